Context: an optimization exercise on an open-source flow, tuned for small area. The choices shown serve that exercise and are no tape-out recipe. RTL that was checked went through simulation tests only; none was proved equivalent to the original. Runs are listed by start time; runs that overlapped did not see each other's results, and the first one shown may already differ from the original design. Some runs may be left out. An edit can pass the tests and still lose a function that they never use. No functional check of the RTL was part of runs 10 to 16. The clock port is modelled as an ideal driver; clocking choices that lean on that would not hold on a real chip. Power figures rest on the tool's default switching activity, not on a simulated workload.

File: flow/design.v
module debounce #(
    parameter counter_size = 19    
) (
    input  wire clk,       
    input  wire rst,       
    input  wire button,    
    output reg  result     
);
    reg [1:0]            flipflops;     
    reg [counter_size:0] counter_out;   
    wire counter_set = flipflops[0] ^ flipflops[1];   
    always @(posedge clk) begin
        if (rst) begin
            flipflops   <= 2'b00;
            counter_out <= {(counter_size+1){1'b0}};
            result      <= 1'b0;
        end else begin
            flipflops[0] <= button;
            flipflops[1] <= flipflops[0];
            if (counter_set)                     
                counter_out <= {(counter_size+1){1'b0}};
            else if (!counter_out[counter_size])  
                counter_out <= counter_out + 1'b1;
            else                                 
                result <= flipflops[1];
        end
    end
endmodule
module ps2_keyboard #(
    parameter clk_freq              = 50_000_000,  
    parameter debounce_counter_size = 8            
) (
    input  wire       clk,           
    input  wire       rst,           
    input  wire       ps2_clk,       
    input  wire       ps2_data,      
    output reg        ps2_code_new,  
    output reg  [7:0] ps2_code       
);
    localparam IDLE_MAX = clk_freq / 18_000;
    reg  [1:0]  sync_ffs;         
    wire        ps2_clk_int;      
    wire        ps2_data_int;     
    reg         ps2_clk_int_d;    
    reg  [10:0] ps2_word;         
    wire        error;            
    reg  [$clog2(IDLE_MAX+1)-1:0] count_idle;  
    always @(posedge clk) begin
        if (rst) begin
            sync_ffs <= 2'b00;
        end else begin
            sync_ffs[0] <= ps2_clk;    
            sync_ffs[1] <= ps2_data;   
        end
    end
    debounce #(.counter_size(debounce_counter_size)) debounce_ps2_clk (
        .clk(clk), .rst(rst), .button(sync_ffs[0]), .result(ps2_clk_int));
    debounce #(.counter_size(debounce_counter_size)) debounce_ps2_data (
        .clk(clk), .rst(rst), .button(sync_ffs[1]), .result(ps2_data_int));
    always @(posedge clk) begin
        if (rst) begin
            ps2_clk_int_d <= 1'b0;
            ps2_word      <= 11'd0;
        end else begin
            ps2_clk_int_d <= ps2_clk_int;
            if (ps2_clk_int_d && !ps2_clk_int)
                ps2_word <= {ps2_data_int, ps2_word[10:1]};   
        end
    end
    assign error = ~(~ps2_word[0] & ps2_word[10] & (^ps2_word[9:1]));
    always @(posedge clk) begin
        if (rst) begin
            count_idle   <= 0;
            ps2_code_new <= 1'b0;
            ps2_code     <= 8'd0;
        end else begin
            if (!ps2_clk_int)                    
                count_idle <= 0;                 
            else if (count_idle != IDLE_MAX)     
                count_idle <= count_idle + 1'b1;  
            if (count_idle == IDLE_MAX && !error) begin  
                ps2_code_new <= 1'b1;                  
                ps2_code     <= ps2_word[8:1];         
            end else begin                            
                ps2_code_new <= 1'b0;                  
            end
        end
    end
endmodule
module ps2_keyboard_to_ascii #(
    parameter clk_freq                  = 50_000_000,  
    parameter ps2_debounce_counter_size = 8            
) (
    input  wire       clk,         
    input  wire       rst,         
    input  wire       ps2_clk,     
    input  wire       ps2_data,    
    output reg        ascii_new,   
    output reg  [6:0] ascii_code   
);
    localparam [2:0] S_READY = 3'd0, S_NEW_CODE = 3'd1, S_TRANSLATE = 3'd2, S_OUTPUT = 3'd3,
                     S_WAIT1 = 3'd4, S_WAIT2 = 3'd5, S_WAIT3 = 3'd6, S_WAIT4 = 3'd7;
    reg  [2:0] state;               
    wire       ps2_code_new;        
    wire [7:0] ps2_code;            
    reg        prev_ps2_code_new;   
    reg        break_code;          
    reg        e0_code;             
    reg        caps_lock;           
    reg        control_r;           
    reg        control_l;           
    reg        shift_r;             
    reg        shift_l;             
    reg  [7:0] ascii;               
    ps2_keyboard #(.clk_freq(clk_freq), .debounce_counter_size(ps2_debounce_counter_size)) ps2_keyboard_0 (
        .clk(clk), .rst(rst), .ps2_clk(ps2_clk), .ps2_data(ps2_data),
        .ps2_code_new(ps2_code_new), .ps2_code(ps2_code));
    always @(posedge clk) begin
        if (rst) begin
            state             <= S_READY;
            prev_ps2_code_new <= 1'b1;
            break_code        <= 1'b0;
            e0_code           <= 1'b0;
            caps_lock         <= 1'b0;
            control_r         <= 1'b0;
            control_l         <= 1'b0;
            shift_r           <= 1'b0;
            shift_l           <= 1'b0;
            ascii             <= 8'hFF;
            ascii_new         <= 1'b0;
            ascii_code        <= 7'd0;
        end else begin
            prev_ps2_code_new <= ps2_code_new;  
            case (state)
            S_READY: begin
                ascii_new <= 1'b0;
                if (!prev_ps2_code_new && ps2_code_new)  
                    state <= S_NEW_CODE;                 
                else                                     
                    state <= S_READY;                    
            end
            S_NEW_CODE: begin
                if (ps2_code == 8'hF0) begin         
                    break_code <= 1'b1;              
                    state      <= S_READY;           
                end else if (ps2_code == 8'hE0) begin  
                    e0_code <= 1'b1;                 
                    state   <= S_READY;              
                end else begin                       
                    ascii[7] <= 1'b1;                
                    state    <= S_TRANSLATE;         
                end
            end
            S_TRANSLATE: begin
                break_code <= 1'b0;   
                e0_code    <= 1'b0;   
                case (ps2_code)
                8'h58: if (!break_code) caps_lock <= ~caps_lock;   
                8'h14: if (e0_code) control_r <= ~break_code;      
                       else         control_l <= ~break_code;      
                8'h12: shift_l <= ~break_code;                     
                8'h59: shift_r <= ~break_code;                     
                default: ;
                endcase
                if (control_l || control_r) begin
                    case (ps2_code)
                    8'h1E: ascii <= 8'h00;  
                    8'h1C: ascii <= 8'h01;  
                    8'h32: ascii <= 8'h02;  
                    8'h21: ascii <= 8'h03;  
                    8'h23: ascii <= 8'h04;  
                    8'h24: ascii <= 8'h05;  
                    8'h2B: ascii <= 8'h06;  
                    8'h34: ascii <= 8'h07;  
                    8'h33: ascii <= 8'h08;  
                    8'h43: ascii <= 8'h09;  
                    8'h3B: ascii <= 8'h0A;  
                    8'h42: ascii <= 8'h0B;  
                    8'h4B: ascii <= 8'h0C;  
                    8'h3A: ascii <= 8'h0D;  
                    8'h31: ascii <= 8'h0E;  
                    8'h44: ascii <= 8'h0F;  
                    8'h4D: ascii <= 8'h10;  
                    8'h15: ascii <= 8'h11;  
                    8'h2D: ascii <= 8'h12;  
                    8'h1B: ascii <= 8'h13;  
                    8'h2C: ascii <= 8'h14;  
                    8'h3C: ascii <= 8'h15;  
                    8'h2A: ascii <= 8'h16;  
                    8'h1D: ascii <= 8'h17;  
                    8'h22: ascii <= 8'h18;  
                    8'h35: ascii <= 8'h19;  
                    8'h1A: ascii <= 8'h1A;  
                    8'h54: ascii <= 8'h1B;  
                    8'h5D: ascii <= 8'h1C;  
                    8'h5B: ascii <= 8'h1D;  
                    8'h36: ascii <= 8'h1E;  
                    8'h4E: ascii <= 8'h1F;  
                    8'h4A: ascii <= 8'h7F;  
                    default: ;
                    endcase
                end else begin
                    case (ps2_code)
                    8'h29: ascii <= 8'h20;  
                    8'h66: ascii <= 8'h08;  
                    8'h0D: ascii <= 8'h09;  
                    8'h5A: ascii <= 8'h0D;  
                    8'h76: ascii <= 8'h1B;  
                    8'h71: if (e0_code) ascii <= 8'h7F;  
                    default: ;
                    endcase
                    if ((!shift_r && !shift_l && !caps_lock) ||
                        ((shift_r || shift_l) && caps_lock)) begin  
                        case (ps2_code)
                        8'h1C: ascii <= 8'h41;  
                        8'h32: ascii <= 8'h42;  
                        8'h21: ascii <= 8'h43;  
                        8'h23: ascii <= 8'h44;  
                        8'h24: ascii <= 8'h45;  
                        8'h2B: ascii <= 8'h46;  
                        8'h34: ascii <= 8'h47;  
                        8'h33: ascii <= 8'h48;  
                        8'h43: ascii <= 8'h49;  
                        8'h3B: ascii <= 8'h4A;  
                        8'h42: ascii <= 8'h4B;  
                        8'h4B: ascii <= 8'h4C;  
                        8'h3A: ascii <= 8'h4D;  
                        8'h31: ascii <= 8'h4E;  
                        8'h44: ascii <= 8'h4F;  
                        8'h4D: ascii <= 8'h50;  
                        8'h15: ascii <= 8'h51;  
                        8'h2D: ascii <= 8'h52;  
                        8'h1B: ascii <= 8'h53;  
                        8'h2C: ascii <= 8'h54;  
                        8'h3C: ascii <= 8'h55;  
                        8'h2A: ascii <= 8'h56;  
                        8'h1D: ascii <= 8'h57;  
                        8'h22: ascii <= 8'h58;  
                        8'h35: ascii <= 8'h59;  
                        8'h1A: ascii <= 8'h5A;  
                        default: ;
                        endcase
                    end else begin                                   
                        case (ps2_code)
                        8'h1C: ascii <= 8'h41;  
                        8'h32: ascii <= 8'h42;  
                        8'h21: ascii <= 8'h43;  
                        8'h23: ascii <= 8'h44;  
                        8'h24: ascii <= 8'h45;  
                        8'h2B: ascii <= 8'h46;  
                        8'h34: ascii <= 8'h47;  
                        8'h33: ascii <= 8'h48;  
                        8'h43: ascii <= 8'h49;  
                        8'h3B: ascii <= 8'h4A;  
                        8'h42: ascii <= 8'h4B;  
                        8'h4B: ascii <= 8'h4C;  
                        8'h3A: ascii <= 8'h4D;  
                        8'h31: ascii <= 8'h4E;  
                        8'h44: ascii <= 8'h4F;  
                        8'h4D: ascii <= 8'h50;  
                        8'h15: ascii <= 8'h51;  
                        8'h2D: ascii <= 8'h52;  
                        8'h1B: ascii <= 8'h53;  
                        8'h2C: ascii <= 8'h54;  
                        8'h3C: ascii <= 8'h55;  
                        8'h2A: ascii <= 8'h56;  
                        8'h1D: ascii <= 8'h57;  
                        8'h22: ascii <= 8'h58;  
                        8'h35: ascii <= 8'h59;  
                        8'h1A: ascii <= 8'h5A;  
                        default: ;
                        endcase
                    end
                    if (shift_l || shift_r) begin   
                        case (ps2_code)
                        8'h16: ascii <= 8'h21;  
                        8'h52: ascii <= 8'h22;  
                        8'h26: ascii <= 8'h23;  
                        8'h25: ascii <= 8'h24;  
                        8'h2E: ascii <= 8'h25;  
                        8'h3D: ascii <= 8'h26;  
                        8'h46: ascii <= 8'h28;  
                        8'h45: ascii <= 8'h29;  
                        8'h3E: ascii <= 8'h2A;  
                        8'h55: ascii <= 8'h2B;  
                        8'h4C: ascii <= 8'h3A;  
                        8'h41: ascii <= 8'h3C;  
                        8'h49: ascii <= 8'h3E;  
                        8'h4A: ascii <= 8'h3F;  
                        8'h1E: ascii <= 8'h40;  
                        8'h36: ascii <= 8'h5E;  
                        8'h4E: ascii <= 8'h5F;  
                        8'h54: ascii <= 8'h7B;  
                        8'h5D: ascii <= 8'h7C;  
                        8'h5B: ascii <= 8'h7D;  
                        8'h0E: ascii <= 8'h7E;  
                        default: ;
                        endcase
                    end else begin                  
                        case (ps2_code)
                        8'h45: ascii <= 8'h30;  
                        8'h16: ascii <= 8'h31;  
                        8'h1E: ascii <= 8'h32;  
                        8'h26: ascii <= 8'h33;  
                        8'h25: ascii <= 8'h34;  
                        8'h2E: ascii <= 8'h35;  
                        8'h36: ascii <= 8'h36;  
                        8'h3D: ascii <= 8'h37;  
                        8'h3E: ascii <= 8'h38;  
                        8'h46: ascii <= 8'h39;  
                        8'h52: ascii <= 8'h27;  
                        8'h41: ascii <= 8'h2C;  
                        8'h4E: ascii <= 8'h2D;  
                        8'h49: ascii <= 8'h2E;  
                        8'h4A: ascii <= 8'h2F;  
                        8'h4C: ascii <= 8'h3B;  
                        8'h55: ascii <= 8'h3D;  
                        8'h54: ascii <= 8'h5B;  
                        8'h5D: ascii <= 8'h5C;  
                        8'h5B: ascii <= 8'h5D;  
                        8'h0E: ascii <= 8'h60;  
                        default: ;
                        endcase
                    end
                end
                if (!break_code)        
                    state <= S_OUTPUT;  
                else                    
                    state <= S_READY;   
            end
            S_OUTPUT: begin
                if (!ascii[7]) begin           
                    ascii_new  <= 1'b1;        
                    ascii_code <= ascii[6:0];  
                end
                state <= S_WAIT1;
            end
            S_WAIT1: state <= S_WAIT2;
            S_WAIT2: state <= S_WAIT3;
            S_WAIT3: state <= S_WAIT4;
            S_WAIT4: state <= S_READY;
            default: state <= S_READY;
            endcase
        end
    end
endmodule
module top_ps2(input wire clk, input wire rst, input wire ps2_clk, input wire ps2_data,
           output wire ascii_new, output wire [6:0] ascii_code);
    ps2_keyboard_to_ascii ps2ascii  (.clk(clk), .rst(rst), .ps2_clk(ps2_clk),
                               .ps2_data(ps2_data), .ascii_code(ascii_code),
                               .ascii_new(ascii_new)) ;
endmodule
File: flow/run.sh
#!/bin/bash
# synth_recipe.tcl (not shown) runs the flow's synth.tcl, then flattens the netlist and writes it again
# the make line also repeats each setting of config.mk as NAME=value (left out here)
make -C /OpenROAD-flow-scripts/flow DESIGN_CONFIG=/design/flow/config.mk WORK_HOME=/design/flow/orfs CLKGATE_MAP_FILE= SYNTH_SCRIPT=/design/flow/synth_recipe.tcl finish
File: flow/config.mk
export PLATFORM = sky130hd
export DESIGN_NAME = top_ps2
export DESIGN_NICKNAME = top_ps2
export VERILOG_FILES = /design/flow/design.v
export SDC_FILE = /design/flow/constraint.sdc
export NUM_CORES = 4
export LEC_CHECK = 0
export CAP_MARGIN = 20
export CORE_MARGIN = 2
export CORE_UTILIZATION = 40
export PLACE_DENSITY = 0.6
export SLEW_MARGIN = 20
File: flow/constraint.sdc
create_clock -name core_clock -period 20.0 [get_ports {clk}]
set_input_delay 4.0000 -clock core_clock [delete_from_list [all_inputs] [get_ports {clk}]]
set_output_delay 4.0000 -clock core_clock [all_outputs]
set_load 0.01 [all_outputs]
==> reports/qor.tcl, run 1 <==
set qor(avg_vias_per_cell) 5.81
set qor(start_util) 0.406
set qor(totalWireLength_um) 13000
set qor(synth_enable_flop_cells) 0
set qor(cp-start-kind) {flip-flop}
set qor(design.final.nets) 646
set qor(worstPathBufferInverterCount) 1
set qor(post-route-drc-count) 0
set qor(synth.cell_area_sq_um) 5080
set qor(port-buffer-count) 11
set qor(sum_of_overflow_across_all_layers_after_global_routing) 0
set qor(synth_cells) 648
set qor(seqPwrFrac) 0.489
set qor(cts_repair_resize_count) 0
set qor(clk_root_buffer_cell) {sky130_fd_sc_hd__clkbuf_16}
set qor(grt_antenna_before_repair) 0
set qor(drt_iter0_markers) 335
set qor(p_per_area_nw_per_um2) 62.9
set qor(cts_setup_buffers) 0
set qor(whs_ns) 0.440
set qor(power.combinational.fraction) 0.017
set qor(num_rows) 41
set qor(finClkSkew_ns) 0.0100
set qor(maxCapViolCount) 0
set qor(routed-via-count) 4732
set qor(route.antenna.remaining_nets) 0
set qor(design.portCount) 12
set qor(critPathArrivalTime_ns) 1.22
set qor(critPathSlowestCell) {sky130_fd_sc_hd__clkdlybuf4s50_1}
set qor(global_route_wire_length_before_repair_um) 22000
set qor(chipWidth_um) 117
set qor(wl_per_cell_um) 16.0
set qor(timing_max_transition_violations_final) 0
set qor(most_instantiated_flip_flop_cell_in_the_synthesis_netlist) {sky130_fd_sc_hd__dfxtp_1}
set qor(design.die.area_sq_um) 13600
set qor(required_ns) 16.00
set qor(cp_cell_sequence) {clkdlybuf4s50_1}
set qor(holdBufCountCts) 0
set qor(grt_util_all_layers) 0.202
set qor(layout-area-overhead-vs-synth_pct) 10.1
set qor(internal-power_uw) 275
set qor(drive_gt1_frac) 0.0747
set qor(core_area_sq_um) 12500
set qor(yosysTopAreaCellShare) 0.335
set qor(cts_made_buffers) 9
set qor(final-hold-violation-count) 0
set qor(grt_setup_unrepaired) {false}
set qor(clock_sink_count) 85
set qor(postSynthRegisterBits) 85
set qor(power.share.switching) 0.218
set qor(ys_seq_area_frac) 0.335
set qor(fillerInstances) 1292
set qor(tns_ns) 0
set qor(yosys_warnings) 3
set qor(place_hpwl_um) 9280
set qor(post-route-min-period_ns) 5.22
set qor(measured_slew_at_the_worst_slew_check_pin_ns) 1.01
set qor(synth_top_cell_by_area) {sky130_fd_sc_hd__dfxtp_1}
set qor(number_of_distinct_library_cells_after_synthesis) 70
set qor(fp.dieH_um) 117
set qor(p_leak_uw) 0.00198
set qor(syn_area_per_cell_sq_um) 7.84
set qor(max_slew_margin) 0.328
set qor(outcome) {finished clean}
set qor(hold_path_class) {flip-flop to flip-flop}
set qor(globalplace.congestion) 0.956
set qor(crit_fanout) 2
set qor(timing.critical_path.max_delay_family) {buffers and inverters}
set qor(period_share) 0.261
set qor(slowest_delay_ns) 0.54
set qor(clock_path_buffers) 2
set qor(synthTopCellsByArea) {sky130_fd_sc_hd__dfxtp_1 33%, sky130_fd_sc_hd__nand2_1 5.1%, sky130_fd_sc_hd__nor2_1 5.1%, sky130_fd_sc_hd__a21oi_1 4.5%, sky130_fd_sc_hd__o21ai_0 4.1%}
set qor(clock_power_frac) 0.494
set qor(synthArstFlopShare) 0
set qor(drt-pass1-iter-count) 5
set qor(vias_in_the_first_global_route) 4390
set qor(max-vdd-ir-drop_v) 0.0000611
set qor(cp-end-kind) {primary output}
set qor(timing.fmax_ghz) 0.191
set qor(synth_nets) 656
set qor(antenna_cells_inserted) 0
set qor(power_switching_uw) 76.5
set qor(critical_path_class) {flip-flop to primary output}
set qor(htreeDepth) 3
set qor(cts.reportedPaths.clkPinSlew_ns) 0.07
set qor(setup_violations) 0
set qor(grt_start_max_net_pins) 59
set qor(clock_latency_ns) 0.34
set qor(cts_tree) {yes}
==> power by group through the flow <==
stage          logic (uW)  registers (uW)  clock network, uW
6_report             6.06             172                174
5_1_grt              6.96             172                186
4_1_cts              6.24             172                179
3_5_place_dp         6.21             176                  0
3_3_place_gp         5.84             176                  0
2_1_floorplan        4.92             176                  0
==> per-stage QoR <==
step	utilization	cells	total power (uW)	setup slack, ns	area, sq um
6_report	0.447	815	352	14.78	5600
5_1_grt	0.447	815	365	14.64	5600
4_1_cts	0.447	815	357	14.75	5600
3_5_place_dp	0.422	799	182	14.43	5280
3_3_place_gp	0.422	799	182	14.50	5280
2_1_floorplan	-	648	180	15.23	5080
==> sequential cells by signal, summed over array words and instances, names as in the netlist, 2 cells and up <==
signal                                                 flops
ps2ascii.ps2_keyboard_0.count_idle                        12
ps2ascii.ps2_keyboard_0.ps2_word                          11
ps2ascii.state                                             3
ps2ascii.ps2_keyboard_0.sync_ffs                           2
ps2ascii.ps2_keyboard_0.debounce_ps2_clk.flipflops         2
ps2ascii.ps2_keyboard_0.debounce_ps2_data.counter_out      9
ps2ascii.ascii                                             8
ps2ascii.ps2_keyboard_0.ps2_code                           8
ps2ascii.ascii_code                                        7
ps2ascii.ps2_keyboard_0.debounce_ps2_data.flipflops        2
ps2ascii.ps2_keyboard_0.debounce_ps2_clk.counter_out       9
==> cell type report <==
type / instances / area (sq um) / share of cell area
Multi-Input combinational cell: 508 / 3130 / 0.560
Sequential cell: 85 / 1700 / 0.304
Clock buffer: 10 / 239 / 0.0427
Tap cell: 172 / 215 / 0.0385
Timing Repair Buffer: 22 / 188 / 0.0335
Clock inverter: 6 / 75.1 / 0.0134
Inverter: 12 / 45.0 / 0.00805
==> worst paths after layout <==
kind	startpoint	to	slack, ns	depth (start not counted)
hold / removal	ps2ascii.ps2_keyboard_0.sync_ffs[1]	flip-flop	0.44	1
setup / recovery	ps2ascii.ascii_code[6]	ascii_code[6]	14.78	1
hold reg to reg	ps2ascii.ps2_keyboard_0.sync_ffs[1]	flip-flop	0.44	1
setup reg to reg	ps2ascii.ps2_keyboard_0.ps2_code[4]	ps2ascii.ascii[3]	16.61	7
==> kinds of logic (layout without fill, tap and decap cells) <==
family                     Yosys count  count (layout)  share of synthesized area
and+or+nand+nor                    304             304                      0.326
xor gates and xnor gates            34              34                     0.0586
adders and majority gates            4               4                    0.00985
DFF                                 85              85                      0.335
AOI/OAI and AO/OA                  147             147                      0.184
muxes                               19              19                     0.0377
buffers and inverters               55              50                     0.0485
==> metal layers <==
| layer | vias up | track usage | part of all wire |
|---|---|---|---|
| met5 | - | 0 | 0 |
| met4 | 0 | 0.0831 | 0.034 |
| met3 | 38 | 0.0457 | 0.059 |
| met2 | 148 | 0.332 | 0.47 |
| met1 | 2221 | 0.256 | 0.44 |
| li1 | 2325 | - | - |
==> synthesized netlist by cell type (all sizes together), types with 6 or more instances <==
| cell type | number |
|---|---|
| buf | 25 |
| xor2 | 17 |
| nor2b | 19 |
| o211ai | 6 |
| and3 | 9 |
| mux2i | 18 |
| clkbuf | 18 |
| o31ai | 8 |
| nor3b | 7 |
| nand3 | 32 |
| dfxtp | 85 |
| nor4b | 11 |
| o21ai | 44 |
| inv | 12 |
| or3 | 12 |
| a21oi | 46 |
| nor3 | 20 |
| xnor2 | 17 |
| nor2 | 69 |
| nand2b | 9 |
| nand2 | 69 |
| nand4 | 7 |
==> placed cells by master, fill, tap and decap left out, types with 4 or more instances in the layout <==
| cell type | netlist | final |
|---|---|---|
| sky130_fd_sc_hd__a21oi_1 | 46 | 46 |
| sky130_fd_sc_hd__ha_1 | 4 | 4 |
| sky130_fd_sc_hd__clkbuf_16 | 0 | 9 |
| sky130_fd_sc_hd__inv_1 | 12 | 12 |
| sky130_fd_sc_hd__xor2_1 | 17 | 17 |
| sky130_fd_sc_hd__nor3_1 | 20 | 20 |
| sky130_fd_sc_hd__nor4_1 | 4 | 4 |
| sky130_fd_sc_hd__nor2_1 | 69 | 69 |
| sky130_fd_sc_hd__a32oi_1 | 5 | 5 |
| sky130_fd_sc_hd__a31oi_1 | 5 | 5 |
| sky130_fd_sc_hd__nor2b_1 | 19 | 19 |
| sky130_fd_sc_hd__or3_1 | 11 | 11 |
| sky130_fd_sc_hd__o21ai_0 | 42 | 42 |
| sky130_fd_sc_hd__buf_4 | 5 | 11 |
| sky130_fd_sc_hd__nand2b_1 | 9 | 9 |
| sky130_fd_sc_hd__dfxtp_1 | 85 | 85 |
| sky130_fd_sc_hd__nor4b_1 | 8 | 8 |
| sky130_fd_sc_hd__o31ai_1 | 6 | 6 |
| sky130_fd_sc_hd__nand4_1 | 7 | 7 |
| sky130_fd_sc_hd__clkdlybuf4s50_1 | 0 | 10 |
| sky130_fd_sc_hd__nor3b_1 | 7 | 7 |
| sky130_fd_sc_hd__o211ai_1 | 5 | 5 |
| sky130_fd_sc_hd__or2_2 | 4 | 4 |
| sky130_fd_sc_hd__nand3_1 | 32 | 32 |
| sky130_fd_sc_hd__mux2i_1 | 18 | 18 |
| sky130_fd_sc_hd__xnor2_1 | 17 | 17 |
| sky130_fd_sc_hd__nand2_1 | 69 | 69 |
| sky130_fd_sc_hd__a211oi_1 | 5 | 5 |
| sky130_fd_sc_hd__nand4bb_1 | 4 | 4 |
| sky130_fd_sc_hd__and3_1 | 9 | 9 |
==> run 2, diff against run 1 <==
==> flow/design.v (replaced) <==
module debounce (
    input  wire clk,
    input  wire rst,
    input  wire button,      
    output reg  result,      
    output wire result_nx    
);
    reg       sync_ff;
    reg [1:0] flipflops;
    reg [8:0] cnt;
    wire set = flipflops[0] ^ flipflops[1];
    wire hit = ~cnt[8] & ~cnt[5] & ~cnt[3] & cnt[2] & ~cnt[1];
    assign result_nx = (hit & ~set) ? flipflops[1] : result;
    always @(posedge clk) begin
        if (rst) begin
            sync_ff   <= 1'b0;
            flipflops <= 2'b00;
            result    <= 1'b0;
        end else begin
            sync_ff   <= button;
            flipflops <= {flipflops[0], sync_ff};
            result    <= result_nx;
        end
        if (set) cnt <= 9'b010110110;
        else     cnt <= {cnt[7:0], cnt[8] ^ cnt[1]};
    end
endmodule
module ps2_keyboard (
    input  wire       clk,
    input  wire       rst,
    input  wire       ps2_clk,
    input  wire       ps2_data,
    output wire       new_code,
    output wire       clk_int,    
    output wire [10:0] word
);
    wire clk_nx, data_nx, data_int;
    reg  [10:0] ps2_word;
    reg  [11:0] idle;
    debounce debounce_ps2_clk  (.clk(clk), .rst(rst), .button(ps2_clk),  .result(clk_int),  .result_nx(clk_nx));
    debounce debounce_ps2_data (.clk(clk), .rst(rst), .button(ps2_data), .result(data_int), .result_nx(data_nx));
    wire fall = clk_int & ~clk_nx;
    always @(posedge clk) begin
        if (rst)
            ps2_word <= 11'd0;
        else if (fall)
            ps2_word <= {data_nx, ps2_word[10:1]};
    end
    wire idle_low0 = ~|idle[10:0];
    always @(posedge clk) begin
        if (!clk_int) idle <= 12'h8d3;
        else          idle <= {idle[10:0], (idle[11] ^ idle[0]) & ~idle_low0};
    end
    assign new_code = idle_low0 & idle[11] & clk_int &
                      ~ps2_word[0] & ps2_word[10] & (^ps2_word[9:1]);
    assign word = ps2_word;
endmodule
module ps2_keyboard_to_ascii (
    input  wire       clk,
    input  wire       rst,
    input  wire       ps2_clk,
    input  wire       ps2_data,
    output wire       ascii_new,
    output reg  [6:0] ascii_code
);
    wire        new_code, clk_int;
    wire [10:0] word;
    reg         break_code, e0_code, control_r, control_l, shift_r, shift_l;
    reg  [3:0]  timer;
    ps2_keyboard ps2_keyboard_0 (.clk(clk), .rst(rst), .ps2_clk(ps2_clk), .ps2_data(ps2_data),
                                 .new_code(new_code), .clk_int(clk_int), .word(word));
    wire [7:0] code  = clk_int ? word[8:1] : word[7:0];
    wire       ctrl  = control_l | control_r;
    wire       shift = shift_l | shift_r;
    reg in_ctrl, in_plain;
    always @(*) begin
        case (code)
        8'h15, 8'h1A, 8'h1B, 8'h1C, 8'h1D, 8'h1E, 8'h21, 8'h22, 8'h23, 8'h24, 8'h2A,
        8'h2B, 8'h2C, 8'h2D, 8'h31, 8'h32, 8'h33, 8'h34, 8'h35, 8'h36, 8'h3A, 8'h3B,
        8'h3C, 8'h42, 8'h43, 8'h44, 8'h4A, 8'h4B, 8'h4D, 8'h4E, 8'h54, 8'h5B, 8'h5D:
            in_ctrl = 1'b1;
        default: in_ctrl = 1'b0;
        endcase
        case (code)
        8'h0D, 8'h0E, 8'h15, 8'h16, 8'h1A, 8'h1B, 8'h1C, 8'h1D, 8'h1E, 8'h21, 8'h22,
        8'h23, 8'h24, 8'h25, 8'h26, 8'h29, 8'h2A, 8'h2B, 8'h2C, 8'h2D, 8'h2E, 8'h31,
        8'h32, 8'h33, 8'h34, 8'h35, 8'h36, 8'h3A, 8'h3B, 8'h3C, 8'h3D, 8'h3E, 8'h41,
        8'h42, 8'h43, 8'h44, 8'h45, 8'h46, 8'h49, 8'h4A, 8'h4B, 8'h4C, 8'h4D, 8'h4E,
        8'h52, 8'h54, 8'h55, 8'h5A, 8'h5B, 8'h5D, 8'h66, 8'h76:
            in_plain = 1'b1;
        default: in_plain = 1'b0;
        endcase
    end
    wire valid = ctrl ? in_ctrl : (in_plain | (code == 8'h71 && e0_code));
    wire is_f0 = code == 8'hF0;
    wire is_e0 = code == 8'hE0;
    wire last  = ~is_f0 & ~is_e0;    
    always @(posedge clk) begin
        if (rst) begin
            break_code <= 1'b0;
            e0_code    <= 1'b0;
            control_r  <= 1'b0;
            control_l  <= 1'b0;
            shift_r    <= 1'b0;
            shift_l    <= 1'b0;
        end else if (new_code) begin
            if (is_f0) break_code <= 1'b1;
            if (is_e0) e0_code    <= 1'b1;
            if (last) begin
                break_code <= 1'b0;
                e0_code    <= 1'b0;
                if (code == 8'h14 &&  e0_code) control_r <= ~break_code;
                if (code == 8'h14 && !e0_code) control_l <= ~break_code;
                if (code == 8'h12) shift_l <= ~break_code;
                if (code == 8'h59) shift_r <= ~break_code;
            end
        end
    end
    reg [3:0] timer_nx;
    always @(*) begin
        case (timer)
        4'd1: timer_nx = 4'd2;   4'd2: timer_nx = 4'd3;   4'd3: timer_nx = 4'd4;
        4'd4: timer_nx = 4'd5;   4'd5: timer_nx = 4'd6;   4'd6: timer_nx = 4'd7;
        4'd7: timer_nx = 4'd8;   4'd8: timer_nx = 4'd9;   4'd9: timer_nx = 4'd10;
        default: timer_nx = 4'd0;
        endcase
    end
    always @(posedge clk) begin
        if (rst)
            timer <= 4'd0;
        else if (new_code && !break_code && valid)
            timer <= 4'd1;
        else
            timer <= timer_nx;
    end
    assign ascii_new = (timer[3] & ~timer[2]) | (timer[2] & timer[1]);
    wire [6:0] tr;
    assign tr[0] = (~code[0] & ~code[2] & code[3] & code[4] & code[5]) | (~code[0] & ~code[1] & code[4]) | (code[0] & ~code[5] & ~code[6]) | (~code[0] & ~code[5] & code[6] & ~shift) | (~code[0] & ~code[1] & ~code[3]) | (~code[1] & code[2] & ~code[3] & code[4]) | (code[0] & ~code[2] & code[4] & code[6]) | (code[1] & ~code[2] & ~code[3] & ~code[4] & ~code[5]) | (~code[0] & code[1] & code[3] & code[6]) | (code[1] & code[2] & ~code[4] & code[5] & ~code[6]) | (~code[1] & ~code[2] & ~code[3] & ~code[4] & code[5]) | (~code[3] & ~code[5] & ~code[6]) | (code[4] & code[5] & code[6]) | (~code[1] & code[2] & code[4] & code[5] & ~shift) | (code[0] & code[2] & ~code[3] & code[6] & shift);
    assign tr[1] = (code[0] & code[3] & code[4] & ~code[6]) | (code[0] & code[2] & code[3] & code[5]) | (~code[2] & ~code[5] & ~code[6]) | (code[1] & code[2] & code[4] & code[5] & shift) | (~code[3] & code[4] & code[6] & shift) | (~code[0] & ~code[3] & code[4] & code[5]) | (~code[0] & code[6] & ctrl) | (~code[1] & ~code[2] & ~code[3] & code[5]) | (code[1] & ~code[2] & code[3] & ~code[4] & code[5]) | (~code[0] & ~code[1] & code[6]) | (~code[0] & ~code[2] & ~code[4] & code[6]) | (~code[1] & ~code[2] & code[3] & code[6]) | (code[1] & code[2] & ~code[3] & ~code[4] & ~code[6]) | (~code[0] & code[3] & ~code[4] & ~code[5] & shift) | (~code[0] & ~code[3] & code[4] & code[6]) | (code[1] & code[3] & code[4] & ~code[5] & ~code[6] & ~ctrl & ~shift);
    assign tr[2] = (~code[1] & ~code[2] & code[4]) | (~code[0] & ~code[2] & code[3] & code[5]) | (~code[0] & ~code[1] & ~code[3] & ~code[4]) | (code[1] & code[3] & code[6]) | (code[0] & code[4] & code[6] & ~shift) | (~code[0] & ~code[1] & code[5]) | (code[0] & code[2] & code[3] & code[4]) | (code[0] & code[1] & ~code[4] & ~code[6]) | (~code[1] & ~code[2] & ~code[5]) | (code[1] & code[2] & ~code[3] & code[4] & code[5] & ~code[6]) | (~code[0] & code[3] & ~code[4] & code[5]) | (~code[1] & code[2] & ~code[3] & ~code[4] & code[5]) | (~code[2] & code[4] & code[6] & ~shift) | (code[1] & code[3] & ~code[4] & shift);
    assign tr[3] = (~code[0] & ~code[2] & ~code[3] & ~code[4]) | (code[0] & ~code[3] & code[4] & code[5]) | (code[1] & code[3] & code[4] & code[5]) | (code[1] & code[2] & code[4] & code[5] & shift) | (code[1] & ~code[4] & code[6]) | (code[2] & code[4] & code[6]) | (code[0] & ~code[2] & code[6]) | (~code[0] & ~code[1] & code[6]) | (~code[0] & ~code[2] & code[3] & ~code[5]) | (~code[4] & ~code[5] & ~code[6] & shift) | (~code[1] & ~code[3] & code[6] & shift) | (code[1] & code[2] & ~code[3] & ctrl) | (~code[1] & ~code[4] & ~code[5] & ~code[6]);
    assign tr[4] = (code[1] & code[2] & ~code[3] & ~code[5] & ~shift) | (~code[2] & ~code[5] & ~code[6]) | (code[1] & code[2] & ~code[3] & code[4] & code[5]) | (~code[0] & ~code[1] & code[3] & code[5]) | (~code[0] & ~code[2] & ~code[4] & code[5]) | (code[0] & code[3] & code[4] & ~code[5]) | (~code[0] & code[3] & ~code[4] & ~code[5] & shift) | (code[0] & code[2] & ~code[3] & ~shift) | (~code[0] & code[2] & code[4] & code[6]) | (code[2] & code[3] & code[5] & ~shift) | (~code[1] & ~code[2] & code[6] & shift) | (~code[1] & code[2] & code[3] & code[6]) | (~code[0] & code[3] & code[6] & ctrl) | (code[0] & code[2] & ~code[3] & code[4] & ~code[6]) | (~code[2] & code[5] & code[6]) | (code[1] & code[2] & code[4] & ~ctrl & ~shift) | (code[1] & code[2] & code[5] & ~code[6] & ~shift) | (~code[1] & code[2] & code[3] & ~code[4] & code[5]);
    assign tr[5] = (code[0] & code[2] & ~code[3] & ~code[4]) | (code[1] & code[2] & ~code[4] & ~code[6]) | (~code[1] & ~code[2] & code[3]) | (code[1] & code[2] & ~code[6] & ~ctrl & ~shift) | (code[1] & code[2] & code[3] & code[5]) | (code[1] & code[2] & ~code[3] & ~code[5]) | (code[0] & code[4] & code[6] & ~ctrl & shift) | (code[0] & ~code[1] & ~code[3] & code[6]) | (~code[0] & ~code[2] & code[3] & ~code[4] & ~code[5]) | (~code[0] & ~code[1] & code[3] & code[6]) | (~code[2] & ~code[3] & code[4] & code[6]) | (code[0] & code[2] & code[3] & code[4] & code[5]) | (code[1] & code[2] & code[3] & ~ctrl & ~shift) | (~code[1] & code[4] & code[6] & ~ctrl & shift);
    assign tr[6] = ~((code[1] & code[2] & code[4] & ~shift) | (code[0] & code[2] & ~code[3] & ~code[4]) | (~code[1] & ~code[2] & code[3]) | (~code[3] & ctrl) | (code[0] & ctrl) | (code[1] & code[2] & code[3] & code[5]) | (code[2] & ctrl) | (~code[6] & ctrl) | (code[1] & code[2] & ~code[3] & ~code[4]) | (~code[0] & code[1] & code[4] & code[6]) | (code[0] & ~code[1] & ~code[3] & ~code[5] & code[6]) | (~code[0] & code[3] & code[6] & ~ctrl & ~shift) | (~code[1] & ~code[4] & ~code[5] & ~code[6]) | (code[0] & code[2] & code[3] & code[4] & code[5]) | (~code[0] & ~code[1] & code[3] & code[6]) | (code[1] & ~code[3] & ~code[5] & ~code[6]) | (~code[0] & ~code[2] & code[3] & code[6] & ~ctrl));
    always @(*) ascii_code = tr;
endmodule
module top_ps2(input wire clk, input wire rst, input wire ps2_clk, input wire ps2_data,
           output wire ascii_new, output wire [6:0] ascii_code);
    ps2_keyboard_to_ascii ps2ascii  (.clk(clk), .rst(rst), .ps2_clk(ps2_clk),
                               .ps2_data(ps2_data), .ascii_code(ascii_code),
                               .ascii_new(ascii_new)) ;
endmodule
==> run 2 against run 1 <==
  * Clock power down about 30%
  * Critical path depth up 8
  * Cell area down 25%
  * Sequential share of layout area down 2.2 points
  * Synthesized cell count down 27%
  * Critical endpoint is now ascii_code[3]
==> reports/qor.tcl, run 2 <==
set qor(timing.fmax_ghz) 0.124 ;# was 0.191 GHz
set qor(most_instantiated_flip_flop_cell_in_the_synthesis_netlist) {sky130_fd_sc_hd__dfxtp_1} ;# unchanged
set qor(slowest_delay_ns) 0.80 ;# was 0.54 ns
set qor(power_switching_uw) 59.4 ;# was 76.5 uW
set qor(ys_seq_area_frac) 0.307 ;# was 0.335
set qor(synth_cells) 475 ;# was 648
set qor(seqPwrFrac) 0.500 ;# was 0.489
set qor(synth.top_cells.by_count) {59 x sky130_fd_sc_hd__dfxtp_1, 37 x sky130_fd_sc_hd__nor2_1, 35 x sky130_fd_sc_hd__nand2_1, 31 x sky130_fd_sc_hd__a21oi_1, 24 x sky130_fd_sc_hd__o21ai_0} ;# was 85 x sky130_fd_sc_hd__dfxtp_1, 69 x sky130_fd_sc_hd__nand2_1, 69 x sky130_fd_sc_hd__nor2_1, 46 x sky130_fd_sc_hd__a21oi_1, 42 x sky130_fd_sc_hd__o21ai_0
set qor(globalplace.congestion) 0.964 ;# was 0.956
set qor(internal-power_uw) 215 ;# was 275 uW
set qor(antenna_cells_inserted) 0 ;# unchanged
set qor(tns_ns) 0 ;# unchanged
set qor(core_area_sq_um) 9280 ;# was 12500 sq um
set qor(cp-start-kind) {flip-flop} ;# unchanged
set qor(outcome) {finished clean} ;# unchanged
set qor(crit_fanout) 64 ;# was 2
set qor(drt_iter0_markers) 420 ;# was 335
set qor(wire_length_the_detailed_router_placed_on_met1_um) 4740 ;# was 5720 um
set qor(period_share) 0.402 ;# was 0.261
set qor(grt_util_all_layers) 0.204 ;# was 0.202
set qor(synth_nets) 494 ;# was 656
set qor(measured_slew_at_the_worst_slew_check_pin_ns) 0.872 ;# was 1.01 ns
set qor(p_leak_uw) 0.00157 ;# was 0.00198 uW
set qor(syn_area_per_cell_sq_um) 8.11 ;# was 7.84 sq um
set qor(drt-pass1-iter-count) 5 ;# unchanged
set qor(synth_enable_flop_cells) 0 ;# unchanged
set qor(final-hold-violation-count) 0 ;# unchanged
set qor(synth_top_cell_by_area) {sky130_fd_sc_hd__dfxtp_1} ;# unchanged
set qor(post-route-min-period_ns) 8.04 ;# was 5.22 ns
set qor(max_ffs_per_register) 12 ;# unchanged
set qor(cts_tree) {yes} ;# unchanged
set qor(cp-end-kind) {primary output} ;# unchanged
set qor(power.combinational.fraction) 0.055 ;# was 0.017
set qor(synth_most_common_cell) {sky130_fd_sc_hd__dfxtp_1} ;# unchanged
set qor(postSynthRegisterBits) 59 ;# was 85
set qor(sum_of_overflow_across_all_layers_after_global_routing) 0 ;# unchanged
set qor(grt_setup_unrepaired) {false} ;# unchanged
set qor(port-buffer-count) 11 ;# unchanged
set qor(final_cell_mix) {58 x sky130_fd_sc_hd__dfxtp_1, 37 x sky130_fd_sc_hd__nor2_1, 35 x sky130_fd_sc_hd__nand2_1, 31 x sky130_fd_sc_hd__a21oi_1, 24 x sky130_fd_sc_hd__o21ai_0} ;# was 85 x sky130_fd_sc_hd__dfxtp_1, 69 x sky130_fd_sc_hd__nor2_1, 69 x sky130_fd_sc_hd__nand2_1, 46 x sky130_fd_sc_hd__a21oi_1, 42 x sky130_fd_sc_hd__o21ai_0
set qor(totalWireLength_um) 10000 ;# was 13000 um
set qor(post-route-drc-count) 0 ;# unchanged
set qor(dr_wl_met2_um) 4230 ;# was 6070 um
set qor(design.portCount) 12 ;# unchanged
set qor(max_slew_margin) 0.407 ;# was 0.328
set qor(setup_violations) 0 ;# unchanged
set qor(p_per_area_nw_per_um2) 65.4 ;# was 62.9 nW/um^2
set qor(start_util) 0.415 ;# was 0.406
set qor(grt_antenna_before_repair) 0 ;# unchanged
set qor(finClkSkew_ns) 0.00684 ;# was 0.0100 ns
set qor(critical_path_class) {flip-flop to primary output} ;# unchanged
set qor(vias_in_the_first_global_route) 3238 ;# was 4390
set qor(largest_register) {ps2ascii.ps2_keyboard_0.idle} ;# was ps2ascii.ps2_keyboard_0.count_idle
set qor(place_hpwl_um) 6900 ;# was 9280 um
set qor(fillerInstances) 966 ;# was 1292
set qor(design.final.nets) 483 ;# was 646
set qor(max-vdd-ir-drop_v) 0.0000493 ;# was 0.0000611 V
set qor(mostFrequentLayoutCell) {sky130_fd_sc_hd__dfxtp_1} ;# unchanged
set qor(timing_max_transition_violations_final) 0 ;# unchanged
set qor(route.antenna.remaining_nets) 0 ;# unchanged
set qor(cts_setup_buffers) 0 ;# unchanged
set qor(clock_sink_count) 59 ;# was 85
set qor(required_ns) 16.00 ;# about the same
set qor(htreeDepth) 3 ;# unchanged
set qor(synthArstFlopShare) 0 ;# unchanged
set qor(clock_power_frac) 0.445 ;# was 0.494
set qor(critPathArrivalTime_ns) 4.04 ;# was 1.22 ns
set qor(clock_latency_ns) 0.34 ;# about the same
set qor(hold_path_class) {flip-flop to flip-flop} ;# unchanged
set qor(cts_repair_resize_count) 0 ;# unchanged
set qor(routed-via-count) 3512 ;# was 4732
set qor(met3_wire_length_um) 785 ;# was 771 um
set qor(number_of_distinct_library_cells_after_synthesis) 72 ;# was 70
set qor(power.share.switching) 0.217 ;# was 0.218
set qor(synth.cell_area_sq_um) 3850 ;# was 5080 sq um
set qor(layout-area-overhead-vs-synth_pct) 8.93 ;# was 10.1%
set qor(design.die.area_sq_um) 10400 ;# was 13600 sq um
set qor(num_rows) 35 ;# was 41
set qor(avg_vias_per_cell) 5.87 ;# was 5.81
set qor(wl_per_cell_um) 16.8 ;# was 16.0 um
set qor(maxCapViolCount) 0 ;# unchanged
set qor(holdBufCountCts) 0 ;# unchanged
set qor(post_dp_cell_area_sq_um) 3970 ;# was 5280 sq um
set qor(clk_root_buffer_cell) {sky130_fd_sc_hd__clkbuf_8} ;# was sky130_fd_sc_hd__clkbuf_16
set qor(cts.reportedPaths.clkPinSlew_ns) 0.07 ;# about the same
set qor(chipWidth_um) 102 ;# was 117 um
set qor(grt_start_max_net_pins) 65 ;# was 59
set qor(cp_cell_sequence) {buf_4 -> mux2i_2 -> inv_2 -> ha_1 -> and3_1 -> a31oi_1 -> o21ai_1 -> or4_1 -> clkdlybuf4s50_1} ;# was clkdlybuf4s50_1
set qor(yosys_warnings) 3 ;# unchanged
set qor(clock_path_buffers) 2 ;# unchanged
set qor(drive_gt1_frac) 0.0853 ;# was 0.0747
set qor(yosysTopAreaCellShare) 0.307 ;# was 0.335
set qor(largest_registers) {ps2ascii.ps2_keyboard_0.idle x12, ps2ascii.ps2_keyboard_0.ps2_word x11} ;# was ps2ascii.ps2_keyboard_0.count_idle x12, ps2ascii.ps2_keyboard_0.ps2_word x11
set qor(top_signal_layer_used) {met4} ;# unchanged
set qor(synthTopCellsByArea) {sky130_fd_sc_hd__dfxtp_1 31%, sky130_fd_sc_hd__mux2i_1 4.9%, sky130_fd_sc_hd__ha_1 4.9%, sky130_fd_sc_hd__a21oi_1 4.0%, sky130_fd_sc_hd__nor2_1 3.6%} ;# was sky130_fd_sc_hd__dfxtp_1 33%, sky130_fd_sc_hd__nand2_1 5.1%, sky130_fd_sc_hd__nor2_1 5.1%, sky130_fd_sc_hd__a21oi_1 4.5%, sky130_fd_sc_hd__o21ai_0 4.1%
set qor(critPathSlowestCell) {sky130_fd_sc_hd__mux2i_2} ;# was sky130_fd_sc_hd__clkdlybuf4s50_1
set qor(cts_made_buffers) 9 ;# unchanged
set qor(stdcell_area_sq_um) 4200 ;# was 5600 sq um
set qor(global_route_wire_length_before_repair_um) 16800 ;# was 22000 um
set qor(fp.dieH_um) 102 ;# was 117 um
run 2: power groups by stage:
stage / Combinational (uW) / Sequential, uW / Clock (uW)
after floorplan: 13.2 / 138 / 0
after global placement: 14.9 / 140 / 0
after detailed placement: 15.6 / 140 / 0
after CTS: 15.6 / 137 / 126
after global routing: 17.6 / 139 / 131
final: 15.1 / 137 / 122
run 2: worst paths after layout:
| check | from | to | slack (ns) | depth (start not counted) |
|---|---|---|---|---|
| min | ps2ascii.ps2_keyboard_0.debounce_ps2_data.cnt[6] | ps2ascii.ps2_keyboard_0.debounce_ps2_data.cnt[7] | 0.40 | 1 |
| max reg2reg | ps2ascii.ps2_keyboard_0.debounce_ps2_clk.result | ps2ascii.timer[3] | 15.96 | 10 |
| min reg2reg | ps2ascii.ps2_keyboard_0.debounce_ps2_data.cnt[6] | ps2ascii.ps2_keyboard_0.debounce_ps2_data.cnt[7] | 0.40 | 1 |
| max | ps2ascii.ps2_keyboard_0.debounce_ps2_clk.result | ascii_code[3] | 11.96 | 9 |
run 2: cell type report:
class                      count  area, sq um  share of cell area
multi-input combinational    364         2430               0.580
sequential                    59         1180               0.282
timing repair buffer          15          135              0.0322
clock buffer                  10          138              0.0328
tap                          129          161              0.0385
inverter                      15         56.3              0.0134
clock inverter                 6         88.8              0.0212
run 2: metrics by stage:
step	instances	total power (uW)	utilization	worst slack, ns	hold WS (ns)
after floorplan	475	152	-	13.64	0.386
after CTS	598	279	0.452	12.00	0.408
after detailed placement	582	155	0.428	12.37	0.395
final	598	274	0.452	11.96	0.403
after global placement	582	155	0.428	12.43	0.389
after global routing	598	288	0.452	11.65	0.420
run 2: per-layer routing:
layer | vias up | global-route usage
li1 | 1690 | -
met1 | 1648 | 0.306
met2 | 148 | 0.282
met3 | 26 | 0.0492
met4 | 0 | 0.0697
met5 | - | 0
run 2: cells by family after synthesis:
family,Yosys count,share of synthesized area
flip-flops,59,0.307
XOR/XNOR,11,0.0286
multiplexers,26,0.0734
adder cells (fa/ha/maj),16,0.0517
buffers and inverters,52,0.0614
AND/OR/NAND/NOR,181,0.255
AO/OA/AOI/OAI,130,0.224
run 2: worst max-delay path, delay by kind of cell (launching register included):
kind            cells  cell delay, ns
compound gates      2            0.22
fa+ha+maj           1            0.39
buf+inv             3            1.29
flops               1            0.31
mux                 1            0.80
simple gates        2            0.67
==> run 3, diff against run 2 <==
==> flow/design.v (replaced) <==
module top_ps2(input wire clk, input wire rst, input wire ps2_clk, input wire ps2_data,
           output wire ascii_new, output wire [6:0] ascii_code);
    reg break_code, control_l, control_r, e0_code, kb_dc_cnt_0, kb_dc_cnt_1, kb_dc_cnt_2, kb_dc_cnt_3, kb_dc_cnt_4, kb_dc_cnt_5, kb_dc_cnt_6, kb_dc_cnt_7, kb_dc_cnt_8, kb_dc_flipflops_0, kb_dc_flipflops_1, kb_dc_result, kb_dc_sync_ff, kb_dd_cnt_0, kb_dd_cnt_1, kb_dd_cnt_2, kb_dd_cnt_3, kb_dd_cnt_4, kb_dd_cnt_5, kb_dd_cnt_6, kb_dd_cnt_7, kb_dd_cnt_8, kb_dd_flipflops_0, kb_dd_flipflops_1, kb_dd_result, kb_dd_sync_ff, kb_idle_0, kb_idle_1, kb_idle_10, kb_idle_11, kb_idle_2, kb_idle_3, kb_idle_4, kb_idle_5, kb_idle_6, kb_idle_7, kb_idle_8, kb_idle_9, kb_ps2_word_0, kb_ps2_word_1, kb_ps2_word_10, kb_ps2_word_2, kb_ps2_word_3, kb_ps2_word_4, kb_ps2_word_5, kb_ps2_word_6, kb_ps2_word_7, kb_ps2_word_8, kb_ps2_word_9, shift_l, shift_r, timer_0, timer_1, timer_2, timer_3;
    wire n101_li15, n106_li16, n111_li17, n116_li18, n121_li19, n126_li20, n131_li21, n136_li22, n141_li23, n146_li24, n151_li25, n156_li26, n161_li27, n166_li28, n171_li29, n176_li30, n181_li31, n186_li32, n191_li33, n196_li34, n201_li35, n206_li36, n211_li37, n216_li38, n221_li39, n226_li40, n231_li41, n236_li42, n241_li43, n246_li44, n251_li45, n256_li46, n261_li47, n266_li48, n26_li00, n271_li49, n276_li50, n281_li51, n286_li52, n291_li53, n296_li54, n301_li55, n306_li56, n311_li57, n316_li58, n31_li01, n36_li02, n41_li03, n46_li04, n51_li05, n56_li06, n61_li07, n66_li08, n71_li09, n76_li10, n81_li11, n86_li12, n91_li13, n96_li14, new_n190, new_n191, new_n193, new_n194, new_n195, new_n196, new_n197, new_n198, new_n199, new_n200, new_n201, new_n202, new_n203, new_n204, new_n205, new_n206, new_n207, new_n208, new_n209, new_n210, new_n211, new_n212, new_n213, new_n214, new_n215, new_n216, new_n217, new_n218, new_n219, new_n220, new_n221, new_n222, new_n223, new_n224, new_n225, new_n226, new_n227, new_n228, new_n229, new_n230, new_n231, new_n232, new_n233, new_n234, new_n235, new_n236, new_n237, new_n238, new_n239, new_n240, new_n241, new_n242, new_n243, new_n244, new_n245, new_n246, new_n247, new_n248, new_n249, new_n250, new_n251, new_n252, new_n253, new_n254, new_n255, new_n256, new_n257, new_n258, new_n259, new_n260, new_n261, new_n262, new_n263, new_n264, new_n265, new_n266, new_n267, new_n268, new_n269, new_n270, new_n271, new_n272, new_n273, new_n274, new_n276, new_n277, new_n278, new_n279, new_n280, new_n281, new_n282, new_n283, new_n284, new_n285, new_n286, new_n287, new_n288, new_n289, new_n290, new_n291, new_n292, new_n293, new_n294, new_n295, new_n296, new_n297, new_n298, new_n299, new_n300, new_n301, new_n302, new_n303, new_n304, new_n305, new_n306, new_n307, new_n308, new_n309, new_n310, new_n311, new_n313, new_n314, new_n315, new_n316, new_n317, new_n318, new_n319, new_n320, new_n321, new_n322, new_n323, new_n324, new_n325, new_n326, new_n327, new_n328, new_n329, new_n330, new_n332, new_n333, new_n334, new_n335, new_n336, new_n337, new_n338, new_n339, new_n340, new_n341, new_n342, new_n343, new_n344, new_n345, new_n346, new_n348, new_n349, new_n350, new_n351, new_n352, new_n353, new_n354, new_n355, new_n356, new_n357, new_n358, new_n359, new_n360, new_n361, new_n362, new_n363, new_n364, new_n365, new_n366, new_n367, new_n368, new_n369, new_n370, new_n371, new_n372, new_n373, new_n374, new_n375, new_n376, new_n377, new_n379, new_n380, new_n381, new_n382, new_n383, new_n384, new_n385, new_n386, new_n387, new_n388, new_n389, new_n390, new_n391, new_n392, new_n393, new_n394, new_n395, new_n396, new_n398, new_n399, new_n401, new_n402, new_n403, new_n404, new_n405, new_n406, new_n407, new_n408, new_n409, new_n410, new_n411, new_n412, new_n413, new_n414, new_n415, new_n416, new_n417, new_n418, new_n419, new_n420, new_n421, new_n422, new_n423, new_n424, new_n425, new_n426, new_n427, new_n428, new_n429, new_n430, new_n431, new_n432, new_n433, new_n434, new_n435, new_n436, new_n437, new_n438, new_n439, new_n440, new_n441, new_n442, new_n443, new_n444, new_n445, new_n446, new_n447, new_n448, new_n449, new_n450, new_n451, new_n452, new_n453, new_n454, new_n455, new_n456, new_n457, new_n458, new_n459, new_n460, new_n461, new_n462, new_n463, new_n464, new_n465, new_n466, new_n467, new_n468, new_n469, new_n470, new_n471, new_n472, new_n473, new_n474, new_n475, new_n476, new_n477, new_n478, new_n480, new_n481, new_n482, new_n483, new_n486, new_n487, new_n488, new_n489, new_n491, new_n492, new_n493, new_n494, new_n495, new_n496, new_n498, new_n499, new_n501, new_n502, new_n503, new_n504, new_n505, new_n506, new_n507, new_n508, new_n510, new_n511, new_n512, new_n513, new_n515, new_n516, new_n517, new_n518, new_n519, new_n521, new_n522, new_n523, new_n524, new_n525, new_n526, new_n528, new_n529, new_n530, new_n532, new_n533, new_n534, new_n535, new_n536, new_n537, new_n538, new_n543, new_n544, new_n553, new_n554, new_n555, new_n557, new_n558, new_n559, new_n560, new_n561, new_n562, new_n563, new_n568, new_n569, new_n578, new_n579, new_n580, new_n581, new_n594, new_n595, new_n596, new_n597, new_n598, new_n600, new_n601, new_n603, new_n604, new_n606, new_n607, new_n609, new_n610, new_n612, new_n613, new_n615, new_n616, new_n618, new_n619, new_n621, new_n622, new_n624, new_n625, new_n627, new_n628;
    assign new_n190 = timer_1 & timer_2;
    assign new_n191 = ~timer_2 & timer_3;
    assign ascii_new = ~(~new_n190 & ~new_n191);
    assign new_n193 = kb_dc_result & ~kb_ps2_word_3;
    assign new_n194 = ~kb_dc_result & ~kb_ps2_word_2;
    assign new_n195 = ~new_n193 & ~new_n194;
    assign new_n196 = kb_dc_result & ~kb_ps2_word_1;
    assign new_n197 = ~kb_dc_result & ~kb_ps2_word_0;
    assign new_n198 = ~new_n196 & ~new_n197;
    assign new_n199 = new_n195 & new_n198;
    assign new_n200 = kb_dc_result & ~kb_ps2_word_4;
    assign new_n201 = ~kb_dc_result & ~kb_ps2_word_3;
    assign new_n202 = ~new_n200 & ~new_n201;
    assign new_n203 = new_n199 & new_n202;
    assign new_n204 = kb_dc_result & ~kb_ps2_word_7;
    assign new_n205 = ~kb_dc_result & ~kb_ps2_word_6;
    assign new_n206 = ~new_n204 & ~new_n205;
    assign new_n207 = kb_dc_result & ~kb_ps2_word_5;
    assign new_n208 = ~kb_dc_result & ~kb_ps2_word_4;
    assign new_n209 = ~new_n207 & ~new_n208;
    assign new_n210 = ~new_n206 & new_n209;
    assign new_n211 = kb_dc_result & ~kb_ps2_word_2;
    assign new_n212 = ~kb_dc_result & ~kb_ps2_word_1;
    assign new_n213 = ~new_n211 & ~new_n212;
    assign new_n214 = new_n195 & new_n213;
    assign new_n215 = ~new_n202 & new_n214;
    assign new_n216 = kb_dc_result & ~kb_ps2_word_6;
    assign new_n217 = ~kb_dc_result & ~kb_ps2_word_5;
    assign new_n218 = ~new_n216 & ~new_n217;
    assign new_n219 = new_n209 & new_n218;
    assign new_n220 = new_n215 & new_n219;
    assign new_n221 = new_n198 & new_n209;
    assign new_n222 = ~new_n214 & ~new_n221;
    assign new_n223 = ~new_n195 & ~new_n209;
    assign new_n224 = new_n222 & ~new_n223;
    assign new_n225 = new_n202 & ~new_n213;
    assign new_n226 = new_n218 & new_n225;
    assign new_n227 = new_n224 & new_n226;
    assign new_n228 = ~new_n220 & ~new_n227;
    assign new_n229 = new_n210 & new_n228;
    assign new_n230 = new_n206 & new_n225;
    assign new_n231 = ~new_n198 & new_n206;
    assign new_n232 = new_n209 & new_n231;
    assign new_n233 = ~new_n230 & ~new_n232;
    assign new_n234 = new_n195 & ~new_n233;
    assign new_n235 = ~shift_r & ~shift_l;
    assign new_n236 = new_n206 & ~new_n235;
    assign new_n237 = ~new_n234 & ~new_n236;
    assign new_n238 = ~new_n229 & new_n237;
    assign new_n239 = ~new_n203 & ~new_n238;
    assign new_n240 = new_n199 & new_n239;
    assign new_n241 = ~new_n198 & new_n202;
    assign new_n242 = ~new_n195 & new_n241;
    assign new_n243 = new_n210 & ~new_n242;
    assign new_n244 = new_n218 & ~new_n243;
    assign new_n245 = new_n202 & ~new_n218;
    assign new_n246 = new_n195 & new_n235;
    assign new_n247 = ~new_n245 & new_n246;
    assign new_n248 = ~new_n213 & new_n247;
    assign new_n249 = ~new_n198 & ~new_n213;
    assign new_n250 = ~new_n248 & ~new_n249;
    assign new_n251 = ~new_n244 & new_n250;
    assign new_n252 = ~new_n206 & ~new_n209;
    assign new_n253 = new_n214 & new_n252;
    assign new_n254 = ~new_n195 & ~new_n213;
    assign new_n255 = ~new_n202 & new_n254;
    assign new_n256 = ~new_n209 & ~new_n255;
    assign new_n257 = ~new_n253 & new_n256;
    assign new_n258 = ~new_n251 & ~new_n257;
    assign new_n259 = ~new_n202 & ~new_n209;
    assign new_n260 = ~new_n221 & ~new_n259;
    assign new_n261 = ~new_n195 & ~new_n218;
    assign new_n262 = ~new_n209 & ~new_n213;
    assign new_n263 = new_n261 & ~new_n262;
    assign new_n264 = ~new_n260 & new_n263;
    assign new_n265 = ~new_n218 & new_n235;
    assign new_n266 = new_n202 & new_n213;
    assign new_n267 = ~new_n265 & ~new_n266;
    assign new_n268 = new_n231 & ~new_n267;
    assign new_n269 = ~new_n206 & ~new_n218;
    assign new_n270 = ~new_n249 & ~new_n269;
    assign new_n271 = ~new_n241 & ~new_n270;
    assign new_n272 = ~new_n268 & ~new_n271;
    assign new_n273 = ~new_n264 & new_n272;
    assign new_n274 = ~new_n258 & new_n273;
    assign ascii_code[0] = ~(~new_n240 & new_n274);
    assign new_n276 = ~control_r & ~control_l;
    assign new_n277 = new_n235 & new_n276;
    assign new_n278 = new_n214 & new_n277;
    assign new_n279 = ~new_n198 & ~new_n278;
    assign new_n280 = new_n209 & ~new_n279;
    assign new_n281 = new_n195 & new_n218;
    assign new_n282 = new_n202 & ~new_n281;
    assign new_n283 = new_n280 & new_n282;
    assign new_n284 = ~new_n209 & new_n215;
    assign new_n285 = ~new_n261 & ~new_n284;
    assign new_n286 = ~new_n283 & new_n285;
    assign new_n287 = ~new_n206 & ~new_n286;
    assign new_n288 = ~new_n209 & ~new_n218;
    assign new_n289 = ~new_n235 & new_n288;
    assign new_n290 = new_n241 & new_n289;
    assign new_n291 = new_n231 & ~new_n276;
    assign new_n292 = ~new_n290 & ~new_n291;
    assign new_n293 = new_n198 & ~new_n236;
    assign new_n294 = ~new_n202 & new_n209;
    assign new_n295 = ~new_n269 & new_n294;
    assign new_n296 = ~new_n293 & new_n295;
    assign new_n297 = ~new_n195 & new_n230;
    assign new_n298 = ~new_n296 & ~new_n297;
    assign new_n299 = new_n292 & new_n298;
    assign new_n300 = ~new_n203 & ~new_n255;
    assign new_n301 = new_n218 & ~new_n300;
    assign new_n302 = new_n218 & new_n266;
    assign new_n303 = ~new_n231 & ~new_n302;
    assign new_n304 = new_n223 & ~new_n303;
    assign new_n305 = ~new_n213 & new_n231;
    assign new_n306 = new_n214 & ~new_n235;
    assign new_n307 = new_n219 & new_n306;
    assign new_n308 = ~new_n305 & ~new_n307;
    assign new_n309 = ~new_n304 & new_n308;
    assign new_n310 = ~new_n301 & new_n309;
    assign new_n311 = new_n299 & new_n310;
    assign ascii_code[1] = ~(~new_n287 & new_n311);
    assign new_n313 = ~new_n265 & new_n266;
    assign new_n314 = ~new_n209 & ~new_n313;
    assign new_n315 = ~new_n239 & ~new_n314;
    assign new_n316 = ~new_n198 & new_n252;
    assign new_n317 = ~new_n202 & new_n206;
    assign new_n318 = ~new_n210 & new_n213;
    assign new_n319 = ~new_n317 & new_n318;
    assign new_n320 = ~new_n316 & new_n319;
    assign new_n321 = ~new_n242 & ~new_n249;
    assign new_n322 = new_n218 & ~new_n321;
    assign new_n323 = new_n198 & ~new_n281;
    assign new_n324 = new_n259 & ~new_n323;
    assign new_n325 = ~new_n195 & new_n209;
    assign new_n326 = ~new_n261 & ~new_n325;
    assign new_n327 = ~new_n324 & new_n326;
    assign new_n328 = ~new_n213 & ~new_n327;
    assign new_n329 = ~new_n322 & ~new_n328;
    assign new_n330 = ~new_n320 & new_n329;
    assign ascii_code[2] = ~(~new_n315 & new_n330);
    assign new_n332 = new_n215 & ~new_n276;
    assign new_n333 = new_n262 & new_n269;
    assign new_n334 = ~new_n332 & ~new_n333;
    assign new_n335 = ~new_n219 & ~new_n236;
    assign new_n336 = ~new_n198 & ~new_n202;
    assign new_n337 = ~new_n225 & ~new_n336;
    assign new_n338 = ~new_n335 & new_n337;
    assign new_n339 = ~new_n245 & ~new_n259;
    assign new_n340 = ~new_n195 & ~new_n198;
    assign new_n341 = ~new_n339 & new_n340;
    assign new_n342 = ~new_n338 & ~new_n341;
    assign new_n343 = new_n334 & new_n342;
    assign new_n344 = ~new_n206 & ~new_n289;
    assign new_n345 = ~new_n224 & ~new_n344;
    assign new_n346 = new_n308 & ~new_n345;
    assign ascii_code[3] = ~(new_n343 & new_n346);
    assign new_n348 = ~new_n206 & new_n240;
    assign new_n349 = new_n199 & new_n259;
    assign new_n350 = ~new_n222 & new_n281;
    assign new_n351 = ~new_n254 & ~new_n305;
    assign new_n352 = ~new_n350 & new_n351;
    assign new_n353 = new_n202 & ~new_n352;
    assign new_n354 = ~new_n349 & ~new_n353;
    assign new_n355 = new_n215 & ~new_n218;
    assign new_n356 = ~new_n253 & ~new_n355;
    assign new_n357 = new_n278 & ~new_n317;
    assign new_n358 = new_n198 & ~new_n213;
    assign new_n359 = ~new_n325 & ~new_n358;
    assign new_n360 = new_n317 & ~new_n359;
    assign new_n361 = ~new_n357 & ~new_n360;
    assign new_n362 = new_n356 & new_n361;
    assign new_n363 = new_n354 & new_n362;
    assign new_n364 = new_n247 & ~new_n363;
    assign new_n365 = ~new_n218 & new_n280;
    assign new_n366 = new_n292 & ~new_n365;
    assign new_n367 = new_n202 & ~new_n366;
    assign new_n368 = ~new_n213 & new_n236;
    assign new_n369 = new_n206 & new_n218;
    assign new_n370 = ~new_n269 & ~new_n369;
    assign new_n371 = ~new_n316 & new_n370;
    assign new_n372 = ~new_n368 & new_n371;
    assign new_n373 = ~new_n195 & ~new_n372;
    assign new_n374 = new_n228 & ~new_n234;
    assign new_n375 = ~new_n373 & new_n374;
    assign new_n376 = ~new_n367 & new_n375;
    assign new_n377 = ~new_n364 & new_n376;
    assign ascii_code[4] = ~(~new_n348 & new_n377);
    assign new_n379 = ~new_n209 & ~new_n231;
    assign new_n380 = new_n278 & ~new_n379;
    assign new_n381 = ~new_n202 & new_n269;
    assign new_n382 = ~new_n232 & ~new_n381;
    assign new_n383 = ~new_n380 & new_n382;
    assign new_n384 = new_n213 & ~new_n383;
    assign new_n385 = new_n206 & new_n242;
    assign new_n386 = ~new_n218 & new_n317;
    assign new_n387 = new_n358 & new_n386;
    assign new_n388 = new_n276 & ~new_n387;
    assign new_n389 = ~new_n385 & new_n388;
    assign new_n390 = new_n385 & ~new_n388;
    assign new_n391 = ~new_n389 & ~new_n390;
    assign new_n392 = ~new_n384 & ~new_n391;
    assign new_n393 = new_n209 & new_n236;
    assign new_n394 = new_n392 & new_n393;
    assign new_n395 = new_n242 & new_n288;
    assign new_n396 = new_n363 & ~new_n395;
    assign ascii_code[5] = ~(~new_n394 & new_n396);
    assign new_n398 = ~new_n333 & new_n354;
    assign new_n399 = ~new_n284 & new_n392;
    assign ascii_code[6] = new_n398 & new_n399;
    assign new_n401 = kb_ps2_word_3 & kb_ps2_word_4;
    assign new_n402 = kb_ps2_word_7 & ~new_n401;
    assign new_n403 = new_n356 & ~new_n402;
    assign new_n404 = ~new_n304 & ~new_n403;
    assign new_n405 = new_n398 & ~new_n404;
    assign new_n406 = kb_ps2_word_1 & kb_ps2_word_2;
    assign new_n407 = ~kb_ps2_word_1 & ~kb_ps2_word_2;
    assign new_n408 = ~new_n406 & ~new_n407;
    assign new_n409 = new_n404 & ~new_n408;
    assign new_n410 = ~new_n276 & ~new_n409;
    assign new_n411 = ~new_n405 & new_n410;
    assign new_n412 = kb_ps2_word_3 & new_n408;
    assign new_n413 = ~kb_ps2_word_3 & ~new_n408;
    assign new_n414 = ~new_n412 & ~new_n413;
    assign new_n415 = ~kb_ps2_word_4 & ~kb_ps2_word_5;
    assign new_n416 = kb_ps2_word_4 & kb_ps2_word_5;
    assign new_n417 = ~new_n415 & ~new_n416;
    assign new_n418 = kb_ps2_word_6 & kb_ps2_word_7;
    assign new_n419 = ~kb_ps2_word_6 & ~kb_ps2_word_7;
    assign new_n420 = ~new_n418 & ~new_n419;
    assign new_n421 = new_n417 & ~new_n420;
    assign new_n422 = ~new_n417 & new_n420;
    assign new_n423 = ~new_n421 & ~new_n422;
    assign new_n424 = ~kb_ps2_word_8 & kb_ps2_word_9;
    assign new_n425 = kb_ps2_word_8 & ~kb_ps2_word_9;
    assign new_n426 = ~new_n424 & ~new_n425;
    assign new_n427 = new_n423 & ~new_n426;
    assign new_n428 = ~new_n423 & new_n426;
    assign new_n429 = ~new_n427 & ~new_n428;
    assign new_n430 = ~new_n414 & new_n429;
    assign new_n431 = ~kb_idle_8 & ~kb_idle_9;
    assign new_n432 = ~kb_idle_10 & new_n431;
    assign new_n433 = ~kb_idle_4 & ~kb_idle_5;
    assign new_n434 = ~kb_idle_6 & ~kb_idle_7;
    assign new_n435 = new_n433 & new_n434;
    assign new_n436 = ~kb_idle_0 & ~kb_idle_1;
    assign new_n437 = ~kb_idle_2 & ~kb_idle_3;
    assign new_n438 = new_n436 & new_n437;
    assign new_n439 = new_n435 & new_n438;
    assign new_n440 = new_n432 & new_n439;
    assign new_n441 = kb_dc_result & kb_idle_11;
    assign new_n442 = ~kb_ps2_word_0 & kb_ps2_word_10;
    assign new_n443 = new_n441 & new_n442;
    assign new_n444 = new_n440 & new_n443;
    assign new_n445 = new_n414 & ~new_n429;
    assign new_n446 = new_n444 & ~new_n445;
    assign new_n447 = ~new_n430 & new_n446;
    assign new_n448 = ~new_n412 & ~new_n416;
    assign new_n449 = ~new_n231 & ~new_n415;
    assign new_n450 = ~new_n448 & new_n449;
    assign new_n451 = new_n222 & new_n402;
    assign new_n452 = ~kb_ps2_word_5 & new_n231;
    assign new_n453 = ~kb_ps2_word_6 & ~new_n452;
    assign new_n454 = ~new_n451 & new_n453;
    assign new_n455 = ~new_n450 & new_n454;
    assign new_n456 = e0_code & ~kb_ps2_word_2;
    assign new_n457 = ~kb_ps2_word_3 & kb_ps2_word_5;
    assign new_n458 = new_n456 & new_n457;
    assign new_n459 = new_n418 & ~new_n458;
    assign new_n460 = ~new_n215 & new_n459;
    assign new_n461 = new_n225 & new_n325;
    assign new_n462 = ~kb_ps2_word_3 & new_n407;
    assign new_n463 = kb_ps2_word_3 & new_n406;
    assign new_n464 = ~break_code & ~kb_ps2_word_8;
    assign new_n465 = ~new_n463 & new_n464;
    assign new_n466 = ~new_n462 & new_n465;
    assign new_n467 = ~new_n461 & new_n466;
    assign new_n468 = ~new_n460 & new_n467;
    assign new_n469 = ~new_n455 & new_n468;
    assign new_n470 = new_n447 & new_n469;
    assign new_n471 = ~new_n411 & new_n470;
    assign new_n472 = ~rst & ~new_n471;
    assign new_n473 = ~timer_1 & ~timer_2;
    assign new_n474 = timer_3 & ~new_n473;
    assign new_n475 = new_n472 & ~new_n474;
    assign new_n476 = timer_1 & timer_0;
    assign new_n477 = ~timer_1 & ~timer_0;
    assign new_n478 = ~new_n476 & ~new_n477;
    assign n26_li00 = new_n475 & new_n478;
    assign new_n480 = timer_2 & new_n476;
    assign new_n481 = ~timer_3 & ~new_n480;
    assign new_n482 = ~timer_2 & ~new_n476;
    assign new_n483 = new_n481 & ~new_n482;
    assign n31_li01 = new_n472 & new_n483;
    assign n36_li02 = new_n475 & ~new_n481;
    assign new_n486 = ~timer_3 & new_n473;
    assign new_n487 = ~timer_0 & ~new_n474;
    assign new_n488 = ~new_n486 & new_n487;
    assign new_n489 = ~new_n471 & ~new_n488;
    assign n41_li03 = ~rst & ~new_n489;
    assign new_n491 = kb_ps2_word_8 & new_n231;
    assign new_n492 = new_n301 & new_n491;
    assign new_n493 = new_n447 & ~new_n492;
    assign new_n494 = ~rst & ~new_n493;
    assign new_n495 = kb_ps2_word_5 & new_n447;
    assign new_n496 = ~break_code & ~new_n495;
    assign n46_li04 = new_n494 & ~new_n496;
    assign new_n498 = ~kb_ps2_word_5 & new_n447;
    assign new_n499 = ~e0_code & ~new_n498;
    assign n51_li05 = new_n494 & ~new_n499;
    assign new_n501 = new_n424 & new_n444;
    assign new_n502 = new_n381 & new_n501;
    assign new_n503 = new_n249 & new_n502;
    assign new_n504 = new_n329 & new_n503;
    assign new_n505 = e0_code & new_n504;
    assign new_n506 = break_code & new_n505;
    assign new_n507 = ~control_r & ~new_n505;
    assign new_n508 = ~rst & ~new_n507;
    assign n56_li06 = ~new_n506 & new_n508;
    assign new_n510 = ~e0_code & new_n504;
    assign new_n511 = break_code & new_n510;
    assign new_n512 = ~control_l & ~new_n510;
    assign new_n513 = ~rst & ~new_n512;
    assign n61_li07 = ~new_n511 & new_n513;
    assign new_n515 = new_n230 & new_n264;
    assign new_n516 = new_n501 & new_n515;
    assign new_n517 = break_code & new_n516;
    assign new_n518 = ~shift_r & ~new_n516;
    assign new_n519 = ~rst & ~new_n518;
    assign n66_li08 = ~new_n517 & new_n519;
    assign new_n521 = kb_ps2_word_2 & new_n209;
    assign new_n522 = new_n222 & new_n521;
    assign new_n523 = new_n502 & new_n522;
    assign new_n524 = break_code & new_n523;
    assign new_n525 = ~shift_l & ~new_n523;
    assign new_n526 = ~rst & ~new_n525;
    assign n71_li09 = ~new_n524 & new_n526;
    assign new_n528 = ~kb_dd_flipflops_0 & ~kb_dd_flipflops_1;
    assign new_n529 = kb_dd_flipflops_0 & kb_dd_flipflops_1;
    assign new_n530 = ~new_n528 & ~new_n529;
    assign n111_li17 = kb_dd_cnt_2 & ~new_n530;
    assign new_n532 = ~kb_dd_cnt_1 & ~kb_dd_cnt_8;
    assign new_n533 = ~kb_dd_cnt_3 & ~kb_dd_cnt_5;
    assign new_n534 = new_n532 & new_n533;
    assign new_n535 = n111_li17 & new_n534;
    assign new_n536 = ~kb_dd_flipflops_1 & new_n535;
    assign new_n537 = ~kb_dd_result & ~new_n535;
    assign new_n538 = ~rst & ~new_n537;
    assign n76_li10 = ~new_n536 & new_n538;
    assign n81_li11 = ~rst & ps2_data;
    assign n86_li12 = ~rst & kb_dd_sync_ff;
    assign n91_li13 = ~rst & kb_dd_flipflops_0;
    assign new_n543 = kb_dd_cnt_1 & kb_dd_cnt_8;
    assign new_n544 = ~new_n532 & ~new_n543;
    assign n96_li14 = ~new_n530 & new_n544;
    assign n101_li15 = ~(~kb_dd_cnt_0 & ~new_n530);
    assign n106_li16 = ~(~kb_dd_cnt_1 & ~new_n530);
    assign n116_li18 = ~(~kb_dd_cnt_3 & ~new_n530);
    assign n121_li19 = ~(~kb_dd_cnt_4 & ~new_n530);
    assign n126_li20 = kb_dd_cnt_5 & ~new_n530;
    assign n131_li21 = ~(~kb_dd_cnt_6 & ~new_n530);
    assign n136_li22 = kb_dd_cnt_7 & ~new_n530;
    assign new_n553 = ~kb_dc_flipflops_0 & ~kb_dc_flipflops_1;
    assign new_n554 = kb_dc_flipflops_0 & kb_dc_flipflops_1;
    assign new_n555 = ~new_n553 & ~new_n554;
    assign n176_li30 = kb_dc_cnt_2 & ~new_n555;
    assign new_n557 = ~kb_dc_cnt_1 & ~kb_dc_cnt_8;
    assign new_n558 = ~kb_dc_cnt_3 & ~kb_dc_cnt_5;
    assign new_n559 = new_n557 & new_n558;
    assign new_n560 = n176_li30 & new_n559;
    assign new_n561 = ~kb_dc_flipflops_1 & new_n560;
    assign new_n562 = ~kb_dc_result & ~new_n560;
    assign new_n563 = ~rst & ~new_n562;
    assign n141_li23 = ~new_n561 & new_n563;
    assign n146_li24 = ~rst & ps2_clk;
    assign n151_li25 = ~rst & kb_dc_sync_ff;
    assign n156_li26 = ~rst & kb_dc_flipflops_0;
    assign new_n568 = kb_dc_cnt_1 & kb_dc_cnt_8;
    assign new_n569 = ~new_n557 & ~new_n568;
    assign n161_li27 = ~new_n555 & new_n569;
    assign n166_li28 = ~(~kb_dc_cnt_0 & ~new_n555);
    assign n171_li29 = ~(~kb_dc_cnt_1 & ~new_n555);
    assign n181_li31 = ~(~kb_dc_cnt_3 & ~new_n555);
    assign n186_li32 = ~(~kb_dc_cnt_4 & ~new_n555);
    assign n191_li33 = kb_dc_cnt_5 & ~new_n555;
    assign n196_li34 = ~(~kb_dc_cnt_6 & ~new_n555);
    assign n201_li35 = kb_dc_cnt_7 & ~new_n555;
    assign new_n578 = ~kb_idle_0 & ~kb_idle_11;
    assign new_n579 = kb_idle_0 & kb_idle_11;
    assign new_n580 = ~new_n578 & ~new_n579;
    assign new_n581 = ~new_n440 & new_n580;
    assign n206_li36 = ~(kb_dc_result & ~new_n581);
    assign n211_li37 = ~(kb_dc_result & ~kb_idle_0);
    assign n216_li38 = kb_dc_result & kb_idle_1;
    assign n221_li39 = kb_dc_result & kb_idle_2;
    assign n226_li40 = ~(kb_dc_result & ~kb_idle_3);
    assign n231_li41 = kb_dc_result & kb_idle_4;
    assign n236_li42 = ~(kb_dc_result & ~kb_idle_5);
    assign n241_li43 = ~(kb_dc_result & ~kb_idle_6);
    assign n246_li44 = kb_dc_result & kb_idle_7;
    assign n251_li45 = kb_dc_result & kb_idle_8;
    assign n256_li46 = kb_dc_result & kb_idle_9;
    assign n261_li47 = ~(kb_dc_result & ~kb_idle_10);
    assign new_n594 = kb_dc_result & new_n561;
    assign new_n595 = ~rst & new_n594;
    assign new_n596 = kb_ps2_word_1 & new_n595;
    assign new_n597 = ~rst & ~new_n594;
    assign new_n598 = kb_ps2_word_0 & new_n597;
    assign n266_li48 = ~(~new_n596 & ~new_n598);
    assign new_n600 = kb_ps2_word_2 & new_n595;
    assign new_n601 = kb_ps2_word_1 & new_n597;
    assign n271_li49 = ~(~new_n600 & ~new_n601);
    assign new_n603 = kb_ps2_word_3 & new_n595;
    assign new_n604 = kb_ps2_word_2 & new_n597;
    assign n276_li50 = ~(~new_n603 & ~new_n604);
    assign new_n606 = kb_ps2_word_4 & new_n595;
    assign new_n607 = kb_ps2_word_3 & new_n597;
    assign n281_li51 = ~(~new_n606 & ~new_n607);
    assign new_n609 = kb_ps2_word_5 & new_n595;
    assign new_n610 = kb_ps2_word_4 & new_n597;
    assign n286_li52 = ~(~new_n609 & ~new_n610);
    assign new_n612 = kb_ps2_word_6 & new_n595;
    assign new_n613 = kb_ps2_word_5 & new_n597;
    assign n291_li53 = ~(~new_n612 & ~new_n613);
    assign new_n615 = kb_ps2_word_7 & new_n595;
    assign new_n616 = kb_ps2_word_6 & new_n597;
    assign n296_li54 = ~(~new_n615 & ~new_n616);
    assign new_n618 = kb_ps2_word_8 & new_n595;
    assign new_n619 = kb_ps2_word_7 & new_n597;
    assign n301_li55 = ~(~new_n618 & ~new_n619);
    assign new_n621 = kb_ps2_word_9 & new_n595;
    assign new_n622 = kb_ps2_word_8 & new_n597;
    assign n306_li56 = ~(~new_n621 & ~new_n622);
    assign new_n624 = kb_ps2_word_10 & new_n595;
    assign new_n625 = kb_ps2_word_9 & new_n597;
    assign n311_li57 = ~(~new_n624 & ~new_n625);
    assign new_n627 = kb_ps2_word_10 & new_n597;
    assign new_n628 = n76_li10 & new_n594;
    assign n316_li58 = ~(~new_n627 & ~new_n628);
    always @(posedge clk) begin
        timer_1 <= n26_li00;
        timer_2 <= n31_li01;
        timer_3 <= n36_li02;
        timer_0 <= n41_li03;
        break_code <= n46_li04;
        e0_code <= n51_li05;
        control_r <= n56_li06;
        control_l <= n61_li07;
        shift_r <= n66_li08;
        shift_l <= n71_li09;
        kb_dd_result <= n76_li10;
        kb_dd_sync_ff <= n81_li11;
        kb_dd_flipflops_0 <= n86_li12;
        kb_dd_flipflops_1 <= n91_li13;
        kb_dd_cnt_0 <= n96_li14;
        kb_dd_cnt_1 <= n101_li15;
        kb_dd_cnt_2 <= n106_li16;
        kb_dd_cnt_3 <= n111_li17;
        kb_dd_cnt_4 <= n116_li18;
        kb_dd_cnt_5 <= n121_li19;
        kb_dd_cnt_6 <= n126_li20;
        kb_dd_cnt_7 <= n131_li21;
        kb_dd_cnt_8 <= n136_li22;
        kb_dc_result <= n141_li23;
        kb_dc_sync_ff <= n146_li24;
        kb_dc_flipflops_0 <= n151_li25;
        kb_dc_flipflops_1 <= n156_li26;
        kb_dc_cnt_0 <= n161_li27;
        kb_dc_cnt_1 <= n166_li28;
        kb_dc_cnt_2 <= n171_li29;
        kb_dc_cnt_3 <= n176_li30;
        kb_dc_cnt_4 <= n181_li31;
        kb_dc_cnt_5 <= n186_li32;
        kb_dc_cnt_6 <= n191_li33;
        kb_dc_cnt_7 <= n196_li34;
        kb_dc_cnt_8 <= n201_li35;
        kb_idle_0 <= n206_li36;
        kb_idle_1 <= n211_li37;
        kb_idle_2 <= n216_li38;
        kb_idle_3 <= n221_li39;
        kb_idle_4 <= n226_li40;
        kb_idle_5 <= n231_li41;
        kb_idle_6 <= n236_li42;
        kb_idle_7 <= n241_li43;
        kb_idle_8 <= n246_li44;
        kb_idle_9 <= n251_li45;
        kb_idle_10 <= n256_li46;
        kb_idle_11 <= n261_li47;
        kb_ps2_word_0 <= n266_li48;
        kb_ps2_word_1 <= n271_li49;
        kb_ps2_word_2 <= n276_li50;
        kb_ps2_word_3 <= n281_li51;
        kb_ps2_word_4 <= n286_li52;
        kb_ps2_word_5 <= n291_li53;
        kb_ps2_word_6 <= n296_li54;
        kb_ps2_word_7 <= n301_li55;
        kb_ps2_word_8 <= n306_li56;
        kb_ps2_word_9 <= n311_li57;
        kb_ps2_word_10 <= n316_li58;
    end
endmodule
--- a/flow/config.mk
+++ b/flow/config.mk
@@ -6,4 +6,5 @@
 export NUM_CORES = 4
 export LEC_CHECK = 0
+export ABC_AREA = 1
 export CAP_MARGIN = 20
 export CORE_MARGIN = 2
==> run 3 against run 2 <==
  * Clock skew down 0.00057 ns
  * Die area down 18%
  * Routed wire length down 27%
  * Sequential power about the same
  * Synthesized area down 19%
  * Flip-flop and latch count unchanged
  * Setup slack better by 0.68 ns
  * Largest cell class unchanged
==> reports/qor.tcl, run 3 <==
set qor(multi_input_comb_area_sq_um) 1570 ;# was 2430 sq um
set qor(min-delay-start) {kb_dc_sync_ff} ;# was ps2ascii.ps2_keyboard_0.debounce_ps2_data.cnt[6]
set qor(grt_setup_unrepaired) {false} ;# unchanged
set qor(totalWireLength_um) 7270 ;# was 10000 um
set qor(whs_path_depth) 2 ;# was 1
set qor(hold_path_class) {flip-flop to flip-flop} ;# unchanged
set qor(route.antenna.remaining_nets) 0 ;# unchanged
set qor(p_per_area_nw_per_um2) 77.5 ;# was 65.4 nW/um^2
set qor(holdBufCountCts) 0 ;# unchanged
set qor(design.final.nets) 489 ;# was 483
set qor(post-place-ws_ns) 13.04 ;# was 12.37 ns
set qor(tns_ns) 0 ;# unchanged
set qor(clock_path_buffers) 2 ;# unchanged
set qor(crit_fanout) 24 ;# was 64
set qor(synth_top_cell_by_area) {sky130_fd_sc_hd__dfxtp_1} ;# unchanged
set qor(required_ns) 16.00 ;# about the same
set qor(cells_after_dpl) 565 ;# was 582
set qor(yosysTopAreaCellShare) 0.378 ;# was 0.307
set qor(syn_area_per_cell_sq_um) 6.76 ;# was 8.11 sq um
set qor(final_cell_mix) {104 x sky130_fd_sc_hd__nand2_1, 76 x sky130_fd_sc_hd__inv_1, 59 x sky130_fd_sc_hd__dfxtp_1, 55 x sky130_fd_sc_hd__nor2_1, 29 x sky130_fd_sc_hd__nand3_1} ;# was 58 x sky130_fd_sc_hd__dfxtp_1, 37 x sky130_fd_sc_hd__nor2_1, 35 x sky130_fd_sc_hd__nand2_1, 31 x sky130_fd_sc_hd__a21oi_1, 24 x sky130_fd_sc_hd__o21ai_0
set qor(synthArstFlopShare) 0 ;# unchanged
set qor(yosys_warnings) 1 ;# was 3
set qor(core_area_sq_um) 7650 ;# was 9280 sq um
set qor(postSynthRegisterBits) 59 ;# unchanged
set qor(routed-via-count) 2923 ;# was 3512
set qor(rr_startpoint) {kb_dc_result} ;# was ps2ascii.ps2_keyboard_0.debounce_ps2_clk.result
set qor(ff_latch_area_sq_um) 1180 ;# about the same
set qor(design.die.area_sq_um) 8530 ;# was 10400 sq um
set qor(measured_slew_at_the_worst_slew_check_pin_ns) 0.950 ;# was 0.872 ns
set qor(setup_violations) 0 ;# unchanged
set qor(htreeDepth) 3 ;# unchanged
set qor(drive_gt1_frac) 0.0960 ;# was 0.0853
set qor(reg2reg_depth) 12 ;# was 10
set qor(clock_latency_ns) 0.34 ;# about the same
set qor(clock_sink_count) 59 ;# unchanged
set qor(final-hold-violation-count) 0 ;# unchanged
set qor(cts_made_buffers) 9 ;# unchanged
set qor(fp.dieH_um) 92.3 ;# was 102 um
set qor(critical_path_class) {flip-flop to primary output} ;# unchanged
set qor(sum_of_overflow_across_all_layers_after_global_routing) 0 ;# unchanged
set qor(synth.top_cells.by_count) {104 x sky130_fd_sc_hd__nand2_1, 76 x sky130_fd_sc_hd__inv_1, 59 x sky130_fd_sc_hd__dfxtp_1, 55 x sky130_fd_sc_hd__nor2_1, 29 x sky130_fd_sc_hd__nand3_1} ;# was 59 x sky130_fd_sc_hd__dfxtp_1, 37 x sky130_fd_sc_hd__nor2_1, 35 x sky130_fd_sc_hd__nand2_1, 31 x sky130_fd_sc_hd__a21oi_1, 24 x sky130_fd_sc_hd__o21ai_0
set qor(cts_tree) {yes} ;# unchanged
set qor(finClkSkew_ns) 0.00627 ;# was 0.00684 ns
set qor(cp-end-kind) {primary output} ;# unchanged
set qor(timing.fmax_ghz) 0.136 ;# was 0.124 GHz
set qor(timing_max_transition_violations_final) 0 ;# unchanged
set qor(cts_repair_resize_count) 0 ;# unchanged
set qor(max_slew_margin) 0.362 ;# was 0.407
set qor(wl_per_cell_um) 12.5 ;# was 16.8 um
set qor(maxCapViolCount) 0 ;# unchanged
set qor(max-vdd-ir-drop_v) 0.0000647 ;# was 0.0000493 V
set qor(post-route-min-period_ns) 7.36 ;# was 8.04 ns
set qor(number_of_distinct_library_cells_after_synthesis) 37 ;# was 72
set qor(layoutNonFillerInstCount) 581 ;# was 598
set qor(avg_vias_per_cell) 5.03 ;# was 5.87
set qor(design.portCount) 12 ;# unchanged
set qor(post-route-worst-setup-slack_ns) 12.64 ;# was 11.96 ns
set qor(cp-start-kind) {flip-flop} ;# unchanged
set qor(vias_in_the_first_global_route) 2796 ;# was 3238
set qor(cts_setup_buffers) 0 ;# unchanged
set qor(chipWidth_um) 92.3 ;# was 102 um
set qor(port-buffer-count) 11 ;# unchanged
set qor(synth_cells) 462 ;# was 475
set qor(cp_cell_sequence) {nand2_1 -> o21ai_1 -> nand2_1 -> nand2_1 -> nor2_1 -> a22oi_2 -> nand3_1 -> nand2_1 -> nand4_1 -> nand2_1 -> clkdlybuf4s50_1} ;# was buf_4 -> mux2i_2 -> inv_2 -> ha_1 -> and3_1 -> a31oi_1 -> o21ai_1 -> or4_1 -> clkdlybuf4s50_1
set qor(globalplace.congestion) 0.996 ;# was 0.964
set qor(num_rows) 32 ;# was 35
set qor(global_route_wire_length_before_repair_um) 12800 ;# was 16800 um
set qor(critical_path.reg2reg.endpoint) {control_l} ;# was ps2ascii.timer[3]
set qor(clk_root_buffer_cell) {sky130_fd_sc_hd__clkbuf_8} ;# unchanged
set qor(synth_enable_flop_cells) 0 ;# unchanged
set qor(antenna_cells_inserted) 0 ;# unchanged
set qor(cts.reportedPaths.clkPinSlew_ns) 0.07 ;# about the same
set qor(fillerInstances) 775 ;# was 966
set qor(grt_util_all_layers) 0.188 ;# was 0.204
set qor(layout-area-overhead-vs-synth_pct) 11.4 ;# was 8.93%
set qor(post-layout-total-power_uw) 270 ;# was 274 uW
set qor(drt_iter0_markers) 160 ;# was 420
set qor(grt_antenna_before_repair) 0 ;# unchanged
set qor(synthTopCellsByArea) {sky130_fd_sc_hd__dfxtp_1 38%, sky130_fd_sc_hd__nand2_1 13%, sky130_fd_sc_hd__inv_1 9.1%, sky130_fd_sc_hd__nor2_1 6.6%, sky130_fd_sc_hd__nand3_1 4.6%} ;# was sky130_fd_sc_hd__dfxtp_1 31%, sky130_fd_sc_hd__mux2i_1 4.9%, sky130_fd_sc_hd__ha_1 4.9%, sky130_fd_sc_hd__a21oi_1 4.0%, sky130_fd_sc_hd__nor2_1 3.6%
set qor(grt_start_max_net_pins) 25 ;# was 65
set qor(p_leak_uw) 0.00157 ;# about the same
set qor(synth_nets) 477 ;# was 494
set qor(synth_most_common_cell) {sky130_fd_sc_hd__nand2_1} ;# was sky130_fd_sc_hd__dfxtp_1
set qor(timing.hold.worst_endpoint) {kb_dc_flipflops_0} ;# was ps2ascii.ps2_keyboard_0.debounce_ps2_data.cnt[7]
set qor(post-route-drc-count) 0 ;# unchanged
set qor(critPathMostFrequentCell) {sky130_fd_sc_hd__nand2_1}
set qor(drt-pass1-iter-count) 5 ;# unchanged
set qor(critPathSlowestCell) {sky130_fd_sc_hd__dfxtp_1} ;# was sky130_fd_sc_hd__mux2i_2
set qor(critPathArrivalTime_ns) 3.36 ;# was 4.04 ns
set qor(ys_seq_area_frac) 0.378 ;# was 0.307
set qor(mostFrequentLayoutCell) {sky130_fd_sc_hd__nand2_1} ;# was sky130_fd_sc_hd__dfxtp_1
set qor(most_instantiated_flip_flop_cell_in_the_synthesis_netlist) {sky130_fd_sc_hd__dfxtp_1} ;# unchanged
set qor(start_util) 0.408 ;# was 0.415
set qor(slowest_delay_ns) 0.82 ;# was 0.80 ns
set qor(outcome) {finished clean} ;# unchanged
set qor(r2r_slack_ns) 17.30 ;# was 15.96 ns
set qor(period_share) 0.368 ;# was 0.402
set qor(synth.cell_area_sq_um) 3120 ;# was 3850 sq um
set qor(place_hpwl_um) 5460 ;# was 6900 um
[run 3: cell types whose count changed after synthesis, moves of 13 or more]
cell,previous run,this run
sky130_fd_sc_hd__nor2b_1,13,0
sky130_fd_sc_hd__mux2i_1,19,0
sky130_fd_sc_hd__clkbuf_1,21,2
sky130_fd_sc_hd__nor2_1,37,55
sky130_fd_sc_hd__nand2b_1,21,0
sky130_fd_sc_hd__and2_1,15,2
sky130_fd_sc_hd__nand2_1,35,104
sky130_fd_sc_hd__nand3_1,10,29
sky130_fd_sc_hd__inv_1,14,76
sky130_fd_sc_hd__a21oi_1,31,10
[run 3: worst max path at each step]
stage / from / to / slack (ns) / depth (start not counted)
6_report: kb_dc_result / ascii_code[4] / 12.64 / 11
5_1_grt: kb_dc_result / ascii_code[2] / 12.24 / 12
3_3_place_gp: kb_dc_result / ascii_code[2] / 13.06 / 11
2_1_floorplan: kb_dc_result / ascii_code[6] / 14.33 / 10
4_1_cts: kb_dc_result / ascii_code[4] / 12.67 / 11
3_5_place_dp: kb_dc_result / ascii_code[4] / 13.04 / 11
[run 3: critical path: cells and delay by family, from the launching register on]
family          cells  cell delay [ns]
compound gates      2             0.71
flops               1             0.82
buf+inv             1             0.52
simple gates        8             0.96
[run 3: through the flow]
step	hold slack [ns]	utilization	area, sq um
4_1_cts	0.411	0.455	3480
3_5_place_dp	0.399	0.431	3290
6_report	0.407	0.455	3480
2_1_floorplan	0.388	-	3120
3_3_place_gp	0.390	0.431	3290
5_1_grt	0.422	0.455	3480
[run 3: final cells by class]
class	count	area share
Clock inverter	7	0.0173
Tap cell	102	0.0367
Timing Repair Buffer	11	0.0317
Clock buffer	9	0.0356
Sequential cell	59	0.340
Inverter	81	0.0874
Multi-Input combinational cell	312	0.452
[run 3: metal layers]
layer  up-vias  global-route usage  wire [um]
met3        26              0.0382        403
met4         0               0.108        287
li1       1499                   -          -
met1      1284               0.239       3420
met5         -                   0          0
met2       114               0.296       3160
[run 3: cells by family (layout without fill, tap and decap cells)]
| logic type | count (synthesis) | count (layout) | share of synthesized area |
|---|---|---|---|
| xor gates and xnor gates | 4 | 4 | 0.0112 |
| AOI/OAI and AO/OA | 64 | 64 | 0.121 |
| adders and majority gates | 11 | 11 | 0.0441 |
| muxes | 1 | 1 | 0.00361 |
| buffers and inverters | 91 | 108 | 0.118 |
| DFF | 59 | 59 | 0.378 |
| and+or+nand+nor | 232 | 232 | 0.323 |
[run 3: power by group]
group / internal (uW) / switching (uW) / leakage, uW
Combinational: 13.4 / 18.1 / 0.000998
Sequential: 133 / 5.65 / 0.000483
Clock: 46.9 / 52.7 / 0.0000848
==> run 4, diff against run 3 <==
--- a/flow/config.mk
+++ b/flow/config.mk
@@ -10,4 +10,7 @@
 export CORE_MARGIN = 2
 export CORE_UTILIZATION = 40
+export CTS_BUF_LIST = sky130_fd_sc_hd__clkbuf_4 sky130_fd_sc_hd__clkbuf_2
+export CTS_CLUSTER_DIAMETER = 100
+export CTS_CLUSTER_SIZE = 30
 export PLACE_DENSITY = 0.6
 export SLEW_MARGIN = 20
==> run 4 against run 3 <==
  * Synthesized cell count unchanged
  * Critical path depth unchanged
  * Global-route usage decreased by 0.086 points
  * Still clean
  * Die area unchanged
  * Non-clock buffer count unchanged
  * Routed wire length about the same
  * Total power decreased by 8.4%
  * Sequential power about the same
  * Flip-flop and latch count unchanged
  * Utilization decreased by 0.74 points
  * Critical path type unchanged
  * Fmax decreased by 1.1%
==> reports/qor.tcl, run 4 <==
set qor(routed-via-count) 2913 ;# was 2923
set qor(antenna_cells_inserted) 0 ;# unchanged
set qor(critPathMostFrequentCell) {sky130_fd_sc_hd__nand2_1} ;# unchanged
set qor(cts_repair_resize_count) 0 ;# unchanged
set qor(yosys_warnings) 1 ;# unchanged
set qor(timing_max_transition_violations_final) 0 ;# unchanged
set qor(whs_ns) 0.412 ;# was 0.407 ns
set qor(cp-start-kind) {flip-flop} ;# unchanged
set qor(design.portCount) 12 ;# unchanged
set qor(slowest_delay_ns) 0.84 ;# was 0.82 ns
set qor(layout-area-overhead-vs-synth_pct) 9.62 ;# was 11.4%
set qor(postSynthRegisterBits) 59 ;# unchanged
set qor(cts_setup_buffers) 0 ;# unchanged
set qor(synth.top_cells.by_count) {104 x sky130_fd_sc_hd__nand2_1, 76 x sky130_fd_sc_hd__inv_1, 59 x sky130_fd_sc_hd__dfxtp_1, 55 x sky130_fd_sc_hd__nor2_1, 29 x sky130_fd_sc_hd__nand3_1} ;# unchanged
set qor(drt-pass1-iter-count) 5 ;# unchanged
set qor(measured_slew_at_the_worst_slew_check_pin_ns) 0.948 ;# was 0.950 ns
set qor(sum_of_overflow_across_all_layers_after_global_routing) 0 ;# unchanged
set qor(synth_cells) 462 ;# unchanged
set qor(design.die.area_sq_um) 8530 ;# unchanged
set qor(post-route-drc-count) 0 ;# unchanged
set qor(totalWireLength_um) 7280 ;# was 7270 um
set qor(critPathSlowestCell) {sky130_fd_sc_hd__dfxtp_1} ;# unchanged
set qor(cp-end-kind) {primary output} ;# unchanged
set qor(final-hold-violation-count) 0 ;# unchanged
set qor(chipWidth_um) 92.3 ;# unchanged
set qor(synth.cell_area_sq_um) 3120 ;# unchanged
set qor(max_slew_margin) 0.364 ;# was 0.362
set qor(clock_sink_count) 59 ;# unchanged
set qor(post-route-worst-setup-slack_ns) 12.55 ;# was 12.64 ns
set qor(critical_path_class) {flip-flop to primary output} ;# unchanged
set qor(num_rows) 32 ;# unchanged
set qor(synthArstFlopShare) 0 ;# unchanged
set qor(drive_gt1_frac) 0.0960 ;# unchanged
set qor(global_route_wire_length_before_repair_um) 12800 ;# about the same
set qor(grt_util_all_layers) 0.187 ;# was 0.188
set qor(syn_area_per_cell_sq_um) 6.76 ;# unchanged
set qor(cts_made_buffers) 9 ;# unchanged
set qor(critPathArrivalTime_ns) 3.45 ;# was 3.36 ns
set qor(globalplace.congestion) 0.996 ;# unchanged
set qor(period_share) 0.372 ;# was 0.368
set qor(grt_start_max_net_pins) 25 ;# unchanged
set qor(post-route-min-period_ns) 7.45 ;# was 7.36 ns
set qor(timing.fmax_ghz) 0.134 ;# was 0.136 GHz
set qor(synth_enable_flop_cells) 0 ;# unchanged
set qor(required_ns) 16.00 ;# about the same
set qor(mostFrequentLayoutCell) {sky130_fd_sc_hd__nand2_1} ;# unchanged
set qor(vias_in_the_first_global_route) 2798 ;# was 2796
set qor(final_core_util) 0.447 ;# was 0.455
set qor(design.final.nets) 489 ;# unchanged
set qor(synth_top_cell_by_area) {sky130_fd_sc_hd__dfxtp_1} ;# unchanged
set qor(synthTopCellsByArea) {sky130_fd_sc_hd__dfxtp_1 38%, sky130_fd_sc_hd__nand2_1 13%, sky130_fd_sc_hd__inv_1 9.1%, sky130_fd_sc_hd__nor2_1 6.6%, sky130_fd_sc_hd__nand3_1 4.6%} ;# unchanged
set qor(port-buffer-count) 11 ;# unchanged
set qor(clk_root_buffer_cell) {sky130_fd_sc_hd__clkbuf_4} ;# was sky130_fd_sc_hd__clkbuf_8
set qor(wl_per_cell_um) 12.5 ;# about the same
set qor(tns_ns) 0 ;# unchanged
set qor(ys_seq_area_frac) 0.378 ;# unchanged
set qor(grt_setup_unrepaired) {false} ;# unchanged
set qor(hold_path_class) {flip-flop to flip-flop} ;# unchanged
set qor(route.antenna.remaining_nets) 0 ;# unchanged
set qor(timing.critical_path.max_delay_family) {simple AND/OR/NAND/NOR gates} ;# unchanged
set qor(worstPathBufferInverterCount) 1 ;# unchanged
set qor(crit_fanout) 24 ;# unchanged
set qor(fp.dieH_um) 92.3 ;# unchanged
set qor(cp_cell_sequence) {nand2_1 -> o21ai_1 -> nand2_1 -> nand2_1 -> nor2_1 -> a22oi_2 -> nand3_1 -> nand2_1 -> nand4_1 -> nand2_1 -> clkdlybuf4s50_1} ;# unchanged
set qor(cts_tree) {yes} ;# unchanged
set qor(finClkSkew_ns) 0.0129 ;# was 0.00627 ns
set qor(clock_path_buffers) 2 ;# unchanged
set qor(start_util) 0.408 ;# unchanged
set qor(htreeDepth) 3 ;# unchanged
set qor(maxCapViolCount) 0 ;# unchanged
set qor(avg_vias_per_cell) 5.01 ;# was 5.03
set qor(post-place-ws_ns) 13.04 ;# unchanged
set qor(outcome) {finished clean} ;# unchanged
set qor(setup_violations) 0 ;# unchanged
set qor(place_hpwl_um) 5460 ;# unchanged
set qor(cts.reportedPaths.clkPinSlew_ns) 0.11 ;# was 0.07 ns
set qor(p_per_area_nw_per_um2) 72.2 ;# was 77.5 nW/um^2
set qor(p_leak_uw) 0.00154 ;# was 0.00157 uW
set qor(clock_latency_ns) 0.41 ;# was 0.34 ns
set qor(core_area_sq_um) 7650 ;# unchanged
set qor(max-vdd-ir-drop_v) 0.0000536 ;# was 0.0000647 V
set qor(synth_most_common_cell) {sky130_fd_sc_hd__nand2_1} ;# unchanged
set qor(drt_iter0_markers) 140 ;# was 160
set qor(yosysTopAreaCellShare) 0.378 ;# unchanged
set qor(number_of_distinct_library_cells_after_synthesis) 37 ;# unchanged
set qor(grt_antenna_before_repair) 0 ;# unchanged
set qor(synth_nets) 477 ;# unchanged
set qor(holdBufCountCts) 0 ;# unchanged
set qor(most_instantiated_flip_flop_cell_in_the_synthesis_netlist) {sky130_fd_sc_hd__dfxtp_1} ;# unchanged
set qor(final_cell_mix) {104 x sky130_fd_sc_hd__nand2_1, 76 x sky130_fd_sc_hd__inv_1, 59 x sky130_fd_sc_hd__dfxtp_1, 55 x sky130_fd_sc_hd__nor2_1, 29 x sky130_fd_sc_hd__nand3_1} ;# unchanged
==> run 4: cell counts after synthesis <==
Identical to the previous run, type by type.
==> run 4: where the power goes <==
| group | internal [uW] | switching (uW) |
|---|---|---|
| combinational | 13.4 | 18.1 |
| sequential | 133 | 5.68 |
| clock | 27.5 | 49.5 |
| total | 174 | 73.3 |
==> run 4: final cells by class <==
class	instances	area, sq um
multi-input cells	312	1570
clock inverters	7	60.1
fillers	787	4230
clock buffers	9	67.6
inverters	81	304
flip-flops and latches	59	1180
repair buffers	11	110
well taps	102	128
==> run 4: tightest hold or removal path, stage by stage, from the launching register on <==
cell and delay (ns):
sky130_fd_sc_hd__dfxtp_1 0.31, sky130_fd_sc_hd__inv_1 0.04, sky130_fd_sc_hd__nor2_1 0.03
==> run 4: cell families after synthesis <==
family	Yosys count	synth area share
AND/OR/NAND/NOR	232	0.323
AO/OA/AOI/OAI	64	0.121
XOR/XNOR	4	0.0112
multiplexers	1	0.00361
buffers and inverters	91	0.118
adder cells (fa/ha/maj)	11	0.0441
flip-flops	59	0.378
==> run 4: final timing paths <==
kind / from / endpoint / slack (ns) / depth (start not counted)
max: kb_dc_result / ascii_code[4] / 12.55 / 11
min: kb_dc_sync_ff / kb_dc_flipflops_0 / 0.41 / 2
max reg2reg: kb_dc_result / control_l / 17.27 / 12
min reg2reg: kb_dc_sync_ff / kb_dc_flipflops_0 / 0.41 / 2
==> run 4: per-stage QoR <==
stage                     area [sq um]  power, uW  std cells
after floorplan                   3120        166        462
after global placement            3290        172        565
after detailed placement          3290        173        565
after CTS                         3420        251        581
after global routing              3420        264        581
final                             3420        247        581
==> run 4: routing by layer <==
metal	GRT usage	up-vias	wire length (um)
met5	0	-	0
met4	0.0945	0	222
met3	0.0382	21	432
met2	0.299	119	3230
met1	0.239	1270	3390
li1	-	1503	-
==> run 5, diff against run 4 <==
--- a/flow/config.mk
+++ b/flow/config.mk
@@ -10,7 +10,7 @@
 export CORE_MARGIN = 2
 export CORE_UTILIZATION = 40
-export CTS_BUF_LIST = sky130_fd_sc_hd__clkbuf_4 sky130_fd_sc_hd__clkbuf_2
-export CTS_CLUSTER_DIAMETER = 100
-export CTS_CLUSTER_SIZE = 30
+export CTS_BUF_LIST = sky130_fd_sc_hd__clkbuf_8
+export CTS_CLUSTER_DIAMETER = 500
+export CTS_CLUSTER_SIZE = 60
 export PLACE_DENSITY = 0.6
 export SLEW_MARGIN = 20
==> run 5 against run 4 <==
  * Worst hold slack worse by 0.0047 ns
  * Clock power is 29% higher
  * Synthesized area stayed put
  * Critical path type unchanged
  * Cell area is 1.6% higher
  * Final cell count stayed put
  * Critical endpoint unchanged
==> reports/qor.tcl, run 5 <==
set qor(outcome) {finished clean} ;# unchanged
set qor(htreeDepth) 3 ;# unchanged
set qor(required_ns) 16.00 ;# about the same
set qor(p_leak_uw) 0.00157 ;# was 0.00154 uW
set qor(holdBufCountCts) 0 ;# unchanged
set qor(setup_violations) 0 ;# unchanged
set qor(drive_gt1_frac) 0.0960 ;# unchanged
set qor(synth.cell_area_sq_um) 3120 ;# unchanged
set qor(global_route_wire_length_before_repair_um) 12800 ;# about the same
set qor(clock_path_buffers) 2 ;# unchanged
set qor(cts_setup_buffers) 0 ;# unchanged
set qor(sum_of_overflow_across_all_layers_after_global_routing) 0 ;# unchanged
set qor(most_instantiated_flip_flop_cell_in_the_synthesis_netlist) {sky130_fd_sc_hd__dfxtp_1} ;# unchanged
set qor(design.die.area_sq_um) 8530 ;# unchanged
set qor(clock_latency_ns) 0.34 ;# was 0.41 ns
set qor(mostFrequentLayoutCell) {sky130_fd_sc_hd__nand2_1} ;# unchanged
set qor(design.portCount) 12 ;# unchanged
set qor(drt-pass1-iter-count) 5 ;# unchanged
set qor(cts_made_buffers) 9 ;# unchanged
set qor(post-route-drc-count) 0 ;# unchanged
set qor(ys_seq_area_frac) 0.378 ;# unchanged
set qor(max_slew_margin) 0.362 ;# was 0.364
set qor(post-place-ws_ns) 13.04 ;# unchanged
set qor(core_area_sq_um) 7650 ;# unchanged
set qor(final_cell_mix) {104 x sky130_fd_sc_hd__nand2_1, 76 x sky130_fd_sc_hd__inv_1, 59 x sky130_fd_sc_hd__dfxtp_1, 55 x sky130_fd_sc_hd__nor2_1, 29 x sky130_fd_sc_hd__nand3_1} ;# unchanged
set qor(drt_iter0_markers) 160 ;# was 140
set qor(design.final.nets) 489 ;# unchanged
set qor(synth_cells) 462 ;# unchanged
set qor(maxCapViolCount) 0 ;# unchanged
set qor(synth_enable_flop_cells) 0 ;# unchanged
set qor(synth_most_common_cell) {sky130_fd_sc_hd__nand2_1} ;# unchanged
set qor(p_per_area_nw_per_um2) 77.5 ;# was 72.2 nW/um^2
set qor(syn_area_per_cell_sq_um) 6.76 ;# unchanged
set qor(synthArstFlopShare) 0 ;# unchanged
set qor(number_of_distinct_library_cells_after_synthesis) 37 ;# unchanged
set qor(post-route-worst-setup-slack_ns) 12.64 ;# was 12.55 ns
set qor(port-buffer-count) 11 ;# unchanged
set qor(final-hold-violation-count) 0 ;# unchanged
set qor(yosys_warnings) 1 ;# unchanged
set qor(cts_tree) {yes} ;# unchanged
set qor(globalplace.congestion) 0.996 ;# unchanged
set qor(synth_nets) 477 ;# unchanged
set qor(chipWidth_um) 92.3 ;# unchanged
set qor(cp-start-kind) {flip-flop} ;# unchanged
set qor(layout-area-overhead-vs-synth_pct) 11.4 ;# was 9.62%
set qor(crit_fanout) 24 ;# unchanged
set qor(vias_in_the_first_global_route) 2796 ;# was 2798
set qor(synthTopCellsByArea) {sky130_fd_sc_hd__dfxtp_1 38%, sky130_fd_sc_hd__nand2_1 13%, sky130_fd_sc_hd__inv_1 9.1%, sky130_fd_sc_hd__nor2_1 6.6%, sky130_fd_sc_hd__nand3_1 4.6%} ;# unchanged
set qor(clk_root_buffer_cell) {sky130_fd_sc_hd__clkbuf_8} ;# was sky130_fd_sc_hd__clkbuf_4
set qor(synth.top_cells.by_count) {104 x sky130_fd_sc_hd__nand2_1, 76 x sky130_fd_sc_hd__inv_1, 59 x sky130_fd_sc_hd__dfxtp_1, 55 x sky130_fd_sc_hd__nor2_1, 29 x sky130_fd_sc_hd__nand3_1} ;# unchanged
set qor(num_rows) 32 ;# unchanged
set qor(routed-via-count) 2923 ;# was 2913
set qor(grt_start_max_net_pins) 25 ;# unchanged
set qor(hold_path_class) {flip-flop to flip-flop} ;# unchanged
set qor(cp-end-kind) {primary output} ;# unchanged
set qor(start_util) 0.408 ;# unchanged
set qor(grt_setup_unrepaired) {false} ;# unchanged
set qor(cts.reportedPaths.clkPinSlew_ns) 0.07 ;# was 0.11 ns
set qor(antenna_cells_inserted) 0 ;# unchanged
set qor(yosysTopAreaCellShare) 0.378 ;# unchanged
set qor(cts_repair_resize_count) 0 ;# unchanged
set qor(measured_slew_at_the_worst_slew_check_pin_ns) 0.950 ;# was 0.948 ns
set qor(route.antenna.remaining_nets) 0 ;# unchanged
set qor(tns_ns) 0 ;# unchanged
set qor(timing.fmax_ghz) 0.136 ;# was 0.134 GHz
set qor(max-vdd-ir-drop_v) 0.0000647 ;# was 0.0000536 V
set qor(period_share) 0.368 ;# was 0.372
set qor(fp.dieH_um) 92.3 ;# unchanged
set qor(clock_sink_count) 59 ;# unchanged
set qor(avg_vias_per_cell) 5.03 ;# was 5.01
set qor(postSynthRegisterBits) 59 ;# unchanged
set qor(timing_max_transition_violations_final) 0 ;# unchanged
set qor(place_hpwl_um) 5460 ;# unchanged
set qor(post-route-min-period_ns) 7.36 ;# was 7.45 ns
set qor(synth_top_cell_by_area) {sky130_fd_sc_hd__dfxtp_1} ;# unchanged
set qor(wl_per_cell_um) 12.5 ;# about the same
set qor(totalWireLength_um) 7270 ;# was 7280 um
set qor(grt_util_all_layers) 0.188 ;# was 0.187
set qor(finClkSkew_ns) 0.00627 ;# was 0.0129 ns
set qor(grt_antenna_before_repair) 0 ;# unchanged
set qor(critPathArrivalTime_ns) 3.36 ;# was 3.45 ns
set qor(critical_path_class) {flip-flop to primary output} ;# unchanged
[run 5: cell counts after synthesis]
Identical to the previous run, type by type.
[run 5: final timing paths]
kind	end	startpoint	slack, ns	cells past startpoint
worst max-delay path	ascii_code[4]	kb_dc_result	12.64	11
worst min-delay path	kb_dc_flipflops_0	kb_dc_sync_ff	0.41	2
worst max register to register	control_l	kb_dc_result	17.30	12
worst min register to register	kb_dc_flipflops_0	kb_dc_sync_ff	0.41	2
[run 5: report_power, final]
group          total [uW]  internal, uW  switching [uW]
logic                31.5          13.4            18.1
registers             139           133            5.65
clock network        99.6          46.9            52.7
total                 270           193            76.4
[run 5: logic make-up (layout without fill, tap and decap cells)]
logic type | count (synthesis) | count (layout) | share of synthesized area
flops | 59 | 59 | 0.378
mux | 1 | 1 | 0.00361
xor+xnor | 4 | 4 | 0.0112
buf+inv | 91 | 108 | 0.118
simple gates | 232 | 232 | 0.323
compound gates | 64 | 64 | 0.121
fa+ha+maj | 11 | 11 | 0.0441
[run 5: per-stage QoR]
stage | instances | total power (uW) | util | instance area [sq um] | hold slack, ns
floorplan | 462 | 166 | - | 3120 | 0.388
global placement | 565 | 172 | 0.431 | 3290 | 0.390
detailed placement | 565 | 173 | 0.431 | 3290 | 0.399
CTS | 581 | 273 | 0.455 | 3480 | 0.411
global route | 581 | 286 | 0.455 | 3480 | 0.422
finish | 581 | 270 | 0.455 | 3480 | 0.407
[run 5: cell type report]
class	instances	area, sq um
Timing Repair Buffer	11	110
Clock inverter	7	60.1
Tap cell	102	128
Multi-Input combinational cell	312	1570
Clock buffer	9	124
Fill cell	775	4170
Inverter	81	304
Sequential cell	59	1180
[run 5: per-layer routing]
layer / up-vias / global-route usage / routed length [um]
li1: 1499 / - / -
met1: 1284 / 0.239 / 3420
met2: 114 / 0.296 / 3160
met5: - / 0 / 0
met3: 26 / 0.0382 / 403
met4: 0 / 0.108 / 287
[run 5: critical path, cell delays in order, from the launching register on]
cell                              delay (ns)
sky130_fd_sc_hd__dfxtp_1                0.82
sky130_fd_sc_hd__nand2_1                0.10
sky130_fd_sc_hd__o21ai_1                0.53
sky130_fd_sc_hd__nand2_1                0.15
sky130_fd_sc_hd__nand2_1                0.21
sky130_fd_sc_hd__nor2_1                 0.07
sky130_fd_sc_hd__a22oi_2                0.18
sky130_fd_sc_hd__nand3_1                0.12
sky130_fd_sc_hd__nand2_1                0.15
sky130_fd_sc_hd__nand4_1                0.09
sky130_fd_sc_hd__nand2_1                0.07
sky130_fd_sc_hd__clkdlybuf4s50_1        0.52
==> run 6, diff against run 5 <==
--- a/flow/config.mk
+++ b/flow/config.mk
@@ -10,5 +10,5 @@
 export CORE_MARGIN = 2
 export CORE_UTILIZATION = 40
-export CTS_BUF_LIST = sky130_fd_sc_hd__clkbuf_8
+export CTS_BUF_LIST = sky130_fd_sc_hd__clkbuf_16
 export CTS_CLUSTER_DIAMETER = 500
 export CTS_CLUSTER_SIZE = 60
==> run 6 against run 5 <==
  * Clock-buffer cell count did not move
  * Largest power group is now clock
  * Synthesized cell count did not move
  * Register-to-register slack got worse by 0.03 ns
  * Synthesized area did not move
  * Clock power rose by 43%
  * Critical endpoint unchanged
  * Clock skew fell by 0.0022 ns
==> reports/qor.tcl, run 6 <==
set qor(ys_seq_area_frac) 0.378 ;# unchanged
set qor(power.share.switching) 0.257 ;# was 0.283
set qor(mostFrequentLayoutCell) {sky130_fd_sc_hd__nand2_1} ;# unchanged
set qor(holdBufCountCts) 0 ;# unchanged
set qor(cts_made_buffers) 9 ;# unchanged
set qor(synth_top_cell_by_area) {sky130_fd_sc_hd__dfxtp_1} ;# unchanged
set qor(drt_iter0_markers) 207 ;# was 160
set qor(seqPwrFrac) 0.444 ;# was 0.514
set qor(tns_ns) 0 ;# unchanged
set qor(grt_antenna_before_repair) 0 ;# unchanged
set qor(cts_repair_resize_count) 0 ;# unchanged
set qor(final_core_util) 0.468 ;# was 0.455
set qor(final-hold-violation-count) 0 ;# unchanged
set qor(rr_startpoint) {kb_dc_result} ;# unchanged
set qor(required_ns) 16.00 ;# about the same
set qor(antenna_cells_inserted) 0 ;# unchanged
set qor(clock_sink_count) 59 ;# unchanged
set qor(critPathArrivalTime_ns) 3.37 ;# was 3.36 ns
set qor(postSynthRegisterBits) 59 ;# unchanged
set qor(measured_slew_at_the_worst_slew_check_pin_ns) 0.968 ;# was 0.950 ns
set qor(max-vdd-ir-drop_v) 0.0000737 ;# was 0.0000647 V
set qor(post-route-min-period_ns) 7.37 ;# was 7.36 ns
set qor(grt_setup_unrepaired) {false} ;# unchanged
set qor(yosysTopAreaCellShare) 0.378 ;# unchanged
set qor(num_rows) 32 ;# unchanged
set qor(whs_ns) 0.407 ;# about the same
set qor(design.final.nets) 489 ;# unchanged
set qor(whs_path_depth) 2 ;# unchanged
set qor(vias_in_the_first_global_route) 2828 ;# was 2796
set qor(drt-pass1-iter-count) 5 ;# unchanged
set qor(critical_path.startpoint) {kb_dc_result} ;# unchanged
set qor(final_cell_mix) {104 x sky130_fd_sc_hd__nand2_1, 76 x sky130_fd_sc_hd__inv_1, 59 x sky130_fd_sc_hd__dfxtp_1, 55 x sky130_fd_sc_hd__nor2_1, 29 x sky130_fd_sc_hd__nand3_1} ;# unchanged
set qor(synthArstFlopShare) 0 ;# unchanged
set qor(start_util) 0.408 ;# unchanged
set qor(chipWidth_um) 92.3 ;# unchanged
set qor(globalplace.congestion) 0.996 ;# unchanged
set qor(cp-end-kind) {primary output} ;# unchanged
set qor(drive_gt1_frac) 0.0960 ;# unchanged
set qor(max_slew_margin) 0.350 ;# was 0.362
set qor(hold_path_class) {flip-flop to flip-flop} ;# unchanged
set qor(cts_setup_buffers) 0 ;# unchanged
set qor(most_instantiated_flip_flop_cell_in_the_synthesis_netlist) {sky130_fd_sc_hd__dfxtp_1} ;# unchanged
set qor(timing.fmax_ghz) 0.136 ;# about the same
set qor(synth_nets) 477 ;# unchanged
set qor(yosys_warnings) 1 ;# unchanged
set qor(cp-start-kind) {flip-flop} ;# unchanged
set qor(layout-area-overhead-vs-synth_pct) 14.7 ;# was 11.4%
set qor(internal-power_uw) 232 ;# was 193 uW
set qor(synth_most_common_cell) {sky130_fd_sc_hd__nand2_1} ;# unchanged
set qor(power.combinational.fraction) 0.101 ;# was 0.117
set qor(p_leak_uw) 0.00161 ;# was 0.00157 uW
set qor(timing_max_transition_violations_final) 0 ;# unchanged
set qor(synth.cell_area_sq_um) 3120 ;# unchanged
set qor(fillerInstances) 763 ;# was 775
set qor(design.die.area_sq_um) 8530 ;# unchanged
set qor(multi_input_comb_area_sq_um) 1570 ;# unchanged
set qor(post-route-drc-count) 0 ;# unchanged
set qor(r2r_slack_ns) 17.27 ;# was 17.30 ns
set qor(route.antenna.remaining_nets) 0 ;# unchanged
set qor(avg_vias_per_cell) 5.05 ;# was 5.03
set qor(grt_util_all_layers) 0.188 ;# about the same
set qor(global_route_wire_length_before_repair_um) 12900 ;# was 12800 um
set qor(synthTopCellsByArea) {sky130_fd_sc_hd__dfxtp_1 38%, sky130_fd_sc_hd__nand2_1 13%, sky130_fd_sc_hd__inv_1 9.1%, sky130_fd_sc_hd__nor2_1 6.6%, sky130_fd_sc_hd__nand3_1 4.6%} ;# unchanged
set qor(timing.hold.worst_endpoint) {kb_dc_flipflops_0} ;# unchanged
set qor(htreeDepth) 3 ;# unchanged
set qor(number_of_distinct_library_cells_after_synthesis) 37 ;# unchanged
set qor(outcome) {finished clean} ;# unchanged
set qor(routed-via-count) 2936 ;# was 2923
set qor(clock_path_buffers) 2 ;# unchanged
set qor(clk_root_buffer_cell) {sky130_fd_sc_hd__clkbuf_16} ;# was sky130_fd_sc_hd__clkbuf_8
set qor(reg2reg_depth) 12 ;# unchanged
set qor(min-delay-start) {kb_dc_sync_ff} ;# unchanged
set qor(sum_of_overflow_across_all_layers_after_global_routing) 0 ;# unchanged
set qor(ff_latch_area_sq_um) 1180 ;# unchanged
set qor(core_area_sq_um) 7650 ;# unchanged
set qor(setup_violations) 0 ;# unchanged
set qor(syn_area_per_cell_sq_um) 6.76 ;# unchanged
set qor(p_per_area_nw_per_um2) 87.4 ;# was 77.5 nW/um^2
set qor(fp.dieH_um) 92.3 ;# unchanged
set qor(totalWireLength_um) 7340 ;# was 7270 um
set qor(port-buffer-count) 11 ;# unchanged
set qor(period_share) 0.368 ;# about the same
set qor(power_switching_uw) 80.6 ;# was 76.4 uW
set qor(critical_path.reg2reg.endpoint) {control_l} ;# unchanged
set qor(crit_fanout) 24 ;# unchanged
set qor(finClkSkew_ns) 0.00402 ;# was 0.00627 ns
set qor(synth_cells) 462 ;# unchanged
set qor(clock_latency_ns) 0.32 ;# was 0.34 ns
set qor(clock_power_frac) 0.455 ;# was 0.369
set qor(critical_path_class) {flip-flop to primary output} ;# unchanged
set qor(grt_start_max_net_pins) 25 ;# unchanged
set qor(synth_enable_flop_cells) 0 ;# unchanged
set qor(wl_per_cell_um) 12.6 ;# was 12.5 um
set qor(place_hpwl_um) 5460 ;# unchanged
set qor(maxCapViolCount) 0 ;# unchanged
set qor(cts.reportedPaths.clkPinSlew_ns) 0.06 ;# was 0.07 ns
set qor(synth.top_cells.by_count) {104 x sky130_fd_sc_hd__nand2_1, 76 x sky130_fd_sc_hd__inv_1, 59 x sky130_fd_sc_hd__dfxtp_1, 55 x sky130_fd_sc_hd__nor2_1, 29 x sky130_fd_sc_hd__nand3_1} ;# unchanged
set qor(cts_tree) {yes} ;# unchanged
set qor(design.portCount) 12 ;# unchanged
==> run 6: routing by layer <==
| metal | vias up | track usage | part of all wire |
|---|---|---|---|
| met4 | 0 | 0.0970 | 0.027 |
| met1 | 1296 | 0.241 | 0.46 |
| met5 | - | 0 | 0 |
| met3 | 20 | 0.0301 | 0.058 |
| li1 | 1500 | - | - |
| met2 | 120 | 0.305 | 0.45 |
==> run 6: area by class of cell <==
cell class              instances  area share
flip-flops and latches         59       0.330
multi-input cells             312       0.439
clock buffers                   9      0.0629
well taps                     102      0.0357
repair buffers                 11      0.0308
inverters                      81      0.0849
clock inverters                 7      0.0168
==> run 6: worst max-delay path by stage <==
stage	depth (start not counted)	end
2_1_floorplan	10	ascii_code[6]
4_1_cts	11	ascii_code[4]
6_report	11	ascii_code[4]
5_1_grt	12	ascii_code[2]
3_5_place_dp	11	ascii_code[4]
3_3_place_gp	11	ascii_code[2]
==> run 6: power by group through the flow <==
stage | clock network [uW] | logic (uW) | registers, uW
final | 142 | 31.6 | 139
after global routing | 151 | 37.6 | 141
after CTS | 146 | 31.8 | 139
after detailed placement | 0 | 31.6 | 141
after global placement | 0 | 31.1 | 141
after floorplan | 0 | 26.5 | 139
==> run 6: through the flow <==
stage	std cells	setup WS, ns	power (uW)	cell area [sq um]
finish	581	12.63	313	3580
global route	581	12.26	330	3580
CTS	581	12.70	317	3580
detailed placement	565	13.04	173	3290
global placement	565	13.06	172	3290
floorplan	462	14.33	166	3120
==> run 6: critical path: stages, from the launching register on <==
cell and delay, ns:
sky130_fd_sc_hd__dfxtp_1 0.83, sky130_fd_sc_hd__nand2_1 0.10, sky130_fd_sc_hd__o21ai_1 0.54, sky130_fd_sc_hd__nand2_1 0.15
sky130_fd_sc_hd__nand2_1 0.22, sky130_fd_sc_hd__nor2_1 0.07, sky130_fd_sc_hd__a22oi_2 0.18, sky130_fd_sc_hd__nand3_1 0.12
sky130_fd_sc_hd__nand2_1 0.15, sky130_fd_sc_hd__nand4_1 0.09, sky130_fd_sc_hd__nand2_1 0.07, sky130_fd_sc_hd__clkdlybuf4s50_1 0.52
==> run 6: logic make-up (layout without fill, tap and decap cells) <==
logic type,count (synthesis),in the layout,synth area share
muxes,1,1,0.00361
and+or+nand+nor,232,232,0.323
DFF,59,59,0.378
AOI/OAI and AO/OA,64,64,0.121
buffers and inverters,91,108,0.118
adders and majority gates,11,11,0.0441
xor gates and xnor gates,4,4,0.0112
==> run 7, diff against run 6 <==
==> flow/flow/run.sh (new file) <==
#!/bin/bash
# Own layout flow: the standard synthesis, then the combinational logic between the
# (unchanged) registers is mapped again with an area-oriented ABC script, then the standard flow's
# standard layout steps from that netlist on. Each tool's output goes to its own log here.
set -euo pipefail
W=$(pwd)
F=$W/flow
R=$W/orfs/results/$FLOW_PLATFORM/top_ps2/base
LIB=$FLOW_HOME/platforms/$FLOW_PLATFORM/lib/sky130_fd_sc_hd__tt_025C_1v80.lib
YOSYS=$FLOW_HOME/../tools/install/yosys/bin/yosys
[ -x "$YOSYS" ] || YOSYS=yosys

bash standard.sh "$R/1_2_yosys.v" > synth_standard.log 2>&1
cp "$R/1_2_yosys.v" netlist_standard.v

# 2. map the logic between the registers again (registers kept as black boxes)
DONT_USE=$(sed -n '/DONT_USE_CELLS += /,/^#/p' "$FLOW_HOME/platforms/$FLOW_PLATFORM/config.mk" \
  | grep -o 'sky130_fd_sc_hd__[a-z0-9_]*' | sed 's/^/-dont_use /' | tr '\n' ' ')
cat > remap.ys <<EOY
read_liberty -ignore_miss_func $LIB
read_verilog netlist_standard.v
hierarchy -top $FLOW_TOP
blackbox sky130_fd_sc_hd__dfxtp_1
flatten
opt -purge
abc -liberty $LIB $DONT_USE -script $F/remap.abc
opt_clean -purge
splitnets
opt_clean -purge
hilomap -singleton -hicell sky130_fd_sc_hd__conb_1 HI -locell sky130_fd_sc_hd__conb_1 LO
insbuf -buf sky130_fd_sc_hd__buf_4 A X
stat -liberty $LIB
write_verilog -noattr -nohex -nodec netlist_remapped.v
EOY
"$YOSYS" -l remap.log -q -s remap.ys
cp netlist_remapped.v "$R/1_2_yosys.v"
touch "$R/1_2_yosys.v"

# 3. the standard layout steps on the remapped netlist
source "$F/layout_env.sh"
bash standard.sh finish > layout.log 2>&1
==> flow/flow/layout_env.sh (new file) <==
# extra settings for the layout steps (none)
==> flow/flow/remap.abc (new file) <==
strash
dch -f
amap
topo
stime -c
==> flow/standard.sh (new file) <==
#!/bin/bash
# synth_recipe.tcl (not shown) runs the flow's synth.tcl, then flattens the netlist and writes it again
# the make line also repeats each setting of config.mk as NAME=value (left out here)
make -C /OpenROAD-flow-scripts/flow DESIGN_CONFIG=/design/flow/config.mk WORK_HOME=/design/flow/orfs CLKGATE_MAP_FILE= SYNTH_SCRIPT=/design/flow/synth_recipe.tcl "${@:-finish}"
--- a/flow/config.mk
+++ b/flow/config.mk
@@ -10,7 +10,4 @@
 export CORE_MARGIN = 2
 export CORE_UTILIZATION = 40
-export CTS_BUF_LIST = sky130_fd_sc_hd__clkbuf_16
-export CTS_CLUSTER_DIAMETER = 500
-export CTS_CLUSTER_SIZE = 60
 export PLACE_DENSITY = 0.6
 export SLEW_MARGIN = 20
removed: flow/run.sh
==> run 7 against run 6 <==
  * Final cell count decreased by 22%
  * Global-route usage increased by 1.8 points
  * Total power decreased by 9.7%
  * Flip-flop and latch count unchanged
  * Fmax decreased by 15%
  * Utilization increased by 1.8 points
  * Cell area decreased by 13%
  * Worst hold slack improved by 0.0092 ns
  * Die area decreased by 14%
  * Clock skew increased by 0.0082 ns
  * Routed wire length decreased by 3.9%
  * Largest power group is now sequential cells
==> reports/qor.tcl, run 7 <==
set qor(outcome) {finished clean} ;# unchanged
set qor(period_share) 0.435 ;# was 0.368
set qor(worstPathBufferInverterCount) 3 ;# was 1
set qor(p_leak_uw) 0.00104 ;# was 0.00161 uW
set qor(power.combinational.fraction) 0.102 ;# was 0.101
set qor(synth.cell_area_sq_um) 2680 ;# was 3120 sq um
set qor(cts_made_buffers) 9 ;# unchanged
set qor(max-vdd-ir-drop_v) 0.0000541 ;# was 0.0000737 V
set qor(drt_iter0_markers) 242 ;# was 207
set qor(synth_nets) 351 ;# was 477
set qor(totalWireLength_um) 7050 ;# was 7340 um
set qor(grt_start_max_net_pins) 19 ;# was 25
set qor(timing.hold.worst_endpoint) {kb_dd_cnt_5} ;# was kb_dc_flipflops_0
set qor(design.die.area_sq_um) 7360 ;# was 8530 sq um
set qor(final-hold-violation-count) 0 ;# unchanged
set qor(cp-start-kind) {flip-flop} ;# unchanged
set qor(synth_cells) 347 ;# was 462
set qor(vias_in_the_first_global_route) 2538 ;# was 2828
set qor(critical_path_class) {flip-flop to primary output} ;# unchanged
set qor(mostFrequentLayoutCell) {sky130_fd_sc_hd__nor2_1} ;# was sky130_fd_sc_hd__nand2_1
set qor(antenna_cells_inserted) 0 ;# unchanged
set qor(required_ns) 16.00 ;# about the same
set qor(grt_antenna_before_repair) 0 ;# unchanged
set qor(post_dp_cell_area_sq_um) 2900 ;# was 3290 sq um
set qor(design.portCount) 12 ;# unchanged
set qor(max_slew_margin) 0.420 ;# was 0.350
set qor(place_hpwl_um) 5180 ;# was 5460 um
set qor(clock_path_buffers) 2 ;# unchanged
set qor(clock_latency_ns) 0.34 ;# was 0.32 ns
set qor(timing.critical_path.max_delay_family) {buffers and inverters} ;# was simple AND/OR/NAND/NOR gates
set qor(min-delay-start) {kb_dd_cnt_4} ;# was kb_dc_sync_ff
set qor(measured_slew_at_the_worst_slew_check_pin_ns) 0.870 ;# was 0.968 ns
set qor(cts.reportedPaths.clkPinSlew_ns) 0.07 ;# was 0.06 ns
set qor(seqPwrFrac) 0.473 ;# was 0.444
set qor(maxCapViolCount) 0 ;# unchanged
set qor(crit_fanout) 18 ;# was 24
set qor(power.share.switching) 0.249 ;# was 0.257
set qor(setup_violations) 0 ;# unchanged
set qor(global_route_wire_length_before_repair_um) 11900 ;# was 12900 um
set qor(whs_ns) 0.416 ;# was 0.407 ns
set qor(clock_power_frac) 0.425 ;# was 0.455
set qor(critPathArrivalTime_ns) 4.70 ;# was 3.37 ns
set qor(power_switching_uw) 70.4 ;# was 80.6 uW
set qor(final_core_util) 0.486 ;# was 0.468
set qor(grt_setup_unrepaired) {false} ;# unchanged
set qor(rr_startpoint) {kb_dc_result} ;# unchanged
set qor(start_util) 0.417 ;# was 0.408
set qor(p_per_area_nw_per_um2) 90.6 ;# was 87.4 nW/um^2
set qor(routed-via-count) 2612 ;# was 2936
set qor(cts_setup_buffers) 0 ;# unchanged
set qor(critPathSlowestCell) {sky130_fd_sc_hd__o22ai_1} ;# was sky130_fd_sc_hd__dfxtp_1
set qor(layout-area-overhead-vs-synth_pct) 16.6 ;# was 14.7%
set qor(globalplace.congestion) 0.928 ;# was 0.996
set qor(core_area_sq_um) 6420 ;# was 7650 sq um
set qor(design.final.nets) 375 ;# was 489
set qor(chipWidth_um) 85.8 ;# was 92.3 um
set qor(whs_path_depth) 1 ;# was 2
set qor(critical_path.reg2reg.endpoint) {timer_3} ;# was control_l
set qor(stdcell_area_sq_um) 3120 ;# was 3580 sq um
set qor(timing_max_transition_violations_final) 0 ;# unchanged
set qor(route.antenna.remaining_nets) 0 ;# unchanged
set qor(hold_path_class) {flip-flop to flip-flop} ;# unchanged
set qor(finClkSkew_ns) 0.0122 ;# was 0.00402 ns
set qor(tns_ns) 0 ;# unchanged
set qor(grt_util_all_layers) 0.206 ;# was 0.188
set qor(yosys_warnings) 1 ;# unchanged
set qor(num_rows) 29 ;# was 32
set qor(cts_repair_resize_count) 0 ;# unchanged
set qor(r2r_slack_ns) 15.60 ;# was 17.27 ns
set qor(crit_cells) 11 ;# unchanged
set qor(cts_tree) {yes} ;# unchanged
set qor(drt-pass1-iter-count) 16 ;# was 5
set qor(port-buffer-count) 11 ;# unchanged
set qor(syn_area_per_cell_sq_um) 7.71 ;# was 6.76 sq um
set qor(final_cell_mix) {71 x sky130_fd_sc_hd__nor2_1, 59 x sky130_fd_sc_hd__dfxtp_1, 37 x sky130_fd_sc_hd__clkinv_1, 23 x sky130_fd_sc_hd__o22ai_1, 19 x sky130_fd_sc_hd__nor3_1} ;# was 104 x sky130_fd_sc_hd__nand2_1, 76 x sky130_fd_sc_hd__inv_1, 59 x sky130_fd_sc_hd__dfxtp_1, 55 x sky130_fd_sc_hd__nor2_1, 29 x sky130_fd_sc_hd__nand3_1
set qor(clock_sink_count) 59 ;# unchanged
set qor(fp.dieH_um) 85.8 ;# was 92.3 um
set qor(holdBufCountCts) 0 ;# unchanged
set qor(slowest_delay_ns) 0.80 ;# was 0.83 ns
set qor(cp_cell_sequence) {clkinv_1 -> o22ai_1 -> clkinv_1 -> nor2_1 -> nand2_1 -> o21ai_0 -> nor2_1 -> nor3_1 -> nor3_1 -> or4_1 -> clkdlybuf4s50_1} ;# was nand2_1 -> o21ai_1 -> nand2_1 -> nand2_1 -> nor2_1 -> a22oi_2 -> nand3_1 -> nand2_1 -> nand4_1 -> nand2_1 -> clkdlybuf4s50_1
set qor(cp-end-kind) {primary output} ;# unchanged
set qor(drive_gt1_frac) 0.0479 ;# was 0.0960
set qor(post-route-drc-count) 0 ;# unchanged
set qor(post-route-min-period_ns) 8.70 ;# was 7.37 ns
set qor(reg2reg_depth) 14 ;# was 12
set qor(avg_vias_per_cell) 5.77 ;# was 5.05
set qor(internal-power_uw) 212 ;# was 232 uW
set qor(timing.fmax_ghz) 0.115 ;# was 0.136 GHz
set qor(sum_of_overflow_across_all_layers_after_global_routing) 0 ;# unchanged
set qor(clk_root_buffer_cell) {sky130_fd_sc_hd__clkbuf_8} ;# was sky130_fd_sc_hd__clkbuf_16
set qor(wl_per_cell_um) 15.6 ;# was 12.6 um
set qor(htreeDepth) 3 ;# unchanged
==> run 7: cell count changes in the layout (fill, tap and decap cells not counted), moves of 10 or more <==
cell,change
sky130_fd_sc_hd__or2_0,+17
sky130_fd_sc_hd__nand3_1,-20
sky130_fd_sc_hd__o22ai_1,+12
sky130_fd_sc_hd__nor2b_1,+17
sky130_fd_sc_hd__nor2_1,+16
sky130_fd_sc_hd__nor3_1,+10
sky130_fd_sc_hd__clkinv_1,+37
sky130_fd_sc_hd__ha_1,-11
sky130_fd_sc_hd__inv_1,-76
sky130_fd_sc_hd__nand2_1,-90
==> run 7: cell type report <==
cell class	instances	area (sq um)
multi-input combinational	251	1360
fill	661	3300
clock buffer	9	124
inverter	37	139
tap	77	96.3
timing repair buffer	13	125
sequential	59	1180
clock inverter	7	98.8
==> run 7: through the flow <==
stage / power (uW) / instances / setup WS (ns)
6_report: 283 / 453 / 11.30
2_1_floorplan: 155 / 347 / 13.02
4_1_cts: 285 / 453 / 11.42
5_1_grt: 296 / 453 / 10.83
3_5_place_dp: 165 / 437 / 11.80
3_3_place_gp: 165 / 437 / 11.70
==> run 7: how the worst max path moves through the flow <==
stage	from	endpoint	slack [ns]
finish	kb_dc_result	ascii_code[0]	11.30
global route	kb_dc_result	ascii_code[6]	10.83
CTS	kb_dc_result	ascii_code[0]	11.42
floorplan	kb_dc_result	ascii_code[0]	13.02
detailed placement	kb_dc_result	ascii_code[6]	11.80
global placement	kb_dc_result	ascii_code[6]	11.70
==> run 7: power groups by stage <==
stage          clock (uW)  combinational [uW]  sequential (uW)
2_1_floorplan           0                20.0              135
3_3_place_gp            0                29.1              136
3_5_place_dp            0                28.3              136
4_1_cts               123                28.5              134
5_1_grt               128                32.5              135
6_report              120                28.8              134
==> run 7: metal layers <==
layer | routed length [um] | up-vias | track usage
li1 | - | 1294 | -
met1 | 3250 | 1171 | 0.275
met4 | 187 | 0 | 0.0967
met2 | 3040 | 124 | 0.308
met5 | 0 | - | 0
met3 | 569 | 23 | 0.0587
==> run 8, diff against run 7 <==
==> flow/design.v (replaced) <==
module top_ps2(input wire clk, input wire rst, input wire ps2_clk, input wire ps2_data,
           output wire ascii_new, output wire [6:0] ascii_code);
    reg break_code, control_l_n, control_r_n, e0_code, kb_dc_cnt_0, kb_dc_cnt_1, kb_dc_cnt_2, kb_dc_cnt_3, kb_dc_cnt_4__n, kb_dc_cnt_5__n, kb_dc_cnt_6, kb_dc_cnt_7__n, kb_dc_cnt_8, kb_dc_flipflops_0, kb_dc_flipflops_1, kb_dc_result, kb_dc_sync_ff_n, kb_dd_cnt_0, kb_dd_cnt_1, kb_dd_cnt_2__n, kb_dd_cnt_3, kb_dd_cnt_4__n, kb_dd_cnt_5__n, kb_dd_cnt_6, kb_dd_cnt_7__n, kb_dd_cnt_8, kb_dd_flipflops_0, kb_dd_flipflops_1, kb_dd_result_n, kb_dd_sync_ff_n, kb_idle_0, kb_idle_1, kb_idle_10, kb_idle_11, kb_idle_2, kb_idle_3, kb_idle_4, kb_idle_5__n, kb_idle_6, kb_idle_7__n, kb_idle_8, kb_idle_9, kb_parity, kb_ps2_word_0__n, kb_ps2_word_1, kb_ps2_word_10, kb_ps2_word_2__n, kb_ps2_word_3__n, kb_ps2_word_4__n, kb_ps2_word_5, kb_ps2_word_6__n, kb_ps2_word_7__n, kb_ps2_word_8__n, kb_ps2_word_9__n, shift_l_n, shift_r_n, timer_0, timer_1__n, timer_2, timer_3__n;
    wire n101, n106, n111, n116, n121, n126, n131, n136, n141, n146, n151, n156, n161, n166, n171, n176, n181, n186, n191, n196, n201, n206, n211, n216, n221, n226, n231, n236, n241, n246, n251, n256, n26, n261, n266, n271, n276, n281, n286, n291, n296, n301, n306, n31, n311, n316, n321, n36, n41, n46, n51, n56, n61, n66, n71, n76, n81, n86, n91, n96, new_n193, new_n194, new_n196_1, new_n197, new_n198, new_n199, new_n200, new_n201_1, new_n202, new_n203, new_n204, new_n205, new_n206_1, new_n207, new_n208, new_n209, new_n210, new_n211_1, new_n212, new_n213, new_n214, new_n215, new_n216_1, new_n217, new_n218, new_n219, new_n220, new_n221_1, new_n222, new_n223, new_n224, new_n225, new_n226_1, new_n227, new_n228, new_n229, new_n230, new_n231_1, new_n232, new_n233, new_n234, new_n235, new_n236_1, new_n237, new_n238, new_n239, new_n240, new_n241_1, new_n242, new_n243, new_n244, new_n245, new_n246_1, new_n247, new_n248, new_n249, new_n250, new_n251_1, new_n252, new_n253, new_n254, new_n255, new_n256_1, new_n257, new_n258, new_n259, new_n260, new_n261_1, new_n262, new_n263, new_n264, new_n265, new_n266_1, new_n267, new_n268, new_n270, new_n271_1, new_n272, new_n273, new_n274, new_n275, new_n276_1, new_n277, new_n278, new_n279, new_n280, new_n281_1, new_n282, new_n283, new_n284, new_n285, new_n286_1, new_n287, new_n288, new_n289, new_n290, new_n291_1, new_n292, new_n293, new_n294, new_n295, new_n296_1, new_n297, new_n298, new_n299, new_n300, new_n301_1, new_n302, new_n303, new_n304, new_n305, new_n306_1, new_n307, new_n308, new_n309, new_n310, new_n311_1, new_n312, new_n313, new_n314, new_n315, new_n317, new_n318, new_n319, new_n320, new_n321_1, new_n322, new_n323, new_n324, new_n325, new_n326, new_n327, new_n328, new_n329, new_n330, new_n331, new_n332, new_n333, new_n334, new_n335, new_n336, new_n337, new_n338, new_n339, new_n340, new_n341, new_n342, new_n343, new_n344, new_n345, new_n346, new_n347, new_n349, new_n350, new_n351, new_n352, new_n353, new_n354, new_n355, new_n356, new_n357, new_n358, new_n359, new_n360, new_n361, new_n362, new_n363, new_n364, new_n365, new_n366, new_n367, new_n369, new_n370, new_n371, new_n372, new_n373, new_n374, new_n375, new_n376, new_n377, new_n378, new_n379, new_n380, new_n381, new_n382, new_n383, new_n384, new_n385, new_n386, new_n387, new_n388, new_n389, new_n390, new_n391, new_n392, new_n393, new_n394, new_n396, new_n397, new_n398, new_n399, new_n400, new_n401, new_n402, new_n403, new_n404, new_n405, new_n406, new_n407, new_n408, new_n409, new_n410, new_n411, new_n412, new_n413, new_n415, new_n416, new_n417, new_n419, new_n420, new_n421, new_n422, new_n423, new_n424, new_n425, new_n426, new_n427, new_n428, new_n429, new_n430, new_n431, new_n432, new_n433, new_n434, new_n435, new_n436, new_n437, new_n438, new_n439, new_n440, new_n441, new_n442, new_n443, new_n444, new_n445, new_n446, new_n447, new_n448, new_n449, new_n450, new_n451, new_n452, new_n453, new_n454, new_n455, new_n456, new_n457, new_n458, new_n459, new_n460, new_n461, new_n462, new_n463, new_n464, new_n465, new_n466, new_n467, new_n468, new_n469, new_n470, new_n471, new_n473, new_n474, new_n475, new_n476, new_n479, new_n480, new_n481, new_n482, new_n484, new_n485, new_n486, new_n487, new_n488, new_n489, new_n491, new_n492, new_n494, new_n495, new_n496, new_n497, new_n498, new_n499, new_n500, new_n502, new_n503, new_n504, new_n505, new_n507, new_n508, new_n509, new_n510, new_n511, new_n513, new_n514, new_n515, new_n516, new_n518, new_n519, new_n520, new_n522, new_n523, new_n524, new_n525, new_n526, new_n527, new_n528, new_n533, new_n534, new_n543, new_n544, new_n545, new_n547, new_n548, new_n549, new_n550, new_n551, new_n552, new_n553, new_n558, new_n559, new_n568, new_n569, new_n570, new_n571, new_n572, new_n574, new_n575, new_n577, new_n578, new_n580, new_n581, new_n583, new_n584, new_n586, new_n587, new_n589, new_n590, new_n592, new_n593, new_n595, new_n596, new_n598, new_n599, new_n601, new_n602, new_n604, new_n605, new_n606, new_n607, new_n620, new_n621, new_n622, new_n623, new_n624, new_n625, new_n626;
    assign new_n193 = ~timer_1__n & timer_2;
    assign new_n194 = ~timer_2 & ~timer_3__n;
    assign ascii_new = ~(~new_n193 & ~new_n194);
    assign new_n196_1 = kb_dc_result & kb_ps2_word_6__n;
    assign new_n197 = ~kb_dc_result & ~kb_ps2_word_5;
    assign new_n198 = ~new_n196_1 & ~new_n197;
    assign new_n199 = kb_dc_result & kb_ps2_word_4__n;
    assign new_n200 = ~kb_dc_result & kb_ps2_word_3__n;
    assign new_n201_1 = ~new_n199 & ~new_n200;
    assign new_n202 = kb_dc_result & kb_ps2_word_2__n;
    assign new_n203 = ~kb_dc_result & ~kb_ps2_word_1;
    assign new_n204 = ~new_n202 & ~new_n203;
    assign new_n205 = kb_dc_result & kb_ps2_word_3__n;
    assign new_n206_1 = ~kb_dc_result & kb_ps2_word_2__n;
    assign new_n207 = ~new_n205 & ~new_n206_1;
    assign new_n208 = ~new_n204 & ~new_n207;
    assign new_n209 = ~new_n201_1 & new_n208;
    assign new_n210 = new_n198 & new_n209;
    assign new_n211_1 = kb_dc_result & ~kb_ps2_word_5;
    assign new_n212 = ~kb_dc_result & kb_ps2_word_4__n;
    assign new_n213 = ~new_n211_1 & ~new_n212;
    assign new_n214 = ~new_n210 & ~new_n213;
    assign new_n215 = ~new_n201_1 & ~new_n213;
    assign new_n216_1 = ~new_n198 & ~new_n215;
    assign new_n217 = kb_dc_result & ~kb_ps2_word_1;
    assign new_n218 = ~kb_dc_result & kb_ps2_word_0__n;
    assign new_n219 = ~new_n217 & ~new_n218;
    assign new_n220 = ~new_n204 & ~new_n219;
    assign new_n221_1 = ~new_n207 & ~new_n219;
    assign new_n222 = new_n201_1 & new_n221_1;
    assign new_n223 = ~new_n220 & ~new_n222;
    assign new_n224 = ~new_n216_1 & ~new_n223;
    assign new_n225 = ~new_n204 & new_n207;
    assign new_n226_1 = ~new_n201_1 & new_n225;
    assign new_n227 = kb_dc_result & kb_ps2_word_7__n;
    assign new_n228 = ~kb_dc_result & kb_ps2_word_6__n;
    assign new_n229 = ~new_n227 & ~new_n228;
    assign new_n230 = new_n198 & new_n229;
    assign new_n231_1 = new_n213 & ~new_n230;
    assign new_n232 = ~new_n226_1 & new_n231_1;
    assign new_n233 = ~new_n224 & new_n232;
    assign new_n234 = ~new_n214 & ~new_n233;
    assign new_n235 = ~new_n219 & new_n229;
    assign new_n236_1 = new_n201_1 & new_n204;
    assign new_n237 = shift_r_n & shift_l_n;
    assign new_n238 = ~new_n198 & new_n237;
    assign new_n239 = ~new_n236_1 & ~new_n238;
    assign new_n240 = new_n235 & ~new_n239;
    assign new_n241_1 = ~new_n201_1 & new_n219;
    assign new_n242 = new_n229 & new_n241_1;
    assign new_n243 = new_n207 & ~new_n237;
    assign new_n244 = new_n242 & new_n243;
    assign new_n245 = ~new_n240 & ~new_n244;
    assign new_n246_1 = new_n213 & new_n237;
    assign new_n247 = new_n198 & new_n225;
    assign new_n248 = new_n246_1 & new_n247;
    assign new_n249 = ~new_n213 & ~new_n229;
    assign new_n250 = new_n204 & new_n207;
    assign new_n251_1 = new_n198 & new_n250;
    assign new_n252 = new_n249 & new_n251_1;
    assign new_n253 = ~new_n248 & ~new_n252;
    assign new_n254 = new_n245 & new_n253;
    assign new_n255 = new_n213 & new_n219;
    assign new_n256_1 = new_n204 & new_n215;
    assign new_n257 = ~new_n255 & ~new_n256_1;
    assign new_n258 = ~new_n198 & ~new_n207;
    assign new_n259 = ~new_n257 & new_n258;
    assign new_n260 = ~new_n198 & ~new_n229;
    assign new_n261_1 = ~new_n198 & new_n201_1;
    assign new_n262 = ~new_n219 & new_n261_1;
    assign new_n263 = new_n260 & ~new_n262;
    assign new_n264 = new_n201_1 & ~new_n213;
    assign new_n265 = new_n220 & ~new_n264;
    assign new_n266_1 = ~new_n263 & ~new_n265;
    assign new_n267 = ~new_n259 & new_n266_1;
    assign new_n268 = new_n254 & new_n267;
    assign ascii_code[0] = ~(~new_n234 & new_n268);
    assign new_n270 = ~new_n213 & ~new_n262;
    assign new_n271_1 = new_n201_1 & new_n213;
    assign new_n272 = new_n213 & ~new_n229;
    assign new_n273 = ~new_n271_1 & ~new_n272;
    assign new_n274 = ~new_n270 & new_n273;
    assign new_n275 = ~new_n237 & new_n274;
    assign new_n276_1 = new_n198 & new_n213;
    assign new_n277 = ~new_n201_1 & ~new_n276_1;
    assign new_n278 = control_r_n & control_l_n;
    assign new_n279 = new_n237 & new_n278;
    assign new_n280 = ~new_n249 & ~new_n279;
    assign new_n281_1 = ~new_n277 & new_n280;
    assign new_n282 = new_n250 & ~new_n281_1;
    assign new_n283 = new_n260 & new_n271_1;
    assign new_n284 = new_n282 & new_n283;
    assign new_n285 = new_n235 & ~new_n278;
    assign new_n286_1 = ~new_n284 & ~new_n285;
    assign new_n287 = ~new_n275 & new_n286_1;
    assign new_n288 = new_n204 & new_n213;
    assign new_n289 = ~new_n250 & ~new_n288;
    assign new_n290 = new_n236_1 & new_n289;
    assign new_n291_1 = new_n201_1 & new_n219;
    assign new_n292 = new_n207 & new_n291_1;
    assign new_n293 = ~new_n290 & ~new_n292;
    assign new_n294 = ~new_n209 & new_n293;
    assign new_n295 = new_n198 & ~new_n294;
    assign new_n296_1 = new_n219 & ~new_n229;
    assign new_n297 = new_n271_1 & new_n296_1;
    assign new_n298 = ~new_n207 & new_n260;
    assign new_n299 = new_n201_1 & new_n229;
    assign new_n300 = new_n208 & new_n299;
    assign new_n301_1 = ~new_n298 & ~new_n300;
    assign new_n302 = ~new_n297 & new_n301_1;
    assign new_n303 = ~new_n201_1 & new_n250;
    assign new_n304 = new_n249 & new_n303;
    assign new_n305 = new_n213 & ~new_n237;
    assign new_n306_1 = new_n251_1 & new_n305;
    assign new_n307 = ~new_n304 & ~new_n306_1;
    assign new_n308 = ~new_n201_1 & ~new_n219;
    assign new_n309 = new_n213 & ~new_n260;
    assign new_n310 = new_n308 & new_n309;
    assign new_n311_1 = new_n235 & new_n289;
    assign new_n312 = ~new_n310 & ~new_n311_1;
    assign new_n313 = new_n307 & new_n312;
    assign new_n314 = new_n302 & new_n313;
    assign new_n315 = ~new_n295 & new_n314;
    assign ascii_code[1] = ~(new_n287 & new_n315);
    assign new_n317 = ~new_n204 & new_n235;
    assign new_n318 = ~new_n208 & ~new_n251_1;
    assign new_n319 = ~new_n317 & new_n318;
    assign new_n320 = new_n201_1 & ~new_n319;
    assign new_n321_1 = ~new_n215 & ~new_n271_1;
    assign new_n322 = new_n207 & new_n219;
    assign new_n323 = ~new_n261_1 & new_n322;
    assign new_n324 = ~new_n321_1 & new_n323;
    assign new_n325 = ~new_n320 & ~new_n324;
    assign new_n326 = ~new_n201_1 & new_n204;
    assign new_n327 = new_n260 & new_n326;
    assign new_n328 = new_n325 & ~new_n327;
    assign new_n329 = new_n272 & new_n328;
    assign new_n330 = new_n303 & new_n329;
    assign new_n331 = new_n215 & new_n247;
    assign new_n332 = ~new_n198 & new_n208;
    assign new_n333 = ~new_n331 & ~new_n332;
    assign new_n334 = ~new_n224 & new_n333;
    assign new_n335 = new_n201_1 & ~new_n238;
    assign new_n336 = ~new_n296_1 & ~new_n335;
    assign new_n337 = new_n204 & ~new_n213;
    assign new_n338 = ~new_n336 & new_n337;
    assign new_n339 = ~new_n208 & ~new_n292;
    assign new_n340 = new_n213 & ~new_n339;
    assign new_n341 = new_n207 & ~new_n219;
    assign new_n342 = new_n246_1 & ~new_n341;
    assign new_n343 = ~new_n236_1 & ~new_n342;
    assign new_n344 = new_n229 & ~new_n343;
    assign new_n345 = ~new_n340 & ~new_n344;
    assign new_n346 = ~new_n338 & new_n345;
    assign new_n347 = new_n334 & new_n346;
    assign ascii_code[2] = ~(~new_n330 & new_n347);
    assign new_n349 = new_n204 & new_n237;
    assign new_n350 = ~new_n198 & new_n249;
    assign new_n351 = ~new_n349 & new_n350;
    assign new_n352 = ~new_n215 & ~new_n261_1;
    assign new_n353 = new_n221_1 & ~new_n352;
    assign new_n354 = new_n229 & ~new_n237;
    assign new_n355 = ~new_n276_1 & ~new_n354;
    assign new_n356 = ~new_n236_1 & ~new_n241_1;
    assign new_n357 = ~new_n355 & ~new_n356;
    assign new_n358 = ~new_n353 & ~new_n357;
    assign new_n359 = ~new_n351 & new_n358;
    assign new_n360 = ~new_n213 & new_n225;
    assign new_n361 = new_n219 & new_n360;
    assign new_n362 = new_n221_1 & new_n288;
    assign new_n363 = new_n229 & ~new_n362;
    assign new_n364 = ~new_n361 & new_n363;
    assign new_n365 = ~new_n278 & new_n303;
    assign new_n366 = ~new_n306_1 & ~new_n365;
    assign new_n367 = ~new_n364 & new_n366;
    assign ascii_code[3] = ~(new_n359 & new_n367);
    assign new_n369 = ~new_n220 & ~new_n360;
    assign new_n370 = new_n198 & ~new_n369;
    assign new_n371 = ~new_n198 & new_n255;
    assign new_n372 = new_n225 & new_n229;
    assign new_n373 = ~new_n371 & ~new_n372;
    assign new_n374 = ~new_n370 & new_n373;
    assign new_n375 = new_n287 & new_n374;
    assign new_n376 = new_n201_1 & ~new_n375;
    assign new_n377 = new_n213 & new_n235;
    assign new_n378 = new_n230 & new_n308;
    assign new_n379 = new_n237 & ~new_n261_1;
    assign new_n380 = ~new_n220 & new_n379;
    assign new_n381 = ~new_n378 & new_n380;
    assign new_n382 = ~new_n377 & ~new_n381;
    assign new_n383 = new_n207 & ~new_n382;
    assign new_n384 = new_n272 & new_n322;
    assign new_n385 = ~new_n306_1 & ~new_n384;
    assign new_n386 = ~new_n201_1 & ~new_n385;
    assign new_n387 = ~new_n204 & ~new_n237;
    assign new_n388 = ~new_n198 & ~new_n387;
    assign new_n389 = ~new_n207 & ~new_n296_1;
    assign new_n390 = ~new_n272 & new_n389;
    assign new_n391 = ~new_n388 & new_n390;
    assign new_n392 = ~new_n298 & ~new_n391;
    assign new_n393 = ~new_n386 & new_n392;
    assign new_n394 = ~new_n383 & new_n393;
    assign ascii_code[4] = ~(~new_n376 & new_n394);
    assign new_n396 = new_n285 & ~new_n293;
    assign new_n397 = ~new_n242 & ~new_n249;
    assign new_n398 = ~new_n198 & ~new_n204;
    assign new_n399 = ~new_n397 & new_n398;
    assign new_n400 = new_n201_1 & ~new_n243;
    assign new_n401 = ~new_n288 & ~new_n400;
    assign new_n402 = new_n235 & ~new_n401;
    assign new_n403 = new_n278 & ~new_n402;
    assign new_n404 = ~new_n399 & new_n403;
    assign new_n405 = ~new_n396 & ~new_n404;
    assign new_n406 = new_n213 & new_n354;
    assign new_n407 = ~new_n405 & new_n406;
    assign new_n408 = ~new_n230 & new_n282;
    assign new_n409 = ~new_n207 & new_n274;
    assign new_n410 = ~new_n204 & new_n242;
    assign new_n411 = ~new_n409 & ~new_n410;
    assign new_n412 = ~new_n408 & new_n411;
    assign new_n413 = new_n325 & new_n412;
    assign ascii_code[5] = ~(~new_n407 & new_n413);
    assign new_n415 = ~new_n215 & ~new_n246_1;
    assign new_n416 = new_n250 & ~new_n415;
    assign new_n417 = new_n328 & ~new_n416;
    assign ascii_code[6] = ~new_n405 & new_n417;
    assign new_n419 = ~kb_ps2_word_5 & new_n295;
    assign new_n420 = ~kb_ps2_word_4__n & new_n229;
    assign new_n421 = ~kb_ps2_word_3__n & ~new_n420;
    assign new_n422 = ~new_n377 & ~new_n421;
    assign new_n423 = new_n319 & new_n422;
    assign new_n424 = new_n220 & ~new_n422;
    assign new_n425 = ~new_n278 & ~new_n424;
    assign new_n426 = ~new_n423 & new_n425;
    assign new_n427 = ~new_n419 & new_n426;
    assign new_n428 = ~new_n329 & new_n427;
    assign new_n429 = ~new_n291_1 & new_n364;
    assign new_n430 = new_n233 & new_n429;
    assign new_n431 = e0_code & new_n213;
    assign new_n432 = new_n208 & new_n431;
    assign new_n433 = new_n230 & ~new_n303;
    assign new_n434 = ~new_n432 & new_n433;
    assign new_n435 = new_n219 & ~new_n271_1;
    assign new_n436 = new_n208 & ~new_n435;
    assign new_n437 = new_n219 & new_n250;
    assign new_n438 = ~break_code & ~new_n437;
    assign new_n439 = ~new_n436 & new_n438;
    assign new_n440 = ~new_n434 & new_n439;
    assign new_n441 = new_n207 & ~new_n215;
    assign new_n442 = ~new_n220 & new_n441;
    assign new_n443 = new_n260 & ~new_n271_1;
    assign new_n444 = ~new_n442 & new_n443;
    assign new_n445 = ~kb_idle_8 & ~kb_idle_9;
    assign new_n446 = ~kb_idle_10 & new_n445;
    assign new_n447 = ~kb_idle_4 & kb_idle_5__n;
    assign new_n448 = ~kb_idle_6 & kb_idle_7__n;
    assign new_n449 = new_n447 & new_n448;
    assign new_n450 = ~kb_idle_0 & ~kb_idle_1;
    assign new_n451 = ~kb_idle_2 & ~kb_idle_3;
    assign new_n452 = new_n450 & new_n451;
    assign new_n453 = new_n449 & new_n452;
    assign new_n454 = new_n446 & new_n453;
    assign new_n455 = kb_dc_result & kb_ps2_word_0__n;
    assign new_n456 = kb_ps2_word_10 & kb_idle_11;
    assign new_n457 = kb_parity & new_n456;
    assign new_n458 = new_n455 & new_n457;
    assign new_n459 = new_n454 & new_n458;
    assign new_n460 = kb_ps2_word_8__n & new_n459;
    assign new_n461 = ~new_n444 & new_n460;
    assign new_n462 = new_n440 & new_n461;
    assign new_n463 = ~new_n430 & new_n462;
    assign new_n464 = ~new_n428 & new_n463;
    assign new_n465 = ~rst & ~new_n464;
    assign new_n466 = timer_1__n & ~timer_2;
    assign new_n467 = ~timer_3__n & ~new_n466;
    assign new_n468 = new_n465 & ~new_n467;
    assign new_n469 = ~timer_1__n & timer_0;
    assign new_n470 = timer_1__n & ~timer_0;
    assign new_n471 = ~new_n469 & ~new_n470;
    assign n26 = ~(new_n468 & new_n471);
    assign new_n473 = timer_2 & new_n469;
    assign new_n474 = timer_3__n & ~new_n473;
    assign new_n475 = ~timer_2 & ~new_n469;
    assign new_n476 = new_n474 & ~new_n475;
    assign n31 = new_n465 & new_n476;
    assign n36 = ~(new_n468 & ~new_n474);
    assign new_n479 = timer_3__n & new_n466;
    assign new_n480 = ~timer_0 & ~new_n467;
    assign new_n481 = ~new_n479 & new_n480;
    assign new_n482 = ~new_n464 & ~new_n481;
    assign n41 = ~rst & ~new_n482;
    assign new_n484 = ~kb_ps2_word_8__n & new_n235;
    assign new_n485 = new_n210 & new_n484;
    assign new_n486 = new_n459 & ~new_n485;
    assign new_n487 = ~rst & ~new_n486;
    assign new_n488 = new_n213 & new_n459;
    assign new_n489 = ~break_code & ~new_n488;
    assign n46 = new_n487 & ~new_n489;
    assign new_n491 = ~new_n213 & new_n459;
    assign new_n492 = ~e0_code & ~new_n491;
    assign n51 = new_n487 & ~new_n492;
    assign new_n494 = new_n444 & new_n460;
    assign new_n495 = new_n234 & new_n494;
    assign new_n496 = e0_code & new_n495;
    assign new_n497 = ~rst & ~break_code;
    assign new_n498 = new_n496 & new_n497;
    assign new_n499 = ~rst & ~control_r_n;
    assign new_n500 = ~new_n496 & new_n499;
    assign n56 = ~new_n498 & ~new_n500;
    assign new_n502 = ~e0_code & new_n495;
    assign new_n503 = new_n497 & new_n502;
    assign new_n504 = ~rst & ~control_l_n;
    assign new_n505 = ~new_n502 & new_n504;
    assign n61 = ~new_n503 & ~new_n505;
    assign new_n507 = new_n300 & new_n371;
    assign new_n508 = new_n460 & new_n507;
    assign new_n509 = new_n497 & new_n508;
    assign new_n510 = ~rst & ~shift_r_n;
    assign new_n511 = ~new_n508 & new_n510;
    assign n66 = ~new_n509 & ~new_n511;
    assign new_n513 = new_n362 & new_n494;
    assign new_n514 = new_n497 & new_n513;
    assign new_n515 = ~rst & ~shift_l_n;
    assign new_n516 = ~new_n513 & new_n515;
    assign n71 = ~new_n514 & ~new_n516;
    assign new_n518 = ~kb_dd_flipflops_0 & ~kb_dd_flipflops_1;
    assign new_n519 = kb_dd_flipflops_0 & kb_dd_flipflops_1;
    assign new_n520 = ~new_n518 & ~new_n519;
    assign n111 = ~kb_dd_cnt_2__n & ~new_n520;
    assign new_n522 = ~kb_dd_cnt_1 & ~kb_dd_cnt_8;
    assign new_n523 = ~kb_dd_cnt_3 & kb_dd_cnt_5__n;
    assign new_n524 = new_n522 & new_n523;
    assign new_n525 = n111 & new_n524;
    assign new_n526 = ~kb_dd_flipflops_1 & new_n525;
    assign new_n527 = kb_dd_result_n & ~new_n525;
    assign new_n528 = ~rst & ~new_n527;
    assign n76 = ~(~new_n526 & new_n528);
    assign n81 = ~(~rst & ps2_data);
    assign n86 = ~rst & ~kb_dd_sync_ff_n;
    assign n91 = ~rst & kb_dd_flipflops_0;
    assign new_n533 = kb_dd_cnt_1 & kb_dd_cnt_8;
    assign new_n534 = ~new_n522 & ~new_n533;
    assign n96 = ~new_n520 & new_n534;
    assign n101 = ~(~kb_dd_cnt_0 & ~new_n520);
    assign n106 = ~kb_dd_cnt_1 & ~new_n520;
    assign n116 = ~kb_dd_cnt_3 & ~new_n520;
    assign n121 = kb_dd_cnt_4__n & ~new_n520;
    assign n126 = ~kb_dd_cnt_5__n & ~new_n520;
    assign n131 = ~kb_dd_cnt_6 & ~new_n520;
    assign n136 = ~kb_dd_cnt_7__n & ~new_n520;
    assign new_n543 = ~kb_dc_flipflops_0 & ~kb_dc_flipflops_1;
    assign new_n544 = kb_dc_flipflops_0 & kb_dc_flipflops_1;
    assign new_n545 = ~new_n543 & ~new_n544;
    assign n176 = kb_dc_cnt_2 & ~new_n545;
    assign new_n547 = ~kb_dc_cnt_1 & ~kb_dc_cnt_8;
    assign new_n548 = ~kb_dc_cnt_3 & kb_dc_cnt_5__n;
    assign new_n549 = new_n547 & new_n548;
    assign new_n550 = n176 & new_n549;
    assign new_n551 = kb_dc_result & ~new_n550;
    assign new_n552 = kb_dc_flipflops_1 & new_n550;
    assign new_n553 = ~new_n551 & ~new_n552;
    assign n141 = ~rst & ~new_n553;
    assign n146 = ~(~rst & ps2_clk);
    assign n151 = ~rst & ~kb_dc_sync_ff_n;
    assign n156 = ~rst & kb_dc_flipflops_0;
    assign new_n558 = kb_dc_cnt_1 & kb_dc_cnt_8;
    assign new_n559 = ~new_n547 & ~new_n558;
    assign n161 = ~new_n545 & new_n559;
    assign n166 = ~(~kb_dc_cnt_0 & ~new_n545);
    assign n171 = ~(~kb_dc_cnt_1 & ~new_n545);
    assign n181 = ~kb_dc_cnt_3 & ~new_n545;
    assign n186 = kb_dc_cnt_4__n & ~new_n545;
    assign n191 = ~kb_dc_cnt_5__n & ~new_n545;
    assign n196 = ~kb_dc_cnt_6 & ~new_n545;
    assign n201 = ~kb_dc_cnt_7__n & ~new_n545;
    assign new_n568 = kb_dc_result & new_n553;
    assign new_n569 = ~rst & new_n568;
    assign new_n570 = kb_ps2_word_1 & new_n569;
    assign new_n571 = ~rst & ~new_n568;
    assign new_n572 = ~kb_ps2_word_0__n & new_n571;
    assign n206 = ~new_n570 & ~new_n572;
    assign new_n574 = ~kb_ps2_word_2__n & new_n569;
    assign new_n575 = kb_ps2_word_1 & new_n571;
    assign n211 = ~(~new_n574 & ~new_n575);
    assign new_n577 = ~kb_ps2_word_3__n & new_n569;
    assign new_n578 = ~kb_ps2_word_2__n & new_n571;
    assign n216 = ~new_n577 & ~new_n578;
    assign new_n580 = ~kb_ps2_word_4__n & new_n569;
    assign new_n581 = ~kb_ps2_word_3__n & new_n571;
    assign n221 = ~new_n580 & ~new_n581;
    assign new_n583 = kb_ps2_word_5 & new_n569;
    assign new_n584 = ~kb_ps2_word_4__n & new_n571;
    assign n226 = ~new_n583 & ~new_n584;
    assign new_n586 = ~kb_ps2_word_6__n & new_n569;
    assign new_n587 = kb_ps2_word_5 & new_n571;
    assign n231 = ~(~new_n586 & ~new_n587);
    assign new_n589 = ~kb_ps2_word_7__n & new_n569;
    assign new_n590 = ~kb_ps2_word_6__n & new_n571;
    assign n236 = ~new_n589 & ~new_n590;
    assign new_n592 = ~kb_ps2_word_8__n & new_n569;
    assign new_n593 = ~kb_ps2_word_7__n & new_n571;
    assign n241 = ~new_n592 & ~new_n593;
    assign new_n595 = ~kb_ps2_word_9__n & new_n569;
    assign new_n596 = ~kb_ps2_word_8__n & new_n571;
    assign n246 = ~new_n595 & ~new_n596;
    assign new_n598 = kb_ps2_word_10 & new_n569;
    assign new_n599 = ~kb_ps2_word_9__n & new_n571;
    assign n251 = ~new_n598 & ~new_n599;
    assign new_n601 = ~n76 & new_n568;
    assign new_n602 = kb_ps2_word_10 & new_n571;
    assign n256 = ~(~new_n601 & ~new_n602);
    assign new_n604 = ~kb_idle_0 & ~kb_idle_11;
    assign new_n605 = kb_idle_0 & kb_idle_11;
    assign new_n606 = ~new_n604 & ~new_n605;
    assign new_n607 = ~new_n454 & new_n606;
    assign n261 = ~(kb_dc_result & ~new_n607);
    assign n266 = ~(kb_dc_result & ~kb_idle_0);
    assign n271 = kb_dc_result & kb_idle_1;
    assign n276 = kb_dc_result & kb_idle_2;
    assign n281 = ~(kb_dc_result & ~kb_idle_3);
    assign n286 = ~(kb_dc_result & kb_idle_4);
    assign n291 = ~(kb_dc_result & kb_idle_5__n);
    assign n296 = kb_dc_result & ~kb_idle_6;
    assign n301 = kb_dc_result & ~kb_idle_7__n;
    assign n306 = kb_dc_result & kb_idle_8;
    assign n311 = kb_dc_result & kb_idle_9;
    assign n316 = ~(kb_dc_result & ~kb_idle_10);
    assign new_n620 = kb_ps2_word_1 & ~kb_ps2_word_10;
    assign new_n621 = ~kb_ps2_word_1 & kb_ps2_word_10;
    assign new_n622 = ~new_n620 & ~new_n621;
    assign new_n623 = new_n568 & ~new_n622;
    assign new_n624 = ~kb_parity & ~new_n623;
    assign new_n625 = kb_parity & new_n623;
    assign new_n626 = ~rst & ~new_n625;
    assign n321 = ~new_n624 & new_n626;
    always @(posedge clk) begin
        timer_1__n <= n26;
        timer_2 <= n31;
        timer_3__n <= n36;
        timer_0 <= n41;
        break_code <= n46;
        e0_code <= n51;
        control_r_n <= n56;
        control_l_n <= n61;
        shift_r_n <= n66;
        shift_l_n <= n71;
        kb_dd_result_n <= n76;
        kb_dd_sync_ff_n <= n81;
        kb_dd_flipflops_0 <= n86;
        kb_dd_flipflops_1 <= n91;
        kb_dd_cnt_0 <= n96;
        kb_dd_cnt_1 <= n101;
        kb_dd_cnt_2__n <= n106;
        kb_dd_cnt_3 <= n111;
        kb_dd_cnt_4__n <= n116;
        kb_dd_cnt_5__n <= n121;
        kb_dd_cnt_6 <= n126;
        kb_dd_cnt_7__n <= n131;
        kb_dd_cnt_8 <= n136;
        kb_dc_result <= n141;
        kb_dc_sync_ff_n <= n146;
        kb_dc_flipflops_0 <= n151;
        kb_dc_flipflops_1 <= n156;
        kb_dc_cnt_0 <= n161;
        kb_dc_cnt_1 <= n166;
        kb_dc_cnt_2 <= n171;
        kb_dc_cnt_3 <= n176;
        kb_dc_cnt_4__n <= n181;
        kb_dc_cnt_5__n <= n186;
        kb_dc_cnt_6 <= n191;
        kb_dc_cnt_7__n <= n196;
        kb_dc_cnt_8 <= n201;
        kb_ps2_word_0__n <= n206;
        kb_ps2_word_1 <= n211;
        kb_ps2_word_2__n <= n216;
        kb_ps2_word_3__n <= n221;
        kb_ps2_word_4__n <= n226;
        kb_ps2_word_5 <= n231;
        kb_ps2_word_6__n <= n236;
        kb_ps2_word_7__n <= n241;
        kb_ps2_word_8__n <= n246;
        kb_ps2_word_9__n <= n251;
        kb_ps2_word_10 <= n256;
        kb_idle_0 <= n261;
        kb_idle_1 <= n266;
        kb_idle_2 <= n271;
        kb_idle_3 <= n276;
        kb_idle_4 <= n281;
        kb_idle_5__n <= n286;
        kb_idle_6 <= n291;
        kb_idle_7__n <= n296;
        kb_idle_8 <= n301;
        kb_idle_9 <= n306;
        kb_idle_10 <= n311;
        kb_idle_11 <= n316;
        kb_parity <= n321;
    end
endmodule
==> flow/flow/layout_env.sh (replaced) <==
export CTS_ARGS="-sink_clustering_enable -repair_clock_nets -dont_use_dummy_load -buf_list {sky130_fd_sc_hd__clkbuf_8}"
# Port buffers: the smallest buffer (the ports are lightly loaded).
export BUFFER_PORTS_ARGS="-buffer_cell sky130_fd_sc_hd__buf_1"
==> run 8 against run 7 <==
  * Still clean
  * Fmax up 7.2%
  * Synthesized cell count decreased by 1.7%
  * Global-route usage shrank 0.36 points
  * Critical path depth up 1
  * Worst hold slack got worse by 0.039 ns
  * Sequential share of layout area grew 3.3 points
  * Flip-flop and latch count rose by 1
  * Utilization shrank 2.6 points
  * Clock power decreased by 35%
  * Clock skew is 0.014 ns higher
  * Critical path type unchanged
  * Critical endpoint is now ascii_code[1]
  * Largest power group unchanged
  * Highest routed layer unchanged
==> reports/qor.tcl, run 8 <==
set qor(outcome) {finished clean} ;# unchanged
set qor(drt_iter0_markers) 211 ;# was 242
set qor(timing.fmax_ghz) 0.123 ;# was 0.115 GHz
set qor(clock_sink_count) 60 ;# was 59
set qor(core_area_sq_um) 6350 ;# was 6420 sq um
set qor(seqPwrFrac) 0.601 ;# was 0.473
set qor(synth_nets) 345 ;# was 351
set qor(mostFrequentLayoutCell) {sky130_fd_sc_hd__nor2_1} ;# unchanged
set qor(cp_cell_sequence) {clkinv_1 -> o22ai_1 -> clkinv_1 -> nor2_1 -> clkinv_1 -> nor2_1 -> clkinv_1 -> nor2_1 -> nor4_1 -> o211ai_1 -> or3_1 -> buf_1} ;# was clkinv_1 -> o22ai_1 -> clkinv_1 -> nor2_1 -> nand2_1 -> o21ai_0 -> nor2_1 -> nor3_1 -> nor3_1 -> or4_1 -> clkdlybuf4s50_1
set qor(cp-end-kind) {primary output} ;# unchanged
set qor(syn_area_per_cell_sq_um) 7.69 ;# was 7.71 sq um
set qor(design.final.nets) 372 ;# was 375
set qor(htreeDepth) 3 ;# unchanged
set qor(clk_root_buffer_cell) {sky130_fd_sc_hd__clkbuf_8} ;# unchanged
set qor(grt_util_all_layers) 0.203 ;# was 0.206
set qor(power.combinational.fraction) 0.056 ;# was 0.102
set qor(cp-start-kind) {flip-flop} ;# unchanged
set qor(setup_violations) 0 ;# unchanged
set qor(clock_path_buffers) 2 ;# unchanged
set qor(cts_setup_buffers) 0 ;# unchanged
set qor(cells_after_dpl) 434 ;# was 437
set qor(critPathMostFrequentCell) {sky130_fd_sc_hd__clkinv_1}
set qor(cts_tree) {yes} ;# unchanged
set qor(grt_antenna_before_repair) 0 ;# unchanged
set qor(critical_path_class) {flip-flop to primary output} ;# unchanged
set qor(crit_fanout) 16 ;# was 18
set qor(timing_max_transition_violations_final) 0 ;# unchanged
set qor(design.die.area_sq_um) 7220 ;# was 7360 sq um
set qor(timing.critical_path.max_delay_family) {buffers and inverters} ;# unchanged
set qor(port-buffer-count) 11 ;# unchanged
set qor(cts_repair_resize_count) 0 ;# unchanged
set qor(num_rows) 29 ;# unchanged
set qor(finClkSkew_ns) 0.0262 ;# was 0.0122 ns
set qor(worstPathBufferInverterCount) 5 ;# was 3
set qor(totalWireLength_um) 7110 ;# was 7050 um
set qor(clock_latency_ns) 0.34 ;# about the same
set qor(final_cell_mix) {76 x sky130_fd_sc_hd__nor2_1, 60 x sky130_fd_sc_hd__dfxtp_1, 34 x sky130_fd_sc_hd__clkinv_1, 30 x sky130_fd_sc_hd__nand2_1, 23 x sky130_fd_sc_hd__nor3_1} ;# was 71 x sky130_fd_sc_hd__nor2_1, 59 x sky130_fd_sc_hd__dfxtp_1, 37 x sky130_fd_sc_hd__clkinv_1, 23 x sky130_fd_sc_hd__o22ai_1, 19 x sky130_fd_sc_hd__nor3_1
set qor(chipWidth_um) 85.0 ;# was 85.8 um
set qor(place_hpwl_um) 5210 ;# was 5180 um
set qor(post-route-drc-count) 0 ;# unchanged
set qor(holdBufCountCts) 0 ;# unchanged
set qor(max_slew_margin) 0.469 ;# was 0.420
set qor(power.share.switching) 0.219 ;# was 0.249
set qor(drive_gt1_frac) 0.0383 ;# was 0.0479
set qor(fp.dieH_um) 85.0 ;# was 85.8 um
set qor(clock_power_frac) 0.344 ;# was 0.425
set qor(tns_ns) 0 ;# unchanged
set qor(layoutNonFillerInstCount) 443 ;# was 453
set qor(slowest_delay_ns) 0.75 ;# was 0.80 ns
set qor(period_share) 0.406 ;# was 0.435
set qor(cts_made_buffers) 9 ;# unchanged
set qor(hold_path_class) {flip-flop to flip-flop} ;# unchanged
set qor(p_per_area_nw_per_um2) 77.4 ;# was 90.6 nW/um^2
set qor(synth.cell_area_sq_um) 2620 ;# was 2680 sq um
set qor(vias_in_the_first_global_route) 2387 ;# was 2538
set qor(avg_vias_per_cell) 5.94 ;# was 5.77
set qor(grt_setup_unrepaired) {false} ;# unchanged
set qor(design.portCount) 12 ;# unchanged
set qor(power_switching_uw) 49.6 ;# was 70.4 uW
set qor(globalplace.congestion) 1.05 ;# was 0.928
set qor(critPathArrivalTime_ns) 4.12 ;# was 4.70 ns
set qor(sum_of_overflow_across_all_layers_after_global_routing) 0 ;# unchanged
set qor(route.antenna.remaining_nets) 0 ;# unchanged
set qor(layout-area-overhead-vs-synth_pct) 11.4 ;# was 16.6%
set qor(post-route-min-period_ns) 8.12 ;# was 8.70 ns
set qor(antenna_cells_inserted) 0 ;# unchanged
set qor(final-hold-violation-count) 0 ;# unchanged
set qor(maxCapViolCount) 0 ;# unchanged
set qor(internal-power_uw) 177 ;# was 212 uW
set qor(required_ns) 16.00 ;# about the same
set qor(routed-via-count) 2631 ;# was 2612
set qor(drt-pass1-iter-count) 6 ;# was 16
set qor(yosys_warnings) 1 ;# unchanged
set qor(grt_start_max_net_pins) 17 ;# was 19
set qor(measured_slew_at_the_worst_slew_check_pin_ns) 0.797 ;# was 0.870 ns
set qor(start_util) 0.413 ;# was 0.417
set qor(whs_ns) 0.377 ;# was 0.416 ns
set qor(cts.reportedPaths.clkPinSlew_ns) 0.06 ;# was 0.07 ns
set qor(p_leak_uw) 0.000990 ;# was 0.00104 uW
set qor(synth_cells) 341 ;# was 347
set qor(global_route_wire_length_before_repair_um) 11500 ;# was 11900 um
set qor(max-vdd-ir-drop_v) 0.0000474 ;# was 0.0000541 V
set qor(wl_per_cell_um) 16.1 ;# was 15.6 um
set qor(critPathSlowestCell) {sky130_fd_sc_hd__o22ai_1} ;# unchanged
==> run 8: layout make-up <==
type / count / area (sq um)
clock buffer: 9 / 124
inverter: 34 / 128
timing repair buffer: 16 / 78.8
fill: 645 / 3430
tap: 77 / 96.3
sequential: 60 / 1200
multi-input combinational: 247 / 1290
==> run 8: stage by stage <==
stage	power [uW]	instance area, sq um	utilization	worst slack, ns
after floorplan	147	2620	-	12.96
after global placement	151	2800	0.440	12.31
after detailed placement	151	2800	0.440	12.38
after CTS	229	2920	0.460	12.04
after global routing	238	2920	0.460	11.55
final	226	2920	0.460	11.88
==> run 8: final timing paths <==
path                    from           endpoint  slack [ns]  cells past startpoint
max             kb_dc_result      ascii_code[1]       11.88                     12
min          kb_dd_sync_ff_n  kb_dd_flipflops_0        0.38                      1
max reg2reg     kb_dc_result         timer_1__n       15.36                     14
min reg2reg  kb_dd_sync_ff_n  kb_dd_flipflops_0        0.38                      1
==> run 8: worst reg2reg max path, delay by kind of cell (launching register included) <==
kind	cells	cell delay, ns
AO/OA/AOI/OAI	6	1.50
AND/OR/NAND/NOR	5	1.27
buffers and inverters	3	1.17
flip-flops	1	0.59
==> run 8: per-layer routing <==
layer	global-route usage	up-vias	part of all wire
li1	-	1267	-
met1	0.258	1148	0.44
met2	0.298	166	0.42
met3	0.0710	50	0.086
met4	0.113	0	0.052
met5	0	-	0
==> run 8: power by group through the flow <==
stage               clock [uW]  combinational [uW]  sequential [uW]
floorplan                    0                9.76              137
finish                    77.7                12.6              136
global placement             0                12.4              138
global route              86.4                14.3              137
CTS                       80.8                12.8              136
detailed placement           0                12.7              138
==> run 9, diff against run 8 <==
==> flow/flow/layout_env.sh (replaced) <==
export CTS_ARGS="-sink_clustering_enable -repair_clock_nets -dont_use_dummy_load -buf_list {sky130_fd_sc_hd__clkbuf_4 sky130_fd_sc_hd__clkbuf_2}"
# Port buffers: the smallest buffer (the ports are lightly loaded).
export BUFFER_PORTS_ARGS="-buffer_cell sky130_fd_sc_hd__buf_1"
==> run 9 against run 8 <==
  * Still clean on timing, DRC and antenna
  * Cell area decreased by 1.9%
  * Clock-buffer cell count unchanged
  * Clock skew up 0.016 ns
  * Utilization decreased by 0.89 points
  * Global-route usage about the same
  * Highest routed layer unchanged
==> reports/qor.tcl, run 9 <==
set qor(htreeDepth) 3 ;# unchanged
set qor(outcome) {finished clean} ;# unchanged
set qor(period_share) 0.406 ;# about the same
set qor(chipWidth_um) 85.0 ;# unchanged
set qor(drt_iter0_markers) 278 ;# was 211
set qor(hold_path_class) {flip-flop to flip-flop} ;# unchanged
set qor(measured_slew_at_the_worst_slew_check_pin_ns) 0.786 ;# was 0.797 ns
set qor(final-hold-violation-count) 0 ;# unchanged
set qor(maxCapViolCount) 0 ;# unchanged
set qor(cp_cell_sequence) {clkinv_1 -> o22ai_1 -> clkinv_1 -> nor2_1 -> clkinv_1 -> nor2_1 -> clkinv_1 -> nor2_1 -> nor4_1 -> o211ai_1 -> or3_1 -> buf_1} ;# unchanged
set qor(critPathMostFrequentCell) {sky130_fd_sc_hd__clkinv_1} ;# unchanged
set qor(critical_path_class) {flip-flop to primary output} ;# unchanged
set qor(design.final.nets) 372 ;# unchanged
set qor(cp-end-kind) {primary output} ;# unchanged
set qor(grt_antenna_before_repair) 0 ;# unchanged
set qor(routed-via-count) 2587 ;# was 2631
set qor(max_slew_margin) 0.476 ;# was 0.469
set qor(whs_ns) 0.381 ;# was 0.377 ns
set qor(cts.reportedPaths.clkPinSlew_ns) 0.08 ;# was 0.06 ns
set qor(layout-area-overhead-vs-synth_pct) 9.26 ;# was 11.4%
set qor(port-buffer-count) 11 ;# unchanged
set qor(clk_root_buffer_cell) {sky130_fd_sc_hd__clkbuf_4} ;# was sky130_fd_sc_hd__clkbuf_8
set qor(timing.critical_path.max_delay_family) {buffers and inverters} ;# unchanged
set qor(cts_repair_resize_count) 0 ;# unchanged
set qor(p_per_area_nw_per_um2) 71.2 ;# was 77.4 nW/um^2
set qor(wl_per_cell_um) 15.8 ;# was 16.1 um
set qor(yosys_warnings) 1 ;# unchanged
set qor(critPathSlowestCell) {sky130_fd_sc_hd__o22ai_1} ;# unchanged
set qor(grt_setup_unrepaired) {false} ;# unchanged
set qor(totalWireLength_um) 7020 ;# was 7110 um
set qor(avg_vias_per_cell) 5.84 ;# was 5.94
set qor(timing.fmax_ghz) 0.123 ;# about the same
set qor(clock_sink_count) 60 ;# unchanged
set qor(cts_made_buffers) 9 ;# unchanged
set qor(max-vdd-ir-drop_v) 0.0000486 ;# was 0.0000474 V
set qor(required_ns) 16.00 ;# about the same
set qor(num_rows) 29 ;# unchanged
set qor(synth_nets) 345 ;# unchanged
set qor(global_route_wire_length_before_repair_um) 11600 ;# was 11500 um
set qor(final_cell_mix) {76 x sky130_fd_sc_hd__nor2_1, 60 x sky130_fd_sc_hd__dfxtp_1, 34 x sky130_fd_sc_hd__clkinv_1, 30 x sky130_fd_sc_hd__nand2_1, 23 x sky130_fd_sc_hd__nor3_1} ;# unchanged
set qor(core_area_sq_um) 6350 ;# unchanged
set qor(cts_tree) {yes} ;# unchanged
set qor(fp.dieH_um) 85.0 ;# unchanged
set qor(post-route-min-period_ns) 8.13 ;# was 8.12 ns
set qor(syn_area_per_cell_sq_um) 7.69 ;# unchanged
set qor(finClkSkew_ns) 0.0418 ;# was 0.0262 ns
set qor(place_hpwl_um) 5210 ;# unchanged
set qor(grt_start_max_net_pins) 17 ;# unchanged
set qor(cts_setup_buffers) 0 ;# unchanged
set qor(post-route-worst-setup-slack_ns) 11.87 ;# was 11.88 ns
set qor(cp-start-kind) {flip-flop} ;# unchanged
set qor(antenna_cells_inserted) 0 ;# unchanged
set qor(clock_latency_ns) 0.40 ;# was 0.34 ns
set qor(crit_fanout) 16 ;# unchanged
set qor(tns_ns) 0 ;# unchanged
set qor(setup_violations) 0 ;# unchanged
set qor(start_util) 0.413 ;# unchanged
set qor(drt-pass1-iter-count) 5 ;# was 6
set qor(r2r_slack_ns) 15.42 ;# was 15.36 ns
set qor(route.antenna.remaining_nets) 0 ;# unchanged
set qor(synth_cells) 341 ;# unchanged
set qor(globalplace.congestion) 1.05 ;# unchanged
set qor(slowest_delay_ns) 0.74 ;# was 0.75 ns
set qor(design.die.area_sq_um) 7220 ;# unchanged
set qor(holdBufCountCts) 0 ;# unchanged
set qor(mostFrequentLayoutCell) {sky130_fd_sc_hd__nor2_1} ;# unchanged
set qor(timing_max_transition_violations_final) 0 ;# unchanged
set qor(sum_of_overflow_across_all_layers_after_global_routing) 0 ;# unchanged
set qor(design.portCount) 12 ;# unchanged
set qor(clock_path_buffers) 2 ;# unchanged
set qor(post-route-drc-count) 0 ;# unchanged
set qor(worstPathBufferInverterCount) 5 ;# unchanged
set qor(post-place-ws_ns) 12.38 ;# unchanged
set qor(synth.cell_area_sq_um) 2620 ;# unchanged
set qor(vias_in_the_first_global_route) 2413 ;# was 2387
set qor(p_leak_uw) 0.000967 ;# was 0.000990 uW
set qor(grt_util_all_layers) 0.203 ;# about the same
set qor(critPathArrivalTime_ns) 4.13 ;# was 4.12 ns
set qor(drive_gt1_frac) 0.0383 ;# unchanged
[run 9: per-stage QoR]
| stage | util | instance area [sq um] | power, uW | instances |
|---|---|---|---|---|
| finish | 0.451 | 2860 | 204 | 443 |
| global route | 0.451 | 2860 | 216 | 443 |
| CTS | 0.451 | 2860 | 207 | 443 |
| detailed placement | 0.440 | 2800 | 151 | 434 |
| global placement | 0.440 | 2800 | 151 | 434 |
| floorplan | - | 2620 | 147 | 341 |
[run 9: final timing paths]
check	from	cells past startpoint	end
hold / removal	kb_dd_sync_ff_n	1	kb_dd_flipflops_0
setup reg to reg	kb_dc_result	14	timer_1__n
setup / recovery	kb_dc_result	12	ascii_code[1]
hold reg to reg	kb_dd_sync_ff_n	1	kb_dd_flipflops_0
[run 9: area by class of cell]
class / count / area [sq um]
Clock buffer: 9 / 67.6
Multi-Input combinational cell: 247 / 1290
Fill cell: 651 / 3490
Tap cell: 77 / 96.3
Timing Repair Buffer: 16 / 78.8
Inverter: 34 / 128
Sequential cell: 60 / 1200
[run 9: power by group]
part,leakage (uW),switching (uW),internal (uW)
Clock,0.0000414,34.8,20.8
Sequential,0.000492,4.66,131
Combinational,0.000434,7.06,5.52
Total,0.000967,46.5,157
[run 9: layer usage]
layer  track usage  vias up  part of all wire
met4         0.121        0             0.050
met1         0.258     1127              0.44
met5             0        -                 0
met2         0.299      148              0.42
li1              -     1271                 -
met3        0.0652       41             0.088
[run 9: worst reg2reg max path, delay by kind of cell (launching register included)]
family,cells,cell delay [ns]
DFF,1,0.60
buffers and inverters,3,1.15
AOI/OAI and AO/OA,6,1.49
and+or+nand+nor,5,1.25
==> run 10, diff against run 9 <==
==> flow/design.v (replaced) <==
module top_ps2(input wire clk, input wire rst, input wire ps2_clk, input wire ps2_data,
           output wire ascii_new, output wire [6:0] ascii_code);
    reg break_code, control_l, control_r, e0_code, kb_dc_cnt_0, kb_dc_cnt_1, kb_dc_cnt_2__n, kb_dc_cnt_3, kb_dc_cnt_4__n, kb_dc_cnt_5__n, kb_dc_cnt_6, kb_dc_cnt_7__n, kb_dc_cnt_8, kb_dc_flipflops_0, kb_dc_flipflops_1__n, kb_dc_result_n, kb_dc_sync_ff_n, kb_dd_cnt_0, kb_dd_cnt_1, kb_dd_cnt_2__n, kb_dd_cnt_3, kb_dd_cnt_4__n, kb_dd_cnt_5__n, kb_dd_cnt_6, kb_dd_cnt_7__n, kb_dd_cnt_8, kb_dd_flipflops_0, kb_dd_flipflops_1, kb_dd_result_n, kb_dd_sync_ff_n, kb_idle_0, kb_idle_10, kb_idle_11, kb_idle_1__n, kb_idle_2, kb_idle_3, kb_idle_4, kb_idle_5, kb_idle_6, kb_idle_7, kb_idle_8, kb_idle_9, kb_parity_n, kb_ps2_word_0__n, kb_ps2_word_1, kb_ps2_word_10, kb_ps2_word_2, kb_ps2_word_3, kb_ps2_word_4__n, kb_ps2_word_5__n, kb_ps2_word_6__n, kb_ps2_word_7__n, kb_ps2_word_8__n, kb_ps2_word_9__n, kb_tail, out_char_n, shift_l, shift_r;
    wire n101, n106, n111, n116, n121, n126, n131, n136, n141, n146, n151, n156, n161, n166, n171, n176, n181, n186, n191, n196, n201, n206, n211, n216, n221, n226, n231, n236, n241, n246, n251, n256, n26, n261, n266, n271, n276, n281, n286, n291, n296, n301, n306, n31, n311, n36, n41, n46, n51, n56, n61, n66, n71, n76, n81, n86, n91, n96, new_n187, new_n188, new_n189, new_n190, new_n191_1, new_n192, new_n193, new_n195, new_n196_1, new_n197, new_n198, new_n199, new_n200, new_n201_1, new_n202, new_n203, new_n204, new_n205, new_n206_1, new_n207, new_n208, new_n209, new_n210, new_n211_1, new_n212, new_n213, new_n214, new_n215, new_n216_1, new_n217, new_n218, new_n219, new_n220, new_n221_1, new_n222, new_n223, new_n224, new_n225, new_n226_1, new_n227, new_n228, new_n229, new_n230, new_n231_1, new_n232, new_n233, new_n234, new_n235, new_n236_1, new_n237, new_n238, new_n239, new_n240, new_n241_1, new_n242, new_n243, new_n244, new_n245, new_n246_1, new_n247, new_n248, new_n249, new_n250, new_n251_1, new_n252, new_n253, new_n254, new_n255, new_n256_1, new_n257, new_n258, new_n259, new_n260, new_n261_1, new_n262, new_n263, new_n264, new_n265, new_n266_1, new_n267, new_n268, new_n269, new_n270, new_n271_1, new_n272, new_n273, new_n275, new_n276_1, new_n277, new_n278, new_n279, new_n280, new_n281_1, new_n282, new_n283, new_n284, new_n285, new_n286_1, new_n287, new_n288, new_n289, new_n290, new_n291_1, new_n292, new_n293, new_n294, new_n295, new_n296_1, new_n297, new_n298, new_n299, new_n300, new_n301_1, new_n302, new_n303, new_n304, new_n305, new_n306_1, new_n307, new_n308, new_n309, new_n310, new_n311_1, new_n312, new_n313, new_n314, new_n315, new_n316, new_n317, new_n318, new_n319, new_n320, new_n321, new_n322, new_n323, new_n325, new_n326, new_n327, new_n328, new_n329, new_n330, new_n331, new_n332, new_n333, new_n334, new_n335, new_n336, new_n337, new_n338, new_n339, new_n340, new_n341, new_n342, new_n343, new_n344, new_n345, new_n346, new_n347, new_n348, new_n349, new_n350, new_n352, new_n353, new_n354, new_n355, new_n356, new_n357, new_n358, new_n359, new_n360, new_n361, new_n362, new_n363, new_n364, new_n365, new_n366, new_n367, new_n368, new_n369, new_n371, new_n372, new_n373, new_n374, new_n375, new_n376, new_n377, new_n378, new_n380, new_n381, new_n382, new_n383, new_n384, new_n385, new_n386, new_n387, new_n388, new_n389, new_n390, new_n391, new_n392, new_n393, new_n394, new_n395, new_n396, new_n397, new_n398, new_n399, new_n400, new_n401, new_n402, new_n403, new_n404, new_n405, new_n406, new_n407, new_n408, new_n409, new_n411, new_n412, new_n413, new_n414, new_n415, new_n416, new_n418, new_n419, new_n420, new_n421, new_n422, new_n423, new_n424, new_n425, new_n426, new_n427, new_n428, new_n429, new_n430, new_n431, new_n432, new_n433, new_n434, new_n435, new_n436, new_n437, new_n438, new_n439, new_n440, new_n441, new_n442, new_n443, new_n444, new_n445, new_n446, new_n447, new_n448, new_n449, new_n450, new_n451, new_n452, new_n453, new_n454, new_n455, new_n456, new_n457, new_n458, new_n459, new_n460, new_n461, new_n463, new_n464, new_n465, new_n466, new_n467, new_n468, new_n470, new_n471, new_n473, new_n474, new_n475, new_n476, new_n477, new_n478, new_n479, new_n481, new_n482, new_n483, new_n484, new_n486, new_n487, new_n488, new_n489, new_n490, new_n492, new_n493, new_n494, new_n495, new_n497, new_n498, new_n499, new_n501, new_n502, new_n503, new_n504, new_n505, new_n506, new_n507, new_n512, new_n513, new_n522, new_n523, new_n524, new_n526, new_n527, new_n528, new_n529, new_n530, new_n531, new_n532, new_n537, new_n538, new_n547, new_n548, new_n549, new_n550, new_n551, new_n552, new_n553, new_n554, new_n556, new_n557, new_n558, new_n559, new_n561, new_n562, new_n564, new_n565, new_n567, new_n568, new_n570, new_n571, new_n573, new_n574, new_n576, new_n577, new_n579, new_n580, new_n582, new_n583, new_n585, new_n586, new_n588, new_n589, new_n591, new_n592, new_n593, new_n594, new_n595, new_n597, new_n609, new_n610, new_n611;
    assign new_n187 = ~kb_idle_4 & ~kb_idle_6;
    assign new_n188 = ~kb_idle_0 & new_n187;
    assign new_n189 = ~kb_idle_3 & ~kb_idle_5;
    assign new_n190 = kb_idle_1__n & ~kb_idle_2;
    assign new_n191_1 = new_n189 & new_n190;
    assign new_n192 = new_n188 & new_n191_1;
    assign new_n193 = ~out_char_n & kb_tail;
    assign ascii_new = new_n192 & new_n193;
    assign new_n195 = ~kb_dc_result_n & ~kb_ps2_word_2;
    assign new_n196_1 = kb_dc_result_n & ~kb_ps2_word_1;
    assign new_n197 = ~new_n195 & ~new_n196_1;
    assign new_n198 = ~kb_dc_result_n & kb_ps2_word_5__n;
    assign new_n199 = kb_dc_result_n & kb_ps2_word_4__n;
    assign new_n200 = ~new_n198 & ~new_n199;
    assign new_n201_1 = ~new_n197 & new_n200;
    assign new_n202 = ~kb_dc_result_n & kb_ps2_word_7__n;
    assign new_n203 = kb_dc_result_n & kb_ps2_word_6__n;
    assign new_n204 = ~new_n202 & ~new_n203;
    assign new_n205 = ~kb_dc_result_n & ~kb_ps2_word_1;
    assign new_n206_1 = kb_dc_result_n & kb_ps2_word_0__n;
    assign new_n207 = ~new_n205 & ~new_n206_1;
    assign new_n208 = new_n204 & ~new_n207;
    assign new_n209 = ~kb_dc_result_n & kb_ps2_word_4__n;
    assign new_n210 = kb_dc_result_n & ~kb_ps2_word_3;
    assign new_n211_1 = ~new_n209 & ~new_n210;
    assign new_n212 = ~kb_dc_result_n & kb_ps2_word_6__n;
    assign new_n213 = kb_dc_result_n & kb_ps2_word_5__n;
    assign new_n214 = ~new_n212 & ~new_n213;
    assign new_n215 = ~new_n211_1 & new_n214;
    assign new_n216_1 = new_n208 & new_n215;
    assign new_n217 = ~kb_dc_result_n & ~kb_ps2_word_3;
    assign new_n218 = kb_dc_result_n & ~kb_ps2_word_2;
    assign new_n219 = ~new_n217 & ~new_n218;
    assign new_n220 = ~new_n197 & ~new_n207;
    assign new_n221_1 = new_n219 & ~new_n220;
    assign new_n222 = ~new_n216_1 & new_n221_1;
    assign new_n223 = ~shift_r & ~shift_l;
    assign new_n224 = new_n211_1 & ~new_n214;
    assign new_n225 = new_n223 & ~new_n224;
    assign new_n226_1 = new_n222 & new_n225;
    assign new_n227 = ~new_n211_1 & new_n219;
    assign new_n228 = ~new_n204 & new_n207;
    assign new_n229 = new_n200 & new_n228;
    assign new_n230 = new_n227 & new_n229;
    assign new_n231_1 = new_n200 & new_n219;
    assign new_n232 = new_n208 & new_n231_1;
    assign new_n233 = ~new_n230 & ~new_n232;
    assign new_n234 = ~new_n226_1 & new_n233;
    assign new_n235 = new_n201_1 & ~new_n234;
    assign new_n236_1 = ~new_n207 & ~new_n219;
    assign new_n237 = new_n211_1 & new_n214;
    assign new_n238 = new_n236_1 & new_n237;
    assign new_n239 = new_n207 & ~new_n214;
    assign new_n240 = ~new_n219 & new_n239;
    assign new_n241_1 = new_n204 & new_n214;
    assign new_n242 = ~new_n240 & ~new_n241_1;
    assign new_n243 = ~new_n238 & new_n242;
    assign new_n244 = new_n200 & ~new_n243;
    assign new_n245 = ~new_n200 & new_n214;
    assign new_n246_1 = ~new_n197 & ~new_n219;
    assign new_n247 = new_n215 & new_n246_1;
    assign new_n248 = new_n197 & ~new_n200;
    assign new_n249 = new_n219 & new_n248;
    assign new_n250 = ~new_n204 & new_n249;
    assign new_n251_1 = ~new_n247 & ~new_n250;
    assign new_n252 = new_n245 & ~new_n251_1;
    assign new_n253 = new_n197 & new_n211_1;
    assign new_n254 = ~new_n214 & new_n223;
    assign new_n255 = ~new_n253 & ~new_n254;
    assign new_n256_1 = new_n208 & ~new_n255;
    assign new_n257 = new_n207 & ~new_n211_1;
    assign new_n258 = new_n204 & ~new_n223;
    assign new_n259 = new_n219 & new_n258;
    assign new_n260 = new_n257 & new_n259;
    assign new_n261_1 = ~new_n256_1 & ~new_n260;
    assign new_n262 = ~new_n211_1 & ~new_n214;
    assign new_n263 = ~new_n219 & new_n248;
    assign new_n264 = new_n262 & new_n263;
    assign new_n265 = ~new_n204 & ~new_n214;
    assign new_n266_1 = ~new_n220 & ~new_n265;
    assign new_n267 = ~new_n207 & new_n211_1;
    assign new_n268 = ~new_n201_1 & new_n267;
    assign new_n269 = ~new_n266_1 & ~new_n268;
    assign new_n270 = ~new_n264 & ~new_n269;
    assign new_n271_1 = new_n261_1 & new_n270;
    assign new_n272 = ~new_n252 & new_n271_1;
    assign new_n273 = ~new_n244 & new_n272;
    assign ascii_code[0] = ~(~new_n235 & new_n273);
    assign new_n275 = ~new_n197 & new_n204;
    assign new_n276_1 = ~new_n227 & new_n275;
    assign new_n277 = new_n200 & new_n211_1;
    assign new_n278 = new_n197 & new_n219;
    assign new_n279 = ~control_r & ~control_l;
    assign new_n280 = new_n223 & new_n279;
    assign new_n281_1 = ~new_n262 & ~new_n280;
    assign new_n282 = new_n278 & ~new_n281_1;
    assign new_n283 = new_n277 & new_n282;
    assign new_n284 = ~new_n276_1 & ~new_n283;
    assign new_n285 = ~new_n219 & new_n223;
    assign new_n286_1 = ~new_n284 & ~new_n285;
    assign new_n287 = ~new_n207 & new_n277;
    assign new_n288 = ~new_n214 & ~new_n287;
    assign new_n289 = new_n277 & new_n288;
    assign new_n290 = ~new_n241_1 & ~new_n265;
    assign new_n291_1 = ~new_n219 & ~new_n290;
    assign new_n292 = ~new_n289 & ~new_n291_1;
    assign new_n293 = ~new_n286_1 & new_n292;
    assign new_n294 = new_n265 & ~new_n293;
    assign new_n295 = new_n207 & ~new_n258;
    assign new_n296_1 = new_n200 & ~new_n265;
    assign new_n297 = ~new_n295 & new_n296_1;
    assign new_n298 = ~new_n211_1 & ~new_n250;
    assign new_n299 = ~new_n297 & new_n298;
    assign new_n300 = new_n207 & new_n219;
    assign new_n301_1 = ~new_n263 & ~new_n300;
    assign new_n302 = new_n214 & ~new_n301_1;
    assign new_n303 = new_n275 & ~new_n300;
    assign new_n304 = new_n211_1 & ~new_n303;
    assign new_n305 = ~new_n229 & new_n304;
    assign new_n306_1 = ~new_n302 & new_n305;
    assign new_n307 = ~new_n299 & ~new_n306_1;
    assign new_n308 = new_n200 & ~new_n211_1;
    assign new_n309 = new_n207 & new_n308;
    assign new_n310 = new_n288 & ~new_n309;
    assign new_n311_1 = ~new_n223 & new_n267;
    assign new_n312 = new_n310 & new_n311_1;
    assign new_n313 = ~new_n200 & ~new_n278;
    assign new_n314 = new_n279 & ~new_n313;
    assign new_n315 = new_n208 & ~new_n314;
    assign new_n316 = new_n219 & ~new_n223;
    assign new_n317 = new_n197 & new_n200;
    assign new_n318 = new_n214 & new_n317;
    assign new_n319 = new_n316 & new_n318;
    assign new_n320 = ~new_n247 & ~new_n319;
    assign new_n321 = ~new_n315 & new_n320;
    assign new_n322 = ~new_n312 & new_n321;
    assign new_n323 = ~new_n307 & new_n322;
    assign ascii_code[1] = ~(~new_n294 & new_n323);
    assign new_n325 = new_n227 & new_n318;
    assign new_n326 = new_n300 & new_n313;
    assign new_n327 = ~new_n220 & ~new_n326;
    assign new_n328 = new_n237 & ~new_n327;
    assign new_n329 = ~new_n325 & ~new_n328;
    assign new_n330 = ~new_n204 & new_n329;
    assign new_n331 = new_n200 & ~new_n258;
    assign new_n332 = ~new_n232 & new_n331;
    assign new_n333 = ~new_n253 & ~new_n332;
    assign new_n334 = ~new_n330 & ~new_n333;
    assign new_n335 = ~new_n197 & new_n227;
    assign new_n336 = ~new_n253 & ~new_n335;
    assign new_n337 = new_n245 & ~new_n336;
    assign new_n338 = ~new_n245 & new_n246_1;
    assign new_n339 = new_n277 & new_n300;
    assign new_n340 = ~new_n238 & ~new_n339;
    assign new_n341 = ~new_n338 & new_n340;
    assign new_n342 = new_n200 & ~new_n214;
    assign new_n343 = new_n220 & ~new_n224;
    assign new_n344 = ~new_n342 & new_n343;
    assign new_n345 = new_n211_1 & ~new_n223;
    assign new_n346 = ~new_n228 & ~new_n345;
    assign new_n347 = new_n248 & ~new_n346;
    assign new_n348 = ~new_n344 & ~new_n347;
    assign new_n349 = new_n341 & new_n348;
    assign new_n350 = ~new_n337 & new_n349;
    assign ascii_code[2] = ~(~new_n334 & new_n350);
    assign new_n352 = new_n236_1 & ~new_n237;
    assign new_n353 = ~new_n308 & new_n352;
    assign new_n354 = ~new_n200 & new_n265;
    assign new_n355 = new_n197 & new_n223;
    assign new_n356 = new_n354 & ~new_n355;
    assign new_n357 = new_n200 & new_n214;
    assign new_n358 = ~new_n258 & ~new_n357;
    assign new_n359 = ~new_n253 & ~new_n257;
    assign new_n360 = ~new_n358 & ~new_n359;
    assign new_n361 = ~new_n356 & ~new_n360;
    assign new_n362 = ~new_n353 & new_n361;
    assign new_n363 = new_n236_1 & new_n317;
    assign new_n364 = new_n204 & ~new_n363;
    assign new_n365 = ~new_n326 & new_n364;
    assign new_n366 = ~new_n211_1 & ~new_n279;
    assign new_n367 = new_n278 & new_n366;
    assign new_n368 = ~new_n319 & ~new_n367;
    assign new_n369 = ~new_n365 & new_n368;
    assign ascii_code[3] = ~(new_n362 & new_n369);
    assign new_n371 = ~new_n200 & new_n236_1;
    assign new_n372 = ~new_n204 & new_n371;
    assign new_n373 = new_n211_1 & ~new_n279;
    assign new_n374 = new_n208 & new_n373;
    assign new_n375 = ~new_n372 & ~new_n374;
    assign new_n376 = new_n234 & new_n375;
    assign new_n377 = ~new_n312 & new_n376;
    assign new_n378 = new_n329 & new_n377;
    assign ascii_code[4] = ~(new_n293 & new_n378);
    assign new_n380 = new_n207 & new_n275;
    assign new_n381 = new_n200 & new_n204;
    assign new_n382 = ~new_n219 & new_n381;
    assign new_n383 = ~new_n380 & ~new_n382;
    assign new_n384 = ~new_n211_1 & ~new_n383;
    assign new_n385 = ~new_n197 & new_n211_1;
    assign new_n386 = new_n222 & ~new_n308;
    assign new_n387 = ~new_n385 & ~new_n386;
    assign new_n388 = new_n214 & new_n327;
    assign new_n389 = new_n219 & new_n304;
    assign new_n390 = ~new_n388 & new_n389;
    assign new_n391 = ~new_n387 & ~new_n390;
    assign new_n392 = ~new_n384 & ~new_n391;
    assign new_n393 = new_n211_1 & ~new_n316;
    assign new_n394 = ~new_n317 & ~new_n393;
    assign new_n395 = new_n208 & ~new_n394;
    assign new_n396 = new_n197 & ~new_n204;
    assign new_n397 = ~new_n380 & ~new_n396;
    assign new_n398 = new_n262 & ~new_n397;
    assign new_n399 = ~new_n197 & new_n354;
    assign new_n400 = new_n279 & ~new_n399;
    assign new_n401 = ~new_n398 & new_n400;
    assign new_n402 = ~new_n395 & new_n401;
    assign new_n403 = new_n200 & new_n258;
    assign new_n404 = new_n402 & new_n403;
    assign new_n405 = ~new_n241_1 & new_n282;
    assign new_n406 = new_n224 & new_n371;
    assign new_n407 = ~new_n250 & ~new_n406;
    assign new_n408 = ~new_n405 & new_n407;
    assign new_n409 = ~new_n404 & new_n408;
    assign ascii_code[5] = ~(new_n392 & new_n409);
    assign new_n411 = new_n371 & new_n374;
    assign new_n412 = ~new_n402 & ~new_n411;
    assign new_n413 = ~new_n211_1 & new_n249;
    assign new_n414 = new_n231_1 & new_n355;
    assign new_n415 = ~new_n413 & ~new_n414;
    assign new_n416 = ~new_n391 & new_n415;
    assign ascii_code[6] = ~new_n412 & new_n416;
    assign new_n418 = ~kb_idle_11 & ~kb_idle_0;
    assign new_n419 = ~kb_idle_7 & ~kb_idle_9;
    assign new_n420 = new_n189 & new_n419;
    assign new_n421 = new_n418 & new_n420;
    assign new_n422 = kb_idle_6 & kb_idle_8;
    assign new_n423 = kb_idle_10 & new_n422;
    assign new_n424 = ~kb_dc_result_n & ~kb_idle_1__n;
    assign new_n425 = kb_idle_2 & kb_idle_4;
    assign new_n426 = new_n424 & new_n425;
    assign new_n427 = new_n423 & new_n426;
    assign new_n428 = new_n421 & new_n427;
    assign new_n429 = ~out_char_n & ~new_n428;
    assign new_n430 = ~new_n279 & ~new_n392;
    assign new_n431 = e0_code & ~kb_ps2_word_2;
    assign new_n432 = ~kb_ps2_word_3 & new_n431;
    assign new_n433 = new_n200 & new_n432;
    assign new_n434 = new_n204 & ~new_n433;
    assign new_n435 = ~new_n310 & new_n434;
    assign new_n436 = ~new_n430 & ~new_n435;
    assign new_n437 = ~new_n243 & ~new_n278;
    assign new_n438 = new_n279 & ~new_n437;
    assign new_n439 = ~new_n391 & new_n438;
    assign new_n440 = ~new_n436 & ~new_n439;
    assign new_n441 = ~new_n366 & ~new_n381;
    assign new_n442 = kb_ps2_word_6__n & ~new_n441;
    assign new_n443 = ~new_n207 & ~new_n442;
    assign new_n444 = new_n278 & ~new_n443;
    assign new_n445 = new_n265 & ~new_n277;
    assign new_n446 = ~new_n221_1 & new_n445;
    assign new_n447 = new_n211_1 & new_n279;
    assign new_n448 = new_n354 & ~new_n447;
    assign new_n449 = ~break_code & ~new_n448;
    assign new_n450 = ~new_n446 & new_n449;
    assign new_n451 = new_n200 & ~new_n215;
    assign new_n452 = new_n207 & ~new_n451;
    assign new_n453 = new_n246_1 & ~new_n452;
    assign new_n454 = ~kb_parity_n & kb_ps2_word_0__n;
    assign new_n455 = kb_ps2_word_10 & new_n454;
    assign new_n456 = new_n428 & new_n455;
    assign new_n457 = kb_ps2_word_8__n & new_n456;
    assign new_n458 = ~new_n453 & new_n457;
    assign new_n459 = new_n450 & new_n458;
    assign new_n460 = ~new_n444 & new_n459;
    assign new_n461 = ~new_n440 & new_n460;
    assign n26 = ~new_n429 & ~new_n461;
    assign new_n463 = ~kb_ps2_word_8__n & new_n208;
    assign new_n464 = new_n247 & new_n463;
    assign new_n465 = new_n456 & ~new_n464;
    assign new_n466 = ~rst & ~new_n465;
    assign new_n467 = new_n200 & new_n456;
    assign new_n468 = ~break_code & ~new_n467;
    assign n31 = new_n466 & ~new_n468;
    assign new_n470 = new_n252 & new_n456;
    assign new_n471 = ~e0_code & ~new_n470;
    assign n36 = new_n466 & ~new_n471;
    assign new_n473 = new_n446 & new_n457;
    assign new_n474 = new_n231_1 & new_n473;
    assign new_n475 = e0_code & new_n474;
    assign new_n476 = ~rst & ~break_code;
    assign new_n477 = new_n475 & new_n476;
    assign new_n478 = ~rst & control_r;
    assign new_n479 = ~new_n475 & new_n478;
    assign n41 = ~(~new_n477 & ~new_n479);
    assign new_n481 = ~e0_code & new_n474;
    assign new_n482 = new_n476 & new_n481;
    assign new_n483 = ~rst & control_l;
    assign new_n484 = ~new_n481 & new_n483;
    assign n46 = ~(~new_n482 & ~new_n484);
    assign new_n486 = new_n289 & new_n303;
    assign new_n487 = new_n457 & new_n486;
    assign new_n488 = new_n476 & new_n487;
    assign new_n489 = ~rst & shift_r;
    assign new_n490 = ~new_n487 & new_n489;
    assign n51 = ~(~new_n488 & ~new_n490);
    assign new_n492 = new_n363 & new_n473;
    assign new_n493 = new_n476 & new_n492;
    assign new_n494 = ~rst & shift_l;
    assign new_n495 = ~new_n492 & new_n494;
    assign n56 = ~(~new_n493 & ~new_n495);
    assign new_n497 = ~kb_dd_flipflops_0 & ~kb_dd_flipflops_1;
    assign new_n498 = kb_dd_flipflops_0 & kb_dd_flipflops_1;
    assign new_n499 = ~new_n497 & ~new_n498;
    assign n96 = ~kb_dd_cnt_2__n & ~new_n499;
    assign new_n501 = ~kb_dd_cnt_1 & ~kb_dd_cnt_8;
    assign new_n502 = ~kb_dd_cnt_3 & kb_dd_cnt_5__n;
    assign new_n503 = new_n501 & new_n502;
    assign new_n504 = n96 & new_n503;
    assign new_n505 = ~kb_dd_flipflops_1 & new_n504;
    assign new_n506 = kb_dd_result_n & ~new_n504;
    assign new_n507 = ~rst & ~new_n506;
    assign n61 = ~(~new_n505 & new_n507);
    assign n66 = ~(~rst & ps2_data);
    assign n71 = ~rst & ~kb_dd_sync_ff_n;
    assign n76 = ~rst & kb_dd_flipflops_0;
    assign new_n512 = kb_dd_cnt_1 & kb_dd_cnt_8;
    assign new_n513 = ~new_n501 & ~new_n512;
    assign n81 = ~new_n499 & new_n513;
    assign n86 = ~(~kb_dd_cnt_0 & ~new_n499);
    assign n91 = ~kb_dd_cnt_1 & ~new_n499;
    assign n101 = ~kb_dd_cnt_3 & ~new_n499;
    assign n106 = kb_dd_cnt_4__n & ~new_n499;
    assign n111 = ~kb_dd_cnt_5__n & ~new_n499;
    assign n116 = ~kb_dd_cnt_6 & ~new_n499;
    assign n121 = ~kb_dd_cnt_7__n & ~new_n499;
    assign new_n522 = ~kb_dc_flipflops_0 & kb_dc_flipflops_1__n;
    assign new_n523 = kb_dc_flipflops_0 & ~kb_dc_flipflops_1__n;
    assign new_n524 = ~new_n522 & ~new_n523;
    assign n161 = ~kb_dc_cnt_2__n & ~new_n524;
    assign new_n526 = ~kb_dc_cnt_1 & ~kb_dc_cnt_8;
    assign new_n527 = ~kb_dc_cnt_3 & kb_dc_cnt_5__n;
    assign new_n528 = new_n526 & new_n527;
    assign new_n529 = n161 & new_n528;
    assign new_n530 = kb_dc_flipflops_1__n & new_n529;
    assign new_n531 = kb_dc_result_n & ~new_n529;
    assign new_n532 = ~rst & ~new_n531;
    assign n126 = ~(~new_n530 & new_n532);
    assign n131 = ~(~rst & ps2_clk);
    assign n136 = ~rst & ~kb_dc_sync_ff_n;
    assign n141 = ~(~rst & kb_dc_flipflops_0);
    assign new_n537 = kb_dc_cnt_1 & kb_dc_cnt_8;
    assign new_n538 = ~new_n526 & ~new_n537;
    assign n146 = ~new_n524 & new_n538;
    assign n151 = ~(~kb_dc_cnt_0 & ~new_n524);
    assign n156 = ~kb_dc_cnt_1 & ~new_n524;
    assign n166 = ~kb_dc_cnt_3 & ~new_n524;
    assign n171 = kb_dc_cnt_4__n & ~new_n524;
    assign n176 = ~kb_dc_cnt_5__n & ~new_n524;
    assign n181 = ~kb_dc_cnt_6 & ~new_n524;
    assign n186 = ~kb_dc_cnt_7__n & ~new_n524;
    assign new_n547 = ~kb_dc_result_n & new_n530;
    assign new_n548 = kb_ps2_word_1 & ~kb_ps2_word_10;
    assign new_n549 = ~kb_ps2_word_1 & kb_ps2_word_10;
    assign new_n550 = ~new_n548 & ~new_n549;
    assign new_n551 = new_n547 & ~new_n550;
    assign new_n552 = kb_parity_n & ~new_n551;
    assign new_n553 = ~kb_parity_n & new_n551;
    assign new_n554 = ~rst & ~new_n553;
    assign n191 = ~(~new_n552 & new_n554);
    assign new_n556 = ~rst & ~new_n547;
    assign new_n557 = ~kb_ps2_word_0__n & new_n556;
    assign new_n558 = ~rst & new_n547;
    assign new_n559 = kb_ps2_word_1 & new_n558;
    assign n196 = ~new_n557 & ~new_n559;
    assign new_n561 = kb_ps2_word_1 & new_n556;
    assign new_n562 = kb_ps2_word_2 & new_n558;
    assign n201 = ~(~new_n561 & ~new_n562);
    assign new_n564 = kb_ps2_word_2 & new_n556;
    assign new_n565 = kb_ps2_word_3 & new_n558;
    assign n206 = ~(~new_n564 & ~new_n565);
    assign new_n567 = kb_ps2_word_3 & new_n556;
    assign new_n568 = ~kb_ps2_word_4__n & new_n558;
    assign n211 = ~(~new_n567 & ~new_n568);
    assign new_n570 = ~kb_ps2_word_4__n & new_n556;
    assign new_n571 = ~kb_ps2_word_5__n & new_n558;
    assign n216 = ~new_n570 & ~new_n571;
    assign new_n573 = ~kb_ps2_word_5__n & new_n556;
    assign new_n574 = ~kb_ps2_word_6__n & new_n558;
    assign n221 = ~new_n573 & ~new_n574;
    assign new_n576 = ~kb_ps2_word_6__n & new_n556;
    assign new_n577 = ~kb_ps2_word_7__n & new_n558;
    assign n226 = ~new_n576 & ~new_n577;
    assign new_n579 = ~kb_ps2_word_7__n & new_n556;
    assign new_n580 = ~kb_ps2_word_8__n & new_n558;
    assign n231 = ~new_n579 & ~new_n580;
    assign new_n582 = ~kb_ps2_word_8__n & new_n556;
    assign new_n583 = ~kb_ps2_word_9__n & new_n558;
    assign n236 = ~new_n582 & ~new_n583;
    assign new_n585 = ~kb_ps2_word_9__n & new_n556;
    assign new_n586 = kb_ps2_word_10 & new_n558;
    assign n241 = ~new_n585 & ~new_n586;
    assign new_n588 = kb_ps2_word_10 & new_n556;
    assign new_n589 = ~n61 & new_n547;
    assign n246 = ~(~new_n588 & ~new_n589);
    assign new_n591 = ~kb_tail & ~new_n428;
    assign new_n592 = ~kb_idle_8 & ~kb_idle_10;
    assign new_n593 = new_n419 & new_n592;
    assign new_n594 = new_n192 & new_n593;
    assign new_n595 = ~rst & ~new_n594;
    assign n251 = ~new_n591 & new_n595;
    assign new_n597 = kb_dc_result_n & ~kb_tail;
    assign n256 = ~kb_idle_0 & ~new_n597;
    assign n261 = ~kb_idle_1__n & ~new_n597;
    assign n266 = ~(~kb_idle_2 & ~new_n597);
    assign n271 = ~(~kb_idle_3 & ~new_n597);
    assign n276 = kb_idle_4 & ~new_n597;
    assign n281 = ~(~kb_idle_5 & ~new_n597);
    assign n286 = kb_idle_6 & ~new_n597;
    assign n291 = kb_idle_7 & ~new_n597;
    assign n296 = kb_idle_8 & ~new_n597;
    assign n301 = ~(~kb_idle_9 & ~new_n597);
    assign n306 = ~(~kb_idle_10 & ~new_n597);
    assign new_n609 = kb_idle_11 & kb_idle_0;
    assign new_n610 = ~kb_dc_result_n & ~kb_tail;
    assign new_n611 = ~new_n418 & new_n610;
    assign n311 = ~new_n609 & new_n611;
    always @(posedge clk) begin
        out_char_n <= n26;
        break_code <= n31;
        e0_code <= n36;
        control_r <= n41;
        control_l <= n46;
        shift_r <= n51;
        shift_l <= n56;
        kb_dd_result_n <= n61;
        kb_dd_sync_ff_n <= n66;
        kb_dd_flipflops_0 <= n71;
        kb_dd_flipflops_1 <= n76;
        kb_dd_cnt_0 <= n81;
        kb_dd_cnt_1 <= n86;
        kb_dd_cnt_2__n <= n91;
        kb_dd_cnt_3 <= n96;
        kb_dd_cnt_4__n <= n101;
        kb_dd_cnt_5__n <= n106;
        kb_dd_cnt_6 <= n111;
        kb_dd_cnt_7__n <= n116;
        kb_dd_cnt_8 <= n121;
        kb_dc_result_n <= n126;
        kb_dc_sync_ff_n <= n131;
        kb_dc_flipflops_0 <= n136;
        kb_dc_flipflops_1__n <= n141;
        kb_dc_cnt_0 <= n146;
        kb_dc_cnt_1 <= n151;
        kb_dc_cnt_2__n <= n156;
        kb_dc_cnt_3 <= n161;
        kb_dc_cnt_4__n <= n166;
        kb_dc_cnt_5__n <= n171;
        kb_dc_cnt_6 <= n176;
        kb_dc_cnt_7__n <= n181;
        kb_dc_cnt_8 <= n186;
        kb_parity_n <= n191;
        kb_ps2_word_0__n <= n196;
        kb_ps2_word_1 <= n201;
        kb_ps2_word_2 <= n206;
        kb_ps2_word_3 <= n211;
        kb_ps2_word_4__n <= n216;
        kb_ps2_word_5__n <= n221;
        kb_ps2_word_6__n <= n226;
        kb_ps2_word_7__n <= n231;
        kb_ps2_word_8__n <= n236;
        kb_ps2_word_9__n <= n241;
        kb_ps2_word_10 <= n246;
        kb_tail <= n251;
        kb_idle_1__n <= n256;
        kb_idle_2 <= n261;
        kb_idle_3 <= n266;
        kb_idle_4 <= n271;
        kb_idle_5 <= n276;
        kb_idle_6 <= n281;
        kb_idle_7 <= n286;
        kb_idle_8 <= n291;
        kb_idle_9 <= n296;
        kb_idle_10 <= n301;
        kb_idle_11 <= n306;
        kb_idle_0 <= n311;
    end
endmodule
==> run 10 against run 9 <==
  * Combinational power is 23% higher
  * Synthesized area is 1.8% lower
  * Highest routed layer unchanged
  * Sequential share of layout area is 0.60 points lower
  * Final cell count is 2.0% lower
==> reports/qor.tcl, run 10 <==
set qor(globalplace.congestion) 1.01 ;# was 1.05
set qor(synth_nets) 337 ;# was 345
set qor(totalWireLength_um) 7140 ;# was 7020 um
set qor(antenna_cells_inserted) 0 ;# unchanged
set qor(cts_repair_resize_count) 0 ;# unchanged
set qor(hold_path_class) {flip-flop to flip-flop} ;# unchanged
set qor(critPathSlowestCell) {sky130_fd_sc_hd__o22ai_1} ;# unchanged
set qor(timing.hold.worst_endpoint) {kb_dc_cnt_7__n} ;# was kb_dd_flipflops_0
set qor(post-route-min-period_ns) 8.25 ;# was 8.13 ns
set qor(chipWidth_um) 84.2 ;# was 85.0 um
set qor(synth.cell_area_sq_um) 2570 ;# was 2620 sq um
set qor(synth_cells) 333 ;# was 341
set qor(wl_per_cell_um) 16.5 ;# was 15.8 um
set qor(stdcell_area_sq_um) 2810 ;# was 2860 sq um
set qor(design.final.nets) 363 ;# was 372
set qor(grt_antenna_before_repair) 0 ;# unchanged
set qor(cts_made_buffers) 9 ;# unchanged
set qor(max-vdd-ir-drop_v) 0.0000479 ;# was 0.0000486 V
set qor(grt_util_all_layers) 0.210 ;# was 0.203
set qor(holdBufCountCts) 0 ;# unchanged
set qor(drt-pass1-iter-count) 7 ;# was 5
set qor(clock_path_buffers) 2 ;# unchanged
set qor(r2r_slack_ns) 15.95 ;# was 15.42 ns
set qor(timing_max_transition_violations_final) 0 ;# unchanged
set qor(measured_slew_at_the_worst_slew_check_pin_ns) 0.918 ;# was 0.786 ns
set qor(design.portCount) 12 ;# unchanged
set qor(post-layout-total-power_uw) 201 ;# was 204 uW
set qor(final_core_util) 0.447 ;# was 0.451
set qor(min-delay-start) {kb_dc_cnt_6} ;# was kb_dd_sync_ff_n
set qor(clock_sink_count) 58 ;# was 60
set qor(cp-end-kind) {primary output} ;# unchanged
set qor(cp-start-kind) {flip-flop} ;# unchanged
set qor(maxCapViolCount) 0 ;# unchanged
set qor(p_leak_uw) 0.000949 ;# was 0.000967 uW
set qor(yosys_warnings) 1 ;# unchanged
set qor(core_area_sq_um) 6280 ;# was 6350 sq um
set qor(drt_iter0_markers) 279 ;# was 278
set qor(layoutNonFillerInstCount) 434 ;# was 443
set qor(critical_path.reg2reg.endpoint) {out_char_n} ;# was timer_1__n
set qor(final-hold-violation-count) 0 ;# unchanged
set qor(required_ns) 16.00 ;# about the same
set qor(cts.reportedPaths.clkPinSlew_ns) 0.10 ;# was 0.08 ns
set qor(final_cell_mix) {84 x sky130_fd_sc_hd__nor2_1, 58 x sky130_fd_sc_hd__dfxtp_1, 27 x sky130_fd_sc_hd__nand2_1, 25 x sky130_fd_sc_hd__clkinv_1, 16 x sky130_fd_sc_hd__o22ai_1} ;# was 76 x sky130_fd_sc_hd__nor2_1, 60 x sky130_fd_sc_hd__dfxtp_1, 34 x sky130_fd_sc_hd__clkinv_1, 30 x sky130_fd_sc_hd__nand2_1, 23 x sky130_fd_sc_hd__nor3_1
set qor(start_util) 0.410 ;# was 0.413
set qor(whs_path_depth) 1 ;# unchanged
set qor(post_dp_cell_area_sq_um) 2740 ;# was 2800 sq um
set qor(global_route_wire_length_before_repair_um) 11900 ;# was 11600 um
set qor(vias_in_the_first_global_route) 2454 ;# was 2413
set qor(rr_startpoint) {kb_dc_result_n} ;# was kb_dc_result
set qor(clk_root_buffer_cell) {sky130_fd_sc_hd__clkbuf_4} ;# unchanged
set qor(grt_setup_unrepaired) {false} ;# unchanged
set qor(port-buffer-count) 11 ;# unchanged
set qor(reg2reg_depth) 13 ;# was 14
set qor(fp.dieH_um) 84.2 ;# was 85.0 um
set qor(num_rows) 29 ;# unchanged
set qor(avg_vias_per_cell) 6.05 ;# was 5.84
set qor(p_per_area_nw_per_um2) 71.7 ;# was 71.2 nW/um^2
set qor(grt_start_max_net_pins) 16 ;# was 17
set qor(tns_ns) 0 ;# unchanged
set qor(setup_violations) 0 ;# unchanged
set qor(cells_after_dpl) 425 ;# was 434
set qor(syn_area_per_cell_sq_um) 7.73 ;# was 7.69 sq um
set qor(place_hpwl_um) 5290 ;# was 5210 um
set qor(crit_fanout) 11 ;# was 16
set qor(design.die.area_sq_um) 7090 ;# was 7220 sq um
set qor(fillerInstances) 678 ;# was 651
set qor(critPathMostFrequentCell) {sky130_fd_sc_hd__clkinv_1} ;# unchanged
set qor(critPathArrivalTime_ns) 4.25 ;# was 4.13 ns
set qor(cts_tree) {yes} ;# unchanged
set qor(routed-via-count) 2625 ;# was 2587
set qor(period_share) 0.413 ;# was 0.406
set qor(drive_gt1_frac) 0.0364 ;# was 0.0383
set qor(htreeDepth) 3 ;# unchanged
set qor(layout-area-overhead-vs-synth_pct) 9.14 ;# was 9.26%
set qor(clock_latency_ns) 0.39 ;# was 0.40 ns
set qor(outcome) {finished clean} ;# unchanged
set qor(timing.fmax_ghz) 0.121 ;# was 0.123 GHz
set qor(max_slew_margin) 0.388 ;# was 0.476
set qor(post-route-drc-count) 0 ;# unchanged
set qor(critical_path_class) {flip-flop to primary output} ;# unchanged
set qor(sum_of_overflow_across_all_layers_after_global_routing) 0 ;# unchanged
set qor(slowest_delay_ns) 0.64 ;# was 0.74 ns
set qor(finClkSkew_ns) 0.0355 ;# was 0.0418 ns
set qor(cts_setup_buffers) 0 ;# unchanged
set qor(mostFrequentLayoutCell) {sky130_fd_sc_hd__nor2_1} ;# unchanged
set qor(route.antenna.remaining_nets) 0 ;# unchanged
set qor(cp_cell_sequence) {clkinv_1 -> o22ai_1 -> clkinv_1 -> nor2_1 -> clkinv_1 -> o31ai_1 -> a211oi_1 -> a221oi_1 -> o211ai_1 -> or3_1 -> buf_1} ;# was clkinv_1 -> o22ai_1 -> clkinv_1 -> nor2_1 -> clkinv_1 -> nor2_1 -> clkinv_1 -> nor2_1 -> nor4_1 -> o211ai_1 -> or3_1 -> buf_1
run 10: cell count changes in the layout (fill, tap and decap cells not counted), sizes merged, moves of 3 or more:
cell,previous run,this run
nor3,23,15
nor2,76,84
nand3,7,3
clkinv,34,25
a311oi,3,0
nand2,30,27
a211oi,8,4
o21a,0,3
run 10: cell type report:
type,count,area [sq um],area share
Clock buffer,9,67.6,0.0241
Inverter,25,93.8,0.0334
Multi-Input combinational cell,250,1320,0.469
Sequential cell,58,1160,0.413
Tap cell,77,96.3,0.0343
Timing Repair Buffer,15,71.3,0.0254
run 10: where the power goes:
group          switching, uW  internal [uW]  total, uW
sequential              4.62            127        132
clock                   33.5           20.8       54.3
combinational           9.28           6.18       15.5
total                   47.4            154        201
run 10: critical path: cells and delay by family, from the launching register on:
| kind | cells | cell delay (ns) |
|---|---|---|
| compound gates | 5 | 1.51 |
| simple gates | 2 | 0.70 |
| flops | 1 | 0.49 |
| buf+inv | 4 | 1.21 |
run 10: how the worst max path moves through the flow:
| stage | from | to | slack [ns] | cells after the start |
|---|---|---|---|---|
| CTS | kb_dc_result_n | ascii_code[4] | 11.84 | 11 |
| floorplan | kb_dc_result_n | ascii_code[1] | 13.13 | 7 |
| global placement | kb_dc_result_n | ascii_code[4] | 12.12 | 11 |
| finish | kb_dc_result_n | ascii_code[4] | 11.75 | 11 |
| global route | kb_dc_result_n | ascii_code[1] | 11.51 | 11 |
| detailed placement | kb_dc_result_n | ascii_code[4] | 12.23 | 11 |
run 10: stage by stage:
stage,hold slack [ns],setup WS [ns]
2_1_floorplan,0.363,13.13
3_3_place_gp,0.363,12.12
3_5_place_dp,0.371,12.23
4_1_cts,0.384,11.84
5_1_grt,0.412,11.51
6_report,0.389,11.75
run 10: layer usage:
metal,part of all wire,vias up,track usage
li1,-,1246,-
met2,0.44,132,0.322
met5,0,-,0
met1,0.45,1220,0.276
met3,0.069,27,0.0570
met4,0.035,0,0.0953
==> run 11, diff against run 10 <==
==> flow/flow/layout_env.sh (replaced) <==
export CTS_ARGS="-sink_clustering_enable -repair_clock_nets -dont_use_dummy_load -buf_list {sky130_fd_sc_hd__clkbuf_8 sky130_fd_sc_hd__clkbuf_4} -sink_clustering_size 30 -sink_clustering_max_diameter 300"
# Port buffers: the smallest buffer (the ports are lightly loaded).
export BUFFER_PORTS_ARGS="-buffer_cell sky130_fd_sc_hd__buf_1"
==> run 11 against run 10 <==
  * Critical path depth unchanged
  * Flip-flop and latch count unchanged
  * Synthesized cell count unchanged
  * Still clean on timing, DRC and antenna
  * Largest cell class unchanged
  * Clock power increased by 41%
  * Cell area increased by 2.0%
  * Setup slack improved by 0.091 ns
==> reports/qor.tcl, run 11 <==
set qor(antenna_cells_inserted) 0 ;# unchanged
set qor(timing.critical_path.max_delay_family) {compound AO/OA/AOI/OAI gates} ;# unchanged
set qor(drive_gt1_frac) 0.0364 ;# unchanged
set qor(layout-area-overhead-vs-synth_pct) 11.3 ;# was 9.14%
set qor(design.final.nets) 363 ;# unchanged
set qor(fp.dieH_um) 84.2 ;# unchanged
set qor(slowest_delay_ns) 0.61 ;# was 0.64 ns
set qor(cts_made_buffers) 9 ;# unchanged
set qor(holdBufCountCts) 0 ;# unchanged
set qor(post-route-min-period_ns) 8.16 ;# was 8.25 ns
set qor(worstPathBufferInverterCount) 4 ;# unchanged
set qor(critPathMostFrequentCell) {sky130_fd_sc_hd__clkinv_1} ;# unchanged
set qor(finClkSkew_ns) 0.0240 ;# was 0.0355 ns
set qor(multi_input_comb_area_sq_um) 1320 ;# unchanged
set qor(crit_fanout) 11 ;# unchanged
set qor(maxCapViolCount) 0 ;# unchanged
set qor(wl_per_cell_um) 16.6 ;# was 16.5 um
set qor(p_leak_uw) 0.000973 ;# was 0.000949 uW
set qor(start_util) 0.410 ;# unchanged
set qor(critical_path.startpoint) {kb_dc_result_n} ;# unchanged
set qor(grt_start_max_net_pins) 16 ;# unchanged
set qor(global_route_wire_length_before_repair_um) 11900 ;# about the same
set qor(cts.reportedPaths.clkPinSlew_ns) 0.06 ;# was 0.10 ns
set qor(synth_nets) 337 ;# unchanged
set qor(r2r_slack_ns) 15.99 ;# was 15.95 ns
set qor(vias_in_the_first_global_route) 2462 ;# was 2454
set qor(design.portCount) 12 ;# unchanged
set qor(synth.cell_area_sq_um) 2570 ;# unchanged
set qor(route.antenna.remaining_nets) 0 ;# unchanged
set qor(max-vdd-ir-drop_v) 0.0000510 ;# was 0.0000479 V
set qor(yosys_warnings) 1 ;# unchanged
set qor(clock_latency_ns) 0.33 ;# was 0.39 ns
set qor(internal-power_uw) 173 ;# was 154 uW
set qor(syn_area_per_cell_sq_um) 7.73 ;# unchanged
set qor(measured_slew_at_the_worst_slew_check_pin_ns) 0.920 ;# was 0.918 ns
set qor(cts_tree) {yes} ;# unchanged
set qor(sum_of_overflow_across_all_layers_after_global_routing) 0 ;# unchanged
set qor(chipWidth_um) 84.2 ;# unchanged
set qor(grt_setup_unrepaired) {false} ;# unchanged
set qor(p_per_area_nw_per_um2) 78.0 ;# was 71.7 nW/um^2
set qor(cp-start-kind) {flip-flop} ;# unchanged
set qor(period_share) 0.408 ;# was 0.413
set qor(cells_after_dpl) 425 ;# unchanged
set qor(timing.fmax_ghz) 0.123 ;# was 0.121 GHz
set qor(critPathSlowestCell) {sky130_fd_sc_hd__o22ai_1} ;# unchanged
set qor(power.combinational.fraction) 0.069 ;# was 0.077
set qor(crit_cells) 11 ;# unchanged
set qor(crit_path_end) {ascii_code[4]} ;# unchanged
set qor(max_slew_margin) 0.386 ;# was 0.388
set qor(globalplace.congestion) 1.01 ;# unchanged
set qor(whs_ns) 0.381 ;# was 0.389 ns
set qor(fillerInstances) 667 ;# was 678
set qor(drt-pass1-iter-count) 5 ;# was 7
set qor(critPathArrivalTime_ns) 4.16 ;# was 4.25 ns
set qor(clock_sink_count) 58 ;# unchanged
set qor(hold_path_class) {flip-flop to flip-flop} ;# unchanged
set qor(totalWireLength_um) 7220 ;# was 7140 um
set qor(critical_path_class) {flip-flop to primary output} ;# unchanged
set qor(rr_startpoint) {kb_dc_result_n} ;# unchanged
set qor(reg2reg_depth) 13 ;# unchanged
set qor(synth_cells) 333 ;# unchanged
set qor(avg_vias_per_cell) 5.99 ;# was 6.05
set qor(tns_ns) 0 ;# unchanged
set qor(setup_violations) 0 ;# unchanged
set qor(design.die.area_sq_um) 7090 ;# unchanged
set qor(cts_setup_buffers) 0 ;# unchanged
set qor(final_cell_mix) {84 x sky130_fd_sc_hd__nor2_1, 58 x sky130_fd_sc_hd__dfxtp_1, 27 x sky130_fd_sc_hd__nand2_1, 25 x sky130_fd_sc_hd__clkinv_1, 16 x sky130_fd_sc_hd__o22ai_1} ;# unchanged
set qor(power.share.switching) 0.226 ;# was 0.235
set qor(outcome) {finished clean} ;# unchanged
set qor(clock_power_frac) 0.341 ;# was 0.270
set qor(cp_cell_sequence) {clkinv_1 -> o22ai_1 -> clkinv_1 -> nor2_1 -> clkinv_1 -> o31ai_1 -> a211oi_1 -> a221oi_1 -> o211ai_1 -> or3_1 -> buf_1} ;# unchanged
set qor(seqPwrFrac) 0.590 ;# was 0.654
set qor(num_rows) 29 ;# unchanged
set qor(clk_root_buffer_cell) {sky130_fd_sc_hd__clkbuf_8} ;# was sky130_fd_sc_hd__clkbuf_4
set qor(grt_antenna_before_repair) 0 ;# unchanged
set qor(routed-via-count) 2598 ;# was 2625
set qor(drt_iter0_markers) 262 ;# was 279
set qor(port-buffer-count) 11 ;# unchanged
set qor(layoutNonFillerInstCount) 434 ;# unchanged
set qor(final-hold-violation-count) 0 ;# unchanged
set qor(place_hpwl_um) 5290 ;# unchanged
set qor(cp-end-kind) {primary output} ;# unchanged
set qor(required_ns) 16.00 ;# about the same
set qor(critical_path.reg2reg.endpoint) {out_char_n} ;# unchanged
set qor(mostFrequentLayoutCell) {sky130_fd_sc_hd__nor2_1} ;# unchanged
set qor(htreeDepth) 3 ;# unchanged
set qor(power_switching_uw) 50.5 ;# was 47.4 uW
set qor(grt_util_all_layers) 0.211 ;# was 0.210
set qor(post-route-drc-count) 0 ;# unchanged
set qor(clock_path_buffers) 2 ;# unchanged
set qor(ff_latch_area_sq_um) 1160 ;# unchanged
set qor(cts_repair_resize_count) 0 ;# unchanged
set qor(core_area_sq_um) 6280 ;# unchanged
set qor(timing_max_transition_violations_final) 0 ;# unchanged
[run 11: per-stage QoR]
step / power [uW] / worst slack, ns / area [sq um] / util
floorplan: 144 / 13.13 / 2570 / -
global placement: 149 / 12.12 / 2740 / 0.437
detailed placement: 150 / 12.23 / 2740 / 0.437
CTS: 227 / 11.89 / 2870 / 0.456
global route: 235 / 11.57 / 2870 / 0.456
finish: 224 / 11.84 / 2870 / 0.456
[run 11: area by class of cell]
type	count	share of cell area
well taps	77	0.0336
flip-flops and latches	58	0.405
multi-input cells	250	0.460
clock buffers	9	0.0432
repair buffers	15	0.0249
inverters	25	0.0328
[run 11: per-layer routing]
layer / GRT usage / part of all wire / vias to the layer above
li1: - / - / 1249
met5: 0 / 0 / -
met2: 0.323 / 0.45 / 126
met1: 0.278 / 0.46 / 1198
met3: 0.0600 / 0.059 / 25
met4: 0.0953 / 0.032 / 0
[run 11: how the worst min path moves through the flow]
stage,startpoint,to,slack (ns),depth (start not counted)
floorplan,kb_dc_sync_ff_n,kb_dc_flipflops_0,0.36,1
global placement,kb_dd_sync_ff_n,kb_dd_flipflops_0,0.36,1
detailed placement,kb_dd_sync_ff_n,kb_dd_flipflops_0,0.37,1
CTS,kb_dd_sync_ff_n,kb_dd_flipflops_0,0.38,1
global route,kb_dd_cnt_7__n,kb_dd_cnt_8,0.40,1
finish,kb_dd_sync_ff_n,kb_dd_flipflops_0,0.38,1
[run 11: power by group through the flow]
stage                     Clock, uW  Sequential, uW  Combinational (uW)
final                          76.3             132                15.5
after global routing           84.2             133                17.8
after CTS                      79.9             132                15.5
after detailed placement          0             134                15.3
after global placement            0             134                15.2
after floorplan                   0             133                11.5
==> run 12, diff against run 11 <==
==> flow/flow/layout_env.sh (replaced) <==
export CTS_ARGS="-sink_clustering_enable -repair_clock_nets -dont_use_dummy_load -buf_list {sky130_fd_sc_hd__clkbuf_16} -sink_clustering_size 60 -sink_clustering_max_diameter 500"
# Port buffers: the smallest buffer (the ports are lightly loaded).
export BUFFER_PORTS_ARGS="-buffer_cell sky130_fd_sc_hd__buf_1"
==> run 12 against run 11 <==
  * Largest power group unchanged
  * First-iteration DRC count down 8.0%
  * Clock-buffer cell count is the same
  * Largest cell class unchanged
  * Synthesized cell count unchanged
  * Still clean
==> reports/qor.tcl, run 12 <==
set qor(critPathMostFrequentCell) {sky130_fd_sc_hd__clkinv_1} ;# unchanged
set qor(groute.layer.met2.usage) 0.328 ;# was 0.323
set qor(clk_root_buffer_cell) {sky130_fd_sc_hd__clkbuf_16} ;# was sky130_fd_sc_hd__clkbuf_8
set qor(grt_antenna_before_repair) 0 ;# unchanged
set qor(synth.cell_area_sq_um) 2570 ;# unchanged
set qor(finClkSkew_ns) 0.0149 ;# was 0.0240 ns
set qor(grt_util_all_layers) 0.214 ;# was 0.211
set qor(cts_made_buffers) 9 ;# unchanged
set qor(globalRouteMet3Util) 0.0541 ;# was 0.0600
set qor(timing.critical_path.max_delay_family) {compound AO/OA/AOI/OAI gates} ;# unchanged
set qor(layoutNonFillerInstCount) 434 ;# unchanged
set qor(fillerInstances) 660 ;# was 667
set qor(grt_setup_unrepaired) {false} ;# unchanged
set qor(period_share) 0.409 ;# was 0.408
set qor(design.portCount) 12 ;# unchanged
set qor(clock_sink_count) 58 ;# unchanged
set qor(drt_iter0_markers) 241 ;# was 262
set qor(fp.dieH_um) 84.2 ;# unchanged
set qor(chipWidth_um) 84.2 ;# unchanged
set qor(synth_cells) 333 ;# unchanged
set qor(place_hpwl_um) 5290 ;# unchanged
set qor(start_util) 0.410 ;# unchanged
set qor(cts_repair_resize_count) 0 ;# unchanged
set qor(routed-via-count) 2618 ;# was 2598
set qor(avg_vias_per_cell) 6.03 ;# was 5.99
set qor(post-route-min-period_ns) 8.17 ;# was 8.16 ns
set qor(sum_of_overflow_across_all_layers_after_global_routing) 0 ;# unchanged
set qor(rr_startpoint) {kb_dc_result_n} ;# unchanged
set qor(final_cell_mix) {84 x sky130_fd_sc_hd__nor2_1, 58 x sky130_fd_sc_hd__dfxtp_1, 27 x sky130_fd_sc_hd__nand2_1, 25 x sky130_fd_sc_hd__clkinv_1, 16 x sky130_fd_sc_hd__o22ai_1} ;# unchanged
set qor(required_ns) 16.00 ;# about the same
set qor(measured_slew_at_the_worst_slew_check_pin_ns) 0.935 ;# was 0.920 ns
set qor(drive_gt1_frac) 0.0364 ;# unchanged
set qor(final-hold-violation-count) 0 ;# unchanged
set qor(cp-end-kind) {primary output} ;# unchanged
set qor(clock_latency_ns) 0.32 ;# was 0.33 ns
set qor(setup_violations) 0 ;# unchanged
set qor(cts.reportedPaths.clkPinSlew_ns) 0.05 ;# was 0.06 ns
set qor(vias_in_the_first_global_route) 2476 ;# was 2462
set qor(outcome) {finished clean} ;# unchanged
set qor(cts_tree) {yes} ;# unchanged
set qor(grt_start_max_net_pins) 16 ;# unchanged
set qor(min-delay-start) {kb_dd_sync_ff_n} ;# unchanged
set qor(post-route-drc-count) 0 ;# unchanged
set qor(cts_setup_buffers) 0 ;# unchanged
set qor(design.die.area_sq_um) 7090 ;# unchanged
set qor(critPathSlowestCell) {sky130_fd_sc_hd__o22ai_1} ;# unchanged
set qor(p_per_area_nw_per_um2) 90.3 ;# was 78.0 nW/um^2
set qor(ff_latch_area_sq_um) 1160 ;# unchanged
set qor(maxCapViolCount) 0 ;# unchanged
set qor(timing.fmax_ghz) 0.122 ;# was 0.123 GHz
set qor(global_route_wire_length_before_repair_um) 12100 ;# was 11900 um
set qor(critical_path.startpoint) {kb_dc_result_n} ;# unchanged
set qor(cells_after_dpl) 425 ;# unchanged
set qor(crit_fanout) 15 ;# was 11
set qor(tns_ns) 0 ;# unchanged
set qor(max_slew_margin) 0.376 ;# was 0.386
set qor(num_rows) 29 ;# unchanged
set qor(totalWireLength_um) 7310 ;# was 7220 um
set qor(p_leak_uw) 0.00102 ;# was 0.000973 uW
set qor(clock_path_buffers) 2 ;# unchanged
set qor(antenna_cells_inserted) 0 ;# unchanged
set qor(whs_ns) 0.380 ;# was 0.381 ns
set qor(syn_area_per_cell_sq_um) 7.73 ;# unchanged
set qor(drt-pass1-iter-count) 6 ;# was 5
set qor(slowest_delay_ns) 0.79 ;# was 0.61 ns
set qor(critical_path_class) {flip-flop to primary output} ;# unchanged
set qor(yosys_warnings) 1 ;# unchanged
set qor(post_dp_cell_area_sq_um) 2740 ;# unchanged
set qor(layout-area-overhead-vs-synth_pct) 15.3 ;# was 11.3%
set qor(groute.layer.met1.usage) 0.278 ;# unchanged
set qor(synth_nets) 337 ;# unchanged
set qor(route.antenna.remaining_nets) 0 ;# unchanged
set qor(stdcell_area_sq_um) 2970 ;# was 2870 sq um
set qor(critPathArrivalTime_ns) 4.17 ;# was 4.16 ns
set qor(busiest_layer) {met2} ;# unchanged
set qor(design.final.nets) 363 ;# unchanged
set qor(port-buffer-count) 11 ;# unchanged
set qor(timing_max_transition_violations_final) 0 ;# unchanged
set qor(hold_path_class) {flip-flop to flip-flop} ;# unchanged
set qor(worstPathBufferInverterCount) 4 ;# unchanged
set qor(cp-start-kind) {flip-flop} ;# unchanged
set qor(globalplace.congestion) 1.01 ;# unchanged
set qor(max-vdd-ir-drop_v) 0.0000691 ;# was 0.0000510 V
set qor(core_area_sq_um) 6280 ;# unchanged
set qor(wl_per_cell_um) 16.8 ;# was 16.6 um
set qor(multi_input_comb_area_sq_um) 1320 ;# unchanged
set qor(htreeDepth) 3 ;# unchanged
set qor(mostFrequentLayoutCell) {sky130_fd_sc_hd__nor2_1} ;# unchanged
set qor(holdBufCountCts) 0 ;# unchanged
set qor(cp_cell_sequence) {clkinv_1 -> o22ai_1 -> clkinv_1 -> nor2_1 -> clkinv_1 -> o22ai_1 -> o21a_1 -> nor2_1 -> o21ai_0 -> a2111o_1 -> buf_1} ;# was clkinv_1 -> o22ai_1 -> clkinv_1 -> nor2_1 -> clkinv_1 -> o31ai_1 -> a211oi_1 -> a221oi_1 -> o211ai_1 -> or3_1 -> buf_1
## run 12: cell type report
| class | count | area share |
|---|---|---|
| timing repair buffer | 15 | 0.0240 |
| sequential | 58 | 0.391 |
| clock buffer | 9 | 0.0759 |
| tap | 77 | 0.0325 |
| inverter | 25 | 0.0316 |
| multi-input combinational | 250 | 0.445 |
## run 12: metrics by stage
| stage | util | total power (uW) | setup slack [ns] |
|---|---|---|---|
| CTS | 0.473 | 271 | 11.91 |
| detailed placement | 0.437 | 150 | 12.23 |
| finish | 0.473 | 268 | 11.83 |
| global placement | 0.437 | 149 | 12.12 |
| global route | 0.473 | 280 | 11.58 |
| floorplan | - | 144 | 13.13 |
## run 12: final timing paths
kind	to	slack [ns]	cells past startpoint
worst max-delay path	ascii_code[1]	11.83	11
worst min-delay path	kb_dd_flipflops_0	0.38	1
worst max register to register	out_char_n	15.98	13
worst min register to register	kb_dd_flipflops_0	0.38	1
## run 12: where the power goes
group          switching [uW]  internal [uW]
combinational            9.27           6.18
clock                    42.3           77.9
sequential               4.62            128
## run 12: per-layer routing
layer	routed length (um)	vias to the layer above
met4	253	0
met1	3230	1187
met5	0	-
met2	3250	155
li1	-	1244
met3	578	32
==> run 13, diff against run 12 <==
==> flow/flow/layout_env.sh (replaced) <==
export CTS_ARGS="-sink_clustering_enable -repair_clock_nets -dont_use_dummy_load -buf_list {sky130_fd_sc_hd__clkbuf_4 sky130_fd_sc_hd__clkbuf_2} -wire_unit 40"
# Port buffers: the smallest buffer (the ports are lightly loaded).
export BUFFER_PORTS_ARGS="-buffer_cell sky130_fd_sc_hd__buf_1"
==> run 13 against run 12 <==
  * Still clean
  * Register-to-register slack worse by 0.03 ns
  * Clock power down 55%
  * Sequential power about the same
  * Synthesized cell count unchanged
  * Critical path type unchanged
  * Largest power group unchanged
==> reports/qor.tcl, run 13 <==
set qor(design.die.area_sq_um) 7090 ;# unchanged
set qor(vias_in_the_first_global_route) 2454 ;# was 2476
set qor(design.portCount) 12 ;# unchanged
set qor(cp_cell_sequence) {clkinv_1 -> o22ai_1 -> clkinv_1 -> nor2_1 -> clkinv_1 -> o31ai_1 -> a211oi_1 -> a221oi_1 -> o211ai_1 -> or3_1 -> buf_1} ;# was clkinv_1 -> o22ai_1 -> clkinv_1 -> nor2_1 -> clkinv_1 -> o22ai_1 -> o21a_1 -> nor2_1 -> o21ai_0 -> a2111o_1 -> buf_1
set qor(layout-area-overhead-vs-synth_pct) 9.14 ;# was 15.3%
set qor(globalplace.congestion) 1.01 ;# unchanged
set qor(fillerInstances) 678 ;# was 660
set qor(critPathSlowestCell) {sky130_fd_sc_hd__o22ai_1} ;# unchanged
set qor(drt_iter0_markers) 279 ;# was 241
set qor(finClkSkew_ns) 0.0355 ;# was 0.0149 ns
set qor(r2r_slack_ns) 15.95 ;# was 15.98 ns
set qor(worstPathBufferInverterCount) 4 ;# unchanged
set qor(grt_util_all_layers) 0.210 ;# was 0.214
set qor(timing.hold.worst_endpoint) {kb_dc_cnt_7__n} ;# was kb_dd_flipflops_0
set qor(min-delay-start) {kb_dc_cnt_6} ;# was kb_dd_sync_ff_n
set qor(totalWireLength_um) 7140 ;# was 7310 um
set qor(final-hold-violation-count) 0 ;# unchanged
set qor(tns_ns) 0 ;# unchanged
set qor(whs_path_depth) 1 ;# unchanged
set qor(cts_tree) {yes} ;# unchanged
set qor(post-place-ws_ns) 12.23 ;# unchanged
set qor(outcome) {finished clean} ;# unchanged
set qor(power.combinational.fraction) 0.077 ;# was 0.058
set qor(critical_path.reg2reg.endpoint) {out_char_n} ;# unchanged
set qor(p_per_area_nw_per_um2) 71.7 ;# was 90.3 nW/um^2
set qor(critPathArrivalTime_ns) 4.25 ;# was 4.17 ns
set qor(clock_sink_count) 58 ;# unchanged
set qor(max-vdd-ir-drop_v) 0.0000479 ;# was 0.0000691 V
set qor(cts_repair_resize_count) 0 ;# unchanged
set qor(cts.reportedPaths.clkPinSlew_ns) 0.10 ;# was 0.05 ns
set qor(clock_power_frac) 0.270 ;# was 0.449
set qor(slowest_delay_ns) 0.64 ;# was 0.79 ns
set qor(yosys_warnings) 1 ;# unchanged
set qor(final_cell_mix) {84 x sky130_fd_sc_hd__nor2_1, 58 x sky130_fd_sc_hd__dfxtp_1, 27 x sky130_fd_sc_hd__nand2_1, 25 x sky130_fd_sc_hd__clkinv_1, 16 x sky130_fd_sc_hd__o22ai_1} ;# unchanged
set qor(global_route_wire_length_before_repair_um) 11900 ;# was 12100 um
set qor(port-buffer-count) 11 ;# unchanged
set qor(route.antenna.remaining_nets) 0 ;# unchanged
set qor(wl_per_cell_um) 16.5 ;# was 16.8 um
set qor(cts_setup_buffers) 0 ;# unchanged
set qor(cp-end-kind) {primary output} ;# unchanged
set qor(multi_input_comb_area_sq_um) 1320 ;# unchanged
set qor(internal-power_uw) 154 ;# was 212 uW
set qor(grt_antenna_before_repair) 0 ;# unchanged
set qor(cts_made_buffers) 9 ;# unchanged
set qor(power.share.switching) 0.235 ;# was 0.210
set qor(chipWidth_um) 84.2 ;# unchanged
set qor(synth.cell_area_sq_um) 2570 ;# unchanged
set qor(drt-pass1-iter-count) 7 ;# was 6
set qor(place_hpwl_um) 5290 ;# unchanged
set qor(core_area_sq_um) 6280 ;# unchanged
set qor(timing.fmax_ghz) 0.121 ;# was 0.122 GHz
set qor(num_rows) 29 ;# unchanged
set qor(clock_path_buffers) 2 ;# unchanged
set qor(timing_max_transition_violations_final) 0 ;# unchanged
set qor(clock_latency_ns) 0.39 ;# was 0.32 ns
set qor(avg_vias_per_cell) 6.05 ;# was 6.03
set qor(htreeDepth) 3 ;# unchanged
set qor(max_slew_margin) 0.388 ;# was 0.376
set qor(critPathMostFrequentCell) {sky130_fd_sc_hd__clkinv_1} ;# unchanged
set qor(reg2reg_depth) 13 ;# unchanged
set qor(post-route-drc-count) 0 ;# unchanged
set qor(cp-start-kind) {flip-flop} ;# unchanged
set qor(seqPwrFrac) 0.654 ;# was 0.493
set qor(design.final.nets) 363 ;# unchanged
set qor(maxCapViolCount) 0 ;# unchanged
set qor(holdBufCountCts) 0 ;# unchanged
set qor(routed-via-count) 2625 ;# was 2618
set qor(antenna_cells_inserted) 0 ;# unchanged
set qor(period_share) 0.413 ;# was 0.409
set qor(measured_slew_at_the_worst_slew_check_pin_ns) 0.918 ;# was 0.935 ns
set qor(rr_startpoint) {kb_dc_result_n} ;# unchanged
set qor(sum_of_overflow_across_all_layers_after_global_routing) 0 ;# unchanged
set qor(post-route-min-period_ns) 8.25 ;# was 8.17 ns
set qor(setup_violations) 0 ;# unchanged
set qor(synth_nets) 337 ;# unchanged
set qor(grt_start_max_net_pins) 16 ;# unchanged
set qor(stdcell_area_sq_um) 2810 ;# was 2970 sq um
set qor(clk_root_buffer_cell) {sky130_fd_sc_hd__clkbuf_4} ;# was sky130_fd_sc_hd__clkbuf_16
set qor(start_util) 0.410 ;# unchanged
set qor(hold_path_class) {flip-flop to flip-flop} ;# unchanged
set qor(power_switching_uw) 47.4 ;# was 56.2 uW
set qor(mostFrequentLayoutCell) {sky130_fd_sc_hd__nor2_1} ;# unchanged
set qor(drive_gt1_frac) 0.0364 ;# unchanged
set qor(fp.dieH_um) 84.2 ;# unchanged
set qor(grt_setup_unrepaired) {false} ;# unchanged
set qor(synth_cells) 333 ;# unchanged
set qor(syn_area_per_cell_sq_um) 7.73 ;# unchanged
set qor(required_ns) 16.00 ;# about the same
set qor(ff_latch_area_sq_um) 1160 ;# unchanged
set qor(post_dp_cell_area_sq_um) 2740 ;# unchanged
set qor(critical_path_class) {flip-flop to primary output} ;# unchanged
set qor(crit_fanout) 11 ;# was 15
set qor(post-route-worst-setup-slack_ns) 11.75 ;# was 11.83 ns
set qor(p_leak_uw) 0.000949 ;# was 0.00102 uW
set qor(timing.critical_path.max_delay_family) {compound AO/OA/AOI/OAI gates} ;# unchanged
[run 13: through the flow]
stage / util / power [uW] / instances / hold WS, ns
2_1_floorplan: - / 144 / 333 / 0.363
5_1_grt: 0.447 / 214 / 434 / 0.412
3_5_place_dp: 0.437 / 150 / 425 / 0.371
6_report: 0.447 / 201 / 434 / 0.389
4_1_cts: 0.447 / 205 / 434 / 0.384
3_3_place_gp: 0.437 / 149 / 425 / 0.363
[run 13: power groups by stage]
| stage | registers (uW) | logic, uW | clock network, uW |
|---|---|---|---|
| final | 132 | 15.5 | 54.3 |
| after detailed placement | 134 | 15.3 | 0 |
| after CTS | 132 | 15.5 | 57.4 |
| after floorplan | 133 | 11.5 | 0 |
| after global placement | 134 | 15.2 | 0 |
| after global routing | 133 | 17.8 | 62.7 |
[run 13: worst max-delay path by stage]
stage | to | slack (ns) | cells after the start | start
detailed placement | ascii_code[4] | 12.23 | 11 | kb_dc_result_n
global route | ascii_code[1] | 11.51 | 11 | kb_dc_result_n
CTS | ascii_code[4] | 11.84 | 11 | kb_dc_result_n
floorplan | ascii_code[1] | 13.13 | 7 | kb_dc_result_n
global placement | ascii_code[4] | 12.12 | 11 | kb_dc_result_n
finish | ascii_code[4] | 11.75 | 11 | kb_dc_result_n
[run 13: routing by layer]
layer / part of all wire / up-vias / track usage
met5: 0 / - / 0
met4: 0.035 / 0 / 0.0953
met3: 0.069 / 27 / 0.0570
met2: 0.44 / 132 / 0.322
met1: 0.45 / 1220 / 0.276
li1: - / 1246 / -
[run 13: layout make-up]
type	instances	area share
clock buffers	9	0.0241
inverters	25	0.0334
multi-input cells	250	0.469
flip-flops and latches	58	0.413
well taps	77	0.0343
repair buffers	15	0.0254
==> run 14, diff against run 13 <==
==> flow/flow/layout_env.sh (replaced) <==
export CTS_ARGS="-sink_clustering_enable -repair_clock_nets -dont_use_dummy_load -buf_list {sky130_fd_sc_hd__clkbuf_4 sky130_fd_sc_hd__clkbuf_2}"
# Port buffers: the smallest buffer (the ports are lightly loaded).
export BUFFER_PORTS_ARGS="-buffer_cell sky130_fd_sc_hd__buf_1"
--- a/flow/config.mk
+++ b/flow/config.mk
@@ -7,7 +7,7 @@
 export LEC_CHECK = 0
 export ABC_AREA = 1
-export CAP_MARGIN = 20
+export CAP_MARGIN = 0
 export CORE_MARGIN = 2
 export CORE_UTILIZATION = 40
 export PLACE_DENSITY = 0.6
-export SLEW_MARGIN = 20
+export SLEW_MARGIN = 0
==> run 14 against run 13 <==
  * Global-route usage unchanged
  * Synthesized cell count unchanged
  * Worst hold slack stayed put
  * Synthesized area is the same
  * Combinational power is essentially flat
  * Non-clock buffer count unchanged
  * Final cell count is the same
  * Sequential power about the same
  * Fmax unchanged
  * Utilization did not move
  * Via count unchanged
  * Setup slack did not move
  * Largest cell class unchanged
  * Highest routed layer unchanged
==> reports/qor.tcl, run 14 <==
set qor(outcome) {finished clean} ;# unchanged
set qor(routed-via-count) 2625 ;# unchanged
set qor(drive_gt1_frac) 0.0364 ;# unchanged
set qor(fp.dieH_um) 84.2 ;# unchanged
set qor(power_switching_uw) 47.4 ;# unchanged
set qor(cts_made_buffers) 9 ;# unchanged
set qor(cts_setup_buffers) 0 ;# unchanged
set qor(totalWireLength_um) 7140 ;# unchanged
set qor(num_rows) 29 ;# unchanged
set qor(grt_setup_unrepaired) {false} ;# unchanged
set qor(stdcell_area_sq_um) 2810 ;# unchanged
set qor(layout-area-overhead-vs-synth_pct) 9.14 ;# unchanged
set qor(syn_area_per_cell_sq_um) 7.73 ;# unchanged
set qor(post-route-min-period_ns) 8.25 ;# unchanged
set qor(worstPathBufferInverterCount) 4 ;# unchanged
set qor(start_util) 0.410 ;# unchanged
set qor(timing_max_transition_violations_final) 0 ;# unchanged
set qor(grt_antenna_before_repair) 0 ;# unchanged
set qor(r2r_slack_ns) 15.95 ;# about the same
set qor(wl_per_cell_um) 16.5 ;# unchanged
set qor(required_ns) 16.00 ;# about the same
set qor(port-buffer-count) 11 ;# unchanged
set qor(mostFrequentLayoutCell) {sky130_fd_sc_hd__nor2_1} ;# unchanged
set qor(cp-end-kind) {primary output} ;# unchanged
set qor(finClkSkew_ns) 0.0355 ;# unchanged
set qor(final-hold-violation-count) 0 ;# unchanged
set qor(power.share.switching) 0.235 ;# unchanged
set qor(drt-pass1-iter-count) 7 ;# unchanged
set qor(internal-power_uw) 154 ;# unchanged
set qor(drt_iter0_markers) 279 ;# unchanged
set qor(whs_ns) 0.389 ;# unchanged
set qor(period_share) 0.413 ;# unchanged
set qor(critPathSlowestCell) {sky130_fd_sc_hd__o22ai_1} ;# unchanged
set qor(clock_sink_count) 58 ;# unchanged
set qor(grt_start_max_net_pins) 16 ;# unchanged
set qor(cp_cell_sequence) {clkinv_1 -> o22ai_1 -> clkinv_1 -> nor2_1 -> clkinv_1 -> o31ai_1 -> a211oi_1 -> a221oi_1 -> o211ai_1 -> or3_1 -> buf_1} ;# unchanged
set qor(place_hpwl_um) 5290 ;# unchanged
set qor(core_area_sq_um) 6280 ;# unchanged
set qor(clock_latency_ns) 0.39 ;# about the same
set qor(maxCapViolCount) 0 ;# unchanged
set qor(p_leak_uw) 0.000949 ;# unchanged
set qor(measured_slew_at_the_worst_slew_check_pin_ns) 0.918 ;# unchanged
set qor(cp-start-kind) {flip-flop} ;# unchanged
set qor(max_slew_margin) 0.388 ;# unchanged
set qor(chipWidth_um) 84.2 ;# unchanged
set qor(timing.critical_path.max_delay_family) {compound AO/OA/AOI/OAI gates} ;# unchanged
set qor(tns_ns) 0 ;# unchanged
set qor(clock_power_frac) 0.270 ;# about the same
set qor(design.die.area_sq_um) 7090 ;# unchanged
set qor(seqPwrFrac) 0.654 ;# about the same
set qor(post-route-drc-count) 0 ;# unchanged
set qor(cts_tree) {yes} ;# unchanged
set qor(synth_cells) 333 ;# unchanged
set qor(design.final.nets) 363 ;# unchanged
set qor(clk_root_buffer_cell) {sky130_fd_sc_hd__clkbuf_4} ;# unchanged
set qor(power.combinational.fraction) 0.077 ;# about the same
set qor(antenna_cells_inserted) 0 ;# unchanged
set qor(cts_repair_resize_count) 0 ;# unchanged
set qor(globalplace.congestion) 1.01 ;# unchanged
set qor(yosys_warnings) 1 ;# unchanged
set qor(post-place-ws_ns) 12.23 ;# unchanged
set qor(synth_nets) 337 ;# unchanged
set qor(vias_in_the_first_global_route) 2454 ;# unchanged
set qor(cts.reportedPaths.clkPinSlew_ns) 0.10 ;# about the same
set qor(clock_path_buffers) 2 ;# unchanged
set qor(global_route_wire_length_before_repair_um) 11900 ;# unchanged
set qor(synth.cell_area_sq_um) 2570 ;# unchanged
set qor(setup_violations) 0 ;# unchanged
set qor(hold_path_class) {flip-flop to flip-flop} ;# unchanged
set qor(crit_fanout) 11 ;# unchanged
set qor(post_dp_cell_area_sq_um) 2740 ;# unchanged
set qor(max-vdd-ir-drop_v) 0.0000479 ;# unchanged
set qor(critPathMostFrequentCell) {sky130_fd_sc_hd__clkinv_1} ;# unchanged
set qor(timing.fmax_ghz) 0.121 ;# unchanged
set qor(grt_util_all_layers) 0.210 ;# unchanged
set qor(route.antenna.remaining_nets) 0 ;# unchanged
set qor(htreeDepth) 3 ;# unchanged
set qor(holdBufCountCts) 0 ;# unchanged
set qor(sum_of_overflow_across_all_layers_after_global_routing) 0 ;# unchanged
set qor(post-route-worst-setup-slack_ns) 11.75 ;# unchanged
set qor(slowest_delay_ns) 0.64 ;# about the same
set qor(avg_vias_per_cell) 6.05 ;# unchanged
set qor(design.portCount) 12 ;# unchanged
set qor(critical_path_class) {flip-flop to primary output} ;# unchanged
set qor(critPathArrivalTime_ns) 4.25 ;# about the same
set qor(p_per_area_nw_per_um2) 71.7 ;# unchanged
set qor(final_cell_mix) {84 x sky130_fd_sc_hd__nor2_1, 58 x sky130_fd_sc_hd__dfxtp_1, 27 x sky130_fd_sc_hd__nand2_1, 25 x sky130_fd_sc_hd__clkinv_1, 16 x sky130_fd_sc_hd__o22ai_1} ;# unchanged
## run 14: cell counts in the layout (fill, tap and decap cells not counted)
Identical to the previous run, type by type.
## run 14: path summary, 6_finish.rpt
| check | start | to | cells after the start |
|---|---|---|---|
| worst max-delay path | kb_dc_result_n | ascii_code[4] | 11 |
| worst min-delay path | kb_dc_cnt_6 | kb_dc_cnt_7__n | 1 |
| worst max register to register | kb_dc_result_n | out_char_n | 13 |
| worst min register to register | kb_dc_cnt_6 | kb_dc_cnt_7__n | 1 |
## run 14: layout make-up
class                           instances  area (sq um)
Multi-Input combinational cell        250          1320
Tap cell                               77          96.3
Clock buffer                            9          67.6
Sequential cell                        58          1160
Inverter                               25          93.8
Timing Repair Buffer                   15          71.3
Fill cell                             678          3470
## run 14: routing by layer
metal / track usage / share of wire
met4: 0.0953 / 0.035
met1: 0.276 / 0.45
met3: 0.0570 / 0.069
met2: 0.322 / 0.44
met5: 0 / 0
## run 14: power groups by stage
stage	clock (uW)	combinational [uW]	sequential, uW
2_1_floorplan	0	11.5	133
3_3_place_gp	0	15.2	134
3_5_place_dp	0	15.3	134
4_1_cts	57.4	15.5	132
5_1_grt	62.7	17.8	133
6_report	54.3	15.5	132
## run 14: per-stage QoR
| step | total power, uW | util | cells |
|---|---|---|---|
| final | 201 | 0.447 | 434 |
| after global routing | 214 | 0.447 | 434 |
| after CTS | 205 | 0.447 | 434 |
| after detailed placement | 150 | 0.437 | 425 |
| after global placement | 149 | 0.437 | 425 |
| after floorplan | 144 | - | 333 |
## run 14: worst register-to-register path: stages (launching register included)
cell and delay [ns]:
sky130_fd_sc_hd__dfxtp_1 0.49, sky130_fd_sc_hd__clkinv_1 0.32, sky130_fd_sc_hd__o22ai_1 0.64, sky130_fd_sc_hd__clkinv_1 0.46
sky130_fd_sc_hd__nor2_1 0.33, sky130_fd_sc_hd__clkinv_1 0.29, sky130_fd_sc_hd__o31ai_1 0.33, sky130_fd_sc_hd__o21ai_0 0.15
sky130_fd_sc_hd__nand2_1 0.09, sky130_fd_sc_hd__a31oi_1 0.08, sky130_fd_sc_hd__nor2_1 0.24, sky130_fd_sc_hd__o32ai_1 0.10
sky130_fd_sc_hd__o31a_1 0.14, sky130_fd_sc_hd__o32a_1 0.28
==> run 15, diff against run 14 <==
--- a/flow/config.mk
+++ b/flow/config.mk
@@ -9,5 +9,5 @@
 export CAP_MARGIN = 0
 export CORE_MARGIN = 2
-export CORE_UTILIZATION = 40
-export PLACE_DENSITY = 0.6
+export CORE_UTILIZATION = 65
+export PLACE_DENSITY = 0.8
 export SLEW_MARGIN = 0
==> run 15 against run 14 <==
  * Still clean on timing, DRC and antenna
  * Synthesized cell count stayed put
  * Clock skew is 0.0036 ns lower
  * Flip-flop and latch count stayed put
  * Setup slack better by 0.24 ns
  * Fmax is 3.0% higher
  * Critical path type unchanged
  * Clock power is 2% higher
  * Via count is 3.6% higher
==> reports/qor.tcl, run 15 <==
set qor(grt_antenna_before_repair) 0 ;# unchanged
set qor(max_slew_margin) 0.513 ;# was 0.388
set qor(num_rows) 22 ;# was 29
set qor(totalWireLength_um) 7260 ;# was 7140 um
set qor(cts_made_buffers) 9 ;# unchanged
set qor(maxCapViolCount) 0 ;# unchanged
set qor(start_util) 0.687 ;# was 0.410
set qor(setup_violations) 0 ;# unchanged
set qor(design.die.area_sq_um) 4480 ;# was 7090 sq um
set qor(internal-power_uw) 154 ;# about the same
set qor(post-route-drc-count) 0 ;# unchanged
set qor(tns_ns) 0 ;# unchanged
set qor(power.combinational.fraction) 0.081 ;# was 0.077
set qor(cp-start-kind) {flip-flop} ;# unchanged
set qor(r2r_slack_ns) 16.22 ;# was 15.95 ns
set qor(clock_path_buffers) 2 ;# unchanged
set qor(dr_wl_met2_um) 3220 ;# was 3170 um
set qor(post-route-worst-setup-slack_ns) 11.99 ;# was 11.75 ns
set qor(cts_tree) {yes} ;# unchanged
set qor(cp-end-kind) {primary output} ;# unchanged
set qor(global_route_wire_length_before_repair_um) 12100 ;# was 11900 um
set qor(cts_repair_resize_count) 0 ;# unchanged
set qor(clock_power_frac) 0.271 ;# was 0.270
set qor(yosys_warnings) 1 ;# unchanged
set qor(wire_length_the_detailed_router_placed_on_met1_um) 2790 ;# was 3230 um
set qor(final-hold-violation-count) 0 ;# unchanged
set qor(fp.dieH_um) 66.9 ;# was 84.2 um
set qor(met3_wire_length_um) 917 ;# was 492 um
set qor(outcome) {finished clean} ;# unchanged
set qor(avg_vias_per_cell) 6.72 ;# was 6.05
set qor(post_dp_cell_area_sq_um) 2710 ;# was 2740 sq um
set qor(hold_path_class) {flip-flop to flip-flop} ;# unchanged
set qor(power.share.switching) 0.248 ;# was 0.235
set qor(antenna_cells_inserted) 0 ;# unchanged
set qor(sum_of_overflow_across_all_layers_after_global_routing) 0 ;# unchanged
set qor(drive_gt1_frac) 0.0364 ;# unchanged
set qor(post-route-min-period_ns) 8.01 ;# was 8.25 ns
set qor(crit_fanout) 11 ;# unchanged
set qor(stdcell_area_sq_um) 2770 ;# was 2810 sq um
set qor(synth_cells) 333 ;# unchanged
set qor(timing_max_transition_violations_final) 0 ;# unchanged
set qor(seqPwrFrac) 0.647 ;# was 0.654
set qor(period_share) 0.400 ;# was 0.413
set qor(top_signal_layer_used) {met4} ;# unchanged
set qor(synth_nets) 337 ;# unchanged
set qor(measured_slew_at_the_worst_slew_check_pin_ns) 0.731 ;# was 0.918 ns
set qor(required_ns) 16.00 ;# about the same
set qor(timing.fmax_ghz) 0.125 ;# was 0.121 GHz
set qor(place_hpwl_um) 5340 ;# was 5290 um
set qor(max-vdd-ir-drop_v) 0.0000703 ;# was 0.0000479 V
set qor(routed-via-count) 2720 ;# was 2625
set qor(design.final.nets) 363 ;# unchanged
set qor(drt_iter0_markers) 509 ;# was 279
set qor(cts.reportedPaths.clkPinSlew_ns) 0.09 ;# was 0.10 ns
set qor(post-place-ws_ns) 12.51 ;# was 12.23 ns
set qor(final_cell_mix) {84 x sky130_fd_sc_hd__nor2_1, 58 x sky130_fd_sc_hd__dfxtp_1, 27 x sky130_fd_sc_hd__nand2_1, 25 x sky130_fd_sc_hd__clkinv_1, 16 x sky130_fd_sc_hd__o22ai_1} ;# unchanged
set qor(holdBufCountCts) 0 ;# unchanged
set qor(post-layout-total-power_uw) 205 ;# was 201 uW
set qor(power_switching_uw) 50.8 ;# was 47.4 uW
set qor(globalplace.congestion) 1.09 ;# was 1.01
set qor(cts_setup_buffers) 0 ;# unchanged
set qor(grt_setup_unrepaired) {false} ;# unchanged
set qor(clock_sink_count) 58 ;# unchanged
set qor(clock_latency_ns) 0.39 ;# about the same
set qor(vias_in_the_first_global_route) 2579 ;# was 2454
set qor(critPathArrivalTime_ns) 4.01 ;# was 4.25 ns
set qor(design.portCount) 12 ;# unchanged
set qor(htreeDepth) 3 ;# unchanged
set qor(grt_start_max_net_pins) 16 ;# unchanged
set qor(critical_path_class) {flip-flop to primary output} ;# unchanged
set qor(layout-area-overhead-vs-synth_pct) 7.73 ;# was 9.14%
set qor(core_area_sq_um) 3740 ;# was 6280 sq um
set qor(port-buffer-count) 11 ;# unchanged
set qor(syn_area_per_cell_sq_um) 7.73 ;# unchanged
set qor(p_per_area_nw_per_um2) 73.8 ;# was 71.7 nW/um^2
set qor(synth.cell_area_sq_um) 2570 ;# unchanged
set qor(clk_root_buffer_cell) {sky130_fd_sc_hd__clkbuf_4} ;# unchanged
set qor(mostFrequentLayoutCell) {sky130_fd_sc_hd__nor2_1} ;# unchanged
set qor(route.antenna.remaining_nets) 0 ;# unchanged
set qor(wl_per_cell_um) 17.9 ;# was 16.5 um
set qor(finClkSkew_ns) 0.0318 ;# was 0.0355 ns
set qor(p_leak_uw) 0.000951 ;# was 0.000949 uW
set qor(chipWidth_um) 66.9 ;# was 84.2 um
set qor(grt_util_all_layers) 0.366 ;# was 0.210
set qor(drt-pass1-iter-count) 7 ;# unchanged
run 15: power by group through the flow:
| stage | Clock [uW] | Sequential, uW | Combinational (uW) |
|---|---|---|---|
| floorplan | 0 | 133 | 11.5 |
| finish | 55.5 | 132 | 16.7 |
| global route | 60.0 | 134 | 18.3 |
| CTS | 56.2 | 133 | 16.3 |
| detailed placement | 0 | 135 | 16.1 |
| global placement | 0 | 134 | 14.7 |
run 15: layout make-up:
class / instances / area (sq um)
Multi-Input combinational cell: 250 / 1320
Inverter: 25 / 93.8
Fill cell: 288 / 971
Clock buffer: 9 / 67.6
Sequential cell: 58 / 1160
Timing Repair Buffer: 15 / 71.3
Tap cell: 48 / 60.1
run 15: routing by layer:
layer	track usage	vias up
met4	0.212	0
met3	0.106	50
met2	0.581	227
met1	0.439	1196
met5	0	-
li1	-	1247
run 15: worst max-delay path, cell delays in order (launching register included):
cell	delay, ns
sky130_fd_sc_hd__dfxtp_1	0.51
sky130_fd_sc_hd__clkinv_1	0.32
sky130_fd_sc_hd__o22ai_1	0.56
sky130_fd_sc_hd__clkinv_1	0.42
sky130_fd_sc_hd__nor2_1	0.28
sky130_fd_sc_hd__clkinv_1	0.24
sky130_fd_sc_hd__o31ai_1	0.30
sky130_fd_sc_hd__a211oi_1	0.08
sky130_fd_sc_hd__a221oi_1	0.29
sky130_fd_sc_hd__o211ai_1	0.13
sky130_fd_sc_hd__or3_1	0.36
sky130_fd_sc_hd__buf_1	0.13
run 15: worst paths after layout:
| path | startpoint | cells past startpoint | endpoint |
|---|---|---|---|
| worst max-delay path | kb_dc_result_n | 11 | ascii_code[4] |
| worst min register to register | kb_dc_cnt_7__n | 1 | kb_dc_cnt_8 |
| worst max register to register | kb_dc_result_n | 13 | out_char_n |
| worst min-delay path | kb_dc_cnt_7__n | 1 | kb_dc_cnt_8 |
run 15: metrics by stage:
step / utilization / hold slack [ns] / cells
final: 0.741 / 0.379 / 405
after global routing: 0.741 / 0.373 / 405
after CTS: 0.741 / 0.376 / 405
after detailed placement: 0.723 / 0.381 / 396
after global placement: 0.723 / 0.368 / 396
after floorplan: - / 0.363 / 333
==> run 16, diff against run 15 <==
--- a/flow/config.mk
+++ b/flow/config.mk
@@ -7,7 +7,8 @@
 export LEC_CHECK = 0
 export ABC_AREA = 1
-export CAP_MARGIN = 0
+export CAP_MARGIN = 20
 export CORE_MARGIN = 2
-export CORE_UTILIZATION = 65
-export PLACE_DENSITY = 0.8
-export SLEW_MARGIN = 0
+export CORE_UTILIZATION = 40
+export GPL_TIMING_DRIVEN = 0
+export PLACE_DENSITY = 0.6
+export SLEW_MARGIN = 20
==> run 16 against run 15 <==
  * Final cell count increased by 6.4%
  * Register-to-register slack got worse by 0.48 ns
  * Sequential power about the same
  * Clock-buffer cell count unchanged
  * Sequential share of layout area decreased by 0.26 points
  * Critical path depth unchanged
  * Total power decreased by 0.94%
  * Highest routed layer unchanged
  * Fmax decreased by 8.0%
  * Still clean
  * Largest cell class unchanged
  * Synthesized cell count unchanged
  * Via count decreased by 7.1%
==> reports/qor.tcl, run 16 <==
set qor(outcome) {finished clean} ;# unchanged
set qor(drt_iter0_markers) 274 ;# was 509
set qor(design.portCount) 12 ;# unchanged
set qor(htreeDepth) 3 ;# unchanged
set qor(post-route-min-period_ns) 8.71 ;# was 8.01 ns
set qor(internal-power_uw) 154 ;# about the same
set qor(wl_per_cell_um) 15.9 ;# was 17.9 um
set qor(post-route-drc-count) 0 ;# unchanged
set qor(timing.hold.worst_endpoint) {kb_dc_cnt_8} ;# unchanged
set qor(avg_vias_per_cell) 5.87 ;# was 6.72
set qor(sum_of_overflow_across_all_layers_after_global_routing) 0 ;# unchanged
set qor(cp_cell_sequence) {clkinv_1 -> o22ai_1 -> clkinv_1 -> nor2_1 -> clkinv_1 -> o22ai_1 -> o21a_1 -> nor2_1 -> o21ai_0 -> a2111o_1 -> buf_1} ;# was clkinv_1 -> o22ai_1 -> clkinv_1 -> nor2_1 -> clkinv_1 -> o31ai_1 -> a211oi_1 -> a221oi_1 -> o211ai_1 -> or3_1 -> buf_1
set qor(grt_util_all_layers) 0.204 ;# was 0.366
set qor(p_per_area_nw_per_um2) 72.7 ;# was 73.8 nW/um^2
set qor(power.combinational.fraction) 0.074 ;# was 0.081
set qor(timing.fmax_ghz) 0.115 ;# was 0.125 GHz
set qor(period_share) 0.435 ;# was 0.400
set qor(grt_setup_unrepaired) {false} ;# unchanged
set qor(clock_sink_count) 58 ;# unchanged
set qor(max-vdd-ir-drop_v) 0.0000502 ;# was 0.0000703 V
set qor(chipWidth_um) 84.2 ;# was 66.9 um
set qor(critical_path_class) {flip-flop to primary output} ;# unchanged
set qor(antenna_cells_inserted) 0 ;# unchanged
set qor(cp-end-kind) {primary output} ;# unchanged
set qor(power_switching_uw) 49.0 ;# was 50.8 uW
set qor(max_slew_margin) 0.229 ;# was 0.513
set qor(mostFrequentLayoutCell) {sky130_fd_sc_hd__nor2_1} ;# unchanged
set qor(cts_repair_resize_count) 0 ;# unchanged
set qor(totalWireLength_um) 6860 ;# was 7260 um
set qor(vias_in_the_first_global_route) 2428 ;# was 2579
set qor(start_util) 0.410 ;# was 0.687
set qor(critPathMostFrequentCell) {sky130_fd_sc_hd__clkinv_1} ;# unchanged
set qor(seqPwrFrac) 0.650 ;# was 0.647
set qor(stdcell_area_sq_um) 2790 ;# was 2770 sq um
set qor(setup_violations) 0 ;# unchanged
set qor(timing_max_transition_violations_final) 0 ;# unchanged
set qor(cts_setup_buffers) 0 ;# unchanged
set qor(power.share.switching) 0.242 ;# was 0.248
set qor(synth_cells) 333 ;# unchanged
set qor(synth_nets) 337 ;# unchanged
set qor(cts.reportedPaths.clkPinSlew_ns) 0.10 ;# was 0.09 ns
set qor(design.final.nets) 360 ;# was 363
set qor(critPathArrivalTime_ns) 4.71 ;# was 4.01 ns
set qor(crit_fanout) 15 ;# was 11
set qor(grt_antenna_before_repair) 0 ;# unchanged
set qor(cp-start-kind) {flip-flop} ;# unchanged
set qor(post_dp_cell_area_sq_um) 2720 ;# was 2710 sq um
set qor(clock_power_frac) 0.276 ;# was 0.271
set qor(cts_tree) {yes} ;# unchanged
set qor(slowest_delay_ns) 0.91 ;# was 0.56 ns
set qor(hold_path_class) {flip-flop to flip-flop} ;# unchanged
set qor(cts_made_buffers) 9 ;# unchanged
set qor(rr_startpoint) {kb_dc_result_n} ;# unchanged
set qor(measured_slew_at_the_worst_slew_check_pin_ns) 1.16 ;# was 0.731 ns
set qor(core_area_sq_um) 6280 ;# was 3740 sq um
set qor(global_route_wire_length_before_repair_um) 11600 ;# was 12100 um
set qor(critical_path.reg2reg.endpoint) {out_char_n} ;# unchanged
set qor(maxCapViolCount) 0 ;# unchanged
set qor(critPathSlowestCell) {sky130_fd_sc_hd__o22ai_1} ;# unchanged
set qor(reg2reg_depth) 13 ;# unchanged
set qor(whs_path_depth) 1 ;# unchanged
set qor(routed-via-count) 2528 ;# was 2720
set qor(syn_area_per_cell_sq_um) 7.73 ;# unchanged
set qor(drive_gt1_frac) 0.0311 ;# was 0.0364
set qor(drt-pass1-iter-count) 5 ;# was 7
set qor(yosys_warnings) 1 ;# unchanged
set qor(clk_root_buffer_cell) {sky130_fd_sc_hd__clkbuf_4} ;# unchanged
set qor(grt_start_max_net_pins) 16 ;# unchanged
set qor(min-delay-start) {kb_dc_cnt_7__n} ;# unchanged
set qor(place_hpwl_um) 4890 ;# was 5340 um
set qor(num_rows) 29 ;# was 22
set qor(synth.cell_area_sq_um) 2570 ;# unchanged
set qor(holdBufCountCts) 0 ;# unchanged
set qor(clock_path_buffers) 2 ;# unchanged
set qor(route.antenna.remaining_nets) 0 ;# unchanged
set qor(finClkSkew_ns) 0.0299 ;# was 0.0318 ns
set qor(port-buffer-count) 11 ;# unchanged
set qor(final_cell_mix) {84 x sky130_fd_sc_hd__nor2_1, 58 x sky130_fd_sc_hd__dfxtp_1, 27 x sky130_fd_sc_hd__nand2_1, 25 x sky130_fd_sc_hd__clkinv_1} ;# was 84 x sky130_fd_sc_hd__nor2_1, 58 x sky130_fd_sc_hd__dfxtp_1, 27 x sky130_fd_sc_hd__nand2_1, 25 x sky130_fd_sc_hd__clkinv_1, 16 x sky130_fd_sc_hd__o22ai_1
set qor(final-hold-violation-count) 0 ;# unchanged
set qor(required_ns) 16.00 ;# about the same
set qor(fp.dieH_um) 84.2 ;# was 66.9 um
set qor(tns_ns) 0 ;# unchanged
set qor(r2r_slack_ns) 15.74 ;# was 16.22 ns
set qor(layout-area-overhead-vs-synth_pct) 8.41 ;# was 7.73%
set qor(clock_latency_ns) 0.39 ;# about the same
set qor(p_leak_uw) 0.000935 ;# was 0.000951 uW
set qor(design.die.area_sq_um) 7090 ;# was 4480 sq um
set qor(critical_path.startpoint) {kb_dc_result_n} ;# unchanged
set qor(globalplace.congestion) 0.942 ;# was 1.09
run 16: worst max-delay path: cells and delay by family (launching register included):
family | cells | cell delay, ns
AND/OR/NAND/NOR | 2 | 0.62
flip-flops | 1 | 0.55
buffers and inverters | 4 | 1.49
AO/OA/AOI/OAI | 5 | 1.65
run 16: per-stage QoR:
stage               hold WS (ns)  total power (uW)  cells   util  worst slack [ns]
finish                     0.365               203    431  0.444             11.29
global route               0.397               214    431  0.444             11.00
CTS                        0.375               206    430  0.444             11.50
detailed placement         0.367               150    421  0.433             11.95
global placement           0.364               149    421  0.432             11.67
floorplan                  0.363               144    333      -             13.13
run 16: layout make-up:
| cell class | instances | area [sq um] |
|---|---|---|
| Clock buffer | 9 | 67.6 |
| Fill cell | 647 | 3490 |
| Inverter | 25 | 93.8 |
| Multi-Input combinational cell | 250 | 1330 |
| Sequential cell | 58 | 1160 |
| Tap cell | 77 | 96.3 |
| Timing Repair Buffer | 12 | 46.3 |
run 16: layer usage:
metal | global-route usage | up-vias | part of all wire
met4 | 0.120 | 0 | 0.042
met1 | 0.271 | 1132 | 0.45
met2 | 0.297 | 128 | 0.43
li1 | - | 1234 | -
met3 | 0.0580 | 34 | 0.074
met5 | 0 | - | 0
run 16: worst max path at each step:
stage | endpoint | slack (ns) | cells past startpoint
6_report | ascii_code[1] | 11.29 | 11
5_1_grt | ascii_code[1] | 11.00 | 11
4_1_cts | ascii_code[1] | 11.50 | 11
3_5_place_dp | ascii_code[1] | 11.95 | 11
3_3_place_gp | ascii_code[1] | 11.67 | 11
2_1_floorplan | ascii_code[1] | 13.13 | 7
run 16: power by group through the flow:
stage	clock [uW]	combinational (uW)	sequential, uW
final	56.0	15.1	132
after global routing	63.4	17.2	133
after CTS	58.7	15.1	132
after detailed placement	0	15.0	135
after global placement	0	14.6	134
after floorplan	0	11.5	133
==> run 17, diff against run 16 <==
==> flow/design.v (replaced) <==
module top_ps2(input wire clk, input wire rst, input wire ps2_clk, input wire ps2_data,
           output wire ascii_new, output wire [6:0] ascii_code);
    reg break_code_n, control_l, control_r, e0_code, kb_dc_cnt_0, kb_dc_cnt_1, kb_dc_cnt_2__n, kb_dc_cnt_3, kb_dc_cnt_4__n, kb_dc_cnt_5__n, kb_dc_cnt_6, kb_dc_cnt_7__n, kb_dc_cnt_8, kb_dc_flipflops_0, kb_dc_flipflops_1, kb_dc_result, kb_dc_sync_ff_n, kb_dd_cnt_0, kb_dd_cnt_1, kb_dd_cnt_2__n, kb_dd_cnt_3, kb_dd_cnt_4__n, kb_dd_cnt_5__n, kb_dd_cnt_6, kb_dd_cnt_7__n, kb_dd_cnt_8, kb_dd_flipflops_0, kb_dd_flipflops_1, kb_dd_result_n, kb_dd_sync_ff_n, kb_idle_0, kb_idle_10, kb_idle_11__n, kb_idle_1__n, kb_idle_2, kb_idle_3__n, kb_idle_4, kb_idle_5, kb_idle_6__n, kb_idle_7__n, kb_idle_8, kb_idle_9__n, kb_parity, kb_ps2_word_0__n, kb_ps2_word_1, kb_ps2_word_10, kb_ps2_word_2__n, kb_ps2_word_3, kb_ps2_word_4__n, kb_ps2_word_5__n, kb_ps2_word_6__n, kb_ps2_word_7__n, kb_ps2_word_8__n, kb_ps2_word_9__n, kb_tail, out_char_n, shift_l, shift_r;
    wire n101, n106, n111, n116, n121, n126, n131, n136, n141, n146, n151, n156, n161, n166, n171, n176, n181, n186, n191, n196, n201, n206, n211, n216, n221, n226, n231, n236, n241, n246, n251, n256, n26, n261, n266, n271, n276, n281, n286, n291, n296, n301, n306, n31, n311, n36, n41, n46, n51, n56, n61, n66, n71, n76, n81, n86, n91, n96, new_n187, new_n188, new_n189, new_n190, new_n191_1, new_n192, new_n193, new_n195, new_n196_1, new_n197, new_n198, new_n199, new_n200, new_n201_1, new_n202, new_n203, new_n204, new_n205, new_n206_1, new_n207, new_n208, new_n209, new_n210, new_n211_1, new_n212, new_n213, new_n214, new_n215, new_n216_1, new_n217, new_n218, new_n219, new_n220, new_n221_1, new_n222, new_n223, new_n224, new_n225, new_n226_1, new_n227, new_n228, new_n229, new_n230, new_n231_1, new_n232, new_n233, new_n234, new_n235, new_n236_1, new_n237, new_n238, new_n239, new_n240, new_n241_1, new_n242, new_n243, new_n244, new_n245, new_n246_1, new_n247, new_n248, new_n249, new_n250, new_n251_1, new_n252, new_n253, new_n254, new_n255, new_n256_1, new_n257, new_n258, new_n259, new_n260, new_n261_1, new_n262, new_n263, new_n264, new_n265, new_n266_1, new_n267, new_n268, new_n269, new_n270, new_n271_1, new_n272, new_n274, new_n275, new_n276_1, new_n277, new_n278, new_n279, new_n280, new_n281_1, new_n282, new_n283, new_n284, new_n285, new_n286_1, new_n287, new_n288, new_n289, new_n290, new_n291_1, new_n292, new_n293, new_n294, new_n295, new_n296_1, new_n297, new_n298, new_n299, new_n300, new_n301_1, new_n302, new_n304, new_n305, new_n306_1, new_n307, new_n308, new_n309, new_n310, new_n311_1, new_n312, new_n313, new_n314, new_n315, new_n316, new_n317, new_n318, new_n319, new_n320, new_n321, new_n322, new_n323, new_n324, new_n325, new_n326, new_n327, new_n328, new_n329, new_n330, new_n331, new_n332, new_n333, new_n334, new_n335, new_n337, new_n338, new_n339, new_n340, new_n341, new_n342, new_n343, new_n344, new_n345, new_n346, new_n347, new_n348, new_n349, new_n350, new_n351, new_n352, new_n353, new_n354, new_n355, new_n356, new_n357, new_n359, new_n360, new_n361, new_n362, new_n363, new_n364, new_n365, new_n366, new_n367, new_n368, new_n369, new_n370, new_n371, new_n372, new_n373, new_n374, new_n375, new_n376, new_n377, new_n378, new_n379, new_n380, new_n381, new_n382, new_n383, new_n384, new_n386, new_n387, new_n388, new_n389, new_n390, new_n391, new_n392, new_n393, new_n394, new_n395, new_n396, new_n397, new_n398, new_n399, new_n401, new_n402, new_n403, new_n404, new_n405, new_n406, new_n407, new_n408, new_n410, new_n411, new_n412, new_n413, new_n414, new_n415, new_n416, new_n417, new_n418, new_n419, new_n420, new_n421, new_n422, new_n423, new_n424, new_n425, new_n426, new_n427, new_n428, new_n429, new_n430, new_n431, new_n432, new_n433, new_n434, new_n435, new_n436, new_n437, new_n438, new_n439, new_n440, new_n441, new_n442, new_n443, new_n444, new_n445, new_n446, new_n447, new_n448, new_n449, new_n450, new_n451, new_n452, new_n454, new_n455, new_n456, new_n457, new_n458, new_n459, new_n460, new_n462, new_n463, new_n465, new_n466, new_n467, new_n468, new_n469, new_n470, new_n471, new_n472, new_n474, new_n475, new_n476, new_n477, new_n479, new_n480, new_n481, new_n482, new_n484, new_n485, new_n486, new_n487, new_n489, new_n490, new_n491, new_n493, new_n494, new_n495, new_n496, new_n497, new_n498, new_n499, new_n504, new_n505, new_n514, new_n515, new_n516, new_n518, new_n519, new_n520, new_n521, new_n522, new_n523, new_n524, new_n529, new_n530, new_n539, new_n540, new_n541, new_n542, new_n543, new_n544, new_n545, new_n546, new_n548, new_n549, new_n550, new_n551, new_n553, new_n554, new_n556, new_n557, new_n559, new_n560, new_n562, new_n563, new_n565, new_n566, new_n568, new_n569, new_n571, new_n572, new_n574, new_n575, new_n577, new_n578, new_n580, new_n581, new_n583, new_n584, new_n585, new_n586, new_n587, new_n589, new_n601, new_n602, new_n603, new_n604;
    assign new_n187 = kb_idle_3__n & ~kb_idle_5;
    assign new_n188 = ~kb_idle_0 & new_n187;
    assign new_n189 = kb_idle_1__n & ~kb_idle_2;
    assign new_n190 = ~kb_idle_4 & kb_idle_6__n;
    assign new_n191_1 = new_n189 & new_n190;
    assign new_n192 = new_n188 & new_n191_1;
    assign new_n193 = ~out_char_n & kb_tail;
    assign ascii_new = new_n192 & new_n193;
    assign new_n195 = ~kb_dc_result & ~kb_ps2_word_3;
    assign new_n196_1 = kb_dc_result & kb_ps2_word_4__n;
    assign new_n197 = ~new_n195 & ~new_n196_1;
    assign new_n198 = ~kb_dc_result & kb_ps2_word_5__n;
    assign new_n199 = kb_dc_result & kb_ps2_word_6__n;
    assign new_n200 = ~new_n198 & ~new_n199;
    assign new_n201_1 = new_n197 & new_n200;
    assign new_n202 = ~kb_dc_result & kb_ps2_word_2__n;
    assign new_n203 = kb_dc_result & ~kb_ps2_word_3;
    assign new_n204 = ~new_n202 & ~new_n203;
    assign new_n205 = ~kb_dc_result & kb_ps2_word_4__n;
    assign new_n206_1 = kb_dc_result & kb_ps2_word_5__n;
    assign new_n207 = ~new_n205 & ~new_n206_1;
    assign new_n208 = ~kb_dc_result & ~kb_ps2_word_1;
    assign new_n209 = kb_dc_result & kb_ps2_word_2__n;
    assign new_n210 = ~new_n208 & ~new_n209;
    assign new_n211_1 = ~new_n207 & ~new_n210;
    assign new_n212 = new_n204 & new_n211_1;
    assign new_n213 = ~kb_dc_result & kb_ps2_word_0__n;
    assign new_n214 = kb_dc_result & ~kb_ps2_word_1;
    assign new_n215 = ~new_n213 & ~new_n214;
    assign new_n216_1 = ~new_n210 & ~new_n215;
    assign new_n217 = ~control_r & ~control_l;
    assign new_n218 = ~shift_r & ~shift_l;
    assign new_n219 = new_n217 & new_n218;
    assign new_n220 = new_n204 & new_n219;
    assign new_n221_1 = ~new_n216_1 & ~new_n220;
    assign new_n222 = ~new_n212 & new_n221_1;
    assign new_n223 = new_n201_1 & ~new_n222;
    assign new_n224 = new_n197 & ~new_n223;
    assign new_n225 = new_n204 & new_n207;
    assign new_n226_1 = ~new_n210 & new_n225;
    assign new_n227 = ~new_n224 & new_n226_1;
    assign new_n228 = new_n200 & new_n207;
    assign new_n229 = new_n204 & ~new_n219;
    assign new_n230 = ~new_n197 & new_n215;
    assign new_n231_1 = new_n229 & new_n230;
    assign new_n232 = ~new_n228 & ~new_n231_1;
    assign new_n233 = ~kb_dc_result & kb_ps2_word_6__n;
    assign new_n234 = kb_dc_result & kb_ps2_word_7__n;
    assign new_n235 = ~new_n233 & ~new_n234;
    assign new_n236_1 = ~new_n232 & new_n235;
    assign new_n237 = new_n200 & ~new_n207;
    assign new_n238 = ~new_n204 & ~new_n210;
    assign new_n239 = new_n237 & new_n238;
    assign new_n240 = ~new_n200 & ~new_n215;
    assign new_n241_1 = new_n219 & new_n240;
    assign new_n242 = ~new_n239 & ~new_n241_1;
    assign new_n243 = ~new_n197 & ~new_n242;
    assign new_n244 = new_n197 & ~new_n215;
    assign new_n245 = ~new_n225 & new_n244;
    assign new_n246_1 = ~new_n197 & ~new_n207;
    assign new_n247 = new_n204 & new_n215;
    assign new_n248 = new_n246_1 & new_n247;
    assign new_n249 = ~new_n245 & ~new_n248;
    assign new_n250 = new_n228 & ~new_n249;
    assign new_n251_1 = ~new_n243 & ~new_n250;
    assign new_n252 = ~new_n236_1 & new_n251_1;
    assign new_n253 = ~new_n204 & new_n207;
    assign new_n254 = new_n215 & new_n253;
    assign new_n255 = ~new_n204 & new_n210;
    assign new_n256_1 = new_n246_1 & new_n255;
    assign new_n257 = ~new_n235 & ~new_n244;
    assign new_n258 = ~new_n256_1 & ~new_n257;
    assign new_n259 = ~new_n254 & new_n258;
    assign new_n260 = ~new_n200 & ~new_n259;
    assign new_n261_1 = ~new_n210 & ~new_n219;
    assign new_n262 = new_n235 & ~new_n261_1;
    assign new_n263 = new_n244 & new_n262;
    assign new_n264 = new_n204 & new_n210;
    assign new_n265 = ~new_n235 & new_n264;
    assign new_n266_1 = new_n237 & new_n265;
    assign new_n267 = new_n197 & ~new_n207;
    assign new_n268 = new_n216_1 & ~new_n267;
    assign new_n269 = ~new_n266_1 & ~new_n268;
    assign new_n270 = ~new_n263 & new_n269;
    assign new_n271_1 = ~new_n260 & new_n270;
    assign new_n272 = new_n252 & new_n271_1;
    assign ascii_code[0] = ~(~new_n227 & new_n272);
    assign new_n274 = new_n215 & new_n235;
    assign new_n275 = ~new_n230 & ~new_n274;
    assign new_n276_1 = ~new_n223 & new_n275;
    assign new_n277 = new_n210 & ~new_n276_1;
    assign new_n278 = new_n197 & new_n207;
    assign new_n279 = ~new_n237 & ~new_n278;
    assign new_n280 = ~new_n216_1 & ~new_n235;
    assign new_n281_1 = ~new_n279 & ~new_n280;
    assign new_n282 = ~new_n250 & ~new_n281_1;
    assign new_n283 = ~new_n277 & new_n282;
    assign new_n284 = new_n197 & new_n247;
    assign new_n285 = ~new_n197 & ~new_n247;
    assign new_n286_1 = ~new_n284 & ~new_n285;
    assign new_n287 = ~new_n210 & new_n286_1;
    assign new_n288 = ~new_n256_1 & ~new_n287;
    assign new_n289 = ~new_n235 & ~new_n288;
    assign new_n290 = new_n210 & ~new_n219;
    assign new_n291_1 = new_n278 & ~new_n290;
    assign new_n292 = ~new_n200 & ~new_n231_1;
    assign new_n293 = ~new_n291_1 & new_n292;
    assign new_n294 = new_n249 & ~new_n293;
    assign new_n295 = ~new_n204 & new_n230;
    assign new_n296_1 = ~new_n264 & ~new_n295;
    assign new_n297 = ~new_n247 & new_n296_1;
    assign new_n298 = new_n240 & new_n267;
    assign new_n299 = ~new_n219 & new_n298;
    assign new_n300 = ~new_n297 & ~new_n299;
    assign new_n301_1 = ~new_n294 & new_n300;
    assign new_n302 = ~new_n289 & ~new_n301_1;
    assign ascii_code[1] = new_n283 & new_n302;
    assign new_n304 = ~new_n204 & new_n235;
    assign new_n305 = ~new_n274 & ~new_n304;
    assign new_n306_1 = new_n219 & ~new_n305;
    assign new_n307 = ~new_n284 & ~new_n306_1;
    assign new_n308 = ~new_n197 & new_n264;
    assign new_n309 = ~new_n304 & ~new_n308;
    assign new_n310 = new_n246_1 & new_n264;
    assign new_n311_1 = new_n200 & ~new_n310;
    assign new_n312 = ~new_n309 & new_n311_1;
    assign new_n313 = new_n197 & new_n235;
    assign new_n314 = ~new_n210 & new_n313;
    assign new_n315 = new_n204 & new_n314;
    assign new_n316 = ~new_n312 & ~new_n315;
    assign new_n317 = ~ascii_code[0] & ~new_n316;
    assign new_n318 = new_n307 & ~new_n317;
    assign new_n319 = new_n207 & ~new_n318;
    assign new_n320 = ~new_n207 & ~new_n215;
    assign new_n321 = new_n204 & new_n237;
    assign new_n322 = ~new_n320 & ~new_n321;
    assign new_n323 = ~new_n197 & ~new_n322;
    assign new_n324 = ~new_n210 & ~new_n323;
    assign new_n325 = ~new_n207 & new_n215;
    assign new_n326 = ~new_n235 & new_n325;
    assign new_n327 = new_n210 & ~new_n313;
    assign new_n328 = ~new_n326 & new_n327;
    assign new_n329 = ~new_n299 & new_n328;
    assign new_n330 = ~new_n324 & ~new_n329;
    assign new_n331 = ~new_n216_1 & ~new_n245;
    assign new_n332 = new_n200 & ~new_n331;
    assign new_n333 = ~new_n237 & new_n238;
    assign new_n334 = ~new_n332 & ~new_n333;
    assign new_n335 = ~new_n330 & new_n334;
    assign ascii_code[2] = ~(~new_n319 & new_n335);
    assign new_n337 = ~new_n197 & ~new_n229;
    assign new_n338 = new_n210 & ~new_n337;
    assign new_n339 = ~new_n230 & ~new_n338;
    assign new_n340 = new_n228 & ~new_n339;
    assign new_n341 = ~new_n204 & ~new_n215;
    assign new_n342 = new_n207 & new_n210;
    assign new_n343 = new_n341 & new_n342;
    assign new_n344 = new_n210 & new_n219;
    assign new_n345 = ~new_n200 & ~new_n207;
    assign new_n346 = ~new_n344 & new_n345;
    assign new_n347 = ~new_n235 & ~new_n346;
    assign new_n348 = ~new_n343 & ~new_n347;
    assign new_n349 = ~new_n197 & new_n253;
    assign new_n350 = ~new_n210 & new_n230;
    assign new_n351 = ~new_n349 & ~new_n350;
    assign new_n352 = ~new_n201_1 & new_n341;
    assign new_n353 = new_n351 & new_n352;
    assign new_n354 = ~new_n348 & ~new_n353;
    assign new_n355 = new_n212 & new_n235;
    assign new_n356 = ~new_n307 & new_n355;
    assign new_n357 = ~new_n354 & ~new_n356;
    assign ascii_code[3] = ~(~new_n340 & ~new_n357);
    assign new_n359 = new_n207 & ~new_n219;
    assign new_n360 = ~new_n215 & ~new_n229;
    assign new_n361 = new_n313 & new_n360;
    assign new_n362 = new_n217 & new_n361;
    assign new_n363 = ~new_n215 & new_n235;
    assign new_n364 = ~new_n220 & ~new_n363;
    assign new_n365 = new_n342 & ~new_n364;
    assign new_n366 = ~new_n217 & ~new_n361;
    assign new_n367 = ~new_n365 & ~new_n366;
    assign new_n368 = ~new_n362 & new_n367;
    assign new_n369 = new_n359 & new_n368;
    assign new_n370 = new_n351 & ~new_n369;
    assign new_n371 = new_n235 & ~new_n370;
    assign new_n372 = new_n204 & ~new_n246_1;
    assign new_n373 = ~new_n314 & new_n372;
    assign new_n374 = ~new_n255 & new_n286_1;
    assign new_n375 = ~new_n373 & new_n374;
    assign new_n376 = new_n201_1 & ~new_n211_1;
    assign new_n377 = ~new_n297 & new_n376;
    assign new_n378 = ~new_n375 & ~new_n377;
    assign new_n379 = ~new_n229 & new_n298;
    assign new_n380 = new_n265 & ~new_n359;
    assign new_n381 = ~new_n200 & new_n308;
    assign new_n382 = ~new_n380 & ~new_n381;
    assign new_n383 = ~new_n379 & new_n382;
    assign new_n384 = new_n378 & new_n383;
    assign ascii_code[5] = ~(~new_n371 & new_n384);
    assign new_n386 = new_n220 & ~new_n267;
    assign new_n387 = ascii_code[5] & new_n386;
    assign new_n388 = ~new_n204 & ~new_n262;
    assign new_n389 = new_n215 & new_n278;
    assign new_n390 = ~new_n388 & ~new_n389;
    assign new_n391 = new_n200 & ~new_n320;
    assign new_n392 = ~new_n390 & ~new_n391;
    assign new_n393 = ~new_n230 & ~new_n235;
    assign new_n394 = new_n225 & ~new_n274;
    assign new_n395 = ~new_n393 & new_n394;
    assign new_n396 = ~new_n299 & ~new_n395;
    assign new_n397 = ~new_n223 & new_n396;
    assign new_n398 = new_n316 & new_n397;
    assign new_n399 = ~new_n392 & new_n398;
    assign ascii_code[4] = ~(~new_n387 & new_n399);
    assign new_n401 = ~new_n197 & new_n210;
    assign new_n402 = ~new_n211_1 & ~new_n235;
    assign new_n403 = ~new_n401 & new_n402;
    assign new_n404 = new_n235 & ~new_n350;
    assign new_n405 = ~new_n200 & ~new_n404;
    assign new_n406 = ~new_n403 & new_n405;
    assign new_n407 = ~new_n310 & ~new_n406;
    assign new_n408 = new_n368 & new_n407;
    assign ascii_code[6] = new_n378 & new_n408;
    assign new_n410 = kb_idle_7__n & kb_idle_9__n;
    assign new_n411 = kb_dc_result & ~kb_idle_1__n;
    assign new_n412 = kb_idle_2 & kb_idle_4;
    assign new_n413 = new_n411 & new_n412;
    assign new_n414 = new_n410 & new_n413;
    assign new_n415 = ~kb_idle_6__n & kb_idle_8;
    assign new_n416 = kb_idle_10 & kb_idle_11__n;
    assign new_n417 = new_n415 & new_n416;
    assign new_n418 = new_n188 & new_n417;
    assign new_n419 = new_n414 & new_n418;
    assign new_n420 = ~out_char_n & ~new_n419;
    assign new_n421 = ~new_n278 & ~new_n311_1;
    assign new_n422 = ~new_n395 & new_n421;
    assign new_n423 = new_n378 & ~new_n422;
    assign new_n424 = new_n235 & new_n422;
    assign new_n425 = ~new_n237 & ~new_n372;
    assign new_n426 = ~new_n216_1 & new_n217;
    assign new_n427 = ~new_n425 & new_n426;
    assign new_n428 = ~new_n424 & ~new_n427;
    assign new_n429 = ~new_n423 & new_n428;
    assign new_n430 = ~new_n238 & ~new_n308;
    assign new_n431 = ~new_n343 & new_n430;
    assign new_n432 = ~new_n287 & new_n431;
    assign new_n433 = ~new_n217 & ~new_n432;
    assign new_n434 = ~new_n200 & new_n207;
    assign new_n435 = ~new_n296_1 & new_n434;
    assign new_n436 = e0_code & new_n333;
    assign new_n437 = new_n200 & ~new_n308;
    assign new_n438 = ~new_n436 & new_n437;
    assign new_n439 = ~new_n435 & ~new_n438;
    assign new_n440 = ~new_n433 & new_n439;
    assign new_n441 = new_n235 & ~new_n440;
    assign new_n442 = kb_parity & kb_ps2_word_0__n;
    assign new_n443 = kb_ps2_word_10 & new_n442;
    assign new_n444 = new_n419 & new_n443;
    assign new_n445 = kb_ps2_word_8__n & new_n444;
    assign new_n446 = ~new_n210 & new_n341;
    assign new_n447 = new_n210 & new_n247;
    assign new_n448 = break_code_n & ~new_n447;
    assign new_n449 = ~new_n446 & new_n448;
    assign new_n450 = new_n445 & new_n449;
    assign new_n451 = ~new_n441 & new_n450;
    assign new_n452 = ~new_n429 & new_n451;
    assign n26 = ~new_n420 & ~new_n452;
    assign new_n454 = new_n207 & new_n444;
    assign new_n455 = break_code_n & ~new_n454;
    assign new_n456 = new_n216_1 & new_n249;
    assign new_n457 = new_n312 & new_n456;
    assign new_n458 = new_n444 & ~new_n457;
    assign new_n459 = ~rst & ~new_n445;
    assign new_n460 = ~new_n458 & new_n459;
    assign n31 = ~(~new_n455 & new_n460);
    assign new_n462 = ~new_n207 & new_n444;
    assign new_n463 = ~e0_code & ~new_n462;
    assign n36 = new_n460 & ~new_n463;
    assign new_n465 = new_n260 & new_n445;
    assign new_n466 = new_n216_1 & new_n225;
    assign new_n467 = new_n465 & new_n466;
    assign new_n468 = e0_code & new_n467;
    assign new_n469 = ~rst & break_code_n;
    assign new_n470 = new_n468 & new_n469;
    assign new_n471 = ~rst & control_r;
    assign new_n472 = ~new_n468 & new_n471;
    assign n41 = ~(~new_n470 & ~new_n472);
    assign new_n474 = ~e0_code & new_n467;
    assign new_n475 = new_n469 & new_n474;
    assign new_n476 = ~rst & control_l;
    assign new_n477 = ~new_n474 & new_n476;
    assign n46 = ~(~new_n475 & ~new_n477);
    assign new_n479 = new_n314 & new_n465;
    assign new_n480 = new_n469 & new_n479;
    assign new_n481 = ~rst & shift_r;
    assign new_n482 = ~new_n479 & new_n481;
    assign n51 = ~(~new_n480 & ~new_n482);
    assign new_n484 = new_n343 & new_n465;
    assign new_n485 = new_n469 & new_n484;
    assign new_n486 = ~rst & shift_l;
    assign new_n487 = ~new_n484 & new_n486;
    assign n56 = ~(~new_n485 & ~new_n487);
    assign new_n489 = ~kb_dd_flipflops_0 & ~kb_dd_flipflops_1;
    assign new_n490 = kb_dd_flipflops_0 & kb_dd_flipflops_1;
    assign new_n491 = ~new_n489 & ~new_n490;
    assign n96 = ~kb_dd_cnt_2__n & ~new_n491;
    assign new_n493 = ~kb_dd_cnt_1 & ~kb_dd_cnt_8;
    assign new_n494 = ~kb_dd_cnt_3 & kb_dd_cnt_5__n;
    assign new_n495 = new_n493 & new_n494;
    assign new_n496 = n96 & new_n495;
    assign new_n497 = kb_dd_result_n & ~new_n496;
    assign new_n498 = ~kb_dd_flipflops_1 & new_n496;
    assign new_n499 = ~rst & ~new_n498;
    assign n61 = ~(~new_n497 & new_n499);
    assign n66 = ~(~rst & ps2_data);
    assign n71 = ~rst & ~kb_dd_sync_ff_n;
    assign n76 = ~rst & kb_dd_flipflops_0;
    assign new_n504 = kb_dd_cnt_1 & kb_dd_cnt_8;
    assign new_n505 = ~new_n493 & ~new_n504;
    assign n81 = ~new_n491 & new_n505;
    assign n86 = ~(~kb_dd_cnt_0 & ~new_n491);
    assign n91 = ~kb_dd_cnt_1 & ~new_n491;
    assign n101 = ~kb_dd_cnt_3 & ~new_n491;
    assign n106 = kb_dd_cnt_4__n & ~new_n491;
    assign n111 = ~kb_dd_cnt_5__n & ~new_n491;
    assign n116 = ~kb_dd_cnt_6 & ~new_n491;
    assign n121 = ~kb_dd_cnt_7__n & ~new_n491;
    assign new_n514 = ~kb_dc_flipflops_0 & ~kb_dc_flipflops_1;
    assign new_n515 = kb_dc_flipflops_0 & kb_dc_flipflops_1;
    assign new_n516 = ~new_n514 & ~new_n515;
    assign n161 = ~kb_dc_cnt_2__n & ~new_n516;
    assign new_n518 = ~kb_dc_cnt_1 & ~kb_dc_cnt_8;
    assign new_n519 = ~kb_dc_cnt_3 & kb_dc_cnt_5__n;
    assign new_n520 = new_n518 & new_n519;
    assign new_n521 = n161 & new_n520;
    assign new_n522 = ~kb_dc_result & ~new_n521;
    assign new_n523 = ~kb_dc_flipflops_1 & new_n521;
    assign new_n524 = ~rst & ~new_n523;
    assign n126 = ~new_n522 & new_n524;
    assign n131 = ~(~rst & ps2_clk);
    assign n136 = ~rst & ~kb_dc_sync_ff_n;
    assign n141 = ~rst & kb_dc_flipflops_0;
    assign new_n529 = kb_dc_cnt_1 & kb_dc_cnt_8;
    assign new_n530 = ~new_n518 & ~new_n529;
    assign n146 = ~new_n516 & new_n530;
    assign n151 = ~(~kb_dc_cnt_0 & ~new_n516);
    assign n156 = ~kb_dc_cnt_1 & ~new_n516;
    assign n166 = ~kb_dc_cnt_3 & ~new_n516;
    assign n171 = kb_dc_cnt_4__n & ~new_n516;
    assign n176 = ~kb_dc_cnt_5__n & ~new_n516;
    assign n181 = ~kb_dc_cnt_6 & ~new_n516;
    assign n186 = ~kb_dc_cnt_7__n & ~new_n516;
    assign new_n539 = kb_dc_result & new_n523;
    assign new_n540 = kb_ps2_word_1 & ~kb_ps2_word_10;
    assign new_n541 = ~kb_ps2_word_1 & kb_ps2_word_10;
    assign new_n542 = ~new_n540 & ~new_n541;
    assign new_n543 = new_n539 & ~new_n542;
    assign new_n544 = kb_parity & new_n543;
    assign new_n545 = ~kb_parity & ~new_n543;
    assign new_n546 = ~rst & ~new_n545;
    assign n191 = ~new_n544 & new_n546;
    assign new_n548 = ~rst & ~new_n539;
    assign new_n549 = ~kb_ps2_word_0__n & new_n548;
    assign new_n550 = ~rst & new_n539;
    assign new_n551 = kb_ps2_word_1 & new_n550;
    assign n196 = ~new_n549 & ~new_n551;
    assign new_n553 = kb_ps2_word_1 & new_n548;
    assign new_n554 = ~kb_ps2_word_2__n & new_n550;
    assign n201 = ~(~new_n553 & ~new_n554);
    assign new_n556 = ~kb_ps2_word_2__n & new_n548;
    assign new_n557 = kb_ps2_word_3 & new_n550;
    assign n206 = ~new_n556 & ~new_n557;
    assign new_n559 = kb_ps2_word_3 & new_n548;
    assign new_n560 = ~kb_ps2_word_4__n & new_n550;
    assign n211 = ~(~new_n559 & ~new_n560);
    assign new_n562 = ~kb_ps2_word_4__n & new_n548;
    assign new_n563 = ~kb_ps2_word_5__n & new_n550;
    assign n216 = ~new_n562 & ~new_n563;
    assign new_n565 = ~kb_ps2_word_5__n & new_n548;
    assign new_n566 = ~kb_ps2_word_6__n & new_n550;
    assign n221 = ~new_n565 & ~new_n566;
    assign new_n568 = ~kb_ps2_word_6__n & new_n548;
    assign new_n569 = ~kb_ps2_word_7__n & new_n550;
    assign n226 = ~new_n568 & ~new_n569;
    assign new_n571 = ~kb_ps2_word_7__n & new_n548;
    assign new_n572 = ~kb_ps2_word_8__n & new_n550;
    assign n231 = ~new_n571 & ~new_n572;
    assign new_n574 = ~kb_ps2_word_8__n & new_n548;
    assign new_n575 = ~kb_ps2_word_9__n & new_n550;
    assign n236 = ~new_n574 & ~new_n575;
    assign new_n577 = ~kb_ps2_word_9__n & new_n548;
    assign new_n578 = kb_ps2_word_10 & new_n550;
    assign n241 = ~new_n577 & ~new_n578;
    assign new_n580 = ~n61 & new_n539;
    assign new_n581 = kb_ps2_word_10 & new_n548;
    assign n246 = ~(~new_n580 & ~new_n581);
    assign new_n583 = ~kb_tail & ~new_n419;
    assign new_n584 = ~kb_idle_8 & ~kb_idle_10;
    assign new_n585 = new_n410 & new_n584;
    assign new_n586 = new_n192 & new_n585;
    assign new_n587 = ~rst & ~new_n586;
    assign n251 = ~new_n583 & new_n587;
    assign new_n589 = ~kb_dc_result & ~kb_tail;
    assign n256 = ~kb_idle_0 & ~new_n589;
    assign n261 = ~kb_idle_1__n & ~new_n589;
    assign n266 = ~kb_idle_2 & ~new_n589;
    assign n271 = ~(kb_idle_3__n & ~new_n589);
    assign n276 = kb_idle_4 & ~new_n589;
    assign n281 = ~kb_idle_5 & ~new_n589;
    assign n286 = ~(~kb_idle_6__n & ~new_n589);
    assign n291 = ~kb_idle_7__n & ~new_n589;
    assign n296 = ~(kb_idle_8 & ~new_n589);
    assign n301 = ~(kb_idle_9__n & ~new_n589);
    assign n306 = ~kb_idle_10 & ~new_n589;
    assign new_n601 = ~kb_idle_11__n & ~kb_idle_0;
    assign new_n602 = kb_idle_11__n & kb_idle_0;
    assign new_n603 = ~new_n601 & ~new_n602;
    assign new_n604 = kb_dc_result & ~kb_tail;
    assign n311 = ~new_n603 & new_n604;
    always @(posedge clk) begin
        out_char_n <= n26;
        break_code_n <= n31;
        e0_code <= n36;
        control_r <= n41;
        control_l <= n46;
        shift_r <= n51;
        shift_l <= n56;
        kb_dd_result_n <= n61;
        kb_dd_sync_ff_n <= n66;
        kb_dd_flipflops_0 <= n71;
        kb_dd_flipflops_1 <= n76;
        kb_dd_cnt_0 <= n81;
        kb_dd_cnt_1 <= n86;
        kb_dd_cnt_2__n <= n91;
        kb_dd_cnt_3 <= n96;
        kb_dd_cnt_4__n <= n101;
        kb_dd_cnt_5__n <= n106;
        kb_dd_cnt_6 <= n111;
        kb_dd_cnt_7__n <= n116;
        kb_dd_cnt_8 <= n121;
        kb_dc_result <= n126;
        kb_dc_sync_ff_n <= n131;
        kb_dc_flipflops_0 <= n136;
        kb_dc_flipflops_1 <= n141;
        kb_dc_cnt_0 <= n146;
        kb_dc_cnt_1 <= n151;
        kb_dc_cnt_2__n <= n156;
        kb_dc_cnt_3 <= n161;
        kb_dc_cnt_4__n <= n166;
        kb_dc_cnt_5__n <= n171;
        kb_dc_cnt_6 <= n176;
        kb_dc_cnt_7__n <= n181;
        kb_dc_cnt_8 <= n186;
        kb_parity <= n191;
        kb_ps2_word_0__n <= n196;
        kb_ps2_word_1 <= n201;
        kb_ps2_word_2__n <= n206;
        kb_ps2_word_3 <= n211;
        kb_ps2_word_4__n <= n216;
        kb_ps2_word_5__n <= n221;
        kb_ps2_word_6__n <= n226;
        kb_ps2_word_7__n <= n231;
        kb_ps2_word_8__n <= n236;
        kb_ps2_word_9__n <= n241;
        kb_ps2_word_10 <= n246;
        kb_tail <= n251;
        kb_idle_1__n <= n256;
        kb_idle_2 <= n261;
        kb_idle_3__n <= n266;
        kb_idle_4 <= n271;
        kb_idle_5 <= n276;
        kb_idle_6__n <= n281;
        kb_idle_7__n <= n286;
        kb_idle_8 <= n291;
        kb_idle_9__n <= n296;
        kb_idle_10 <= n301;
        kb_idle_11__n <= n306;
        kb_idle_0 <= n311;
    end
endmodule
==> run 17 against run 16 <==
  * Synthesized area down 0.73%
  * Largest cell class unchanged
  * Clock skew rose by 0.016 ns
  * Critical path type unchanged
  * Still clean
  * Setup slack worse by 0.042 ns
  * Final cell count decreased by 1.6%
==> reports/qor.tcl, run 17 <==
set qor(globalplace.congestion) 0.921 ;# was 0.942
set qor(route.antenna.remaining_nets) 0 ;# unchanged
set qor(fillerInstances) 628 ;# was 647
set qor(measured_slew_at_the_worst_slew_check_pin_ns) 1.11 ;# was 1.16 ns
set qor(p_per_area_nw_per_um2) 70.9 ;# was 72.7 nW/um^2
set qor(totalWireLength_um) 6220 ;# was 6860 um
set qor(period_share) 0.437 ;# was 0.435
set qor(rr_startpoint) {kb_dc_result} ;# was kb_dc_result_n
set qor(synth.cell_area_sq_um) 2550 ;# was 2570 sq um
set qor(drt-pass1-iter-count) 6 ;# was 5
set qor(cts_repair_resize_count) 0 ;# unchanged
set qor(avg_vias_per_cell) 5.78 ;# was 5.87
set qor(chipWidth_um) 83.9 ;# was 84.2 um
set qor(final-hold-violation-count) 0 ;# unchanged
set qor(num_rows) 29 ;# unchanged
set qor(place_hpwl_um) 4430 ;# was 4890 um
set qor(mostFrequentLayoutCell) {sky130_fd_sc_hd__nor2_1} ;# unchanged
set qor(start_util) 0.407 ;# was 0.410
set qor(required_ns) 16.00 ;# about the same
set qor(max_slew_margin) 0.261 ;# was 0.229
set qor(tns_ns) 0 ;# unchanged
set qor(post-route-min-period_ns) 8.75 ;# was 8.71 ns
set qor(timing_max_transition_violations_final) 0 ;# unchanged
set qor(drive_gt1_frac) 0.0288 ;# was 0.0311
set qor(clock_sink_count) 58 ;# unchanged
set qor(syn_area_per_cell_sq_um) 7.81 ;# was 7.73 sq um
set qor(hold_path_class) {flip-flop to flip-flop} ;# unchanged
set qor(maxCapViolCount) 0 ;# unchanged
set qor(crit_path_end) {ascii_code[2]} ;# was ascii_code[1]
set qor(wl_per_cell_um) 14.7 ;# was 15.9 um
set qor(port-buffer-count) 11 ;# unchanged
set qor(grt_setup_unrepaired) {false} ;# unchanged
set qor(htreeDepth) 3 ;# unchanged
set qor(p_leak_uw) 0.000892 ;# was 0.000935 uW
set qor(synth_cells) 327 ;# was 333
set qor(critical_path.reg2reg.endpoint) {out_char_n} ;# unchanged
set qor(timing.fmax_ghz) 0.114 ;# was 0.115 GHz
set qor(design.portCount) 12 ;# unchanged
set qor(routed-via-count) 2452 ;# was 2528
set qor(post-route-drc-count) 0 ;# unchanged
set qor(global_route_wire_length_before_repair_um) 10500 ;# was 11600 um
set qor(cts_tree) {yes} ;# unchanged
set qor(vias_in_the_first_global_route) 2221 ;# was 2428
set qor(clk_root_buffer_cell) {sky130_fd_sc_hd__clkbuf_4} ;# unchanged
set qor(cts_made_buffers) 9 ;# unchanged
set qor(synth_nets) 331 ;# was 337
set qor(slowest_delay_ns) 0.88 ;# was 0.91 ns
set qor(crit_cells) 13 ;# was 11
set qor(yosys_warnings) 1 ;# unchanged
set qor(reg2reg_depth) 12 ;# was 13
set qor(clock_path_buffers) 2 ;# unchanged
set qor(post-layout-total-power_uw) 196 ;# was 203 uW
set qor(sum_of_overflow_across_all_layers_after_global_routing) 0 ;# unchanged
set qor(design.die.area_sq_um) 7040 ;# was 7090 sq um
set qor(cp-end-kind) {primary output} ;# unchanged
set qor(critical_path_class) {flip-flop to primary output} ;# unchanged
set qor(critPathArrivalTime_ns) 4.75 ;# was 4.71 ns
set qor(design.final.nets) 353 ;# was 360
set qor(crit_fanout) 15 ;# unchanged
set qor(critPathMostFrequentCell) {sky130_fd_sc_hd__nor2_1} ;# was sky130_fd_sc_hd__clkinv_1
set qor(cp-start-kind) {flip-flop} ;# unchanged
set qor(outcome) {finished clean} ;# unchanged
set qor(core_area_sq_um) 6280 ;# unchanged
set qor(layout-area-overhead-vs-synth_pct) 8.28 ;# was 8.41%
set qor(cp_cell_sequence) {clkinv_1 -> o22ai_1 -> clkinv_1 -> nor2_1 -> nor2_1 -> a21oi_1 -> nor3_1 -> nor2_1 -> o21ai_0 -> or4b_1 -> o21a_1 -> o221ai_1 -> buf_1} ;# was clkinv_1 -> o22ai_1 -> clkinv_1 -> nor2_1 -> clkinv_1 -> o22ai_1 -> o21a_1 -> nor2_1 -> o21ai_0 -> a2111o_1 -> buf_1
set qor(grt_util_all_layers) 0.183 ;# was 0.204
set qor(grt_start_max_net_pins) 19 ;# was 16
set qor(antenna_cells_inserted) 0 ;# unchanged
set qor(finClkSkew_ns) 0.0454 ;# was 0.0299 ns
set qor(cts.reportedPaths.clkPinSlew_ns) 0.09 ;# was 0.10 ns
set qor(max-vdd-ir-drop_v) 0.0000464 ;# was 0.0000502 V
set qor(cts_setup_buffers) 0 ;# unchanged
set qor(drt_iter0_markers) 293 ;# was 274
set qor(grt_antenna_before_repair) 0 ;# unchanged
set qor(critPathSlowestCell) {sky130_fd_sc_hd__o22ai_1} ;# unchanged
set qor(worstPathBufferInverterCount) 3 ;# was 4
set qor(final_cell_mix) {82 x sky130_fd_sc_hd__nor2_1, 58 x sky130_fd_sc_hd__dfxtp_1, 37 x sky130_fd_sc_hd__clkinv_1, 15 x sky130_fd_sc_hd__nand2_1, 15 x sky130_fd_sc_hd__o21ai_0} ;# was 84 x sky130_fd_sc_hd__nor2_1, 58 x sky130_fd_sc_hd__dfxtp_1, 27 x sky130_fd_sc_hd__nand2_1, 25 x sky130_fd_sc_hd__clkinv_1
set qor(setup_violations) 0 ;# unchanged
set qor(critical_path.startpoint) {kb_dc_result} ;# was kb_dc_result_n
set qor(clock_latency_ns) 0.38 ;# was 0.39 ns
set qor(r2r_slack_ns) 15.73 ;# was 15.74 ns
set qor(fp.dieH_um) 83.9 ;# was 84.2 um
set qor(multi_input_comb_area_sq_um) 1260 ;# was 1330 sq um
set qor(ff_latch_area_sq_um) 1160 ;# unchanged
set qor(holdBufCountCts) 0 ;# unchanged
set qor(timing.critical_path.max_delay_family) {compound AO/OA/AOI/OAI gates} ;# unchanged
-- run 17: worst min-delay path by stage --
stage | startpoint | endpoint | slack (ns) | depth (start not counted)
after global placement | kb_dc_sync_ff_n | kb_dc_flipflops_0 | 0.37 | 1
after CTS | kb_dd_cnt_7__n | kb_dd_cnt_8 | 0.35 | 1
final | kb_dd_cnt_7__n | kb_dd_cnt_8 | 0.35 | 1
after detailed placement | kb_dc_sync_ff_n | kb_dc_flipflops_0 | 0.37 | 1
after floorplan | kb_dc_sync_ff_n | kb_dc_flipflops_0 | 0.36 | 1
after global routing | kb_dd_cnt_7__n | kb_dd_cnt_8 | 0.37 | 1
-- run 17: per-stage QoR --
| stage | area (sq um) | hold WS [ns] | utilization | std cells | setup slack (ns) |
|---|---|---|---|---|---|
| finish | 2770 | 0.349 | 0.441 | 424 | 11.25 |
| global route | 2770 | 0.370 | 0.441 | 424 | 10.99 |
| CTS | 2760 | 0.352 | 0.440 | 424 | 11.15 |
| detailed placement | 2690 | 0.371 | 0.429 | 415 | 11.53 |
| global placement | 2690 | 0.367 | 0.429 | 415 | 11.50 |
| floorplan | 2550 | 0.363 | - | 327 | 12.51 |
-- run 17: cell type report --
| type | instances | area share |
|---|---|---|
| timing repair buffer | 11 | 0.0149 |
| clock buffer | 9 | 0.0244 |
| multi-input combinational | 232 | 0.456 |
| sequential | 58 | 0.420 |
| tap | 77 | 0.0348 |
| inverter | 37 | 0.0502 |
-- run 17: worst register-to-register path: cells and delay by family (launching register included) --
kind / cells / cell delay (ns)
buffers and inverters: 2 / 0.96
and+or+nand+nor: 4 / 0.77
AOI/OAI and AO/OA: 6 / 1.77
DFF: 1 / 0.65
-- run 17: report_power, final --
part	switching, uW	internal (uW)	leakage (uW)
registers	4.91	127	0.000476
logic	5.66	4.83	0.000375
clock network	32.9	20.8	0.0000414
total	43.5	153	0.000892
-- run 17: per-layer routing --
layer,up-vias,global-route usage,share of wire
li1,1218,-,-
met1,1079,0.252,0.46
met2,127,0.268,0.43
met3,28,0.0435,0.077
met4,0,0.0894,0.033
met5,-,0,0
==> run 18, diff against run 17 <==
==> flow/design.v (replaced) <==
module top_ps2(input wire clk, input wire rst, input wire ps2_clk, input wire ps2_data,
           output wire ascii_new, output wire [6:0] ascii_code);
    reg break_code, control_l, control_r_n, e0_code, kb_dc_cnt_0, kb_dc_cnt_1, kb_dc_cnt_2__n, kb_dc_cnt_3, kb_dc_cnt_4__n, kb_dc_cnt_5__n, kb_dc_cnt_6, kb_dc_cnt_7__n, kb_dc_cnt_8, kb_dc_flipflops_0, kb_dc_flipflops_1__n, kb_dc_result, kb_dc_sync_ff_n, kb_dd_cnt_0, kb_dd_cnt_1, kb_dd_cnt_2__n, kb_dd_cnt_3, kb_dd_cnt_4__n, kb_dd_cnt_5__n, kb_dd_cnt_6, kb_dd_cnt_7__n, kb_dd_cnt_8, kb_dd_flipflops_0, kb_dd_flipflops_1, kb_dd_result_n, kb_dd_sync_ff_n, kb_idle_0, kb_idle_1, kb_idle_10, kb_idle_11, kb_idle_2, kb_idle_3__n, kb_idle_4, kb_idle_5, kb_idle_6, kb_idle_7, kb_idle_8, kb_idle_9__n, kb_parity_n, kb_ps2_word_0, kb_ps2_word_1, kb_ps2_word_10, kb_ps2_word_2__n, kb_ps2_word_3__n, kb_ps2_word_4__n, kb_ps2_word_5__n, kb_ps2_word_6, kb_ps2_word_7__n, kb_ps2_word_8, kb_ps2_word_9__n, kb_tail_n, shift_l, shift_r;
    wire n101, n106, n111, n116, n121, n126, n131, n136, n141, n146, n151, n156, n161, n166, n171, n176, n181, n186, n191, n196, n201, n206, n211, n216, n221, n226, n231, n236, n241, n246, n251, n256, n26, n261, n266, n271, n276, n281, n286, n291, n296, n301, n306, n31, n36, n41, n46, n51, n56, n61, n66, n71, n76, n81, n86, n91, n96, new_n184, new_n185, new_n186_1, new_n187, new_n188, new_n189, new_n191_1, new_n192, new_n193, new_n194, new_n195, new_n196_1, new_n197, new_n198, new_n199, new_n200, new_n201_1, new_n202, new_n203, new_n204, new_n205, new_n206_1, new_n207, new_n208, new_n209, new_n210, new_n211_1, new_n212, new_n213, new_n214, new_n215, new_n216_1, new_n217, new_n218, new_n219, new_n220, new_n221_1, new_n222, new_n223, new_n224, new_n225, new_n226_1, new_n227, new_n228, new_n229, new_n230, new_n231_1, new_n232, new_n233, new_n234, new_n235, new_n236_1, new_n237, new_n238, new_n239, new_n240, new_n241_1, new_n242, new_n243, new_n244, new_n245, new_n246_1, new_n247, new_n248, new_n249, new_n250, new_n251_1, new_n252, new_n253, new_n254, new_n255, new_n256_1, new_n257, new_n258, new_n259, new_n260, new_n261_1, new_n262, new_n263, new_n264, new_n265, new_n266_1, new_n267, new_n268, new_n269, new_n270, new_n271_1, new_n273, new_n274, new_n275, new_n276_1, new_n277, new_n278, new_n279, new_n280, new_n281_1, new_n282, new_n283, new_n284, new_n286_1, new_n287, new_n288, new_n289, new_n290, new_n291_1, new_n292, new_n293, new_n294, new_n295, new_n296_1, new_n297, new_n298, new_n299, new_n300, new_n301_1, new_n302, new_n303, new_n304, new_n305, new_n306_1, new_n307, new_n308, new_n309, new_n310, new_n311, new_n312, new_n313, new_n314, new_n315, new_n316, new_n317, new_n318, new_n319, new_n320, new_n321, new_n322, new_n323, new_n324, new_n325, new_n326, new_n327, new_n328, new_n329, new_n330, new_n331, new_n332, new_n333, new_n334, new_n336, new_n337, new_n338, new_n339, new_n340, new_n341, new_n342, new_n343, new_n344, new_n345, new_n346, new_n347, new_n348, new_n349, new_n350, new_n351, new_n352, new_n353, new_n354, new_n355, new_n356, new_n357, new_n358, new_n360, new_n361, new_n362, new_n363, new_n364, new_n365, new_n366, new_n367, new_n368, new_n369, new_n370, new_n371, new_n372, new_n373, new_n374, new_n375, new_n376, new_n377, new_n378, new_n379, new_n380, new_n381, new_n382, new_n384, new_n385, new_n386, new_n387, new_n388, new_n389, new_n390, new_n391, new_n392, new_n393, new_n394, new_n395, new_n396, new_n397, new_n400, new_n401, new_n402, new_n403, new_n404, new_n405, new_n406, new_n407, new_n408, new_n409, new_n410, new_n411, new_n412, new_n413, new_n414, new_n415, new_n416, new_n417, new_n418, new_n419, new_n421, new_n422, new_n423, new_n425, new_n426, new_n427, new_n428, new_n429, new_n430, new_n431, new_n432, new_n433, new_n435, new_n436, new_n437, new_n438, new_n440, new_n441, new_n442, new_n443, new_n444, new_n445, new_n446, new_n447, new_n448, new_n449, new_n451, new_n452, new_n453, new_n454, new_n456, new_n457, new_n458, new_n460, new_n461, new_n462, new_n463, new_n464, new_n465, new_n466, new_n471, new_n472, new_n481, new_n482, new_n483, new_n485, new_n486, new_n487, new_n488, new_n489, new_n490, new_n491, new_n496, new_n497, new_n506, new_n507, new_n508, new_n509, new_n510, new_n511, new_n512, new_n513, new_n515, new_n516, new_n517, new_n518, new_n520, new_n521, new_n523, new_n524, new_n526, new_n527, new_n529, new_n530, new_n532, new_n533, new_n535, new_n536, new_n538, new_n539, new_n541, new_n542, new_n544, new_n545, new_n547, new_n548, new_n550, new_n551, new_n552, new_n553, new_n554, new_n555, new_n556, new_n557, new_n559, new_n560, new_n561, new_n562, new_n563, new_n564, new_n565, new_n566, new_n567, new_n568, new_n569, new_n570, new_n571, new_n572, new_n573, new_n574, new_n575, new_n576, new_n577, new_n578, new_n579, new_n580, new_n581, new_n582, new_n583, new_n584, new_n585, new_n586, new_n587, new_n588, new_n589, new_n590, new_n591, new_n592, new_n593, new_n594, new_n595;
    assign new_n184 = ~kb_idle_2 & ~kb_idle_4;
    assign new_n185 = ~kb_idle_6 & ~kb_idle_0;
    assign new_n186_1 = new_n184 & new_n185;
    assign new_n187 = ~kb_idle_1 & kb_idle_3__n;
    assign new_n188 = ~kb_idle_5 & new_n187;
    assign new_n189 = new_n186_1 & new_n188;
    assign ascii_new = ~kb_tail_n & new_n189;
    assign new_n191_1 = ~kb_dc_result & kb_ps2_word_5__n;
    assign new_n192 = kb_dc_result & ~kb_ps2_word_6;
    assign new_n193 = ~new_n191_1 & ~new_n192;
    assign new_n194 = ~kb_dc_result & ~kb_ps2_word_6;
    assign new_n195 = kb_dc_result & kb_ps2_word_7__n;
    assign new_n196_1 = ~new_n194 & ~new_n195;
    assign new_n197 = new_n193 & new_n196_1;
    assign new_n198 = ~kb_dc_result & ~kb_ps2_word_1;
    assign new_n199 = kb_dc_result & kb_ps2_word_2__n;
    assign new_n200 = ~new_n198 & ~new_n199;
    assign new_n201_1 = ~kb_dc_result & kb_ps2_word_2__n;
    assign new_n202 = kb_dc_result & kb_ps2_word_3__n;
    assign new_n203 = ~new_n201_1 & ~new_n202;
    assign new_n204 = control_r_n & ~control_l;
    assign new_n205 = ~kb_dc_result & kb_ps2_word_4__n;
    assign new_n206_1 = kb_dc_result & kb_ps2_word_5__n;
    assign new_n207 = ~new_n205 & ~new_n206_1;
    assign new_n208 = new_n200 & new_n203;
    assign new_n209 = ~shift_r & ~shift_l;
    assign new_n210 = new_n204 & new_n209;
    assign new_n211_1 = new_n208 & new_n210;
    assign new_n212 = new_n207 & new_n211_1;
    assign new_n213 = new_n196_1 & ~new_n210;
    assign new_n214 = ~kb_dc_result & kb_ps2_word_3__n;
    assign new_n215 = kb_dc_result & kb_ps2_word_4__n;
    assign new_n216_1 = ~new_n214 & ~new_n215;
    assign new_n217 = ~kb_dc_result & ~kb_ps2_word_0;
    assign new_n218 = kb_dc_result & ~kb_ps2_word_1;
    assign new_n219 = ~new_n217 & ~new_n218;
    assign new_n220 = new_n203 & new_n219;
    assign new_n221_1 = ~new_n207 & new_n220;
    assign new_n222 = new_n196_1 & new_n207;
    assign new_n223 = ~new_n203 & new_n222;
    assign new_n224 = ~new_n193 & new_n208;
    assign new_n225 = ~new_n223 & ~new_n224;
    assign new_n226_1 = ~new_n221_1 & new_n225;
    assign new_n227 = ~new_n216_1 & ~new_n226_1;
    assign new_n228 = ~new_n213 & new_n227;
    assign new_n229 = ~new_n200 & ~new_n210;
    assign new_n230 = new_n196_1 & ~new_n229;
    assign new_n231_1 = new_n216_1 & new_n230;
    assign new_n232 = ~new_n228 & ~new_n231_1;
    assign new_n233 = ~new_n207 & ~new_n219;
    assign new_n234 = new_n203 & ~new_n210;
    assign new_n235 = new_n233 & ~new_n234;
    assign new_n236_1 = ~new_n232 & new_n235;
    assign new_n237 = ~new_n212 & ~new_n236_1;
    assign new_n238 = new_n204 & ~new_n237;
    assign new_n239 = ~new_n200 & ~new_n203;
    assign new_n240 = ~new_n200 & new_n221_1;
    assign new_n241_1 = ~new_n200 & ~new_n219;
    assign new_n242 = new_n193 & ~new_n241_1;
    assign new_n243 = new_n203 & new_n242;
    assign new_n244 = ~new_n240 & new_n243;
    assign new_n245 = ~new_n239 & ~new_n244;
    assign new_n246_1 = new_n216_1 & ~new_n245;
    assign new_n247 = new_n204 & ~new_n246_1;
    assign new_n248 = new_n237 & ~new_n247;
    assign new_n249 = new_n216_1 & ~new_n219;
    assign new_n250 = new_n200 & ~new_n219;
    assign new_n251_1 = ~new_n249 & ~new_n250;
    assign new_n252 = new_n196_1 & ~new_n200;
    assign new_n253 = ~new_n222 & ~new_n252;
    assign new_n254 = ~new_n251_1 & ~new_n253;
    assign new_n255 = ~new_n193 & ~new_n196_1;
    assign new_n256_1 = ~new_n207 & new_n255;
    assign new_n257 = ~new_n200 & new_n256_1;
    assign new_n258 = ~new_n254 & ~new_n257;
    assign new_n259 = ~new_n216_1 & new_n219;
    assign new_n260 = ~new_n249 & ~new_n259;
    assign new_n261_1 = new_n252 & ~new_n260;
    assign new_n262 = new_n200 & ~new_n216_1;
    assign new_n263 = ~new_n196_1 & new_n262;
    assign new_n264 = ~new_n261_1 & ~new_n263;
    assign new_n265 = ~new_n193 & ~new_n264;
    assign new_n266_1 = ~new_n207 & ~new_n216_1;
    assign new_n267 = new_n203 & ~new_n241_1;
    assign new_n268 = new_n266_1 & new_n267;
    assign new_n269 = ~new_n265 & ~new_n268;
    assign new_n270 = new_n258 & new_n269;
    assign new_n271_1 = ~new_n248 & new_n270;
    assign ascii_code[6] = ~new_n238 & new_n271_1;
    assign new_n273 = new_n207 & new_n213;
    assign new_n274 = ascii_code[6] & new_n273;
    assign new_n275 = ~new_n193 & new_n216_1;
    assign new_n276_1 = new_n233 & new_n275;
    assign new_n277 = ~new_n234 & new_n276_1;
    assign new_n278 = ~new_n227 & ~new_n277;
    assign new_n279 = ~new_n246_1 & new_n278;
    assign new_n280 = ~new_n196_1 & new_n208;
    assign new_n281_1 = new_n207 & ~new_n210;
    assign new_n282 = new_n280 & ~new_n281_1;
    assign new_n283 = ~new_n261_1 & ~new_n282;
    assign new_n284 = new_n279 & new_n283;
    assign ascii_code[5] = ~(~new_n274 & new_n284);
    assign new_n286_1 = new_n210 & ~new_n275;
    assign new_n287 = ascii_code[5] & new_n286_1;
    assign new_n288 = ~new_n200 & new_n216_1;
    assign new_n289 = ~new_n196_1 & new_n207;
    assign new_n290 = ~new_n255 & ~new_n289;
    assign new_n291_1 = new_n288 & new_n290;
    assign new_n292 = ~new_n219 & new_n222;
    assign new_n293 = new_n259 & new_n289;
    assign new_n294 = ~new_n292 & ~new_n293;
    assign new_n295 = ~new_n291_1 & new_n294;
    assign new_n296_1 = ~new_n287 & new_n295;
    assign new_n297 = new_n203 & ~new_n296_1;
    assign new_n298 = new_n207 & new_n216_1;
    assign new_n299 = ~new_n193 & ~new_n219;
    assign new_n300 = new_n298 & ~new_n299;
    assign new_n301_1 = ~new_n242 & new_n300;
    assign new_n302 = new_n193 & ~new_n233;
    assign new_n303 = ~new_n230 & ~new_n302;
    assign new_n304 = ~new_n197 & ~new_n303;
    assign new_n305 = new_n203 & new_n237;
    assign new_n306_1 = ~new_n304 & ~new_n305;
    assign new_n307 = ~new_n301_1 & ~new_n306_1;
    assign new_n308 = ~new_n297 & new_n307;
    assign new_n309 = new_n193 & new_n308;
    assign new_n310 = ~new_n200 & ~new_n309;
    assign new_n311 = ~new_n197 & ~new_n310;
    assign new_n312 = new_n207 & ~new_n301_1;
    assign new_n313 = ~new_n311 & new_n312;
    assign new_n314 = ~new_n193 & ~new_n216_1;
    assign new_n315 = ~ascii_code[5] & new_n314;
    assign new_n316 = new_n193 & ~new_n207;
    assign new_n317 = ~new_n216_1 & new_n239;
    assign new_n318 = ~new_n280 & ~new_n317;
    assign new_n319 = new_n316 & ~new_n318;
    assign new_n320 = new_n193 & ~new_n208;
    assign new_n321 = ~new_n266_1 & ~new_n320;
    assign new_n322 = ~new_n219 & ~new_n321;
    assign new_n323 = ~new_n267 & ~new_n298;
    assign new_n324 = ~new_n266_1 & ~new_n323;
    assign new_n325 = new_n322 & new_n324;
    assign new_n326 = ~new_n319 & ~new_n325;
    assign new_n327 = new_n232 & ~new_n251_1;
    assign new_n328 = new_n213 & new_n227;
    assign new_n329 = new_n219 & ~new_n255;
    assign new_n330 = ~new_n223 & new_n329;
    assign new_n331 = ~new_n328 & new_n330;
    assign new_n332 = ~new_n327 & ~new_n331;
    assign new_n333 = new_n326 & ~new_n332;
    assign new_n334 = ~new_n315 & new_n333;
    assign ascii_code[0] = ~(~new_n313 & new_n334);
    assign new_n336 = new_n211_1 & ~new_n279;
    assign new_n337 = new_n216_1 & ~new_n281_1;
    assign new_n338 = new_n208 & ~new_n337;
    assign new_n339 = ~new_n234 & new_n259;
    assign new_n340 = ~new_n221_1 & ~new_n339;
    assign new_n341 = ~new_n338 & new_n340;
    assign new_n342 = ~new_n326 & new_n341;
    assign new_n343 = ~new_n220 & new_n288;
    assign new_n344 = ~new_n203 & ~new_n219;
    assign new_n345 = new_n266_1 & new_n344;
    assign new_n346 = ~new_n259 & ~new_n345;
    assign new_n347 = ~new_n239 & ~new_n346;
    assign new_n348 = ~new_n343 & ~new_n347;
    assign new_n349 = ~new_n196_1 & ~new_n348;
    assign new_n350 = ~new_n193 & ~new_n341;
    assign new_n351 = ~new_n196_1 & ~new_n241_1;
    assign new_n352 = new_n200 & new_n219;
    assign new_n353 = ~new_n298 & ~new_n316;
    assign new_n354 = ~new_n352 & new_n353;
    assign new_n355 = ~new_n351 & ~new_n354;
    assign new_n356 = ~new_n350 & ~new_n355;
    assign new_n357 = ~new_n349 & new_n356;
    assign new_n358 = ~new_n342 & new_n357;
    assign ascii_code[1] = ~new_n336 & new_n358;
    assign new_n360 = new_n200 & new_n210;
    assign new_n361 = new_n256_1 & ~new_n360;
    assign new_n362 = ~new_n290 & ~new_n361;
    assign new_n363 = new_n200 & ~new_n362;
    assign new_n364 = ~new_n322 & ~new_n363;
    assign new_n365 = ~new_n262 & ~new_n364;
    assign new_n366 = new_n193 & new_n207;
    assign new_n367 = new_n208 & ~new_n216_1;
    assign new_n368 = new_n366 & new_n367;
    assign new_n369 = ~new_n207 & new_n352;
    assign new_n370 = ~new_n368 & ~new_n369;
    assign new_n371 = ~new_n196_1 & ~new_n370;
    assign new_n372 = new_n203 & ~new_n219;
    assign new_n373 = new_n210 & new_n222;
    assign new_n374 = ~new_n372 & new_n373;
    assign new_n375 = new_n203 & new_n266_1;
    assign new_n376 = new_n320 & new_n375;
    assign new_n377 = new_n239 & ~new_n316;
    assign new_n378 = new_n220 & new_n298;
    assign new_n379 = ~new_n377 & ~new_n378;
    assign new_n380 = ~new_n376 & new_n379;
    assign new_n381 = ~new_n374 & new_n380;
    assign new_n382 = ~new_n371 & new_n381;
    assign ascii_code[2] = ~(~new_n365 & new_n382);
    assign new_n384 = new_n262 & new_n344;
    assign new_n385 = new_n275 & new_n344;
    assign new_n386 = ~new_n196_1 & ~new_n385;
    assign new_n387 = ~new_n240 & ~new_n386;
    assign new_n388 = ~new_n328 & ~new_n387;
    assign new_n389 = ~new_n384 & ~new_n388;
    assign new_n390 = ~new_n276_1 & ~new_n368;
    assign new_n391 = ~new_n210 & ~new_n390;
    assign new_n392 = ~new_n216_1 & ~new_n219;
    assign new_n393 = ~new_n288 & new_n366;
    assign new_n394 = ~new_n392 & new_n393;
    assign new_n395 = ~new_n345 & ~new_n361;
    assign new_n396 = ~new_n394 & new_n395;
    assign new_n397 = ~new_n391 & new_n396;
    assign ascii_code[3] = ~(~new_n389 & new_n397);
    assign ascii_code[4] = ~(new_n308 & ~new_n391);
    assign new_n400 = ~kb_idle_10 & ~kb_idle_11;
    assign new_n401 = kb_dc_result & kb_idle_1;
    assign new_n402 = ~kb_idle_3__n & kb_idle_5;
    assign new_n403 = new_n401 & new_n402;
    assign new_n404 = new_n400 & new_n403;
    assign new_n405 = kb_idle_7 & ~kb_idle_8;
    assign new_n406 = ~kb_idle_9__n & new_n405;
    assign new_n407 = new_n186_1 & new_n406;
    assign new_n408 = new_n404 & new_n407;
    assign new_n409 = ~kb_parity_n & ~kb_ps2_word_0;
    assign new_n410 = kb_ps2_word_10 & new_n409;
    assign new_n411 = new_n408 & new_n410;
    assign new_n412 = ~rst & ~new_n411;
    assign new_n413 = ~rst & kb_ps2_word_8;
    assign new_n414 = ~new_n219 & new_n413;
    assign new_n415 = new_n197 & new_n414;
    assign new_n416 = new_n317 & new_n415;
    assign new_n417 = ~new_n412 & ~new_n416;
    assign new_n418 = new_n207 & new_n411;
    assign new_n419 = ~break_code & ~new_n418;
    assign n26 = ~new_n417 & ~new_n419;
    assign new_n421 = e0_code & ~new_n417;
    assign new_n422 = kb_ps2_word_5__n & new_n411;
    assign new_n423 = new_n416 & new_n422;
    assign n31 = ~(~new_n421 & ~new_n423);
    assign new_n425 = new_n255 & ~new_n324;
    assign new_n426 = ~kb_ps2_word_8 & new_n411;
    assign new_n427 = new_n207 & new_n426;
    assign new_n428 = new_n425 & new_n427;
    assign new_n429 = new_n203 & new_n428;
    assign new_n430 = e0_code & new_n429;
    assign new_n431 = break_code & new_n430;
    assign new_n432 = control_r_n & ~new_n430;
    assign new_n433 = ~rst & ~new_n432;
    assign n36 = ~(~new_n431 & new_n433);
    assign new_n435 = ~e0_code & new_n429;
    assign new_n436 = break_code & new_n435;
    assign new_n437 = ~control_l & ~new_n435;
    assign new_n438 = ~rst & ~new_n437;
    assign n41 = ~new_n436 & new_n438;
    assign new_n440 = kb_ps2_word_2__n & ~kb_ps2_word_6;
    assign new_n441 = ~kb_ps2_word_7__n & ~new_n440;
    assign new_n442 = new_n207 & new_n441;
    assign new_n443 = new_n269 & ~new_n442;
    assign new_n444 = new_n216_1 & new_n223;
    assign new_n445 = new_n426 & new_n444;
    assign new_n446 = new_n443 & new_n445;
    assign new_n447 = break_code & new_n446;
    assign new_n448 = ~shift_r & ~new_n446;
    assign new_n449 = ~rst & ~new_n448;
    assign n46 = ~new_n447 & new_n449;
    assign new_n451 = new_n250 & new_n428;
    assign new_n452 = break_code & new_n451;
    assign new_n453 = ~shift_l & ~new_n451;
    assign new_n454 = ~rst & ~new_n453;
    assign n51 = ~new_n452 & new_n454;
    assign new_n456 = ~kb_dd_flipflops_0 & ~kb_dd_flipflops_1;
    assign new_n457 = kb_dd_flipflops_0 & kb_dd_flipflops_1;
    assign new_n458 = ~new_n456 & ~new_n457;
    assign n91 = ~kb_dd_cnt_2__n & ~new_n458;
    assign new_n460 = ~kb_dd_cnt_1 & ~kb_dd_cnt_8;
    assign new_n461 = ~kb_dd_cnt_3 & kb_dd_cnt_5__n;
    assign new_n462 = new_n460 & new_n461;
    assign new_n463 = n91 & new_n462;
    assign new_n464 = ~kb_dd_flipflops_1 & new_n463;
    assign new_n465 = kb_dd_result_n & ~new_n463;
    assign new_n466 = ~rst & ~new_n465;
    assign n56 = ~(~new_n464 & new_n466);
    assign n61 = ~(~rst & ps2_data);
    assign n66 = ~rst & ~kb_dd_sync_ff_n;
    assign n71 = ~rst & kb_dd_flipflops_0;
    assign new_n471 = kb_dd_cnt_1 & kb_dd_cnt_8;
    assign new_n472 = ~new_n460 & ~new_n471;
    assign n76 = ~new_n458 & new_n472;
    assign n81 = ~(~kb_dd_cnt_0 & ~new_n458);
    assign n86 = ~kb_dd_cnt_1 & ~new_n458;
    assign n96 = ~kb_dd_cnt_3 & ~new_n458;
    assign n101 = kb_dd_cnt_4__n & ~new_n458;
    assign n106 = ~kb_dd_cnt_5__n & ~new_n458;
    assign n111 = ~kb_dd_cnt_6 & ~new_n458;
    assign n116 = ~kb_dd_cnt_7__n & ~new_n458;
    assign new_n481 = ~kb_dc_flipflops_0 & kb_dc_flipflops_1__n;
    assign new_n482 = kb_dc_flipflops_0 & ~kb_dc_flipflops_1__n;
    assign new_n483 = ~new_n481 & ~new_n482;
    assign n156 = ~kb_dc_cnt_2__n & ~new_n483;
    assign new_n485 = ~kb_dc_cnt_1 & ~kb_dc_cnt_8;
    assign new_n486 = ~kb_dc_cnt_3 & kb_dc_cnt_5__n;
    assign new_n487 = new_n485 & new_n486;
    assign new_n488 = n156 & new_n487;
    assign new_n489 = kb_dc_flipflops_1__n & new_n488;
    assign new_n490 = ~kb_dc_result & ~new_n488;
    assign new_n491 = ~rst & ~new_n490;
    assign n121 = ~new_n489 & new_n491;
    assign n126 = ~(~rst & ps2_clk);
    assign n131 = ~rst & ~kb_dc_sync_ff_n;
    assign n136 = ~(~rst & kb_dc_flipflops_0);
    assign new_n496 = kb_dc_cnt_1 & kb_dc_cnt_8;
    assign new_n497 = ~new_n485 & ~new_n496;
    assign n141 = ~new_n483 & new_n497;
    assign n146 = ~(~kb_dc_cnt_0 & ~new_n483);
    assign n151 = ~kb_dc_cnt_1 & ~new_n483;
    assign n161 = ~kb_dc_cnt_3 & ~new_n483;
    assign n166 = kb_dc_cnt_4__n & ~new_n483;
    assign n171 = ~kb_dc_cnt_5__n & ~new_n483;
    assign n176 = ~kb_dc_cnt_6 & ~new_n483;
    assign n181 = ~kb_dc_cnt_7__n & ~new_n483;
    assign new_n506 = kb_dc_result & new_n489;
    assign new_n507 = kb_ps2_word_1 & ~kb_ps2_word_10;
    assign new_n508 = ~kb_ps2_word_1 & kb_ps2_word_10;
    assign new_n509 = ~new_n507 & ~new_n508;
    assign new_n510 = new_n506 & ~new_n509;
    assign new_n511 = ~kb_parity_n & new_n510;
    assign new_n512 = kb_parity_n & ~new_n510;
    assign new_n513 = ~rst & ~new_n512;
    assign n186 = ~(~new_n511 & new_n513);
    assign new_n515 = ~rst & ~new_n506;
    assign new_n516 = kb_ps2_word_0 & new_n515;
    assign new_n517 = ~rst & new_n506;
    assign new_n518 = kb_ps2_word_1 & new_n517;
    assign n191 = ~(~new_n516 & ~new_n518);
    assign new_n520 = kb_ps2_word_1 & new_n515;
    assign new_n521 = ~kb_ps2_word_2__n & new_n517;
    assign n196 = ~(~new_n520 & ~new_n521);
    assign new_n523 = ~kb_ps2_word_2__n & new_n515;
    assign new_n524 = ~kb_ps2_word_3__n & new_n517;
    assign n201 = ~new_n523 & ~new_n524;
    assign new_n526 = ~kb_ps2_word_3__n & new_n515;
    assign new_n527 = ~kb_ps2_word_4__n & new_n517;
    assign n206 = ~new_n526 & ~new_n527;
    assign new_n529 = ~kb_ps2_word_4__n & new_n515;
    assign new_n530 = ~kb_ps2_word_5__n & new_n517;
    assign n211 = ~new_n529 & ~new_n530;
    assign new_n532 = ~kb_ps2_word_5__n & new_n515;
    assign new_n533 = kb_ps2_word_6 & new_n517;
    assign n216 = ~new_n532 & ~new_n533;
    assign new_n535 = kb_ps2_word_6 & new_n515;
    assign new_n536 = ~kb_ps2_word_7__n & new_n517;
    assign n221 = ~(~new_n535 & ~new_n536);
    assign new_n538 = ~kb_ps2_word_7__n & new_n515;
    assign new_n539 = kb_ps2_word_8 & new_n517;
    assign n226 = ~new_n538 & ~new_n539;
    assign new_n541 = ~kb_ps2_word_9__n & new_n517;
    assign new_n542 = kb_ps2_word_8 & new_n515;
    assign n231 = ~(~new_n541 & ~new_n542);
    assign new_n544 = ~kb_ps2_word_9__n & new_n515;
    assign new_n545 = kb_ps2_word_10 & new_n517;
    assign n236 = ~new_n544 & ~new_n545;
    assign new_n547 = ~n56 & new_n506;
    assign new_n548 = kb_ps2_word_10 & new_n515;
    assign n241 = ~(~new_n547 & ~new_n548);
    assign new_n550 = ~kb_dc_result & kb_idle_0;
    assign new_n551 = ~kb_tail_n & ~new_n550;
    assign new_n552 = ~new_n408 & ~new_n551;
    assign new_n553 = ~kb_idle_7 & ~kb_idle_8;
    assign new_n554 = kb_idle_9__n & ~kb_idle_10;
    assign new_n555 = new_n553 & new_n554;
    assign new_n556 = new_n189 & new_n555;
    assign new_n557 = ~rst & ~new_n556;
    assign n246 = ~(~new_n552 & new_n557);
    assign new_n559 = ~new_n246_1 & ~new_n256_1;
    assign new_n560 = new_n443 & new_n559;
    assign new_n561 = ~new_n204 & ~new_n301_1;
    assign new_n562 = ~new_n560 & new_n561;
    assign new_n563 = kb_ps2_word_4__n & ~new_n203;
    assign new_n564 = new_n258 & ~new_n563;
    assign new_n565 = ~new_n203 & ~new_n258;
    assign new_n566 = ~kb_ps2_word_5__n & ~kb_ps2_word_6;
    assign new_n567 = ~new_n565 & new_n566;
    assign new_n568 = ~new_n564 & new_n567;
    assign new_n569 = e0_code & new_n207;
    assign new_n570 = new_n239 & new_n569;
    assign new_n571 = new_n197 & ~new_n367;
    assign new_n572 = ~new_n570 & new_n571;
    assign new_n573 = new_n219 & ~new_n298;
    assign new_n574 = new_n239 & ~new_n573;
    assign new_n575 = new_n200 & new_n220;
    assign new_n576 = ~break_code & ~new_n575;
    assign new_n577 = ~new_n574 & new_n576;
    assign new_n578 = new_n426 & new_n577;
    assign new_n579 = ~new_n572 & new_n578;
    assign new_n580 = ~new_n425 & new_n579;
    assign new_n581 = ~new_n568 & new_n580;
    assign new_n582 = ~new_n562 & new_n581;
    assign new_n583 = new_n408 & ~new_n582;
    assign new_n584 = ~kb_tail_n & kb_idle_0;
    assign new_n585 = kb_idle_10 & kb_idle_11;
    assign new_n586 = ~new_n400 & ~new_n585;
    assign new_n587 = ~kb_idle_3__n & kb_idle_9__n;
    assign new_n588 = kb_idle_3__n & ~kb_idle_9__n;
    assign new_n589 = ~new_n587 & ~new_n588;
    assign new_n590 = new_n586 & new_n589;
    assign new_n591 = ~new_n586 & ~new_n589;
    assign new_n592 = kb_dc_result & ~new_n591;
    assign new_n593 = ~new_n590 & new_n592;
    assign new_n594 = kb_tail_n & ~new_n593;
    assign new_n595 = ~new_n584 & ~new_n594;
    assign n306 = ~(~new_n583 & new_n595);
    assign n261 = ~kb_idle_2;
    assign n266 = ~kb_idle_3__n;
    assign n291 = ~kb_idle_8;
    assign n296 = ~kb_idle_9__n;
    assign n251 = kb_idle_0;
    assign n256 = kb_idle_1;
    assign n271 = kb_idle_4;
    assign n276 = kb_idle_5;
    assign n281 = kb_idle_6;
    assign n286 = kb_idle_7;
    assign n301 = kb_idle_10;
    always @(posedge clk) begin
        break_code <= n26;
        e0_code <= n31;
        control_r_n <= n36;
        control_l <= n41;
        shift_r <= n46;
        shift_l <= n51;
        kb_dd_result_n <= n56;
        kb_dd_sync_ff_n <= n61;
        kb_dd_flipflops_0 <= n66;
        kb_dd_flipflops_1 <= n71;
        kb_dd_cnt_0 <= n76;
        kb_dd_cnt_1 <= n81;
        kb_dd_cnt_2__n <= n86;
        kb_dd_cnt_3 <= n91;
        kb_dd_cnt_4__n <= n96;
        kb_dd_cnt_5__n <= n101;
        kb_dd_cnt_6 <= n106;
        kb_dd_cnt_7__n <= n111;
        kb_dd_cnt_8 <= n116;
        kb_dc_result <= n121;
        kb_dc_sync_ff_n <= n126;
        kb_dc_flipflops_0 <= n131;
        kb_dc_flipflops_1__n <= n136;
        kb_dc_cnt_0 <= n141;
        kb_dc_cnt_1 <= n146;
        kb_dc_cnt_2__n <= n151;
        kb_dc_cnt_3 <= n156;
        kb_dc_cnt_4__n <= n161;
        kb_dc_cnt_5__n <= n166;
        kb_dc_cnt_6 <= n171;
        kb_dc_cnt_7__n <= n176;
        kb_dc_cnt_8 <= n181;
        kb_parity_n <= n186;
        kb_ps2_word_0 <= n191;
        kb_ps2_word_1 <= n196;
        kb_ps2_word_2__n <= n201;
        kb_ps2_word_3__n <= n206;
        kb_ps2_word_4__n <= n211;
        kb_ps2_word_5__n <= n216;
        kb_ps2_word_6 <= n221;
        kb_ps2_word_7__n <= n226;
        kb_ps2_word_8 <= n231;
        kb_ps2_word_9__n <= n236;
        kb_ps2_word_10 <= n241;
        kb_tail_n <= n246;
        kb_idle_1 <= n251;
        kb_idle_2 <= n256;
        kb_idle_3__n <= n261;
        kb_idle_4 <= n266;
        kb_idle_5 <= n271;
        kb_idle_6 <= n276;
        kb_idle_7 <= n281;
        kb_idle_8 <= n286;
        kb_idle_9__n <= n291;
        kb_idle_10 <= n296;
        kb_idle_11 <= n301;
        kb_idle_0 <= n306;
    end
endmodule
==> run 18 against run 17 <==
  * Critical path depth increased by 6
  * Highest routed layer unchanged
  * Sequential power about the same
  * Setup slack got worse by 0.68 ns
  * Largest power group unchanged
  * Still clean on timing, DRC and antenna
  * Clock skew decreased by 0.017 ns
  * Synthesized area decreased by 1.8%
==> reports/qor.tcl, run 18 <==
set qor(outcome) {finished clean} ;# unchanged
set qor(power.share.switching) 0.248 ;# was 0.222
set qor(yosys_warnings) 1 ;# unchanged
set qor(grt_setup_unrepaired) {false} ;# unchanged
set qor(final-hold-violation-count) 0 ;# unchanged
set qor(synth_cells) 321 ;# was 327
set qor(port-buffer-count) 11 ;# unchanged
set qor(wl_per_cell_um) 15.1 ;# was 14.7 um
set qor(final_cell_mix) {64 x sky130_fd_sc_hd__nor2_1, 57 x sky130_fd_sc_hd__dfxtp_1, 45 x sky130_fd_sc_hd__clkinv_1, 23 x sky130_fd_sc_hd__o21ai_0, 22 x sky130_fd_sc_hd__nand2_1} ;# was 82 x sky130_fd_sc_hd__nor2_1, 58 x sky130_fd_sc_hd__dfxtp_1, 37 x sky130_fd_sc_hd__clkinv_1, 15 x sky130_fd_sc_hd__nand2_1, 15 x sky130_fd_sc_hd__o21ai_0
set qor(chipWidth_um) 83.2 ;# was 83.9 um
set qor(layout-area-overhead-vs-synth_pct) 8.08 ;# was 8.28%
set qor(crit_fanout) 11 ;# was 15
set qor(drt_iter0_markers) 255 ;# was 293
set qor(cp-start-kind) {flip-flop} ;# unchanged
set qor(core_area_sq_um) 5990 ;# was 6280 sq um
set qor(clock_power_frac) 0.268 ;# was 0.274
set qor(r2r_slack_ns) 15.70 ;# was 15.73 ns
set qor(synth.cell_area_sq_um) 2510 ;# was 2550 sq um
set qor(whs_ns) 0.345 ;# was 0.349 ns
set qor(avg_vias_per_cell) 5.88 ;# was 5.78
set qor(timing.fmax_ghz) 0.106 ;# was 0.114 GHz
set qor(syn_area_per_cell_sq_um) 7.82 ;# was 7.81 sq um
set qor(design.portCount) 12 ;# unchanged
set qor(setup_violations) 0 ;# unchanged
set qor(power_switching_uw) 50.6 ;# was 43.5 uW
set qor(measured_slew_at_the_worst_slew_check_pin_ns) 1.03 ;# was 1.11 ns
set qor(design.final.nets) 347 ;# was 353
set qor(mostFrequentLayoutCell) {sky130_fd_sc_hd__nor2_1} ;# unchanged
set qor(totalWireLength_um) 6280 ;# was 6220 um
set qor(drt-pass1-iter-count) 6 ;# unchanged
set qor(post-route-min-period_ns) 9.43 ;# was 8.75 ns
set qor(holdBufCountCts) 0 ;# unchanged
set qor(cts_made_buffers) 9 ;# unchanged
set qor(seqPwrFrac) 0.637 ;# was 0.672
set qor(hold_path_class) {flip-flop to flip-flop} ;# unchanged
set qor(clock_sink_count) 57 ;# was 58
set qor(post-route-worst-setup-slack_ns) 10.57 ;# was 11.25 ns
set qor(period_share) 0.472 ;# was 0.437
set qor(cts_tree) {yes} ;# unchanged
set qor(final_core_util) 0.453 ;# was 0.441
set qor(post-place-ws_ns) 11.12 ;# was 11.53 ns
set qor(wire_length_the_detailed_router_placed_on_met1_um) 2880 ;# was 2830 um
set qor(fillerInstances) 596 ;# was 628
set qor(max-vdd-ir-drop_v) 0.0000615 ;# was 0.0000464 V
set qor(top_signal_layer_used) {met4} ;# unchanged
set qor(fp.dieH_um) 83.2 ;# was 83.9 um
set qor(routed-via-count) 2448 ;# was 2452
set qor(cts_setup_buffers) 0 ;# unchanged
set qor(finClkSkew_ns) 0.0288 ;# was 0.0454 ns
set qor(reg2reg_depth) 12 ;# unchanged
set qor(place_hpwl_um) 4530 ;# was 4430 um
set qor(p_per_area_nw_per_um2) 75.2 ;# was 70.9 nW/um^2
set qor(grt_start_max_net_pins) 15 ;# was 19
set qor(internal-power_uw) 153 ;# about the same
set qor(htreeDepth) 3 ;# unchanged
set qor(grt_util_all_layers) 0.188 ;# was 0.183
set qor(power.combinational.fraction) 0.095 ;# was 0.053
set qor(tns_ns) 0 ;# unchanged
set qor(dr_wl_met2_um) 2680 ;# was 2700 um
set qor(clk_root_buffer_cell) {sky130_fd_sc_hd__clkbuf_4} ;# unchanged
set qor(cells_after_dpl) 407 ;# was 415
set qor(layoutNonFillerInstCount) 416 ;# was 424
set qor(critPathArrivalTime_ns) 5.43 ;# was 4.75 ns
set qor(met3_wire_length_um) 540 ;# was 480 um
set qor(max_slew_margin) 0.312 ;# was 0.261
set qor(sum_of_overflow_across_all_layers_after_global_routing) 0 ;# unchanged
set qor(start_util) 0.419 ;# was 0.407
set qor(critical_path_class) {flip-flop to primary output} ;# unchanged
set qor(global_route_wire_length_before_repair_um) 10600 ;# was 10500 um
set qor(required_ns) 16.00 ;# about the same
set qor(grt_antenna_before_repair) 0 ;# unchanged
set qor(globalplace.congestion) 0.930 ;# was 0.921
set qor(cts_repair_resize_count) 0 ;# unchanged
set qor(timing_max_transition_violations_final) 0 ;# unchanged
set qor(maxCapViolCount) 0 ;# unchanged
set qor(drive_gt1_frac) 0.0264 ;# was 0.0288
set qor(cts.reportedPaths.clkPinSlew_ns) 0.08 ;# was 0.09 ns
set qor(synth_nets) 325 ;# was 331
set qor(clock_path_buffers) 2 ;# unchanged
set qor(vias_in_the_first_global_route) 2299 ;# was 2221
set qor(p_leak_uw) 0.000884 ;# was 0.000892 uW
set qor(cp-end-kind) {primary output} ;# unchanged
set qor(post-route-drc-count) 0 ;# unchanged
set qor(whs_path_depth) 0 ;# was 1
set qor(route.antenna.remaining_nets) 0 ;# unchanged
set qor(clock_latency_ns) 0.39 ;# was 0.38 ns
set qor(num_rows) 28 ;# was 29
set qor(antenna_cells_inserted) 0 ;# unchanged
set qor(design.die.area_sq_um) 6920 ;# was 7040 sq um
[run 18: worst max-delay path, stage by stage, from the launching register on]
cell and delay [ns]:
sky130_fd_sc_hd__dfxtp_1 0.52, sky130_fd_sc_hd__clkinv_1 0.33, sky130_fd_sc_hd__o22ai_1 0.67, sky130_fd_sc_hd__clkinv_1 0.53
sky130_fd_sc_hd__nor2_1 0.44, sky130_fd_sc_hd__nand2_1 0.10, sky130_fd_sc_hd__a31oi_1 0.28, sky130_fd_sc_hd__clkinv_1 0.11
sky130_fd_sc_hd__o22ai_1 0.24, sky130_fd_sc_hd__clkinv_1 0.10, sky130_fd_sc_hd__o32ai_1 0.26, sky130_fd_sc_hd__o2111a_1 0.28
sky130_fd_sc_hd__a31o_1 0.21, sky130_fd_sc_hd__nand3_1 0.09, sky130_fd_sc_hd__a31oi_1 0.31, sky130_fd_sc_hd__nor3_1 0.09
sky130_fd_sc_hd__nor2_1 0.09, sky130_fd_sc_hd__nor2_1 0.05, sky130_fd_sc_hd__o21ai_0 0.16, sky130_fd_sc_hd__buf_1 0.17
[run 18: worst paths after layout]
| path | startpoint | to |
|---|---|---|
| worst max-delay path | kb_dc_result | ascii_code[0] |
| worst min-delay path | kb_idle_4 | kb_idle_5 |
| worst max register to register | kb_dc_result | kb_idle_0 |
| worst min register to register | kb_idle_4 | kb_idle_5 |
[run 18: area by class of cell]
cell class	count	area (sq um)	area share
tap	75	93.8	0.0346
multi-input combinational	219	1200	0.442
sequential	57	1140	0.421
inverter	45	169	0.0623
timing repair buffer	11	41.3	0.0152
clock buffer	9	67.6	0.0249
[run 18: power groups by stage]
| stage | Sequential (uW) | Clock [uW] | Combinational [uW] |
|---|---|---|---|
| after floorplan | 131 | 0 | 14.7 |
| after global placement | 133 | 0 | 19.1 |
| after detailed placement | 133 | 0 | 19.2 |
| after CTS | 130 | 57.5 | 19.4 |
| after global routing | 131 | 61.8 | 21.9 |
| final | 130 | 54.6 | 19.4 |
[run 18: layer usage]
layer	up-vias	track usage
li1	1208	-
met1	1085	0.248
met2	132	0.279
met3	23	0.0477
met4	0	0.103
met5	-	0
[run 18: metrics by stage]
stage / instance area (sq um) / power, uW
after floorplan: 2510 / 146
after detailed placement: 2640 / 152
after global placement: 2640 / 152
final: 2710 / 204
after CTS: 2710 / 207
after global routing: 2710 / 215
==> run 19, diff against run 18 <==
--- a/flow/design.v
+++ b/flow/design.v
@@ -1,29 +1,29 @@
 module top_ps2(input wire clk, input wire rst, input wire ps2_clk, input wire ps2_data,
            output wire ascii_new, output wire [6:0] ascii_code);
-    reg break_code, control_l, control_r_n, e0_code, kb_dc_cnt_0, kb_dc_cnt_1, kb_dc_cnt_2__n, kb_dc_cnt_3, kb_dc_cnt_4__n, kb_dc_cnt_5__n, kb_dc_cnt_6, kb_dc_cnt_7__n, kb_dc_cnt_8, kb_dc_flipflops_0, kb_dc_flipflops_1__n, kb_dc_result, kb_dc_sync_ff_n, kb_dd_cnt_0, kb_dd_cnt_1, kb_dd_cnt_2__n, kb_dd_cnt_3, kb_dd_cnt_4__n, kb_dd_cnt_5__n, kb_dd_cnt_6, kb_dd_cnt_7__n, kb_dd_cnt_8, kb_dd_flipflops_0, kb_dd_flipflops_1, kb_dd_result_n, kb_dd_sync_ff_n, kb_idle_0, kb_idle_1, kb_idle_10, kb_idle_11, kb_idle_2, kb_idle_3__n, kb_idle_4, kb_idle_5, kb_idle_6, kb_idle_7, kb_idle_8, kb_idle_9__n, kb_parity_n, kb_ps2_word_0, kb_ps2_word_1, kb_ps2_word_10, kb_ps2_word_2__n, kb_ps2_word_3__n, kb_ps2_word_4__n, kb_ps2_word_5__n, kb_ps2_word_6, kb_ps2_word_7__n, kb_ps2_word_8, kb_ps2_word_9__n, kb_tail_n, shift_l, shift_r;
+    reg break_code, control_l, control_r_n, e0_code_n, kb_dc_cnt_0, kb_dc_cnt_1, kb_dc_cnt_2, kb_dc_cnt_3, kb_dc_cnt_4__n, kb_dc_cnt_5, kb_dc_cnt_6, kb_dc_cnt_7__n, kb_dc_cnt_8, kb_dc_flipflops_0, kb_dc_flipflops_1, kb_dc_result, kb_dc_sync_ff_n, kb_dd_cnt_0, kb_dd_cnt_1, kb_dd_cnt_2__n, kb_dd_cnt_3, kb_dd_cnt_4__n, kb_dd_cnt_5__n, kb_dd_cnt_6, kb_dd_cnt_7__n, kb_dd_cnt_8, kb_dd_flipflops_0, kb_dd_flipflops_1, kb_dd_result_n, kb_dd_sync_ff_n, kb_idle_0, kb_idle_1, kb_idle_10__n, kb_idle_11__n, kb_idle_2, kb_idle_3, kb_idle_4, kb_idle_5, kb_idle_6, kb_idle_7, kb_idle_8, kb_idle_9, kb_parity, kb_ps2_word_0__n, kb_ps2_word_1, kb_ps2_word_10, kb_ps2_word_2, kb_ps2_word_3, kb_ps2_word_4, kb_ps2_word_5, kb_ps2_word_6, kb_ps2_word_7, kb_ps2_word_8, kb_ps2_word_9__n, kb_tail, shift_l, shift_r;
     wire n101, n106, n111, n116, n121, n126, n131, n136, n141, n146, n151, n156, n161, n166, n171, n176, n181, n186, n191, n196, n201, n206, n211, n216, n221, n226, n231, n236, n241, n246, n251, n256, n26, n261, n266, n271, n276, n281, n286, n291, n296, n301, n306, n31, n36, n41, n46, n51, n56, n61, n66, n71, n76, n81, n86, n91, n96, new_n184, new_n185, new_n186_1, new_n187, new_n188, new_n189, new_n191_1, new_n192, new_n193, new_n194, new_n195, new_n196_1, new_n197, new_n198, new_n199, new_n200, new_n201_1, new_n202, new_n203, new_n204, new_n205, new_n206_1, new_n207, new_n208, new_n209, new_n210, new_n211_1, new_n212, new_n213, new_n214, new_n215, new_n216_1, new_n217, new_n218, new_n219, new_n220, new_n221_1, new_n222, new_n223, new_n224, new_n225, new_n226_1, new_n227, new_n228, new_n229, new_n230, new_n231_1, new_n232, new_n233, new_n234, new_n235, new_n236_1, new_n237, new_n238, new_n239, new_n240, new_n241_1, new_n242, new_n243, new_n244, new_n245, new_n246_1, new_n247, new_n248, new_n249, new_n250, new_n251_1, new_n252, new_n253, new_n254, new_n255, new_n256_1, new_n257, new_n258, new_n259, new_n260, new_n261_1, new_n262, new_n263, new_n264, new_n265, new_n266_1, new_n267, new_n268, new_n269, new_n270, new_n271_1, new_n273, new_n274, new_n275, new_n276_1, new_n277, new_n278, new_n279, new_n280, new_n281_1, new_n282, new_n283, new_n284, new_n286_1, new_n287, new_n288, new_n289, new_n290, new_n291_1, new_n292, new_n293, new_n294, new_n295, new_n296_1, new_n297, new_n298, new_n299, new_n300, new_n301_1, new_n302, new_n303, new_n304, new_n305, new_n306_1, new_n307, new_n308, new_n309, new_n310, new_n311, new_n312, new_n313, new_n314, new_n315, new_n316, new_n317, new_n318, new_n319, new_n320, new_n321, new_n322, new_n323, new_n324, new_n325, new_n326, new_n327, new_n328, new_n329, new_n330, new_n331, new_n332, new_n333, new_n334, new_n336, new_n337, new_n338, new_n339, new_n340, new_n341, new_n342, new_n343, new_n344, new_n345, new_n346, new_n347, new_n348, new_n349, new_n350, new_n351, new_n352, new_n353, new_n354, new_n355, new_n356, new_n357, new_n358, new_n360, new_n361, new_n362, new_n363, new_n364, new_n365, new_n366, new_n367, new_n368, new_n369, new_n370, new_n371, new_n372, new_n373, new_n374, new_n375, new_n376, new_n377, new_n378, new_n379, new_n380, new_n381, new_n382, new_n384, new_n385, new_n386, new_n387, new_n388, new_n389, new_n390, new_n391, new_n392, new_n393, new_n394, new_n395, new_n396, new_n397, new_n400, new_n401, new_n402, new_n403, new_n404, new_n405, new_n406, new_n407, new_n408, new_n409, new_n410, new_n411, new_n412, new_n413, new_n414, new_n415, new_n416, new_n417, new_n418, new_n419, new_n421, new_n422, new_n423, new_n425, new_n426, new_n427, new_n428, new_n429, new_n430, new_n431, new_n432, new_n433, new_n435, new_n436, new_n437, new_n438, new_n440, new_n441, new_n442, new_n443, new_n444, new_n445, new_n446, new_n447, new_n448, new_n449, new_n451, new_n452, new_n453, new_n454, new_n456, new_n457, new_n458, new_n460, new_n461, new_n462, new_n463, new_n464, new_n465, new_n466, new_n471, new_n472, new_n481, new_n482, new_n483, new_n485, new_n486, new_n487, new_n488, new_n489, new_n490, new_n491, new_n496, new_n497, new_n506, new_n507, new_n508, new_n509, new_n510, new_n511, new_n512, new_n513, new_n515, new_n516, new_n517, new_n518, new_n520, new_n521, new_n523, new_n524, new_n526, new_n527, new_n529, new_n530, new_n532, new_n533, new_n535, new_n536, new_n538, new_n539, new_n541, new_n542, new_n544, new_n545, new_n547, new_n548, new_n550, new_n551, new_n552, new_n553, new_n554, new_n555, new_n556, new_n557, new_n559, new_n560, new_n561, new_n562, new_n563, new_n564, new_n565, new_n566, new_n567, new_n568, new_n569, new_n570, new_n571, new_n572, new_n573, new_n574, new_n575, new_n576, new_n577, new_n578, new_n579, new_n580, new_n581, new_n582, new_n583, new_n584, new_n585, new_n586, new_n587, new_n588, new_n589, new_n590, new_n591, new_n592, new_n593, new_n594, new_n595;
     assign new_n184 = ~kb_idle_2 & ~kb_idle_4;
     assign new_n185 = ~kb_idle_6 & ~kb_idle_0;
     assign new_n186_1 = new_n184 & new_n185;
-    assign new_n187 = ~kb_idle_1 & kb_idle_3__n;
+    assign new_n187 = ~kb_idle_1 & ~kb_idle_3;
     assign new_n188 = ~kb_idle_5 & new_n187;
     assign new_n189 = new_n186_1 & new_n188;
-    assign ascii_new = ~kb_tail_n & new_n189;
-    assign new_n191_1 = ~kb_dc_result & kb_ps2_word_5__n;
+    assign ascii_new = kb_tail & new_n189;
+    assign new_n191_1 = ~kb_dc_result & ~kb_ps2_word_5;
     assign new_n192 = kb_dc_result & ~kb_ps2_word_6;
     assign new_n193 = ~new_n191_1 & ~new_n192;
     assign new_n194 = ~kb_dc_result & ~kb_ps2_word_6;
-    assign new_n195 = kb_dc_result & kb_ps2_word_7__n;
+    assign new_n195 = kb_dc_result & ~kb_ps2_word_7;
     assign new_n196_1 = ~new_n194 & ~new_n195;
     assign new_n197 = new_n193 & new_n196_1;
     assign new_n198 = ~kb_dc_result & ~kb_ps2_word_1;
-    assign new_n199 = kb_dc_result & kb_ps2_word_2__n;
+    assign new_n199 = kb_dc_result & ~kb_ps2_word_2;
     assign new_n200 = ~new_n198 & ~new_n199;
-    assign new_n201_1 = ~kb_dc_result & kb_ps2_word_2__n;
-    assign new_n202 = kb_dc_result & kb_ps2_word_3__n;
+    assign new_n201_1 = ~kb_dc_result & ~kb_ps2_word_2;
+    assign new_n202 = kb_dc_result & ~kb_ps2_word_3;
     assign new_n203 = ~new_n201_1 & ~new_n202;
     assign new_n204 = control_r_n & ~control_l;
-    assign new_n205 = ~kb_dc_result & kb_ps2_word_4__n;
-    assign new_n206_1 = kb_dc_result & kb_ps2_word_5__n;
+    assign new_n205 = ~kb_dc_result & ~kb_ps2_word_4;
+    assign new_n206_1 = kb_dc_result & ~kb_ps2_word_5;
     assign new_n207 = ~new_n205 & ~new_n206_1;
     assign new_n208 = new_n200 & new_n203;
@@ -33,8 +33,8 @@
     assign new_n212 = new_n207 & new_n211_1;
     assign new_n213 = new_n196_1 & ~new_n210;
-    assign new_n214 = ~kb_dc_result & kb_ps2_word_3__n;
-    assign new_n215 = kb_dc_result & kb_ps2_word_4__n;
+    assign new_n214 = ~kb_dc_result & ~kb_ps2_word_3;
+    assign new_n215 = kb_dc_result & ~kb_ps2_word_4;
     assign new_n216_1 = ~new_n214 & ~new_n215;
-    assign new_n217 = ~kb_dc_result & ~kb_ps2_word_0;
+    assign new_n217 = ~kb_dc_result & kb_ps2_word_0__n;
     assign new_n218 = kb_dc_result & ~kb_ps2_word_1;
     assign new_n219 = ~new_n217 & ~new_n218;
@@ -219,14 +219,14 @@
     assign ascii_code[3] = ~(~new_n389 & new_n397);
     assign ascii_code[4] = ~(new_n308 & ~new_n391);
-    assign new_n400 = ~kb_idle_10 & ~kb_idle_11;
+    assign new_n400 = kb_idle_10__n & kb_idle_11__n;
     assign new_n401 = kb_dc_result & kb_idle_1;
-    assign new_n402 = ~kb_idle_3__n & kb_idle_5;
+    assign new_n402 = kb_idle_3 & kb_idle_5;
     assign new_n403 = new_n401 & new_n402;
     assign new_n404 = new_n400 & new_n403;
     assign new_n405 = kb_idle_7 & ~kb_idle_8;
-    assign new_n406 = ~kb_idle_9__n & new_n405;
+    assign new_n406 = kb_idle_9 & new_n405;
     assign new_n407 = new_n186_1 & new_n406;
     assign new_n408 = new_n404 & new_n407;
-    assign new_n409 = ~kb_parity_n & ~kb_ps2_word_0;
+    assign new_n409 = kb_parity & kb_ps2_word_0__n;
     assign new_n410 = kb_ps2_word_10 & new_n409;
     assign new_n411 = new_n408 & new_n410;
@@ -240,8 +240,8 @@
     assign new_n419 = ~break_code & ~new_n418;
     assign n26 = ~new_n417 & ~new_n419;
-    assign new_n421 = e0_code & ~new_n417;
-    assign new_n422 = kb_ps2_word_5__n & new_n411;
+    assign new_n421 = ~e0_code_n & ~new_n417;
+    assign new_n422 = ~kb_ps2_word_5 & new_n411;
     assign new_n423 = new_n416 & new_n422;
-    assign n31 = ~(~new_n421 & ~new_n423);
+    assign n31 = ~new_n421 & ~new_n423;
     assign new_n425 = new_n255 & ~new_n324;
     assign new_n426 = ~kb_ps2_word_8 & new_n411;
@@ -249,16 +249,16 @@
     assign new_n428 = new_n425 & new_n427;
     assign new_n429 = new_n203 & new_n428;
-    assign new_n430 = e0_code & new_n429;
+    assign new_n430 = ~e0_code_n & new_n429;
     assign new_n431 = break_code & new_n430;
     assign new_n432 = control_r_n & ~new_n430;
     assign new_n433 = ~rst & ~new_n432;
     assign n36 = ~(~new_n431 & new_n433);
-    assign new_n435 = ~e0_code & new_n429;
+    assign new_n435 = e0_code_n & new_n429;
     assign new_n436 = break_code & new_n435;
     assign new_n437 = ~control_l & ~new_n435;
     assign new_n438 = ~rst & ~new_n437;
     assign n41 = ~new_n436 & new_n438;
-    assign new_n440 = kb_ps2_word_2__n & ~kb_ps2_word_6;
-    assign new_n441 = ~kb_ps2_word_7__n & ~new_n440;
+    assign new_n440 = ~kb_ps2_word_2 & ~kb_ps2_word_6;
+    assign new_n441 = kb_ps2_word_7 & ~new_n440;
     assign new_n442 = new_n207 & new_n441;
     assign new_n443 = new_n269 & ~new_n442;
@@ -300,13 +300,13 @@
     assign n111 = ~kb_dd_cnt_6 & ~new_n458;
     assign n116 = ~kb_dd_cnt_7__n & ~new_n458;
-    assign new_n481 = ~kb_dc_flipflops_0 & kb_dc_flipflops_1__n;
-    assign new_n482 = kb_dc_flipflops_0 & ~kb_dc_flipflops_1__n;
+    assign new_n481 = ~kb_dc_flipflops_0 & ~kb_dc_flipflops_1;
+    assign new_n482 = kb_dc_flipflops_0 & kb_dc_flipflops_1;
     assign new_n483 = ~new_n481 & ~new_n482;
-    assign n156 = ~kb_dc_cnt_2__n & ~new_n483;
+    assign n156 = kb_dc_cnt_2 & ~new_n483;
     assign new_n485 = ~kb_dc_cnt_1 & ~kb_dc_cnt_8;
-    assign new_n486 = ~kb_dc_cnt_3 & kb_dc_cnt_5__n;
+    assign new_n486 = ~kb_dc_cnt_3 & ~kb_dc_cnt_5;
     assign new_n487 = new_n485 & new_n486;
     assign new_n488 = n156 & new_n487;
-    assign new_n489 = kb_dc_flipflops_1__n & new_n488;
+    assign new_n489 = ~kb_dc_flipflops_1 & new_n488;
     assign new_n490 = ~kb_dc_result & ~new_n488;
     assign new_n491 = ~rst & ~new_n490;
@@ -314,13 +314,13 @@
     assign n126 = ~(~rst & ps2_clk);
     assign n131 = ~rst & ~kb_dc_sync_ff_n;
-    assign n136 = ~(~rst & kb_dc_flipflops_0);
+    assign n136 = ~rst & kb_dc_flipflops_0;
     assign new_n496 = kb_dc_cnt_1 & kb_dc_cnt_8;
     assign new_n497 = ~new_n485 & ~new_n496;
     assign n141 = ~new_n483 & new_n497;
     assign n146 = ~(~kb_dc_cnt_0 & ~new_n483);
-    assign n151 = ~kb_dc_cnt_1 & ~new_n483;
+    assign n151 = ~(~kb_dc_cnt_1 & ~new_n483);
     assign n161 = ~kb_dc_cnt_3 & ~new_n483;
-    assign n166 = kb_dc_cnt_4__n & ~new_n483;
-    assign n171 = ~kb_dc_cnt_5__n & ~new_n483;
+    assign n166 = ~(kb_dc_cnt_4__n & ~new_n483);
+    assign n171 = kb_dc_cnt_5 & ~new_n483;
     assign n176 = ~kb_dc_cnt_6 & ~new_n483;
     assign n181 = ~kb_dc_cnt_7__n & ~new_n483;
@@ -330,34 +330,34 @@
     assign new_n509 = ~new_n507 & ~new_n508;
     assign new_n510 = new_n506 & ~new_n509;
-    assign new_n511 = ~kb_parity_n & new_n510;
-    assign new_n512 = kb_parity_n & ~new_n510;
+    assign new_n511 = kb_parity & new_n510;
+    assign new_n512 = ~kb_parity & ~new_n510;
     assign new_n513 = ~rst & ~new_n512;
-    assign n186 = ~(~new_n511 & new_n513);
+    assign n186 = ~new_n511 & new_n513;
     assign new_n515 = ~rst & ~new_n506;
-    assign new_n516 = kb_ps2_word_0 & new_n515;
+    assign new_n516 = ~kb_ps2_word_0__n & new_n515;
     assign new_n517 = ~rst & new_n506;
     assign new_n518 = kb_ps2_word_1 & new_n517;
-    assign n191 = ~(~new_n516 & ~new_n518);
+    assign n191 = ~new_n516 & ~new_n518;
     assign new_n520 = kb_ps2_word_1 & new_n515;
-    assign new_n521 = ~kb_ps2_word_2__n & new_n517;
+    assign new_n521 = kb_ps2_word_2 & new_n517;
     assign n196 = ~(~new_n520 & ~new_n521);
-    assign new_n523 = ~kb_ps2_word_2__n & new_n515;
-    assign new_n524 = ~kb_ps2_word_3__n & new_n517;
-    assign n201 = ~new_n523 & ~new_n524;
-    assign new_n526 = ~kb_ps2_word_3__n & new_n515;
-    assign new_n527 = ~kb_ps2_word_4__n & new_n517;
-    assign n206 = ~new_n526 & ~new_n527;
-    assign new_n529 = ~kb_ps2_word_4__n & new_n515;
-    assign new_n530 = ~kb_ps2_word_5__n & new_n517;
-    assign n211 = ~new_n529 & ~new_n530;
-    assign new_n532 = ~kb_ps2_word_5__n & new_n515;
+    assign new_n523 = kb_ps2_word_2 & new_n515;
+    assign new_n524 = kb_ps2_word_3 & new_n517;
+    assign n201 = ~(~new_n523 & ~new_n524);
+    assign new_n526 = kb_ps2_word_3 & new_n515;
+    assign new_n527 = kb_ps2_word_4 & new_n517;
+    assign n206 = ~(~new_n526 & ~new_n527);
+    assign new_n529 = kb_ps2_word_4 & new_n515;
+    assign new_n530 = kb_ps2_word_5 & new_n517;
+    assign n211 = ~(~new_n529 & ~new_n530);
+    assign new_n532 = kb_ps2_word_5 & new_n515;
     assign new_n533 = kb_ps2_word_6 & new_n517;
-    assign n216 = ~new_n532 & ~new_n533;
+    assign n216 = ~(~new_n532 & ~new_n533);
     assign new_n535 = kb_ps2_word_6 & new_n515;
-    assign new_n536 = ~kb_ps2_word_7__n & new_n517;
+    assign new_n536 = kb_ps2_word_7 & new_n517;
     assign n221 = ~(~new_n535 & ~new_n536);
-    assign new_n538 = ~kb_ps2_word_7__n & new_n515;
+    assign new_n538 = kb_ps2_word_7 & new_n515;
     assign new_n539 = kb_ps2_word_8 & new_n517;
-    assign n226 = ~new_n538 & ~new_n539;
+    assign n226 = ~(~new_n538 & ~new_n539);
     assign new_n541 = ~kb_ps2_word_9__n & new_n517;
     assign new_n542 = kb_ps2_word_8 & new_n515;
@@ -370,23 +370,23 @@
     assign n241 = ~(~new_n547 & ~new_n548);
     assign new_n550 = ~kb_dc_result & kb_idle_0;
-    assign new_n551 = ~kb_tail_n & ~new_n550;
+    assign new_n551 = kb_tail & ~new_n550;
     assign new_n552 = ~new_n408 & ~new_n551;
     assign new_n553 = ~kb_idle_7 & ~kb_idle_8;
-    assign new_n554 = kb_idle_9__n & ~kb_idle_10;
+    assign new_n554 = ~kb_idle_9 & kb_idle_10__n;
     assign new_n555 = new_n553 & new_n554;
     assign new_n556 = new_n189 & new_n555;
     assign new_n557 = ~rst & ~new_n556;
-    assign n246 = ~(~new_n552 & new_n557);
+    assign n246 = ~new_n552 & new_n557;
     assign new_n559 = ~new_n246_1 & ~new_n256_1;
     assign new_n560 = new_n443 & new_n559;
     assign new_n561 = ~new_n204 & ~new_n301_1;
     assign new_n562 = ~new_n560 & new_n561;
-    assign new_n563 = kb_ps2_word_4__n & ~new_n203;
+    assign new_n563 = ~kb_ps2_word_4 & ~new_n203;
     assign new_n564 = new_n258 & ~new_n563;
     assign new_n565 = ~new_n203 & ~new_n258;
-    assign new_n566 = ~kb_ps2_word_5__n & ~kb_ps2_word_6;
+    assign new_n566 = kb_ps2_word_5 & ~kb_ps2_word_6;
     assign new_n567 = ~new_n565 & new_n566;
     assign new_n568 = ~new_n564 & new_n567;
-    assign new_n569 = e0_code & new_n207;
+    assign new_n569 = ~e0_code_n & new_n207;
     assign new_n570 = new_n239 & new_n569;
     assign new_n571 = new_n197 & ~new_n367;
@@ -403,9 +403,9 @@
     assign new_n582 = ~new_n562 & new_n581;
     assign new_n583 = new_n408 & ~new_n582;
-    assign new_n584 = ~kb_tail_n & kb_idle_0;
-    assign new_n585 = kb_idle_10 & kb_idle_11;
+    assign new_n584 = kb_tail & kb_idle_0;
+    assign new_n585 = ~kb_idle_10__n & ~kb_idle_11__n;
     assign new_n586 = ~new_n400 & ~new_n585;
-    assign new_n587 = ~kb_idle_3__n & kb_idle_9__n;
-    assign new_n588 = kb_idle_3__n & ~kb_idle_9__n;
+    assign new_n587 = kb_idle_3 & ~kb_idle_9;
+    assign new_n588 = ~kb_idle_3 & kb_idle_9;
     assign new_n589 = ~new_n587 & ~new_n588;
     assign new_n590 = new_n586 & new_n589;
@@ -413,21 +413,21 @@
     assign new_n592 = kb_dc_result & ~new_n591;
     assign new_n593 = ~new_n590 & new_n592;
-    assign new_n594 = kb_tail_n & ~new_n593;
+    assign new_n594 = ~kb_tail & ~new_n593;
     assign new_n595 = ~new_n584 & ~new_n594;
     assign n306 = ~(~new_n583 & new_n595);
-    assign n261 = ~kb_idle_2;
-    assign n266 = ~kb_idle_3__n;
-    assign n291 = ~kb_idle_8;
-    assign n296 = ~kb_idle_9__n;
+    assign n296 = ~kb_idle_9;
     assign n251 = kb_idle_0;
     assign n256 = kb_idle_1;
+    assign n261 = kb_idle_2;
+    assign n266 = kb_idle_3;
     assign n271 = kb_idle_4;
     assign n276 = kb_idle_5;
     assign n281 = kb_idle_6;
     assign n286 = kb_idle_7;
-    assign n301 = kb_idle_10;
+    assign n291 = kb_idle_8;
+    assign n301 = kb_idle_10__n;
     always @(posedge clk) begin
         break_code <= n26;
-        e0_code <= n31;
+        e0_code_n <= n31;
         control_r_n <= n36;
         control_l <= n41;
@@ -450,30 +450,30 @@
         kb_dc_sync_ff_n <= n126;
         kb_dc_flipflops_0 <= n131;
-        kb_dc_flipflops_1__n <= n136;
+        kb_dc_flipflops_1 <= n136;
         kb_dc_cnt_0 <= n141;
         kb_dc_cnt_1 <= n146;
-        kb_dc_cnt_2__n <= n151;
+        kb_dc_cnt_2 <= n151;
         kb_dc_cnt_3 <= n156;
         kb_dc_cnt_4__n <= n161;
-        kb_dc_cnt_5__n <= n166;
+        kb_dc_cnt_5 <= n166;
         kb_dc_cnt_6 <= n171;
         kb_dc_cnt_7__n <= n176;
         kb_dc_cnt_8 <= n181;
-        kb_parity_n <= n186;
-        kb_ps2_word_0 <= n191;
+        kb_parity <= n186;
+        kb_ps2_word_0__n <= n191;
         kb_ps2_word_1 <= n196;
-        kb_ps2_word_2__n <= n201;
-        kb_ps2_word_3__n <= n206;
-        kb_ps2_word_4__n <= n211;
-        kb_ps2_word_5__n <= n216;
+        kb_ps2_word_2 <= n201;
+        kb_ps2_word_3 <= n206;
+        kb_ps2_word_4 <= n211;
+        kb_ps2_word_5 <= n216;
         kb_ps2_word_6 <= n221;
-        kb_ps2_word_7__n <= n226;
+        kb_ps2_word_7 <= n226;
         kb_ps2_word_8 <= n231;
         kb_ps2_word_9__n <= n236;
         kb_ps2_word_10 <= n241;
-        kb_tail_n <= n246;
+        kb_tail <= n246;
         kb_idle_1 <= n251;
         kb_idle_2 <= n256;
-        kb_idle_3__n <= n261;
+        kb_idle_3 <= n261;
         kb_idle_4 <= n266;
         kb_idle_5 <= n271;
@@ -481,7 +481,7 @@
         kb_idle_7 <= n281;
         kb_idle_8 <= n286;
-        kb_idle_9__n <= n291;
-        kb_idle_10 <= n296;
-        kb_idle_11 <= n301;
+        kb_idle_9 <= n291;
+        kb_idle_10__n <= n296;
+        kb_idle_11__n <= n301;
         kb_idle_0 <= n306;
     end
==> run 19 against run 18 <==
  * Still clean on timing, DRC and antenna
  * Synthesized area fell by 1.3%
  * Final cell count is 0.96% lower
  * Via count decreased by 1.8%
  * Die area down 1.2%
  * Critical endpoint unchanged
  * Largest power group unchanged
==> reports/qor.tcl, run 19 <==
set qor(p_per_area_nw_per_um2) 75.7 ;# was 75.2 nW/um^2
set qor(port-buffer-count) 11 ;# unchanged
set qor(p_leak_uw) 0.000879 ;# was 0.000884 uW
set qor(synth.cell_area_sq_um) 2480 ;# was 2510 sq um
set qor(route.antenna.remaining_nets) 0 ;# unchanged
set qor(holdBufCountCts) 0 ;# unchanged
set qor(core_area_sq_um) 5960 ;# was 5990 sq um
set qor(cts_tree) {yes} ;# unchanged
set qor(clk_root_buffer_cell) {sky130_fd_sc_hd__clkbuf_4} ;# unchanged
set qor(yosys_warnings) 1 ;# unchanged
set qor(tns_ns) 0 ;# unchanged
set qor(routed-via-count) 2405 ;# was 2448
set qor(global_route_wire_length_before_repair_um) 10200 ;# was 10600 um
set qor(post-route-drc-count) 0 ;# unchanged
set qor(start_util) 0.416 ;# was 0.419
set qor(cells_after_dpl) 403 ;# was 407
set qor(layoutNonFillerInstCount) 412 ;# was 416
set qor(setup_violations) 0 ;# unchanged
set qor(seqPwrFrac) 0.643 ;# was 0.637
set qor(timing.fmax_ghz) 0.103 ;# was 0.106 GHz
set qor(chipWidth_um) 82.7 ;# was 83.2 um
set qor(syn_area_per_cell_sq_um) 7.81 ;# was 7.82 sq um
set qor(r2r_slack_ns) 15.68 ;# was 15.70 ns
set qor(cts_setup_buffers) 0 ;# unchanged
set qor(timing_max_transition_violations_final) 0 ;# unchanged
set qor(final-hold-violation-count) 0 ;# unchanged
set qor(vias_in_the_first_global_route) 2180 ;# was 2299
set qor(power_switching_uw) 49.3 ;# was 50.6 uW
set qor(grt_antenna_before_repair) 0 ;# unchanged
set qor(hold_path_class) {flip-flop to flip-flop} ;# unchanged
set qor(crit_fanout) 11 ;# unchanged
set qor(post-route-min-period_ns) 9.67 ;# was 9.43 ns
set qor(drt-pass1-iter-count) 5 ;# was 6
set qor(period_share) 0.483 ;# was 0.472
set qor(num_rows) 28 ;# unchanged
set qor(antenna_cells_inserted) 0 ;# unchanged
set qor(mostFrequentLayoutCell) {sky130_fd_sc_hd__nor2_1} ;# unchanged
set qor(cts_repair_resize_count) 0 ;# unchanged
set qor(final_cell_mix) {63 x sky130_fd_sc_hd__nor2_1, 57 x sky130_fd_sc_hd__dfxtp_1, 39 x sky130_fd_sc_hd__clkinv_1, 21 x sky130_fd_sc_hd__nand2_1, 19 x sky130_fd_sc_hd__o22ai_1} ;# was 64 x sky130_fd_sc_hd__nor2_1, 57 x sky130_fd_sc_hd__dfxtp_1, 45 x sky130_fd_sc_hd__clkinv_1, 23 x sky130_fd_sc_hd__o21ai_0, 22 x sky130_fd_sc_hd__nand2_1
set qor(critical_path_class) {flip-flop to primary output} ;# unchanged
set qor(clock_path_buffers) 2 ;# unchanged
set qor(cp-end-kind) {primary output} ;# unchanged
set qor(design.portCount) 12 ;# unchanged
set qor(sum_of_overflow_across_all_layers_after_global_routing) 0 ;# unchanged
set qor(clock_power_frac) 0.266 ;# was 0.268
set qor(grt_setup_unrepaired) {false} ;# unchanged
set qor(whs_ns) 0.357 ;# was 0.345 ns
set qor(drt_iter0_markers) 226 ;# was 255
set qor(cts.reportedPaths.clkPinSlew_ns) 0.08 ;# about the same
set qor(synth_cells) 317 ;# was 321
set qor(required_ns) 16.00 ;# about the same
set qor(clock_sink_count) 57 ;# unchanged
set qor(measured_slew_at_the_worst_slew_check_pin_ns) 1.14 ;# was 1.03 ns
set qor(power.combinational.fraction) 0.090 ;# was 0.095
set qor(synth_nets) 321 ;# was 325
set qor(fp.dieH_um) 82.7 ;# was 83.2 um
set qor(cp-start-kind) {flip-flop} ;# unchanged
set qor(totalWireLength_um) 6170 ;# was 6280 um
set qor(cts_made_buffers) 9 ;# unchanged
set qor(layout-area-overhead-vs-synth_pct) 8.19 ;# was 8.08%
set qor(power.share.switching) 0.243 ;# was 0.248
set qor(clock_latency_ns) 0.38 ;# was 0.39 ns
set qor(max-vdd-ir-drop_v) 0.0000515 ;# was 0.0000615 V
set qor(max_slew_margin) 0.233 ;# was 0.312
set qor(design.die.area_sq_um) 6840 ;# was 6920 sq um
set qor(wl_per_cell_um) 15.0 ;# was 15.1 um
set qor(internal-power_uw) 153 ;# about the same
set qor(fillerInstances) 612 ;# was 596
set qor(final_core_util) 0.450 ;# was 0.453
set qor(htreeDepth) 3 ;# unchanged
set qor(globalplace.congestion) 0.922 ;# was 0.930
set qor(outcome) {finished clean} ;# unchanged
set qor(whs_path_depth) 0 ;# unchanged
set qor(design.final.nets) 343 ;# was 347
set qor(avg_vias_per_cell) 5.84 ;# was 5.88
set qor(finClkSkew_ns) 0.0255 ;# was 0.0288 ns
set qor(maxCapViolCount) 0 ;# unchanged
set qor(critPathArrivalTime_ns) 5.67 ;# was 5.43 ns
set qor(drive_gt1_frac) 0.0267 ;# was 0.0264
set qor(grt_start_max_net_pins) 14 ;# was 15
set qor(reg2reg_depth) 11 ;# was 12
set qor(place_hpwl_um) 4320 ;# was 4530 um
set qor(grt_util_all_layers) 0.198 ;# was 0.188
==> run 19: layer usage <==
metal / GRT usage / up-vias / wire length, um
met1: 0.279 / 1067 / 2960
met2: 0.269 / 133 / 2450
met3: 0.0891 / 16 / 671
met4: 0.0607 / 0 / 87
li1: - / 1189 / -
met5: 0 / - / 0
==> run 19: worst paths after layout <==
| kind | start | end |
|---|---|---|
| max | kb_dc_result | ascii_code[0] |
| min | kb_idle_2 | kb_idle_3 |
| max reg2reg | kb_dc_result | kb_idle_0 |
| min reg2reg | kb_idle_2 | kb_idle_3 |
==> run 19: critical path: stages, from the launching register on <==
cell and delay (ns):
sky130_fd_sc_hd__dfxtp_1 0.52, sky130_fd_sc_hd__clkinv_1 0.36, sky130_fd_sc_hd__o22ai_1 0.73, sky130_fd_sc_hd__clkinv_1 0.55
sky130_fd_sc_hd__nor2_1 0.36, sky130_fd_sc_hd__nand2_1 0.10, sky130_fd_sc_hd__a31oi_1 0.25, sky130_fd_sc_hd__clkinv_1 0.13
sky130_fd_sc_hd__o22ai_1 0.23, sky130_fd_sc_hd__a31oi_1 0.17, sky130_fd_sc_hd__clkinv_1 0.09, sky130_fd_sc_hd__nor2_1 0.04
sky130_fd_sc_hd__nor4_1 0.45, sky130_fd_sc_hd__a31o_1 0.28, sky130_fd_sc_hd__nand3_1 0.09, sky130_fd_sc_hd__o2111ai_1 0.15
sky130_fd_sc_hd__nand2_1 0.08, sky130_fd_sc_hd__o211ai_1 0.15, sky130_fd_sc_hd__nor2_1 0.06, sky130_fd_sc_hd__nor2_1 0.09
sky130_fd_sc_hd__nor2_1 0.05, sky130_fd_sc_hd__o21ai_0 0.17, sky130_fd_sc_hd__buf_1 0.17
==> run 19: power by group through the flow <==
stage                     Sequential, uW  Combinational (uW)  Clock, uW
after floorplan                      132                13.9          0
after global placement               133                18.0          0
after detailed placement             133                18.0          0
after CTS                            131                18.3       56.2
after global routing                 132                21.1       62.1
final                                130                18.3       54.0
==> run 19: layout make-up <==
| cell class | instances | area [sq um] | area share |
|---|---|---|---|
| well taps | 75 | 93.8 | 0.0350 |
| clock buffers | 9 | 67.6 | 0.0252 |
| flip-flops and latches | 57 | 1140 | 0.426 |
| inverters | 39 | 146 | 0.0546 |
| multi-input cells | 221 | 1190 | 0.444 |
| repair buffers | 11 | 41.3 | 0.0154 |
==> run 19: metrics by stage <==
| stage | instance area (sq um) | total power [uW] | worst slack (ns) |
|---|---|---|---|
| finish | 2680 | 203 | 10.33 |
| global route | 2680 | 215 | 9.85 |
| CTS | 2680 | 205 | 10.50 |
| detailed placement | 2610 | 151 | 10.94 |
| global placement | 2610 | 151 | 10.91 |
| floorplan | 2480 | 146 | 11.89 |
==> run 20, diff against run 19 <==
--- a/flow/design.v
+++ b/flow/design.v
@@ -1,5 +1,5 @@
 module top_ps2(input wire clk, input wire rst, input wire ps2_clk, input wire ps2_data,
            output wire ascii_new, output wire [6:0] ascii_code);
-    reg break_code, control_l, control_r_n, e0_code_n, kb_dc_cnt_0, kb_dc_cnt_1, kb_dc_cnt_2, kb_dc_cnt_3, kb_dc_cnt_4__n, kb_dc_cnt_5, kb_dc_cnt_6, kb_dc_cnt_7__n, kb_dc_cnt_8, kb_dc_flipflops_0, kb_dc_flipflops_1, kb_dc_result, kb_dc_sync_ff_n, kb_dd_cnt_0, kb_dd_cnt_1, kb_dd_cnt_2__n, kb_dd_cnt_3, kb_dd_cnt_4__n, kb_dd_cnt_5__n, kb_dd_cnt_6, kb_dd_cnt_7__n, kb_dd_cnt_8, kb_dd_flipflops_0, kb_dd_flipflops_1, kb_dd_result_n, kb_dd_sync_ff_n, kb_idle_0, kb_idle_1, kb_idle_10__n, kb_idle_11__n, kb_idle_2, kb_idle_3, kb_idle_4, kb_idle_5, kb_idle_6, kb_idle_7, kb_idle_8, kb_idle_9, kb_parity, kb_ps2_word_0__n, kb_ps2_word_1, kb_ps2_word_10, kb_ps2_word_2, kb_ps2_word_3, kb_ps2_word_4, kb_ps2_word_5, kb_ps2_word_6, kb_ps2_word_7, kb_ps2_word_8, kb_ps2_word_9__n, kb_tail, shift_l, shift_r;
+    reg break_code, control_l, control_r, e0_code_n, kb_dc_cnt_0, kb_dc_cnt_1, kb_dc_cnt_2__n, kb_dc_cnt_3, kb_dc_cnt_4__n, kb_dc_cnt_5, kb_dc_cnt_6__n, kb_dc_cnt_7__n, kb_dc_cnt_8, kb_dc_flipflops_0, kb_dc_flipflops_1, kb_dc_result, kb_dc_sync_ff_n, kb_dd_cnt_0, kb_dd_cnt_1, kb_dd_cnt_2__n, kb_dd_cnt_3, kb_dd_cnt_4__n, kb_dd_cnt_5__n, kb_dd_cnt_6, kb_dd_cnt_7__n, kb_dd_cnt_8, kb_dd_flipflops_0, kb_dd_flipflops_1, kb_dd_result_n, kb_dd_sync_ff_n, kb_idle_0, kb_idle_1, kb_idle_10__n, kb_idle_11__n, kb_idle_2, kb_idle_3, kb_idle_4, kb_idle_5, kb_idle_6, kb_idle_7, kb_idle_8, kb_idle_9, kb_parity, kb_ps2_word_0__n, kb_ps2_word_1, kb_ps2_word_10, kb_ps2_word_2, kb_ps2_word_3, kb_ps2_word_4, kb_ps2_word_5, kb_ps2_word_6, kb_ps2_word_7__n, kb_ps2_word_8, kb_ps2_word_9__n, kb_tail, shift_l, shift_r;
     wire n101, n106, n111, n116, n121, n126, n131, n136, n141, n146, n151, n156, n161, n166, n171, n176, n181, n186, n191, n196, n201, n206, n211, n216, n221, n226, n231, n236, n241, n246, n251, n256, n26, n261, n266, n271, n276, n281, n286, n291, n296, n301, n306, n31, n36, n41, n46, n51, n56, n61, n66, n71, n76, n81, n86, n91, n96, new_n184, new_n185, new_n186_1, new_n187, new_n188, new_n189, new_n191_1, new_n192, new_n193, new_n194, new_n195, new_n196_1, new_n197, new_n198, new_n199, new_n200, new_n201_1, new_n202, new_n203, new_n204, new_n205, new_n206_1, new_n207, new_n208, new_n209, new_n210, new_n211_1, new_n212, new_n213, new_n214, new_n215, new_n216_1, new_n217, new_n218, new_n219, new_n220, new_n221_1, new_n222, new_n223, new_n224, new_n225, new_n226_1, new_n227, new_n228, new_n229, new_n230, new_n231_1, new_n232, new_n233, new_n234, new_n235, new_n236_1, new_n237, new_n238, new_n239, new_n240, new_n241_1, new_n242, new_n243, new_n244, new_n245, new_n246_1, new_n247, new_n248, new_n249, new_n250, new_n251_1, new_n252, new_n253, new_n254, new_n255, new_n256_1, new_n257, new_n258, new_n259, new_n260, new_n261_1, new_n262, new_n263, new_n264, new_n265, new_n266_1, new_n267, new_n268, new_n269, new_n270, new_n271_1, new_n273, new_n274, new_n275, new_n276_1, new_n277, new_n278, new_n279, new_n280, new_n281_1, new_n282, new_n283, new_n284, new_n286_1, new_n287, new_n288, new_n289, new_n290, new_n291_1, new_n292, new_n293, new_n294, new_n295, new_n296_1, new_n297, new_n298, new_n299, new_n300, new_n301_1, new_n302, new_n303, new_n304, new_n305, new_n306_1, new_n307, new_n308, new_n309, new_n310, new_n311, new_n312, new_n313, new_n314, new_n315, new_n316, new_n317, new_n318, new_n319, new_n320, new_n321, new_n322, new_n323, new_n324, new_n325, new_n326, new_n327, new_n328, new_n329, new_n330, new_n331, new_n332, new_n333, new_n334, new_n336, new_n337, new_n338, new_n339, new_n340, new_n341, new_n342, new_n343, new_n344, new_n345, new_n346, new_n347, new_n348, new_n349, new_n350, new_n351, new_n352, new_n353, new_n354, new_n355, new_n356, new_n357, new_n358, new_n360, new_n361, new_n362, new_n363, new_n364, new_n365, new_n366, new_n367, new_n368, new_n369, new_n370, new_n371, new_n372, new_n373, new_n374, new_n375, new_n376, new_n377, new_n378, new_n379, new_n380, new_n381, new_n382, new_n384, new_n385, new_n386, new_n387, new_n388, new_n389, new_n390, new_n391, new_n392, new_n393, new_n394, new_n395, new_n396, new_n397, new_n400, new_n401, new_n402, new_n403, new_n404, new_n405, new_n406, new_n407, new_n408, new_n409, new_n410, new_n411, new_n412, new_n413, new_n414, new_n415, new_n416, new_n417, new_n418, new_n419, new_n421, new_n422, new_n423, new_n425, new_n426, new_n427, new_n428, new_n429, new_n430, new_n431, new_n432, new_n433, new_n435, new_n436, new_n437, new_n438, new_n440, new_n441, new_n442, new_n443, new_n444, new_n445, new_n446, new_n447, new_n448, new_n449, new_n451, new_n452, new_n453, new_n454, new_n456, new_n457, new_n458, new_n460, new_n461, new_n462, new_n463, new_n464, new_n465, new_n466, new_n471, new_n472, new_n481, new_n482, new_n483, new_n485, new_n486, new_n487, new_n488, new_n489, new_n490, new_n491, new_n496, new_n497, new_n506, new_n507, new_n508, new_n509, new_n510, new_n511, new_n512, new_n513, new_n515, new_n516, new_n517, new_n518, new_n520, new_n521, new_n523, new_n524, new_n526, new_n527, new_n529, new_n530, new_n532, new_n533, new_n535, new_n536, new_n538, new_n539, new_n541, new_n542, new_n544, new_n545, new_n547, new_n548, new_n550, new_n551, new_n552, new_n553, new_n554, new_n555, new_n556, new_n557, new_n559, new_n560, new_n561, new_n562, new_n563, new_n564, new_n565, new_n566, new_n567, new_n568, new_n569, new_n570, new_n571, new_n572, new_n573, new_n574, new_n575, new_n576, new_n577, new_n578, new_n579, new_n580, new_n581, new_n582, new_n583, new_n584, new_n585, new_n586, new_n587, new_n588, new_n589, new_n590, new_n591, new_n592, new_n593, new_n594, new_n595;
     assign new_n184 = ~kb_idle_2 & ~kb_idle_4;
@@ -14,5 +14,5 @@
     assign new_n193 = ~new_n191_1 & ~new_n192;
     assign new_n194 = ~kb_dc_result & ~kb_ps2_word_6;
-    assign new_n195 = kb_dc_result & ~kb_ps2_word_7;
+    assign new_n195 = kb_dc_result & kb_ps2_word_7__n;
     assign new_n196_1 = ~new_n194 & ~new_n195;
     assign new_n197 = new_n193 & new_n196_1;
@@ -23,5 +23,5 @@
     assign new_n202 = kb_dc_result & ~kb_ps2_word_3;
     assign new_n203 = ~new_n201_1 & ~new_n202;
-    assign new_n204 = control_r_n & ~control_l;
+    assign new_n204 = ~control_r & ~control_l;
     assign new_n205 = ~kb_dc_result & ~kb_ps2_word_4;
     assign new_n206_1 = kb_dc_result & ~kb_ps2_word_5;
@@ -251,7 +251,7 @@
     assign new_n430 = ~e0_code_n & new_n429;
     assign new_n431 = break_code & new_n430;
-    assign new_n432 = control_r_n & ~new_n430;
+    assign new_n432 = ~control_r & ~new_n430;
     assign new_n433 = ~rst & ~new_n432;
-    assign n36 = ~(~new_n431 & new_n433);
+    assign n36 = ~new_n431 & new_n433;
     assign new_n435 = e0_code_n & new_n429;
     assign new_n436 = break_code & new_n435;
@@ -260,5 +260,5 @@
     assign n41 = ~new_n436 & new_n438;
     assign new_n440 = ~kb_ps2_word_2 & ~kb_ps2_word_6;
-    assign new_n441 = kb_ps2_word_7 & ~new_n440;
+    assign new_n441 = ~kb_ps2_word_7__n & ~new_n440;
     assign new_n442 = new_n207 & new_n441;
     assign new_n443 = new_n269 & ~new_n442;
@@ -303,5 +303,5 @@
     assign new_n482 = kb_dc_flipflops_0 & kb_dc_flipflops_1;
     assign new_n483 = ~new_n481 & ~new_n482;
-    assign n156 = kb_dc_cnt_2 & ~new_n483;
+    assign n156 = ~kb_dc_cnt_2__n & ~new_n483;
     assign new_n485 = ~kb_dc_cnt_1 & ~kb_dc_cnt_8;
     assign new_n486 = ~kb_dc_cnt_3 & ~kb_dc_cnt_5;
@@ -319,9 +319,9 @@
     assign n141 = ~new_n483 & new_n497;
     assign n146 = ~(~kb_dc_cnt_0 & ~new_n483);
-    assign n151 = ~(~kb_dc_cnt_1 & ~new_n483);
+    assign n151 = ~kb_dc_cnt_1 & ~new_n483;
     assign n161 = ~kb_dc_cnt_3 & ~new_n483;
     assign n166 = ~(kb_dc_cnt_4__n & ~new_n483);
-    assign n171 = kb_dc_cnt_5 & ~new_n483;
-    assign n176 = ~kb_dc_cnt_6 & ~new_n483;
+    assign n171 = ~(kb_dc_cnt_5 & ~new_n483);
+    assign n176 = kb_dc_cnt_6__n & ~new_n483;
     assign n181 = ~kb_dc_cnt_7__n & ~new_n483;
     assign new_n506 = kb_dc_result & new_n489;
@@ -355,9 +355,9 @@
     assign n216 = ~(~new_n532 & ~new_n533);
     assign new_n535 = kb_ps2_word_6 & new_n515;
-    assign new_n536 = kb_ps2_word_7 & new_n517;
+    assign new_n536 = ~kb_ps2_word_7__n & new_n517;
     assign n221 = ~(~new_n535 & ~new_n536);
-    assign new_n538 = kb_ps2_word_7 & new_n515;
+    assign new_n538 = ~kb_ps2_word_7__n & new_n515;
     assign new_n539 = kb_ps2_word_8 & new_n517;
-    assign n226 = ~(~new_n538 & ~new_n539);
+    assign n226 = ~new_n538 & ~new_n539;
     assign new_n541 = ~kb_ps2_word_9__n & new_n517;
     assign new_n542 = kb_ps2_word_8 & new_n515;
@@ -430,5 +430,5 @@
         break_code <= n26;
         e0_code_n <= n31;
-        control_r_n <= n36;
+        control_r <= n36;
         control_l <= n41;
         shift_r <= n46;
@@ -453,9 +453,9 @@
         kb_dc_cnt_0 <= n141;
         kb_dc_cnt_1 <= n146;
-        kb_dc_cnt_2 <= n151;
+        kb_dc_cnt_2__n <= n151;
         kb_dc_cnt_3 <= n156;
         kb_dc_cnt_4__n <= n161;
         kb_dc_cnt_5 <= n166;
-        kb_dc_cnt_6 <= n171;
+        kb_dc_cnt_6__n <= n171;
         kb_dc_cnt_7__n <= n176;
         kb_dc_cnt_8 <= n181;
@@ -468,5 +468,5 @@
         kb_ps2_word_5 <= n216;
         kb_ps2_word_6 <= n221;
-        kb_ps2_word_7 <= n226;
+        kb_ps2_word_7__n <= n226;
         kb_ps2_word_8 <= n231;
         kb_ps2_word_9__n <= n236;
==> run 20 against run 19 <==
  * Synthesized area decreased by 0.96%
  * Highest routed layer unchanged
  * Critical path type unchanged
  * Non-clock buffer count is 1 higher
  * Clock-buffer cell count stayed put
  * Register-to-register slack better by 0.34 ns
==> reports/qor.tcl, run 20 <==
set qor(outcome) {finished clean} ;# unchanged
set qor(port-buffer-count) 11 ;# unchanged
set qor(design.final.nets) 334 ;# was 343
set qor(core_area_sq_um) 5920 ;# was 5960 sq um
set qor(fp.dieH_um) 82.3 ;# was 82.7 um
set qor(measured_slew_at_the_worst_slew_check_pin_ns) 1.02 ;# was 1.14 ns
set qor(seqPwrFrac) 0.639 ;# was 0.643
set qor(vias_in_the_first_global_route) 2130 ;# was 2180
set qor(antenna_cells_inserted) 0 ;# unchanged
set qor(reg2reg_depth) 10 ;# was 11
set qor(final-hold-violation-count) 0 ;# unchanged
set qor(p_per_area_nw_per_um2) 76.9 ;# was 75.7 nW/um^2
set qor(cp-end-kind) {primary output} ;# unchanged
set qor(avg_vias_per_cell) 5.92 ;# was 5.84
set qor(critical_path.reg2reg.endpoint) {kb_idle_0} ;# unchanged
set qor(r2r_slack_ns) 16.02 ;# was 15.68 ns
set qor(setup_violations) 0 ;# unchanged
set qor(yosys_warnings) 1 ;# unchanged
set qor(synth_cells) 307 ;# was 317
set qor(globalRouteMet3Util) 0.0891 ;# unchanged
set qor(post_dp_cell_area_sq_um) 2590 ;# was 2610 sq um
set qor(global_route_wire_length_before_repair_um) 9910 ;# was 10200 um
set qor(routed-via-count) 2384 ;# was 2405
set qor(place_hpwl_um) 4190 ;# was 4320 um
set qor(clk_root_buffer_cell) {sky130_fd_sc_hd__clkbuf_4} ;# unchanged
set qor(globalplace.congestion) 0.936 ;# was 0.922
set qor(busiest_layer) {met2} ;# was met1
set qor(max-vdd-ir-drop_v) 0.0000439 ;# was 0.0000515 V
set qor(tns_ns) 0 ;# unchanged
set qor(grt_setup_unrepaired) {false} ;# unchanged
set qor(cts.reportedPaths.clkPinSlew_ns) 0.08 ;# about the same
set qor(route.antenna.remaining_nets) 0 ;# unchanged
set qor(maxCapViolCount) 0 ;# unchanged
set qor(critPathArrivalTime_ns) 5.81 ;# was 5.67 ns
set qor(syn_area_per_cell_sq_um) 7.99 ;# was 7.81 sq um
set qor(clock_latency_ns) 0.38 ;# about the same
set qor(power.share.switching) 0.248 ;# was 0.243
set qor(multi_input_comb_area_sq_um) 1200 ;# was 1190 sq um
set qor(num_rows) 28 ;# unchanged
set qor(clock_power_frac) 0.270 ;# was 0.266
set qor(drt_iter0_markers) 176 ;# was 226
set qor(required_ns) 16.00 ;# about the same
set qor(cts_repair_resize_count) 0 ;# unchanged
set qor(layout-area-overhead-vs-synth_pct) 8.47 ;# was 8.19%
set qor(rr_startpoint) {kb_dc_result} ;# unchanged
set qor(grt_antenna_before_repair) 0 ;# unchanged
set qor(whs_path_depth) 0 ;# unchanged
set qor(ff_latch_area_sq_um) 1140 ;# unchanged
set qor(min-delay-start) {kb_idle_2} ;# unchanged
set qor(finClkSkew_ns) 0.0192 ;# was 0.0255 ns
set qor(power.combinational.fraction) 0.091 ;# was 0.090
set qor(hold_path_class) {flip-flop to flip-flop} ;# unchanged
set qor(power_switching_uw) 50.7 ;# was 49.3 uW
set qor(groute.layer.met1.usage) 0.253 ;# was 0.279
set qor(internal-power_uw) 154 ;# was 153 uW
set qor(timing.hold.worst_endpoint) {kb_idle_3} ;# unchanged
set qor(max_slew_margin) 0.323 ;# was 0.233
set qor(crit_fanout) 14 ;# was 11
set qor(totalWireLength_um) 5970 ;# was 6170 um
set qor(final_cell_mix) {72 x sky130_fd_sc_hd__nor2_1, 57 x sky130_fd_sc_hd__dfxtp_1, 30 x sky130_fd_sc_hd__clkinv_1, 19 x sky130_fd_sc_hd__o21ai_0, 18 x sky130_fd_sc_hd__o22ai_1} ;# was 63 x sky130_fd_sc_hd__nor2_1, 57 x sky130_fd_sc_hd__dfxtp_1, 39 x sky130_fd_sc_hd__clkinv_1, 21 x sky130_fd_sc_hd__nand2_1, 19 x sky130_fd_sc_hd__o22ai_1
set qor(p_leak_uw) 0.000886 ;# was 0.000879 uW
set qor(stdcell_area_sq_um) 2660 ;# was 2680 sq um
set qor(cts_tree) {yes} ;# unchanged
set qor(wl_per_cell_um) 14.8 ;# was 15.0 um
set qor(synth_nets) 311 ;# was 321
set qor(post-route-drc-count) 0 ;# unchanged
set qor(clock_sink_count) 57 ;# unchanged
set qor(synth.cell_area_sq_um) 2450 ;# was 2480 sq um
set qor(design.die.area_sq_um) 6770 ;# was 6840 sq um
set qor(chipWidth_um) 82.3 ;# was 82.7 um
set qor(post-route-min-period_ns) 9.81 ;# was 9.67 ns
set qor(clock_path_buffers) 2 ;# unchanged
set qor(sum_of_overflow_across_all_layers_after_global_routing) 0 ;# unchanged
set qor(mostFrequentLayoutCell) {sky130_fd_sc_hd__nor2_1} ;# unchanged
set qor(drive_gt1_frac) 0.0305 ;# was 0.0267
set qor(start_util) 0.414 ;# was 0.416
set qor(design.portCount) 12 ;# unchanged
set qor(grt_util_all_layers) 0.193 ;# was 0.198
set qor(drt-pass1-iter-count) 5 ;# unchanged
set qor(cts_setup_buffers) 0 ;# unchanged
set qor(htreeDepth) 3 ;# unchanged
set qor(grt_start_max_net_pins) 15 ;# was 14
set qor(critical_path_class) {flip-flop to primary output} ;# unchanged
set qor(timing.fmax_ghz) 0.102 ;# was 0.103 GHz
set qor(holdBufCountCts) 0 ;# unchanged
set qor(timing_max_transition_violations_final) 0 ;# unchanged
set qor(cts_made_buffers) 9 ;# unchanged
set qor(cp-start-kind) {flip-flop} ;# unchanged
set qor(period_share) 0.491 ;# was 0.483
set qor(groute.layer.met2.usage) 0.276 ;# was 0.269
set qor(fillerInstances) 610 ;# was 612
run 20: cell types whose count changed in the layout (fill, tap and decap cells not counted), sizes merged, moves of 3 or more:
| cell | previous run | this run |
|---|---|---|
| nor3 | 15 | 9 |
| or2 | 6 | 3 |
| o22a | 2 | 5 |
| nor4 | 5 | 2 |
| a31oi | 3 | 0 |
| nand2 | 21 | 17 |
| o32ai | 4 | 1 |
| clkinv | 39 | 30 |
| nor2 | 63 | 72 |
run 20: power by group through the flow:
stage	clock, uW	sequential [uW]	combinational (uW)
6_report	55.3	131	18.6
5_1_grt	63.3	132	21.9
4_1_cts	57.9	131	18.7
3_5_place_dp	0	133	18.6
3_3_place_gp	0	133	18.3
2_1_floorplan	0	132	14.3
run 20: worst max-delay path by stage:
stage                       startpoint            end  slack (ns)
final                     kb_dc_result  ascii_code[0]       10.19
after global routing      kb_dc_result  ascii_code[0]        9.76
after CTS                 kb_dc_result  ascii_code[0]       10.22
after detailed placement  kb_dc_result  ascii_code[0]       10.70
after global placement    kb_dc_result  ascii_code[0]       10.49
after floorplan           kb_dc_result  ascii_code[0]       11.83
run 20: final cells by class:
class | instances | area share
flip-flops and latches | 57 | 0.429
clock buffers | 9 | 0.0254
inverters | 30 | 0.0423
repair buffers | 12 | 0.0174
multi-input cells | 220 | 0.451
well taps | 75 | 0.0353
run 20: metal layers:
layer,vias to the layer above,part of all wire,wire [um]
li1,1175,-,-
met5,-,0,0
met4,0,0.015,90
met1,1078,0.47,2800
met2,113,0.43,2570
met3,18,0.086,515
run 20: critical path, stage by stage (launching register included):
cell and delay (ns):
sky130_fd_sc_hd__dfxtp_1 0.52, sky130_fd_sc_hd__clkinv_1 0.36, sky130_fd_sc_hd__o22ai_1 0.77, sky130_fd_sc_hd__clkinv_1 0.64
sky130_fd_sc_hd__nand2_1 0.30, sky130_fd_sc_hd__nor2_1 0.11, sky130_fd_sc_hd__a222oi_1 0.49, sky130_fd_sc_hd__o22a_1 0.27
sky130_fd_sc_hd__o32ai_1 0.12, sky130_fd_sc_hd__o2111a_1 0.31, sky130_fd_sc_hd__nand3_1 0.09, sky130_fd_sc_hd__o311ai_0 0.24
sky130_fd_sc_hd__a2111oi_0 0.53, sky130_fd_sc_hd__o221ai_1 0.19, sky130_fd_sc_hd__nor2_1 0.14, sky130_fd_sc_hd__nor2_1 0.05
sky130_fd_sc_hd__nor2_1 0.08, sky130_fd_sc_hd__o21ai_0 0.09, sky130_fd_sc_hd__buf_1 0.14
run 20: per-stage QoR:
stage	std cells	hold slack, ns	setup WS [ns]	power, uW	util
after floorplan	307	0.323	11.83	146	-
after global placement	393	0.331	10.49	152	0.437
after detailed placement	393	0.336	10.70	152	0.437
after CTS	402	0.359	10.22	207	0.448
after global routing	403	0.368	9.76	217	0.449
final	403	0.355	10.19	205	0.449
==> run 21, diff against run 20 <==
==> flow/flow/layout_env.sh (replaced) <==
export CTS_ARGS="-repair_clock_nets -dont_use_dummy_load -buf_list {sky130_fd_sc_hd__clkbuf_4 sky130_fd_sc_hd__clkbuf_2}"
# Port buffers: the smallest buffer (the ports are lightly loaded).
export BUFFER_PORTS_ARGS="-buffer_cell sky130_fd_sc_hd__buf_1"
==> run 21 against run 20 <==
  * Synthesized cell count is the same
  * Register-to-register slack is essentially flat
  * Sequential power hardly changed
  * Via count did not move
  * Final cell count is the same
  * Global-route usage stayed put
  * Worst hold slack stayed put
  * Critical path depth did not move
  * Critical endpoint unchanged
==> reports/qor.tcl, run 21 <==
set qor(outcome) {finished clean} ;# unchanged
set qor(holdBufCountCts) 0 ;# unchanged
set qor(layout-area-overhead-vs-synth_pct) 8.47 ;# unchanged
set qor(mostFrequentLayoutCell) {sky130_fd_sc_hd__nor2_1} ;# unchanged
set qor(critical_path_class) {flip-flop to primary output} ;# unchanged
set qor(cts_tree) {yes} ;# unchanged
set qor(timing_max_transition_violations_final) 0 ;# unchanged
set qor(grt_start_max_net_pins) 15 ;# unchanged
set qor(route.antenna.remaining_nets) 0 ;# unchanged
set qor(power.combinational.fraction) 0.091 ;# about the same
set qor(cts_setup_buffers) 0 ;# unchanged
set qor(post_dp_cell_area_sq_um) 2590 ;# unchanged
set qor(antenna_cells_inserted) 0 ;# unchanged
set qor(start_util) 0.414 ;# unchanged
set qor(drive_gt1_frac) 0.0305 ;# unchanged
set qor(avg_vias_per_cell) 5.92 ;# unchanged
set qor(global_route_wire_length_before_repair_um) 9910 ;# unchanged
set qor(synth.cell_area_sq_um) 2450 ;# unchanged
set qor(clock_latency_ns) 0.38 ;# about the same
set qor(chipWidth_um) 82.3 ;# unchanged
set qor(period_share) 0.491 ;# unchanged
set qor(p_leak_uw) 0.000886 ;# unchanged
set qor(cts_repair_resize_count) 0 ;# unchanged
set qor(cp-start-kind) {flip-flop} ;# unchanged
set qor(sum_of_overflow_across_all_layers_after_global_routing) 0 ;# unchanged
set qor(place_hpwl_um) 4190 ;# unchanged
set qor(cp_cell_sequence) {clkinv_1 -> o22ai_1 -> clkinv_1 -> nand2_1 -> nor2_1 -> a222oi_1 -> o22a_1 -> o32ai_1 -> o2111a_1 -> nand3_1 -> o311ai_0 -> a2111oi_0 -> o221ai_1 -> nor2_1 -> nor2_1 -> nor2_1 -> o21ai_0 -> buf_1} ;# unchanged
set qor(finClkSkew_ns) 0.0192 ;# unchanged
set qor(timing.critical_path.max_delay_family) {compound AO/OA/AOI/OAI gates} ;# unchanged
set qor(htreeDepth) 3 ;# unchanged
set qor(cp-end-kind) {primary output} ;# unchanged
set qor(hold_path_class) {flip-flop to flip-flop} ;# unchanged
set qor(core_area_sq_um) 5920 ;# unchanged
set qor(cts_made_buffers) 9 ;# unchanged
set qor(yosys_warnings) 1 ;# unchanged
set qor(critPathArrivalTime_ns) 5.81 ;# about the same
set qor(drt-pass1-iter-count) 5 ;# unchanged
set qor(clock_power_frac) 0.270 ;# about the same
set qor(slowest_delay_ns) 0.77 ;# about the same
set qor(synth_cells) 307 ;# unchanged
set qor(routed-via-count) 2384 ;# unchanged
set qor(stdcell_area_sq_um) 2660 ;# unchanged
set qor(grt_antenna_before_repair) 0 ;# unchanged
set qor(post-route-drc-count) 0 ;# unchanged
set qor(setup_violations) 0 ;# unchanged
set qor(crit_fanout) 14 ;# unchanged
set qor(whs_path_depth) 0 ;# unchanged
set qor(critPathSlowestCell) {sky130_fd_sc_hd__o22ai_1} ;# unchanged
set qor(design.final.nets) 334 ;# unchanged
set qor(num_rows) 28 ;# unchanged
set qor(grt_util_all_layers) 0.193 ;# unchanged
set qor(synth_nets) 311 ;# unchanged
set qor(grt_setup_unrepaired) {false} ;# unchanged
set qor(reg2reg_depth) 10 ;# unchanged
set qor(final-hold-violation-count) 0 ;# unchanged
set qor(required_ns) 16.00 ;# about the same
set qor(fp.dieH_um) 82.3 ;# unchanged
set qor(totalWireLength_um) 5970 ;# unchanged
set qor(max-vdd-ir-drop_v) 0.0000439 ;# unchanged
set qor(cts.reportedPaths.clkPinSlew_ns) 0.08 ;# about the same
set qor(design.portCount) 12 ;# unchanged
set qor(worstPathBufferInverterCount) 3 ;# unchanged
set qor(max_slew_margin) 0.323 ;# unchanged
set qor(post-route-min-period_ns) 9.81 ;# unchanged
set qor(whs_ns) 0.355 ;# unchanged
set qor(final_cell_mix) {72 x sky130_fd_sc_hd__nor2_1, 57 x sky130_fd_sc_hd__dfxtp_1, 30 x sky130_fd_sc_hd__clkinv_1, 19 x sky130_fd_sc_hd__o21ai_0, 18 x sky130_fd_sc_hd__o22ai_1} ;# unchanged
set qor(wl_per_cell_um) 14.8 ;# unchanged
set qor(globalplace.congestion) 0.936 ;# unchanged
set qor(clock_sink_count) 57 ;# unchanged
set qor(measured_slew_at_the_worst_slew_check_pin_ns) 1.02 ;# unchanged
set qor(clk_root_buffer_cell) {sky130_fd_sc_hd__clkbuf_4} ;# unchanged
set qor(seqPwrFrac) 0.639 ;# about the same
set qor(vias_in_the_first_global_route) 2130 ;# unchanged
set qor(p_per_area_nw_per_um2) 76.9 ;# unchanged
set qor(power_switching_uw) 50.7 ;# unchanged
set qor(critPathMostFrequentCell) {sky130_fd_sc_hd__nor2_1} ;# unchanged
set qor(maxCapViolCount) 0 ;# unchanged
set qor(syn_area_per_cell_sq_um) 7.99 ;# unchanged
set qor(power.share.switching) 0.248 ;# unchanged
set qor(drt_iter0_markers) 176 ;# unchanged
set qor(internal-power_uw) 154 ;# unchanged
set qor(port-buffer-count) 11 ;# unchanged
set qor(crit_cells) 18 ;# unchanged
set qor(design.die.area_sq_um) 6770 ;# unchanged
set qor(tns_ns) 0 ;# unchanged
set qor(clock_path_buffers) 2 ;# unchanged
set qor(timing.fmax_ghz) 0.102 ;# unchanged
-- run 21: final timing paths --
path / start / end / slack, ns
worst min-delay path: kb_idle_2 / kb_idle_3 / 0.36
worst max register to register: kb_dc_result / kb_idle_0 / 16.02
worst min register to register: kb_idle_2 / kb_idle_3 / 0.36
worst max-delay path: kb_dc_result / ascii_code[0] / 10.19
-- run 21: power by group through the flow --
stage | sequential, uW | combinational, uW | clock [uW]
6_report | 131 | 18.6 | 55.3
5_1_grt | 132 | 21.9 | 63.3
4_1_cts | 131 | 18.7 | 57.9
3_5_place_dp | 133 | 18.6 | 0
3_3_place_gp | 133 | 18.3 | 0
2_1_floorplan | 132 | 14.3 | 0
-- run 21: final cells by class --
class	count	area, sq um
Clock buffer	9	67.6
Fill cell	610	3260
Inverter	30	113
Multi-Input combinational cell	220	1200
Sequential cell	57	1140
Tap cell	75	93.8
Timing Repair Buffer	12	46.3
-- run 21: layer usage --
| metal | up-vias | GRT usage | part of all wire |
|---|---|---|---|
| met5 | - | 0 | 0 |
| met4 | 0 | 0.0733 | 0.015 |
| met3 | 18 | 0.0891 | 0.086 |
| met2 | 113 | 0.276 | 0.43 |
| met1 | 1078 | 0.253 | 0.47 |
| li1 | 1175 | - | - |
-- run 21: per-stage QoR --
step                utilization  setup slack, ns  power, uW  cells
floorplan                     -            11.83        146    307
global placement          0.437            10.49        152    393
detailed placement        0.437            10.70        152    393
CTS                       0.448            10.22        207    402
global route              0.449             9.76        217    403
finish                    0.449            10.19        205    403
==> run 22, diff against run 21 <==
==> flow/flow/layout_env.sh (replaced) <==
export CTS_ARGS="-sink_clustering_enable -repair_clock_nets -dont_use_dummy_load -buf_list {sky130_fd_sc_hd__clkbuf_4 sky130_fd_sc_hd__clkbuf_2} -sink_clustering_levels 1 -sink_clustering_size 30"
# Port buffers: the smallest buffer (the ports are lightly loaded).
export BUFFER_PORTS_ARGS="-buffer_cell sky130_fd_sc_hd__buf_1"
==> run 22 against run 21 <==
  * Global-route usage unchanged
  * Routed wire length did not move
  * Via count stayed put
  * Sequential power about the same
  * Critical path depth stayed put
  * Synthesized area unchanged
  * Worst hold slack unchanged
  * Clock power about the same
  * Sequential share of layout area stayed put
  * Flip-flop and latch count unchanged
  * Critical path type unchanged
  * Critical endpoint unchanged
  * Largest cell class unchanged
==> reports/qor.tcl, run 22 <==
set qor(global_route_wire_length_before_repair_um) 9910 ;# unchanged
set qor(antenna_cells_inserted) 0 ;# unchanged
set qor(crit_fanout) 14 ;# unchanged
set qor(grt_util_all_layers) 0.193 ;# unchanged
set qor(vias_in_the_first_global_route) 2130 ;# unchanged
set qor(drt_iter0_markers) 176 ;# unchanged
set qor(drive_gt1_frac) 0.0305 ;# unchanged
set qor(clock_path_buffers) 2 ;# unchanged
set qor(post-route-min-period_ns) 9.81 ;# unchanged
set qor(whs_path_depth) 0 ;# unchanged
set qor(mostFrequentLayoutCell) {sky130_fd_sc_hd__nor2_1} ;# unchanged
set qor(final_core_util) 0.449 ;# unchanged
set qor(max_slew_margin) 0.323 ;# unchanged
set qor(setup_violations) 0 ;# unchanged
set qor(cp-end-kind) {primary output} ;# unchanged
set qor(design.portCount) 12 ;# unchanged
set qor(place_hpwl_um) 4190 ;# unchanged
set qor(r2r_slack_ns) 16.02 ;# about the same
set qor(final-hold-violation-count) 0 ;# unchanged
set qor(cp-start-kind) {flip-flop} ;# unchanged
set qor(maxCapViolCount) 0 ;# unchanged
set qor(finClkSkew_ns) 0.0192 ;# unchanged
set qor(critical_path.reg2reg.endpoint) {kb_idle_0} ;# unchanged
set qor(final_cell_mix) {72 x sky130_fd_sc_hd__nor2_1, 57 x sky130_fd_sc_hd__dfxtp_1, 30 x sky130_fd_sc_hd__clkinv_1, 19 x sky130_fd_sc_hd__o21ai_0, 18 x sky130_fd_sc_hd__o22ai_1} ;# unchanged
set qor(outcome) {finished clean} ;# unchanged
set qor(p_leak_uw) 0.000886 ;# unchanged
set qor(max-vdd-ir-drop_v) 0.0000439 ;# unchanged
set qor(route.antenna.remaining_nets) 0 ;# unchanged
set qor(timing_max_transition_violations_final) 0 ;# unchanged
set qor(globalplace.congestion) 0.936 ;# unchanged
set qor(clock_sink_count) 57 ;# unchanged
set qor(cts_tree) {yes} ;# unchanged
set qor(tns_ns) 0 ;# unchanged
set qor(required_ns) 16.00 ;# about the same
set qor(syn_area_per_cell_sq_um) 7.99 ;# unchanged
set qor(wl_per_cell_um) 14.8 ;# unchanged
set qor(cts_made_buffers) 9 ;# unchanged
set qor(core_area_sq_um) 5920 ;# unchanged
set qor(drt-pass1-iter-count) 5 ;# unchanged
set qor(post-route-drc-count) 0 ;# unchanged
set qor(port-buffer-count) 11 ;# unchanged
set qor(p_per_area_nw_per_um2) 76.9 ;# unchanged
set qor(layoutNonFillerInstCount) 403 ;# unchanged
set qor(timing.hold.worst_endpoint) {kb_idle_3} ;# unchanged
set qor(cts.reportedPaths.clkPinSlew_ns) 0.08 ;# about the same
set qor(cells_after_dpl) 393 ;# unchanged
set qor(synth_cells) 307 ;# unchanged
set qor(rr_startpoint) {kb_dc_result} ;# unchanged
set qor(design.die.area_sq_um) 6770 ;# unchanged
set qor(critical_path_class) {flip-flop to primary output} ;# unchanged
set qor(grt_antenna_before_repair) 0 ;# unchanged
set qor(totalWireLength_um) 5970 ;# unchanged
set qor(synth_nets) 311 ;# unchanged
set qor(holdBufCountCts) 0 ;# unchanged
set qor(cts_setup_buffers) 0 ;# unchanged
set qor(design.final.nets) 334 ;# unchanged
set qor(clock_latency_ns) 0.38 ;# about the same
set qor(hold_path_class) {flip-flop to flip-flop} ;# unchanged
set qor(chipWidth_um) 82.3 ;# unchanged
set qor(min-delay-start) {kb_idle_2} ;# unchanged
set qor(yosys_warnings) 1 ;# unchanged
set qor(timing.fmax_ghz) 0.102 ;# unchanged
set qor(grt_start_max_net_pins) 15 ;# unchanged
set qor(clk_root_buffer_cell) {sky130_fd_sc_hd__clkbuf_4} ;# unchanged
set qor(num_rows) 28 ;# unchanged
set qor(cts_repair_resize_count) 0 ;# unchanged
set qor(post-place-ws_ns) 10.70 ;# unchanged
set qor(sum_of_overflow_across_all_layers_after_global_routing) 0 ;# unchanged
set qor(critPathArrivalTime_ns) 5.81 ;# about the same
set qor(layout-area-overhead-vs-synth_pct) 8.47 ;# unchanged
set qor(reg2reg_depth) 10 ;# unchanged
set qor(avg_vias_per_cell) 5.92 ;# unchanged
set qor(post-route-worst-setup-slack_ns) 10.19 ;# unchanged
set qor(routed-via-count) 2384 ;# unchanged
set qor(synth.cell_area_sq_um) 2450 ;# unchanged
set qor(start_util) 0.414 ;# unchanged
set qor(fp.dieH_um) 82.3 ;# unchanged
set qor(grt_setup_unrepaired) {false} ;# unchanged
set qor(measured_slew_at_the_worst_slew_check_pin_ns) 1.02 ;# unchanged
set qor(period_share) 0.491 ;# unchanged
set qor(htreeDepth) 3 ;# unchanged
-- run 22: layout make-up --
cell class / count / area [sq um]
flip-flops and latches: 57 / 1140
inverters: 30 / 113
multi-input cells: 220 / 1200
clock buffers: 9 / 67.6
repair buffers: 12 / 46.3
fillers: 610 / 3260
well taps: 75 / 93.8
-- run 22: report_power, final --
part	switching, uW	internal, uW
registers	5.07	126
clock network	34.4	20.9
logic	11.2	7.46
total	50.7	154
-- run 22: worst max-delay path by stage --
stage,start,to,slack (ns),cells past startpoint
global route,kb_dc_result,ascii_code[0],9.76,18
floorplan,kb_dc_result,ascii_code[0],11.83,19
global placement,kb_dc_result,ascii_code[0],10.49,20
CTS,kb_dc_result,ascii_code[0],10.22,20
detailed placement,kb_dc_result,ascii_code[0],10.70,20
finish,kb_dc_result,ascii_code[0],10.19,18
-- run 22: layer usage --
layer,part of all wire,wire [um],global-route usage,vias to the layer above
li1,-,-,-,1175
met1,0.47,2800,0.253,1078
met2,0.43,2570,0.276,113
met3,0.086,515,0.0891,18
met4,0.015,90,0.0733,0
met5,0,0,0,-
-- run 22: through the flow --
step           power (uW)  cell area, sq um  hold WS, ns
6_report              205              2660        0.355
3_5_place_dp          152              2590        0.336
2_1_floorplan         146              2450        0.323
5_1_grt               217              2660        0.368
3_3_place_gp          152              2590        0.331
4_1_cts               207              2660        0.359
-- run 22: critical path: stages (launching register included) --
cell and delay, ns:
sky130_fd_sc_hd__dfxtp_1 0.52, sky130_fd_sc_hd__clkinv_1 0.36, sky130_fd_sc_hd__o22ai_1 0.77, sky130_fd_sc_hd__clkinv_1 0.64, sky130_fd_sc_hd__nand2_1 0.30, sky130_fd_sc_hd__nor2_1 0.11, sky130_fd_sc_hd__a222oi_1 0.49, sky130_fd_sc_hd__o22a_1 0.27
sky130_fd_sc_hd__o32ai_1 0.12, sky130_fd_sc_hd__o2111a_1 0.31, sky130_fd_sc_hd__nand3_1 0.09, sky130_fd_sc_hd__o311ai_0 0.24, sky130_fd_sc_hd__a2111oi_0 0.53, sky130_fd_sc_hd__o221ai_1 0.19, sky130_fd_sc_hd__nor2_1 0.14, sky130_fd_sc_hd__nor2_1 0.05
sky130_fd_sc_hd__nor2_1 0.08, sky130_fd_sc_hd__o21ai_0 0.09, sky130_fd_sc_hd__buf_1 0.14
==> run 23, diff against run 22 <==
==> flow/flow/layout_env.sh (replaced) <==
export CTS_ARGS="-sink_clustering_enable -repair_clock_nets -dont_use_dummy_load -buf_list {sky130_fd_sc_hd__clkbuf_4 sky130_fd_sc_hd__clkbuf_2}"
# Port buffers: the smallest buffer (the ports are lightly loaded).
export BUFFER_PORTS_ARGS="-buffer_cell sky130_fd_sc_hd__buf_1"
export PRE_CTS_TCL=$PWD/flow/pre_cts.tcl
export OWN_CLKBUF=sky130_fd_sc_hd__clkbuf_8
export OWN_CLK_GROUPS=3
==> flow/flow/pre_cts.tcl (new file) <==
set block [ord::get_db_block]
set db [ord::get_db]
set master [$db findMaster $::env(OWN_CLKBUF)]
set ngroups $::env(OWN_CLK_GROUPS)
set clknet [$block findNet clk]
set pins {}
foreach iterm [$clknet getITerms] {
  if {[[$iterm getMTerm] getName] == "CLK"} {
    set bb [[$iterm getInst] getBBox]
    lappend pins [list $iterm [expr {([$bb xMin] + [$bb xMax]) / 2}] [expr {([$bb yMin] + [$bb yMax]) / 2}]]
  }
}
proc split_groups {pins n axis} {
  if {$n <= 1} { return [list $pins] }
  set sorted [lsort -integer -index $axis $pins]
  set h [expr {$n / 2}]
  set cut [expr {[llength $sorted] * $h / $n}]
  set other [expr {$axis == 1 ? 2 : 1}]
  return [concat [split_groups [lrange $sorted 0 [expr {$cut - 1}]] $h $other] \
                 [split_groups [lrange $sorted $cut end] [expr {$n - $h}] $other]]
}
set skip {clk}
set g 0
foreach grp [split_groups $pins $ngroups 1] {
  set net [odb::dbNet_create $block "clk_leaf$g"]
  $net setSigType CLOCK
  set xs 0; set ys 0
  foreach p $grp {
    set it [lindex $p 0]
    $it disconnect
    $it connect $net
    incr xs [lindex $p 1]; incr ys [lindex $p 2]
  }
  set n [llength $grp]
  set buf [odb::dbInst_create $block $master "clkleaf_buf$g"]
  [$buf findITerm A] connect $clknet
  [$buf findITerm X] connect $net
  $buf setLocation [expr {$xs / $n}] [expr {$ys / $n}]
  $buf setPlacementStatus PLACED
  puts "pre_cts: clk_leaf$g drives $n clock pins"
  lappend skip "clk_leaf$g"
  incr g
}
global_connect
set_cts_config -skip_nets $skip
==> run 23 against run 22 <==
  * First-iteration DRC count down 5.7%
  * Via count decreased by 1.1%
  * Clock power fell by 25%
  * Critical path depth increased by 2
  * Flip-flop and latch count unchanged
  * Worst hold slack gained 0.0042 ns
  * Sequential share of layout area grew 0.51 points
  * Combinational power hardly changed
  * Highest routed layer unchanged
==> reports/qor.tcl, run 23 <==
set qor(chipWidth_um) 82.3 ;# unchanged
set qor(sum_of_overflow_across_all_layers_after_global_routing) 0 ;# unchanged
set qor(outcome) {finished clean} ;# unchanged
set qor(routed-via-count) 2358 ;# was 2384
set qor(holdBufCountCts) 0 ;# unchanged
set qor(fillerInstances) 607 ;# was 610
set qor(yosys_warnings) 1 ;# unchanged
set qor(grt_start_max_net_pins) 20 ;# was 15
set qor(required_ns) 16.00 ;# about the same
set qor(place_hpwl_um) 4190 ;# unchanged
set qor(internal-power_uw) 147 ;# was 154 uW
set qor(global_route_wire_length_before_repair_um) 9780 ;# was 9910 um
set qor(antenna_cells_inserted) 0 ;# unchanged
set qor(design.final.nets) 327 ;# was 334
set qor(final_core_util) 0.444 ;# was 0.449
set qor(grt_antenna_before_repair) 0 ;# unchanged
set qor(design.portCount) 12 ;# unchanged
set qor(grt_util_all_layers) 0.176 ;# was 0.193
set qor(globalplace.congestion) 0.936 ;# unchanged
set qor(cp-start-kind) {flip-flop} ;# unchanged
set qor(core_area_sq_um) 5920 ;# unchanged
set qor(drt_iter0_markers) 166 ;# was 176
set qor(ff_latch_area_sq_um) 1140 ;# unchanged
set qor(critical_path_class) {flip-flop to primary output} ;# unchanged
set qor(timing_max_transition_violations_final) 0 ;# unchanged
set qor(clock_power_frac) 0.218 ;# was 0.270
set qor(grt_setup_unrepaired) {false} ;# unchanged
set qor(port-buffer-count) 11 ;# unchanged
set qor(cts.reportedPaths.clkPinSlew_ns) 0.11 ;# was 0.08 ns
set qor(post-route-min-period_ns) 9.78 ;# was 9.81 ns
set qor(max-vdd-ir-drop_v) 0.0000534 ;# was 0.0000439 V
set qor(final_cell_mix) {72 x sky130_fd_sc_hd__nor2_1, 57 x sky130_fd_sc_hd__dfxtp_1, 30 x sky130_fd_sc_hd__clkinv_1, 19 x sky130_fd_sc_hd__o21ai_0, 18 x sky130_fd_sc_hd__o22ai_1} ;# unchanged
set qor(mostFrequentLayoutCell) {sky130_fd_sc_hd__nor2_1} ;# unchanged
set qor(design.die.area_sq_um) 6770 ;# unchanged
set qor(cts_repair_resize_count) 0 ;# unchanged
set qor(measured_slew_at_the_worst_slew_check_pin_ns) 1.10 ;# was 1.02 ns
set qor(synth_cells) 307 ;# unchanged
set qor(cts_setup_buffers) 0 ;# unchanged
set qor(post-route-drc-count) 0 ;# unchanged
set qor(slowest_delay_ns) 0.94 ;# was 0.77 ns
set qor(max_slew_margin) 0.263 ;# was 0.323
set qor(multi_input_comb_area_sq_um) 1200 ;# unchanged
set qor(vias_in_the_first_global_route) 2076 ;# was 2130
set qor(drt-pass1-iter-count) 5 ;# unchanged
set qor(synth_nets) 311 ;# unchanged
set qor(power.combinational.fraction) 0.098 ;# was 0.091
set qor(clock_latency_ns) 0.17 ;# was 0.38 ns
set qor(tns_ns) 0 ;# unchanged
set qor(p_per_area_nw_per_um2) 72.7 ;# was 76.9 nW/um^2
set qor(final-hold-violation-count) 0 ;# unchanged
set qor(period_share) 0.489 ;# was 0.491
set qor(start_util) 0.414 ;# unchanged
set qor(critPathMostFrequentCell) {sky130_fd_sc_hd__nor2_1} ;# unchanged
set qor(setup_violations) 0 ;# unchanged
set qor(fp.dieH_um) 82.3 ;# unchanged
set qor(wl_per_cell_um) 14.8 ;# about the same
set qor(avg_vias_per_cell) 5.95 ;# was 5.92
set qor(syn_area_per_cell_sq_um) 7.99 ;# unchanged
set qor(critPathArrivalTime_ns) 5.78 ;# was 5.81 ns
set qor(p_leak_uw) 0.000861 ;# was 0.000886 uW
set qor(maxCapViolCount) 0 ;# unchanged
set qor(critPathSlowestCell) {sky130_fd_sc_hd__o22ai_1} ;# unchanged
set qor(num_rows) 28 ;# unchanged
set qor(cp_cell_sequence) {clkinv_1 -> o22ai_1 -> clkinv_1 -> nor2_1 -> clkinv_1 -> nor2_1 -> a222oi_1 -> o22a_1 -> o32ai_1 -> o21ai_0 -> o2111a_1 -> nand3_1 -> o311ai_0 -> a2111oi_0 -> o221ai_1 -> nor2_1 -> nor2_1 -> nor2_1 -> o21ai_0 -> buf_1} ;# was clkinv_1 -> o22ai_1 -> clkinv_1 -> nand2_1 -> nor2_1 -> a222oi_1 -> o22a_1 -> o32ai_1 -> o2111a_1 -> nand3_1 -> o311ai_0 -> a2111oi_0 -> o221ai_1 -> nor2_1 -> nor2_1 -> nor2_1 -> o21ai_0 -> buf_1
set qor(hold_path_class) {flip-flop to flip-flop} ;# unchanged
set qor(drive_gt1_frac) 0.00935 ;# was 0.0305
set qor(route.antenna.remaining_nets) 0 ;# unchanged
set qor(finClkSkew_ns) 0.00676 ;# was 0.0192 ns
set qor(layout-area-overhead-vs-synth_pct) 7.19 ;# was 8.47%
set qor(crit_fanout) 12 ;# was 14
set qor(whs_ns) 0.360 ;# was 0.355 ns
set qor(synth.cell_area_sq_um) 2450 ;# unchanged
set qor(power_switching_uw) 44.1 ;# was 50.7 uW
set qor(cp-end-kind) {primary output} ;# unchanged
set qor(seqPwrFrac) 0.684 ;# was 0.639
set qor(timing.fmax_ghz) 0.102 ;# about the same
set qor(power.share.switching) 0.230 ;# was 0.248
set qor(totalWireLength_um) 5870 ;# was 5970 um
-- run 23: worst paths after layout --
kind                                      end  cells after the start    startpoint  slack, ns
worst max-delay path            ascii_code[0]                     20  kb_dc_result      10.22
worst min-delay path                kb_idle_3                      0     kb_idle_2       0.36
worst max register to register      kb_idle_0                     12  kb_dc_result      15.64
worst min register to register      kb_idle_3                      0     kb_idle_2       0.36
-- run 23: area by class of cell --
type | count | share of cell area
Buffer | 3 | 0.0157
Multi-Input combinational cell | 220 | 0.456
Timing Repair Buffer | 11 | 0.0157
Inverter | 30 | 0.0428
Sequential cell | 57 | 0.434
Tap cell | 75 | 0.0357
-- run 23: power by group through the flow --
stage	clock network [uW]	registers (uW)	logic, uW
3_5_place_dp	0	133	18.6
4_1_cts	31.1	133	18.7
5_1_grt	47.7	132	22.0
6_report	41.7	131	18.7
2_1_floorplan	0	132	14.3
3_3_place_gp	0	133	18.3
-- run 23: metrics by stage --
| stage | total power, uW | worst slack (ns) | std cells | cell area (sq um) |
|---|---|---|---|---|
| after floorplan | 146 | 11.83 | 307 | 2450 |
| after global placement | 152 | 10.49 | 393 | 2590 |
| after detailed placement | 152 | 10.70 | 393 | 2590 |
| after CTS | 183 | 10.64 | 396 | 2630 |
| after global routing | 202 | 9.84 | 396 | 2630 |
| final | 191 | 10.22 | 396 | 2630 |
-- run 23: worst max-delay path: cells and delay by family (launching register included) --
kind                   cells  cell delay, ns
AO/OA/AOI/OAI             10            3.00
flip-flops                 1            0.54
AND/OR/NAND/NOR            6            0.92
buffers and inverters      4            1.17
-- run 23: per-layer routing --
| metal | routed length, um | GRT usage |
|---|---|---|
| met1 | 2710 | 0.261 |
| met5 | 0 | 0 |
| met4 | 75 | 0.0350 |
| met2 | 2550 | 0.273 |
| met3 | 525 | 0.0217 |
==> run 24, diff against run 23 <==
==> flow/flow/layout_env.sh (replaced) <==
# Settings for the layout steps after synthesis.
# Clock: before CTS, flow/pre_cts.tcl splits the register clock pins into three
# groups by position, each behind one clkbuf_8 that the clock port drives, and
# tells TritonCTS to leave those nets alone.
export PRE_CTS_TCL=$PWD/flow/pre_cts.tcl
export OWN_CLKBUF=sky130_fd_sc_hd__clkbuf_8
export OWN_CLK_GROUPS=3
# (CTS options, used only if TritonCTS has a net to build: small buffers, no dummy loads.)
export CTS_ARGS="-sink_clustering_enable -repair_clock_nets -dont_use_dummy_load -buf_list {sky130_fd_sc_hd__clkbuf_4 sky130_fd_sc_hd__clkbuf_2}"
# Port buffers: the smallest buffer (the ports are lightly loaded).
export BUFFER_PORTS_ARGS="-buffer_cell sky130_fd_sc_hd__buf_1"
==> run 24 against run 23 <==
  * Clock power about the same
  * Sequential power about the same
  * Still clean
  * Clock skew unchanged
  * Critical path depth unchanged
  * Combinational power about the same
  * Critical endpoint unchanged
  * Register-to-register slack about the same
==> reports/qor.tcl, run 24 <==
set qor(grt_antenna_before_repair) 0 ;# unchanged
set qor(required_ns) 16.00 ;# about the same
set qor(avg_vias_per_cell) 5.95 ;# unchanged
set qor(maxCapViolCount) 0 ;# unchanged
set qor(wl_per_cell_um) 14.8 ;# unchanged
set qor(synth_cells) 307 ;# unchanged
set qor(power_switching_uw) 44.1 ;# unchanged
set qor(r2r_slack_ns) 15.64 ;# about the same
set qor(mostFrequentLayoutCell) {sky130_fd_sc_hd__nor2_1} ;# unchanged
set qor(ff_latch_area_sq_um) 1140 ;# unchanged
set qor(start_util) 0.414 ;# unchanged
set qor(measured_slew_at_the_worst_slew_check_pin_ns) 1.10 ;# unchanged
set qor(p_leak_uw) 0.000861 ;# unchanged
set qor(design.die.area_sq_um) 6770 ;# unchanged
set qor(critical_path_class) {flip-flop to primary output} ;# unchanged
set qor(post-route-drc-count) 0 ;# unchanged
set qor(syn_area_per_cell_sq_um) 7.99 ;# unchanged
set qor(num_rows) 28 ;# unchanged
set qor(seqPwrFrac) 0.684 ;# about the same
set qor(final-hold-violation-count) 0 ;# unchanged
set qor(port-buffer-count) 11 ;# unchanged
set qor(outcome) {finished clean} ;# unchanged
set qor(critPathArrivalTime_ns) 5.78 ;# about the same
set qor(timing.critical_path.max_delay_family) {compound AO/OA/AOI/OAI gates} ;# unchanged
set qor(synth.cell_area_sq_um) 2450 ;# unchanged
set qor(max_slew_margin) 0.263 ;# unchanged
set qor(totalWireLength_um) 5870 ;# unchanged
set qor(whs_ns) 0.360 ;# unchanged
set qor(design.portCount) 12 ;# unchanged
set qor(globalplace.congestion) 0.936 ;# unchanged
set qor(grt_util_all_layers) 0.176 ;# unchanged
set qor(grt_setup_unrepaired) {false} ;# unchanged
set qor(critPathMostFrequentCell) {sky130_fd_sc_hd__nor2_1} ;# unchanged
set qor(cp-start-kind) {flip-flop} ;# unchanged
set qor(cp-end-kind) {primary output} ;# unchanged
set qor(timing_max_transition_violations_final) 0 ;# unchanged
set qor(post-layout-total-power_uw) 191 ;# unchanged
set qor(yosys_warnings) 1 ;# unchanged
set qor(multi_input_comb_area_sq_um) 1200 ;# unchanged
set qor(drt-pass1-iter-count) 5 ;# unchanged
set qor(slowest_delay_ns) 0.94 ;# about the same
set qor(fillerInstances) 607 ;# unchanged
set qor(max-vdd-ir-drop_v) 0.0000534 ;# unchanged
set qor(p_per_area_nw_per_um2) 72.7 ;# unchanged
set qor(worstPathBufferInverterCount) 4 ;# unchanged
set qor(place_hpwl_um) 4190 ;# unchanged
set qor(clock_power_frac) 0.218 ;# about the same
set qor(clock_latency_ns) 0.17 ;# about the same
set qor(routed-via-count) 2358 ;# unchanged
set qor(post-route-min-period_ns) 9.78 ;# unchanged
set qor(layout-area-overhead-vs-synth_pct) 7.19 ;# unchanged
set qor(route.antenna.remaining_nets) 0 ;# unchanged
set qor(setup_violations) 0 ;# unchanged
set qor(grt_start_max_net_pins) 20 ;# unchanged
set qor(fp.dieH_um) 82.3 ;# unchanged
set qor(sum_of_overflow_across_all_layers_after_global_routing) 0 ;# unchanged
set qor(crit_fanout) 12 ;# unchanged
set qor(core_area_sq_um) 5920 ;# unchanged
set qor(synth_nets) 311 ;# unchanged
set qor(critPathSlowestCell) {sky130_fd_sc_hd__o22ai_1} ;# unchanged
set qor(drive_gt1_frac) 0.00935 ;# unchanged
set qor(chipWidth_um) 82.3 ;# unchanged
set qor(power.combinational.fraction) 0.098 ;# about the same
set qor(drt_iter0_markers) 166 ;# unchanged
set qor(cp_cell_sequence) {clkinv_1 -> o22ai_1 -> clkinv_1 -> nor2_1 -> clkinv_1 -> nor2_1 -> a222oi_1 -> o22a_1 -> o32ai_1 -> o21ai_0 -> o2111a_1 -> nand3_1 -> o311ai_0 -> a2111oi_0 -> o221ai_1 -> nor2_1 -> nor2_1 -> nor2_1 -> o21ai_0 -> buf_1} ;# unchanged
set qor(finClkSkew_ns) 0.00676 ;# unchanged
set qor(antenna_cells_inserted) 0 ;# unchanged
set qor(cts_setup_buffers) 0 ;# unchanged
set qor(timing.fmax_ghz) 0.102 ;# unchanged
set qor(cts_repair_resize_count) 0 ;# unchanged
set qor(internal-power_uw) 147 ;# unchanged
set qor(design.final.nets) 327 ;# unchanged
set qor(final_core_util) 0.444 ;# unchanged
set qor(tns_ns) 0 ;# unchanged
set qor(final_cell_mix) {72 x sky130_fd_sc_hd__nor2_1, 57 x sky130_fd_sc_hd__dfxtp_1, 30 x sky130_fd_sc_hd__clkinv_1, 19 x sky130_fd_sc_hd__o21ai_0, 18 x sky130_fd_sc_hd__o22ai_1} ;# unchanged
set qor(hold_path_class) {flip-flop to flip-flop} ;# unchanged
set qor(period_share) 0.489 ;# unchanged
set qor(global_route_wire_length_before_repair_um) 9780 ;# unchanged
set qor(power.share.switching) 0.230 ;# unchanged
set qor(holdBufCountCts) 0 ;# unchanged
set qor(cts.reportedPaths.clkPinSlew_ns) 0.11 ;# about the same
set qor(vias_in_the_first_global_route) 2076 ;# unchanged
==> run 24: final timing paths <==
kind	start	to	cells after the start
max	kb_dc_result	ascii_code[0]	20
min	kb_idle_2	kb_idle_3	0
max reg2reg	kb_dc_result	kb_idle_0	12
min reg2reg	kb_idle_2	kb_idle_3	0
==> run 24: area by class of cell <==
cell class / instances / share of cell area
Buffer: 3 / 0.0157
Sequential cell: 57 / 0.434
Multi-Input combinational cell: 220 / 0.456
Tap cell: 75 / 0.0357
Inverter: 30 / 0.0428
Timing Repair Buffer: 11 / 0.0157
==> run 24: routing by layer <==
layer	global-route usage	up-vias	share of wire
li1	-	1153	-
met1	0.261	1072	0.46
met2	0.273	123	0.44
met3	0.0217	10	0.089
met4	0.0350	0	0.013
met5	0	-	0
==> run 24: power by group through the flow <==
| stage | Clock (uW) | Combinational (uW) | Sequential (uW) |
|---|---|---|---|
| after floorplan | 0 | 14.3 | 132 |
| after global placement | 0 | 18.3 | 133 |
| after detailed placement | 0 | 18.6 | 133 |
| after CTS | 31.1 | 18.7 | 133 |
| after global routing | 47.7 | 22.0 | 132 |
| final | 41.7 | 18.7 | 131 |
==> run 24: stage by stage <==
stage / area (sq um) / instances / setup slack, ns
2_1_floorplan: 2450 / 307 / 11.83
3_3_place_gp: 2590 / 393 / 10.49
3_5_place_dp: 2590 / 393 / 10.70
4_1_cts: 2630 / 396 / 10.64
5_1_grt: 2630 / 396 / 9.84
6_report: 2630 / 396 / 10.22
==> run 25, diff against run 24 <==
==> flow/design.v (replaced) <==
module top_ps2(input wire clk, input wire rst, input wire ps2_clk, input wire ps2_data,
           output wire ascii_new, output wire [6:0] ascii_code);
    reg break_code, control_l, control_r, e0_code_n, kb_dc_cnt_0, kb_dc_cnt_1, kb_dc_cnt_2__n, kb_dc_cnt_3, kb_dc_cnt_4__n, kb_dc_cnt_5__n, kb_dc_cnt_6, kb_dc_cnt_7__n, kb_dc_cnt_8, kb_dc_flipflops_0, kb_dc_flipflops_1, kb_dc_result, kb_dc_sync_ff_n, kb_dd_cnt_0, kb_dd_cnt_1, kb_dd_cnt_2__n, kb_dd_cnt_3, kb_dd_cnt_4__n, kb_dd_cnt_5__n, kb_dd_cnt_6, kb_dd_cnt_7__n, kb_dd_cnt_8, kb_dd_flipflops_0, kb_dd_flipflops_1, kb_dd_result_n, kb_dd_sync_ff_n, kb_idle_0, kb_idle_1, kb_idle_10, kb_idle_11__n, kb_idle_2, kb_idle_3, kb_idle_4, kb_idle_5, kb_idle_6, kb_idle_7, kb_idle_8, kb_idle_9, kb_parity_n, kb_ps2_word_0, kb_ps2_word_10, kb_ps2_word_1__n, kb_ps2_word_2, kb_ps2_word_3, kb_ps2_word_4__n, kb_ps2_word_5, kb_ps2_word_6, kb_ps2_word_7, kb_ps2_word_8, kb_ps2_word_9__n, kb_tail, shift_l, shift_r;
    wire n101, n106, n111, n116, n121, n126, n131, n136, n141, n146, n151, n156, n161, n166, n171, n176, n181, n186, n191, n196, n201, n206, n211, n216, n221, n226, n231, n236, n241, n246, n251, n256, n26, n261, n266, n271, n276, n281, n286, n291, n296, n301, n306, n31, n36, n41, n46, n51, n56, n61, n66, n71, n76, n81, n86, n91, n96, new_n184, new_n185, new_n186_1, new_n187, new_n188, new_n189, new_n191_1, new_n192, new_n193, new_n194, new_n195, new_n196_1, new_n197, new_n198, new_n199, new_n200, new_n201_1, new_n202, new_n203, new_n204, new_n205, new_n206_1, new_n207, new_n208, new_n209, new_n210, new_n211_1, new_n212, new_n213, new_n214, new_n215, new_n216_1, new_n217, new_n218, new_n219, new_n220, new_n221_1, new_n222, new_n223, new_n224, new_n225, new_n226_1, new_n227, new_n228, new_n229, new_n230, new_n231_1, new_n232, new_n233, new_n234, new_n235, new_n236_1, new_n237, new_n238, new_n239, new_n240, new_n241_1, new_n242, new_n243, new_n244, new_n245, new_n246_1, new_n247, new_n248, new_n249, new_n250, new_n251_1, new_n252, new_n253, new_n254, new_n255, new_n256_1, new_n257, new_n258, new_n259, new_n260, new_n261_1, new_n262, new_n263, new_n264, new_n265, new_n266_1, new_n267, new_n268, new_n269, new_n270, new_n271_1, new_n272, new_n273, new_n274, new_n275, new_n276_1, new_n277, new_n278, new_n279, new_n280, new_n282, new_n283, new_n284, new_n285, new_n286_1, new_n287, new_n288, new_n289, new_n290, new_n291_1, new_n292, new_n293, new_n294, new_n295, new_n296_1, new_n297, new_n298, new_n299, new_n300, new_n301_1, new_n302, new_n303, new_n304, new_n305, new_n307, new_n308, new_n309, new_n310, new_n311, new_n312, new_n313, new_n314, new_n315, new_n316, new_n317, new_n318, new_n319, new_n320, new_n321, new_n322, new_n323, new_n324, new_n325, new_n326, new_n327, new_n328, new_n329, new_n330, new_n332, new_n333, new_n334, new_n335, new_n336, new_n337, new_n338, new_n339, new_n340, new_n341, new_n342, new_n343, new_n344, new_n345, new_n346, new_n347, new_n349, new_n350, new_n351, new_n352, new_n353, new_n354, new_n355, new_n356, new_n357, new_n358, new_n359, new_n360, new_n361, new_n362, new_n363, new_n364, new_n365, new_n366, new_n368, new_n369, new_n370, new_n371, new_n372, new_n373, new_n375, new_n376, new_n377, new_n378, new_n379, new_n380, new_n381, new_n382, new_n383, new_n384, new_n385, new_n387, new_n388, new_n389, new_n390, new_n391, new_n392, new_n393, new_n394, new_n395, new_n396, new_n397, new_n398, new_n399, new_n400, new_n401, new_n402, new_n403, new_n404, new_n405, new_n407, new_n408, new_n409, new_n410, new_n411, new_n412, new_n413, new_n414, new_n415, new_n417, new_n418, new_n420, new_n421, new_n422, new_n423, new_n424, new_n425, new_n427, new_n428, new_n429, new_n430, new_n432, new_n433, new_n434, new_n435, new_n436, new_n438, new_n439, new_n440, new_n442, new_n443, new_n444, new_n445, new_n446, new_n447, new_n448, new_n453, new_n454, new_n463, new_n464, new_n465, new_n467, new_n468, new_n469, new_n470, new_n471, new_n472, new_n473, new_n478, new_n479, new_n488, new_n489, new_n490, new_n491, new_n492, new_n493, new_n494, new_n495, new_n497, new_n498, new_n499, new_n500, new_n502, new_n503, new_n505, new_n506, new_n508, new_n509, new_n511, new_n512, new_n514, new_n515, new_n517, new_n518, new_n520, new_n521, new_n523, new_n524, new_n526, new_n527, new_n529, new_n530, new_n532, new_n533, new_n534, new_n535, new_n536, new_n537, new_n538, new_n539, new_n541, new_n542, new_n543, new_n544, new_n545, new_n546, new_n547, new_n548, new_n549, new_n550, new_n551, new_n552, new_n553, new_n554, new_n555, new_n556, new_n557, new_n558, new_n559, new_n560, new_n561, new_n562, new_n563, new_n564, new_n565, new_n566, new_n567, new_n568, new_n569, new_n570, new_n571, new_n572, new_n573, new_n574, new_n575, new_n576, new_n577, new_n578, new_n579, new_n580, new_n581, new_n582, new_n583, new_n584, new_n585, new_n586, new_n587, new_n588, new_n589, new_n590, new_n591, new_n592;
    assign new_n184 = ~kb_idle_2 & ~kb_idle_4;
    assign new_n185 = ~kb_idle_6 & ~kb_idle_0;
    assign new_n186_1 = new_n184 & new_n185;
    assign new_n187 = ~kb_idle_1 & ~kb_idle_3;
    assign new_n188 = ~kb_idle_5 & new_n187;
    assign new_n189 = new_n186_1 & new_n188;
    assign ascii_new = kb_tail & new_n189;
    assign new_n191_1 = kb_dc_result & kb_ps2_word_5;
    assign new_n192 = ~kb_dc_result & ~kb_ps2_word_4__n;
    assign new_n193 = ~new_n191_1 & ~new_n192;
    assign new_n194 = kb_dc_result & kb_ps2_word_3;
    assign new_n195 = ~kb_dc_result & kb_ps2_word_2;
    assign new_n196_1 = ~new_n194 & ~new_n195;
    assign new_n197 = ~new_n193 & new_n196_1;
    assign new_n198 = kb_dc_result & kb_ps2_word_6;
    assign new_n199 = ~kb_dc_result & kb_ps2_word_5;
    assign new_n200 = ~new_n198 & ~new_n199;
    assign new_n201_1 = kb_dc_result & ~kb_ps2_word_1__n;
    assign new_n202 = ~kb_dc_result & kb_ps2_word_0;
    assign new_n203 = ~new_n201_1 & ~new_n202;
    assign new_n204 = new_n200 & new_n203;
    assign new_n205 = ~new_n197 & ~new_n204;
    assign new_n206_1 = kb_dc_result & ~kb_ps2_word_4__n;
    assign new_n207 = ~kb_dc_result & kb_ps2_word_3;
    assign new_n208 = ~new_n206_1 & ~new_n207;
    assign new_n209 = kb_dc_result & kb_ps2_word_2;
    assign new_n210 = ~kb_dc_result & ~kb_ps2_word_1__n;
    assign new_n211_1 = ~new_n209 & ~new_n210;
    assign new_n212 = ~new_n208 & new_n211_1;
    assign new_n213 = new_n203 & new_n208;
    assign new_n214 = ~new_n212 & ~new_n213;
    assign new_n215 = ~control_r & ~control_l;
    assign new_n216_1 = ~shift_l & ~shift_r;
    assign new_n217 = new_n215 & new_n216_1;
    assign new_n218 = ~new_n214 & ~new_n217;
    assign new_n219 = ~new_n205 & ~new_n218;
    assign new_n220 = ~new_n193 & ~new_n200;
    assign new_n221_1 = kb_dc_result & kb_ps2_word_7;
    assign new_n222 = ~kb_dc_result & kb_ps2_word_6;
    assign new_n223 = ~new_n221_1 & ~new_n222;
    assign new_n224 = ~new_n220 & ~new_n223;
    assign new_n225 = ~new_n196_1 & ~new_n217;
    assign new_n226_1 = ~new_n203 & new_n208;
    assign new_n227 = new_n200 & new_n226_1;
    assign new_n228 = new_n225 & new_n227;
    assign new_n229 = new_n224 & ~new_n228;
    assign new_n230 = ~new_n219 & new_n229;
    assign new_n231_1 = ~new_n196_1 & ~new_n211_1;
    assign new_n232 = ~new_n200 & new_n231_1;
    assign new_n233 = new_n193 & new_n232;
    assign new_n234 = new_n203 & ~new_n208;
    assign new_n235 = new_n200 & ~new_n234;
    assign new_n236_1 = new_n223 & ~new_n235;
    assign new_n237 = ~new_n233 & new_n236_1;
    assign new_n238 = ~new_n230 & ~new_n237;
    assign new_n239 = new_n193 & new_n200;
    assign new_n240 = ~new_n208 & new_n220;
    assign new_n241_1 = ~new_n239 & ~new_n240;
    assign new_n242 = new_n196_1 & ~new_n211_1;
    assign new_n243 = ~new_n241_1 & new_n242;
    assign new_n244 = ~new_n193 & ~new_n196_1;
    assign new_n245 = new_n211_1 & new_n244;
    assign new_n246_1 = new_n196_1 & new_n211_1;
    assign new_n247 = new_n193 & ~new_n200;
    assign new_n248 = new_n246_1 & new_n247;
    assign new_n249 = new_n203 & new_n211_1;
    assign new_n250 = ~new_n248 & ~new_n249;
    assign new_n251_1 = ~new_n245 & new_n250;
    assign new_n252 = ~new_n243 & new_n251_1;
    assign new_n253 = ~new_n193 & new_n217;
    assign new_n254 = ~new_n196_1 & ~new_n203;
    assign new_n255 = new_n193 & new_n208;
    assign new_n256_1 = ~new_n240 & ~new_n255;
    assign new_n257 = new_n254 & ~new_n256_1;
    assign new_n258 = ~new_n232 & ~new_n246_1;
    assign new_n259 = ~new_n208 & ~new_n258;
    assign new_n260 = ~new_n257 & ~new_n259;
    assign new_n261_1 = ~new_n226_1 & ~new_n234;
    assign new_n262 = new_n211_1 & ~new_n261_1;
    assign new_n263 = new_n197 & new_n208;
    assign new_n264 = ~new_n262 & ~new_n263;
    assign new_n265 = ~new_n223 & ~new_n264;
    assign new_n266_1 = new_n200 & new_n208;
    assign new_n267 = ~new_n193 & ~new_n217;
    assign new_n268 = new_n223 & ~new_n267;
    assign new_n269 = ~new_n266_1 & ~new_n268;
    assign new_n270 = new_n231_1 & ~new_n269;
    assign new_n271_1 = ~new_n225 & new_n234;
    assign new_n272 = new_n239 & new_n271_1;
    assign new_n273 = ~new_n270 & ~new_n272;
    assign new_n274 = ~new_n265 & new_n273;
    assign new_n275 = new_n260 & new_n274;
    assign new_n276_1 = new_n253 & ~new_n275;
    assign new_n277 = ~new_n193 & new_n203;
    assign new_n278 = ~new_n208 & ~new_n277;
    assign new_n279 = ~new_n276_1 & new_n278;
    assign new_n280 = ~new_n252 & ~new_n279;
    assign ascii_code[0] = ~(~new_n238 & ~new_n280);
    assign new_n282 = new_n234 & ~new_n244;
    assign new_n283 = ~new_n249 & ~new_n282;
    assign new_n284 = ~new_n200 & ~new_n283;
    assign new_n285 = new_n193 & new_n217;
    assign new_n286_1 = ~new_n208 & ~new_n267;
    assign new_n287 = ~new_n285 & new_n286_1;
    assign new_n288 = new_n200 & ~new_n287;
    assign new_n289 = ~new_n284 & ~new_n288;
    assign new_n290 = new_n231_1 & ~new_n289;
    assign new_n291_1 = ~new_n231_1 & ~new_n254;
    assign new_n292 = ~new_n214 & new_n291_1;
    assign new_n293 = new_n223 & ~new_n292;
    assign new_n294 = ~new_n193 & new_n208;
    assign new_n295 = ~new_n239 & ~new_n294;
    assign new_n296_1 = ~new_n293 & new_n295;
    assign new_n297 = new_n203 & new_n240;
    assign new_n298 = ~new_n227 & ~new_n297;
    assign new_n299 = ~new_n225 & ~new_n298;
    assign new_n300 = new_n208 & new_n223;
    assign new_n301_1 = ~new_n239 & ~new_n300;
    assign new_n302 = ~new_n203 & ~new_n246_1;
    assign new_n303 = ~new_n301_1 & new_n302;
    assign new_n304 = ~new_n299 & ~new_n303;
    assign new_n305 = ~new_n296_1 & new_n304;
    assign ascii_code[1] = ~new_n290 & new_n305;
    assign new_n307 = ~new_n203 & new_n223;
    assign new_n308 = ~new_n196_1 & new_n307;
    assign new_n309 = ~new_n232 & ~new_n308;
    assign new_n310 = new_n294 & ~new_n309;
    assign new_n311 = ~ascii_code[0] & new_n310;
    assign new_n312 = new_n234 & new_n239;
    assign new_n313 = ~new_n246_1 & ~new_n312;
    assign new_n314 = ~new_n217 & ~new_n313;
    assign new_n315 = new_n193 & new_n307;
    assign new_n316 = ~new_n208 & ~new_n223;
    assign new_n317 = ~new_n211_1 & ~new_n316;
    assign new_n318 = ~new_n315 & new_n317;
    assign new_n319 = ~new_n314 & new_n318;
    assign new_n320 = ~new_n227 & new_n255;
    assign new_n321 = ~new_n196_1 & new_n211_1;
    assign new_n322 = ~new_n193 & ~new_n208;
    assign new_n323 = ~new_n203 & new_n322;
    assign new_n324 = new_n321 & ~new_n323;
    assign new_n325 = ~new_n320 & new_n324;
    assign new_n326 = ~new_n248 & ~new_n325;
    assign new_n327 = ~new_n319 & new_n326;
    assign new_n328 = new_n253 & new_n265;
    assign new_n329 = ~new_n284 & ~new_n328;
    assign new_n330 = ~new_n327 & new_n329;
    assign ascii_code[2] = ~(~new_n311 & new_n330);
    assign new_n332 = ~new_n217 & new_n231_1;
    assign new_n333 = ~new_n214 & ~new_n332;
    assign new_n334 = new_n220 & ~new_n333;
    assign new_n335 = new_n196_1 & new_n203;
    assign new_n336 = ~new_n223 & ~new_n335;
    assign new_n337 = new_n208 & ~new_n217;
    assign new_n338 = new_n193 & new_n254;
    assign new_n339 = ~new_n337 & new_n338;
    assign new_n340 = new_n336 & ~new_n339;
    assign new_n341 = ~new_n200 & ~new_n208;
    assign new_n342 = ~new_n294 & new_n335;
    assign new_n343 = ~new_n341 & new_n342;
    assign new_n344 = new_n223 & new_n239;
    assign new_n345 = ~new_n271_1 & new_n344;
    assign new_n346 = ~new_n343 & ~new_n345;
    assign new_n347 = ~new_n340 & new_n346;
    assign ascii_code[3] = ~(~new_n334 & new_n347);
    assign new_n349 = new_n217 & ~new_n312;
    assign new_n350 = ~new_n275 & new_n349;
    assign new_n351 = new_n223 & ~new_n247;
    assign new_n352 = new_n212 & ~new_n351;
    assign new_n353 = ~new_n223 & new_n277;
    assign new_n354 = ~new_n352 & ~new_n353;
    assign new_n355 = ~new_n350 & new_n354;
    assign new_n356 = ~new_n196_1 & ~new_n355;
    assign new_n357 = new_n196_1 & ~new_n224;
    assign new_n358 = ~new_n314 & ~new_n357;
    assign new_n359 = ~new_n307 & ~new_n351;
    assign new_n360 = ~new_n200 & ~new_n359;
    assign new_n361 = ~new_n358 & ~new_n360;
    assign new_n362 = new_n249 & new_n341;
    assign new_n363 = new_n200 & new_n323;
    assign new_n364 = ~new_n362 & ~new_n363;
    assign new_n365 = ~new_n310 & new_n364;
    assign new_n366 = ~new_n361 & new_n365;
    assign ascii_code[4] = ~(~new_n356 & new_n366);
    assign new_n368 = new_n223 & new_n266_1;
    assign new_n369 = ~new_n353 & ~new_n368;
    assign new_n370 = ~new_n211_1 & ~new_n369;
    assign new_n371 = new_n215 & ~new_n223;
    assign new_n372 = new_n267 & new_n371;
    assign new_n373 = ~new_n370 & new_n372;
    assign ascii_code[5] = ~(new_n275 & ~new_n373);
    assign new_n375 = ~new_n215 & ~new_n272;
    assign new_n376 = new_n271_1 & new_n371;
    assign new_n377 = ~new_n253 & ~new_n255;
    assign new_n378 = new_n231_1 & ~new_n377;
    assign new_n379 = ~new_n376 & ~new_n378;
    assign new_n380 = ~new_n370 & new_n379;
    assign new_n381 = ~new_n375 & new_n380;
    assign new_n382 = new_n224 & ~new_n261_1;
    assign new_n383 = ~new_n345 & ~new_n382;
    assign new_n384 = new_n211_1 & ~new_n383;
    assign new_n385 = new_n260 & ~new_n384;
    assign ascii_code[6] = new_n381 & new_n385;
    assign new_n387 = ~kb_idle_10 & kb_idle_11__n;
    assign new_n388 = kb_dc_result & kb_idle_1;
    assign new_n389 = kb_idle_3 & kb_idle_5;
    assign new_n390 = new_n388 & new_n389;
    assign new_n391 = new_n387 & new_n390;
    assign new_n392 = kb_idle_7 & ~kb_idle_8;
    assign new_n393 = kb_idle_9 & new_n392;
    assign new_n394 = new_n186_1 & new_n393;
    assign new_n395 = new_n391 & new_n394;
    assign new_n396 = ~kb_parity_n & ~kb_ps2_word_0;
    assign new_n397 = kb_ps2_word_10 & new_n396;
    assign new_n398 = new_n395 & new_n397;
    assign new_n399 = ~kb_ps2_word_8 & new_n398;
    assign new_n400 = new_n277 & new_n368;
    assign new_n401 = new_n399 & new_n400;
    assign new_n402 = new_n242 & new_n401;
    assign new_n403 = break_code & new_n402;
    assign new_n404 = ~shift_l & ~new_n402;
    assign new_n405 = ~rst & ~new_n404;
    assign n26 = ~new_n403 & new_n405;
    assign new_n407 = ~rst & ~new_n398;
    assign new_n408 = kb_ps2_word_5 & ~new_n407;
    assign new_n409 = ~break_code & ~new_n408;
    assign new_n410 = ~new_n223 & new_n246_1;
    assign new_n411 = ~rst & kb_ps2_word_8;
    assign new_n412 = ~new_n200 & new_n411;
    assign new_n413 = new_n213 & new_n412;
    assign new_n414 = new_n410 & new_n413;
    assign new_n415 = ~new_n407 & ~new_n414;
    assign n31 = ~new_n409 & ~new_n415;
    assign new_n417 = ~kb_ps2_word_5 & ~new_n407;
    assign new_n418 = e0_code_n & ~new_n417;
    assign n36 = ~(~new_n415 & ~new_n418);
    assign new_n420 = ~kb_ps2_word_2 & kb_ps2_word_3;
    assign new_n421 = new_n401 & new_n420;
    assign new_n422 = ~e0_code_n & new_n421;
    assign new_n423 = break_code & new_n422;
    assign new_n424 = ~control_r & ~new_n422;
    assign new_n425 = ~rst & ~new_n424;
    assign n41 = ~new_n423 & new_n425;
    assign new_n427 = e0_code_n & new_n421;
    assign new_n428 = break_code & new_n427;
    assign new_n429 = ~control_l & ~new_n427;
    assign new_n430 = ~rst & ~new_n429;
    assign n46 = ~new_n428 & new_n430;
    assign new_n432 = new_n363 & new_n410;
    assign new_n433 = new_n399 & new_n432;
    assign new_n434 = break_code & new_n433;
    assign new_n435 = ~shift_r & ~new_n433;
    assign new_n436 = ~rst & ~new_n435;
    assign n51 = ~new_n434 & new_n436;
    assign new_n438 = ~kb_dd_flipflops_0 & ~kb_dd_flipflops_1;
    assign new_n439 = kb_dd_flipflops_0 & kb_dd_flipflops_1;
    assign new_n440 = ~new_n438 & ~new_n439;
    assign n91 = ~kb_dd_cnt_2__n & ~new_n440;
    assign new_n442 = ~kb_dd_cnt_1 & ~kb_dd_cnt_8;
    assign new_n443 = ~kb_dd_cnt_3 & kb_dd_cnt_5__n;
    assign new_n444 = new_n442 & new_n443;
    assign new_n445 = n91 & new_n444;
    assign new_n446 = ~kb_dd_flipflops_1 & new_n445;
    assign new_n447 = kb_dd_result_n & ~new_n445;
    assign new_n448 = ~rst & ~new_n447;
    assign n56 = ~(~new_n446 & new_n448);
    assign n61 = ~(~rst & ps2_data);
    assign n66 = ~rst & ~kb_dd_sync_ff_n;
    assign n71 = ~rst & kb_dd_flipflops_0;
    assign new_n453 = kb_dd_cnt_1 & kb_dd_cnt_8;
    assign new_n454 = ~new_n442 & ~new_n453;
    assign n76 = ~new_n440 & new_n454;
    assign n81 = ~(~kb_dd_cnt_0 & ~new_n440);
    assign n86 = ~kb_dd_cnt_1 & ~new_n440;
    assign n96 = ~kb_dd_cnt_3 & ~new_n440;
    assign n101 = kb_dd_cnt_4__n & ~new_n440;
    assign n106 = ~kb_dd_cnt_5__n & ~new_n440;
    assign n111 = ~kb_dd_cnt_6 & ~new_n440;
    assign n116 = ~kb_dd_cnt_7__n & ~new_n440;
    assign new_n463 = ~kb_dc_flipflops_0 & ~kb_dc_flipflops_1;
    assign new_n464 = kb_dc_flipflops_0 & kb_dc_flipflops_1;
    assign new_n465 = ~new_n463 & ~new_n464;
    assign n156 = ~kb_dc_cnt_2__n & ~new_n465;
    assign new_n467 = ~kb_dc_cnt_1 & ~kb_dc_cnt_8;
    assign new_n468 = ~kb_dc_cnt_3 & kb_dc_cnt_5__n;
    assign new_n469 = new_n467 & new_n468;
    assign new_n470 = n156 & new_n469;
    assign new_n471 = kb_dc_flipflops_1 & new_n470;
    assign new_n472 = kb_dc_result & ~new_n470;
    assign new_n473 = ~new_n471 & ~new_n472;
    assign n121 = ~rst & ~new_n473;
    assign n126 = ~(~rst & ps2_clk);
    assign n131 = ~rst & ~kb_dc_sync_ff_n;
    assign n136 = ~rst & kb_dc_flipflops_0;
    assign new_n478 = kb_dc_cnt_1 & kb_dc_cnt_8;
    assign new_n479 = ~new_n467 & ~new_n478;
    assign n141 = ~new_n465 & new_n479;
    assign n146 = ~(~kb_dc_cnt_0 & ~new_n465);
    assign n151 = ~kb_dc_cnt_1 & ~new_n465;
    assign n161 = ~kb_dc_cnt_3 & ~new_n465;
    assign n166 = kb_dc_cnt_4__n & ~new_n465;
    assign n171 = ~kb_dc_cnt_5__n & ~new_n465;
    assign n176 = ~kb_dc_cnt_6 & ~new_n465;
    assign n181 = ~kb_dc_cnt_7__n & ~new_n465;
    assign new_n488 = kb_dc_result & new_n473;
    assign new_n489 = ~kb_ps2_word_1__n & ~kb_ps2_word_10;
    assign new_n490 = kb_ps2_word_1__n & kb_ps2_word_10;
    assign new_n491 = ~new_n489 & ~new_n490;
    assign new_n492 = new_n488 & ~new_n491;
    assign new_n493 = kb_parity_n & ~new_n492;
    assign new_n494 = ~kb_parity_n & new_n492;
    assign new_n495 = ~rst & ~new_n494;
    assign n186 = ~(~new_n493 & new_n495);
    assign new_n497 = ~rst & new_n488;
    assign new_n498 = ~kb_ps2_word_1__n & new_n497;
    assign new_n499 = ~rst & ~new_n488;
    assign new_n500 = kb_ps2_word_0 & new_n499;
    assign n191 = ~(~new_n498 & ~new_n500);
    assign new_n502 = kb_ps2_word_2 & new_n497;
    assign new_n503 = ~kb_ps2_word_1__n & new_n499;
    assign n196 = ~new_n502 & ~new_n503;
    assign new_n505 = kb_ps2_word_3 & new_n497;
    assign new_n506 = kb_ps2_word_2 & new_n499;
    assign n201 = ~(~new_n505 & ~new_n506);
    assign new_n508 = ~kb_ps2_word_4__n & new_n497;
    assign new_n509 = kb_ps2_word_3 & new_n499;
    assign n206 = ~(~new_n508 & ~new_n509);
    assign new_n511 = kb_ps2_word_5 & new_n497;
    assign new_n512 = ~kb_ps2_word_4__n & new_n499;
    assign n211 = ~new_n511 & ~new_n512;
    assign new_n514 = kb_ps2_word_6 & new_n497;
    assign new_n515 = kb_ps2_word_5 & new_n499;
    assign n216 = ~(~new_n514 & ~new_n515);
    assign new_n517 = kb_ps2_word_7 & new_n497;
    assign new_n518 = kb_ps2_word_6 & new_n499;
    assign n221 = ~(~new_n517 & ~new_n518);
    assign new_n520 = kb_ps2_word_7 & new_n499;
    assign new_n521 = kb_ps2_word_8 & new_n497;
    assign n226 = ~(~new_n520 & ~new_n521);
    assign new_n523 = ~kb_ps2_word_9__n & new_n497;
    assign new_n524 = kb_ps2_word_8 & new_n499;
    assign n231 = ~(~new_n523 & ~new_n524);
    assign new_n526 = kb_ps2_word_10 & new_n497;
    assign new_n527 = ~kb_ps2_word_9__n & new_n499;
    assign n236 = ~new_n526 & ~new_n527;
    assign new_n529 = ~n56 & new_n488;
    assign new_n530 = kb_ps2_word_10 & new_n499;
    assign n241 = ~(~new_n529 & ~new_n530);
    assign new_n532 = ~kb_dc_result & kb_idle_0;
    assign new_n533 = kb_tail & ~new_n532;
    assign new_n534 = ~new_n395 & ~new_n533;
    assign new_n535 = ~kb_idle_7 & ~kb_idle_8;
    assign new_n536 = ~kb_idle_9 & ~kb_idle_10;
    assign new_n537 = new_n535 & new_n536;
    assign new_n538 = new_n189 & new_n537;
    assign new_n539 = ~rst & ~new_n538;
    assign n246 = ~new_n534 & new_n539;
    assign new_n541 = new_n213 & new_n232;
    assign new_n542 = ~new_n234 & new_n321;
    assign new_n543 = ~new_n226_1 & new_n242;
    assign new_n544 = ~new_n542 & ~new_n543;
    assign new_n545 = new_n200 & ~new_n544;
    assign new_n546 = ~new_n541 & ~new_n545;
    assign new_n547 = ~new_n223 & ~new_n546;
    assign new_n548 = ~e0_code_n & ~new_n203;
    assign new_n549 = new_n197 & new_n548;
    assign new_n550 = ~new_n223 & ~new_n549;
    assign new_n551 = ~new_n200 & ~new_n322;
    assign new_n552 = ~new_n196_1 & ~new_n255;
    assign new_n553 = ~new_n551 & ~new_n552;
    assign new_n554 = ~new_n203 & ~new_n211_1;
    assign new_n555 = ~new_n249 & ~new_n554;
    assign new_n556 = ~new_n553 & new_n555;
    assign new_n557 = ~new_n550 & new_n556;
    assign new_n558 = ~new_n242 & ~new_n321;
    assign new_n559 = new_n223 & ~new_n239;
    assign new_n560 = ~new_n266_1 & new_n559;
    assign new_n561 = ~new_n558 & new_n560;
    assign new_n562 = new_n239 & ~new_n254;
    assign new_n563 = new_n336 & new_n562;
    assign new_n564 = ~new_n561 & ~new_n563;
    assign new_n565 = ~new_n557 & new_n564;
    assign new_n566 = ~new_n547 & new_n565;
    assign new_n567 = new_n213 & ~new_n220;
    assign new_n568 = new_n559 & ~new_n567;
    assign new_n569 = new_n260 & new_n568;
    assign new_n570 = ~new_n291_1 & new_n316;
    assign new_n571 = new_n242 & ~new_n277;
    assign new_n572 = new_n211_1 & new_n213;
    assign new_n573 = ~new_n215 & ~new_n572;
    assign new_n574 = ~new_n571 & new_n573;
    assign new_n575 = ~new_n570 & new_n574;
    assign new_n576 = ~new_n569 & new_n575;
    assign new_n577 = ~break_code & new_n399;
    assign new_n578 = ~new_n576 & new_n577;
    assign new_n579 = ~new_n566 & new_n578;
    assign new_n580 = new_n395 & ~new_n579;
    assign new_n581 = kb_tail & kb_idle_0;
    assign new_n582 = kb_idle_10 & ~kb_idle_11__n;
    assign new_n583 = ~new_n387 & ~new_n582;
    assign new_n584 = kb_idle_3 & ~new_n583;
    assign new_n585 = ~kb_idle_3 & new_n583;
    assign new_n586 = ~new_n584 & ~new_n585;
    assign new_n587 = kb_idle_9 & new_n586;
    assign new_n588 = ~kb_idle_9 & ~new_n586;
    assign new_n589 = kb_dc_result & ~new_n588;
    assign new_n590 = ~new_n587 & new_n589;
    assign new_n591 = ~kb_tail & ~new_n590;
    assign new_n592 = ~new_n581 & ~new_n591;
    assign n306 = ~(~new_n580 & new_n592);
    assign n301 = ~kb_idle_10;
    assign n251 = kb_idle_0;
    assign n256 = kb_idle_1;
    assign n261 = kb_idle_2;
    assign n266 = kb_idle_3;
    assign n271 = kb_idle_4;
    assign n276 = kb_idle_5;
    assign n281 = kb_idle_6;
    assign n286 = kb_idle_7;
    assign n291 = kb_idle_8;
    assign n296 = kb_idle_9;
    always @(posedge clk) begin
        shift_l <= n26;
        break_code <= n31;
        e0_code_n <= n36;
        control_r <= n41;
        control_l <= n46;
        shift_r <= n51;
        kb_dd_result_n <= n56;
        kb_dd_sync_ff_n <= n61;
        kb_dd_flipflops_0 <= n66;
        kb_dd_flipflops_1 <= n71;
        kb_dd_cnt_0 <= n76;
        kb_dd_cnt_1 <= n81;
        kb_dd_cnt_2__n <= n86;
        kb_dd_cnt_3 <= n91;
        kb_dd_cnt_4__n <= n96;
        kb_dd_cnt_5__n <= n101;
        kb_dd_cnt_6 <= n106;
        kb_dd_cnt_7__n <= n111;
        kb_dd_cnt_8 <= n116;
        kb_dc_result <= n121;
        kb_dc_sync_ff_n <= n126;
        kb_dc_flipflops_0 <= n131;
        kb_dc_flipflops_1 <= n136;
        kb_dc_cnt_0 <= n141;
        kb_dc_cnt_1 <= n146;
        kb_dc_cnt_2__n <= n151;
        kb_dc_cnt_3 <= n156;
        kb_dc_cnt_4__n <= n161;
        kb_dc_cnt_5__n <= n166;
        kb_dc_cnt_6 <= n171;
        kb_dc_cnt_7__n <= n176;
        kb_dc_cnt_8 <= n181;
        kb_parity_n <= n186;
        kb_ps2_word_0 <= n191;
        kb_ps2_word_1__n <= n196;
        kb_ps2_word_2 <= n201;
        kb_ps2_word_3 <= n206;
        kb_ps2_word_4__n <= n211;
        kb_ps2_word_5 <= n216;
        kb_ps2_word_6 <= n221;
        kb_ps2_word_7 <= n226;
        kb_ps2_word_8 <= n231;
        kb_ps2_word_9__n <= n236;
        kb_ps2_word_10 <= n241;
        kb_tail <= n246;
        kb_idle_1 <= n251;
        kb_idle_2 <= n256;
        kb_idle_3 <= n261;
        kb_idle_4 <= n266;
        kb_idle_5 <= n271;
        kb_idle_6 <= n276;
        kb_idle_7 <= n281;
        kb_idle_8 <= n286;
        kb_idle_9 <= n291;
        kb_idle_10 <= n296;
        kb_idle_11__n <= n301;
        kb_idle_0 <= n306;
    end
endmodule
==> run 25 against run 24 <==
  * Highest routed layer unchanged
  * Final cell count increased by 2.8%
  * First-iteration DRC count increased by 83%
  * Critical path type unchanged
  * Utilization increased by 0.19 points
  * Cell area increased by 0.43%
  * Routed wire length increased by 1.1%
  * Fmax increased by 14%
  * Global-route usage increased by 0.49 points
  * Critical path depth decreased by 8
  * Combinational power increased by 26%
  * Via count increased by 0.21%
==> reports/qor.tcl, run 25 <==
set qor(cp-start-kind) {flip-flop} ;# unchanged
set qor(vias_in_the_first_global_route) 2168 ;# was 2076
set qor(antenna_cells_inserted) 0 ;# unchanged
set qor(synth_cells) 318 ;# was 307
set qor(drt_iter0_markers) 303 ;# was 166
set qor(worstPathBufferInverterCount) 3 ;# was 4
set qor(period_share) 0.430 ;# was 0.489
set qor(final_core_util) 0.446 ;# was 0.444
set qor(p_per_area_nw_per_um2) 73.6 ;# was 72.7 nW/um^2
set qor(finClkSkew_ns) 0.0136 ;# was 0.00676 ns
set qor(fillerInstances) 605 ;# was 607
set qor(core_area_sq_um) 5920 ;# unchanged
set qor(post-route-drc-count) 0 ;# unchanged
set qor(outcome) {finished clean} ;# unchanged
set qor(avg_vias_per_cell) 5.81 ;# was 5.95
set qor(grt_util_all_layers) 0.181 ;# was 0.176
set qor(tns_ns) 0 ;# unchanged
set qor(timing_max_transition_violations_final) 0 ;# unchanged
set qor(timing.critical_path.max_delay_family) {compound AO/OA/AOI/OAI gates} ;# unchanged
set qor(cts.reportedPaths.clkPinSlew_ns) 0.11 ;# about the same
set qor(chipWidth_um) 82.4 ;# was 82.3 um
set qor(fp.dieH_um) 82.4 ;# was 82.3 um
set qor(global_route_wire_length_before_repair_um) 9970 ;# was 9780 um
set qor(yosys_warnings) 1 ;# unchanged
set qor(place_hpwl_um) 4310 ;# was 4190 um
set qor(route.antenna.remaining_nets) 0 ;# unchanged
set qor(timing.fmax_ghz) 0.116 ;# was 0.102 GHz
set qor(design.die.area_sq_um) 6790 ;# was 6770 sq um
set qor(sum_of_overflow_across_all_layers_after_global_routing) 0 ;# unchanged
set qor(post-route-min-period_ns) 8.60 ;# was 9.78 ns
set qor(wl_per_cell_um) 14.6 ;# was 14.8 um
set qor(synth_nets) 322 ;# was 311
set qor(cp-end-kind) {primary output} ;# unchanged
set qor(critPathMostFrequentCell) {sky130_fd_sc_hd__nor3_1} ;# was sky130_fd_sc_hd__nor2_1
set qor(port-buffer-count) 11 ;# unchanged
set qor(slowest_delay_ns) 0.90 ;# was 0.94 ns
set qor(critPathSlowestCell) {sky130_fd_sc_hd__o22ai_1} ;# unchanged
set qor(syn_area_per_cell_sq_um) 7.73 ;# was 7.99 sq um
set qor(routed-via-count) 2363 ;# was 2358
set qor(grt_start_max_net_pins) 20 ;# unchanged
set qor(grt_setup_unrepaired) {false} ;# unchanged
set qor(cp_cell_sequence) {clkinv_1 -> o22ai_1 -> clkinv_1 -> nor3_1 -> nor2_1 -> o21ai_0 -> nor4_1 -> nor3_1 -> nor3_1 -> o21ai_0 -> o2111ai_1 -> buf_1} ;# was clkinv_1 -> o22ai_1 -> clkinv_1 -> nor2_1 -> clkinv_1 -> nor2_1 -> a222oi_1 -> o22a_1 -> o32ai_1 -> o21ai_0 -> o2111a_1 -> nand3_1 -> o311ai_0 -> a2111oi_0 -> o221ai_1 -> nor2_1 -> nor2_1 -> nor2_1 -> o21ai_0 -> buf_1
set qor(required_ns) 16.00 ;# about the same
set qor(hold_path_class) {flip-flop to flip-flop} ;# unchanged
set qor(design.portCount) 12 ;# unchanged
set qor(critPathArrivalTime_ns) 4.60 ;# was 5.78 ns
set qor(cts_repair_resize_count) 0 ;# unchanged
set qor(layout-area-overhead-vs-synth_pct) 7.43 ;# was 7.19%
set qor(final-hold-violation-count) 0 ;# unchanged
set qor(cts_setup_buffers) 0 ;# unchanged
set qor(design.final.nets) 338 ;# was 327
set qor(maxCapViolCount) 0 ;# unchanged
set qor(start_util) 0.415 ;# was 0.414
set qor(mostFrequentLayoutCell) {sky130_fd_sc_hd__nor2_1} ;# unchanged
set qor(critical_path_class) {flip-flop to primary output} ;# unchanged
set qor(final_cell_mix) {85 x sky130_fd_sc_hd__nor2_1, 57 x sky130_fd_sc_hd__dfxtp_1, 35 x sky130_fd_sc_hd__clkinv_1, 18 x sky130_fd_sc_hd__nor3_1, 18 x sky130_fd_sc_hd__o21ai_0} ;# was 72 x sky130_fd_sc_hd__nor2_1, 57 x sky130_fd_sc_hd__dfxtp_1, 30 x sky130_fd_sc_hd__clkinv_1, 19 x sky130_fd_sc_hd__o21ai_0, 18 x sky130_fd_sc_hd__o22ai_1
set qor(drive_gt1_frac) 0.0120 ;# was 0.00935
set qor(globalplace.congestion) 0.986 ;# was 0.936
set qor(holdBufCountCts) 0 ;# unchanged
set qor(max-vdd-ir-drop_v) 0.0000718 ;# was 0.0000534 V
set qor(max_slew_margin) 0.292 ;# was 0.263
set qor(measured_slew_at_the_worst_slew_check_pin_ns) 1.06 ;# was 1.10 ns
set qor(grt_antenna_before_repair) 0 ;# unchanged
set qor(setup_violations) 0 ;# unchanged
set qor(drt-pass1-iter-count) 5 ;# unchanged
set qor(totalWireLength_um) 5930 ;# was 5870 um
set qor(clock_latency_ns) 0.17 ;# about the same
set qor(synth.cell_area_sq_um) 2460 ;# was 2450 sq um
set qor(p_leak_uw) 0.000897 ;# was 0.000861 uW
set qor(crit_fanout) 12 ;# unchanged
set qor(num_rows) 28 ;# unchanged
-- run 25: changes by cell type in the layout (fill, tap and decap cells not counted), sizes merged, moves of 3 or more --
cell / previous run / this run
a211oi: 9 / 6
clkinv: 30 / 35
nand4: 4 / 1
nor2: 72 / 85
nor3: 9 / 18
o2111ai: 0 / 3
o22ai: 18 / 15
or3: 0 / 3
-- run 25: path summary, 6_finish.rpt --
| kind | from | end | slack [ns] | cells after the start |
|---|---|---|---|---|
| setup / recovery | kb_dc_result | ascii_code[2] | 11.40 | 12 |
| hold / removal | kb_idle_4 | kb_idle_5 | 0.36 | 0 |
| setup reg to reg | kb_dc_result | kb_idle_0 | 16.03 | 10 |
| hold reg to reg | kb_idle_4 | kb_idle_5 | 0.36 | 0 |
-- run 25: per-layer routing --
layer / part of all wire / vias to the layer above / global-route usage
met5: 0 / - / 0
met2: 0.44 / 124 / 0.290
met4: 0.016 / 0 / 0.0250
met3: 0.096 / 12 / 0.0272
li1: - / 1166 / -
met1: 0.45 / 1061 / 0.263
-- run 25: area by class of cell --
cell class / count / area, sq um / share of cell area
plain buffers: 3 / 41.3 / 0.0156
multi-input cells: 226 / 1190 / 0.451
well taps: 75 / 93.8 / 0.0355
repair buffers: 11 / 41.3 / 0.0156
flip-flops and latches: 57 / 1140 / 0.432
inverters: 35 / 131 / 0.0498
-- run 25: worst register-to-register path, delay by kind of cell, from the launching register on --
| kind | cells | cell delay [ns] |
|---|---|---|
| compound gates | 4 | 1.65 |
| simple gates | 4 | 0.69 |
| flops | 1 | 0.60 |
| buf+inv | 2 | 0.96 |
-- run 25: stage by stage --
stage | cell area, sq um | total power, uW | setup slack, ns | std cells | hold WS [ns]
2_1_floorplan | 2460 | 149 | 12.77 | 318 | 0.323
3_3_place_gp | 2590 | 156 | 11.65 | 404 | 0.331
4_1_cts | 2640 | 188 | 11.86 | 407 | 0.341
6_report | 2640 | 194 | 11.40 | 407 | 0.358
3_5_place_dp | 2600 | 156 | 11.86 | 404 | 0.337
5_1_grt | 2640 | 206 | 11.16 | 407 | 0.369
-- run 25: power breakdown --
group	switching (uW)	total, uW	internal, uW
Combinational	15.1	23.5	8.41
Clock	26.1	40.1	14.0
Sequential	5.15	131	126
==> run 26, diff against run 25 <==
--- a/flow/config.mk
+++ b/flow/config.mk
@@ -9,6 +9,6 @@
 export CAP_MARGIN = 20
 export CORE_MARGIN = 2
-export CORE_UTILIZATION = 40
+export CORE_UTILIZATION = 70
 export GPL_TIMING_DRIVEN = 0
-export PLACE_DENSITY = 0.6
+export PLACE_DENSITY = 0.9
 export SLEW_MARGIN = 20
==> run 26 against run 25 <==
  * Still clean
  * Combinational power is 2% higher
  * Synthesized cell count stayed put
  * Total power is 0.90% higher
  * Setup slack better by 0.10 ns
  * Worst hold slack hardly changed
  * Utilization is 33 points higher
  * Flip-flop and latch count stayed put
  * Fmax is 1.2% higher
  * Critical path type unchanged
==> reports/qor.tcl, run 26 <==
set qor(antenna_cells_inserted) 0 ;# unchanged
set qor(fp.dieH_um) 63.3 ;# was 82.4 um
set qor(period_share) 0.425 ;# was 0.430
set qor(chipWidth_um) 63.3 ;# was 82.4 um
set qor(critPathSlowestCell) {sky130_fd_sc_hd__o22ai_1} ;# unchanged
set qor(syn_area_per_cell_sq_um) 7.73 ;# unchanged
set qor(critical_path_class) {flip-flop to primary output} ;# unchanged
set qor(drt-pass1-iter-count) 7 ;# was 5
set qor(cts_repair_resize_count) 0 ;# unchanged
set qor(post_dp_cell_area_sq_um) 2560 ;# was 2600 sq um
set qor(place_hpwl_um) 4590 ;# was 4310 um
set qor(core_area_sq_um) 3360 ;# was 5920 sq um
set qor(timing_max_transition_violations_final) 0 ;# unchanged
set qor(timing.fmax_ghz) 0.118 ;# was 0.116 GHz
set qor(timing.critical_path.max_delay_family) {compound AO/OA/AOI/OAI gates} ;# unchanged
set qor(finClkSkew_ns) 0.0191 ;# was 0.0136 ns
set qor(cp-start-kind) {flip-flop} ;# unchanged
set qor(internal-power_uw) 148 ;# about the same
set qor(design.final.nets) 338 ;# unchanged
set qor(post-route-drc-count) 0 ;# unchanged
set qor(vias_in_the_first_global_route) 2279 ;# was 2168
set qor(tns_ns) 0 ;# unchanged
set qor(grt_antenna_before_repair) 0 ;# unchanged
set qor(drt_iter0_markers) 319 ;# was 303
set qor(outcome) {finished clean} ;# unchanged
set qor(final_cell_mix) {85 x sky130_fd_sc_hd__nor2_1, 57 x sky130_fd_sc_hd__dfxtp_1, 35 x sky130_fd_sc_hd__clkinv_1, 18 x sky130_fd_sc_hd__nor3_1, 18 x sky130_fd_sc_hd__o21ai_0} ;# unchanged
set qor(required_ns) 16.00 ;# about the same
set qor(start_util) 0.731 ;# was 0.415
set qor(wl_per_cell_um) 16.6 ;# was 14.6 um
set qor(port-buffer-count) 11 ;# unchanged
set qor(drive_gt1_frac) 0.0120 ;# unchanged
set qor(synth.cell_area_sq_um) 2460 ;# unchanged
set qor(design.portCount) 12 ;# unchanged
set qor(setup_violations) 0 ;# unchanged
set qor(routed-via-count) 2483 ;# was 2363
set qor(worstPathBufferInverterCount) 3 ;# unchanged
set qor(global_route_wire_length_before_repair_um) 10400 ;# was 9970 um
set qor(hold_path_class) {flip-flop to flip-flop} ;# unchanged
set qor(crit_fanout) 12 ;# unchanged
set qor(critPathArrivalTime_ns) 4.49 ;# was 4.60 ns
set qor(num_rows) 21 ;# was 28
set qor(maxCapViolCount) 0 ;# unchanged
set qor(p_per_area_nw_per_um2) 75.3 ;# was 73.6 nW/um^2
set qor(max-vdd-ir-drop_v) 0.0000752 ;# was 0.0000718 V
set qor(seqPwrFrac) 0.669 ;# was 0.673
set qor(totalWireLength_um) 6290 ;# was 5930 um
set qor(p_leak_uw) 0.000897 ;# unchanged
set qor(post-route-min-period_ns) 8.49 ;# was 8.60 ns
set qor(final-hold-violation-count) 0 ;# unchanged
set qor(layout-area-overhead-vs-synth_pct) 5.96 ;# was 7.43%
set qor(design.die.area_sq_um) 4000 ;# was 6790 sq um
set qor(measured_slew_at_the_worst_slew_check_pin_ns) 1.07 ;# was 1.06 ns
set qor(avg_vias_per_cell) 6.57 ;# was 5.81
set qor(grt_start_max_net_pins) 20 ;# unchanged
set qor(slowest_delay_ns) 0.85 ;# was 0.90 ns
set qor(yosys_warnings) 1 ;# unchanged
set qor(cts.reportedPaths.clkPinSlew_ns) 0.12 ;# was 0.11 ns
set qor(grt_util_all_layers) 0.314 ;# was 0.181
set qor(cp_cell_sequence) {clkinv_1 -> o22ai_1 -> clkinv_1 -> nor3_1 -> nor2_1 -> o21ai_0 -> nor4_1 -> nor3_1 -> nor3_1 -> o21ai_0 -> o2111ai_1 -> buf_1} ;# unchanged
set qor(holdBufCountCts) 0 ;# unchanged
set qor(grt_setup_unrepaired) {false} ;# unchanged
set qor(synth_nets) 322 ;# unchanged
set qor(power.share.switching) 0.245 ;# was 0.238
set qor(clock_power_frac) 0.209 ;# was 0.206
set qor(synth_cells) 318 ;# unchanged
set qor(stdcell_area_sq_um) 2600 ;# was 2640 sq um
set qor(cp-end-kind) {primary output} ;# unchanged
set qor(sum_of_overflow_across_all_layers_after_global_routing) 0 ;# unchanged
set qor(globalplace.congestion) 1.04 ;# was 0.986
set qor(cts_setup_buffers) 0 ;# unchanged
set qor(max_slew_margin) 0.287 ;# was 0.292
set qor(power_switching_uw) 48.0 ;# was 46.3 uW
set qor(critPathMostFrequentCell) {sky130_fd_sc_hd__nor3_1} ;# unchanged
set qor(clock_latency_ns) 0.17 ;# about the same
set qor(power.combinational.fraction) 0.122 ;# was 0.121
set qor(route.antenna.remaining_nets) 0 ;# unchanged
set qor(mostFrequentLayoutCell) {sky130_fd_sc_hd__nor2_1} ;# unchanged
## run 26: cell counts in the layout (fill, tap and decap cells not counted)
No cell type changed its count.
## run 26: per-stage QoR
stage          hold slack (ns)  total power, uW  std cells  worst slack, ns  utilization
6_report                 0.358              196        378            11.51        0.774
5_1_grt                  0.365              204        378            11.29        0.774
4_1_cts                  0.344              188        378            11.94        0.774
3_5_place_dp             0.336              157        375            11.96        0.762
3_3_place_gp             0.326              155        375            11.79        0.760
2_1_floorplan            0.323              149        318            12.77            -
## run 26: path summary, 6_finish.rpt
check | end | cells after the start | start | slack [ns]
setup / recovery | ascii_code[2] | 12 | kb_dc_result | 11.51
hold / removal | kb_idle_5 | 0 | kb_idle_4 | 0.36
setup reg to reg | control_l | 11 | kb_dc_result | 16.08
hold reg to reg | kb_idle_5 | 0 | kb_idle_4 | 0.36
## run 26: cell type report
class | instances | area, sq um
plain buffers | 3 | 41.3
repair buffers | 11 | 41.3
multi-input cells | 226 | 1190
fillers | 258 | 759
inverters | 35 | 131
flip-flops and latches | 57 | 1140
well taps | 46 | 57.6
## run 26: power groups by stage
stage / Sequential [uW] / Combinational [uW] / Clock, uW
finish: 131 / 23.9 / 40.9
detailed placement: 134 / 23.1 / 0
CTS: 134 / 23.4 / 31.1
floorplan: 132 / 17.2 / 0
global route: 132 / 26.3 / 45.4
global placement: 133 / 22.2 / 0
## run 26: worst reg2reg max path, stage by stage (launching register included)
cell and delay [ns]:
sky130_fd_sc_hd__dfxtp_1 0.61, sky130_fd_sc_hd__clkinv_1 0.38, sky130_fd_sc_hd__o22ai_1 0.87, sky130_fd_sc_hd__clkinv_1 0.47, sky130_fd_sc_hd__nor2_1 0.30, sky130_fd_sc_hd__clkinv_1 0.14, sky130_fd_sc_hd__nor2_1 0.18, sky130_fd_sc_hd__nand4_1 0.14
sky130_fd_sc_hd__or3_1 0.38, sky130_fd_sc_hd__nor2_1 0.16, sky130_fd_sc_hd__o21ai_0 0.10, sky130_fd_sc_hd__a21oi_1 0.13
## run 26: layer usage
metal  GRT usage  vias to the layer above  wire length, um
met5           0                        -                0
met4      0.0679                        0              163
met3      0.0571                       31              615
met2       0.535                      169             2880
met1       0.418                     1118             2630
li1            -                     1165                -
==> run 27, diff against run 26 <==
--- a/flow/design.v
+++ b/flow/design.v
@@ -1,5 +1,5 @@
 module top_ps2(input wire clk, input wire rst, input wire ps2_clk, input wire ps2_data,
            output wire ascii_new, output wire [6:0] ascii_code);
-    reg break_code, control_l, control_r, e0_code_n, kb_dc_cnt_0, kb_dc_cnt_1, kb_dc_cnt_2__n, kb_dc_cnt_3, kb_dc_cnt_4__n, kb_dc_cnt_5__n, kb_dc_cnt_6, kb_dc_cnt_7__n, kb_dc_cnt_8, kb_dc_flipflops_0, kb_dc_flipflops_1, kb_dc_result, kb_dc_sync_ff_n, kb_dd_cnt_0, kb_dd_cnt_1, kb_dd_cnt_2__n, kb_dd_cnt_3, kb_dd_cnt_4__n, kb_dd_cnt_5__n, kb_dd_cnt_6, kb_dd_cnt_7__n, kb_dd_cnt_8, kb_dd_flipflops_0, kb_dd_flipflops_1, kb_dd_result_n, kb_dd_sync_ff_n, kb_idle_0, kb_idle_1, kb_idle_10, kb_idle_11__n, kb_idle_2, kb_idle_3, kb_idle_4, kb_idle_5, kb_idle_6, kb_idle_7, kb_idle_8, kb_idle_9, kb_parity_n, kb_ps2_word_0, kb_ps2_word_10, kb_ps2_word_1__n, kb_ps2_word_2, kb_ps2_word_3, kb_ps2_word_4__n, kb_ps2_word_5, kb_ps2_word_6, kb_ps2_word_7, kb_ps2_word_8, kb_ps2_word_9__n, kb_tail, shift_l, shift_r;
+    reg break_code, control_l, control_r, e0_code, kb_dc_cnt_0, kb_dc_cnt_1, kb_dc_cnt_2__n, kb_dc_cnt_3, kb_dc_cnt_4__n, kb_dc_cnt_5__n, kb_dc_cnt_6, kb_dc_cnt_7__n, kb_dc_cnt_8, kb_dc_flipflops_0, kb_dc_flipflops_1, kb_dc_result, kb_dc_sync_ff_n, kb_dd_cnt_0, kb_dd_cnt_1, kb_dd_cnt_2__n, kb_dd_cnt_3, kb_dd_cnt_4__n, kb_dd_cnt_5__n, kb_dd_cnt_6, kb_dd_cnt_7__n, kb_dd_cnt_8, kb_dd_flipflops_0, kb_dd_flipflops_1, kb_dd_result_n, kb_dd_sync_ff_n, kb_idle_0, kb_idle_1, kb_idle_10, kb_idle_11__n, kb_idle_2, kb_idle_3, kb_idle_4, kb_idle_5, kb_idle_6, kb_idle_7, kb_idle_8, kb_idle_9, kb_parity_n, kb_ps2_word_0__n, kb_ps2_word_1, kb_ps2_word_10, kb_ps2_word_2, kb_ps2_word_3__n, kb_ps2_word_4__n, kb_ps2_word_5, kb_ps2_word_6, kb_ps2_word_7, kb_ps2_word_8, kb_ps2_word_9__n, kb_tail_n, shift_l, shift_r;
     wire n101, n106, n111, n116, n121, n126, n131, n136, n141, n146, n151, n156, n161, n166, n171, n176, n181, n186, n191, n196, n201, n206, n211, n216, n221, n226, n231, n236, n241, n246, n251, n256, n26, n261, n266, n271, n276, n281, n286, n291, n296, n301, n306, n31, n36, n41, n46, n51, n56, n61, n66, n71, n76, n81, n86, n91, n96, new_n184, new_n185, new_n186_1, new_n187, new_n188, new_n189, new_n191_1, new_n192, new_n193, new_n194, new_n195, new_n196_1, new_n197, new_n198, new_n199, new_n200, new_n201_1, new_n202, new_n203, new_n204, new_n205, new_n206_1, new_n207, new_n208, new_n209, new_n210, new_n211_1, new_n212, new_n213, new_n214, new_n215, new_n216_1, new_n217, new_n218, new_n219, new_n220, new_n221_1, new_n222, new_n223, new_n224, new_n225, new_n226_1, new_n227, new_n228, new_n229, new_n230, new_n231_1, new_n232, new_n233, new_n234, new_n235, new_n236_1, new_n237, new_n238, new_n239, new_n240, new_n241_1, new_n242, new_n243, new_n244, new_n245, new_n246_1, new_n247, new_n248, new_n249, new_n250, new_n251_1, new_n252, new_n253, new_n254, new_n255, new_n256_1, new_n257, new_n258, new_n259, new_n260, new_n261_1, new_n262, new_n263, new_n264, new_n265, new_n266_1, new_n267, new_n268, new_n269, new_n270, new_n271_1, new_n272, new_n273, new_n274, new_n275, new_n276_1, new_n277, new_n278, new_n279, new_n280, new_n282, new_n283, new_n284, new_n285, new_n286_1, new_n287, new_n288, new_n289, new_n290, new_n291_1, new_n292, new_n293, new_n294, new_n295, new_n296_1, new_n297, new_n298, new_n299, new_n300, new_n301_1, new_n302, new_n303, new_n304, new_n305, new_n307, new_n308, new_n309, new_n310, new_n311, new_n312, new_n313, new_n314, new_n315, new_n316, new_n317, new_n318, new_n319, new_n320, new_n321, new_n322, new_n323, new_n324, new_n325, new_n326, new_n327, new_n328, new_n329, new_n330, new_n332, new_n333, new_n334, new_n335, new_n336, new_n337, new_n338, new_n339, new_n340, new_n341, new_n342, new_n343, new_n344, new_n345, new_n346, new_n347, new_n349, new_n350, new_n351, new_n352, new_n353, new_n354, new_n355, new_n356, new_n357, new_n358, new_n359, new_n360, new_n361, new_n362, new_n363, new_n364, new_n365, new_n366, new_n368, new_n369, new_n370, new_n371, new_n372, new_n373, new_n375, new_n376, new_n377, new_n378, new_n379, new_n380, new_n381, new_n382, new_n383, new_n384, new_n385, new_n387, new_n388, new_n389, new_n390, new_n391, new_n392, new_n393, new_n394, new_n395, new_n396, new_n397, new_n398, new_n399, new_n400, new_n401, new_n402, new_n403, new_n404, new_n405, new_n407, new_n408, new_n409, new_n410, new_n411, new_n412, new_n413, new_n414, new_n415, new_n417, new_n418, new_n420, new_n421, new_n422, new_n423, new_n424, new_n425, new_n427, new_n428, new_n429, new_n430, new_n432, new_n433, new_n434, new_n435, new_n436, new_n438, new_n439, new_n440, new_n442, new_n443, new_n444, new_n445, new_n446, new_n447, new_n448, new_n453, new_n454, new_n463, new_n464, new_n465, new_n467, new_n468, new_n469, new_n470, new_n471, new_n472, new_n473, new_n478, new_n479, new_n488, new_n489, new_n490, new_n491, new_n492, new_n493, new_n494, new_n495, new_n497, new_n498, new_n499, new_n500, new_n502, new_n503, new_n505, new_n506, new_n508, new_n509, new_n511, new_n512, new_n514, new_n515, new_n517, new_n518, new_n520, new_n521, new_n523, new_n524, new_n526, new_n527, new_n529, new_n530, new_n532, new_n533, new_n534, new_n535, new_n536, new_n537, new_n538, new_n539, new_n541, new_n542, new_n543, new_n544, new_n545, new_n546, new_n547, new_n548, new_n549, new_n550, new_n551, new_n552, new_n553, new_n554, new_n555, new_n556, new_n557, new_n558, new_n559, new_n560, new_n561, new_n562, new_n563, new_n564, new_n565, new_n566, new_n567, new_n568, new_n569, new_n570, new_n571, new_n572, new_n573, new_n574, new_n575, new_n576, new_n577, new_n578, new_n579, new_n580, new_n581, new_n582, new_n583, new_n584, new_n585, new_n586, new_n587, new_n588, new_n589, new_n590, new_n591, new_n592;
     assign new_n184 = ~kb_idle_2 & ~kb_idle_4;
@@ -9,9 +9,9 @@
     assign new_n188 = ~kb_idle_5 & new_n187;
     assign new_n189 = new_n186_1 & new_n188;
-    assign ascii_new = kb_tail & new_n189;
+    assign ascii_new = ~kb_tail_n & new_n189;
     assign new_n191_1 = kb_dc_result & kb_ps2_word_5;
     assign new_n192 = ~kb_dc_result & ~kb_ps2_word_4__n;
     assign new_n193 = ~new_n191_1 & ~new_n192;
-    assign new_n194 = kb_dc_result & kb_ps2_word_3;
+    assign new_n194 = kb_dc_result & ~kb_ps2_word_3__n;
     assign new_n195 = ~kb_dc_result & kb_ps2_word_2;
     assign new_n196_1 = ~new_n194 & ~new_n195;
@@ -20,14 +20,14 @@
     assign new_n199 = ~kb_dc_result & kb_ps2_word_5;
     assign new_n200 = ~new_n198 & ~new_n199;
-    assign new_n201_1 = kb_dc_result & ~kb_ps2_word_1__n;
-    assign new_n202 = ~kb_dc_result & kb_ps2_word_0;
+    assign new_n201_1 = kb_dc_result & kb_ps2_word_1;
+    assign new_n202 = ~kb_dc_result & ~kb_ps2_word_0__n;
     assign new_n203 = ~new_n201_1 & ~new_n202;
     assign new_n204 = new_n200 & new_n203;
     assign new_n205 = ~new_n197 & ~new_n204;
     assign new_n206_1 = kb_dc_result & ~kb_ps2_word_4__n;
-    assign new_n207 = ~kb_dc_result & kb_ps2_word_3;
+    assign new_n207 = ~kb_dc_result & ~kb_ps2_word_3__n;
     assign new_n208 = ~new_n206_1 & ~new_n207;
     assign new_n209 = kb_dc_result & kb_ps2_word_2;
-    assign new_n210 = ~kb_dc_result & ~kb_ps2_word_1__n;
+    assign new_n210 = ~kb_dc_result & kb_ps2_word_1;
     assign new_n211_1 = ~new_n209 & ~new_n210;
     assign new_n212 = ~new_n208 & new_n211_1;
@@ -215,5 +215,5 @@
     assign new_n394 = new_n186_1 & new_n393;
     assign new_n395 = new_n391 & new_n394;
-    assign new_n396 = ~kb_parity_n & ~kb_ps2_word_0;
+    assign new_n396 = ~kb_parity_n & kb_ps2_word_0__n;
     assign new_n397 = kb_ps2_word_10 & new_n396;
     assign new_n398 = new_n395 & new_n397;
@@ -237,14 +237,14 @@
     assign n31 = ~new_n409 & ~new_n415;
     assign new_n417 = ~kb_ps2_word_5 & ~new_n407;
-    assign new_n418 = e0_code_n & ~new_n417;
-    assign n36 = ~(~new_n415 & ~new_n418);
-    assign new_n420 = ~kb_ps2_word_2 & kb_ps2_word_3;
+    assign new_n418 = ~e0_code & ~new_n417;
+    assign n36 = ~new_n415 & ~new_n418;
+    assign new_n420 = ~kb_ps2_word_2 & ~kb_ps2_word_3__n;
     assign new_n421 = new_n401 & new_n420;
-    assign new_n422 = ~e0_code_n & new_n421;
+    assign new_n422 = e0_code & new_n421;
     assign new_n423 = break_code & new_n422;
     assign new_n424 = ~control_r & ~new_n422;
     assign new_n425 = ~rst & ~new_n424;
     assign n41 = ~new_n423 & new_n425;
-    assign new_n427 = e0_code_n & new_n421;
+    assign new_n427 = ~e0_code & new_n421;
     assign new_n428 = break_code & new_n427;
     assign new_n429 = ~control_l & ~new_n427;
@@ -308,6 +308,6 @@
     assign n181 = ~kb_dc_cnt_7__n & ~new_n465;
     assign new_n488 = kb_dc_result & new_n473;
-    assign new_n489 = ~kb_ps2_word_1__n & ~kb_ps2_word_10;
-    assign new_n490 = kb_ps2_word_1__n & kb_ps2_word_10;
+    assign new_n489 = kb_ps2_word_1 & ~kb_ps2_word_10;
+    assign new_n490 = ~kb_ps2_word_1 & kb_ps2_word_10;
     assign new_n491 = ~new_n489 & ~new_n490;
     assign new_n492 = new_n488 & ~new_n491;
@@ -317,17 +317,17 @@
     assign n186 = ~(~new_n493 & new_n495);
     assign new_n497 = ~rst & new_n488;
-    assign new_n498 = ~kb_ps2_word_1__n & new_n497;
+    assign new_n498 = kb_ps2_word_1 & new_n497;
     assign new_n499 = ~rst & ~new_n488;
-    assign new_n500 = kb_ps2_word_0 & new_n499;
-    assign n191 = ~(~new_n498 & ~new_n500);
+    assign new_n500 = ~kb_ps2_word_0__n & new_n499;
+    assign n191 = ~new_n498 & ~new_n500;
     assign new_n502 = kb_ps2_word_2 & new_n497;
-    assign new_n503 = ~kb_ps2_word_1__n & new_n499;
-    assign n196 = ~new_n502 & ~new_n503;
-    assign new_n505 = kb_ps2_word_3 & new_n497;
+    assign new_n503 = kb_ps2_word_1 & new_n499;
+    assign n196 = ~(~new_n502 & ~new_n503);
+    assign new_n505 = ~kb_ps2_word_3__n & new_n497;
     assign new_n506 = kb_ps2_word_2 & new_n499;
     assign n201 = ~(~new_n505 & ~new_n506);
     assign new_n508 = ~kb_ps2_word_4__n & new_n497;
-    assign new_n509 = kb_ps2_word_3 & new_n499;
-    assign n206 = ~(~new_n508 & ~new_n509);
+    assign new_n509 = ~kb_ps2_word_3__n & new_n499;
+    assign n206 = ~new_n508 & ~new_n509;
     assign new_n511 = kb_ps2_word_5 & new_n497;
     assign new_n512 = ~kb_ps2_word_4__n & new_n499;
@@ -352,5 +352,5 @@
     assign n241 = ~(~new_n529 & ~new_n530);
     assign new_n532 = ~kb_dc_result & kb_idle_0;
-    assign new_n533 = kb_tail & ~new_n532;
+    assign new_n533 = ~kb_tail_n & ~new_n532;
     assign new_n534 = ~new_n395 & ~new_n533;
     assign new_n535 = ~kb_idle_7 & ~kb_idle_8;
@@ -359,5 +359,5 @@
     assign new_n538 = new_n189 & new_n537;
     assign new_n539 = ~rst & ~new_n538;
-    assign n246 = ~new_n534 & new_n539;
+    assign n246 = ~(~new_n534 & new_n539);
     assign new_n541 = new_n213 & new_n232;
     assign new_n542 = ~new_n234 & new_n321;
@@ -367,5 +367,5 @@
     assign new_n546 = ~new_n541 & ~new_n545;
     assign new_n547 = ~new_n223 & ~new_n546;
-    assign new_n548 = ~e0_code_n & ~new_n203;
+    assign new_n548 = e0_code & ~new_n203;
     assign new_n549 = new_n197 & new_n548;
     assign new_n550 = ~new_n223 & ~new_n549;
@@ -400,5 +400,5 @@
     assign new_n579 = ~new_n566 & new_n578;
     assign new_n580 = new_n395 & ~new_n579;
-    assign new_n581 = kb_tail & kb_idle_0;
+    assign new_n581 = ~kb_tail_n & kb_idle_0;
     assign new_n582 = kb_idle_10 & ~kb_idle_11__n;
     assign new_n583 = ~new_n387 & ~new_n582;
@@ -410,5 +410,5 @@
     assign new_n589 = kb_dc_result & ~new_n588;
     assign new_n590 = ~new_n587 & new_n589;
-    assign new_n591 = ~kb_tail & ~new_n590;
+    assign new_n591 = kb_tail_n & ~new_n590;
     assign new_n592 = ~new_n581 & ~new_n591;
     assign n306 = ~(~new_n580 & new_n592);
@@ -427,5 +427,5 @@
         shift_l <= n26;
         break_code <= n31;
-        e0_code_n <= n36;
+        e0_code <= n36;
         control_r <= n41;
         control_l <= n46;
@@ -458,8 +458,8 @@
         kb_dc_cnt_8 <= n181;
         kb_parity_n <= n186;
-        kb_ps2_word_0 <= n191;
-        kb_ps2_word_1__n <= n196;
+        kb_ps2_word_0__n <= n191;
+        kb_ps2_word_1 <= n196;
         kb_ps2_word_2 <= n201;
-        kb_ps2_word_3 <= n206;
+        kb_ps2_word_3__n <= n206;
         kb_ps2_word_4__n <= n211;
         kb_ps2_word_5 <= n216;
@@ -469,5 +469,5 @@
         kb_ps2_word_9__n <= n236;
         kb_ps2_word_10 <= n241;
-        kb_tail <= n246;
+        kb_tail_n <= n246;
         kb_idle_1 <= n251;
         kb_idle_2 <= n256;
--- a/flow/config.mk
+++ b/flow/config.mk
@@ -9,6 +9,6 @@
 export CAP_MARGIN = 20
 export CORE_MARGIN = 2
-export CORE_UTILIZATION = 70
+export CORE_UTILIZATION = 40
 export GPL_TIMING_DRIVEN = 0
-export PLACE_DENSITY = 0.9
+export PLACE_DENSITY = 0.6
 export SLEW_MARGIN = 20
==> run 27 against run 26 <==
  * Sequential power about the same
  * Setup slack got worse by 0.044 ns
  * Register-to-register slack worse by 0.07 ns
  * Combinational power fell by 34%
  * Synthesized area shrank 0.87%
  * First-iteration DRC count down 23%
  * Critical path depth up 2
  * Global-route usage down 12 points
==> reports/qor.tcl, run 27 <==
set qor(outcome) {finished clean} ;# unchanged
set qor(antenna_cells_inserted) 0 ;# unchanged
set qor(cp-end-kind) {primary output} ;# unchanged
set qor(required_ns) 16.00 ;# about the same
set qor(synth_nets) 316 ;# was 322
set qor(sum_of_overflow_across_all_layers_after_global_routing) 0 ;# unchanged
set qor(power.combinational.fraction) 0.084 ;# was 0.122
set qor(totalWireLength_um) 6150 ;# was 6290 um
set qor(layout-area-overhead-vs-synth_pct) 7.24 ;# was 5.96%
set qor(route.antenna.remaining_nets) 0 ;# unchanged
set qor(measured_slew_at_the_worst_slew_check_pin_ns) 1.10 ;# was 1.07 ns
set qor(mostFrequentLayoutCell) {sky130_fd_sc_hd__nor2_1} ;# unchanged
set qor(holdBufCountCts) 0 ;# unchanged
set qor(cts.reportedPaths.clkPinSlew_ns) 0.10 ;# was 0.12 ns
set qor(global_route_wire_length_before_repair_um) 10300 ;# was 10400 um
set qor(worstPathBufferInverterCount) 4 ;# was 3
set qor(fillerInstances) 614 ;# was 258
set qor(slowest_delay_ns) 0.60 ;# was 0.85 ns
set qor(final_cell_mix) {72 x sky130_fd_sc_hd__nor2_1, 57 x sky130_fd_sc_hd__dfxtp_1, 30 x sky130_fd_sc_hd__clkinv_1, 28 x sky130_fd_sc_hd__nand2_1, 21 x sky130_fd_sc_hd__a21oi_1} ;# was 85 x sky130_fd_sc_hd__nor2_1, 57 x sky130_fd_sc_hd__dfxtp_1, 35 x sky130_fd_sc_hd__clkinv_1, 18 x sky130_fd_sc_hd__nor3_1, 18 x sky130_fd_sc_hd__o21ai_0
set qor(cp_cell_sequence) {clkinv_1 -> o22ai_1 -> clkinv_1 -> nor2_1 -> clkinv_1 -> nor2_1 -> nor2_1 -> o21ai_0 -> nor3_1 -> nor3_1 -> nor3_1 -> o21ai_0 -> o211ai_1 -> buf_1} ;# was clkinv_1 -> o22ai_1 -> clkinv_1 -> nor3_1 -> nor2_1 -> o21ai_0 -> nor4_1 -> nor3_1 -> nor3_1 -> o21ai_0 -> o2111ai_1 -> buf_1
set qor(globalplace.congestion) 0.948 ;# was 1.04
set qor(design.portCount) 12 ;# unchanged
set qor(cells_after_dpl) 398 ;# was 375
set qor(wl_per_cell_um) 15.3 ;# was 16.6 um
set qor(critPathSlowestCell) {sky130_fd_sc_hd__dfxtp_1} ;# was sky130_fd_sc_hd__o22ai_1
set qor(max-vdd-ir-drop_v) 0.0000649 ;# was 0.0000752 V
set qor(critical_path.reg2reg.endpoint) {kb_idle_0} ;# was control_l
set qor(post-layout-total-power_uw) 187 ;# was 196 uW
set qor(synth.cell_area_sq_um) 2440 ;# was 2460 sq um
set qor(num_rows) 28 ;# was 21
set qor(cp-start-kind) {flip-flop} ;# unchanged
set qor(drt_iter0_markers) 247 ;# was 319
set qor(post-place-ws_ns) 11.84 ;# was 11.96 ns
set qor(rr_startpoint) {kb_dc_result} ;# unchanged
set qor(hold_path_class) {flip-flop to flip-flop} ;# unchanged
set qor(syn_area_per_cell_sq_um) 7.81 ;# was 7.73 sq um
set qor(grt_setup_unrepaired) {false} ;# unchanged
set qor(clock_power_frac) 0.217 ;# was 0.209
set qor(timing.critical_path.max_delay_family) {compound AO/OA/AOI/OAI gates} ;# unchanged
set qor(place_hpwl_um) 4500 ;# was 4590 um
set qor(vias_in_the_first_global_route) 2128 ;# was 2279
set qor(max_slew_margin) 0.266 ;# was 0.287
set qor(cts_repair_resize_count) 0 ;# unchanged
set qor(synth_cells) 312 ;# was 318
set qor(yosys_warnings) 1 ;# unchanged
set qor(tns_ns) 0 ;# unchanged
set qor(grt_util_all_layers) 0.191 ;# was 0.314
set qor(core_area_sq_um) 5920 ;# was 3360 sq um
set qor(clock_latency_ns) 0.17 ;# about the same
set qor(internal-power_uw) 146 ;# was 148 uW
set qor(whs_ns) 0.355 ;# was 0.358 ns
set qor(seqPwrFrac) 0.699 ;# was 0.669
set qor(grt_start_max_net_pins) 20 ;# unchanged
set qor(power_switching_uw) 41.2 ;# was 48.0 uW
set qor(fp.dieH_um) 82.0 ;# was 63.3 um
set qor(layoutNonFillerInstCount) 401 ;# was 378
set qor(p_leak_uw) 0.000924 ;# was 0.000897 uW
set qor(chipWidth_um) 82.0 ;# was 63.3 um
set qor(design.final.nets) 332 ;# was 338
set qor(timing_max_transition_violations_final) 0 ;# unchanged
set qor(design.die.area_sq_um) 6730 ;# was 4000 sq um
set qor(critPathArrivalTime_ns) 4.54 ;# was 4.49 ns
set qor(crit_fanout) 12 ;# unchanged
set qor(power.share.switching) 0.220 ;# was 0.245
set qor(port-buffer-count) 11 ;# unchanged
set qor(post-route-min-period_ns) 8.54 ;# was 8.49 ns
set qor(p_per_area_nw_per_um2) 71.6 ;# was 75.3 nW/um^2
set qor(final-hold-violation-count) 0 ;# unchanged
set qor(grt_antenna_before_repair) 0 ;# unchanged
set qor(timing.hold.worst_endpoint) {kb_idle_3} ;# was kb_idle_5
set qor(start_util) 0.411 ;# was 0.731
set qor(drive_gt1_frac) 0.00920 ;# was 0.0120
set qor(post-route-worst-setup-slack_ns) 11.46 ;# was 11.51 ns
set qor(reg2reg_depth) 12 ;# was 11
set qor(period_share) 0.427 ;# was 0.425
set qor(whs_path_depth) 0 ;# unchanged
set qor(routed-via-count) 2327 ;# was 2483
set qor(timing.fmax_ghz) 0.117 ;# was 0.118 GHz
set qor(avg_vias_per_cell) 5.80 ;# was 6.57
set qor(drt-pass1-iter-count) 6 ;# was 7
set qor(critical_path_class) {flip-flop to primary output} ;# unchanged
set qor(setup_violations) 0 ;# unchanged
set qor(finClkSkew_ns) 0.0155 ;# was 0.0191 ns
set qor(post-route-drc-count) 0 ;# unchanged
set qor(cts_setup_buffers) 0 ;# unchanged
set qor(r2r_slack_ns) 16.01 ;# was 16.08 ns
set qor(maxCapViolCount) 0 ;# unchanged
set qor(crit_cells) 14 ;# was 12
set qor(min-delay-start) {kb_idle_2} ;# was kb_idle_4
[run 27: cell type report]
type / count / area [sq um] / share of cell area
multi-input combinational: 225 / 1180 / 0.453
sequential: 57 / 1140 / 0.437
inverter: 30 / 113 / 0.0431
tap: 75 / 93.8 / 0.0359
timing repair buffer: 11 / 41.3 / 0.0158
buffer: 3 / 41.3 / 0.0158
[run 27: power groups by stage]
stage / combinational (uW) / clock (uW) / sequential [uW]
2_1_floorplan: 11.9 / 0 / 132
3_3_place_gp: 15.5 / 0 / 133
3_5_place_dp: 15.7 / 0 / 133
4_1_cts: 15.8 / 31.1 / 134
5_1_grt: 18.4 / 46.2 / 133
6_report: 15.8 / 40.5 / 131
[run 27: metal layers]
layer,vias to the layer above,track usage,share of wire
met5,-,0,0
li1,1155,-,-
met1,1051,0.293,0.49
met3,23,0.0187,0.064
met4,0,0.0400,0.024
met2,98,0.289,0.42
[run 27: worst reg2reg max path, delay by kind of cell, from the launching register on]
kind            cells  cell delay, ns
buf+inv             4            1.18
compound gates      4            1.35
simple gates        4            0.80
flops               1            0.60
[run 27: how the worst max path moves through the flow]
stage,from,to
after floorplan,kb_dc_result,ascii_code[2]
after global placement,kb_dc_result,ascii_code[2]
after detailed placement,kb_dc_result,ascii_code[2]
after CTS,kb_dc_result,ascii_code[2]
after global routing,kb_dc_result,ascii_code[2]
final,kb_dc_result,ascii_code[2]
[run 27: metrics by stage]
step	instance area (sq um)	utilization
3_5_place_dp	2570	0.434
3_3_place_gp	2570	0.434
4_1_cts	2610	0.441
6_report	2610	0.441
2_1_floorplan	2440	-
5_1_grt	2610	0.441

-- re-timing with driven ports --
Ports are ideal in the flow. The routed layouts listed here were re-timed in OpenROAD. Step 1 assumes that a clkbuf_16 drives the clock port and a buf_2 every other input. Step 2 times the ports against the registers' clock, not the clock port: input delays grow and output delays shrink by t, the midpoint of the rising clock arrivals with the driver on. Slacks: ideal / step 1 / step 2; pairs: ideal / step 1.
run	t, ns	slack for setup (ns)	worst register clock-pin slew, ns	worst slew at a driven data input, ns
run 1	0.368	14.778 / 14.743 / 14.495	0.07 / 0.07	0.03
run 2	0.359	11.961 / 11.934 / 12.294	0.07 / 0.07	0.03
run 3	0.368	12.637 / 12.607 / 12.975	0.08 / 0.08	0.03
run 4	0.429	12.555 / 12.529 / 12.959	0.12 / 0.12	0.03
run 5	0.368	12.637 / 12.607 / 12.975	0.08 / 0.08	0.03
run 6	0.352	12.631 / 12.597 / 12.949	0.06 / 0.06	0.03
run 7	0.359	11.302 / 11.274 / 11.633	0.07 / 0.07	0.03
run 8	0.350	11.885 / 11.858 / 12.208	0.07 / 0.07	0.03
run 9	0.404	11.870 / 11.845 / 12.249	0.11 / 0.11	0.03
run 10	0.393	11.750 / 11.725 / 12.118	0.10 / 0.10	0.03
run 11	0.344	11.840 / 11.814 / 12.158	0.06 / 0.06	0.03
run 12	0.350	11.828 / 11.792 / 12.141	0.05 / 0.05	0.03
run 13	0.393	11.750 / 11.725 / 12.118	0.10 / 0.10	0.03
run 14	0.393	11.750 / 11.725 / 12.118	0.10 / 0.10	0.03
run 15	0.398	11.991 / 11.964 / 12.362	0.09 / 0.09	0.03
run 16	0.401	11.294 / 11.269 / 11.670	0.10 / 0.10	0.03
run 17	0.385	11.252 / 11.227 / 11.612	0.11 / 0.11	0.03
run 18	0.408	10.568 / 10.543 / 10.951	0.11 / 0.11	0.03
run 19	0.392	10.330 / 10.305 / 10.697	0.09 / 0.09	0.03
run 20	0.398	10.189 / 10.161 / 10.559	0.09 / 0.09	0.03
run 21	0.398	10.189 / 10.161 / 10.559	0.09 / 0.09	0.03
run 22	0.398	10.189 / 10.161 / 10.559	0.09 / 0.09	0.03
run 23	0.210	10.221 / 10.174 / 10.384	0.11 / 0.11	0.03
run 24	0.210	10.221 / 10.174 / 10.384	0.11 / 0.11	0.03
run 25	0.206	11.405 / 11.358 / 11.564	0.11 / 0.11	0.03
run 26	0.208	11.506 / 11.460 / 11.667	0.12 / 0.12	0.04
run 27	0.207	11.462 / 11.417 / 11.624	0.11 / 0.11	0.03
After both steps setup and hold are still met in every run listed. The setup slack of run 1, which loses most, moves by -0.035 ns with the drivers and by -0.283 ns with both steps.
